This is an optimization exercise on Yosys and OpenROAD, whose aim is a short achievable clock period, not a production implementation. Where RTL was checked, it was by simulation tests only, not by an equivalence proof against the original. The runs stand in the order in which they began. Some may have run side by side, so a run need not build on the results above it, and the first need not be the original design. Some runs may be left out. An edit can pass the tests and still lose a function that they never use. Only the layout flow was run in run 1; the RTL was not checked for function there. Power figures rest on the tool's default switching activity, not on a simulated workload.

==> flow/design.v <==
package pqr5_core_pkg ;
localparam int   RSIZE  = 32 ;   
localparam int   DSIZE  = RSIZE ;   
localparam [1:0] BYTE   = 2'b00 ;   
localparam [1:0] HWORD  = 2'b01 ;   
localparam [1:0] WORD   = 2'b10 ;   
localparam [6:0] OP_LUI     = 7'b011_0111 ;   
localparam [6:0] OP_AUIPC   = 7'b001_0111 ;   
localparam [6:0] OP_JAL     = 7'b110_1111 ;   
localparam [6:0] OP_JALR    = 7'b110_0111 ;   
localparam [6:0] OP_BRANCH  = 7'b110_0011 ;   
localparam [6:0] OP_LOAD    = 7'b000_0011 ;   
localparam [6:0] OP_STORE   = 7'b010_0011 ;   
localparam [6:0] OP_ALU     = 7'b011_0011 ;   
localparam [6:0] OP_ALUI    = 7'b001_0011 ;   
localparam [2:0] F3_ADDX  = 3'b000 ;
localparam [2:0] F3_SUB   = 3'b000 ;
localparam [2:0] F3_SLTX  = 3'b010 ;
localparam [2:0] F3_SLTUX = 3'b011 ;
localparam [2:0] F3_XORX  = 3'b100 ;
localparam [2:0] F3_ORX   = 3'b110 ;
localparam [2:0] F3_ANDX  = 3'b111 ;
localparam [2:0] F3_SLLX  = 3'b001 ;
localparam [2:0] F3_SRXX  = 3'b101 ;
localparam [2:0] F3_JALR = 3'b000 ;
localparam [2:0] F3_BEQ  = 3'b000 ;
localparam [2:0] F3_BNE  = 3'b001 ;
localparam [2:0] F3_BLT  = 3'b100 ;
localparam [2:0] F3_BGE  = 3'b101 ;  
localparam [2:0] F3_BLTU = 3'b110 ;
localparam [2:0] F3_BGEU = 3'b111 ;
localparam [2:0] F3_LB   = 3'b000 ;
localparam [2:0] F3_LH   = 3'b001 ;
localparam [2:0] F3_LW   = 3'b010 ;
localparam [2:0] F3_LBU  = 3'b100 ;
localparam [2:0] F3_LHU  = 3'b101 ;
localparam [2:0] F3_SB   = 3'b000 ;
localparam [2:0] F3_SH   = 3'b001 ;
localparam [2:0] F3_SW   = 3'b010 ;
localparam [3:0] ALU_ADD  = 4'b0000 ;
localparam [3:0] ALU_SUB  = 4'b0001 ;
localparam [3:0] ALU_SLT  = 4'b010? ;
localparam [3:0] ALU_SLTU = 4'b011? ;
localparam [3:0] ALU_XOR  = 4'b100? ;
localparam [3:0] ALU_OR   = 4'b110? ;
localparam [3:0] ALU_AND  = 4'b111? ;
localparam [3:0] ALU_SLL  = 4'b001? ;
localparam [3:0] ALU_SRL  = 4'b1010 ;
localparam [3:0] ALU_SRA  = 4'b1011 ;
localparam [3:0] ALU_ILLG = 4'b1111 ;   
endpackage
module call_stack #(
   parameter  DPT   = 8  ,          
   parameter  DW    = 32 ,          
   localparam PTRW  = $clog2(DPT)   
)(
   input  logic            clk         ,   
   input  logic            aresetn     ,   
   input  logic            i_rbk_en       ,   
   input  logic [PTRW-1:0] i_rbk_ptr      ,   
   input  logic            i_rbk_full     ,   
   input  logic            i_rbk_incr_ptr ,   
   input  logic [1:0]      i_spec_state   ,   
   output logic [PTRW-1:0] o_stack_ptr ,   
   input  logic            i_push_en   ,   
   input  logic [DW-1:0]   i_push_data ,   
   output logic            o_full      ,   
   output logic            o_alm_full  ,   
   input  logic            i_pop_en    ,   
   output logic [DW-1:0]   o_pop_data  ,   
   output logic            o_empty         
);
localparam [PTRW:0] MAX_CNT = 2**(PTRW);
logic [DW-1:0]   stack [DPT];       
logic [PTRW-1:0] top_ptr_ff;        
logic [PTRW-1:0] top_ptr_m1;        
logic [PTRW-1:0] wr_ptr;            
logic            wr_en;             
logic [DW-1:0]   wr_data;           
logic [PTRW:0]   count_ff;          
logic            push_en, pop_en;   
logic [DW-1:0]   spare_buff[2];     
logic [PTRW-1:0] rbk_ptr_p1;
logic [PTRW-1:0] top_ptr_post_rbk;
always_ff @(posedge clk or negedge aresetn) begin
   if (!aresetn) begin
      top_ptr_ff <= '0 ;
      count_ff   <= '0 ;
   end  
   else if (i_rbk_en) begin
      top_ptr_ff <= top_ptr_post_rbk ;
      count_ff   <= i_rbk_full? MAX_CNT : {1'b0, top_ptr_post_rbk} ;   
   end
   else begin
      if      (push_en) top_ptr_ff <= top_ptr_ff + 1 ;   
      else if (pop_en)  top_ptr_ff <= top_ptr_ff - 1 ;   
      if      (push_en && !o_full) count_ff <= count_ff + 1 ;   
      else if (pop_en)             count_ff <= count_ff - 1 ;   
   end
end
assign rbk_ptr_p1       = i_rbk_ptr + 1 ;
assign top_ptr_post_rbk = i_rbk_incr_ptr? rbk_ptr_p1 : i_rbk_ptr ;
logic rbk_en_ff    ;   
logic rbk_en_gated ;   
logic rbk_en_extnd ;   
logic rbk_cyc_ff   ;   
logic is_rbk_2cyc;
assign is_rbk_2cyc = (i_spec_state == 2'b10);   
always_ff @(posedge clk or negedge aresetn) begin
   if (!aresetn) begin
      rbk_en_ff  <= 1'b0;
      rbk_cyc_ff <= 1'b0;
   end  
   else begin
      rbk_en_ff  <= is_rbk_2cyc? i_rbk_en : 1'b0 ;   
      rbk_cyc_ff <= i_rbk_en? 1'b1 : 1'b0 ;          
   end 
end
assign rbk_en_gated = i_rbk_en && (i_spec_state != 2'b00);   
assign rbk_en_extnd = rbk_en_gated | rbk_en_ff ;             
logic [PTRW-1:0] curr_rbk_ptr;            
logic            curr_rbk_sbuff_addr;     
logic [DW-1:0]   curr_rbk_sbuff;          
logic [PTRW-1:0] nxt_rbk_ptr_ff;          
logic            nxt_rbk_sbuff_addr_ff;   
always_comb begin
   if (~rbk_cyc_ff) begin
      case (i_spec_state)
         2'b01  : begin curr_rbk_ptr = i_rbk_ptr+0; curr_rbk_sbuff_addr = 1'b0; end
         2'b10  : begin curr_rbk_ptr = i_rbk_ptr+0; curr_rbk_sbuff_addr = 1'b1; end
         2'b11  : begin curr_rbk_ptr = i_rbk_ptr-1; curr_rbk_sbuff_addr = 1'b0; end
         default: begin curr_rbk_ptr = i_rbk_ptr+0; curr_rbk_sbuff_addr = 1'b0; end
      endcase  
   end
   else begin
      curr_rbk_ptr        = nxt_rbk_ptr_ff        ;
      curr_rbk_sbuff_addr = nxt_rbk_sbuff_addr_ff ;
   end 
end
assign curr_rbk_sbuff = spare_buff[curr_rbk_sbuff_addr];
always_ff @(posedge clk or negedge aresetn) begin
   if (!aresetn) begin
      nxt_rbk_ptr_ff        <= '0 ;
      nxt_rbk_sbuff_addr_ff <= '0 ;
   end  
   else if (i_rbk_en) begin
      nxt_rbk_ptr_ff        <= is_rbk_2cyc? rbk_ptr_p1 : nxt_rbk_ptr_ff ;   
      nxt_rbk_sbuff_addr_ff <= 1'b0 ;   
   end
end
always_ff @(posedge clk) begin
   if (wr_en) stack[wr_ptr] <= wr_data;
end
always_comb begin
   if (rbk_en_extnd) begin
      wr_ptr  = curr_rbk_ptr  ; 
      wr_data = curr_rbk_sbuff;
   end
   else begin
      wr_ptr  = top_ptr_ff ;
      wr_data = i_push_data;  
   end
end
assign wr_en = rbk_en_extnd | push_en ;   
assign top_ptr_m1 = top_ptr_ff-1 ;
assign o_pop_data = stack[top_ptr_m1]  ;
assign push_en     = i_push_en           ;   
assign pop_en      = i_pop_en & ~o_empty ;   
assign o_full     = (count_ff[PTRW] == 1'b1);   
assign o_empty    = (count_ff == 0);
assign o_alm_full = &count_ff[PTRW-1:0];   
always_ff @(posedge clk or negedge aresetn) begin
   if (!aresetn) begin
      spare_buff[0] <= '0 ;
      spare_buff[1] <= '0 ;
   end  
   else if (push_en && !i_rbk_en) begin
      spare_buff[0] <= stack[wr_ptr];
      spare_buff[1] <= spare_buff[0];
   end
end
assign o_stack_ptr = top_ptr_ff ;
endmodule
module ras_predictor #(
   parameter  ST_DPT   = 8,         
   parameter  ST_DW    = 32,            
   localparam ST_PTRW  = $clog2(ST_DPT)    
)(
   input  logic               clk           ,   
   input  logic               aresetn       ,   
   input  logic               i_st_rbk_en       ,   
   input  logic [ST_PTRW-1:0] i_st_rbk_ptr      ,   
   input  logic               i_st_rbk_full     ,   
   input  logic               i_st_rbk_incr_ptr ,   
   input  logic               i_is_call_fu        ,   
   input  logic               i_is_call_du        ,   
   input  logic               i_is_ret_taken_du   ,   
   input  logic [32-1:0]   i_pc          ,   
   input  logic               i_stall       ,   
   input  logic               i_is_call     ,   
   input  logic               i_is_ret      ,   
   input  logic               i_instr_valid ,   
   output logic [ST_PTRW-1:0] o_st_snap_ptr ,   
   output logic               o_st_snap_full,   
   output logic [32-1:0]   o_ret_addr    ,   
   output logic               o_ret_taken   ,   
   output logic               o_flush           
);
logic               is_call_valid       ;   
logic               is_ret_valid        ;   
logic               ret_taken           ;   
logic               ret_taken_rg        ;   
logic               ras_flush_rg        ;   
logic [32-1:0]   ret_addr_on_call    ;   
logic [32-1:0]   ret_addr_on_ret     ;   
logic [32-1:0]   ret_addr_on_ret_rg  ;   
logic               push_en, pop_en     ;   
logic               st_full,st_empty    ;   
logic               st_alm_full         ;   
logic [ST_PTRW-1:0] curr_st_ptr         ;   
logic [1:0]         cpu_spec_state      ;   
call_stack #(
   .DPT (ST_DPT),
   .DW  (ST_DW)
)  inst_call_stack (
   .clk            (clk),
   .aresetn        (aresetn),
   .i_rbk_en       (i_st_rbk_en),
   .i_rbk_ptr      (i_st_rbk_ptr),
   .i_rbk_full     (i_st_rbk_full),
   .i_rbk_incr_ptr (i_st_rbk_incr_ptr),
   .i_spec_state   (cpu_spec_state),
   .o_stack_ptr    (curr_st_ptr),
   .i_push_en      (push_en),
   .i_push_data    (ret_addr_on_call),
   .o_full         (st_full),
   .o_alm_full     (st_alm_full),
   .i_pop_en       (pop_en),
   .o_pop_data     (ret_addr_on_ret),
   .o_empty        (st_empty)
);
assign is_call_valid    = i_is_call & i_instr_valid ;
assign is_ret_valid     = i_is_ret  & i_instr_valid ;
assign push_en          = is_call_valid  & ~i_stall & ~ras_flush_rg ;
assign pop_en           = is_ret_valid   & ~i_stall & ~ras_flush_rg ;
assign ret_addr_on_call = i_pc + 32'(4);   
always_comb begin
   if   (i_is_ret_taken_du && i_is_call_fu) cpu_spec_state = 2'b11;
   else                                     cpu_spec_state = {1'b0, i_is_call_du} + {1'b0, i_is_call_fu};
end
logic [ST_PTRW-1:0] curr_st_ptr_p1;
logic [ST_PTRW-1:0] curr_st_ptr_m1;
always_ff @(posedge clk or negedge aresetn) begin
   if (!aresetn) begin
      o_st_snap_ptr <= '0;
      o_st_snap_full<= 1'b0;
   end
   else if (!i_stall) begin 
      o_st_snap_ptr <= i_is_call? curr_st_ptr_p1 : (ret_taken? curr_st_ptr_m1 : curr_st_ptr);
      o_st_snap_full<= i_is_call? st_alm_full : st_full ;
   end
end
assign curr_st_ptr_p1 = curr_st_ptr + 1;
assign curr_st_ptr_m1 = curr_st_ptr - 1;
always_ff @(posedge clk or negedge aresetn) begin
   if (!aresetn) begin
      ret_addr_on_ret_rg <= '0;
      ret_taken_rg       <= '0;
   end
   else if (!i_stall) begin 
      ret_addr_on_ret_rg <= ret_addr_on_ret ;   
      ret_taken_rg       <= ret_taken       ;   
   end
end
assign o_ret_addr  = ret_addr_on_ret_rg ;
assign o_ret_taken = ret_taken_rg       ;
assign ret_taken   = (is_ret_valid && !st_empty);   
always_ff @(posedge clk or negedge aresetn) begin
   if (!aresetn) begin
      ras_flush_rg <= 1'b0;
   end
   else begin
      if      (ras_flush_rg) begin ras_flush_rg <= 1'b0      ; end   
      else if (!i_stall)     begin ras_flush_rg <= ret_taken ; end   
   end
end
assign o_flush = ras_flush_rg ;
endmodule
module bhistory_table#(
   parameter  TGT    = "blkram",   
   parameter  DPT    = 64      ,   
   parameter  RSTVAL = 2'b10   ,   
   localparam ADW    = $clog2(DPT),   
   localparam DPT_2N = 2**ADW         
)
(
   input  logic           clk       ,   
   input  logic           aresetn   ,   
   input  logic           i_wren    ,   
   input  logic [ADW-1:0] i_waddr   ,   
   input  logic [1:0]     i_wdata   ,   
   input  logic           i_rden0  ,   
   input  logic [ADW-1:0] i_raddr0 ,   
   output logic [1:0]     o_rdata0 ,   
   input  logic           i_rden1  ,   
   input  logic [ADW-1:0] i_raddr1 ,   
   output logic [1:0]     o_rdata1     
);
logic [DPT_2N-1:0][1:0] ram ;   
logic [1:0] rdata0_rg, rdata1_rg ;   
always_ff @(posedge clk or negedge aresetn) begin
   if (!aresetn) begin
      ram <= {DPT_2N{RSTVAL}};
   end else begin
      for (integer i=0; i<DPT_2N; i=i+1) begin
         if (i_wren && (i_waddr == i[ADW-1:0])) ram[i] <= i_wdata ;
      end
   end
end
always_ff @(posedge clk) begin
   if (i_rden0) begin      
      rdata0_rg <= ram[i_raddr0];
   end
end
always_ff @(posedge clk) begin
   if (i_rden1) begin      
      rdata1_rg <= ram[i_raddr1];
   end
end
assign o_rdata0 = rdata0_rg ;
assign o_rdata1 = rdata1_rg ;
endmodule
module pqGshare_bpredictor#(
   parameter  GHRW     = (8+2),       
   parameter  BHT_IDW  = 8,    
   parameter  BHT_TYPE = "flops",   
   parameter  BHT_BIAS = 2'b10,   
   localparam BHT_DPT  = 2**BHT_IDW,  
   localparam BPCW     = BHT_IDW+2    
)(
   input  logic             clk               ,   
   input  logic             aresetn           ,   
   input  logic [32-1:0] i_req_pc          ,   
   input  logic             i_stall           ,   
   input  logic             i_is_op_jal       ,   
   input  logic             i_is_op_branch    ,   
   input  logic [32-1:0] i_immJ            ,   
   input  logic [32-1:0] i_immB            ,   
   input  logic             i_instr_valid     ,   
   output logic [32-1:0] o_branch_pc       ,   
   output logic             o_pred_btaken     ,   
   output logic [GHRW-1:0]  o_ghr_snapshot    ,   
   output logic             o_flush           ,   
   input  logic             i_upd_ghr         ,   
   input  logic             i_upd_bht         ,   
   input  logic [BPCW-1:0]  i_upd_idx_pc      ,   
   input  logic [GHRW-1:0]  i_upd_idx_ghr     ,   
   input  logic             i_actual_btaken       
);
logic [BPCW-1:0]    req_pc_lower    ;   
logic [BHT_IDW-1:0] req_idx         ;   
logic               req_en          ;   
logic               is_valid_branch ;   
logic               is_valid_jal    ;   
logic [1:0]         bhist           ;   
logic               is_bhist_taken  ;   
logic               en_bht_ff       ;   
logic               en_b_flush_ff   ;   
logic               is_jal_ff       ;   
logic               en_jal_flush_ff ;   
logic               bp_flush        ;   
logic [BPCW-1:0]    upd_pc_lower    ;   
logic [BHT_IDW-1:0] upd_idx         ;   
logic               upd_en          ;   
logic [1:0]         old_bhist       ;   
logic               upd_en_ff       ;   
logic [BHT_IDW-1:0] upd_idx_ff      ;   
logic               actual_btaken_ff;   
logic [1:0]         upd_bhist       ;   
logic [GHRW-1:0]    ghr_ff          ;   
logic [GHRW-1:0]    ghr_p1_ff       ;   
bhistory_table#(
   .TGT    (BHT_TYPE),
   .DPT    (BHT_DPT) ,
   .RSTVAL (BHT_BIAS) 
) inst_bhistory_table (
   .clk       (clk),
   .aresetn   (aresetn),
   .i_wren    (upd_en_ff) ,
   .i_waddr   (upd_idx_ff),
   .i_wdata   (upd_bhist) ,
   .i_rden0   (req_en)    ,
   .i_raddr0  (req_idx)   ,
   .o_rdata0  (bhist)     ,
   .i_rden1   (upd_en)    ,
   .i_raddr1  (upd_idx)   ,
   .o_rdata1  (old_bhist)
);
assign is_valid_branch = i_instr_valid & i_is_op_branch ;
assign is_valid_jal = i_instr_valid & i_is_op_jal ;
assign req_pc_lower = i_req_pc[BPCW-1:0];
assign req_idx      = hash_bht(req_pc_lower, ghr_ff);
assign req_en       = is_valid_branch & ~i_stall ;
always_ff @(posedge clk or negedge aresetn) begin
   if (!aresetn) begin
      en_bht_ff <= 1'b0 ; 
      is_jal_ff <= 1'b0 ;
      ghr_p1_ff <= '0   ;
   end  
   else if (!i_stall) begin
      en_bht_ff <= is_valid_branch ;   
      is_jal_ff <= is_valid_jal    ;
      ghr_p1_ff <= ghr_ff          ;
   end
end
always_ff @(posedge clk or negedge aresetn) begin
   if (!aresetn) begin
      en_b_flush_ff <= 1'b0 ; 
   end  
   else begin
      if      (bp_flush) begin en_b_flush_ff <= 1'b0            ; end   
      else if (!i_stall) begin en_b_flush_ff <= is_valid_branch ; end   
   end
end
always_ff @(posedge clk or negedge aresetn) begin
   if (!aresetn) begin
      en_jal_flush_ff <= 1'b0 ; 
   end  
   else begin
      if      (bp_flush) begin en_jal_flush_ff <= 1'b0         ; end   
      else if (!i_stall) begin en_jal_flush_ff <= is_valid_jal ; end   
   end
end
assign is_bhist_taken = (bhist[1] == 1'b1);                                      
assign o_pred_btaken  = (is_bhist_taken && en_bht_ff)     || is_jal_ff       ;   
assign bp_flush       = (is_bhist_taken && en_b_flush_ff) || en_jal_flush_ff ;   
assign o_flush        =  bp_flush ;
logic [32-1:0] req_pc_offset ;   
logic [32-1:0] branch_pc     ;   
always_comb begin   
   if      (i_is_op_jal)    begin req_pc_offset = i_immJ ; end   
   else if (i_is_op_branch) begin req_pc_offset = i_immB ; end   
   else                     begin req_pc_offset = '0     ; end   
end
assign branch_pc = i_req_pc + req_pc_offset ;
logic [32-1:0] branch_pc_rg ;   
always_ff @(posedge clk or negedge aresetn) begin
   if (!aresetn) begin
      branch_pc_rg <=  '0 ;
   end
   else if (!i_stall) begin  
      branch_pc_rg <= branch_pc ;
   end
end
assign o_branch_pc = branch_pc_rg ;
assign o_ghr_snapshot = ghr_p1_ff ;
always_ff @(posedge clk or negedge aresetn) begin
   if (!aresetn) begin
      ghr_ff <= '0;   
   end  
   else if (i_upd_ghr) begin
      ghr_ff <= {ghr_ff[GHRW-2:0], i_actual_btaken};   
   end
end
assign upd_pc_lower = i_upd_idx_pc ;
assign upd_idx      = hash_bht(upd_pc_lower, i_upd_idx_ghr);
assign upd_en       = i_upd_bht ; 
always_comb begin
   case ({actual_btaken_ff, old_bhist})
      3'b000  : upd_bhist = 2'b00 ;   
      3'b001  : upd_bhist = 2'b00 ;
      3'b010  : upd_bhist = 2'b01 ;
      3'b011  : upd_bhist = 2'b10 ;
      3'b100  : upd_bhist = 2'b01 ;
      3'b101  : upd_bhist = 2'b10 ;
      3'b110  : upd_bhist = 2'b11 ;
      default : upd_bhist = 2'b11 ;   
   endcase  
end
always_ff @(posedge clk or negedge aresetn) begin
   if (!aresetn) begin
      upd_idx_ff       <= '0   ;
      upd_en_ff        <= 1'b0 ;
      actual_btaken_ff <= 1'b0 ;
   end
   else begin
      upd_idx_ff       <= upd_idx ;
      upd_en_ff        <= upd_en  ;
      actual_btaken_ff <= i_actual_btaken ;
   end
end
function automatic logic [BHT_IDW-1:0] hash_bht (
   input logic [BPCW-1:0] pc,   
   input logic [GHRW-1:0] ghr
);
    logic [BHT_IDW-1:0] pc_part  ;
    logic [BHT_IDW-1:0] ghr_fold ;
begin
    pc_part = pc[BPCW-1:2];
    ghr_fold = '0;
    for (integer i=0; i<GHRW; i++) begin
        ghr_fold = ghr_fold ^ (ghr[i] << (i % BHT_IDW));
    end
    hash_bht = pc_part ^ ghr_fold;
end
endfunction
endmodule
module static_bpredictor (  
   input  logic             clk               ,   
   input  logic             aresetn           ,   
   input  logic [32-1:0] i_pc              ,   
   input  logic             i_stall           ,   
   input  logic             i_is_op_jal       ,   
   input  logic             i_is_op_branch    ,   
   input  logic [32-1:0] i_immJ            ,   
   input  logic [32-1:0] i_immB            ,   
   input  logic             i_instr_valid     ,   
   output logic [32-1:0] o_branch_pc       ,   
   output logic             o_branch_taken    ,   
   output logic             o_flush               
);
logic [32-1:0] pc_offset ;   
logic [32-1:0] branch_pc ;   
always_comb begin   
   if      (i_is_op_jal)    begin pc_offset = i_immJ ; end   
   else if (i_is_op_branch) begin pc_offset = i_immB ; end   
   else                     begin pc_offset = '0     ; end   
end
assign branch_pc = i_pc + pc_offset ;
logic branch_taken ;
assign branch_taken = (i_is_op_jal || (i_is_op_branch && i_immB[31])) & i_instr_valid ;  
logic             branch_taken_rg ;   
logic [32-1:0] branch_pc_rg    ;   
always_ff @(posedge clk or negedge aresetn) begin
   if (!aresetn) begin
      branch_taken_rg <= 1'b0 ;
      branch_pc_rg    <=  '0  ;
   end
   else if (!i_stall) begin 
      branch_taken_rg <= branch_taken ; 
      branch_pc_rg    <= branch_pc    ;
   end
end
assign o_branch_taken = branch_taken_rg ;
assign o_branch_pc    = branch_pc_rg    ;
logic bp_flush_rg ;
always_ff @(posedge clk or negedge aresetn) begin
   if (!aresetn) begin
      bp_flush_rg <= 1'b0 ;
   end
   else begin
      if      (bp_flush_rg) begin bp_flush_rg <= 1'b0         ; end   
      else if (!i_stall)    begin bp_flush_rg <= branch_taken ; end   
   end
end
assign o_flush = bp_flush_rg ;
endmodule
import pqr5_core_pkg :: * ;
module fetch_unit #(
   parameter PC_INIT         = 32'h0000_0000        ,   
   parameter EN_BPREDICT_DYN = 1,   
   parameter BHT_IDW         = 8        ,   
   parameter BHT_TYPE        = "flops"       ,   
   parameter BHT_BIAS        = 2'b10       ,   
   parameter GHRW            = (8+2)           ,   
   parameter EN_RAS          = 1         ,   
   parameter RAS_DPT         = 8        ,   
   localparam BPCW           = BHT_IDW+2       ,   
   localparam RPTW           = $clog2(RAS_DPT)     
)
(   
   input  logic             clk                ,   
   input  logic             aresetn            ,   
   output logic [32-1:0] o_imem_pc          ,   
   output logic             o_imem_pc_valid    ,   
   input  logic             i_imem_stall       ,   
   input  logic [32-1:0] i_imem_pc          ,   
   input  logic [32-1:0] i_imem_pkt         ,   
   input  logic             i_imem_pkt_valid   ,   
   output logic             o_imem_stall       ,   
   output logic             o_imem_flush       ,   
   output logic [32-1:0] o_du_pc            ,   
   output logic [32-1:0] o_du_instr         ,   
   output logic             o_du_br_taken      ,   
   output logic [GHRW-1:0]  o_du_ghr_snapshot  ,   
   input  logic             i_ras_rbk_en       ,   
   input  logic [RPTW-1:0]  i_ras_rbk_ptr      ,   
   input  logic             i_ras_rbk_full     ,   
   input  logic             i_ras_rbk_incr_ptr ,   
   input  logic             i_du_is_call       ,   
   input  logic             i_du_is_ret_taken  ,   
   output logic             o_du_is_call       ,   
   output logic [32-1:0] o_du_ras_ret_addr  ,   
   output logic             o_du_ras_ret_taken ,   
   output logic [RPTW-1:0]  o_du_ras_snap_ptr  ,   
   output logic             o_du_ras_snap_full ,   
   output logic             o_du_bubble        ,   
   input  logic             i_du_stall         ,   
   input  logic             i_exu_bp_upd_ghr   ,   
   input  logic             i_exu_bp_upd_bht   ,   
   input  logic [BPCW-1:0]  i_exu_bp_idx_pc    ,   
   input  logic [GHRW-1:0]  i_exu_bp_idx_ghr   ,   
   input  logic             i_exu_bp_sts_btaken,   
   input  logic             i_exu_bu_flush     ,   
   input  logic [32-1:0] i_exu_bu_pc            
);
logic [32-1:0] pc_rg              ;   
logic             pc_valid_rg        ;   
logic             pc_rst_flag_rg     ;   
logic [32-1:0] pc_plus_four       ;   
logic [32-1:0] nxt_pc             ;   
logic [32-1:0] instr_rg [1]       ;   
logic             instr_valid_rg [1] ;   
logic [32-1:0] instr_pc_rg [1]    ;   
logic             branch_taken       ;   
logic             bp_flush           ;   
logic [32-1:0] branch_pc          ;   
logic [32-1:0] instr              ;   
logic             instr_valid        ;   
logic [32-1:0] instr_pc           ;   
logic [6:0]       op                 ;   
logic [2:0]       funct3             ;   
logic [32-1:0] immJ, immB         ;   
logic             is_op_jal          ;   
logic             is_op_branch       ;   
logic [4:0]       rs0, rdt             ;   
logic             is_call, is_ret      ;   
logic [32-1:0] ras_ret_addr         ;   
logic             ras_ret_taken        ;   
logic is_call_rg, is_ret_rg            ;   
logic             ras_flush            ;   
logic             stall           ;   
logic             fu_stall_ext    ;   
logic             flush           ;   
logic             bu_or_ras_flush ;   
logic             bu_or_bp_flush  ;   
logic             bp_or_ras_flush ;   
logic             fu_flush_ext    ;   
always_ff @(posedge clk or negedge aresetn) begin
   if (!aresetn) begin
      pc_rg          <= '0   ; 
      pc_valid_rg    <= 1'b0 ; 
      pc_rst_flag_rg <= 1'b1 ;         
   end   
   else begin
      if      (i_exu_bu_flush) begin pc_rg <= i_exu_bu_pc ; end   
      else if (bp_flush)       begin pc_rg <= branch_pc   ; end   
      else if (ras_flush)      begin pc_rg <= ras_ret_addr; end   
      else if (!i_imem_stall)  begin pc_rg <= nxt_pc      ; end   
      if (!i_imem_stall) begin pc_valid_rg <= 1'b1 ;  end   
      if (!i_imem_stall) begin pc_rst_flag_rg <= 1'b0 ; end              
   end
end 
assign pc_plus_four = pc_rg + 32'(4) ;
assign nxt_pc       = pc_rst_flag_rg ? PC_INIT : pc_plus_four ;
always_ff @(posedge clk or negedge aresetn) begin
   if (!aresetn) begin
      instr_rg      [0] <= 32'h0000_0013 ;
      instr_valid_rg[0] <= 1'b0       ;
      instr_pc_rg   [0] <= PC_INIT    ;
   end
   else begin 
      if (!stall) begin instr_rg[0] <= i_imem_pkt ; end   
      if      (flush)                     begin instr_valid_rg[0] <= 1'b0 ; end               
      else if (bp_or_ras_flush && !stall) begin instr_valid_rg[0] <= 1'b0 ; end               
      else if (!stall)                    begin instr_valid_rg[0] <= i_imem_pkt_valid ; end   
      if (!stall) begin instr_pc_rg[0] <= i_imem_pc ; end             
   end
end
generate
if (!EN_BPREDICT_DYN) begin : GEN_BPREDICT_STT
   static_bpredictor inst_static_bpredictor(
      .clk            (clk)          ,
      .aresetn        (aresetn)      ,
      .i_pc           (instr_pc)     ,            
      .i_stall        (stall)        ,
      .i_is_op_jal    (is_op_jal)    ,    
      .i_is_op_branch (is_op_branch) ,   
      .i_immJ         (immJ)         ,      
      .i_immB         (immB)         , 
      .i_instr_valid  (instr_valid & ~bu_or_ras_flush),   
      .o_branch_pc    (branch_pc)    ,  
      .o_branch_taken (branch_taken) ,
      .o_flush        (bp_flush)
   );
end else begin : GEN_BPREDICT_DYN
   pqGshare_bpredictor#(
      .GHRW     (GHRW),
      .BHT_IDW  (BHT_IDW),
      .BHT_TYPE (BHT_TYPE),
      .BHT_BIAS (BHT_BIAS)
   ) inst_pqGshare_bpredictor (
      .clk            (clk)          ,
      .aresetn        (aresetn)      ,
      .i_req_pc       (instr_pc)     ,   
      .i_stall        (stall)        ,
      .i_is_op_jal    (is_op_jal)    ,    
      .i_is_op_branch (is_op_branch) ,  
      .i_immJ         (immJ)         ,      
      .i_immB         (immB)         ,  
      .i_instr_valid  (instr_valid & ~bu_or_ras_flush),   
      .o_branch_pc    (branch_pc)    ,
      .o_pred_btaken  (branch_taken) ,
      .o_ghr_snapshot (o_du_ghr_snapshot),   
      .o_flush        (bp_flush)     ,
      .i_upd_ghr      (i_exu_bp_upd_ghr),
      .i_upd_bht      (i_exu_bp_upd_bht),
      .i_upd_idx_pc   (i_exu_bp_idx_pc) ,
      .i_upd_idx_ghr  (i_exu_bp_idx_ghr),
      .i_actual_btaken(i_exu_bp_sts_btaken)
   );
end   
endgenerate
generate
if (EN_RAS) begin : GEN_RAS
ras_predictor #(
   .ST_DPT (RAS_DPT),
   .ST_DW  (32)
)  inst_ras_predictor (
   .clk               (clk),
   .aresetn           (aresetn),
   .i_st_rbk_en       (i_ras_rbk_en),
   .i_st_rbk_ptr      (i_ras_rbk_ptr),
   .i_st_rbk_full     (i_ras_rbk_full),
   .i_st_rbk_incr_ptr (i_ras_rbk_incr_ptr),
   .i_is_call_fu      (is_call_rg & instr_valid_rg[0]),   
   .i_is_call_du      (i_du_is_call),                     
   .i_is_ret_taken_du (i_du_is_ret_taken),                
   .i_pc              (instr_pc),
   .i_stall           (stall),
   .i_is_call         (is_call),
   .i_is_ret          (is_ret),
   .i_instr_valid     (instr_valid & ~bu_or_bp_flush),   
   .o_st_snap_ptr     (o_du_ras_snap_ptr),
   .o_st_snap_full    (o_du_ras_snap_full),
   .o_ret_addr        (ras_ret_addr),
   .o_ret_taken       (ras_ret_taken),
   .o_flush           (ras_flush)
);
assign rs0     = instr[19:15];
assign rdt     = instr[11:7];
assign is_call = ((op == OP_JALR) || (op == OP_JAL)) && (rdt == 5'd1);
assign is_ret  =  (op == OP_JALR) && (rs0 == 5'd1)   && (rdt == 5'd0);
always_ff @(posedge clk or negedge aresetn) begin
   if (!aresetn) begin
      is_call_rg <= 1'b0;
      is_ret_rg  <= 1'b0;
   end
   else if (!stall) begin 
      is_call_rg <= is_call ;
      is_ret_rg  <= is_ret  ;              
   end
end
end   
else begin : NO_RAS
   assign is_call_rg = 1'b0 ;   
   assign is_ret_rg  = 1'b0 ;   
   assign ras_flush  = 1'b0 ;   
end
endgenerate
assign instr        = i_imem_pkt        ;
assign instr_valid  = i_imem_pkt_valid  ;
assign instr_pc     = i_imem_pc         ;
assign immJ         = {{(32-20){instr[31]}}, instr[19:12], instr[20], instr[30:21], 1'b0} ;
assign immB         = {{(32-12){instr[31]}}, instr[7], instr[30:25], instr[11:8], 1'b0}   ;
assign op           = instr[6:0]        ;
assign funct3       = instr[14:12]      ;
assign is_op_jal    = (op == OP_JAL)    ;  
assign is_op_branch = (op == OP_BRANCH) && (funct3 != 3'b010) && (funct3 != 3'b011) ;
assign stall        = i_du_stall & instr_valid_rg[0] ;   
assign fu_stall_ext = stall        ;
assign o_imem_stall = fu_stall_ext ;   
assign flush           = i_exu_bu_flush             ;   
assign bu_or_ras_flush = flush    | ras_flush       ;
assign bu_or_bp_flush  = flush    | bp_flush        ; 
assign bp_or_ras_flush = bp_flush | ras_flush       ;
assign fu_flush_ext    = flush    | bp_or_ras_flush ;   
assign o_imem_flush    = fu_flush_ext               ;   
assign o_imem_pc       = pc_rg        ;
assign o_imem_pc_valid = pc_valid_rg  ;
assign o_du_pc       =  instr_pc_rg[0]    ; 
assign o_du_instr    =  instr_rg[0]       ;
assign o_du_br_taken =  branch_taken      ;
assign o_du_bubble   = ~instr_valid_rg[0] ;   
assign o_du_is_call       = is_call_rg    ;
assign o_du_ras_ret_addr  = ras_ret_addr  ;
assign o_du_ras_ret_taken = ras_ret_taken ;
endmodule
module opfwd_control (
   input  logic             clk                 ,
   input  logic             aresetn             ,
   input  logic [4:0]       i_fu_rs0            ,   
   input  logic [4:0]       i_fu_rs1            ,   
   input  logic [4:0]       i_du_rdt            ,   
   input  logic             i_du_hold           ,   
   input  logic             i_exu_hold          ,   
   input  logic             i_wbu_hold          ,   
   input  logic [32-1:0] i_rf_op0            ,
   input  logic [32-1:0] i_rf_op1            ,
   input  logic [32-1:0] i_du_pc             ,
   input  logic [4:0]       i_du_rs0            ,
   input  logic [4:0]       i_du_rs1            ,
   input  logic             i_du_is_i_type      ,
   input  logic [11:0]      i_du_i_type_imm     ,
   input  logic             i_du_is_u_type      ,
   input  logic [19:0]      i_du_u_type_imm     ,
   input  logic             i_du_is_lui         ,
   input  logic             i_du_instr_rsb      ,
   input  logic             i_du_instr_risb     ,
   input  logic [32-1:0] i_exu_bu_result     ,   
   input  logic [32-1:0] i_exu_alu_result    ,   
   input  logic             i_exu_bu_sel        ,   
   input  logic [4:0]       i_exu_rdt           ,
   input  logic             i_exu_rdt_not_x0    ,
   input  logic             i_exu_instr_riuj    ,
   input  logic [32-1:0] i_dmem_load_data    ,
   input  logic [32-1:0] i_maccu_wbdata      ,
   input  logic             i_is_load           ,
   input  logic [4:0]       i_maccu_rdt         ,
   input  logic             i_maccu_rdt_not_x0  ,
   input  logic             i_maccu_instr_riuj  ,
   input  logic [32-1:0] i_wbu_result        ,
   input  logic [4:0]       i_wbu_rdt           ,
   input  logic             i_wbu_rdt_not_x0    ,
   input  logic             i_wbu_instr_riuj    ,
   output logic             o_rs0_eq_exu_rdt    ,
   output logic             o_rs1_eq_exu_rdt    ,
   output logic [32-1:0] o_fwd_op0           ,
   output logic [32-1:0] o_fwd_op1
);
logic e_e0, e_e1, e_m0, e_m1, e_w0, e_w1 ;
logic n_e0, n_e1, n_m0, n_m1, n_w0, n_w1 ;
always_comb begin
   case ({i_du_hold, i_exu_hold})
      2'b00  : begin n_e0 = (i_fu_rs0 == i_du_rdt ); n_e1 = (i_fu_rs1 == i_du_rdt ); end
      2'b01  : begin n_e0 = (i_fu_rs0 == i_exu_rdt); n_e1 = (i_fu_rs1 == i_exu_rdt); end
      2'b10  : begin n_e0 = (i_du_rs0 == i_du_rdt ); n_e1 = (i_du_rs1 == i_du_rdt ); end
      default: begin n_e0 = (i_du_rs0 == i_exu_rdt); n_e1 = (i_du_rs1 == i_exu_rdt); end
   endcase
   case ({i_du_hold, i_exu_hold})
      2'b00  : begin n_m0 = (i_fu_rs0 == i_exu_rdt  ); n_m1 = (i_fu_rs1 == i_exu_rdt  ); end
      2'b01  : begin n_m0 = (i_fu_rs0 == i_maccu_rdt); n_m1 = (i_fu_rs1 == i_maccu_rdt); end
      2'b10  : begin n_m0 = (i_du_rs0 == i_exu_rdt  ); n_m1 = (i_du_rs1 == i_exu_rdt  ); end
      default: begin n_m0 = (i_du_rs0 == i_maccu_rdt); n_m1 = (i_du_rs1 == i_maccu_rdt); end
   endcase
   case ({i_du_hold, i_wbu_hold})
      2'b00  : begin n_w0 = (i_fu_rs0 == i_maccu_rdt); n_w1 = (i_fu_rs1 == i_maccu_rdt); end
      2'b01  : begin n_w0 = (i_fu_rs0 == i_wbu_rdt  ); n_w1 = (i_fu_rs1 == i_wbu_rdt  ); end
      2'b10  : begin n_w0 = (i_du_rs0 == i_maccu_rdt); n_w1 = (i_du_rs1 == i_maccu_rdt); end
      default: begin n_w0 = (i_du_rs0 == i_wbu_rdt  ); n_w1 = (i_du_rs1 == i_wbu_rdt  ); end
   endcase
end
always_ff @(posedge clk or negedge aresetn) begin
   if (!aresetn) begin
      e_e0 <= 1'b1 ; e_e1 <= 1'b1 ;
      e_m0 <= 1'b1 ; e_m1 <= 1'b1 ;
      e_w0 <= 1'b1 ; e_w1 <= 1'b1 ;
   end
   else begin
      e_e0 <= n_e0 ; e_e1 <= n_e1 ;
      e_m0 <= n_m0 ; e_m1 <= n_m1 ;
      e_w0 <= n_w0 ; e_w1 <= n_w1 ;
   end
end
assign o_rs0_eq_exu_rdt = e_e0 ;
assign o_rs1_eq_exu_rdt = e_e1 ;
logic raw_e0, raw_m0, raw_w0, raw_e1, raw_m1, raw_w1 ;
assign raw_e0 = i_exu_instr_riuj   & i_du_instr_risb & e_e0 & i_exu_rdt_not_x0   ;
assign raw_m0 = i_maccu_instr_riuj & i_du_instr_risb & e_m0 & i_maccu_rdt_not_x0 ;
assign raw_w0 = i_wbu_instr_riuj   & i_du_instr_risb & e_w0 & i_wbu_rdt_not_x0   ;
assign raw_e1 = i_exu_instr_riuj   & i_du_instr_rsb  & e_e1 & i_exu_rdt_not_x0   ;
assign raw_m1 = i_maccu_instr_riuj & i_du_instr_rsb  & e_m1 & i_maccu_rdt_not_x0 ;
assign raw_w1 = i_wbu_instr_riuj   & i_du_instr_rsb  & e_w1 & i_wbu_rdt_not_x0   ;
logic s0_ebu, s0_ealu, s0_mld, s0_mwb, s0_wb, s0_rf, s0_pc ;
logic s1_ebu, s1_ealu, s1_mld, s1_mwb, s1_wb, s1_rf, s1_immi, s1_immu ;
logic n0, n1 ;
assign n0      = ~(raw_e0 | raw_m0 | raw_w0) ;
assign s0_ebu  = raw_e0 &  i_exu_bu_sel ;
assign s0_ealu = raw_e0 & ~i_exu_bu_sel ;
assign s0_mld  = ~raw_e0 & raw_m0 &  i_is_load ;
assign s0_mwb  = ~raw_e0 & raw_m0 & ~i_is_load ;
assign s0_wb   = ~raw_e0 & ~raw_m0 & raw_w0 ;
assign s0_rf   = n0 & ~i_du_is_u_type ;
assign s0_pc   = n0 &  i_du_is_u_type & ~i_du_is_lui ;
assign n1      = ~(raw_e1 | raw_m1 | raw_w1) ;
assign s1_ebu  = raw_e1 &  i_exu_bu_sel ;
assign s1_ealu = raw_e1 & ~i_exu_bu_sel ;
assign s1_mld  = ~raw_e1 & raw_m1 &  i_is_load ;
assign s1_mwb  = ~raw_e1 & raw_m1 & ~i_is_load ;
assign s1_wb   = ~raw_e1 & ~raw_m1 & raw_w1 ;
assign s1_rf   = n1 & ~(i_du_is_i_type | i_du_is_u_type) ;
assign s1_immi = n1 &  i_du_is_i_type ;
assign s1_immu = n1 & ~i_du_is_i_type & i_du_is_u_type ;
logic [32-1:0] immI, immU ;
assign immI = {{(32-12){i_du_i_type_imm[11]}}, i_du_i_type_imm} ;
assign immU = {i_du_u_type_imm, {(32-20){1'b0}}} ;
assign o_fwd_op0 = ({32{s0_ebu }} & i_exu_bu_result ) |
                   ({32{s0_ealu}} & i_exu_alu_result) |
                   ({32{s0_mld }} & i_dmem_load_data) |
                   ({32{s0_mwb }} & i_maccu_wbdata  ) |
                   ({32{s0_wb  }} & i_wbu_result    ) |
                   ({32{s0_rf  }} & i_rf_op0        ) |
                   ({32{s0_pc  }} & i_du_pc         ) ;
assign o_fwd_op1 = ({32{s1_ebu }} & i_exu_bu_result ) |
                   ({32{s1_ealu}} & i_exu_alu_result) |
                   ({32{s1_mld }} & i_dmem_load_data) |
                   ({32{s1_mwb }} & i_maccu_wbdata  ) |
                   ({32{s1_wb  }} & i_wbu_result    ) |
                   ({32{s1_rf  }} & i_rf_op1        ) |
                   ({32{s1_immi}} & immI            ) |
                   ({32{s1_immu}} & immU            ) ;
endmodule
module rf_rdctl (
   input  logic       i_du_rf_rden  ,   
   input  logic [4:0] i_du_rs0      ,   
   input  logic [4:0] i_du_rs1      ,   
   input  logic [4:0] i_pkt2exu_rs0 ,   
   input  logic [4:0] i_pkt2exu_rs1 ,   
   input  logic       i_du_stall    ,   
   input  logic [4:0] i_wbk_rdt     ,   
   input  logic       i_wbk_en      ,   
   output logic       o_rf_rden0    ,   
   output logic       o_rf_rden1    ,   
   output logic [4:0] o_rf_rs0_addr ,   
   output logic [4:0] o_rf_rs1_addr     
);
logic is_wbk_rdt_eq_pkt2exu_rs0, is_wbk_rdt_eq_pkt2exu_rs1;
logic rdbk_en_rs0, rdbk_en_rs1;
assign is_wbk_rdt_eq_pkt2exu_rs0 = (i_wbk_rdt == i_pkt2exu_rs0);           
assign is_wbk_rdt_eq_pkt2exu_rs1 = (i_wbk_rdt == i_pkt2exu_rs1);           
assign rdbk_en_rs0               = i_wbk_en & is_wbk_rdt_eq_pkt2exu_rs0;   
assign rdbk_en_rs1               = i_wbk_en & is_wbk_rdt_eq_pkt2exu_rs1;   
assign o_rf_rden0    = i_du_stall? rdbk_en_rs0 : i_du_rf_rden ;              
assign o_rf_rden1    = i_du_stall? rdbk_en_rs1 : i_du_rf_rden ;              
assign o_rf_rs0_addr = (i_du_stall && rdbk_en_rs0)? i_wbk_rdt : i_du_rs0 ;   
assign o_rf_rs1_addr = (i_du_stall && rdbk_en_rs1)? i_wbk_rdt : i_du_rs1 ;   
endmodule
module bram_dp_r2w1#(
   parameter  DTW = 32,   
   parameter  DPT = 32,   
   localparam ADW    = $clog2(DPT),   
   localparam DPT_2N = 2**ADW         
)
(
   input  logic clk,
   input  logic           i_wren  ,   
   input  logic [ADW-1:0] i_waddr ,   
   input  logic [DTW-1:0] i_wdata ,   
   input  logic           i_rden0  ,   
   input  logic [ADW-1:0] i_raddr0 ,   
   output logic [DTW-1:0] o_rdata0 ,   
   input  logic           i_rden1  ,   
   input  logic [ADW-1:0] i_raddr1 ,   
   output logic [DTW-1:0] o_rdata1     
);
(* ram_style = "block" *)
logic [DTW-1:0] ram [DPT_2N]         ;   
logic [DTW-1:0] rdata0_rg, rdata1_rg ;   
always_ff @(posedge clk) begin
   if (i_wren) begin
      ram[i_waddr] <= i_wdata ;
   end
end
always_ff @(posedge clk) begin
   if (i_rden0) begin      
      rdata0_rg <= ram[i_raddr0];
   end
end
always_ff @(posedge clk) begin
   if (i_rden1) begin      
      rdata1_rg <= ram[i_raddr1];
   end
end
assign o_rdata0 = rdata0_rg ;
assign o_rdata1 = rdata1_rg ;
endmodule
import pqr5_core_pkg :: * ;
module regfile #(
   parameter IS_RF_ON_BRAM = 0   
)(
   input  logic             clk        ,   
   input  logic             aresetn    ,   
   input  logic             i_rden0    ,   
   input  logic [4:0]       i_rs0_addr ,   
   output logic [32-1:0] o_rs0_data ,   
   input  logic             i_rden1    ,   
   input  logic [4:0]       i_rs1_addr ,   
   output logic [32-1:0] o_rs1_data ,   
   input  logic             i_wren     ,   
   input  logic [4:0]       i_rdt_addr ,   
   input  logic [32-1:0] i_rdt_data     
);
logic wren ;                          
logic rden0, rden1 ;                  
logic [32-1:0] reg_file [1:31] ;   
generate
if (IS_RF_ON_BRAM) begin : GEN_RF_ON_BRAM
logic [32-1:0] rdata0, rdata1 ;   
bram_dp_r2w1 #(
   .DTW (32),
   .DPT (32)
)  inst_bram_regfile (
   .clk      (clk),
   .i_wren   (wren),
   .i_waddr  (i_rdt_addr),
   .i_wdata  (i_rdt_data),
   .i_rden0  (rden0),      
   .i_raddr0 (i_rs0_addr),
   .o_rdata0 (rdata0),
   .i_rden1  (rden1),  
   .i_raddr1 (i_rs1_addr),
   .o_rdata1 (rdata1)
);
assign wren  = i_wren  ;   
assign rden0 = i_rden0 ;
assign rden1 = i_rden1 ;
logic is_rs0_not_x0_rg ;
always_ff @(posedge clk) begin
   if (rden0) begin      
      is_rs0_not_x0_rg <= |i_rs0_addr ;
   end
end
assign o_rs0_data = is_rs0_not_x0_rg? rdata0 : '0 ;   
logic is_rs1_not_x0_rg ;
always_ff @(posedge clk) begin
   if (rden1) begin      
      is_rs1_not_x0_rg <= |i_rs1_addr ;
   end
end
assign o_rs1_data = is_rs1_not_x0_rg? rdata1 : '0 ;   
end else begin : GEN_RF_ON_FLOPS
logic [32-1:0] rs0_data_rg   ;   
logic [32-1:0] rs1_data_rg   ;   
assign wren  = i_wren  ;   
assign rden0 = i_rden0 ;
assign rden1 = i_rden1 ;
always_ff @(posedge clk) begin
   if (wren) begin
      reg_file[i_rdt_addr] <= i_rdt_data ;
   end
end
always_ff @(posedge clk) begin
   if (rden0) begin      
      if (~|i_rs0_addr) begin rs0_data_rg <= '0                   ; end   
      else              begin rs0_data_rg <= reg_file[i_rs0_addr] ; end
   end
end
assign o_rs0_data = rs0_data_rg ;
always_ff @(posedge clk) begin
   if (rden1) begin
      if (~|i_rs1_addr) begin rs1_data_rg <= '0                   ; end   
      else              begin rs1_data_rg <= reg_file[i_rs1_addr] ; end
   end
end
assign o_rs1_data = rs1_data_rg ;
end   
endgenerate
endmodule
import pqr5_core_pkg :: * ;
module decode_unit #(
   parameter PC_INIT = 32'h0000_0000,   
   parameter GHRW    = (8+2),      
   parameter RPTW    = ($clog2(8))       
)
(
   input  logic             clk                ,   
   input  logic             aresetn            ,   
   input  logic [32-1:0] i_fu_pc            ,   
   input  logic [32-1:0] i_fu_instr         ,   
   input  logic             i_fu_br_taken      ,   
   input  logic [GHRW-1:0]  i_fu_ghr_snapshot  ,   
   input  logic             i_fu_is_call       ,   
   input  logic [32-1:0] i_fu_ras_ret_addr  ,   
   input  logic             i_fu_ras_ret_taken ,   
   input  logic [RPTW-1:0]  i_fu_ras_snap_ptr  ,   
   input  logic             i_fu_ras_snap_full ,   
   input  logic             i_fu_bubble        ,   
   output logic             o_fu_stall         ,   
   output logic             o_rf_rden          ,   
   output logic [4:0]       o_rf_rs0           ,   
   output logic [4:0]       o_rf_rs1           ,   
   input  logic             i_exu_bu_flush     ,   
   output logic             o_exu_bu_br_taken  ,   
   output logic [GHRW-1:0]  o_exu_ghr_snapshot ,   
   output logic [32-1:0] o_exu_pc           ,   
   output logic             o_exu_bubble       ,   
   output logic             o_exu_pkt_valid    ,   
   input  logic             i_exu_stall        ,   
   output logic             o_exu_is_call      ,   
   output logic [32-1:0] o_exu_ras_ret_addr ,   
   output logic             o_exu_ras_ret_taken,   
   output logic [RPTW-1:0]  o_exu_ras_snap_ptr ,   
   output logic             o_exu_ras_snap_full,   
   output logic             o_exu_is_alu_op    ,   
   output logic [3:0]       o_exu_alu_opcode   ,   
   output logic [4:0]       o_exu_rs0          ,   
   output logic [4:0]       o_exu_rs0_cpy_ff   ,   
   output logic [4:0]       o_exu_rs1          ,   
   output logic [4:0]       o_exu_rs1_cpy_ff   ,   
   output logic [4:0]       o_exu_rdt          ,   
   output logic             o_exu_rdt_not_x0   ,   
   output logic [2:0]       o_exu_funct3       ,   
   output logic             o_exu_is_r_type    ,   
   output logic             o_exu_is_i_type    ,   
   output logic             o_exu_is_s_type    ,   
   output logic             o_exu_is_b_type    ,   
   output logic             o_exu_is_u_type    ,   
   output logic             o_exu_is_rsb       ,   
   output logic             o_exu_is_risb      ,   
   output logic             o_exu_is_riuj      ,   
   output logic             o_exu_is_jalr      ,   
   output logic             o_exu_is_j_or_jalr ,   
   output logic             o_exu_is_load      ,   
   output logic             o_exu_is_lui       ,   
   output logic [11:0]      o_exu_i_type_imm   ,   
   output logic [11:0]      o_exu_s_type_imm   ,   
   output logic [11:0]      o_exu_b_type_imm   ,   
   output logic [19:0]      o_exu_u_type_imm       
);
logic [4:0]       rf_reg_src0         ;   
logic [4:0]       rf_reg_src1         ;   
logic [6:0]       fu_opcode           ;   
logic [2:0]       fu_funct3           ;   
logic [6:0]       fu_funct7           ;   
logic [5:0]       instr_type          ;   
logic [5:0]       instr_type_rg       ;   
logic             is_rsb              ;   
logic             is_rsb_rg           ;   
logic             is_risb             ;   
logic             is_risb_rg          ;   
logic             is_jal              ;   
logic             is_jalr             ;   
logic             is_jalr_rg          ;   
logic             is_j_or_jalr        ;   
logic             is_j_or_jalr_rg     ;   
logic             is_load             ;   
logic             is_load_rg          ;   
logic             is_alur             ;   
logic             is_alui             ;   
logic             is_alui_rg          ;   
logic             is_lui              ;   
logic             is_lui_rg           ;   
logic             is_auipc            ;   
logic             is_lui_or_auipc     ;   
logic             is_sli_sri          ;   
logic             is_illegal          ;   
logic             is_alu_op           ;   
logic             is_alu_op_rg        ;   
logic [3:0]       alu_opcode          ;   
logic [3:0]       alu_opcode_rg       ;   
logic             is_r_type           ;   
logic             is_i_type           ;   
logic             is_s_type           ;   
logic             is_b_type           ;   
logic             is_u_type           ;   
logic             is_j_type           ;   
logic [4:0]       reg_src0, reg_src1  ;   
logic [4:0]       reg_dest            ;   
logic [6:0]       du_opcode           ;   
logic [2:0]       funct3              ;   
logic [6:0]       funct7              ;   
logic [32-1:0] du_pc_rg            ;   
logic [32-1:0] du_instr_rg         ;   
logic             du_bubble_rg        ;   
logic             du_pkt_valid_rg     ;   
logic             du_br_taken_rg      ;   
logic             stall               ;   
logic             du_stall_ext        ;   
logic             flush               ;   
always_ff @(posedge clk or negedge aresetn) begin
   if (!aresetn) begin
      instr_type_rg   <= 6'b000000 ;   
      is_risb_rg      <= 1'b0 ; 
      is_rsb_rg       <= 1'b0 ;
      is_jalr_rg      <= 1'b0 ;
      is_j_or_jalr_rg <= 1'b0 ;
      is_load_rg      <= 1'b0 ;
      is_lui_rg       <= 1'b0 ;
      is_alui_rg      <= 1'b0 ;
   end
   else begin 
      if (!stall) begin
         instr_type_rg   <= instr_type   ;
         is_risb_rg      <= is_risb      ;
         is_rsb_rg       <= is_rsb       ;
         is_jalr_rg      <= is_jalr      ;
         is_j_or_jalr_rg <= is_j_or_jalr ;
         is_load_rg      <= is_load      ; 
         is_alui_rg      <= is_alui      ; 
         is_lui_rg       <= is_lui       ;
      end                   
   end
end
always_comb begin
   case (fu_opcode)  
      OP_ALU    : begin 
                     instr_type = 6'b100000    ;   
                     is_risb    = ~i_fu_bubble ;
                     is_rsb     = ~i_fu_bubble ; 
                  end
      OP_JALR,
      OP_LOAD,
      OP_ALUI   : begin 
                     instr_type = 6'b010000    ;   
                     is_risb    = ~i_fu_bubble ; 
                     is_rsb     = 1'b0         ; 
                  end
      OP_STORE  : begin 
                     instr_type = 6'b001000    ;   
                     is_risb    = ~i_fu_bubble ; 
                     is_rsb     = ~i_fu_bubble ;
                  end
      OP_BRANCH : begin 
                     instr_type = 6'b000100    ;   
                     is_risb    = ~i_fu_bubble ; 
                     is_rsb     = ~i_fu_bubble ; 
                  end
      OP_LUI,
      OP_AUIPC  : begin 
                     instr_type = 6'b000010    ;   
                     is_risb    = 1'b0         ; 
                     is_rsb     = 1'b0         ; 
                  end
      OP_JAL    : begin 
                     instr_type = 6'b000001    ;   
                     is_risb    = 1'b0         ; 
                     is_rsb     = 1'b0         ;
                  end
      default   : begin 
                     instr_type = 6'b000000    ;   
                     is_risb    = 1'b0         ; 
                     is_rsb     = 1'b0         ; 
                  end  
   endcase
end
assign is_jal          = (fu_opcode == OP_JAL)  ;
assign is_jalr         = (fu_opcode == OP_JALR) ;
assign is_j_or_jalr    = (is_jal || is_jalr)    ;
assign is_load         = (fu_opcode == OP_LOAD) ;
assign is_alur         = (fu_opcode == OP_ALU)  ;
assign is_alui         = (fu_opcode == OP_ALUI) ;
assign is_lui          = (fu_opcode == OP_LUI)  ;
assign is_auipc        = (fu_opcode == OP_AUIPC);
assign is_lui_or_auipc = (is_lui || is_auipc)   ;
assign is_sli_sri      = (fu_funct3 == F3_SLLX || fu_funct3 == F3_SRXX);
assign is_illegal      = ~|(instr_type);
always_ff @(posedge clk or negedge aresetn) begin
   if (!aresetn) begin
      is_alu_op_rg  <= 1'b0 ;
      alu_opcode_rg <= '0   ;
   end
   else begin 
      if (!stall) begin
         is_alu_op_rg  <= is_alu_op  ;
         alu_opcode_rg <= alu_opcode ;
      end 
   end
end
assign is_alu_op  = (is_alur || is_alui || is_lui_or_auipc);
always_comb begin
   case ({is_lui_or_auipc, (is_alui && !is_sli_sri)})
      2'b10   : alu_opcode = ALU_ADD ;                    
      2'b01   : alu_opcode = {fu_funct3, 1'b0} ;          
      default : alu_opcode = {fu_funct3, fu_funct7[5]};   
   endcase
end
always_ff @(posedge clk or negedge aresetn) begin
   if      (!aresetn) begin du_pc_rg <= PC_INIT ; end
   else if (!stall)   begin du_pc_rg <= i_fu_pc ; end   
end
always_ff @(posedge clk or negedge aresetn) begin
   if      (!aresetn) begin du_instr_rg <= 32'h0000_0013 ; end
   else if (!stall)   begin du_instr_rg <= i_fu_instr ; end   
end
always_ff @(posedge clk or negedge aresetn) begin
   if      (!aresetn) begin du_bubble_rg <= 1'b1        ; end
   else if (flush)    begin du_bubble_rg <= 1'b1        ; end   
   else if (!stall)   begin du_bubble_rg <= i_fu_bubble ; end   
end
always_ff @(posedge clk or negedge aresetn) begin
   if      (!aresetn) begin du_pkt_valid_rg <= 1'b0         ; end
   else if (flush)    begin du_pkt_valid_rg <= 1'b0         ; end   
   else if (!stall)   begin du_pkt_valid_rg <= ~i_fu_bubble ; end   
end
always_ff @(posedge clk or negedge aresetn) begin
   if      (!aresetn) begin du_br_taken_rg <= 1'b0          ; end
   else if (!stall)   begin du_br_taken_rg <= i_fu_br_taken ; end   
end
logic [GHRW-1:0] du_ghr_snapshot_rg ;   
always_ff @(posedge clk or negedge aresetn) begin
   if      (!aresetn) begin du_ghr_snapshot_rg <= '0 ; end
   else if (!stall)   begin du_ghr_snapshot_rg <= i_fu_ghr_snapshot ; end   
end
logic             du_is_call_rg      ;   
logic [32-1:0] du_ras_ret_addr_rg ;   
logic             du_ras_ret_taken_rg;   
logic [RPTW-1:0]  du_ras_snap_ptr_rg ;   
logic             du_ras_snap_full_rg;   
always_ff @(posedge clk or negedge aresetn) begin
   if (!aresetn) begin
      du_is_call_rg       <= 1'b0;
      du_ras_ret_addr_rg  <= '0  ;
      du_ras_ret_taken_rg <= 1'b0;
      du_ras_snap_ptr_rg  <= '0  ;
      du_ras_snap_full_rg <= 1'b0;
   end
   else if (!stall) begin   
      du_is_call_rg       <= i_fu_is_call       ;
      du_ras_ret_addr_rg  <= i_fu_ras_ret_addr  ;
      du_ras_ret_taken_rg <= i_fu_ras_ret_taken ;
      du_ras_snap_ptr_rg  <= i_fu_ras_snap_ptr  ;
      du_ras_snap_full_rg <= i_fu_ras_snap_full ;           
   end
end
always_ff @(posedge clk or negedge aresetn) begin
   if (!aresetn) begin 
      o_exu_rs0_cpy_ff <= '0; 
      o_exu_rs1_cpy_ff <= '0;
   end 
   else if (!stall)   begin
      o_exu_rs0_cpy_ff <= i_fu_instr[19:15]; 
      o_exu_rs1_cpy_ff <= i_fu_instr[24:20]; 
   end
end
assign stall        = i_exu_stall & du_pkt_valid_rg ;   
assign du_stall_ext = stall        ;
assign o_fu_stall   = du_stall_ext ;   
assign flush = i_exu_bu_flush ;   
assign fu_opcode  = i_fu_instr[6:0]    ;
assign fu_funct3  = i_fu_instr[14:12]  ;
assign fu_funct7  = i_fu_instr[31:25]  ;
assign reg_src0   = du_instr_rg[19:15] ;
assign reg_src1   = du_instr_rg[24:20] ;
assign reg_dest   = du_instr_rg[11:7]  ;
assign du_opcode  = du_instr_rg[6:0]   ;
assign is_r_type  = instr_type_rg[5]   ;
assign is_i_type  = instr_type_rg[4]   ;
assign is_s_type  = instr_type_rg[3]   ;
assign is_b_type  = instr_type_rg[2]   ;
assign is_u_type  = instr_type_rg[1]   ;
assign is_j_type  = instr_type_rg[0]   ;
assign funct3     = du_instr_rg[14:12] ;
assign funct7     = du_instr_rg[31:25] ;
assign o_rf_rden   = ~i_fu_bubble      ;   
assign rf_reg_src0 = i_fu_instr[19:15] ; 
assign rf_reg_src1 = i_fu_instr[24:20] ;
assign o_rf_rs0    = rf_reg_src0       ;   
assign o_rf_rs1    = rf_reg_src1       ;   
assign o_exu_pc           = du_pc_rg        ;
assign o_exu_bubble       = du_bubble_rg    ;
assign o_exu_pkt_valid    = du_pkt_valid_rg ;
assign o_exu_bu_br_taken  = du_br_taken_rg  ;
assign o_exu_ghr_snapshot = du_ghr_snapshot_rg ;
assign o_exu_is_alu_op    = is_alu_op_rg  ;
assign o_exu_alu_opcode   = alu_opcode_rg ;
assign o_exu_rs0          = reg_src0      ;
assign o_exu_rs1          = reg_src1      ;
assign o_exu_rdt          = reg_dest      ;
assign o_exu_rdt_not_x0   = |reg_dest     ;
assign o_exu_funct3       = funct3        ;
assign o_exu_is_r_type    = is_r_type  ;
assign o_exu_is_i_type    = is_i_type  ;
assign o_exu_is_s_type    = is_s_type  ;
assign o_exu_is_b_type    = is_b_type  ;
assign o_exu_is_u_type    = is_u_type  ;
assign o_exu_is_rsb       = is_rsb_rg  ;
assign o_exu_is_risb      = is_risb_rg ; 
assign o_exu_is_riuj      = is_r_type | is_i_type | is_u_type | is_j_type ;   
assign o_exu_is_jalr      = is_jalr_rg ;
assign o_exu_is_j_or_jalr = is_j_or_jalr_rg ;
assign o_exu_is_load      = is_load_rg ;
assign o_exu_is_lui       = is_lui_rg  ;
assign o_exu_is_call      = du_is_call_rg       ;
assign o_exu_ras_ret_addr = du_ras_ret_addr_rg  ;
assign o_exu_ras_ret_taken= du_ras_ret_taken_rg ;
assign o_exu_ras_snap_ptr = du_ras_snap_ptr_rg  ;
assign o_exu_ras_snap_full= du_ras_snap_full_rg ;
assign o_exu_i_type_imm   = {du_instr_rg[31:20]}                                                       ;
assign o_exu_s_type_imm   = {du_instr_rg[31:25], du_instr_rg[11:7]}                                    ;
assign o_exu_b_type_imm   = {du_instr_rg[31], du_instr_rg[7], du_instr_rg[30:25], du_instr_rg[11:8]}   ;
assign o_exu_u_type_imm   = {du_instr_rg[31:12]}                                                       ;
endmodule
import pqr5_core_pkg :: * ;
module exu_branch_unit #(
   parameter PC_INIT         = 32'h0000_0000,           
   parameter GHRW            = (8+2),              
   parameter BPCW            = 8+2          
)
(
   input  logic             clk              ,   
   input  logic             aresetn          ,   
   input  logic             i_stall          ,   
   input  logic [32-1:0] i_pc             ,   
   input  logic             i_bubble         ,   
   input  logic             i_is_b_type      ,   
   input  logic             i_is_jalr        ,   
   input  logic             i_is_j_or_jalr   ,   
   input  logic [2:0]       i_funct3         ,   
   input  logic [11:0]      i_immI           ,   
   input  logic [11:0]      i_immB           ,   
   input  logic [32-1:0] i_op0            ,   
   input  logic [32-1:0] i_op1            ,   
   input  logic             i_op0_lt_op1     ,   
   input  logic             i_sign_op0_lt_op1,   
   input  logic             i_branch_taken   ,   
   input  logic [32-1:0] i_ras_ret_addr   ,   
   input  logic             i_ras_ret_taken  ,   
   output logic             o_is_ras_mispred ,   
   input  logic [GHRW-1:0]  i_bp_ghr_snapshot,   
   output logic             o_bp_upd_ghr     ,   
   output logic             o_bp_upd_bht     ,   
   output logic [BPCW-1:0]  o_bp_idx_pc      ,   
   output logic [GHRW-1:0]  o_bp_idx_ghr     ,   
   output logic             o_bp_sts_btaken  ,   
   output logic [32-1:0] o_nxt_instr_pc   ,   
   output logic             o_bubble         ,   
   output logic             o_branch_taken   ,   
   output logic [32-1:0] o_branch_pc      ,   
   output logic             o_flush              
);
logic [32-1:0] nxt_instr_pc_rg               ;   
logic             branch_taken, branch_taken_rg ;   
logic             bp_branch_taken_rg            ;   
logic             en_branch_comp_rg             ;   
logic [32-1:0] branch_pc, branch_pc_rg       ;   
logic             bubble, bubble_rg             ;   
logic             flush                         ;   
logic [32-1:0] immI, immB                    ;   
logic [32-1:0] pc_plus_4                     ;   
logic [32-1:0] pc_plus_immB                  ;   
logic [32-1:0] op0_plus_immI                 ;   
logic [32-1:0] jalr_branch_addr              ;   
logic             is_op0_eq_op1, is_op0_lt_op1  ;   
logic             is_sign_op0_lt_op1            ;   
logic             is_branch_taken_diff          ;   
logic             ovr_bp_sts_btaken_rg          ;   
logic is_ras_pred_true ;   
always_ff @(posedge clk or negedge aresetn) begin
   if (!aresetn) begin
      nxt_instr_pc_rg    <= PC_INIT   ;
      bubble_rg          <= 1'b1      ;
      branch_taken_rg    <= 1'b0      ;
      bp_branch_taken_rg <= 1'b0      ;
      branch_pc_rg       <= PC_INIT   ;  
      ovr_bp_sts_btaken_rg <= 1'b0    ;
   end
   else if (!i_stall) begin 
      nxt_instr_pc_rg    <= pc_plus_4      ;
      bubble_rg          <= bubble         ;  
      branch_taken_rg    <= branch_taken   ;
      bp_branch_taken_rg <= i_ras_ret_taken? is_ras_pred_true : i_branch_taken ;
      branch_pc_rg       <= branch_pc      ;
      ovr_bp_sts_btaken_rg <= i_ras_ret_taken;   
   end
end
logic [32-1:0] ras_cmp_z, ras_cmp_k ;
assign ras_cmp_z = {i_ras_ret_addr[32-1:1], i_op0[0] ^ immI[0]} ;
assign ras_cmp_k = (i_op0 & immI) | ((i_op0 | immI) & ~ras_cmp_z) ;
assign is_ras_pred_true = ~i_ras_ret_addr[0] && ((i_op0 ^ immI ^ ras_cmp_z) == {ras_cmp_k[32-2:0], 1'b0}) ;
assign o_is_ras_mispred = i_ras_ret_taken & ~is_ras_pred_true ;   
always_ff @(posedge clk or negedge aresetn) begin
   if (!aresetn) begin
      en_branch_comp_rg  <= 1'b0;
   end
   else if (flush)    begin en_branch_comp_rg <= 1'b0      ; end   
   else if (!i_stall) begin en_branch_comp_rg <= ~i_bubble ; end
end
always_comb begin
   case ({i_is_j_or_jalr, i_is_b_type})
      2'b10   : begin
                   branch_taken = 1'b1 ;
                end
      2'b01   : begin
                   case (i_funct3)
                      F3_BEQ  : branch_taken =  is_op0_eq_op1      ;                
                      F3_BNE  : branch_taken = ~is_op0_eq_op1      ; 
                      F3_BLT  : branch_taken =  is_sign_op0_lt_op1 ;
                      F3_BGE  : branch_taken = ~is_sign_op0_lt_op1 ;
                      F3_BLTU : branch_taken =  is_op0_lt_op1      ;
                      F3_BGEU : branch_taken = ~is_op0_lt_op1      ;
                      default : branch_taken =  1'b0               ;   
                   endcase
                end
      default : branch_taken = 1'b0 ;   
   endcase
end
assign is_op0_eq_op1        = (i_op0 == i_op1)  ;   
assign is_op0_lt_op1        = i_op0_lt_op1      ;   
assign is_sign_op0_lt_op1   = i_sign_op0_lt_op1 ;   
always_comb begin
   case ({i_is_jalr, i_is_b_type})
      2'b10   : branch_pc = jalr_branch_addr ;
      2'b01   : branch_pc = branch_taken ? pc_plus_immB : pc_plus_4 ;
      default : branch_pc = pc_plus_4 ;
   endcase
end
assign jalr_branch_addr = op0_plus_immI & {{32-1{1'b1}}, 1'b0} ;   
assign is_branch_taken_diff = branch_taken_rg ^ bp_branch_taken_rg     ;   
assign flush                = is_branch_taken_diff & en_branch_comp_rg ;   
assign bubble = i_is_j_or_jalr ? i_bubble : 1'b1 ;   
assign immI          = {{(32-12){i_immI[11]}}, i_immI}             ;   
assign immB          = {{(32-12){i_immB[11]}}, i_immB[10:0], 1'b0} ;   
assign pc_plus_4     = i_pc  + 32'(4) ;
assign op0_plus_immI = i_op0 + immI      ;
assign pc_plus_immB  = i_pc  + immB      ;
assign o_nxt_instr_pc = nxt_instr_pc_rg ;
assign o_branch_taken = branch_taken_rg ;
assign o_branch_pc    = branch_pc_rg    ;
assign o_bubble       = bubble_rg       ;
assign o_flush        = flush           ;
logic is_legal_branch     ;   
logic upd_ghr, upd_ghr_ff ;   
logic upd_bht, upd_bht_ff ;   
assign is_legal_branch = i_is_b_type && (i_funct3 != 3'b010) && (i_funct3 != 3'b011);
assign upd_ghr = (i_is_j_or_jalr || is_legal_branch) & ~i_bubble ;   
assign upd_bht = is_legal_branch & ~i_bubble ;                       
always_ff @(posedge clk or negedge aresetn) begin
   if (!aresetn) begin
      upd_ghr_ff <= 1'b0 ;
      upd_bht_ff <= 1'b0 ;
   end
   else begin 
      upd_ghr_ff <= i_stall ? 1'b0 : upd_ghr ;   
      upd_bht_ff <= i_stall ? 1'b0 : upd_bht ;   
   end
end
logic [BPCW-1:0] bp_idx_pc_rg  ;
logic [GHRW-1:0] bp_idx_ghr_rg ;
always_ff @(posedge clk or negedge aresetn) begin
   if (!aresetn) begin
      bp_idx_pc_rg  <= '0 ;
      bp_idx_ghr_rg <= '0 ;
   end
   else if (!i_stall) begin 
      bp_idx_pc_rg  <= i_pc[BPCW-1:0]    ; 
      bp_idx_ghr_rg <= i_bp_ghr_snapshot ;
   end
end
assign o_bp_upd_ghr    = upd_ghr_ff      ;
assign o_bp_upd_bht    = upd_bht_ff      ;
assign o_bp_idx_pc     = bp_idx_pc_rg    ;
assign o_bp_idx_ghr    = bp_idx_ghr_rg   ;
assign o_bp_sts_btaken = ovr_bp_sts_btaken_rg? 1'b1 : branch_taken_rg;   
endmodule
import pqr5_core_pkg :: * ;
module alu (
   input  logic             clk                 ,   
   input  logic             aresetn             ,   
   input  logic             i_stall             ,   
   input  logic             i_bubble            ,   
   input  logic             i_is_alu_op         ,   
   input  logic [32-1:0] i_op0               ,   
   input  logic [32-1:0] i_op1               ,   
   input  logic [3:0]       i_opcode            ,   
   output logic [32-1:0] o_result            ,   
   output logic             o_op0_lt_op1        ,   
   output logic             o_sign_op0_lt_op1   ,   
   output logic             o_bubble                
);
logic [32-1:0] result             ;   
logic             is_op0_lt_op1      ;   
logic             is_sign_op0_lt_op1 ;   
logic             bubble             ;   
always_comb begin
   casez (i_opcode)
      ALU_ADD  : result = i_op0 + i_op1 ; 
      ALU_SUB  : result = i_op0 - i_op1 ;
      ALU_SLT  : result = {{32-1{1'b0}}, is_sign_op0_lt_op1} ;
      ALU_SLTU : result = {{32-1{1'b0}}, is_op0_lt_op1} ;
      ALU_XOR  : result = i_op0 ^ i_op1 ;
      ALU_OR   : result = i_op0 | i_op1 ;
      ALU_AND  : result = i_op0 & i_op1 ;
      ALU_SLL  : result = i_op0 << i_op1[4:0] ;
      ALU_SRL  : result = i_op0 >> i_op1[4:0] ;
      ALU_SRA  : result = (signed'(i_op0)) >>> i_op1[4:0] ;
      default  : result = '0 ;   
   endcase
end
assign is_op0_lt_op1      = (i_op0 < i_op1) ;                     
assign is_sign_op0_lt_op1 = (signed'(i_op0) < signed'(i_op1)) ;   
assign bubble             = i_is_alu_op? i_bubble : 1'b1 ;   
logic [32-1:0] result_rg ;   
logic             bubble_rg ;   
always_ff @(posedge clk or negedge aresetn) begin
   if (!aresetn) begin
      result_rg <= '0   ;
      bubble_rg <= 1'b1 ;       
   end
   else if (!i_stall) begin
      result_rg <= result ;
      bubble_rg <= bubble ;
   end
end
assign o_result          = result_rg          ;
assign o_op0_lt_op1      = is_op0_lt_op1      ;
assign o_sign_op0_lt_op1 = is_sign_op0_lt_op1 ;
assign o_bubble          = bubble_rg          ;
endmodule
import pqr5_core_pkg :: * ;
module loadstore_unit (
   input  logic             clk         ,   
   input  logic             aresetn     ,   
   input  logic             i_stall     ,   
   input  logic             i_bubble    ,   
   input  logic             i_is_s_type ,   
   input  logic             i_is_load   ,   
   input  logic [2:0]       i_funct3    ,   
   input  logic [11:0]      i_immI      ,   
   input  logic [11:0]      i_immS      ,   
   input  logic [32-1:0] i_op0       ,   
   input  logic [32-1:0] i_op1       ,   
   output logic             o_mem_cmd   ,   
   output logic [32-1:0] o_mem_addr  ,   
   output logic [1:0]       o_mem_size  ,   
   output logic [32-1:0] o_mem_data  ,   
   output logic             o_bubble        
);
localparam LOAD  = 1'b0 ;
localparam STORE = 1'b1 ;
logic             mem_cmd_rg              ;   
logic [32-1:0] mem_addr_rg             ;   
logic [1:0]       mem_size_rg             ;   
logic [32-1:0] mem_data_rg             ;   
logic             bubble, bubble_rg       ;   
logic [32-1:0] immI, immS              ;   
logic [32-1:0] load_addr, store_addr   ;   
logic [32-1:0] store_data              ;   
logic [1:0]       memacc_size             ;   
logic             is_op_load, is_op_store ;   
always_ff @(posedge clk or negedge aresetn) begin
   if (!aresetn) begin
      mem_cmd_rg  <= LOAD  ; 
      mem_addr_rg <= '0    ;
      mem_size_rg <= BYTE  ;
      mem_data_rg <= '0    ;
      bubble_rg   <= 1'b1  ;            
   end
   else if (!i_stall) begin 
      mem_cmd_rg  <= is_op_store ;      
      mem_addr_rg <= is_op_store ? store_addr : load_addr ;  
      mem_size_rg <= memacc_size ;
      mem_data_rg <= is_op_store ? store_data : '0 ;
      bubble_rg   <= bubble ;          
   end
end
always_comb begin
   case (memacc_size)
      BYTE    : store_data = i_op1[7:0]  << (8 * store_addr[$clog2(32/8)-1:0]) ;   
      HWORD   : store_data = i_op1[15:0] << (8 * store_addr[$clog2(32/8)-1:0]) ;   
      WORD    : store_data = i_op1 ;                                        
      default : store_data = i_op1 ;                                        
   endcase      
end
assign is_op_load  = i_is_load    ;
assign is_op_store = i_is_s_type  ;
assign memacc_size = i_funct3[1:0];
assign bubble      = (is_op_load || is_op_store)? i_bubble : 1'b1 ;   
assign immI        = {{(32-12){i_immI[11]}}, i_immI} ;   
assign immS        = {{(32-12){i_immS[11]}}, i_immS} ;   
assign load_addr   = i_op0 + immI ;
assign store_addr  = i_op0 + immS ;
assign o_mem_cmd   = mem_cmd_rg  ;
assign o_mem_addr  = mem_addr_rg ;
assign o_mem_size  = mem_size_rg ;
assign o_mem_data  = mem_data_rg ;
assign o_bubble    = bubble_rg   ;
endmodule
import pqr5_core_pkg :: * ;
module execution_unit #(
   parameter PC_INIT         = 32'h0000_0000,           
   parameter GHRW            = (8+2) ,             
   parameter BPCW            = 8+2,         
   parameter RPTW            = ($clog2(8))               
)
(
   input  logic             clk                 ,   
   input  logic             aresetn             ,   
   input  logic [32-1:0] i_op0               ,   
   input  logic [32-1:0] i_op1               ,   
   output logic             o_exu_bu_flush      ,   
   output logic [32-1:0] o_exu_bu_pc         ,   
   input  logic             i_exu_bu_pred_btaken,   
   input  logic [GHRW-1:0]  i_du_ghr_snapshot   ,   
   output logic             o_bp_upd_ghr        ,   
   output logic             o_bp_upd_bht        ,   
   output logic [BPCW-1:0]  o_bp_idx_pc         ,   
   output logic [GHRW-1:0]  o_bp_idx_ghr        ,   
   output logic             o_bp_sts_btaken     ,   
   input  logic [32-1:0] i_du_pc             ,   
   input  logic             i_du_bubble         ,   
   input  logic             i_du_pkt_valid      ,   
   output logic             o_du_stall          ,   
   input  logic             i_du_is_call        ,   
   input  logic [32-1:0] i_du_ras_ret_addr   ,   
   input  logic             i_du_ras_ret_taken  ,   
   input  logic [RPTW-1:0]  i_du_ras_snap_ptr   ,   
   input  logic             i_du_ras_snap_full  ,   
   output logic             o_ras_rbk_en        ,   
   output logic [RPTW-1:0]  o_ras_rbk_ptr       ,   
   output logic             o_ras_rbk_full      ,   
   output logic             o_ras_rbk_incr_ptr  ,   
   input  logic             i_du_is_alu_op      ,   
   input  logic [3:0]       i_du_alu_opcode     ,   
   input  logic [4:0]       i_du_rs0            ,   
   input  logic [4:0]       i_du_rs1            ,   
   input  logic             i_rs0_eq_exu_rdt    ,   
   input  logic             i_rs1_eq_exu_rdt    ,   
   input  logic [4:0]       i_du_rdt            ,   
   input  logic             i_du_rdt_not_x0     ,   
   input  logic [2:0]       i_du_funct3         ,   
   input  logic             i_du_is_r_type      ,   
   input  logic             i_du_is_i_type      ,   
   input  logic             i_du_is_s_type      ,   
   input  logic             i_du_is_b_type      ,   
   input  logic             i_du_is_riuj        ,   
   input  logic             i_du_is_jalr        ,   
   input  logic             i_du_is_jal_or_jalr ,   
   input  logic             i_du_is_load        ,   
   input  logic [11:0]      i_du_i_type_imm     ,   
   input  logic [11:0]      i_du_s_type_imm     ,   
   input  logic [11:0]      i_du_b_type_imm     ,   
   output logic             o_maccu_is_riuj     ,   
   output logic [2:0]       o_maccu_funct3      ,   
   output logic             o_maccu_bubble      ,   
   input  logic             i_maccu_stall       ,   
   output logic [4:0]       o_maccu_rdt_addr    ,   
   output logic [32-1:0] o_maccu_rdt_data    ,   
   output logic [32-1:0] o_maccu_bu_result   ,   
   output logic [32-1:0] o_maccu_alu_result  ,   
   output logic             o_maccu_bu_sel      ,   
   output logic             o_maccu_rdt_not_x0  ,   
   output logic             o_maccu_is_macc_op  ,   
   output logic             o_maccu_macc_cmd    ,   
   output logic [32-1:0] o_maccu_macc_addr   ,   
   output logic [1:0]       o_maccu_macc_size   ,   
   output logic [32-1:0] o_maccu_macc_data       
);
logic [32-1:0] bu_result          ;   
logic             bu_bubble          ;   
logic             bu_branch_taken    ;   
logic [32-1:0] bu_branch_pc       ;   
logic             bu_flush           ;   
logic [3:0]       alu_opcode         ;   
logic [32-1:0] alu_op0, alu_op1   ;   
logic [32-1:0] alu_result         ;   
logic             alu_bubble         ;   
logic             lsu_mem_cmd        ;   
logic [32-1:0] lsu_mem_addr       ;   
logic [1:0]       lsu_mem_size       ;   
logic [32-1:0] lsu_mem_data       ;   
logic             lsu_bubble         ;   
logic             du_bubble          ;   
logic [2:0]       exu_funct3_rg      ;   
logic             exu_is_riuj_rg     ;   
logic [4:0]       exu_rdt_rg         ;   
logic             exu_rdt_not_x0_rg  ;   
logic             exu_bubble         ;   
logic             exu_bubble_rg      ;   
logic [32-1:0] exu_result         ;   
logic             bubble_insert      ;   
logic             is_exu_instr_load    ;   
logic             is_src_eq_dest       ;   
logic             is_du_rs0_eq_exu_rdt ;   
logic             is_du_rs1_eq_exu_rdt ;   
logic             is_du_rsx_eq_exu_rdt ;   
logic             is_exu_rdt_not_x0    ;   
logic [3:0]       is_du_instr_risb     ;   
logic             is_du_instr_valid    ;   
logic             is_exu_result_wb     ;   
logic             is_exu_result_mem    ;   
logic             is_pipe_inlock       ;   
logic             stall         ;   
logic             exu_stall_ext ;   
logic             op0_lt_op1      ;   
logic             sign_op0_lt_op1 ;   
logic             is_ras_mispred  ;   
exu_branch_unit #(
   .PC_INIT         (PC_INIT),
   .GHRW            (GHRW),
   .BPCW            (BPCW)
)  inst_exu_branch_unit (
   .clk               (clk)     ,
   .aresetn           (aresetn) ,
   .i_stall           (stall)             ,
   .i_pc              (i_du_pc)           ,    
   .i_bubble          (du_bubble)         ,  
   .i_is_b_type       (i_du_is_b_type)    ,  
   .i_is_jalr         (i_du_is_jalr)      ,
   .i_is_j_or_jalr    (i_du_is_jal_or_jalr),
   .i_funct3          (i_du_funct3)       ,    
   .i_immI            (i_du_i_type_imm)   ,    
   .i_immB            (i_du_b_type_imm)   ,    
   .i_op0             (i_op0)             ,    
   .i_op1             (i_op1)             ,  
   .i_op0_lt_op1      (op0_lt_op1)        ,  
   .i_sign_op0_lt_op1 (sign_op0_lt_op1)   ,
   .i_branch_taken    (i_exu_bu_pred_btaken) ,
   .i_ras_ret_addr    (i_du_ras_ret_addr) ,
   .i_ras_ret_taken   (i_du_ras_ret_taken),
   .o_is_ras_mispred  (is_ras_mispred),
   .i_bp_ghr_snapshot (i_du_ghr_snapshot),
   .o_bp_upd_ghr      (o_bp_upd_ghr)    ,
   .o_bp_upd_bht      (o_bp_upd_bht)    ,
   .o_bp_idx_pc       (o_bp_idx_pc)     ,
   .o_bp_idx_ghr      (o_bp_idx_ghr)    ,
   .o_bp_sts_btaken   (o_bp_sts_btaken) ,
   .o_nxt_instr_pc    (bu_result)       ,  
   .o_bubble          (bu_bubble)       , 
   .o_branch_taken    (bu_branch_taken) ,
   .o_branch_pc       (bu_branch_pc)    , 
   .o_flush           (bu_flush)      
);
alu inst_alu (
   .clk               (clk)            , 
   .aresetn           (aresetn)        ,
   .i_stall           (stall)          ,
   .i_bubble          (du_bubble)      ,
   .i_is_alu_op       (i_du_is_alu_op) ,  
   .i_op0             (alu_op0)        , 
   .i_op1             (alu_op1)        , 
   .i_opcode          (alu_opcode)     ,
   .o_result          (alu_result)     ,
   .o_op0_lt_op1      (op0_lt_op1)     ,
   .o_sign_op0_lt_op1 (sign_op0_lt_op1) ,
   .o_bubble          (alu_bubble)
);
loadstore_unit inst_loadstore_unit (
   .clk         (clk)     ,
   .aresetn     (aresetn) ,
   .i_stall     (stall)           ,
   .i_bubble    (du_bubble)       ,
   .i_is_s_type (i_du_is_s_type)  ,
   .i_is_load   (i_du_is_load)    ,
   .i_funct3    (i_du_funct3)     ,
   .i_immI      (i_du_i_type_imm) ,
   .i_immS      (i_du_s_type_imm) ,
   .i_op0       (i_op0)           ,    
   .i_op1       (i_op1)           , 
   .o_mem_cmd   (lsu_mem_cmd)  ,
   .o_mem_addr  (lsu_mem_addr) ,
   .o_mem_size  (lsu_mem_size) ,
   .o_mem_data  (lsu_mem_data) ,    
   .o_bubble    (lsu_bubble)   
);
assign bubble_insert = bu_flush | is_pipe_inlock   ;
assign du_bubble     = i_du_bubble | bubble_insert ;
always_comb begin
   case ({i_du_is_jal_or_jalr, i_du_is_alu_op, i_du_is_s_type, i_du_is_load})
      4'b1000,
      4'b0100,
      4'b0010,
      4'b0001 : exu_bubble = du_bubble ;
      default : exu_bubble = 1'b1      ;   
   endcase   
end
always_ff @(posedge clk or negedge aresetn) begin
   if      (!aresetn) begin exu_bubble_rg <= 1'b1       ; end
   else if (!stall)   begin exu_bubble_rg <= exu_bubble ; end 
end
assign alu_op1    = i_op1 ;
assign alu_op0    = i_op0 ;
assign alu_opcode = i_du_alu_opcode ;
always_ff @(posedge clk or negedge aresetn) begin
   if (!aresetn) begin 
      exu_is_riuj_rg    <= 1'b0 ;
      exu_funct3_rg     <= 3'h0 ;
      exu_rdt_rg        <= '0   ; 
      exu_rdt_not_x0_rg <= 1'b0 ;
   end
   else if (!stall) begin   
      exu_is_riuj_rg    <= i_du_is_riuj & ~exu_bubble ; 
      exu_funct3_rg     <= i_du_funct3     ;
      exu_rdt_rg        <= i_du_rdt        ;  
      exu_rdt_not_x0_rg <= i_du_rdt_not_x0 ;
   end 
end
logic [RPTW-1:0] ras_rbk_ptr_rg      ;   
logic            ras_rbk_full_rg     ;   
logic            ras_rbk_incr_ptr_rg ;   
always_ff @(posedge clk or negedge aresetn) begin
   if (!aresetn) begin 
      ras_rbk_ptr_rg      <= '0;
      ras_rbk_full_rg     <= 1'b0;
      ras_rbk_incr_ptr_rg <= 1'b0;
   end
   else if (!stall) begin
      ras_rbk_ptr_rg      <= i_du_ras_snap_ptr;
      ras_rbk_full_rg     <= i_du_ras_snap_full;
      ras_rbk_incr_ptr_rg <= is_ras_mispred;   
   end 
end
assign o_ras_rbk_en       = bu_flush            ;   
assign o_ras_rbk_ptr      = ras_rbk_ptr_rg      ;
assign o_ras_rbk_full     = ras_rbk_full_rg     ; 
assign o_ras_rbk_incr_ptr = ras_rbk_incr_ptr_rg ;
always_comb begin
   case ({bu_bubble, alu_bubble})       
      2'b01   : exu_result = bu_result  ;
      2'b10   : exu_result = alu_result ;      
      default : exu_result = alu_result ;
   endcase   
end 
assign is_exu_result_wb  = ~bu_bubble | ~alu_bubble ;    
assign is_exu_result_mem = ~lsu_bubble  ;                
always_comb begin
   case (is_du_instr_risb)
      4'b1000 ,  
      4'b0010 ,  
      4'b0001 : is_src_eq_dest = is_du_rsx_eq_exu_rdt && is_exu_rdt_not_x0 ;   
      4'b0100 : is_src_eq_dest = is_du_rs0_eq_exu_rdt && is_exu_rdt_not_x0 ;   
      default : is_src_eq_dest = 1'b0 ;   
   endcase
end
assign is_du_rs0_eq_exu_rdt = i_rs0_eq_exu_rdt ;
assign is_du_rs1_eq_exu_rdt = i_rs1_eq_exu_rdt ;
assign is_du_rsx_eq_exu_rdt = is_du_rs0_eq_exu_rdt | is_du_rs1_eq_exu_rdt ;
assign is_exu_rdt_not_x0    = exu_rdt_not_x0_rg ;
assign is_du_instr_risb     = {i_du_is_r_type, i_du_is_i_type, i_du_is_s_type, i_du_is_b_type} ;
assign is_du_instr_valid    = i_du_pkt_valid ;
assign is_exu_instr_load    = ~lsu_mem_cmd  ;
assign is_pipe_inlock = (is_exu_result_mem && is_exu_instr_load && is_du_instr_valid && is_src_eq_dest) ;
assign stall         = i_maccu_stall           ;   
assign exu_stall_ext = stall | is_pipe_inlock  ;   
assign o_du_stall    = exu_stall_ext           ;   
assign o_exu_bu_flush = bu_flush     ;
assign o_exu_bu_pc    = bu_branch_pc ;
assign o_maccu_funct3     = exu_funct3_rg     ;
assign o_maccu_is_riuj    = exu_is_riuj_rg    ;
assign o_maccu_bubble     = exu_bubble_rg     ;
assign o_maccu_rdt_addr   = exu_rdt_rg        ;
assign o_maccu_rdt_data   = exu_result        ;
assign o_maccu_bu_result  = bu_result         ;
assign o_maccu_alu_result = alu_result        ;
assign o_maccu_bu_sel     = ~bu_bubble & alu_bubble ;
assign o_maccu_rdt_not_x0 = exu_rdt_not_x0_rg ;
assign o_maccu_is_macc_op = is_exu_result_mem ;
assign o_maccu_macc_cmd   = lsu_mem_cmd       ;
assign o_maccu_macc_addr  = lsu_mem_addr      ;
assign o_maccu_macc_size  = lsu_mem_size      ;
assign o_maccu_macc_data  = lsu_mem_data      ;
endmodule
import pqr5_core_pkg :: * ;
module memory_access_unit #(
   parameter PC_INIT = 32'h0000_0000   
)
( 
   input  logic             clk                ,   
   input  logic             aresetn            ,   
   input  logic             i_exu_is_riuj      ,   
   input  logic [2:0]       i_exu_funct3       ,   
   input  logic             i_exu_bubble       ,   
   output logic             o_exu_stall        ,   
   input  logic [4:0]       i_exu_rdt_addr     ,   
   input  logic [32-1:0] i_exu_rdt_data     ,   
   input  logic             i_exu_rdt_not_x0   ,   
   input  logic             i_exu_is_macc_op   ,   
   input  logic             i_exu_macc_cmd     ,   
   input  logic [32-1:0] i_exu_macc_addr    ,   
   input  logic [1:0]       i_exu_macc_size    ,   
   input  logic [32-1:0] i_exu_macc_data    ,   
   output logic             o_dmem_wen         ,   
   output logic [32-1:0] o_dmem_addr        ,   
   output logic [1:0]       o_dmem_size        ,   
   output logic [32-1:0] o_dmem_wdata       ,   
   output logic             o_dmem_req         ,   
   input  logic             i_dmem_stall       ,   
   output logic             o_dmem_flush       ,   
   output logic             o_wbu_is_riuj      ,   
   output logic [2:0]       o_wbu_funct3       ,   
   output logic             o_wbu_bubble       ,   
   input  logic             i_wbu_stall        ,   
   output logic [4:0]       o_wbu_rdt_addr     ,   
   output logic [32-1:0] o_wbu_rdt_data     ,   
   output logic             o_wbu_rdt_not_x0   ,   
   output logic             o_wbu_is_macc      ,   
   output logic             o_wbu_is_load      ,   
   output logic             o_wbu_is_dwback    ,   
   output logic [$clog2(32/8)-1:0] o_wbu_macc_addr_lsb    
);
localparam LOAD  = 1'b0 ;
localparam STORE = 1'b1 ;
logic             exu_bubble          ;   
logic [2:0]       maccu_funct3_rg     ;   
logic             maccu_is_riuj_rg    ;   
logic             maccu_bubble_rg     ;   
logic [4:0]       rdt_addr_rg         ;   
logic [32-1:0] rdt_data_rg         ;   
logic             rdt_not_x0_rg       ;   
logic             is_macc             ;   
logic             is_macc_rg          ;   
logic             is_cmd_load         ;   
logic             is_load             ;   
logic             is_load_rg          ;   
logic             is_store            ;   
logic             is_dwback           ;   
logic             is_dwback_rg        ;   
logic [$clog2(32/8)-1:0] macc_addr_lsb_rg    ;   
logic             stall           ;   
logic             maccu_stall_ext ;   
always_ff @(posedge clk or negedge aresetn) begin
   if (!aresetn) begin
      maccu_is_riuj_rg    <= 1'b0       ;
      maccu_funct3_rg     <= 3'h0       ;
      maccu_bubble_rg     <= 1'b1       ;
      rdt_addr_rg         <= '0         ;  
      rdt_data_rg         <= '0         ;
      rdt_not_x0_rg       <= 1'b0       ;
      is_macc_rg          <= 1'b0       ;
      is_load_rg          <= 1'b0       ;
      is_dwback_rg        <= 1'b0       ;
      macc_addr_lsb_rg    <= '0         ;
   end
   else if (!stall) begin   
      maccu_is_riuj_rg    <= i_exu_is_riuj & ~exu_bubble ;
      maccu_funct3_rg     <= i_exu_funct3     ;
      maccu_bubble_rg     <= exu_bubble       ;
      rdt_addr_rg         <= i_exu_rdt_addr   ;  
      rdt_data_rg         <= i_exu_rdt_data   ;
      rdt_not_x0_rg       <= i_exu_rdt_not_x0 ;
      is_macc_rg          <= is_macc          ;  
      is_load_rg          <= is_load          ;
      is_dwback_rg        <= is_dwback        ;
      macc_addr_lsb_rg    <= i_exu_macc_addr[$clog2(32/8)-1:0];
   end
end
assign exu_bubble  =  i_exu_bubble | i_wbu_stall ;     
assign is_macc     =  i_exu_is_macc_op & ~exu_bubble ;
assign is_cmd_load =  (i_exu_macc_cmd == LOAD);
assign is_load     =  is_macc &&  is_cmd_load ;
assign is_store    =  is_macc && !is_cmd_load ;
assign is_dwback   = ~i_exu_is_macc_op & ~exu_bubble ;
assign stall           = (i_wbu_stall | i_dmem_stall) & ~maccu_bubble_rg ;   
assign maccu_stall_ext = stall           ;  
assign o_exu_stall     = maccu_stall_ext ;   
assign o_dmem_wen   = is_store ;
assign o_dmem_addr  = i_exu_macc_addr ;
assign o_dmem_size  = i_exu_macc_size ;
assign o_dmem_wdata = i_exu_macc_data ;
assign o_dmem_req   = is_macc ;
assign o_dmem_flush = 1'b0 ;   
assign o_wbu_is_riuj       = maccu_is_riuj_rg    ;
assign o_wbu_funct3        = maccu_funct3_rg     ;
assign o_wbu_bubble        = maccu_bubble_rg     ;
assign o_wbu_rdt_addr      = rdt_addr_rg         ;
assign o_wbu_rdt_data      = rdt_data_rg         ;
assign o_wbu_rdt_not_x0    = rdt_not_x0_rg       ;
assign o_wbu_is_macc       = is_macc_rg          ;
assign o_wbu_is_load       = is_load_rg          ;
assign o_wbu_is_dwback     = is_dwback_rg        ;
assign o_wbu_macc_addr_lsb = macc_addr_lsb_rg    ;
endmodule
import pqr5_core_pkg :: * ;
module writeback_unit #(
   parameter PC_INIT = 32'h0000_0000   
)
(
   input  logic             clk                   ,   
   input  logic             aresetn               ,   
   input  logic [32-1:0] i_dmem_rdata          ,   
   input  logic             i_dmem_ack            ,   
   output logic             o_dmem_stall          ,   
   output logic [32-1:0] o_load_data           ,   
   input  logic             i_maccu_is_riuj       ,   
   input  logic [2:0]       i_maccu_funct3        ,   
   input  logic             i_maccu_bubble        ,   
   output logic             o_maccu_stall         ,   
   input  logic [4:0]       i_maccu_rdt_addr      ,   
   input  logic [32-1:0] i_maccu_rdt_data      ,   
   input  logic             i_maccu_rdt_not_x0    ,   
   input  logic             i_maccu_is_macc       ,   
   input  logic             i_maccu_is_load       ,   
   input  logic             i_maccu_is_dwback     ,   
   input  logic [$clog2(32/8)-1:0] i_maccu_macc_addr_lsb ,   
   output logic             o_rf_wren             ,   
   output logic [4:0]       o_rf_rdt_addr         ,   
   output logic [32-1:0] o_rf_rdt_data         ,   
   output logic             o_is_riuj             ,   
   output logic             o_rdt_wren            ,   
   output logic [4:0]       o_rdt_addr            ,   
   output logic [32-1:0] o_rdt_data            ,   
   output logic             o_rdt_not_x0          ,   
   output logic             o_pkt_valid           ,   
   input  logic             i_stall                   
);
logic             wbu_is_riuj_rg    ;   
logic             wbu_pkt_valid_rg  ;   
logic             is_dmem_acc      ;   
logic             is_dmem_acc_load ;   
logic             is_dir_writeback ;   
logic             is_usig_macc     ;   
logic [$clog2(32/8)-1:0] maddr_lsb        ;   
logic [1:0]       msize            ;   
logic [7:0]       load_byte        ;   
logic [15:0]      load_hword       ;   
logic [31:0]      load_word        ;   
logic [32-1:0] load_data        ;   
logic             rdt_wren         ;   
logic [4:0]       rdt_addr         ;   
logic [32-1:0] rdt_data         ;   
logic             rdt_wren_rg      ;   
logic [4:0]       rdt_addr_rg      ;   
logic [32-1:0] rdt_data_rg      ;   
logic             rdt_not_x0_rg    ;   
logic             ext_stall        ;   
logic             dmem_stall_ext   ;   
logic             dmem_acc_stall   ;   
logic             pipe_stall       ;   
logic             wbu_stall_ext    ;   
always_ff @(posedge clk or negedge aresetn) begin
   if (!aresetn) begin
      wbu_is_riuj_rg   <= 1'b0       ;
      wbu_pkt_valid_rg <= 1'b0       ;      
   end
   else if (!pipe_stall) begin
      wbu_is_riuj_rg   <= i_maccu_is_riuj & ~i_maccu_bubble ;
      wbu_pkt_valid_rg <= ~i_maccu_bubble ;      
   end
end
always_ff @(posedge clk or negedge aresetn) begin
   if (!aresetn) begin
      rdt_wren_rg   <= 1'b0 ;
      rdt_addr_rg   <= '0   ;
      rdt_data_rg   <= '0   ; 
      rdt_not_x0_rg <= 1'b0 ;     
   end
   else if (!pipe_stall) begin
      rdt_wren_rg   <= rdt_wren ;      	
      rdt_data_rg   <= rdt_data ;
      rdt_addr_rg   <= rdt_addr ;
      rdt_not_x0_rg <= i_maccu_rdt_not_x0 ;       
   end
end
assign rdt_wren = pipe_stall ? 1'b0 : ((is_dmem_acc_load | is_dir_writeback) && i_maccu_rdt_not_x0);
assign rdt_addr = i_maccu_rdt_addr ;
assign rdt_data = is_dmem_acc_load ? load_data : i_maccu_rdt_data ;   
always_comb begin
   case ({is_usig_macc, msize})
      {1'b0,  BYTE} : load_data = {{(32-8) {load_byte  [7]}}, load_byte } ;   
      {1'b0, HWORD} : load_data = {{(32-16){load_hword[15]}}, load_hword} ;   
      {1'b0,  WORD} : load_data = {                              load_word } ;   
      {1'b1,  BYTE} : load_data = {{(32-8) {          1'b0}}, load_byte } ;   
      {1'b1, HWORD} : load_data = {{(32-16){          1'b0}}, load_hword} ;   
      default       : load_data = {                              load_word } ;   
   endcase      
end
assign is_usig_macc = i_maccu_funct3[2]     ;
assign maddr_lsb    = i_maccu_macc_addr_lsb ;
assign msize        = i_maccu_funct3[1:0]   ;
always_comb begin
   case (maddr_lsb)   
      2'b00   : load_hword = i_dmem_rdata[15:0] ;
      2'b01   : load_hword = i_dmem_rdata[23:8] ;
      2'b10   : load_hword = i_dmem_rdata[31:16];
      default : load_hword = {8'h00, i_dmem_rdata[31:24]};        
   endcase
end
assign load_byte    = load_hword[7:0];
assign load_word    = i_dmem_rdata ;
assign o_load_data  = load_data ;
assign ext_stall      = i_stall                    ;   
assign dmem_stall_ext = ext_stall                  ;   
assign dmem_acc_stall = is_dmem_acc & ~i_dmem_ack  ;   
assign pipe_stall     = ext_stall | dmem_acc_stall ;   
assign wbu_stall_ext  = pipe_stall                 ;   
assign o_dmem_stall   = dmem_stall_ext             ;   
assign o_maccu_stall  = wbu_stall_ext              ;   
assign is_dmem_acc      = i_maccu_is_macc   ;   
assign is_dmem_acc_load = i_maccu_is_load   ;   
assign is_dir_writeback = i_maccu_is_dwback ;   
assign o_rf_wren     = rdt_wren ;
assign o_rf_rdt_addr = rdt_addr ;
assign o_rf_rdt_data = rdt_data ;
assign o_is_riuj     = wbu_is_riuj_rg   ;
assign o_rdt_wren    = rdt_wren_rg      ;
assign o_rdt_addr    = rdt_addr_rg      ;
assign o_rdt_data    = rdt_data_rg      ;
assign o_rdt_not_x0  = rdt_not_x0_rg    ;
assign o_pkt_valid   = wbu_pkt_valid_rg ;
endmodule
import pqr5_core_pkg :: * ;
module pqr5_core_top #(
   parameter PC_INIT         = 32'h0000_0000,           
   parameter IS_RF_ON_BRAM   = 0,     
   parameter EN_BPREDICT_DYN = 1,   
   parameter BHT_IDW         = 8,           
   parameter BHT_TYPE        = "flops",          
   parameter BHT_BIAS        = 2'b10,          
   parameter GHRW            = (8+2),              
   parameter EN_RAS          = 1,            
   parameter RAS_DPT         = 8            
)
(   
   input  logic             clk                 ,   
   input  logic             aresetn             ,   
   input  logic             i_ext_stall         ,   
   output logic [32-1:0] o_imem_pc           ,   
   output logic             o_imem_pc_valid     ,   
   input  logic             i_imem_stall        ,   
   input  logic [32-1:0] i_imem_pc           ,   
   input  logic [32-1:0] i_imem_pkt          ,   
   input  logic             i_imem_pkt_valid    ,   
   output logic             o_imem_stall        ,   
   output logic             o_imem_flush        ,   
   output logic             o_dmem_wen          ,   
   output logic [32-1:0] o_dmem_addr         ,   
   output logic [1:0]       o_dmem_size         ,   
   output logic [32-1:0] o_dmem_wdata        ,   
   output logic             o_dmem_req          ,   
   input  logic             i_dmem_stall        ,   
   output logic             o_dmem_flush        ,   
   input  logic [32-1:0] i_dmem_rdata        ,   
   input  logic             i_dmem_ack          ,   
   output logic             o_dmem_stall            
);
localparam BPCW  = BHT_IDW+2 ;         
localparam RPTW  = $clog2(RAS_DPT) ;   
logic [32-1:0] fu_du_pc          ;   
logic [32-1:0] fu_du_instr       ;   
logic             fu_du_br_taken    ;   
logic             fu_du_bubble      ;   
logic             du_fu_stall       ;   
logic             fu_du_is_call      ;   
logic [32-1:0] fu_du_ras_ret_addr ;   
logic             fu_du_ras_ret_taken;   
logic [RPTW-1:0]  fu_du_ras_snap_ptr ;   
logic             fu_du_ras_snap_full;   
logic             du_rf_rden        ;   
logic [4:0]       du_rf_rs0         ;   
logic [4:0]       du_rf_rs1         ;   
logic             rf_rden0          ;   
logic             rf_rden1          ;   
logic [4:0]       rf_rs0_addr       ;   
logic [4:0]       rf_rs1_addr       ;   
logic [32-1:0] opfwd_exu_op0     ;
logic             opfwd_rs0_eq_exu_rdt ;
logic             opfwd_rs1_eq_exu_rdt ;
logic [32-1:0] exu_maccu_bu_result  ;
logic [32-1:0] exu_maccu_alu_result ;
logic             exu_maccu_bu_sel     ;   
logic [32-1:0] opfwd_exu_op1     ;   
logic             exu_bu_flush          ;   
logic [32-1:0] exu_bu_pc             ;   
logic             du_exu_bu_pred_btaken ;   
logic [32-1:0] rf_exu_op0        ;   
logic [32-1:0] rf_exu_op1        ;   
logic [32-1:0] du_exu_pc         ;   
logic             du_exu_bubble     ;   
logic             du_exu_pkt_valid  ;   
logic             exu_du_stall      ;   
logic [6:0]       du_exu_opcode     ;   
logic             du_exu_is_alu_op  ;   
logic [3:0]       du_exu_alu_opcode ;   
logic [4:0]       du_exu_rs0        ;   
logic [4:0]       du_exu_rs0_cpy    ;   
logic [4:0]       du_exu_rs1        ;   
logic [4:0]       du_exu_rs1_cpy    ;   
logic [4:0]       du_exu_rdt        ;   
logic             du_exu_rdt_not_x0 ;   
logic [2:0]       du_exu_funct3     ;   
logic             du_exu_is_r_type    ;   
logic             du_exu_is_i_type    ;   
logic             du_exu_is_s_type    ;   
logic             du_exu_is_b_type    ;   
logic             du_exu_is_u_type    ;   
logic             du_exu_is_j_type    ;   
logic             du_exu_is_rsb       ;   
logic             du_exu_is_risb      ;   
logic             du_exu_is_riuj      ;   
logic             du_exu_is_j_or_jalr ;   
logic             du_exu_is_jalr      ;   
logic             du_exu_is_load      ;   
logic             du_exu_is_lui       ;   
logic             du_exu_is_call      ;   
logic [32-1:0] du_exu_ras_ret_addr ;   
logic             du_exu_ras_ret_taken;   
logic [RPTW-1:0]  du_exu_ras_snap_ptr ;   
logic             du_exu_ras_snap_full;   
logic [11:0]      du_exu_i_type_imm   ;   
logic [11:0]      du_exu_s_type_imm   ;   
logic [11:0]      du_exu_b_type_imm   ;   
logic [19:0]      du_exu_u_type_imm   ;   
logic [19:0]      du_exu_j_type_imm   ;   
logic             exu_maccu_is_riuj       ;   
logic [2:0]       exu_maccu_funct3        ;   
logic             exu_maccu_bubble        ;   
logic             maccu_exu_stall         ;   
logic [4:0]       exu_maccu_rdt_addr      ;   
logic [32-1:0] exu_maccu_rdt_data      ;   
logic             exu_maccu_rdt_not_x0    ;   
logic             exu_maccu_is_macc_op    ;   
logic             exu_maccu_cmd           ;   
logic [32-1:0] exu_maccu_addr          ;   
logic [1:0]       exu_maccu_size          ;   
logic [32-1:0] exu_maccu_data          ;   
logic             maccu_wbu_is_riuj       ;   
logic [2:0]       maccu_wbu_funct3        ;   
logic             maccu_wbu_bubble        ;   
logic             wbu_maccu_stall         ;   
logic [4:0]       maccu_wbu_rdt_addr      ;   
logic [32-1:0] maccu_wbu_rdt_data      ;   
logic             maccu_wbu_rdt_not_x0    ;   
logic             maccu_wbu_is_macc       ;   
logic             maccu_wbu_is_load       ;   
logic             maccu_wbu_is_dwback     ;   
logic [$clog2(32/8)-1:0] maccu_wbu_macc_addr_lsb ;   
logic [32-1:0] dmem_load_data          ;   
logic             wbu_rf_wren      ;   
logic [4:0]       wbu_rf_rdt_addr  ;   
logic [32-1:0] wbu_rf_rdt_data  ;   
logic             wbu_is_riuj_out      ;   
logic             wbu_pkt_valid_out    ;   
logic             wbu_rdt_wren_out     ;   
logic [4:0]       wbu_rdt_addr_out     ;   
logic [32-1:0] wbu_rdt_data_out     ;   
logic             wbu_rdt_not_x0_out   ;   
logic [GHRW-1:0] fu_du_ghr_snapshot  ;   
logic [GHRW-1:0] du_exu_ghr_snapshot ;   
logic            exu_bp_upd_ghr      ;   
logic            exu_bp_upd_bht      ;   
logic [BPCW-1:0] exu_bp_upd_pc       ;   
logic            exu_bp_sts_btaken   ;   
logic [BPCW-1:0] exu_bp_idx_pc       ;   
logic [GHRW-1:0] exu_bp_idx_ghr      ;   
logic             ras_rbk_en       ;   
logic [RPTW-1:0]  ras_rbk_ptr      ;   
logic             ras_rbk_full     ;   
logic             ras_rbk_incr_ptr ;   
fetch_unit #(
   .PC_INIT         (PC_INIT),
   .EN_BPREDICT_DYN (EN_BPREDICT_DYN),
   .BHT_IDW         (BHT_IDW),
   .BHT_TYPE        (BHT_TYPE),
   .BHT_BIAS        (BHT_BIAS),
   .GHRW            (GHRW),
   .EN_RAS          (EN_RAS),
   .RAS_DPT         (RAS_DPT)
)  inst_fetch_unit (
   .clk                 (clk),
   .aresetn             (aresetn),
   .o_imem_pc           (o_imem_pc),
   .o_imem_pc_valid     (o_imem_pc_valid) ,
   .i_imem_stall        (i_imem_stall),
   .i_imem_pc           (i_imem_pc),
   .i_imem_pkt          (i_imem_pkt),
   .i_imem_pkt_valid    (i_imem_pkt_valid),
   .o_imem_stall        (o_imem_stall),
   .o_imem_flush        (o_imem_flush),
   .o_du_pc             (fu_du_pc),
   .o_du_instr          (fu_du_instr),
   .o_du_br_taken       (fu_du_br_taken),
   .o_du_ghr_snapshot   (fu_du_ghr_snapshot),
   .i_ras_rbk_en        (ras_rbk_en),
   .i_ras_rbk_ptr       (ras_rbk_ptr),
   .i_ras_rbk_full      (ras_rbk_full),
   .i_ras_rbk_incr_ptr  (ras_rbk_incr_ptr),
   .i_du_is_call        (du_exu_is_call       & ~du_exu_bubble),   
   .i_du_is_ret_taken   (du_exu_ras_ret_taken & ~du_exu_bubble),   
   .o_du_is_call        (fu_du_is_call),
   .o_du_ras_ret_addr   (fu_du_ras_ret_addr),
   .o_du_ras_ret_taken  (fu_du_ras_ret_taken),
   .o_du_ras_snap_ptr   (fu_du_ras_snap_ptr),
   .o_du_ras_snap_full  (fu_du_ras_snap_full),
   .o_du_bubble         (fu_du_bubble),
   .i_du_stall          (du_fu_stall),
   .i_exu_bp_upd_ghr    (exu_bp_upd_ghr),
   .i_exu_bp_upd_bht    (exu_bp_upd_bht),
   .i_exu_bp_idx_pc     (exu_bp_idx_pc),
   .i_exu_bp_idx_ghr    (exu_bp_idx_ghr),
   .i_exu_bp_sts_btaken (exu_bp_sts_btaken),
   .i_exu_bu_flush      (exu_bu_flush),
   .i_exu_bu_pc         (exu_bu_pc)
);
decode_unit #(
   .PC_INIT (PC_INIT),
   .GHRW    (GHRW)   
)  inst_decode_unit (
   .clk               (clk),     
   .aresetn           (aresetn),
   .i_fu_pc           (fu_du_pc),      
   .i_fu_instr        (fu_du_instr),
   .i_fu_br_taken     (fu_du_br_taken),
   .i_fu_ghr_snapshot (fu_du_ghr_snapshot),
   .i_fu_is_call      (fu_du_is_call),
   .i_fu_ras_ret_addr (fu_du_ras_ret_addr),
   .i_fu_ras_ret_taken(fu_du_ras_ret_taken),
   .i_fu_ras_snap_ptr (fu_du_ras_snap_ptr),
   .i_fu_ras_snap_full(fu_du_ras_snap_full),
   .i_fu_bubble       (fu_du_bubble),
   .o_fu_stall        (du_fu_stall),
   .o_rf_rden         (du_rf_rden),      
   .o_rf_rs0          (du_rf_rs0),      
   .o_rf_rs1          (du_rf_rs1),      
   .i_exu_bu_flush    (exu_bu_flush),
   .o_exu_bu_br_taken (du_exu_bu_pred_btaken),
   .o_exu_ghr_snapshot(du_exu_ghr_snapshot),
   .o_exu_pc          (du_exu_pc),
   .o_exu_bubble      (du_exu_bubble),  
   .o_exu_pkt_valid   (du_exu_pkt_valid),
   .i_exu_stall       (exu_du_stall),
   .o_exu_is_call      (du_exu_is_call),
   .o_exu_ras_ret_addr (du_exu_ras_ret_addr),
   .o_exu_ras_ret_taken(du_exu_ras_ret_taken),
   .o_exu_ras_snap_ptr (du_exu_ras_snap_ptr),
   .o_exu_ras_snap_full(du_exu_ras_snap_full),
   .o_exu_is_alu_op   (du_exu_is_alu_op),
   .o_exu_alu_opcode  (du_exu_alu_opcode),
   .o_exu_rs0         (du_exu_rs0),
   .o_exu_rs0_cpy_ff  (du_exu_rs0_cpy),
   .o_exu_rs1         (du_exu_rs1),
   .o_exu_rs1_cpy_ff  (du_exu_rs1_cpy),
   .o_exu_rdt         (du_exu_rdt), 
   .o_exu_rdt_not_x0  (du_exu_rdt_not_x0),
   .o_exu_funct3      (du_exu_funct3), 
   .o_exu_is_r_type   (du_exu_is_r_type),
   .o_exu_is_i_type   (du_exu_is_i_type),
   .o_exu_is_s_type   (du_exu_is_s_type),
   .o_exu_is_b_type   (du_exu_is_b_type),
   .o_exu_is_u_type   (du_exu_is_u_type),
   .o_exu_is_rsb      (du_exu_is_rsb),
   .o_exu_is_risb     (du_exu_is_risb),
   .o_exu_is_riuj     (du_exu_is_riuj),
   .o_exu_is_jalr     (du_exu_is_jalr),
   .o_exu_is_j_or_jalr(du_exu_is_j_or_jalr),
   .o_exu_is_load     (du_exu_is_load),
   .o_exu_is_lui      (du_exu_is_lui),
   .o_exu_i_type_imm  (du_exu_i_type_imm),
   .o_exu_s_type_imm  (du_exu_s_type_imm),
   .o_exu_b_type_imm  (du_exu_b_type_imm),
   .o_exu_u_type_imm  (du_exu_u_type_imm) 
);
rf_rdctl inst_rf_rdctl (
   .i_du_rf_rden  (du_rf_rden),
   .i_du_rs0      (du_rf_rs0),
   .i_du_rs1      (du_rf_rs1),
   .i_du_stall    (du_fu_stall),
   .i_pkt2exu_rs0 (du_exu_rs0),
   .i_pkt2exu_rs1 (du_exu_rs1),
   .i_wbk_rdt     (wbu_rdt_addr_out),
   .i_wbk_en      (wbu_rdt_wren_out),
   .o_rf_rden0    (rf_rden0),
   .o_rf_rden1    (rf_rden1),
   .o_rf_rs0_addr (rf_rs0_addr),
   .o_rf_rs1_addr (rf_rs1_addr)
);
regfile #(
   .IS_RF_ON_BRAM (IS_RF_ON_BRAM)
)  inst_regfile (
   .clk        (clk),  
   .aresetn    (aresetn), 
   .i_rden0    (rf_rden0),
   .i_rs0_addr (rf_rs0_addr),  
   .o_rs0_data (rf_exu_op0),  
   .i_rden1    (rf_rden1),
   .i_rs1_addr (rf_rs1_addr),  
   .o_rs1_data (rf_exu_op1),  
   .i_wren     (wbu_rf_wren),
   .i_rdt_addr (wbu_rf_rdt_addr), 
   .i_rdt_data (wbu_rf_rdt_data)
);
opfwd_control inst_opfwd_control (
   .clk                 (clk)                  ,
   .aresetn             (aresetn)              ,
   .i_fu_rs0            (fu_du_instr[19:15])   ,
   .i_fu_rs1            (fu_du_instr[24:20])   ,
   .i_du_rdt            (du_exu_rdt)           ,
   .i_du_hold           (du_fu_stall)          ,
   .i_exu_hold          (maccu_exu_stall)      ,
   .i_wbu_hold          (wbu_maccu_stall)      ,
   .i_rf_op0            (rf_exu_op0)           ,
   .i_rf_op1            (rf_exu_op1)           ,
   .i_du_pc             (du_exu_pc)            ,
   .i_du_rs0            (du_exu_rs0)           ,
   .i_du_rs1            (du_exu_rs1)           ,
   .i_du_is_i_type      (du_exu_is_i_type)     ,
   .i_du_i_type_imm     (du_exu_i_type_imm)    ,
   .i_du_is_u_type      (du_exu_is_u_type)     ,
   .i_du_u_type_imm     (du_exu_u_type_imm)    ,
   .i_du_is_lui         (du_exu_is_lui)        ,
   .i_du_instr_rsb      (du_exu_is_rsb)        ,
   .i_du_instr_risb     (du_exu_is_risb)       ,
   .i_exu_bu_result     (exu_maccu_bu_result)  ,
   .i_exu_alu_result    (exu_maccu_alu_result) ,
   .i_exu_bu_sel        (exu_maccu_bu_sel)     ,
   .i_exu_rdt           (exu_maccu_rdt_addr)   ,
   .i_exu_rdt_not_x0    (exu_maccu_rdt_not_x0) ,
   .i_exu_instr_riuj    (exu_maccu_is_riuj)    ,
   .i_dmem_load_data    (dmem_load_data)       ,
   .i_maccu_wbdata      (maccu_wbu_rdt_data)   ,
   .i_is_load           (maccu_wbu_is_load)    ,
   .i_maccu_rdt         (maccu_wbu_rdt_addr)   ,
   .i_maccu_rdt_not_x0  (maccu_wbu_rdt_not_x0) ,
   .i_maccu_instr_riuj  (maccu_wbu_is_riuj)    ,
   .i_wbu_result        (wbu_rdt_data_out)     ,
   .i_wbu_rdt           (wbu_rdt_addr_out)     ,
   .i_wbu_rdt_not_x0    (wbu_rdt_not_x0_out)   ,
   .i_wbu_instr_riuj    (wbu_is_riuj_out)      ,
   .o_rs0_eq_exu_rdt    (opfwd_rs0_eq_exu_rdt) ,
   .o_rs1_eq_exu_rdt    (opfwd_rs1_eq_exu_rdt) ,
   .o_fwd_op0           (opfwd_exu_op0)        ,
   .o_fwd_op1           (opfwd_exu_op1)
);
execution_unit #(
   .PC_INIT         (PC_INIT),
   .GHRW            (GHRW), 
   .BPCW            (BPCW)
)  inst_execution_unit (
   .clk                  (clk),          
   .aresetn              (aresetn),
   .i_op0                (opfwd_exu_op0),
   .i_op1                (opfwd_exu_op1),
   .o_exu_bu_flush       (exu_bu_flush),   
   .o_exu_bu_pc          (exu_bu_pc),  
   .i_exu_bu_pred_btaken (du_exu_bu_pred_btaken),
   .i_du_ghr_snapshot  (du_exu_ghr_snapshot),
   .o_bp_upd_ghr       (exu_bp_upd_ghr),
   .o_bp_upd_bht       (exu_bp_upd_bht),
   .o_bp_idx_pc        (exu_bp_idx_pc),
   .o_bp_idx_ghr       (exu_bp_idx_ghr),
   .o_bp_sts_btaken    (exu_bp_sts_btaken),
   .i_du_pc            (du_exu_pc),
   .i_du_bubble        (du_exu_bubble),
   .i_du_pkt_valid     (du_exu_pkt_valid),
   .o_du_stall         (exu_du_stall),
   .i_du_is_call       (du_exu_is_call),
   .i_du_ras_ret_addr  (du_exu_ras_ret_addr),
   .i_du_ras_ret_taken (du_exu_ras_ret_taken),
   .i_du_ras_snap_ptr  (du_exu_ras_snap_ptr),
   .i_du_ras_snap_full (du_exu_ras_snap_full),
   .o_ras_rbk_en       (ras_rbk_en),
   .o_ras_rbk_ptr      (ras_rbk_ptr),
   .o_ras_rbk_full     (ras_rbk_full),
   .o_ras_rbk_incr_ptr (ras_rbk_incr_ptr),
   .i_du_is_alu_op     (du_exu_is_alu_op),
   .i_du_alu_opcode    (du_exu_alu_opcode),
   .i_du_rs0           (du_exu_rs0),
   .i_du_rs1           (du_exu_rs1),
   .i_rs0_eq_exu_rdt   (opfwd_rs0_eq_exu_rdt),
   .i_rs1_eq_exu_rdt   (opfwd_rs1_eq_exu_rdt),
   .i_du_rdt           (du_exu_rdt),
   .i_du_rdt_not_x0    (du_exu_rdt_not_x0),
   .i_du_funct3        (du_exu_funct3),
   .i_du_is_r_type     (du_exu_is_r_type),
   .i_du_is_i_type     (du_exu_is_i_type),
   .i_du_is_s_type     (du_exu_is_s_type),
   .i_du_is_b_type     (du_exu_is_b_type),
   .i_du_is_riuj       (du_exu_is_riuj),
   .i_du_is_jal_or_jalr(du_exu_is_j_or_jalr),
   .i_du_is_jalr       (du_exu_is_jalr),
   .i_du_is_load       (du_exu_is_load),
   .i_du_i_type_imm    (du_exu_i_type_imm),
   .i_du_s_type_imm    (du_exu_s_type_imm),
   .i_du_b_type_imm    (du_exu_b_type_imm),
   .o_maccu_is_riuj    (exu_maccu_is_riuj),
   .o_maccu_funct3     (exu_maccu_funct3),
   .o_maccu_bubble     (exu_maccu_bubble),
   .i_maccu_stall      (maccu_exu_stall),
   .o_maccu_rdt_addr   (exu_maccu_rdt_addr),
   .o_maccu_rdt_data   (exu_maccu_rdt_data),
   .o_maccu_bu_result  (exu_maccu_bu_result),
   .o_maccu_alu_result (exu_maccu_alu_result),
   .o_maccu_bu_sel     (exu_maccu_bu_sel),
   .o_maccu_rdt_not_x0 (exu_maccu_rdt_not_x0),
   .o_maccu_is_macc_op (exu_maccu_is_macc_op), 
   .o_maccu_macc_cmd   (exu_maccu_cmd),
   .o_maccu_macc_addr  (exu_maccu_addr),
   .o_maccu_macc_size  (exu_maccu_size),
   .o_maccu_macc_data  (exu_maccu_data)
);
memory_access_unit #(
   .PC_INIT(PC_INIT)
)  inst_memory_access_unit (   
   .clk                 (clk)     ,
   .aresetn             (aresetn) ,
   .i_exu_is_riuj       (exu_maccu_is_riuj)    ,
   .i_exu_funct3        (exu_maccu_funct3)     ,
   .i_exu_bubble        (exu_maccu_bubble)     ,
   .o_exu_stall         (maccu_exu_stall)      ,
   .i_exu_rdt_addr      (exu_maccu_rdt_addr)   ,
   .i_exu_rdt_data      (exu_maccu_rdt_data)   ,
   .i_exu_rdt_not_x0    (exu_maccu_rdt_not_x0) ,
   .i_exu_is_macc_op    (exu_maccu_is_macc_op) ,
   .i_exu_macc_cmd      (exu_maccu_cmd)        ,
   .i_exu_macc_addr     (exu_maccu_addr)       ,
   .i_exu_macc_size     (exu_maccu_size)       ,
   .i_exu_macc_data     (exu_maccu_data)       ,
   .o_dmem_wen          (o_dmem_wen)           ,
   .o_dmem_addr         (o_dmem_addr)          ,
   .o_dmem_size         (o_dmem_size)          ,
   .o_dmem_wdata        (o_dmem_wdata)         ,
   .o_dmem_req          (o_dmem_req)           ,
   .i_dmem_stall        (i_dmem_stall)         ,
   .o_dmem_flush        (o_dmem_flush)         ,
   .o_wbu_is_riuj       (maccu_wbu_is_riuj)    ,
   .o_wbu_funct3        (maccu_wbu_funct3)     ,
   .o_wbu_bubble        (maccu_wbu_bubble)     ,
   .i_wbu_stall         (wbu_maccu_stall)      ,
   .o_wbu_rdt_addr      (maccu_wbu_rdt_addr)   ,
   .o_wbu_rdt_data      (maccu_wbu_rdt_data)   ,
   .o_wbu_rdt_not_x0    (maccu_wbu_rdt_not_x0) ,
   .o_wbu_is_macc       (maccu_wbu_is_macc)    ,
   .o_wbu_is_load       (maccu_wbu_is_load)    ,
   .o_wbu_is_dwback     (maccu_wbu_is_dwback)  ,
   .o_wbu_macc_addr_lsb (maccu_wbu_macc_addr_lsb)  
);
writeback_unit #(
   .PC_INIT(PC_INIT)
)  inst_writeback_unit ( 
   .clk                   (clk),
   .aresetn               (aresetn),
   .i_dmem_rdata          (i_dmem_rdata),
   .i_dmem_ack            (i_dmem_ack),
   .o_dmem_stall          (o_dmem_stall),
   .o_load_data           (dmem_load_data),
   .i_maccu_is_riuj       (maccu_wbu_is_riuj),
   .i_maccu_funct3        (maccu_wbu_funct3),
   .i_maccu_bubble        (maccu_wbu_bubble),
   .o_maccu_stall         (wbu_maccu_stall),
   .i_maccu_rdt_addr      (maccu_wbu_rdt_addr),
   .i_maccu_rdt_data      (maccu_wbu_rdt_data),
   .i_maccu_rdt_not_x0    (maccu_wbu_rdt_not_x0),
   .i_maccu_is_macc       (maccu_wbu_is_macc),
   .i_maccu_is_load       (maccu_wbu_is_load),
   .i_maccu_is_dwback     (maccu_wbu_is_dwback),
   .i_maccu_macc_addr_lsb (maccu_wbu_macc_addr_lsb),
   .o_rf_wren             (wbu_rf_wren),
   .o_rf_rdt_addr         (wbu_rf_rdt_addr),
   .o_rf_rdt_data         (wbu_rf_rdt_data),
   .o_is_riuj             (wbu_is_riuj_out),  
   .o_pkt_valid           (wbu_pkt_valid_out),
   .o_rdt_wren            (wbu_rdt_wren_out),
   .o_rdt_addr            (wbu_rdt_addr_out),
   .o_rdt_data            (wbu_rdt_data_out), 
   .o_rdt_not_x0          (wbu_rdt_not_x0_out), 
   .i_stall               (i_ext_stall)        
);
endmodule
==> flow/run.sh <==
#!/bin/bash
# synth_recipe.tcl (not shown) runs the flow's synth.tcl, then flattens the netlist and writes it again
# the make line also repeats each setting of config.mk as NAME=value (left out here)
make -C /OpenROAD-flow-scripts/flow DESIGN_CONFIG=/design/flow/config.mk WORK_HOME=/design/flow/orfs CLKGATE_MAP_FILE= SYNTH_SCRIPT=/design/flow/synth_recipe.tcl finish
==> flow/config.mk <==
export PLATFORM = sky130hd
export DESIGN_NAME = pqr5_core_top
export DESIGN_NICKNAME = pqr5_core_top
export VERILOG_FILES = /design/flow/design.v
export SDC_FILE = /design/flow/constraint.sdc
export NUM_CORES = 4
export LEC_CHECK = 0
export ABC_CLOCK_PERIOD_IN_PS = 4000
export CAP_MARGIN = 35
export CORE_MARGIN = 2
export CORE_UTILIZATION = 40
export PLACE_DENSITY = 0.6
export SETUP_SLACK_MARGIN = 5
export SLEW_MARGIN = 35
export TNS_END_PERCENT = 100
==> flow/constraint.sdc <==
create_clock -name core_clock -period 10.0 [get_ports {clk}]
set_input_delay 2.0000 -clock core_clock [delete_from_list [all_inputs] [get_ports {clk}]]
set_output_delay 2.0000 -clock core_clock [all_outputs]
set_load 0.01 [all_outputs]
==> reports/metrics.csv, run 1 <==
stage;metric;value;unit
drt;initial DRC count;15000;
critical_path;reg2reg start;inst_memory_access_unit.is_load_rg;
sta;Setup violations, final;0;
global_routing;initial antenna violation count;37;
yosys;adder-cell area share of the yosys netlist;2.71;%
drt;met2 wire len;249;mm
sta;clock period minus worst slack;6.13;ns
yosys;number of synthesized flops with an enable pin;1315;
sta;headroom to the max-slew limit;28.6;%
finish;fraction of layout cells with a size suffix above 1;22.7;%
floorplanning;num ports;208;
yosys;post-synthesis average cell area;10.8;um2
floorplanning;chip height;591;um
worst_hold_path;Tightest Hold Check Type;register to register;
drt;drt wl/cell;32.3;um
floorplanning;Die Width;591;um
yosys;Async SR Flop Fraction;48.0;%
critical_path;crit end category;register;
finish;most common cell after layout, fill and taps aside;nand2_1;
yosys;post-synthesis xor/xnor area fraction;2.33;%
finish;synth-to-layout area growth;17.9;%
drt;routed via count;112000;
power_and_ir_drop;sequential share of power;39.4;%
floorplanning;Row Count;215;
power_and_ir_drop;P_sw;11.8;mW
drt;Via density;6.33;
power_and_ir_drop;peak supply drop;0.000170;V
sta;setup TNS;0;ns
drt;ANT nets after route;0;
clocking;clock tree root buffer cell;clkbuf_16;
worst_hold_path;number of cells on the worst hold path;2;
drt;WL met3;67.1;mm
critical_path;crit path from;i_dmem_rdata[15];
global_routing;vias in the first global route;106000;
yosys;Syn. warnings;24;
clocking;CTS sink cnt;2529;
clocking;Longest Clk Path Bufs;4;
clocking;Clk Latency, worst-skew pair;0.94;ns
global_routing;largest net degree at the start of global routing;171;
sta;Clock Skews;0.0596;ns
placement;GPL Wtd Cong;1.04;
critical_path;CP Launch Type;input pin;
yosys;post-synthesis simple-gate area fraction;14.1;%
yosys;post-synthesis cell area;138000;um2
sta;Worst Tran Pin Value;1.07;ns
global_routing;Total GRT Usage;31.9;%
power_and_ir_drop;Power per Cell Area;207;nW/um2
sta;post-route clock period utilization;61.3;%
flow_run;max_cap viols;0;
power_and_ir_drop;Switching Share;35.1;%
power_and_ir_drop;Clock power frac;32.3;%
outcome;outcome;timing/DRC/antenna clean;
floorplanning;Initial Util;40.2;%
yosys;Netlist cell types;106;
finish;# nets final;13300;
floorplanning;die footprint;349000;um2
yosys;Cells after Synth;12700;
critical_path;Worst Path Class, Setup;input pin to register;
yosys;largest family of logic cells by synthesized area;multiplexers;
drt;Post-Route WL;573;mm
power_and_ir_drop;Comb power frac;28.3;%
power_and_ir_drop;leakage power;62.0;nW
clocking;TritonCTS clock tree;built;
yosys;post-synthesis sequential area ratio;51.0;%
drt;TritonRoute pass-1 iters;7;
global_routing;first-pass GRT wire length;801;mm
finish;final core occ;47.4;%
clocking;clk slew on worst S/H paths;0.06;ns
yosys;mux share of post-synthesis cell area;14.6;%
yosys;#FFs+latches synth;2529;
sta;f_max;163;MHz
clocking;hold-fix buffers at CTS;0;
yosys;Mapped Nets;13100;
sta;RSZ-0062 raised after global routing;yes;
critical_path;worst endpoint required time;10.79;ns
critical_path;Arr. time, crit path;6.92;ns
finish;fillers;31100;
clocking;H-tree lvl count;5;
placement;port buffer count;206;
power_and_ir_drop;Int Power;21.8;mW
critical_path;CP max FO;33;
placement;DP Wirelength;363;mm
drt;top sig layer;met5;
drt;Remaining DRCs;0;
critical_path;reg2reg path depth;21;
finish;most frequent cells in the layout;nand2_1, edfxtp_1, dfrtp_1, nor2_1, a21oi_1;
clocking;Num CTS Buffers;287;
critical_path;R2R Setup Slk;3.98;ns
sta;Final Hold Viols;0;
floorplanning;Core Region;343000;um2
sta;Slew Viols, Final;0;
yosys;post-synthesis compound-gate area fraction;12.1;%
yosys;Post-synth top flop;edfxtp_1;
global_routing;gr ovfl total;0;
drt;WL met1;218;mm
==> stage by stage <==
| step | instances | total power, mW | hold WS [ns] | setup WS (ns) | cell area (um2) |
|---|---|---|---|---|---|
| after floorplan | 12700 | 17.8 | 0.391 | 3.28 | 139000 |
| after global placement | 16900 | 21.4 | 0.446 | 1.39 | 146000 |
| after detailed placement | 16900 | 21.4 | 0.452 | 1.38 | 147000 |
| after CTS | 17600 | 33.0 | 0.442 | 4.11 | 160000 |
| after global routing | 17700 | 34.6 | 0.464 | 3.82 | 162000 |
| final | 17700 | 33.6 | 0.436 | 3.87 | 162000 |
==> power groups by stage <==
stage | logic (mW) | registers [mW] | clock network (mW)
after floorplan | 5.04 | 12.8 | 0
after global placement | 8.02 | 13.4 | 0
after detailed placement | 8.06 | 13.4 | 0
after CTS | 8.86 | 13.2 | 11.0
after global routing | 9.93 | 13.3 | 11.4
final | 9.51 | 13.3 | 10.9
==> Yosys cell counts (36+ instances only) <==
cell type | number | share of area [%]
nor2b_1 | 66 | 0.30
nor4_1 | 36 | 0.16
a2111oi_0 | 36 | 0.23
buf_1 | 104 | 0.28
mux2_2 | 397 | 3.2
a311oi_1 | 161 | 1.0
nand4_1 | 66 | 0.30
nor2_1 | 946 | 2.6
a211oi_1 | 93 | 0.51
a21o_1 | 67 | 0.37
dfstp_2 | 272 | 5.2
clkbuf_1 | 712 | 1.9
and2_1 | 50 | 0.23
a21oi_1 | 717 | 2.6
o221ai_1 | 57 | 0.36
a221oi_1 | 95 | 0.60
o21ai_0 | 661 | 2.4
and3_1 | 174 | 0.79
a31oi_1 | 111 | 0.50
xnor2_1 | 230 | 1.5
mux4_2 | 541 | 8.9
ha_1 | 239 | 2.2
a221o_1 | 88 | 0.64
o2111ai_1 | 54 | 0.34
a22oi_1 | 51 | 0.28
nand2b_1 | 45 | 0.20
o22ai_1 | 62 | 0.28
xor2_1 | 136 | 0.87
nand3_1 | 213 | 0.77
inv_1 | 173 | 0.47
edfxtp_1 | 1315 | 29
dfrtp_1 | 942 | 17
mux2i_1 | 335 | 2.4
nor3_1 | 121 | 0.44
buf_2 | 106 | 0.39
nand2_1 | 2700 | 7.4
nand3b_1 | 38 | 0.21
fa_1 | 37 | 0.54
==> critical path, stage by stage <==
cell and delay [ns]:
buf_2 0.12, mux4_2 0.53, and3b_4 0.29, a211oi_4 0.23, a21oi_2 0.11, buf_12 0.21, nand2_1 0.09, nand4_1 0.23
ha_4 0.40, inv_1 0.11, a21oi_2 0.21, o31ai_2 0.11, o31a_4 0.37, a41o_1 0.29, or4_4 0.46, a31oi_4 0.21
buf_12 0.17, buf_12 0.12, mux2_4 0.30, a221oi_2 0.23, nor2_1 0.08
==> worst min-delay path by stage <==
stage,from,endpoint
global route,inst_fetch_unit.instr_pc_rg[0][3],inst_decode_unit.du_pc_rg[3]
finish,inst_fetch_unit.instr_pc_rg[0][6],inst_decode_unit.du_pc_rg[6]
floorplan,register,register
global placement,register,inst_decode_unit.du_ghr_snapshot_rg[8]
detailed placement,register,inst_decode_unit.du_ghr_snapshot_rg[6]
CTS,inst_fetch_unit.instr_pc_rg[0][6],inst_decode_unit.du_pc_rg[6]
==> final cells by class <==
| class | count | area (um2) | area share, % |
|---|---|---|---|
| repair buffers | 820 | 8180 | 5.04 |
| inverters | 179 | 803 | 0.495 |
| well taps | 4557 | 5700 | 3.51 |
| multi-input cells | 9099 | 67800 | 41.8 |
| flip-flops and latches | 2529 | 70200 | 43.3 |
| diodes | 30 | 75.1 | 0.0462 |
| repair inverters | 2 | 17.5 | 0.0108 |
| clock buffers | 397 | 8060 | 4.97 |
| clock inverters | 128 | 1440 | 0.888 |
==> what timing repair did <==
| action | 4_1_cts | 5_1_grt |
|---|---|---|
| buffers inserted | 189 | 93 |
| cloned | 29 | 6 |
| pin swaps | 131 | 131 |
| resized for setup | 612 | 264 |
| setup endpoints to repair | 651 | 277 |
==> metal layers <==
layer	vias to the layer above	GRT usage, %
met5	-	0
met4	14	18.3
met3	1538	8.36
met2	7215	47.4
met1	56400	42.2
li1	47200	-
==> kinds of logic after synthesis <==
kind of cell	after synthesis
other	1
flip-flops	2529
adder cells (fa/ha/maj)	276
XOR/XNOR	366
AND/OR/NAND/NOR	4591
AO/OA/AOI/OAI	2570
buffers and inverters	1113
multiplexers	1274
==> run 2, diff against run 1 <==
--- a/flow/design.v
+++ b/flow/design.v
@@ -795,6 +795,24 @@
    input  logic             i_du_hold           ,   
    input  logic             i_exu_hold          ,   
    input  logic             i_wbu_hold          ,   
+   input  logic             i_nxt_is_rsb_type   ,   
+   input  logic             i_nxt_is_i_type     ,   
+   input  logic             i_du_is_rsb_type    ,   
+   input  logic             i_du_is_i_type_rg   ,   
+   input  logic             i_du_rdt_not_x0     ,   
+   input  logic             i_nxt_exu_riuj      ,   
+   input  logic             i_nxt_exu_nx0       ,
+   input  logic             i_nxt_bu_sel        ,
+   input  logic             i_nxt_mac_riuj      ,
+   input  logic             i_nxt_mac_nx0       ,
+   input  logic             i_nxt_mac_is_load   ,
+   input  logic             i_nxt_wb_riuj       ,
+   input  logic             i_nxt_wb_nx0        ,
+   input  logic             i_nxt_risb          ,
+   input  logic             i_nxt_rsb           ,
+   input  logic             i_nxt_i_type        ,
+   input  logic             i_nxt_u_type        ,
+   input  logic             i_nxt_lui           ,
    input  logic [32-1:0] i_rf_op0            ,
    input  logic [32-1:0] i_rf_op1            ,
    input  logic [32-1:0] i_du_pc             ,
@@ -814,6 +832,9 @@
    input  logic             i_exu_rdt_not_x0    ,
    input  logic             i_exu_instr_riuj    ,
    input  logic [32-1:0] i_dmem_load_data    ,
+   input  logic [32-1:0] i_dmem_rdata        ,   
+   input  logic [2:0]       i_maccu_funct3      ,   
+   input  logic [1:0]       i_maccu_addr_lsb    ,   
    input  logic [32-1:0] i_maccu_wbdata      ,
    input  logic             i_is_load           ,
    input  logic [4:0]       i_maccu_rdt         ,
@@ -825,7 +846,10 @@
    input  logic             i_wbu_instr_riuj    ,
    output logic             o_rs0_eq_exu_rdt    ,
    output logic             o_rs1_eq_exu_rdt    ,
+   output logic             o_src_eq_dest       ,   
    output logic [32-1:0] o_fwd_op0           ,
+   output logic [32-1:0] o_fwd_rs0           ,   
+   output logic [32-1:0] o_fwd_rs1           ,   
    output logic [32-1:0] o_fwd_op1
 );
 logic e_e0, e_e1, e_m0, e_m1, e_w0, e_w1 ;
@@ -863,52 +887,119 @@
    end
 end
 assign o_rs0_eq_exu_rdt = e_e0 ;
+logic sed_rg, n_rsb, n_i, n_exu_nx0 ;
+assign n_rsb     = i_du_hold  ? i_du_is_rsb_type : i_nxt_is_rsb_type ;
+assign n_i       = i_du_hold  ? i_du_is_i_type_rg : i_nxt_is_i_type  ;
+assign n_exu_nx0 = i_exu_hold ? i_exu_rdt_not_x0 : i_du_rdt_not_x0   ;
+always_ff @(posedge clk or negedge aresetn) begin
+   if (!aresetn) sed_rg <= 1'b0 ;
+   else          sed_rg <= n_exu_nx0 & ((n_rsb & (n_e0 | n_e1)) | (n_i & n_e0)) ;
+end
+assign o_src_eq_dest = sed_rg ;
 assign o_rs1_eq_exu_rdt = e_e1 ;
-logic raw_e0, raw_m0, raw_w0, raw_e1, raw_m1, raw_w1 ;
-assign raw_e0 = i_exu_instr_riuj   & i_du_instr_risb & e_e0 & i_exu_rdt_not_x0   ;
-assign raw_m0 = i_maccu_instr_riuj & i_du_instr_risb & e_m0 & i_maccu_rdt_not_x0 ;
-assign raw_w0 = i_wbu_instr_riuj   & i_du_instr_risb & e_w0 & i_wbu_rdt_not_x0   ;
-assign raw_e1 = i_exu_instr_riuj   & i_du_instr_rsb  & e_e1 & i_exu_rdt_not_x0   ;
-assign raw_m1 = i_maccu_instr_riuj & i_du_instr_rsb  & e_m1 & i_maccu_rdt_not_x0 ;
-assign raw_w1 = i_wbu_instr_riuj   & i_du_instr_rsb  & e_w1 & i_wbu_rdt_not_x0   ;
+function automatic logic [9:0] fwd_sel (
+   input logic raw_e, input logic raw_m, input logic raw_w,
+   input logic bu_sel, input logic is_load
+);
+   logic n ;
+   n = ~(raw_e | raw_m | raw_w) ;
+   fwd_sel = {raw_e & bu_sel, raw_e & ~bu_sel, ~raw_e & raw_m & is_load, ~raw_e & raw_m & ~is_load, ~raw_e & ~raw_m & raw_w, n, 4'b0} ;
+endfunction
+logic nraw_e0, nraw_m0, nraw_w0, nraw_e1, nraw_m1, nraw_w1 ;
+assign nraw_e0 = i_nxt_exu_riuj & i_nxt_risb & n_e0 & i_nxt_exu_nx0 ;
+assign nraw_m0 = i_nxt_mac_riuj & i_nxt_risb & n_m0 & i_nxt_mac_nx0 ;
+assign nraw_w0 = i_nxt_wb_riuj  & i_nxt_risb & n_w0 & i_nxt_wb_nx0  ;
+assign nraw_e1 = i_nxt_exu_riuj & i_nxt_rsb  & n_e1 & i_nxt_exu_nx0 ;
+assign nraw_m1 = i_nxt_mac_riuj & i_nxt_rsb  & n_m1 & i_nxt_mac_nx0 ;
+assign nraw_w1 = i_nxt_wb_riuj  & i_nxt_rsb  & n_w1 & i_nxt_wb_nx0  ;
+logic [9:0] nsel0, nsel1 ;
+assign nsel0 = fwd_sel(nraw_e0, nraw_m0, nraw_w0, i_nxt_bu_sel, i_nxt_mac_is_load) ;
+assign nsel1 = fwd_sel(nraw_e1, nraw_m1, nraw_w1, i_nxt_bu_sel, i_nxt_mac_is_load) ;
 logic s0_ebu, s0_ealu, s0_mld, s0_mwb, s0_wb, s0_rf, s0_pc ;
 logic s1_ebu, s1_ealu, s1_mld, s1_mwb, s1_wb, s1_rf, s1_immi, s1_immu ;
 logic n0, n1 ;
-assign n0      = ~(raw_e0 | raw_m0 | raw_w0) ;
-assign s0_ebu  = raw_e0 &  i_exu_bu_sel ;
-assign s0_ealu = raw_e0 & ~i_exu_bu_sel ;
-assign s0_mld  = ~raw_e0 & raw_m0 &  i_is_load ;
-assign s0_mwb  = ~raw_e0 & raw_m0 & ~i_is_load ;
-assign s0_wb   = ~raw_e0 & ~raw_m0 & raw_w0 ;
-assign s0_rf   = n0 & ~i_du_is_u_type ;
-assign s0_pc   = n0 &  i_du_is_u_type & ~i_du_is_lui ;
-assign n1      = ~(raw_e1 | raw_m1 | raw_w1) ;
-assign s1_ebu  = raw_e1 &  i_exu_bu_sel ;
-assign s1_ealu = raw_e1 & ~i_exu_bu_sel ;
-assign s1_mld  = ~raw_e1 & raw_m1 &  i_is_load ;
-assign s1_mwb  = ~raw_e1 & raw_m1 & ~i_is_load ;
-assign s1_wb   = ~raw_e1 & ~raw_m1 & raw_w1 ;
-assign s1_rf   = n1 & ~(i_du_is_i_type | i_du_is_u_type) ;
-assign s1_immi = n1 &  i_du_is_i_type ;
-assign s1_immu = n1 & ~i_du_is_i_type & i_du_is_u_type ;
+always_ff @(posedge clk or negedge aresetn) begin
+   if (!aresetn) begin
+      {s0_ebu, s0_ealu, s0_mld, s0_mwb, s0_wb, n0, s0_rf, s0_pc}          <= 8'b00000110 ;
+      {s1_ebu, s1_ealu, s1_mld, s1_mwb, s1_wb, n1, s1_rf, s1_immi, s1_immu} <= 9'b000001100 ;
+   end
+   else begin
+      {s0_ebu, s0_ealu, s0_mld, s0_mwb, s0_wb, n0} <= nsel0[9:4] ;
+      s0_rf   <= nsel0[4] & ~i_nxt_u_type ;
+      s0_pc   <= nsel0[4] &  i_nxt_u_type & ~i_nxt_lui ;
+      {s1_ebu, s1_ealu, s1_mld, s1_mwb, s1_wb, n1} <= nsel1[9:4] ;
+      s1_rf   <= nsel1[4] & ~(i_nxt_i_type | i_nxt_u_type) ;
+      s1_immi <= nsel1[4] &  i_nxt_i_type ;
+      s1_immu <= nsel1[4] & ~i_nxt_i_type & i_nxt_u_type ;
+   end
+end
 logic [32-1:0] immI, immU ;
 assign immI = {{(32-12){i_du_i_type_imm[11]}}, i_du_i_type_imm} ;
 assign immU = {i_du_u_type_imm, {(32-20){1'b0}}} ;
+logic ld_w, ld_h, ld_b, ld_s ;
+logic [3:0] lsb_oh, sel_lo, sgn_hi, sgn_mid ;
+logic [2:0] sel_mid ;
+assign ld_w    = i_maccu_funct3[1] ;
+assign ld_h    = ~i_maccu_funct3[1] &  i_maccu_funct3[0] ;
+assign ld_b    = ~i_maccu_funct3[1] & ~i_maccu_funct3[0] ;
+assign ld_s    = ~i_maccu_funct3[2] ;
+assign lsb_oh  = 4'b0001 << i_maccu_addr_lsb ;
+assign sel_lo  = ld_w ? 4'b0001 : lsb_oh ;
+assign sel_mid = {ld_h & lsb_oh[2], ld_h & lsb_oh[1], ld_w | (ld_h & lsb_oh[0])} ;
+assign sgn_mid = {4{ld_b & ld_s}} & lsb_oh ;
+assign sgn_hi  = ({4{ld_b & ld_s}} & lsb_oh) | ({4{ld_h & ld_s}} & {lsb_oh[2:0], 1'b0}) ;
+function automatic logic [32-1:0] ld_fwd (
+   input logic             s,
+   input logic [32-1:0] rd,
+   input logic [3:0]       lo,
+   input logic [2:0]       mid,
+   input logic             w,
+   input logic [3:0]       shi,
+   input logic [3:0]       smid
+);
+   logic [3:0] lo_s, shi_s, smid_s ;
+   logic [2:0] mid_s ;
+   logic       w_s, sh, sm ;
+   lo_s   = lo   & {4{s}} ;
+   mid_s  = mid  & {3{s}} ;
+   w_s    = w    & s ;
+   shi_s  = shi  & {4{s}} ;
+   smid_s = smid & {4{s}} ;
+   sh     = |(shi_s  & {rd[31], rd[23], rd[15], rd[7]}) ;
+   sm     = |(smid_s & {rd[31], rd[23], rd[15], rd[7]}) ;
+   ld_fwd[7:0]   = ({8{lo_s[0]}} & rd[7:0])   | ({8{lo_s[1]}} & rd[15:8]) |
+                   ({8{lo_s[2]}} & rd[23:16]) | ({8{lo_s[3]}} & rd[31:24]) ;
+   ld_fwd[15:8]  = ({8{mid_s[0]}} & rd[15:8]) | ({8{mid_s[1]}} & rd[23:16]) |
+                   ({8{mid_s[2]}} & rd[31:24]) | {8{sm}} ;
+   ld_fwd[31:16] = ({16{w_s}} & rd[31:16]) | {16{sh}} ;
+endfunction
 assign o_fwd_op0 = ({32{s0_ebu }} & i_exu_bu_result ) |
                    ({32{s0_ealu}} & i_exu_alu_result) |
-                   ({32{s0_mld }} & i_dmem_load_data) |
+                   ld_fwd(s0_mld, i_dmem_rdata, sel_lo, sel_mid, ld_w, sgn_hi, sgn_mid) |
                    ({32{s0_mwb }} & i_maccu_wbdata  ) |
                    ({32{s0_wb  }} & i_wbu_result    ) |
                    ({32{s0_rf  }} & i_rf_op0        ) |
                    ({32{s0_pc  }} & i_du_pc         ) ;
 assign o_fwd_op1 = ({32{s1_ebu }} & i_exu_bu_result ) |
                    ({32{s1_ealu}} & i_exu_alu_result) |
-                   ({32{s1_mld }} & i_dmem_load_data) |
+                   ld_fwd(s1_mld, i_dmem_rdata, sel_lo, sel_mid, ld_w, sgn_hi, sgn_mid) |
                    ({32{s1_mwb }} & i_maccu_wbdata  ) |
                    ({32{s1_wb  }} & i_wbu_result    ) |
                    ({32{s1_rf  }} & i_rf_op1        ) |
                    ({32{s1_immi}} & immI            ) |
                    ({32{s1_immu}} & immU            ) ;
+assign o_fwd_rs0 = ({32{s0_ebu }} & i_exu_bu_result ) |
+                   ({32{s0_ealu}} & i_exu_alu_result) |
+                   ld_fwd(s0_mld, i_dmem_rdata, sel_lo, sel_mid, ld_w, sgn_hi, sgn_mid) |
+                   ({32{s0_mwb }} & i_maccu_wbdata  ) |
+                   ({32{s0_wb  }} & i_wbu_result    ) |
+                   ({32{n0     }} & i_rf_op0        ) ;
+assign o_fwd_rs1 = ({32{s1_ebu }} & i_exu_bu_result ) |
+                   ({32{s1_ealu}} & i_exu_alu_result) |
+                   ld_fwd(s1_mld, i_dmem_rdata, sel_lo, sel_mid, ld_w, sgn_hi, sgn_mid) |
+                   ({32{s1_mwb }} & i_maccu_wbdata  ) |
+                   ({32{s1_wb  }} & i_wbu_result    ) |
+                   ({32{n1     }} & i_rf_op1        ) ;
 endmodule
 module rf_rdctl (
    input  logic       i_du_rf_rden  ,   
@@ -1111,7 +1202,16 @@
    output logic             o_exu_is_jalr      ,   
    output logic             o_exu_is_j_or_jalr ,   
    output logic             o_exu_is_load      ,   
-   output logic             o_exu_is_lui       ,   
+   output logic             o_exu_is_lui       ,
+   output logic             o_nxt_is_rsb_type  ,   
+   output logic             o_nxt_is_i_type    ,   
+   output logic             o_nxt_risb         ,   
+   output logic             o_nxt_rsb          ,   
+   output logic             o_nxt_i_type       ,   
+   output logic             o_nxt_u_type       ,   
+   output logic             o_nxt_lui          ,   
+   output logic             o_exu_is_rsb_type  ,   
+   output logic             o_exu_is_i_type_rg ,   
    output logic [11:0]      o_exu_i_type_imm   ,   
    output logic [11:0]      o_exu_s_type_imm   ,   
    output logic [11:0]      o_exu_b_type_imm   ,   
@@ -1379,6 +1479,15 @@
 assign o_exu_s_type_imm   = {du_instr_rg[31:25], du_instr_rg[11:7]}                                    ;
 assign o_exu_b_type_imm   = {du_instr_rg[31], du_instr_rg[7], du_instr_rg[30:25], du_instr_rg[11:8]}   ;
 assign o_exu_u_type_imm   = {du_instr_rg[31:12]}                                                       ;
+assign o_nxt_is_rsb_type  = instr_type[5] | instr_type[3] | instr_type[2] ;
+assign o_nxt_is_i_type    = instr_type[4] ;
+assign o_exu_is_rsb_type  = instr_type_rg[5] | instr_type_rg[3] | instr_type_rg[2] ;
+assign o_exu_is_i_type_rg = instr_type_rg[4] ;
+assign o_nxt_risb   = stall ? is_risb_rg       : is_risb       ;
+assign o_nxt_rsb    = stall ? is_rsb_rg        : is_rsb        ;
+assign o_nxt_i_type = stall ? instr_type_rg[4] : instr_type[4] ;
+assign o_nxt_u_type = stall ? instr_type_rg[1] : instr_type[1] ;
+assign o_nxt_lui    = stall ? is_lui_rg        : is_lui        ;
 endmodule
 import pqr5_core_pkg :: * ;
 module exu_branch_unit #(
@@ -1422,7 +1531,8 @@
 logic             branch_taken, branch_taken_rg ;   
 logic             bp_branch_taken_rg            ;   
 logic             en_branch_comp_rg             ;   
-logic [32-1:0] branch_pc, branch_pc_rg       ;   
+logic [32-1:0] branch_tgt, branch_tgt_rg     ;   
+logic             use_tgt, use_tgt_rg           ;   
 logic             bubble, bubble_rg             ;   
 logic             flush                         ;   
 logic [32-1:0] immI, immB                    ;   
@@ -1441,7 +1551,8 @@
       bubble_rg          <= 1'b1      ;
       branch_taken_rg    <= 1'b0      ;
       bp_branch_taken_rg <= 1'b0      ;
-      branch_pc_rg       <= PC_INIT   ;  
+      branch_tgt_rg      <= PC_INIT   ;
+      use_tgt_rg         <= 1'b0      ;
       ovr_bp_sts_btaken_rg <= 1'b0    ;
    end
    else if (!i_stall) begin 
@@ -1449,7 +1560,8 @@
       bubble_rg          <= bubble         ;  
       branch_taken_rg    <= branch_taken   ;
       bp_branch_taken_rg <= i_ras_ret_taken? is_ras_pred_true : i_branch_taken ;
-      branch_pc_rg       <= branch_pc      ;
+      branch_tgt_rg      <= branch_tgt     ;
+      use_tgt_rg         <= use_tgt        ;
       ovr_bp_sts_btaken_rg <= i_ras_ret_taken;   
    end
 end
@@ -1484,14 +1596,50 @@
       default : branch_taken = 1'b0 ;   
    endcase
 end
-assign is_op0_eq_op1        = (i_op0 == i_op1)  ;   
-assign is_op0_lt_op1        = i_op0_lt_op1      ;   
-assign is_sign_op0_lt_op1   = i_sign_op0_lt_op1 ;   
+function automatic logic [32-1:0] ks_add (input logic [32-1:0] a, input logic [32-1:0] b, input logic cin);
+   logic [32-1:0] p, g, gg, pp, gn, pn ;
+   p  = a ^ b ;
+   g  = a & b ;
+   gg = g ;
+   pp = p ;
+   gg[0] = g[0] | (p[0] & cin) ;
+   for (integer d = 1; d < 32; d = d * 2) begin
+      gn = gg ;
+      pn = pp ;
+      for (integer i = d; i < 32; i = i + 1) begin
+         gn[i] = gg[i] | (pp[i] & gg[i-d]) ;
+         pn[i] = pp[i] & pp[i-d] ;
+      end
+      gg = gn ;
+      pp = pn ;
+   end
+   ks_add = p ^ {gg[32-2:0], cin} ;
+endfunction
+function automatic logic [1:0] cmp31 (input logic [30:0] a, input logic [30:0] b);
+   logic [31:0] lt, eq ;
+   lt = {1'b0, ~a & b} ;
+   eq = {1'b1, ~(a ^ b)} ;
+   for (integer w = 1; w < 32; w = w * 2) begin
+      for (integer i = 0; i < 32; i = i + 2*w) begin
+         lt[i] = lt[i+w] | (eq[i+w] & lt[i]) ;
+         eq[i] = eq[i+w] & eq[i] ;
+      end
+   end
+   cmp31 = {lt[0], eq[0]} ;
+endfunction
+logic [1:0] cmp_low ;
+logic       msb_eq ;
+assign cmp_low              = cmp31(i_op0[30:0], i_op1[30:0]) ;
+assign msb_eq               = ~(i_op0[31] ^ i_op1[31]) ;
+assign is_op0_eq_op1        = msb_eq & cmp_low[0] ;
+assign is_op0_lt_op1        = (~i_op0[31] & i_op1[31]) | (msb_eq & cmp_low[1]) ;
+assign is_sign_op0_lt_op1   = ( i_op0[31] & ~i_op1[31]) | (msb_eq & cmp_low[1]) ;
 always_comb begin
+   branch_tgt = i_is_jalr ? jalr_branch_addr : pc_plus_immB ;
    case ({i_is_jalr, i_is_b_type})
-      2'b10   : branch_pc = jalr_branch_addr ;
-      2'b01   : branch_pc = branch_taken ? pc_plus_immB : pc_plus_4 ;
-      default : branch_pc = pc_plus_4 ;
+      2'b10   : use_tgt = 1'b1 ;
+      2'b01   : use_tgt = branch_taken ;
+      default : use_tgt = 1'b0 ;
    endcase
 end
 assign jalr_branch_addr = op0_plus_immI & {{32-1{1'b1}}, 1'b0} ;   
@@ -1501,11 +1649,11 @@
 assign immI          = {{(32-12){i_immI[11]}}, i_immI}             ;   
 assign immB          = {{(32-12){i_immB[11]}}, i_immB[10:0], 1'b0} ;   
 assign pc_plus_4     = i_pc  + 32'(4) ;
-assign op0_plus_immI = i_op0 + immI      ;
-assign pc_plus_immB  = i_pc  + immB      ;
+assign op0_plus_immI = ks_add(i_op0, immI, 1'b0) ;
+assign pc_plus_immB  = ks_add(i_pc, immB, 1'b0) ;
 assign o_nxt_instr_pc = nxt_instr_pc_rg ;
 assign o_branch_taken = branch_taken_rg ;
-assign o_branch_pc    = branch_pc_rg    ;
+assign o_branch_pc    = use_tgt_rg ? branch_tgt_rg : nxt_instr_pc_rg ;
 assign o_bubble       = bubble_rg       ;
 assign o_flush        = flush           ;
 logic is_legal_branch     ;   
@@ -1561,23 +1709,67 @@
 logic             is_op0_lt_op1      ;   
 logic             is_sign_op0_lt_op1 ;   
 logic             bubble             ;   
-always_comb begin
-   casez (i_opcode)
-      ALU_ADD  : result = i_op0 + i_op1 ; 
-      ALU_SUB  : result = i_op0 - i_op1 ;
-      ALU_SLT  : result = {{32-1{1'b0}}, is_sign_op0_lt_op1} ;
-      ALU_SLTU : result = {{32-1{1'b0}}, is_op0_lt_op1} ;
-      ALU_XOR  : result = i_op0 ^ i_op1 ;
-      ALU_OR   : result = i_op0 | i_op1 ;
-      ALU_AND  : result = i_op0 & i_op1 ;
-      ALU_SLL  : result = i_op0 << i_op1[4:0] ;
-      ALU_SRL  : result = i_op0 >> i_op1[4:0] ;
-      ALU_SRA  : result = (signed'(i_op0)) >>> i_op1[4:0] ;
-      default  : result = '0 ;   
-   endcase
-end
-assign is_op0_lt_op1      = (i_op0 < i_op1) ;                     
-assign is_sign_op0_lt_op1 = (signed'(i_op0) < signed'(i_op1)) ;   
+function automatic logic [32-1:0] ks_add (input logic [32-1:0] a, input logic [32-1:0] b, input logic cin);
+   logic [32-1:0] p, g, gg, pp, gn, pn ;
+   p  = a ^ b ;
+   g  = a & b ;
+   gg = g ;
+   pp = p ;
+   gg[0] = g[0] | (p[0] & cin) ;
+   for (integer d = 1; d < 32; d = d * 2) begin
+      gn = gg ;
+      pn = pp ;
+      for (integer i = d; i < 32; i = i + 1) begin
+         gn[i] = gg[i] | (pp[i] & gg[i-d]) ;
+         pn[i] = pp[i] & pp[i-d] ;
+      end
+      gg = gn ;
+      pp = pn ;
+   end
+   ks_add = p ^ {gg[32-2:0], cin} ;
+endfunction
+function automatic logic [1:0] cmp31 (input logic [30:0] a, input logic [30:0] b);
+   logic [31:0] lt, eq ;
+   lt = {1'b0, ~a & b} ;
+   eq = {1'b1, ~(a ^ b)} ;
+   for (integer w = 1; w < 32; w = w * 2) begin
+      for (integer i = 0; i < 32; i = i + 2*w) begin
+         lt[i] = lt[i+w] | (eq[i+w] & lt[i]) ;
+         eq[i] = eq[i+w] & eq[i] ;
+      end
+   end
+   cmp31 = {lt[0], eq[0]} ;
+endfunction
+logic op_add, op_sub, op_slt, op_sltu, op_xor, op_or, op_and, op_sll, op_srl, op_sra ;
+assign op_add  = (i_opcode == 4'b0000) ;
+assign op_sub  = (i_opcode == 4'b0001) ;
+assign op_sll  = (i_opcode[3:1] == 3'b001) ;
+assign op_slt  = (i_opcode[3:1] == 3'b010) ;
+assign op_sltu = (i_opcode[3:1] == 3'b011) ;
+assign op_xor  = (i_opcode[3:1] == 3'b100) ;
+assign op_srl  = (i_opcode == 4'b1010) ;
+assign op_sra  = (i_opcode == 4'b1011) ;
+assign op_or   = (i_opcode[3:1] == 3'b110) ;
+assign op_and  = (i_opcode[3:1] == 3'b111) ;
+logic [32-1:0] sum, diff, shl, shr ;
+logic [1:0]       cmp_low ;
+logic             msb_eq ;
+assign sum     = ks_add(i_op0,  i_op1, 1'b0) ;
+assign diff    = ks_add(i_op0, ~i_op1, 1'b1) ;
+assign shl     = i_op0 << i_op1[4:0] ;
+assign shr     = (signed'({op_sra & i_op0[32-1], i_op0}) >>> i_op1[4:0]) ;
+assign cmp_low = cmp31(i_op0[30:0], i_op1[30:0]) ;
+assign msb_eq  = ~(i_op0[31] ^ i_op1[31]) ;
+assign is_op0_lt_op1      = (~i_op0[31] & i_op1[31]) | (msb_eq & cmp_low[1]) ;
+assign is_sign_op0_lt_op1 = ( i_op0[31] & ~i_op1[31]) | (msb_eq & cmp_low[1]) ;
+assign result = ({32{op_add }} & sum            ) |
+                ({32{op_sub }} & diff           ) |
+                ({32{op_xor }} & (i_op0 ^ i_op1)) |
+                ({32{op_or  }} & (i_op0 | i_op1)) |
+                ({32{op_and }} & (i_op0 & i_op1)) |
+                ({32{op_sll }} & shl            ) |
+                ({32{op_srl | op_sra}} & shr    ) |
+                {{(32-1){1'b0}}, (op_slt & is_sign_op0_lt_op1) | (op_sltu & is_op0_lt_op1)} ;
 assign bubble             = i_is_alu_op? i_bubble : 1'b1 ;   
 logic [32-1:0] result_rg ;   
 logic             bubble_rg ;   
@@ -1613,7 +1805,8 @@
    output logic [32-1:0] o_mem_addr  ,   
    output logic [1:0]       o_mem_size  ,   
    output logic [32-1:0] o_mem_data  ,   
-   output logic             o_bubble        
+   output logic             o_bubble    ,   
+   output logic             o_is_load       
 );
 localparam LOAD  = 1'b0 ;
 localparam STORE = 1'b1 ;
@@ -1621,7 +1814,8 @@
 logic [32-1:0] mem_addr_rg             ;   
 logic [1:0]       mem_size_rg             ;   
 logic [32-1:0] mem_data_rg             ;   
-logic             bubble, bubble_rg       ;   
+logic             bubble, bubble_rg       ;
+logic             is_load_rg              ;   
 logic [32-1:0] immI, immS              ;   
 logic [32-1:0] load_addr, store_addr   ;   
 logic [32-1:0] store_data              ;   
@@ -1633,14 +1827,16 @@
       mem_addr_rg <= '0    ;
       mem_size_rg <= BYTE  ;
       mem_data_rg <= '0    ;
-      bubble_rg   <= 1'b1  ;            
+      bubble_rg   <= 1'b1  ;
+      is_load_rg  <= 1'b0  ;
    end
    else if (!i_stall) begin 
       mem_cmd_rg  <= is_op_store ;      
       mem_addr_rg <= is_op_store ? store_addr : load_addr ;  
       mem_size_rg <= memacc_size ;
       mem_data_rg <= is_op_store ? store_data : '0 ;
-      bubble_rg   <= bubble ;          
+      bubble_rg   <= bubble ;
+      is_load_rg  <= ~bubble & ~is_op_store ;
    end
 end
 always_comb begin
@@ -1657,13 +1853,33 @@
 assign bubble      = (is_op_load || is_op_store)? i_bubble : 1'b1 ;   
 assign immI        = {{(32-12){i_immI[11]}}, i_immI} ;   
 assign immS        = {{(32-12){i_immS[11]}}, i_immS} ;   
-assign load_addr   = i_op0 + immI ;
-assign store_addr  = i_op0 + immS ;
+function automatic logic [32-1:0] ks_add (input logic [32-1:0] a, input logic [32-1:0] b, input logic cin);
+   logic [32-1:0] p, g, gg, pp, gn, pn ;
+   p  = a ^ b ;
+   g  = a & b ;
+   gg = g ;
+   pp = p ;
+   gg[0] = g[0] | (p[0] & cin) ;
+   for (integer d = 1; d < 32; d = d * 2) begin
+      gn = gg ;
+      pn = pp ;
+      for (integer i = d; i < 32; i = i + 1) begin
+         gn[i] = gg[i] | (pp[i] & gg[i-d]) ;
+         pn[i] = pp[i] & pp[i-d] ;
+      end
+      gg = gn ;
+      pp = pn ;
+   end
+   ks_add = p ^ {gg[32-2:0], cin} ;
+endfunction
+assign store_addr  = ks_add(i_op0, (is_op_store ? immS : immI), 1'b0) ;   
+assign load_addr   = store_addr ;
 assign o_mem_cmd   = mem_cmd_rg  ;
 assign o_mem_addr  = mem_addr_rg ;
 assign o_mem_size  = mem_size_rg ;
 assign o_mem_data  = mem_data_rg ;
 assign o_bubble    = bubble_rg   ;
+assign o_is_load   = is_load_rg  ;
 endmodule
 import pqr5_core_pkg :: * ;
 module execution_unit #(
@@ -1677,6 +1893,8 @@
    input  logic             aresetn             ,   
    input  logic [32-1:0] i_op0               ,   
    input  logic [32-1:0] i_op1               ,   
+   input  logic [32-1:0] i_rs0               ,   
+   input  logic [32-1:0] i_rs1               ,   
    output logic             o_exu_bu_flush      ,   
    output logic [32-1:0] o_exu_bu_pc         ,   
    input  logic             i_exu_bu_pred_btaken,   
@@ -1690,6 +1908,10 @@
    input  logic             i_du_bubble         ,   
    input  logic             i_du_pkt_valid      ,   
    output logic             o_du_stall          ,   
+   output logic             o_pipe_inlock       ,   
+   output logic             o_nxt_exu_riuj      ,   
+   output logic             o_nxt_exu_nx0       ,   
+   output logic             o_nxt_bu_sel        ,   
    input  logic             i_du_is_call        ,   
    input  logic [32-1:0] i_du_ras_ret_addr   ,   
    input  logic             i_du_ras_ret_taken  ,   
@@ -1705,6 +1927,7 @@
    input  logic [4:0]       i_du_rs1            ,   
    input  logic             i_rs0_eq_exu_rdt    ,   
    input  logic             i_rs1_eq_exu_rdt    ,   
+   input  logic             i_src_eq_dest       ,   
    input  logic [4:0]       i_du_rdt            ,   
    input  logic             i_du_rdt_not_x0     ,   
    input  logic [2:0]       i_du_funct3         ,   
@@ -1768,7 +1991,8 @@
 logic             is_du_instr_valid    ;   
 logic             is_exu_result_wb     ;   
 logic             is_exu_result_mem    ;   
-logic             is_pipe_inlock       ;   
+logic             is_pipe_inlock       ;
+logic             lsu_is_load          ;   
 logic             stall         ;   
 logic             exu_stall_ext ;   
 logic             op0_lt_op1      ;   
@@ -1790,8 +2014,8 @@
    .i_funct3          (i_du_funct3)       ,    
    .i_immI            (i_du_i_type_imm)   ,    
    .i_immB            (i_du_b_type_imm)   ,    
-   .i_op0             (i_op0)             ,    
-   .i_op1             (i_op1)             ,  
+   .i_op0             (i_rs0)             ,
+   .i_op1             (i_rs1)             ,
    .i_op0_lt_op1      (op0_lt_op1)        ,  
    .i_sign_op0_lt_op1 (sign_op0_lt_op1)   ,
    .i_branch_taken    (i_exu_bu_pred_btaken) ,
@@ -1834,13 +2058,14 @@
    .i_funct3    (i_du_funct3)     ,
    .i_immI      (i_du_i_type_imm) ,
    .i_immS      (i_du_s_type_imm) ,
-   .i_op0       (i_op0)           ,    
-   .i_op1       (i_op1)           , 
+   .i_op0       (i_rs0)           ,
+   .i_op1       (i_rs1)           ,
    .o_mem_cmd   (lsu_mem_cmd)  ,
    .o_mem_addr  (lsu_mem_addr) ,
    .o_mem_size  (lsu_mem_size) ,
    .o_mem_data  (lsu_mem_data) ,    
-   .o_bubble    (lsu_bubble)   
+   .o_bubble    (lsu_bubble)   ,
+   .o_is_load   (lsu_is_load)  
 );
 assign bubble_insert = bu_flush | is_pipe_inlock   ;
 assign du_bubble     = i_du_bubble | bubble_insert ;
@@ -1918,10 +2143,11 @@
 assign is_du_instr_risb     = {i_du_is_r_type, i_du_is_i_type, i_du_is_s_type, i_du_is_b_type} ;
 assign is_du_instr_valid    = i_du_pkt_valid ;
 assign is_exu_instr_load    = ~lsu_mem_cmd  ;
-assign is_pipe_inlock = (is_exu_result_mem && is_exu_instr_load && is_du_instr_valid && is_src_eq_dest) ;
+assign is_pipe_inlock = lsu_is_load & is_du_instr_valid & i_src_eq_dest ;
 assign stall         = i_maccu_stall           ;   
 assign exu_stall_ext = stall | is_pipe_inlock  ;   
-assign o_du_stall    = exu_stall_ext           ;   
+assign o_du_stall    = exu_stall_ext           ;
+assign o_pipe_inlock = is_pipe_inlock          ;   
 assign o_exu_bu_flush = bu_flush     ;
 assign o_exu_bu_pc    = bu_branch_pc ;
 assign o_maccu_funct3     = exu_funct3_rg     ;
@@ -1938,6 +2164,12 @@
 assign o_maccu_macc_addr  = lsu_mem_addr      ;
 assign o_maccu_macc_size  = lsu_mem_size      ;
 assign o_maccu_macc_data  = lsu_mem_data      ;
+logic nxt_bu_bubble, nxt_alu_bubble ;
+assign o_nxt_exu_riuj = stall ? exu_is_riuj_rg    : (i_du_is_riuj & ~exu_bubble) ;
+assign o_nxt_exu_nx0  = stall ? exu_rdt_not_x0_rg : i_du_rdt_not_x0 ;
+assign nxt_bu_bubble  = stall ? bu_bubble  : (i_du_is_jal_or_jalr ? du_bubble : 1'b1) ;
+assign nxt_alu_bubble = stall ? alu_bubble : (i_du_is_alu_op      ? du_bubble : 1'b1) ;
+assign o_nxt_bu_sel   = ~nxt_bu_bubble & nxt_alu_bubble ;
 endmodule
 import pqr5_core_pkg :: * ;
 module memory_access_unit #(
@@ -1963,7 +2195,12 @@
    output logic [1:0]       o_dmem_size        ,   
    output logic [32-1:0] o_dmem_wdata       ,   
    output logic             o_dmem_req         ,   
-   input  logic             i_dmem_stall       ,   
+   input  logic             i_dmem_stall       ,
+   input  logic             i_ext_stall        ,   
+   output logic             o_nxt_mac_riuj     ,   
+   output logic             o_nxt_mac_nx0      ,   
+   output logic             o_nxt_mac_is_load  ,   
+   input  logic             i_dmem_ack         ,   
    output logic             o_dmem_flush       ,   
    output logic             o_wbu_is_riuj      ,   
    output logic [2:0]       o_wbu_funct3       ,   
@@ -2032,11 +2269,15 @@
 assign stall           = (i_wbu_stall | i_dmem_stall) & ~maccu_bubble_rg ;   
 assign maccu_stall_ext = stall           ;  
 assign o_exu_stall     = maccu_stall_ext ;   
-assign o_dmem_wen   = is_store ;
+logic dmem_req_pre, dmem_wen_pre, dmem_ack_ok ;
+assign dmem_req_pre = i_exu_is_macc_op & ~i_exu_bubble ;
+assign dmem_wen_pre = dmem_req_pre & ~is_cmd_load ;
+assign dmem_ack_ok  = ~is_macc_rg | i_dmem_ack ;
+assign o_dmem_wen   = dmem_wen_pre & ~i_ext_stall & dmem_ack_ok ;
 assign o_dmem_addr  = i_exu_macc_addr ;
 assign o_dmem_size  = i_exu_macc_size ;
 assign o_dmem_wdata = i_exu_macc_data ;
-assign o_dmem_req   = is_macc ;
+assign o_dmem_req   = dmem_req_pre & ~i_ext_stall & dmem_ack_ok ;
 assign o_dmem_flush = 1'b0 ;   
 assign o_wbu_is_riuj       = maccu_is_riuj_rg    ;
 assign o_wbu_funct3        = maccu_funct3_rg     ;
@@ -2048,6 +2289,9 @@
 assign o_wbu_is_load       = is_load_rg          ;
 assign o_wbu_is_dwback     = is_dwback_rg        ;
 assign o_wbu_macc_addr_lsb = macc_addr_lsb_rg    ;
+assign o_nxt_mac_riuj    = stall ? maccu_is_riuj_rg : (i_exu_is_riuj & ~exu_bubble) ;
+assign o_nxt_mac_nx0     = stall ? rdt_not_x0_rg    : i_exu_rdt_not_x0 ;
+assign o_nxt_mac_is_load = stall ? is_load_rg       : is_load ;
 endmodule
 import pqr5_core_pkg :: * ;
 module writeback_unit #(
@@ -2080,6 +2324,8 @@
    output logic [32-1:0] o_rdt_data            ,   
    output logic             o_rdt_not_x0          ,   
    output logic             o_pkt_valid           ,   
+   output logic             o_nxt_wb_riuj         ,   
+   output logic             o_nxt_wb_nx0          ,   
    input  logic             i_stall                   
 );
 logic             wbu_is_riuj_rg    ;   
@@ -2133,29 +2379,32 @@
 assign rdt_wren = pipe_stall ? 1'b0 : ((is_dmem_acc_load | is_dir_writeback) && i_maccu_rdt_not_x0);
 assign rdt_addr = i_maccu_rdt_addr ;
 assign rdt_data = is_dmem_acc_load ? load_data : i_maccu_rdt_data ;   
-always_comb begin
-   case ({is_usig_macc, msize})
-      {1'b0,  BYTE} : load_data = {{(32-8) {load_byte  [7]}}, load_byte } ;   
-      {1'b0, HWORD} : load_data = {{(32-16){load_hword[15]}}, load_hword} ;   
-      {1'b0,  WORD} : load_data = {                              load_word } ;   
-      {1'b1,  BYTE} : load_data = {{(32-8) {          1'b0}}, load_byte } ;   
-      {1'b1, HWORD} : load_data = {{(32-16){          1'b0}}, load_hword} ;   
-      default       : load_data = {                              load_word } ;   
-   endcase      
-end
-assign is_usig_macc = i_maccu_funct3[2]     ;
-assign maddr_lsb    = i_maccu_macc_addr_lsb ;
-assign msize        = i_maccu_funct3[1:0]   ;
-always_comb begin
-   case (maddr_lsb)   
-      2'b00   : load_hword = i_dmem_rdata[15:0] ;
-      2'b01   : load_hword = i_dmem_rdata[23:8] ;
-      2'b10   : load_hword = i_dmem_rdata[31:16];
-      default : load_hword = {8'h00, i_dmem_rdata[31:24]};        
-   endcase
-end
-assign load_byte    = load_hword[7:0];
-assign load_word    = i_dmem_rdata ;
+assign is_usig_macc = i_maccu_funct3[2]     ;   
+assign maddr_lsb    = i_maccu_macc_addr_lsb ;   
+assign msize        = i_maccu_funct3[1:0]   ;   
+logic ld_w, ld_h, ld_b, ld_s ;
+logic [3:0] lsb_oh ;
+logic [3:0] sel_lo ;    
+logic [2:0] sel_mid ;   
+logic [3:0] sgn_hi ;    
+logic [3:0] sgn_mid ;   
+logic       s_hi, s_mid ;
+assign ld_w   = msize[1] ;
+assign ld_h   = ~msize[1] &  msize[0] ;
+assign ld_b   = ~msize[1] & ~msize[0] ;
+assign ld_s   = ~is_usig_macc ;
+assign lsb_oh = 4'b0001 << maddr_lsb ;
+assign sel_lo  = ld_w ? 4'b0001 : lsb_oh ;
+assign sel_mid = {ld_h & lsb_oh[2], ld_h & lsb_oh[1], ld_w | (ld_h & lsb_oh[0])} ;
+assign sgn_mid = {4{ld_b & ld_s}} & lsb_oh ;
+assign sgn_hi  = ({4{ld_b & ld_s}} & lsb_oh) | ({4{ld_h & ld_s}} & {lsb_oh[2:0], 1'b0}) ;
+assign s_hi    = |(sgn_hi  & {i_dmem_rdata[31], i_dmem_rdata[23], i_dmem_rdata[15], i_dmem_rdata[7]}) ;
+assign s_mid   = |(sgn_mid & {i_dmem_rdata[31], i_dmem_rdata[23], i_dmem_rdata[15], i_dmem_rdata[7]}) ;
+assign load_data[7:0]   = ({8{sel_lo[0]}} & i_dmem_rdata[7:0])   | ({8{sel_lo[1]}} & i_dmem_rdata[15:8]) |
+                          ({8{sel_lo[2]}} & i_dmem_rdata[23:16]) | ({8{sel_lo[3]}} & i_dmem_rdata[31:24]) ;
+assign load_data[15:8]  = ({8{sel_mid[0]}} & i_dmem_rdata[15:8]) | ({8{sel_mid[1]}} & i_dmem_rdata[23:16]) |
+                          ({8{sel_mid[2]}} & i_dmem_rdata[31:24]) | {8{s_mid}} ;
+assign load_data[31:16] = ({16{ld_w}} & i_dmem_rdata[31:16]) | {16{s_hi}} ;
 assign o_load_data  = load_data ;
 assign ext_stall      = i_stall                    ;   
 assign dmem_stall_ext = ext_stall                  ;   
@@ -2176,6 +2425,8 @@
 assign o_rdt_data    = rdt_data_rg      ;
 assign o_rdt_not_x0  = rdt_not_x0_rg    ;
 assign o_pkt_valid   = wbu_pkt_valid_rg ;
+assign o_nxt_wb_riuj = pipe_stall ? wbu_is_riuj_rg : (i_maccu_is_riuj & ~i_maccu_bubble) ;
+assign o_nxt_wb_nx0  = pipe_stall ? rdt_not_x0_rg  : i_maccu_rdt_not_x0 ;
 endmodule
 import pqr5_core_pkg :: * ;
 module pqr5_core_top #(
@@ -2233,6 +2484,27 @@
 logic [4:0]       rf_rs1_addr       ;   
 logic [32-1:0] opfwd_exu_op0     ;
 logic             opfwd_rs0_eq_exu_rdt ;
+logic             exu_pipe_inlock      ;
+logic             nxt_exu_riuj ;
+logic             nxt_exu_nx0 ;
+logic             nxt_bu_sel ;
+logic             nxt_mac_riuj ;
+logic             nxt_mac_nx0 ;
+logic             nxt_mac_is_load ;
+logic             nxt_wb_riuj ;
+logic             nxt_wb_nx0 ;
+logic             nxt_risb ;
+logic             nxt_rsb ;
+logic             nxt_i_type ;
+logic             nxt_u_type ;
+logic             nxt_lui ;
+logic             opfwd_src_eq_dest    ;
+logic [32-1:0] opfwd_exu_rs0        ;
+logic [32-1:0] opfwd_exu_rs1        ;
+logic             du_nxt_is_rsb_type   ;
+logic             du_nxt_is_i_type     ;
+logic             du_exu_is_rsb_type   ;
+logic             du_exu_is_i_type_rg  ;
 logic             opfwd_rs1_eq_exu_rdt ;
 logic [32-1:0] exu_maccu_bu_result  ;
 logic [32-1:0] exu_maccu_alu_result ;
@@ -2343,7 +2615,7 @@
    .i_imem_pc           (i_imem_pc),
    .i_imem_pkt          (i_imem_pkt),
    .i_imem_pkt_valid    (i_imem_pkt_valid),
-   .o_imem_stall        (o_imem_stall),
+   .o_imem_stall        (),
    .o_imem_flush        (o_imem_flush),
    .o_du_pc             (fu_du_pc),
    .o_du_instr          (fu_du_instr),
@@ -2423,6 +2695,15 @@
    .o_exu_is_j_or_jalr(du_exu_is_j_or_jalr),
    .o_exu_is_load     (du_exu_is_load),
    .o_exu_is_lui      (du_exu_is_lui),
+   .o_nxt_is_rsb_type (du_nxt_is_rsb_type),
+   .o_nxt_is_i_type   (du_nxt_is_i_type),
+   .o_nxt_risb        (nxt_risb),
+   .o_nxt_rsb         (nxt_rsb),
+   .o_nxt_i_type      (nxt_i_type),
+   .o_nxt_u_type      (nxt_u_type),
+   .o_nxt_lui         (nxt_lui),
+   .o_exu_is_rsb_type (du_exu_is_rsb_type),
+   .o_exu_is_i_type_rg(du_exu_is_i_type_rg),
    .o_exu_i_type_imm  (du_exu_i_type_imm),
    .o_exu_s_type_imm  (du_exu_s_type_imm),
    .o_exu_b_type_imm  (du_exu_b_type_imm),
@@ -2466,6 +2747,24 @@
    .i_du_hold           (du_fu_stall)          ,
    .i_exu_hold          (maccu_exu_stall)      ,
    .i_wbu_hold          (wbu_maccu_stall)      ,
+   .i_nxt_is_rsb_type   (du_nxt_is_rsb_type)   ,
+   .i_nxt_is_i_type     (du_nxt_is_i_type)     ,
+   .i_du_is_rsb_type    (du_exu_is_rsb_type)   ,
+   .i_du_is_i_type_rg   (du_exu_is_i_type_rg)  ,
+   .i_du_rdt_not_x0     (du_exu_rdt_not_x0)    ,
+   .i_nxt_exu_riuj      (nxt_exu_riuj),
+   .i_nxt_exu_nx0       (nxt_exu_nx0),
+   .i_nxt_bu_sel        (nxt_bu_sel),
+   .i_nxt_mac_riuj      (nxt_mac_riuj),
+   .i_nxt_mac_nx0       (nxt_mac_nx0),
+   .i_nxt_mac_is_load   (nxt_mac_is_load),
+   .i_nxt_wb_riuj       (nxt_wb_riuj),
+   .i_nxt_wb_nx0        (nxt_wb_nx0),
+   .i_nxt_risb          (nxt_risb),
+   .i_nxt_rsb           (nxt_rsb),
+   .i_nxt_i_type        (nxt_i_type),
+   .i_nxt_u_type        (nxt_u_type),
+   .i_nxt_lui           (nxt_lui),
    .i_rf_op0            (rf_exu_op0)           ,
    .i_rf_op1            (rf_exu_op1)           ,
    .i_du_pc             (du_exu_pc)            ,
@@ -2485,6 +2784,9 @@
    .i_exu_rdt_not_x0    (exu_maccu_rdt_not_x0) ,
    .i_exu_instr_riuj    (exu_maccu_is_riuj)    ,
    .i_dmem_load_data    (dmem_load_data)       ,
+   .i_dmem_rdata        (i_dmem_rdata)         ,
+   .i_maccu_funct3      (maccu_wbu_funct3)     ,
+   .i_maccu_addr_lsb    (maccu_wbu_macc_addr_lsb),
    .i_maccu_wbdata      (maccu_wbu_rdt_data)   ,
    .i_is_load           (maccu_wbu_is_load)    ,
    .i_maccu_rdt         (maccu_wbu_rdt_addr)   ,
@@ -2496,7 +2798,10 @@
    .i_wbu_instr_riuj    (wbu_is_riuj_out)      ,
    .o_rs0_eq_exu_rdt    (opfwd_rs0_eq_exu_rdt) ,
    .o_rs1_eq_exu_rdt    (opfwd_rs1_eq_exu_rdt) ,
+   .o_src_eq_dest       (opfwd_src_eq_dest)    ,
    .o_fwd_op0           (opfwd_exu_op0)        ,
+   .o_fwd_rs0           (opfwd_exu_rs0)        ,
+   .o_fwd_rs1           (opfwd_exu_rs1)        ,
    .o_fwd_op1           (opfwd_exu_op1)
 );
 execution_unit #(
@@ -2508,6 +2813,8 @@
    .aresetn              (aresetn),
    .i_op0                (opfwd_exu_op0),
    .i_op1                (opfwd_exu_op1),
+   .i_rs0              (opfwd_exu_rs0),
+   .i_rs1              (opfwd_exu_rs1),
    .o_exu_bu_flush       (exu_bu_flush),   
    .o_exu_bu_pc          (exu_bu_pc),  
    .i_exu_bu_pred_btaken (du_exu_bu_pred_btaken),
@@ -2521,6 +2828,10 @@
    .i_du_bubble        (du_exu_bubble),
    .i_du_pkt_valid     (du_exu_pkt_valid),
    .o_du_stall         (exu_du_stall),
+   .o_pipe_inlock      (exu_pipe_inlock),
+   .o_nxt_exu_riuj     (nxt_exu_riuj),
+   .o_nxt_exu_nx0      (nxt_exu_nx0),
+   .o_nxt_bu_sel       (nxt_bu_sel),
    .i_du_is_call       (du_exu_is_call),
    .i_du_ras_ret_addr  (du_exu_ras_ret_addr),
    .i_du_ras_ret_taken (du_exu_ras_ret_taken),
@@ -2536,6 +2847,7 @@
    .i_du_rs1           (du_exu_rs1),
    .i_rs0_eq_exu_rdt   (opfwd_rs0_eq_exu_rdt),
    .i_rs1_eq_exu_rdt   (opfwd_rs1_eq_exu_rdt),
+   .i_src_eq_dest      (opfwd_src_eq_dest),
    .i_du_rdt           (du_exu_rdt),
    .i_du_rdt_not_x0    (du_exu_rdt_not_x0),
    .i_du_funct3        (du_exu_funct3),
@@ -2589,6 +2901,11 @@
    .o_dmem_wdata        (o_dmem_wdata)         ,
    .o_dmem_req          (o_dmem_req)           ,
    .i_dmem_stall        (i_dmem_stall)         ,
+   .i_ext_stall         (i_ext_stall)          ,
+   .o_nxt_mac_riuj      (nxt_mac_riuj)         ,
+   .o_nxt_mac_nx0       (nxt_mac_nx0)          ,
+   .o_nxt_mac_is_load   (nxt_mac_is_load)      ,
+   .i_dmem_ack          (i_dmem_ack)           ,
    .o_dmem_flush        (o_dmem_flush)         ,
    .o_wbu_is_riuj       (maccu_wbu_is_riuj)    ,
    .o_wbu_funct3        (maccu_wbu_funct3)     ,
@@ -2627,10 +2944,14 @@
    .o_rf_rdt_data         (wbu_rf_rdt_data),
    .o_is_riuj             (wbu_is_riuj_out),  
    .o_pkt_valid           (wbu_pkt_valid_out),
+   .o_nxt_wb_riuj         (nxt_wb_riuj),
+   .o_nxt_wb_nx0          (nxt_wb_nx0),
    .o_rdt_wren            (wbu_rdt_wren_out),
    .o_rdt_addr            (wbu_rdt_addr_out),
    .o_rdt_data            (wbu_rdt_data_out), 
    .o_rdt_not_x0          (wbu_rdt_not_x0_out), 
    .i_stall               (i_ext_stall)        
 );
+assign o_imem_stall = ~fu_du_bubble & du_exu_pkt_valid &
+                      (exu_pipe_inlock | (~maccu_wbu_bubble & (i_ext_stall | i_dmem_stall | (maccu_wbu_is_macc & ~i_dmem_ack)))) ;
 endmodule
==> flow/flow/run.sh (new file) <==
#!/bin/bash
set -euo pipefail
MARGIN=${SETUP_MARGIN_OVERRIDE:-6}
sed -E "s/\"\\$\\{@:-finish\\}\"/SETUP_SLACK_MARGIN=${MARGIN} \"\${@:-finish}\"/" standard.sh > standard_margin.sh
grep -q "SETUP_SLACK_MARGIN=${MARGIN} " standard_margin.sh
bash standard_margin.sh synth > synth.log 2>&1
bash standard_margin.sh floorplan > floorplan.log 2>&1
bash standard_margin.sh place > place.log 2>&1
bash standard_margin.sh cts > cts.log 2>&1
bash standard_margin.sh route > route.log 2>&1
bash standard_margin.sh finish > finish.log 2>&1
test -f out/final.def
==> flow/standard.sh (new file) <==
#!/bin/bash
# synth_recipe.tcl (not shown) runs the flow's synth.tcl, then flattens the netlist and writes it again
# the make line also repeats each setting of config.mk as NAME=value (left out here)
make -C /OpenROAD-flow-scripts/flow DESIGN_CONFIG=/design/flow/config.mk WORK_HOME=/design/flow/orfs CLKGATE_MAP_FILE= SYNTH_SCRIPT=/design/flow/synth_recipe.tcl "${@:-finish}"
removed: flow/run.sh
==> run 2 against run 1 <==
Highest routed layer unchanged. Worst setup slack improved by 0.73 ns. Still clean on timing, DRC and antenna. Count of clock-buffer cells in the layout decreased by 21. Clock power barely moved. Sequential power about the same. Sequential share of layout area is 2.6 points lower. Power decreased by 0.11%. First-iteration DRC count is 6.0% higher. Via count up 2.4%.
==> reports/metrics.csv, run 2 <==
stage;metric;value;unit
outcome;outcome;timing/DRC/antenna clean;
sta;setup TNS;0;ns
power_and_ir_drop;Power per Cell Area;193;nW/um2
critical_path;CP max stage cell;a2111o_1;
drt;Via density;6.34;
sta;Setup violations, final;0;
critical_path;CP max FO;7;
floorplanning;die footprint;354000;um2
global_routing;initial antenna violation count;43;
yosys;number of synthesized flops with an enable pin;1315;
floorplanning;chip height;595;um
floorplanning;Row Count;216;
yosys;post-synthesis cell area;140000;um2
drt;routed via count;115000;
finish;fillers;30000;
yosys;post-synthesis average cell area;11.0;um2
critical_path;R2R Setup Slk;4.72;ns
critical_path;reg2reg start;inst_opfwd_control.s0_mld;
clocking;clock tree root buffer cell;clkbuf_16;
yosys;Async SR Flop Fraction;48.3;%
drt;Post-Route WL;587;mm
sta;headroom to the max-slew limit;31.7;%
global_routing;vias in the first global route;109000;
finish;synth-to-layout area growth;24.3;%
sta;f_max;185;MHz
sta;Final Hold Viols;0;
worst_hold_path;Tightest Hold Check Type;register to register;
yosys;Mapped Nets;13100;
worst_hold_path;Hold Path Sink;inst_decode_unit.du_ghr_snapshot_rg[7];
sta;Worst Tran Pin Value;1.02;ns
yosys;Syn. warnings;24;
finish;most common cell after layout, fill and taps aside;nand2_1;
clocking;H-tree lvl count;5;
yosys;Post-synth top flop;edfxtp_1;
worst_hold_path;number of cells on the worst hold path;2;
sta;clock period minus worst slack;5.40;ns
clocking;TritonCTS clock tree;built;
flow_run;max_cap viols;0;
sta;Clock Skews;0.0511;ns
yosys;post-synthesis sequential area ratio;50.5;%
drt;met2 wire len;253;mm
drt;WL met1;218;mm
drt;WL met3;72.0;mm
global_routing;largest net degree at the start of global routing;151;
clocking;Clk Latency, worst-skew pair;0.95;ns
drt;ANT nets after route;0;
finish;# nets final;13800;
yosys;Cells after Synth;12700;
critical_path;Arr. time, crit path;6.21;ns
finish;most frequent cells in the layout;nand2_1, edfxtp_1, dfrtp_1, nor2_1, mux4_2;
yosys;top cells by area, synth;edfxtp_1, dfrtp_1, mux4_2;
critical_path;Crit path top cell by count;a211oi_4;
yosys;share of the synthesized area in the top cell type;28.3;%
placement;port buffer count;206;
drt;top sig layer;met5;
global_routing;first-pass GRT wire length;820;mm
drt;Remaining DRCs;0;
clocking;Num CTS Buffers;280;
critical_path;CP Launch Type;input pin;
finish;final core occ;50.0;%
critical_path;crit end category;register;
placement;DP Wirelength;362;mm
floorplanning;Core Region;347000;um2
floorplanning;num ports;208;
critical_path;Buf/Inv on CP;2;
placement;GPL Wtd Cong;1.02;
power_and_ir_drop;peak supply drop;0.000153;V
critical_path;CP cell instances;buf_8 > mux4_2 > nor3b_4 > buf_4 > o31ai_4 > nand3_4 > ha_4 > nand2_4 > a21o_1 > a211oi_4 > o21ai_2 > a211o_1 > a2111o_1 > a211oi_4 > nor3_2 > nand4b_1 > o32a_1;
yosys;most frequent cells after synthesis;nand2_1, edfxtp_1, dfrtp_1;
yosys;Yosys top cell by area;edfxtp_1;
clocking;CTS sink cnt;2543;
floorplanning;Die Width;595;um
sta;post-route clock period utilization;54.0;%
critical_path;end of the worst register-to-register path;inst_execution_unit.inst_alu.result_rg[30];
power_and_ir_drop;leakage power;67.2;nW
finish;fraction of layout cells with a size suffix above 1;29.5;%
critical_path;crit path from;i_dmem_rdata[31];
critical_path;reg2reg path depth;18;
critical_path;CP top delay family;compound AO/OA/AOI/OAI gates;
critical_path;highest cell delay on the worst timing path;0.51;ns
floorplanning;Initial Util;40.3;%
sta;RSZ-0062 raised after global routing;yes;
drt;drt wl/cell;32.4;um
global_routing;Total GRT Usage;32.0;%
sta;Fin Hold WS;0.463;ns
yosys;Netlist cell types;100;
sta;Slew Viols, Final;0;
placement;Cells after DPL;16900;
yosys;most frequent cell after synthesis;nand2_1;
critical_path;worst endpoint required time;10.81;ns
drt;TritonRoute pass-1 iters;7;
clocking;Longest Clk Path Bufs;4;
global_routing;gr ovfl total;0;
clocking;clk slew on worst S/H paths;0.07;ns
yosys;#FFs+latches synth;2543;
critical_path;Worst Path Class, Setup;input pin to register;
drt;initial DRC count;15900;
power_and_ir_drop;Power Total;33.6;mW
finish;Post-Layout Cell Count;18100;
run 2: cell count changes in the layout (fill, tap and decap cells not counted), sizes merged, moves of 50 or more:
cell and delta:
nand3 +63, a311oi -128, inv +50, mux4 +93
o21ai +86, ha +61, a22oi +109, nor2 -125
and3 -90, buf +374
run 2: layer usage:
metal | vias up | track usage [%]
met4 | 39 | 19.3
met2 | 7594 | 47.3
met5 | - | 0.379
li1 | 47900 | -
met1 | 57600 | 41.2
met3 | 1881 | 9.67
run 2: cells by family (layout without fill, tap and decap cells):
family	after synthesis	after routing	share of synthesized area, %
xor+xnor	348	348	2.19
compound gates	2589	2589	11.8
mux	1410	1422	16.2
fa+ha+maj	337	337	3.22
buf+inv	1101	1935	3.12
flops	2543	2543	50.5
simple gates	4349	4362	13.0
other cells	1	21	0.00268
run 2: worst max-delay path by stage:
stage,endpoint,slack (ns),cells after the start
detailed placement,o_imem_stall,1.92,7
finish,inst_execution_unit.inst_alu.result_rg[30],4.60,17
floorplan,inst_execution_unit.inst_alu.result_rg[30],4.10,19
global placement,o_imem_stall,1.93,7
CTS,inst_execution_unit.inst_alu.result_rg[30],4.67,18
global route,inst_execution_unit.inst_alu.result_rg[30],4.55,17
run 2: power breakdown:
part           internal, mW  switching, mW  leakage (nW)
Sequential             12.2           1.18          27.0
Combinational          3.60           5.98          35.7
Clock                  6.04           4.60          4.49
run 2: through the flow:
stage	cell area, um2	setup WS, ns
finish	174000	4.60
CTS	170000	4.67
global placement	149000	1.93
floorplan	142000	4.10
detailed placement	149000	1.92
global route	174000	4.55
run 2: worst reg2reg max path, cell delays in order, from the launching register on:
cell	delay [ns]
dfrtp_4	0.70
nand3b_1	0.43
o211ai_1	0.47
nor4_4	0.09
buf_4	0.18
buf_6	0.13
inv_4	0.07
ha_4	0.15
fa_2	0.26
a211oi_4	0.08
o41a_1	0.47
a211oi_4	0.34
o21ai_2	0.10
a211o_1	0.34
a2111o_1	0.51
a211oi_4	0.31
nor3_2	0.06
nand4b_1	0.17
o32a_1	0.31
run 2: layout make-up:
| type | count | area (um2) | area share, % |
|---|---|---|---|
| clock buffer | 376 | 7740 | 4.46 |
| clock inverter | 130 | 1470 | 0.844 |
| antenna | 20 | 50.0 | 0.0288 |
| inverter | 225 | 951 | 0.548 |
| multi-input combinational | 9059 | 73200 | 42.2 |
| timing repair buffer | 1201 | 13900 | 7.99 |
| timing repair inverter | 3 | 26.3 | 0.0151 |
| sequential | 2543 | 70600 | 40.7 |
| tap | 4578 | 5730 | 3.30 |
run 2: what timing repair did:
item | in CTS | in global routing
endpoints found under the hold margin | 0 | 0
pin swaps | 392 | 375
gates resized for setup | 1473 | 494
setup buffers | 449 | 176
cloned | 95 | 13
hold buffers | 0 | 0
endpoints found under the setup margin | 2256 | 400
==> run 3, diff against run 2 <==
--- a/flow/design.v
+++ b/flow/design.v
@@ -594,6 +594,7 @@
    output logic             o_du_ras_ret_taken ,   
    output logic [RPTW-1:0]  o_du_ras_snap_ptr  ,   
    output logic             o_du_ras_snap_full ,   
+   output logic             o_nxt_instr_valid  ,   
    output logic             o_du_bubble        ,   
    input  logic             i_du_stall         ,   
    input  logic             i_exu_bp_upd_ghr   ,   
@@ -785,6 +786,7 @@
 assign o_du_is_call       = is_call_rg    ;
 assign o_du_ras_ret_addr  = ras_ret_addr  ;
 assign o_du_ras_ret_taken = ras_ret_taken ;
+assign o_nxt_instr_valid = flush ? 1'b0 : (stall ? instr_valid_rg[0] : (~bp_or_ras_flush & i_imem_pkt_valid)) ;
 endmodule
 module opfwd_control (
    input  logic             clk                 ,
@@ -813,6 +815,8 @@
    input  logic             i_nxt_i_type        ,
    input  logic             i_nxt_u_type        ,
    input  logic             i_nxt_lui           ,
+   input  logic [2:0]       i_nxt_funct3        ,   
+   input  logic [1:0]       i_nxt_addr_lsb      ,   
    input  logic [32-1:0] i_rf_op0            ,
    input  logic [32-1:0] i_rf_op1            ,
    input  logic [32-1:0] i_du_pc             ,
@@ -847,6 +851,7 @@
    output logic             o_rs0_eq_exu_rdt    ,
    output logic             o_rs1_eq_exu_rdt    ,
    output logic             o_src_eq_dest       ,   
+   output logic             o_nxt_src_eq_dest   ,   
    output logic [32-1:0] o_fwd_op0           ,
    output logic [32-1:0] o_fwd_rs0           ,   
    output logic [32-1:0] o_fwd_rs1           ,   
@@ -893,8 +898,9 @@
 assign n_exu_nx0 = i_exu_hold ? i_exu_rdt_not_x0 : i_du_rdt_not_x0   ;
 always_ff @(posedge clk or negedge aresetn) begin
    if (!aresetn) sed_rg <= 1'b0 ;
-   else          sed_rg <= n_exu_nx0 & ((n_rsb & (n_e0 | n_e1)) | (n_i & n_e0)) ;
+   else          sed_rg <= o_nxt_src_eq_dest ;
 end
+assign o_nxt_src_eq_dest = n_exu_nx0 & ((n_rsb & (n_e0 | n_e1)) | (n_i & n_e0)) ;
 assign o_src_eq_dest = sed_rg ;
 assign o_rs1_eq_exu_rdt = e_e1 ;
 function automatic logic [9:0] fwd_sel (
@@ -936,53 +942,55 @@
 logic [32-1:0] immI, immU ;
 assign immI = {{(32-12){i_du_i_type_imm[11]}}, i_du_i_type_imm} ;
 assign immU = {i_du_u_type_imm, {(32-20){1'b0}}} ;
-logic ld_w, ld_h, ld_b, ld_s ;
-logic [3:0] lsb_oh, sel_lo, sgn_hi, sgn_mid ;
-logic [2:0] sel_mid ;
-assign ld_w    = i_maccu_funct3[1] ;
-assign ld_h    = ~i_maccu_funct3[1] &  i_maccu_funct3[0] ;
-assign ld_b    = ~i_maccu_funct3[1] & ~i_maccu_funct3[0] ;
-assign ld_s    = ~i_maccu_funct3[2] ;
-assign lsb_oh  = 4'b0001 << i_maccu_addr_lsb ;
-assign sel_lo  = ld_w ? 4'b0001 : lsb_oh ;
-assign sel_mid = {ld_h & lsb_oh[2], ld_h & lsb_oh[1], ld_w | (ld_h & lsb_oh[0])} ;
-assign sgn_mid = {4{ld_b & ld_s}} & lsb_oh ;
-assign sgn_hi  = ({4{ld_b & ld_s}} & lsb_oh) | ({4{ld_h & ld_s}} & {lsb_oh[2:0], 1'b0}) ;
-function automatic logic [32-1:0] ld_fwd (
-   input logic             s,
-   input logic [32-1:0] rd,
-   input logic [3:0]       lo,
-   input logic [2:0]       mid,
-   input logic             w,
-   input logic [3:0]       shi,
-   input logic [3:0]       smid
-);
-   logic [3:0] lo_s, shi_s, smid_s ;
-   logic [2:0] mid_s ;
-   logic       w_s, sh, sm ;
-   lo_s   = lo   & {4{s}} ;
-   mid_s  = mid  & {3{s}} ;
-   w_s    = w    & s ;
-   shi_s  = shi  & {4{s}} ;
-   smid_s = smid & {4{s}} ;
-   sh     = |(shi_s  & {rd[31], rd[23], rd[15], rd[7]}) ;
-   sm     = |(smid_s & {rd[31], rd[23], rd[15], rd[7]}) ;
-   ld_fwd[7:0]   = ({8{lo_s[0]}} & rd[7:0])   | ({8{lo_s[1]}} & rd[15:8]) |
-                   ({8{lo_s[2]}} & rd[23:16]) | ({8{lo_s[3]}} & rd[31:24]) ;
-   ld_fwd[15:8]  = ({8{mid_s[0]}} & rd[15:8]) | ({8{mid_s[1]}} & rd[23:16]) |
-                   ({8{mid_s[2]}} & rd[31:24]) | {8{sm}} ;
-   ld_fwd[31:16] = ({16{w_s}} & rd[31:16]) | {16{sh}} ;
+function automatic logic [15:0] ld_sel (input logic s, input logic [2:0] f3, input logic [1:0] lsb);
+   logic w, h, b, sg ;
+   logic [3:0] oh, lo, shi, smid ;
+   logic [2:0] mid ;
+   w    = f3[1] ;
+   h    = ~f3[1] &  f3[0] ;
+   b    = ~f3[1] & ~f3[0] ;
+   sg   = ~f3[2] ;
+   oh   = 4'b0001 << lsb ;
+   lo   = w ? 4'b0001 : oh ;
+   mid  = {h & oh[2], h & oh[1], w | (h & oh[0])} ;
+   smid = {4{b & sg}} & oh ;
+   shi  = ({4{b & sg}} & oh) | ({4{h & sg}} & {oh[2:0], 1'b0}) ;
+   ld_sel = {lo & {4{s}}, shi & {4{s}}, mid & {3{s}}, w & s, smid & {4{s}}} ;
+endfunction
+logic [15:0] ls0, ls1 ;
+always_ff @(posedge clk or negedge aresetn) begin
+   if (!aresetn) begin
+      ls0 <= '0 ;
+      ls1 <= '0 ;
+   end
+   else begin
+      ls0 <= ld_sel(nsel0[7], i_nxt_funct3, i_nxt_addr_lsb) ;
+      ls1 <= ld_sel(nsel1[7], i_nxt_funct3, i_nxt_addr_lsb) ;
+   end
+end
+function automatic logic [32-1:0] ld_fwd (input logic [32-1:0] rd, input logic [15:0] ls);
+   logic [3:0] lo, shi, smid ;
+   logic [2:0] mid ;
+   logic       w, sh, sm ;
+   {lo, shi, mid, w, smid} = ls ;
+   sh = |(shi  & {rd[31], rd[23], rd[15], rd[7]}) ;
+   sm = |(smid & {rd[31], rd[23], rd[15], rd[7]}) ;
+   ld_fwd[7:0]   = ({8{lo[0]}} & rd[7:0])   | ({8{lo[1]}} & rd[15:8]) |
+                   ({8{lo[2]}} & rd[23:16]) | ({8{lo[3]}} & rd[31:24]) ;
+   ld_fwd[15:8]  = ({8{mid[0]}} & rd[15:8]) | ({8{mid[1]}} & rd[23:16]) |
+                   ({8{mid[2]}} & rd[31:24]) | {8{sm}} ;
+   ld_fwd[31:16] = ({16{w}} & rd[31:16]) | {16{sh}} ;
 endfunction
 assign o_fwd_op0 = ({32{s0_ebu }} & i_exu_bu_result ) |
                    ({32{s0_ealu}} & i_exu_alu_result) |
-                   ld_fwd(s0_mld, i_dmem_rdata, sel_lo, sel_mid, ld_w, sgn_hi, sgn_mid) |
+                   ld_fwd(i_dmem_rdata, ls0) |
                    ({32{s0_mwb }} & i_maccu_wbdata  ) |
                    ({32{s0_wb  }} & i_wbu_result    ) |
                    ({32{s0_rf  }} & i_rf_op0        ) |
                    ({32{s0_pc  }} & i_du_pc         ) ;
 assign o_fwd_op1 = ({32{s1_ebu }} & i_exu_bu_result ) |
                    ({32{s1_ealu}} & i_exu_alu_result) |
-                   ld_fwd(s1_mld, i_dmem_rdata, sel_lo, sel_mid, ld_w, sgn_hi, sgn_mid) |
+                   ld_fwd(i_dmem_rdata, ls1) |
                    ({32{s1_mwb }} & i_maccu_wbdata  ) |
                    ({32{s1_wb  }} & i_wbu_result    ) |
                    ({32{s1_rf  }} & i_rf_op1        ) |
@@ -990,13 +998,13 @@
                    ({32{s1_immu}} & immU            ) ;
 assign o_fwd_rs0 = ({32{s0_ebu }} & i_exu_bu_result ) |
                    ({32{s0_ealu}} & i_exu_alu_result) |
-                   ld_fwd(s0_mld, i_dmem_rdata, sel_lo, sel_mid, ld_w, sgn_hi, sgn_mid) |
+                   ld_fwd(i_dmem_rdata, ls0) |
                    ({32{s0_mwb }} & i_maccu_wbdata  ) |
                    ({32{s0_wb  }} & i_wbu_result    ) |
                    ({32{n0     }} & i_rf_op0        ) ;
 assign o_fwd_rs1 = ({32{s1_ebu }} & i_exu_bu_result ) |
                    ({32{s1_ealu}} & i_exu_alu_result) |
-                   ld_fwd(s1_mld, i_dmem_rdata, sel_lo, sel_mid, ld_w, sgn_hi, sgn_mid) |
+                   ld_fwd(i_dmem_rdata, ls1) |
                    ({32{s1_mwb }} & i_maccu_wbdata  ) |
                    ({32{s1_wb  }} & i_wbu_result    ) |
                    ({32{n1     }} & i_rf_op1        ) ;
@@ -1210,6 +1218,9 @@
    output logic             o_nxt_i_type       ,   
    output logic             o_nxt_u_type       ,   
    output logic             o_nxt_lui          ,   
+   output logic             o_nxt_pkt_valid    ,   
+   output logic [32-1:0] o_exu_pc4          ,   
+   output logic [32-1:0] o_exu_pcb          ,   
    output logic             o_exu_is_rsb_type  ,   
    output logic             o_exu_is_i_type_rg ,   
    output logic [11:0]      o_exu_i_type_imm   ,   
@@ -1488,6 +1499,21 @@
 assign o_nxt_i_type = stall ? instr_type_rg[4] : instr_type[4] ;
 assign o_nxt_u_type = stall ? instr_type_rg[1] : instr_type[1] ;
 assign o_nxt_lui    = stall ? is_lui_rg        : is_lui        ;
+assign o_nxt_pkt_valid = flush ? 1'b0 : (stall ? du_pkt_valid_rg : ~i_fu_bubble) ;
+logic [32-1:0] du_pc4_rg, du_pcb_rg, fu_immB ;
+assign fu_immB = {{(32-12){i_fu_instr[31]}}, i_fu_instr[7], i_fu_instr[30:25], i_fu_instr[11:8], 1'b0} ;
+always_ff @(posedge clk or negedge aresetn) begin
+   if (!aresetn) begin
+      du_pc4_rg <= PC_INIT + 32'(4) ;
+      du_pcb_rg <= PC_INIT ;
+   end
+   else if (!stall) begin
+      du_pc4_rg <= i_fu_pc + 32'(4) ;
+      du_pcb_rg <= i_fu_pc + fu_immB ;
+   end
+end
+assign o_exu_pc4 = du_pc4_rg ;
+assign o_exu_pcb = du_pcb_rg ;
 endmodule
 import pqr5_core_pkg :: * ;
 module exu_branch_unit #(
@@ -1507,6 +1533,8 @@
    input  logic [2:0]       i_funct3         ,   
    input  logic [11:0]      i_immI           ,   
    input  logic [11:0]      i_immB           ,   
+   input  logic [32-1:0] i_pc4            ,   
+   input  logic [32-1:0] i_pcb            ,   
    input  logic [32-1:0] i_op0            ,   
    input  logic [32-1:0] i_op1            ,   
    input  logic             i_op0_lt_op1     ,   
@@ -1648,9 +1676,9 @@
 assign bubble = i_is_j_or_jalr ? i_bubble : 1'b1 ;   
 assign immI          = {{(32-12){i_immI[11]}}, i_immI}             ;   
 assign immB          = {{(32-12){i_immB[11]}}, i_immB[10:0], 1'b0} ;   
-assign pc_plus_4     = i_pc  + 32'(4) ;
+assign pc_plus_4     = i_pc4 ;
 assign op0_plus_immI = ks_add(i_op0, immI, 1'b0) ;
-assign pc_plus_immB  = ks_add(i_pc, immB, 1'b0) ;
+assign pc_plus_immB  = i_pcb ;
 assign o_nxt_instr_pc = nxt_instr_pc_rg ;
 assign o_branch_taken = branch_taken_rg ;
 assign o_branch_pc    = use_tgt_rg ? branch_tgt_rg : nxt_instr_pc_rg ;
@@ -1806,7 +1834,10 @@
    output logic [1:0]       o_mem_size  ,   
    output logic [32-1:0] o_mem_data  ,   
    output logic             o_bubble    ,   
-   output logic             o_is_load       
+   output logic             o_is_load   ,   
+   output logic             o_nxt_is_macc_op ,   
+   output logic             o_nxt_is_store   ,   
+   output logic             o_nxt_is_load        
 );
 localparam LOAD  = 1'b0 ;
 localparam STORE = 1'b1 ;
@@ -1880,6 +1911,9 @@
 assign o_mem_data  = mem_data_rg ;
 assign o_bubble    = bubble_rg   ;
 assign o_is_load   = is_load_rg  ;
+assign o_nxt_is_macc_op = ~(i_stall ? bubble_rg : bubble) ;
+assign o_nxt_is_store   = i_stall ? mem_cmd_rg : is_op_store ;
+assign o_nxt_is_load    = i_stall ? is_load_rg : (~bubble & ~is_op_store) ;
 endmodule
 import pqr5_core_pkg :: * ;
 module execution_unit #(
@@ -1895,6 +1929,8 @@
    input  logic [32-1:0] i_op1               ,   
    input  logic [32-1:0] i_rs0               ,   
    input  logic [32-1:0] i_rs1               ,   
+   input  logic [32-1:0] i_du_pc4            ,   
+   input  logic [32-1:0] i_du_pcb            ,   
    output logic             o_exu_bu_flush      ,   
    output logic [32-1:0] o_exu_bu_pc         ,   
    input  logic             i_exu_bu_pred_btaken,   
@@ -1912,6 +1948,9 @@
    output logic             o_nxt_exu_riuj      ,   
    output logic             o_nxt_exu_nx0       ,   
    output logic             o_nxt_bu_sel        ,   
+   output logic             o_nxt_dmem_req      ,   
+   output logic             o_nxt_dmem_wen      ,   
+   output logic             o_nxt_lsu_is_load   ,   
    input  logic             i_du_is_call        ,   
    input  logic [32-1:0] i_du_ras_ret_addr   ,   
    input  logic             i_du_ras_ret_taken  ,   
@@ -1992,7 +2031,9 @@
 logic             is_exu_result_wb     ;   
 logic             is_exu_result_mem    ;   
 logic             is_pipe_inlock       ;
-logic             lsu_is_load          ;   
+logic             lsu_is_load          ;
+logic             nxt_lsu_is_macc_op   ;
+logic             nxt_lsu_is_store     ;   
 logic             stall         ;   
 logic             exu_stall_ext ;   
 logic             op0_lt_op1      ;   
@@ -2006,6 +2047,8 @@
    .clk               (clk)     ,
    .aresetn           (aresetn) ,
    .i_stall           (stall)             ,
+   .i_pc4             (i_du_pc4)          ,
+   .i_pcb             (i_du_pcb)          ,
    .i_pc              (i_du_pc)           ,    
    .i_bubble          (du_bubble)         ,  
    .i_is_b_type       (i_du_is_b_type)    ,  
@@ -2065,7 +2108,10 @@
    .o_mem_size  (lsu_mem_size) ,
    .o_mem_data  (lsu_mem_data) ,    
    .o_bubble    (lsu_bubble)   ,
-   .o_is_load   (lsu_is_load)  
+   .o_is_load   (lsu_is_load)  ,
+   .o_nxt_is_macc_op (nxt_lsu_is_macc_op),
+   .o_nxt_is_store   (nxt_lsu_is_store),
+   .o_nxt_is_load    (o_nxt_lsu_is_load)
 );
 assign bubble_insert = bu_flush | is_pipe_inlock   ;
 assign du_bubble     = i_du_bubble | bubble_insert ;
@@ -2170,6 +2216,10 @@
 assign nxt_bu_bubble  = stall ? bu_bubble  : (i_du_is_jal_or_jalr ? du_bubble : 1'b1) ;
 assign nxt_alu_bubble = stall ? alu_bubble : (i_du_is_alu_op      ? du_bubble : 1'b1) ;
 assign o_nxt_bu_sel   = ~nxt_bu_bubble & nxt_alu_bubble ;
+logic nxt_exu_bubble ;
+assign nxt_exu_bubble = stall ? exu_bubble_rg : exu_bubble ;
+assign o_nxt_dmem_req = nxt_lsu_is_macc_op & ~nxt_exu_bubble ;
+assign o_nxt_dmem_wen = nxt_lsu_is_macc_op & ~nxt_exu_bubble & nxt_lsu_is_store ;
 endmodule
 import pqr5_core_pkg :: * ;
 module memory_access_unit #(
@@ -2200,6 +2250,10 @@
    output logic             o_nxt_mac_riuj     ,   
    output logic             o_nxt_mac_nx0      ,   
    output logic             o_nxt_mac_is_load  ,   
+   output logic             o_nxt_mac_bubble   ,   
+   output logic             o_nxt_mac_is_macc  ,   
+   output logic [2:0]       o_nxt_funct3       ,   
+   output logic [$clog2(32/8)-1:0] o_nxt_addr_lsb     ,   
    input  logic             i_dmem_ack         ,   
    output logic             o_dmem_flush       ,   
    output logic             o_wbu_is_riuj      ,   
@@ -2292,6 +2346,10 @@
 assign o_nxt_mac_riuj    = stall ? maccu_is_riuj_rg : (i_exu_is_riuj & ~exu_bubble) ;
 assign o_nxt_mac_nx0     = stall ? rdt_not_x0_rg    : i_exu_rdt_not_x0 ;
 assign o_nxt_mac_is_load = stall ? is_load_rg       : is_load ;
+assign o_nxt_mac_bubble  = stall ? maccu_bubble_rg : exu_bubble ;
+assign o_nxt_mac_is_macc = stall ? is_macc_rg      : is_macc ;
+assign o_nxt_funct3   = stall ? maccu_funct3_rg  : i_exu_funct3 ;
+assign o_nxt_addr_lsb = stall ? macc_addr_lsb_rg : i_exu_macc_addr[$clog2(32/8)-1:0] ;
 endmodule
 import pqr5_core_pkg :: * ;
 module writeback_unit #(
@@ -2485,6 +2543,18 @@
 logic [32-1:0] opfwd_exu_op0     ;
 logic             opfwd_rs0_eq_exu_rdt ;
 logic             exu_pipe_inlock      ;
+logic [32-1:0] du_exu_pc4           ;
+logic [32-1:0] du_exu_pcb           ;
+logic [2:0]       nxt_mac_funct3       ;
+logic [1:0]       nxt_mac_addr_lsb     ;
+logic             nxt_fu_instr_valid   ;
+logic             nxt_du_pkt_valid     ;
+logic             nxt_mac_bubble       ;
+logic             nxt_mac_is_macc      ;
+logic             nxt_dmem_req         ;
+logic             nxt_dmem_wen         ;
+logic             nxt_lsu_is_load      ;
+logic             nxt_src_eq_dest      ;
 logic             nxt_exu_riuj ;
 logic             nxt_exu_nx0 ;
 logic             nxt_bu_sel ;
@@ -2632,6 +2702,7 @@
    .o_du_ras_ret_taken  (fu_du_ras_ret_taken),
    .o_du_ras_snap_ptr   (fu_du_ras_snap_ptr),
    .o_du_ras_snap_full  (fu_du_ras_snap_full),
+   .o_nxt_instr_valid   (nxt_fu_instr_valid),
    .o_du_bubble         (fu_du_bubble),
    .i_du_stall          (du_fu_stall),
    .i_exu_bp_upd_ghr    (exu_bp_upd_ghr),
@@ -2702,6 +2773,9 @@
    .o_nxt_i_type      (nxt_i_type),
    .o_nxt_u_type      (nxt_u_type),
    .o_nxt_lui         (nxt_lui),
+   .o_nxt_pkt_valid   (nxt_du_pkt_valid),
+   .o_exu_pc4         (du_exu_pc4),
+   .o_exu_pcb         (du_exu_pcb),
    .o_exu_is_rsb_type (du_exu_is_rsb_type),
    .o_exu_is_i_type_rg(du_exu_is_i_type_rg),
    .o_exu_i_type_imm  (du_exu_i_type_imm),
@@ -2765,6 +2839,8 @@
    .i_nxt_i_type        (nxt_i_type),
    .i_nxt_u_type        (nxt_u_type),
    .i_nxt_lui           (nxt_lui),
+   .i_nxt_funct3        (nxt_mac_funct3),
+   .i_nxt_addr_lsb      (nxt_mac_addr_lsb),
    .i_rf_op0            (rf_exu_op0)           ,
    .i_rf_op1            (rf_exu_op1)           ,
    .i_du_pc             (du_exu_pc)            ,
@@ -2799,6 +2875,7 @@
    .o_rs0_eq_exu_rdt    (opfwd_rs0_eq_exu_rdt) ,
    .o_rs1_eq_exu_rdt    (opfwd_rs1_eq_exu_rdt) ,
    .o_src_eq_dest       (opfwd_src_eq_dest)    ,
+   .o_nxt_src_eq_dest   (nxt_src_eq_dest)      ,
    .o_fwd_op0           (opfwd_exu_op0)        ,
    .o_fwd_rs0           (opfwd_exu_rs0)        ,
    .o_fwd_rs1           (opfwd_exu_rs1)        ,
@@ -2815,6 +2892,8 @@
    .i_op1                (opfwd_exu_op1),
    .i_rs0              (opfwd_exu_rs0),
    .i_rs1              (opfwd_exu_rs1),
+   .i_du_pc4           (du_exu_pc4),
+   .i_du_pcb           (du_exu_pcb),
    .o_exu_bu_flush       (exu_bu_flush),   
    .o_exu_bu_pc          (exu_bu_pc),  
    .i_exu_bu_pred_btaken (du_exu_bu_pred_btaken),
@@ -2832,6 +2911,9 @@
    .o_nxt_exu_riuj     (nxt_exu_riuj),
    .o_nxt_exu_nx0      (nxt_exu_nx0),
    .o_nxt_bu_sel       (nxt_bu_sel),
+   .o_nxt_dmem_req     (nxt_dmem_req),
+   .o_nxt_dmem_wen     (nxt_dmem_wen),
+   .o_nxt_lsu_is_load  (nxt_lsu_is_load),
    .i_du_is_call       (du_exu_is_call),
    .i_du_ras_ret_addr  (du_exu_ras_ret_addr),
    .i_du_ras_ret_taken (du_exu_ras_ret_taken),
@@ -2895,16 +2977,20 @@
    .i_exu_macc_addr     (exu_maccu_addr)       ,
    .i_exu_macc_size     (exu_maccu_size)       ,
    .i_exu_macc_data     (exu_maccu_data)       ,
-   .o_dmem_wen          (o_dmem_wen)           ,
+   .o_dmem_wen          ()                     ,
    .o_dmem_addr         (o_dmem_addr)          ,
    .o_dmem_size         (o_dmem_size)          ,
    .o_dmem_wdata        (o_dmem_wdata)         ,
-   .o_dmem_req          (o_dmem_req)           ,
+   .o_dmem_req          ()                     ,
    .i_dmem_stall        (i_dmem_stall)         ,
    .i_ext_stall         (i_ext_stall)          ,
    .o_nxt_mac_riuj      (nxt_mac_riuj)         ,
    .o_nxt_mac_nx0       (nxt_mac_nx0)          ,
    .o_nxt_mac_is_load   (nxt_mac_is_load)      ,
+   .o_nxt_mac_bubble    (nxt_mac_bubble)       ,
+   .o_nxt_mac_is_macc   (nxt_mac_is_macc)      ,
+   .o_nxt_funct3        (nxt_mac_funct3)       ,
+   .o_nxt_addr_lsb      (nxt_mac_addr_lsb)     ,
    .i_dmem_ack          (i_dmem_ack)           ,
    .o_dmem_flush        (o_dmem_flush)         ,
    .o_wbu_is_riuj       (maccu_wbu_is_riuj)    ,
@@ -2952,6 +3038,25 @@
    .o_rdt_not_x0          (wbu_rdt_not_x0_out), 
    .i_stall               (i_ext_stall)        
 );
-assign o_imem_stall = ~fu_du_bubble & du_exu_pkt_valid &
-                      (exu_pipe_inlock | (~maccu_wbu_bubble & (i_ext_stall | i_dmem_stall | (maccu_wbu_is_macc & ~i_dmem_ack)))) ;
+logic os_p1, os_p2, os_p3, dq_x1, dq_x2, dw_y1, dw_y2 ;
+logic nxt_v2 ;
+assign nxt_v2 = nxt_fu_instr_valid & nxt_du_pkt_valid ;
+always_ff @(posedge clk or negedge aresetn) begin
+   if (!aresetn) begin
+      os_p1 <= 1'b0 ; os_p2 <= 1'b0 ; os_p3 <= 1'b0 ;
+      dq_x1 <= 1'b0 ; dq_x2 <= 1'b0 ; dw_y1 <= 1'b0 ; dw_y2 <= 1'b0 ;
+   end
+   else begin
+      os_p1 <= nxt_v2 & nxt_lsu_is_load & nxt_src_eq_dest ;
+      os_p2 <= nxt_v2 & ~nxt_mac_bubble ;
+      os_p3 <= nxt_v2 & ~nxt_mac_bubble & nxt_mac_is_macc ;
+      dq_x1 <= nxt_dmem_req & ~nxt_mac_is_macc ;
+      dq_x2 <= nxt_dmem_req &  nxt_mac_is_macc ;
+      dw_y1 <= nxt_dmem_wen & ~nxt_mac_is_macc ;
+      dw_y2 <= nxt_dmem_wen &  nxt_mac_is_macc ;
+   end
+end
+assign o_imem_stall = os_p1 | (os_p2 & (i_ext_stall | i_dmem_stall)) | (os_p3 & ~i_dmem_ack) ;
+assign o_dmem_req   = ~i_ext_stall & (dq_x1 | (dq_x2 & i_dmem_ack)) ;
+assign o_dmem_wen   = ~i_ext_stall & (dw_y1 | (dw_y2 & i_dmem_ack)) ;
 endmodule
==> run 3 against run 2 <==
Still clean on timing, DRC and antenna. Area after synthesis is 3.6% higher. Sequential power is 7% higher. Combinational power is 26% higher. Worst setup slack better by 0.47 ns. Die area is 3.6% higher. Global-route usage is 3.3 points higher. Design area is 4.9% higher. Sequential share of layout area is 0.58 points lower. Flip-flop and latch count is 96 higher. Critical endpoint is now inst_execution_unit.inst_alu.result_rg[28]. Largest cell class unchanged.
==> reports/metrics.csv, run 3 <==
stage;metric;value;unit
global_routing;Total GRT Usage;35.3;%
sta;f_max;203;MHz
yosys;Netlist cell types;100;
sta;Slew Viols, Final;0;
clocking;clk slew on worst S/H paths;0.06;ns
floorplanning;chip height;606;um
finish;most frequent cells in the layout;nand2_1, edfxtp_1, dfrtp_1, nand3_1, nor2_1;
critical_path;worst endpoint required time;10.82;ns
critical_path;CP top delay family;compound AO/OA/AOI/OAI gates;
sta;RSZ-0062 raised after global routing;yes;
yosys;#FFs+latches synth;2639;
yosys;share of the synthesized area in the top cell type;27.3;%
finish;fillers;31400;
placement;GPL Wtd Cong;1.02;
finish;Reg area;73000;um2
clocking;Longest Clk Path Bufs;4;
yosys;number of synthesized flops with an enable pin;1315;
yosys;post-synthesis cell area;145000;um2
flow_run;max_cap viols;0;
floorplanning;die footprint;367000;um2
power_and_ir_drop;leakage power;71.5;nW
sta;Worst Slack Setup Final;5.08;ns
finish;most common cell after layout, fill and taps aside;nand2_1;
global_routing;initial antenna violation count;50;
finish;synth-to-layout area growth;25.8;%
yosys;Mapped Nets;15100;
critical_path;Buf/Inv on CP;3;
placement;DP Wirelength;399;mm
floorplanning;num ports;208;
sta;headroom to the max-slew limit;28.8;%
clocking;Num CTS Buffers;294;
drt;Via density;6.46;
sta;setup TNS;0;ns
global_routing;gr ovfl total;0;
finish;multi-input logic area;76300;um2
drt;TritonRoute pass-1 iters;12;
yosys;post-synthesis sequential area ratio;50.4;%
yosys;top cells by area, synth;edfxtp_1, dfrtp_1, nand2_1;
yosys;most frequent cells after synthesis;nand2_1, edfxtp_1, dfrtp_1;
drt;drt wl/cell;33.5;um
sta;post-route clock period utilization;49.2;%
yosys;Yosys top cell by area;edfxtp_1;
critical_path;Arr. time, crit path;5.74;ns
power_and_ir_drop;peak supply drop;0.000187;V
clocking;CTS sink cnt;2639;
floorplanning;Initial Util;40.2;%
sta;clock period minus worst slack;4.92;ns
critical_path;highest cell delay on the worst timing path;0.50;ns
floorplanning;Row Count;220;
drt;ANT nets after route;0;
critical_path;CP max stage cell;a221o_2;
placement;Setup WS pre-CTS;2.51;ns
floorplanning;Core Region;360000;um2
clocking;TritonCTS clock tree;built;
clocking;clock tree root buffer cell;clkbuf_16;
clocking;hold-fix buffers at CTS;0;
yosys;most frequent cell after synthesis;nand2_1;
yosys;post-synthesis average cell area;9.88;um2
yosys;Syn. warnings;25;
drt;Remaining DRCs;0;
yosys;Cells after Synth;14700;
critical_path;CP Launch Type;input pin;
critical_path;CP max FO;5;
outcome;outcome;timing/DRC/antenna clean;
critical_path;Worst Path Class, Setup;input pin to register;
drt;initial DRC count;20500;
global_routing;largest net degree at the start of global routing;166;
sta;Clock Skews;0.0759;ns
drt;Post-Route WL;682;mm
yosys;Async SR Flop Fraction;50.2;%
global_routing;vias in the first global route;122000;
clocking;Clk Latency, worst-skew pair;0.99;ns
finish;# nets final;15800;
finish;fraction of layout cells with a size suffix above 1;25.8;%
yosys;Post-synth top flop;edfxtp_1;
critical_path;crit end category;register;
global_routing;first-pass GRT wire length;926;mm
sta;Final Hold Viols;0;
sta;Worst Tran Pin Value;1.07;ns
critical_path;CP cell instances;buf_8 > buf_12 > a22oi_2 > and3_4 > nand4_1 > a221o_2 > ha_4 > buf_6 > nand2_2 > o2111ai_2 > a211oi_4 > nor2_4 > a31oi_4 > o211ai_1 > nor3_1 > nor3_1 > o32a_1;
floorplanning;Die Width;606;um
clocking;H-tree lvl count;5;
power_and_ir_drop;Power per Cell Area;208;nW/um2
drt;routed via count;132000;
worst_hold_path;Tightest Hold Check Type;register to register;
placement;port buffer count;206;
sta;Setup violations, final;0;
critical_path;Crit path top cell by count;nor3_1;
==> run 3: changes by cell type in the layout (fill, tap and decap cells not counted), moves of 61 or more <==
| cell | before | now |
|---|---|---|
| nand3_1 | 256 | 924 |
| mux4_2 | 634 | 310 |
| dfrtp_1 | 934 | 1015 |
| nand4_1 | 74 | 167 |
| o21ai_0 | 571 | 644 |
| nand2_1 | 2606 | 3530 |
| a21oi_1 | 516 | 455 |
| buf_4 | 596 | 710 |
==> run 3: final cells by class <==
cell class | count | area share, %
Antenna cell | 38 | 0.0522
Multi-Input combinational cell | 10800 | 41.9
Sequential cell | 2639 | 40.1
Timing Repair Buffer | 1361 | 8.71
Clock buffer | 378 | 4.40
Inverter | 239 | 0.547
Tap cell | 4773 | 3.28
Clock inverter | 157 | 1.05
==> run 3: worst reg2reg max path, cell delays in order, from the launching register on <==
cell      delay [ns]
dfstp_2         1.20
a22o_1          0.62
or2_4           0.26
ha_4            0.17
nor2b_1         0.05
or4_1           0.49
o211ai_1        0.18
buf_4           0.18
buf_6           0.12
nand2_2         0.05
a211oi_2        0.23
a21oi_1         0.08
xnor2_1         0.30
nor2_1          0.14
o32a_1          0.35
==> run 3: report_power, final <==
group / switching, mW / internal [mW]
sequential: 1.55 / 12.8
combinational: 7.59 / 4.55
clock: 4.93 / 6.49
total: 14.1 / 23.8
==> run 3: cells by family (layout without fill, tap and decap cells) <==
group / Yosys count / count (layout) / share of synthesized area [%]
buf+inv: 1278 / 2135 / 3.48
mux: 1041 / 1057 / 10.2
flops: 2639 / 2639 / 50.4
other cells: 1 / 39 / 0.00259
xor+xnor: 335 / 337 / 2.07
compound gates: 2756 / 2769 / 12.3
fa+ha+maj: 339 / 339 / 3.12
simple gates: 6265 / 6275 / 18.4
==> run 3: worst paths after layout <==
path / startpoint / to / slack, ns / cells after the start
max: i_dmem_rdata[23] / inst_execution_unit.inst_alu.result_rg[28] / 5.08 / 17
min: register / inst_decode_unit.du_ras_snap_ptr_rg[0] / 0.44 / 2
max reg2reg: inst_opfwd_control.s0_rf / inst_execution_unit.inst_alu.result_rg[13] / 5.47 / 14
min reg2reg: register / inst_decode_unit.du_ras_snap_ptr_rg[0] / 0.44 / 2
max in group asynchronous: aresetn / inst_memory_access_unit.maccu_funct3_rg[1] / 6.95 / 3
min in group asynchronous: aresetn / asynchronous set/reset pin / 0.98 / 1
==> run 3: what timing repair did <==
action,CTS,global route
pin swaps,437,423
buffers inserted,542,194
gates resized for setup,1424,607
gates cloned,99,44
endpoints found under the setup margin,2668,346
==> run 3: metal layers <==
layer / global-route usage [%] / vias up / part of all wire, %
met5: 0.614 / - / 0.056
met4: 26.1 / 30 / 9.7
met3: 13.4 / 3006 / 14
met2: 50.1 / 9820 / 41
met1: 43.6 / 64400 / 36
li1: - / 54300 / -
==> run 3: metrics by stage <==
stage | power, mW | util (%) | cells | hold WS, ns | area (um2)
floorplan | 19.6 | - | 14700 | 0.391 | 148000
CTS | 36.6 | 49.1 | 20100 | 0.444 | 176000
global placement | 23.7 | 42.8 | 18900 | 0.445 | 154000
finish | 37.9 | 50.6 | 20400 | 0.444 | 182000
detailed placement | 23.9 | 42.9 | 18900 | 0.452 | 155000
global route | 38.8 | 50.6 | 20300 | 0.475 | 182000
==> run 4, diff against run 3 <==
--- a/flow/design.v
+++ b/flow/design.v
@@ -831,6 +831,11 @@
    input  logic             i_du_instr_risb     ,
    input  logic [32-1:0] i_exu_bu_result     ,   
    input  logic [32-1:0] i_exu_alu_result    ,   
+   input  logic [32-1:0] i_exu_alu_sum       ,   
+   input  logic [32-1:0] i_exu_alu_diff      ,   
+   input  logic [32-1:0] i_exu_alu_oth       ,   
+   input  logic             i_nxt_alu_is_add    ,   
+   input  logic             i_nxt_alu_is_sub    ,   
    input  logic             i_exu_bu_sel        ,   
    input  logic [4:0]       i_exu_rdt           ,
    input  logic             i_exu_rdt_not_x0    ,
@@ -922,14 +927,22 @@
 assign nsel0 = fwd_sel(nraw_e0, nraw_m0, nraw_w0, i_nxt_bu_sel, i_nxt_mac_is_load) ;
 assign nsel1 = fwd_sel(nraw_e1, nraw_m1, nraw_w1, i_nxt_bu_sel, i_nxt_mac_is_load) ;
 logic s0_ebu, s0_ealu, s0_mld, s0_mwb, s0_wb, s0_rf, s0_pc ;
+logic s0_esum, s0_ediff, s0_eoth, s1_esum, s1_ediff, s1_eoth ;
 logic s1_ebu, s1_ealu, s1_mld, s1_mwb, s1_wb, s1_rf, s1_immi, s1_immu ;
 logic n0, n1 ;
 always_ff @(posedge clk or negedge aresetn) begin
    if (!aresetn) begin
+      {s0_esum, s0_ediff, s0_eoth, s1_esum, s1_ediff, s1_eoth} <= 6'b000000 ;
       {s0_ebu, s0_ealu, s0_mld, s0_mwb, s0_wb, n0, s0_rf, s0_pc}          <= 8'b00000110 ;
       {s1_ebu, s1_ealu, s1_mld, s1_mwb, s1_wb, n1, s1_rf, s1_immi, s1_immu} <= 9'b000001100 ;
    end
    else begin
+      s0_esum  <= nsel0[8] & i_nxt_alu_is_add ;
+      s0_ediff <= nsel0[8] & ~i_nxt_alu_is_add & i_nxt_alu_is_sub ;
+      s0_eoth  <= nsel0[8] & ~i_nxt_alu_is_add & ~i_nxt_alu_is_sub ;
+      s1_esum  <= nsel1[8] & i_nxt_alu_is_add ;
+      s1_ediff <= nsel1[8] & ~i_nxt_alu_is_add & i_nxt_alu_is_sub ;
+      s1_eoth  <= nsel1[8] & ~i_nxt_alu_is_add & ~i_nxt_alu_is_sub ;
       {s0_ebu, s0_ealu, s0_mld, s0_mwb, s0_wb, n0} <= nsel0[9:4] ;
       s0_rf   <= nsel0[4] & ~i_nxt_u_type ;
       s0_pc   <= nsel0[4] &  i_nxt_u_type & ~i_nxt_lui ;
@@ -982,14 +995,18 @@
    ld_fwd[31:16] = ({16{w}} & rd[31:16]) | {16{sh}} ;
 endfunction
 assign o_fwd_op0 = ({32{s0_ebu }} & i_exu_bu_result ) |
-                   ({32{s0_ealu}} & i_exu_alu_result) |
+                   ({32{s0_esum }} & i_exu_alu_sum   ) |
+                   ({32{s0_ediff}} & i_exu_alu_diff  ) |
+                   ({32{s0_eoth }} & i_exu_alu_oth   ) |
                    ld_fwd(i_dmem_rdata, ls0) |
                    ({32{s0_mwb }} & i_maccu_wbdata  ) |
                    ({32{s0_wb  }} & i_wbu_result    ) |
                    ({32{s0_rf  }} & i_rf_op0        ) |
                    ({32{s0_pc  }} & i_du_pc         ) ;
 assign o_fwd_op1 = ({32{s1_ebu }} & i_exu_bu_result ) |
-                   ({32{s1_ealu}} & i_exu_alu_result) |
+                   ({32{s1_esum }} & i_exu_alu_sum   ) |
+                   ({32{s1_ediff}} & i_exu_alu_diff  ) |
+                   ({32{s1_eoth }} & i_exu_alu_oth   ) |
                    ld_fwd(i_dmem_rdata, ls1) |
                    ({32{s1_mwb }} & i_maccu_wbdata  ) |
                    ({32{s1_wb  }} & i_wbu_result    ) |
@@ -997,13 +1014,17 @@
                    ({32{s1_immi}} & immI            ) |
                    ({32{s1_immu}} & immU            ) ;
 assign o_fwd_rs0 = ({32{s0_ebu }} & i_exu_bu_result ) |
-                   ({32{s0_ealu}} & i_exu_alu_result) |
+                   ({32{s0_esum }} & i_exu_alu_sum   ) |
+                   ({32{s0_ediff}} & i_exu_alu_diff  ) |
+                   ({32{s0_eoth }} & i_exu_alu_oth   ) |
                    ld_fwd(i_dmem_rdata, ls0) |
                    ({32{s0_mwb }} & i_maccu_wbdata  ) |
                    ({32{s0_wb  }} & i_wbu_result    ) |
                    ({32{n0     }} & i_rf_op0        ) ;
 assign o_fwd_rs1 = ({32{s1_ebu }} & i_exu_bu_result ) |
-                   ({32{s1_ealu}} & i_exu_alu_result) |
+                   ({32{s1_esum }} & i_exu_alu_sum   ) |
+                   ({32{s1_ediff}} & i_exu_alu_diff  ) |
+                   ({32{s1_eoth }} & i_exu_alu_oth   ) |
                    ld_fwd(i_dmem_rdata, ls1) |
                    ({32{s1_mwb }} & i_maccu_wbdata  ) |
                    ({32{s1_wb  }} & i_wbu_result    ) |
@@ -1559,7 +1580,8 @@
 logic             branch_taken, branch_taken_rg ;   
 logic             bp_branch_taken_rg            ;   
 logic             en_branch_comp_rg             ;   
-logic [32-1:0] branch_tgt, branch_tgt_rg     ;   
+logic [32-1:0] jalr_tgt_rg, pcb_tgt_rg       ;   
+logic             tgt_is_jalr_rg                ;   
 logic             use_tgt, use_tgt_rg           ;   
 logic             bubble, bubble_rg             ;   
 logic             flush                         ;   
@@ -1579,7 +1601,9 @@
       bubble_rg          <= 1'b1      ;
       branch_taken_rg    <= 1'b0      ;
       bp_branch_taken_rg <= 1'b0      ;
-      branch_tgt_rg      <= PC_INIT   ;
+      jalr_tgt_rg        <= PC_INIT   ;
+      pcb_tgt_rg         <= PC_INIT   ;
+      tgt_is_jalr_rg     <= 1'b0      ;
       use_tgt_rg         <= 1'b0      ;
       ovr_bp_sts_btaken_rg <= 1'b0    ;
    end
@@ -1588,7 +1612,9 @@
       bubble_rg          <= bubble         ;  
       branch_taken_rg    <= branch_taken   ;
       bp_branch_taken_rg <= i_ras_ret_taken? is_ras_pred_true : i_branch_taken ;
-      branch_tgt_rg      <= branch_tgt     ;
+      jalr_tgt_rg        <= jalr_branch_addr ;
+      pcb_tgt_rg         <= pc_plus_immB   ;
+      tgt_is_jalr_rg     <= i_is_jalr      ;
       use_tgt_rg         <= use_tgt        ;
       ovr_bp_sts_btaken_rg <= i_ras_ret_taken;   
    end
@@ -1663,7 +1689,6 @@
 assign is_op0_lt_op1        = (~i_op0[31] & i_op1[31]) | (msb_eq & cmp_low[1]) ;
 assign is_sign_op0_lt_op1   = ( i_op0[31] & ~i_op1[31]) | (msb_eq & cmp_low[1]) ;
 always_comb begin
-   branch_tgt = i_is_jalr ? jalr_branch_addr : pc_plus_immB ;
    case ({i_is_jalr, i_is_b_type})
       2'b10   : use_tgt = 1'b1 ;
       2'b01   : use_tgt = branch_taken ;
@@ -1681,7 +1706,7 @@
 assign pc_plus_immB  = i_pcb ;
 assign o_nxt_instr_pc = nxt_instr_pc_rg ;
 assign o_branch_taken = branch_taken_rg ;
-assign o_branch_pc    = use_tgt_rg ? branch_tgt_rg : nxt_instr_pc_rg ;
+assign o_branch_pc    = use_tgt_rg ? (tgt_is_jalr_rg ? jalr_tgt_rg : pcb_tgt_rg) : nxt_instr_pc_rg ;
 assign o_bubble       = bubble_rg       ;
 assign o_flush        = flush           ;
 logic is_legal_branch     ;   
@@ -1729,11 +1754,15 @@
    input  logic [32-1:0] i_op1               ,   
    input  logic [3:0]       i_opcode            ,   
    output logic [32-1:0] o_result            ,   
+   output logic [32-1:0] o_sum               ,   
+   output logic [32-1:0] o_diff              ,   
+   output logic [32-1:0] o_oth               ,   
+   output logic             o_nxt_is_add        ,   
+   output logic             o_nxt_is_sub        ,   
    output logic             o_op0_lt_op1        ,   
    output logic             o_sign_op0_lt_op1   ,   
    output logic             o_bubble                
 );
-logic [32-1:0] result             ;   
 logic             is_op0_lt_op1      ;   
 logic             is_sign_op0_lt_op1 ;   
 logic             bubble             ;   
@@ -1790,28 +1819,41 @@
 assign msb_eq  = ~(i_op0[31] ^ i_op1[31]) ;
 assign is_op0_lt_op1      = (~i_op0[31] & i_op1[31]) | (msb_eq & cmp_low[1]) ;
 assign is_sign_op0_lt_op1 = ( i_op0[31] & ~i_op1[31]) | (msb_eq & cmp_low[1]) ;
-assign result = ({32{op_add }} & sum            ) |
-                ({32{op_sub }} & diff           ) |
-                ({32{op_xor }} & (i_op0 ^ i_op1)) |
+logic [32-1:0] oth ;
+assign oth    = ({32{op_xor }} & (i_op0 ^ i_op1)) |
                 ({32{op_or  }} & (i_op0 | i_op1)) |
                 ({32{op_and }} & (i_op0 & i_op1)) |
                 ({32{op_sll }} & shl            ) |
                 ({32{op_srl | op_sra}} & shr    ) |
                 {{(32-1){1'b0}}, (op_slt & is_sign_op0_lt_op1) | (op_sltu & is_op0_lt_op1)} ;
 assign bubble             = i_is_alu_op? i_bubble : 1'b1 ;   
-logic [32-1:0] result_rg ;   
+logic [32-1:0] sum_rg, diff_rg, oth_rg ;
+logic             is_add_rg, is_sub_rg ;
 logic             bubble_rg ;   
 always_ff @(posedge clk or negedge aresetn) begin
    if (!aresetn) begin
-      result_rg <= '0   ;
-      bubble_rg <= 1'b1 ;       
+      sum_rg    <= '0   ;
+      diff_rg   <= '0   ;
+      oth_rg    <= '0   ;
+      is_add_rg <= 1'b0 ;
+      is_sub_rg <= 1'b0 ;
+      bubble_rg <= 1'b1 ;
    end
    else if (!i_stall) begin
-      result_rg <= result ;
+      sum_rg    <= sum    ;
+      diff_rg   <= diff   ;
+      oth_rg    <= oth    ;
+      is_add_rg <= op_add ;
+      is_sub_rg <= op_sub ;
       bubble_rg <= bubble ;
    end
 end
-assign o_result          = result_rg          ;
+assign o_result          = is_add_rg ? sum_rg : (is_sub_rg ? diff_rg : oth_rg) ;
+assign o_sum             = sum_rg             ;
+assign o_diff            = diff_rg            ;
+assign o_oth             = oth_rg             ;
+assign o_nxt_is_add      = i_stall ? is_add_rg : op_add ;
+assign o_nxt_is_sub      = i_stall ? is_sub_rg : op_sub ;
 assign o_op0_lt_op1      = is_op0_lt_op1      ;
 assign o_sign_op0_lt_op1 = is_sign_op0_lt_op1 ;
 assign o_bubble          = bubble_rg          ;
@@ -1989,6 +2031,11 @@
    output logic [32-1:0] o_maccu_rdt_data    ,   
    output logic [32-1:0] o_maccu_bu_result   ,   
    output logic [32-1:0] o_maccu_alu_result  ,   
+   output logic [32-1:0] o_maccu_alu_sum     ,   
+   output logic [32-1:0] o_maccu_alu_diff    ,   
+   output logic [32-1:0] o_maccu_alu_oth     ,   
+   output logic             o_nxt_alu_is_add    ,   
+   output logic             o_nxt_alu_is_sub    ,   
    output logic             o_maccu_bu_sel      ,   
    output logic             o_maccu_rdt_not_x0  ,   
    output logic             o_maccu_is_macc_op  ,   
@@ -2086,6 +2133,11 @@
    .i_op0             (alu_op0)        , 
    .i_op1             (alu_op1)        , 
    .i_opcode          (alu_opcode)     ,
+   .o_sum             (o_maccu_alu_sum)  ,
+   .o_diff            (o_maccu_alu_diff) ,
+   .o_oth             (o_maccu_alu_oth)  ,
+   .o_nxt_is_add      (o_nxt_alu_is_add) ,
+   .o_nxt_is_sub      (o_nxt_alu_is_sub) ,
    .o_result          (alu_result)     ,
    .o_op0_lt_op1      (op0_lt_op1)     ,
    .o_sign_op0_lt_op1 (sign_op0_lt_op1) ,
@@ -2543,6 +2595,11 @@
 logic [32-1:0] opfwd_exu_op0     ;
 logic             opfwd_rs0_eq_exu_rdt ;
 logic             exu_pipe_inlock      ;
+logic [32-1:0] exu_maccu_alu_sum    ;
+logic [32-1:0] exu_maccu_alu_diff   ;
+logic [32-1:0] exu_maccu_alu_oth    ;
+logic             nxt_alu_is_add       ;
+logic             nxt_alu_is_sub       ;
 logic [32-1:0] du_exu_pc4           ;
 logic [32-1:0] du_exu_pcb           ;
 logic [2:0]       nxt_mac_funct3       ;
@@ -2855,6 +2912,11 @@
    .i_du_instr_risb     (du_exu_is_risb)       ,
    .i_exu_bu_result     (exu_maccu_bu_result)  ,
    .i_exu_alu_result    (exu_maccu_alu_result) ,
+   .i_exu_alu_sum       (exu_maccu_alu_sum)    ,
+   .i_exu_alu_diff      (exu_maccu_alu_diff)   ,
+   .i_exu_alu_oth       (exu_maccu_alu_oth)    ,
+   .i_nxt_alu_is_add    (nxt_alu_is_add)       ,
+   .i_nxt_alu_is_sub    (nxt_alu_is_sub)       ,
    .i_exu_bu_sel        (exu_maccu_bu_sel)     ,
    .i_exu_rdt           (exu_maccu_rdt_addr)   ,
    .i_exu_rdt_not_x0    (exu_maccu_rdt_not_x0) ,
@@ -2952,6 +3014,11 @@
    .o_maccu_rdt_data   (exu_maccu_rdt_data),
    .o_maccu_bu_result  (exu_maccu_bu_result),
    .o_maccu_alu_result (exu_maccu_alu_result),
+   .o_maccu_alu_sum    (exu_maccu_alu_sum),
+   .o_maccu_alu_diff   (exu_maccu_alu_diff),
+   .o_maccu_alu_oth    (exu_maccu_alu_oth),
+   .o_nxt_alu_is_add   (nxt_alu_is_add),
+   .o_nxt_alu_is_sub   (nxt_alu_is_sub),
    .o_maccu_bu_sel     (exu_maccu_bu_sel),
    .o_maccu_rdt_not_x0 (exu_maccu_rdt_not_x0),
    .o_maccu_is_macc_op (exu_maccu_is_macc_op), 
==> run 4 against run 3 <==
Count of clock-buffer cells in the layout grew 48. First-iteration DRC count fell by 2.1%. Still clean on timing, DRC and antenna. Flip-flop and latch count increased by 100. Register-to-register slack got worse by 0.10 ns. Synthesized cell count grew 0.48%. Worst setup slack improved by 0.024 ns. Highest routed layer unchanged. Power rose by 7.7%.
==> reports/metrics.csv, run 4 <==
stage;metric;value;unit
finish;multi-input logic area;78000;um2
clocking;clock tree root buffer cell;clkbuf_16;
critical_path;worst endpoint required time;8.00;ns
power_and_ir_drop;Comb power frac;33.4;%
sta;headroom to the max-slew limit;28.1;%
sta;setup TNS;0;ns
finish;most common cell after layout, fill and taps aside;nand2_1;
clocking;Longest Clk Path Bufs;4;
placement;GPL Wtd Cong;0.994;
yosys;most frequent cell after synthesis;nand2_1;
sta;Clock Skews;0.0862;ns
floorplanning;Die Width;616;um
floorplanning;die footprint;379000;um2
sta;post-route clock period utilization;49.0;%
drt;ANT nets after route;0;
global_routing;gr ovfl total;0;
yosys;post-synthesis average cell area;10.2;um2
drt;Post-Route WL;697;mm
placement;port buffer count;206;
yosys;most frequent cells after synthesis;nand2_1, edfxtp_1, dfrtp_1;
yosys;Mapped Nets;15200;
critical_path;CP Launch Type;input pin;
drt;routed via count;134000;
power_and_ir_drop;Int Power;25.5;mW
yosys;Netlist cell types;113;
sta;Final Hold Viols;0;
critical_path;Arr. time, crit path;2.90;ns
finish;final core occ;50.3;%
finish;fillers;32700;
finish;Reg area;75500;um2
power_and_ir_drop;sequential share of power;37.5;%
power_and_ir_drop;peak supply drop;0.000190;V
clocking;clk slew on worst S/H paths;0.06;ns
outcome;outcome;timing/DRC/antenna clean;
critical_path;crit end category;primary output;
yosys;number of synthesized flops with an enable pin;1315;
drt;Via density;6.48;
sta;Slew Viols, Final;0;
global_routing;largest net degree at the start of global routing;182;
finish;synth-to-layout area growth;25.0;%
sta;RSZ-0062 raised after global routing;yes;
floorplanning;chip height;616;um
yosys;share of the synthesized area in the top cell type;26.4;%
yosys;post-synthesis sequential area ratio;50.4;%
drt;Remaining DRCs;0;
yosys;Cells after Synth;14700;
yosys;Syn. warnings;25;
sta;clock period minus worst slack;4.90;ns
yosys;Post-synth top flop;edfxtp_1;
global_routing;initial antenna violation count;51;
floorplanning;Core Region;372000;um2
clocking;Num CTS Buffers;308;
global_routing;first-pass GRT wire length;958;mm
critical_path;Worst Path Class, Setup;input pin to primary output;
yosys;post-synthesis cell area;150000;um2
floorplanning;Row Count;224;
drt;initial DRC count;20000;
finish;most frequent cells in the layout;nand2_1, edfxtp_1, dfrtp_1, nor2_1, buf_4;
sta;Setup violations, final;0;
power_and_ir_drop;leakage power;73.4;nW
clocking;TritonCTS clock tree;built;
yosys;Async SR Flop Fraction;52.0;%
power_and_ir_drop;Clock power frac;29.1;%
clocking;H-tree lvl count;5;
worst_hold_path;Tightest Hold Check Type;register to register;
clocking;CTS sink cnt;2739;
power_and_ir_drop;Power per Cell Area;218;nW/um2
drt;TritonRoute pass-1 iters;11;
clocking;Clk Latency, worst-skew pair;0.99;ns
placement;DP Wirelength;412;mm
global_routing;Total GRT Usage;35.0;%
global_routing;vias in the first global route;124000;
critical_path;CP max FO;4;
finish;fraction of layout cells with a size suffix above 1;25.6;%
drt;drt wl/cell;33.8;um
sta;f_max;204;MHz
sta;Worst Tran Pin Value;1.08;ns
floorplanning;num ports;208;
floorplanning;Initial Util;40.2;%
yosys;Yosys top cell by area;edfxtp_1;
yosys;#FFs+latches synth;2739;
clocking;hold-fix buffers at CTS;0;
yosys;top cells by area, synth;edfxtp_1, dfrtp_1, nand2_1;
flow_run;max_cap viols;0;
finish;# nets final;15800;
power_and_ir_drop;P_sw;15.3;mW
power_and_ir_drop;Switching Share;37.6;%
## run 4: cell types whose count changed in the layout (fill, tap and decap cells not counted), moves of 52 or more
cell | before | now
nand2_1 | 3530 | 3468
nand4_1 | 167 | 115
a31oi_1 | 135 | 219
nand3_1 | 924 | 493
a21oi_1 | 455 | 606
dfrtp_1 | 1015 | 1109
a22oi_1 | 172 | 238
mux2i_1 | 316 | 374
and3_1 | 104 | 164
## run 4: layout make-up
type / instances / share of cell area (%)
Multi-Input combinational cell: 10700 / 41.7
Sequential cell: 2739 / 40.3
Timing Repair Buffer: 1347 / 8.48
Clock buffer: 426 / 4.67
Tap cell: 4972 / 3.32
Clock inverter: 142 / 0.838
Inverter: 243 / 0.614
Antenna cell: 37 / 0.0494
Timing Repair inverter: 3 / 0.0180
## run 4: worst paths after layout
path / from / endpoint / slack (ns) / cells past startpoint
setup reg to reg: inst_opfwd_control.s0_mwb / inst_execution_unit.inst_alu.sum_rg[31] / 5.37 / 16
hold / removal: inst_decode_unit.du_pc4_rg[3] / register / 0.44 / 2
min in group asynchronous: aresetn / inst_opfwd_control.ls1[6] / 1.00 / 1
setup / recovery: i_dmem_ack / o_dmem_wen / 5.10 / 4
max in group asynchronous: aresetn / asynchronous set/reset pin / 6.77 / 4
hold reg to reg: inst_decode_unit.du_pc4_rg[3] / register / 0.44 / 2
## run 4: cells by family after synthesis
logic type | share of synthesized area (%)
AOI/OAI and AO/OA | 13.6
xor gates and xnor gates | 2.06
adders and majority gates | 3.01
buffers and inverters | 3.60
DFF | 50.4
muxes | 11.3
other | 0.00250
and+or+nand+nor | 16.1
## run 4: repair_timing
item,CTS,global route
setup buffers,537,176
endpoints found under the setup margin,2746,720
pin swaps,449,350
resized for setup,1428,549
cloned,106,24
endpoints found under the hold margin,0,0
## run 4: layer usage
metal | vias to the layer above | routed length, um | track usage, %
li1 | 54900 | - | -
met1 | 66100 | 253000 | 44.9
met2 | 9959 | 288000 | 50.5
met3 | 2738 | 95600 | 11.3
met4 | 34 | 60800 | 23.2
met5 | - | 311 | 0
## run 4: stage by stage
stage | setup WS (ns) | area [um2] | instances | hold WS [ns] | power [mW]
final | 5.10 | 187000 | 20600 | 0.441 | 40.8
after global routing | 5.05 | 187000 | 20600 | 0.461 | 41.8
after CTS | 5.25 | 182000 | 20400 | 0.442 | 39.5
after detailed placement | 2.53 | 159000 | 19200 | 0.445 | 26.0
after global placement | 2.62 | 159000 | 19100 | 0.442 | 25.9
after floorplan | 4.46 | 153000 | 14700 | 0.391 | 21.3
## run 4: power by group through the flow
stage / registers (mW) / clock network (mW) / logic [mW]
finish: 15.3 / 11.9 / 13.6
floorplan: 14.3 / 0 / 7.02
detailed placement: 15.4 / 0 / 10.6
CTS: 15.2 / 11.9 / 12.4
global route: 15.3 / 12.3 / 14.2
global placement: 15.4 / 0 / 10.5
## run 4: worst max-delay path, cell delays in order
cell and delay (ns):
buf_16 0.13, a21oi_4 0.53, nor2_2 0.06, buf_2 0.16
==> run 5, diff against run 4 <==
--- a/flow/design.v
+++ b/flow/design.v
@@ -1042,7 +1042,10 @@
    output logic       o_rf_rden0    ,   
    output logic       o_rf_rden1    ,   
    output logic [4:0] o_rf_rs0_addr ,   
-   output logic [4:0] o_rf_rs1_addr     
+   output logic [4:0] o_rf_rs1_addr ,   
+   output logic [4:0] o_rf_alt_addr ,   
+   output logic       o_rf_rs0_alt  ,   
+   output logic       o_rf_rs1_alt      
 );
 logic is_wbk_rdt_eq_pkt2exu_rs0, is_wbk_rdt_eq_pkt2exu_rs1;
 logic rdbk_en_rs0, rdbk_en_rs1;
@@ -1052,8 +1055,11 @@
 assign rdbk_en_rs1               = i_wbk_en & is_wbk_rdt_eq_pkt2exu_rs1;   
 assign o_rf_rden0    = i_du_stall? rdbk_en_rs0 : i_du_rf_rden ;              
 assign o_rf_rden1    = i_du_stall? rdbk_en_rs1 : i_du_rf_rden ;              
-assign o_rf_rs0_addr = (i_du_stall && rdbk_en_rs0)? i_wbk_rdt : i_du_rs0 ;   
-assign o_rf_rs1_addr = (i_du_stall && rdbk_en_rs1)? i_wbk_rdt : i_du_rs1 ;   
+assign o_rf_rs0_addr = i_du_rs0 ;
+assign o_rf_rs0_alt  = i_du_stall && rdbk_en_rs0 ;
+assign o_rf_alt_addr = i_wbk_rdt ;   
+assign o_rf_rs1_addr = i_du_rs1 ;
+assign o_rf_rs1_alt  = i_du_stall && rdbk_en_rs1 ;   
 endmodule
 module bram_dp_r2w1#(
    parameter  DTW = 32,   
@@ -1106,6 +1112,9 @@
    input  logic             i_rden1    ,   
    input  logic [4:0]       i_rs1_addr ,   
    output logic [32-1:0] o_rs1_data ,   
+   input  logic [4:0]       i_alt_addr ,   
+   input  logic             i_rs0_alt  ,   
+   input  logic             i_rs1_alt  ,   
    input  logic             i_wren     ,   
    input  logic [4:0]       i_rdt_addr ,   
    input  logic [32-1:0] i_rdt_data     
@@ -1159,17 +1168,19 @@
       reg_file[i_rdt_addr] <= i_rdt_data ;
    end
 end
+logic [32-1:0] rd_a0, rd_a1, rd_alt ;
+assign rd_a0  = (~|i_rs0_addr) ? '0 : reg_file[i_rs0_addr] ;
+assign rd_a1  = (~|i_rs1_addr) ? '0 : reg_file[i_rs1_addr] ;
+assign rd_alt = (~|i_alt_addr) ? '0 : reg_file[i_alt_addr] ;
 always_ff @(posedge clk) begin
-   if (rden0) begin      
-      if (~|i_rs0_addr) begin rs0_data_rg <= '0                   ; end   
-      else              begin rs0_data_rg <= reg_file[i_rs0_addr] ; end
+   if (rden0) begin
+      rs0_data_rg <= i_rs0_alt ? rd_alt : rd_a0 ;
    end
 end
 assign o_rs0_data = rs0_data_rg ;
 always_ff @(posedge clk) begin
    if (rden1) begin
-      if (~|i_rs1_addr) begin rs1_data_rg <= '0                   ; end   
-      else              begin rs1_data_rg <= reg_file[i_rs1_addr] ; end
+      rs1_data_rg <= i_rs1_alt ? rd_alt : rd_a1 ;
    end
 end
 assign o_rs1_data = rs1_data_rg ;
@@ -2595,6 +2606,9 @@
 logic [32-1:0] opfwd_exu_op0     ;
 logic             opfwd_rs0_eq_exu_rdt ;
 logic             exu_pipe_inlock      ;
+logic [4:0]       rf_alt_addr          ;
+logic             rf_rs0_alt           ;
+logic             rf_rs1_alt           ;
 logic [32-1:0] exu_maccu_alu_sum    ;
 logic [32-1:0] exu_maccu_alu_diff   ;
 logic [32-1:0] exu_maccu_alu_oth    ;
@@ -2852,7 +2866,10 @@
    .o_rf_rden0    (rf_rden0),
    .o_rf_rden1    (rf_rden1),
    .o_rf_rs0_addr (rf_rs0_addr),
-   .o_rf_rs1_addr (rf_rs1_addr)
+   .o_rf_rs1_addr (rf_rs1_addr),
+   .o_rf_alt_addr (rf_alt_addr),
+   .o_rf_rs0_alt  (rf_rs0_alt),
+   .o_rf_rs1_alt  (rf_rs1_alt)
 );
 regfile #(
    .IS_RF_ON_BRAM (IS_RF_ON_BRAM)
@@ -2865,6 +2882,9 @@
    .i_rden1    (rf_rden1),
    .i_rs1_addr (rf_rs1_addr),  
    .o_rs1_data (rf_exu_op1),  
+   .i_alt_addr (rf_alt_addr),
+   .i_rs0_alt  (rf_rs0_alt),
+   .i_rs1_alt  (rf_rs1_alt),
    .i_wren     (wbu_rf_wren),
    .i_rdt_addr (wbu_rf_rdt_addr), 
    .i_rdt_data (wbu_rf_rdt_data)
==> run 5 against run 4 <==
Routed wire length fell by 5.8%. Critical path depth rose by 14. Critical path type is now input pin to register. Worst setup slack improved by 0.035 ns. Design area is 0.25% lower. First-iteration DRC count is 7.9% lower. Sequential share of layout area rose by 0.13 points. Global-route usage decreased by 3.0 points. Fmax up 0.71%. Largest cell class unchanged. Sequential power about the same. Still clean on timing, DRC and antenna.
==> reports/metrics.csv, run 5 <==
stage;metric;value;unit
outcome;outcome;timing/DRC/antenna clean;
finish;fraction of layout cells with a size suffix above 1;28.7;%
yosys;Post-synth top flop;edfxtp_1;
clocking;H-tree lvl count;5;
sta;Slew Viols, Final;0;
clocking;Clk Latency, worst-skew pair;0.97;ns
yosys;#FFs+latches synth;2739;
power_and_ir_drop;Comb power frac;30.5;%
yosys;post-synthesis cell area;156000;um2
sta;Fin Hold WS;0.451;ns
global_routing;vias in the first global route;120000;
sta;clock period minus worst slack;4.86;ns
drt;Remaining DRCs;0;
power_and_ir_drop;Power per Cell Area;208;nW/um2
sta;Worst Tran Pin Value;1.16;ns
drt;ANT nets after route;0;
finish;most frequent cells in the layout;nand2_1, edfxtp_1, dfrtp_1, mux4_2, nor2_1;
power_and_ir_drop;Clock power frac;30.6;%
critical_path;crit end category;register;
sta;Clock Skews;0.0662;ns
global_routing;Total GRT Usage;32.0;%
clocking;hold-fix buffers at CTS;0;
worst_hold_path;Tightest Hold Check Type;register to register;
critical_path;worst endpoint required time;10.84;ns
sta;Setup violations, final;0;
worst_hold_path;number of cells on the worst hold path;2;
placement;port buffer count;206;
sta;Final Hold Viols;0;
floorplanning;Die Width;629;um
sta;f_max;206;MHz
floorplanning;Initial Util;40.2;%
yosys;number of synthesized flops with an enable pin;1315;
power_and_ir_drop;Int Power;24.7;mW
critical_path;reg2reg path depth;16;
yosys;most frequent cells after synthesis;nand2_1, edfxtp_1, dfrtp_1;
finish;cell area after layout;187000;um2
drt;routed via count;126000;
yosys;top cells by area, synth;edfxtp_1, dfrtp_1, mux4_2;
drt;Post-Route WL;657;mm
yosys;Mapped Nets;14200;
global_routing;first-pass GRT wire length;917;mm
finish;fillers;34500;
clocking;Num CTS Buffers;320;
yosys;Cells after Synth;13700;
global_routing;gr ovfl total;0;
critical_path;CP Launch Type;input pin;
floorplanning;Row Count;229;
worst_hold_path;Worst Hold Launch;inst_decode_unit.du_pc4_rg[10];
drt;TritonRoute pass-1 iters;8;
power_and_ir_drop;P_sw;14.1;mW
critical_path;end of the worst register-to-register path;inst_execution_unit.inst_alu.sum_rg[24];
flow_run;max_cap viols;0;
yosys;post-synthesis average cell area;11.4;um2
clocking;clk slew on worst S/H paths;0.06;ns
floorplanning;die footprint;396000;um2
floorplanning;Core Region;389000;um2
power_and_ir_drop;sequential share of power;38.9;%
finish;synth-to-layout area growth;19.4;%
placement;placed cell area;166000;um2
drt;Via density;6.46;
critical_path;reg2reg start;inst_opfwd_control.s1_rf;
sta;RSZ-0062 raised after global routing;yes;
yosys;Netlist cell types;116;
drt;initial DRC count;18500;
critical_path;CP max FO;6;
power_and_ir_drop;leakage power;71.0;nW
finish;most common cell after layout, fill and taps aside;nand2_1;
yosys;Syn. warnings;25;
sta;headroom to the max-slew limit;22.7;%
finish;# nets final;14500;
global_routing;largest net degree at the start of global routing;159;
clocking;TritonCTS clock tree;built;
yosys;post-synthesis sequential area ratio;48.3;%
placement;DP Wirelength;421;mm
global_routing;initial antenna violation count;48;
floorplanning;chip height;629;um
clocking;clock tree root buffer cell;clkbuf_16;
finish;multi-input logic area;82200;um2
yosys;Yosys top cell by area;edfxtp_1;
power_and_ir_drop;Switching Share;36.4;%
power_and_ir_drop;peak supply drop;0.000198;V
clocking;CTS sink cnt;2739;
clocking;Longest Clk Path Bufs;4;
finish;final core occ;48.0;%
floorplanning;num ports;208;
finish;Reg area;75600;um2
yosys;share of the synthesized area in the top cell type;25.3;%
drt;drt wl/cell;33.6;um
sta;setup TNS;0;ns
power_and_ir_drop;Power Total;38.8;mW
critical_path;Worst Path Class, Setup;input pin to register;
critical_path;R2R Setup Slk;5.60;ns
critical_path;Arr. time, crit path;5.70;ns
placement;GPL Wtd Cong;1.03;
sta;post-route clock period utilization;48.6;%
yosys;most frequent cell after synthesis;nand2_1;
yosys;Async SR Flop Fraction;52.0;%
-- run 5: changes by cell type after synthesis, moves of 82 or more --
cell      before   now
mux2_2       395   527
a31oi_1      244    80
mux2i_1      427   638
mux4_2       360   859
o21ai_0      758   840
nand3_1      522   192
nand2_1     3527  2316
and3_1       188    59
a221oi_1      72   169
-- run 5: routing by layer --
layer  vias to the layer above  wire (um)  track usage, %
met1                     63900     253000            43.1
met4                        18      45300            18.3
met5                         -        171           0.217
li1                      52200          -               -
met2                      8289     280000            46.5
met3                      1861      78600            8.56
-- run 5: through the flow --
| stage | std cells | worst slack [ns] |
|---|---|---|
| 2_1_floorplan | 13700 | 4.83 |
| 3_3_place_gp | 18400 | 2.98 |
| 3_5_place_dp | 18400 | 2.90 |
| 4_1_cts | 19300 | 5.32 |
| 5_1_grt | 19500 | 5.09 |
| 6_report | 19600 | 5.14 |
-- run 5: power by group through the flow --
stage | combinational, mW | clock (mW) | sequential [mW]
5_1_grt | 12.4 | 12.4 | 15.0
2_1_floorplan | 6.71 | 0 | 14.0
6_report | 11.8 | 11.9 | 15.1
3_3_place_gp | 9.95 | 0 | 15.2
3_5_place_dp | 10.0 | 0 | 15.2
4_1_cts | 10.9 | 12.0 | 14.9
-- run 5: kinds of logic after synthesis --
kind of cell,count (synthesis),synth area share [%]
AO/OA/AOI/OAI,2971,12.3
multiplexers,2026,20.3
AND/OR/NAND/NOR,3989,10.9
XOR/XNOR,356,2.02
adder cells (fa/ha/maj),337,2.87
other,1,0.00240
flip-flops,2739,48.3
buffers and inverters,1297,3.39
-- run 5: worst max-delay path, stage by stage --
cell and delay (ns):
buf_12 0.12, a22o_1 0.22, a221oi_4 0.22, buf_12 0.16
buf_4 0.10, buf_6 0.08, nand4_1 0.14, a221o_2 0.43
ha_4 0.28, nor2_1 0.09, nor4b_2 0.19, a21boi_2 0.27
o31a_1 0.28, a211oi_4 0.12, or4b_1 0.54, a31oi_1 0.20
or3_1 0.15, a31oi_1 0.08
-- run 5: final cells by class --
class | count | share of cell area (%)
Multi-Input combinational cell | 9692 | 44.0
Clock inverter | 128 | 0.698
Timing Repair inverter | 2 | 0.0147
Sequential cell | 2739 | 40.5
Clock buffer | 456 | 4.87
Inverter | 249 | 0.606
Timing Repair Buffer | 1042 | 5.79
Antenna cell | 48 | 0.0643
Tap cell | 5197 | 3.48
-- run 5: worst max-delay path by stage --
stage                           startpoint                                  endpoint  slack, ns  cells after the start
after global routing       i_dmem_rdata[7]                                  register       5.09                     23
after global placement    i_dmem_rdata[31]  inst_execution_unit.inst_alu.diff_rg[30]       2.98                     15
after floorplan           i_dmem_rdata[26]  inst_execution_unit.inst_alu.diff_rg[30]       4.83                     18
final                     i_dmem_rdata[15]  inst_execution_unit.inst_alu.diff_rg[25]       5.14                     18
after detailed placement  i_dmem_rdata[31]  inst_execution_unit.inst_alu.diff_rg[30]       2.90                     15
after CTS                       i_dmem_ack                                o_dmem_wen       5.32                      4
-- run 5: repair_timing --
action | CTS | global route
setup endpoints to repair | 3067 | 716
pin swaps | 307 | 282
setup buffers | 358 | 144
cloned | 25 | 10
resized for setup | 1039 | 447
==> run 6, diff against run 5 <==
--- a/flow/config.mk
+++ b/flow/config.mk
@@ -8,8 +8,8 @@
 export ABC_CLOCK_PERIOD_IN_PS = 4000
 export CAP_MARGIN = 35
 export CORE_MARGIN = 2
-export CORE_UTILIZATION = 40
-export PLACE_DENSITY = 0.6
+export CORE_UTILIZATION = 55
+export PLACE_DENSITY = 0.72
 export SETUP_SLACK_MARGIN = 5
 export SLEW_MARGIN = 35
 export TNS_END_PERCENT = 100
==> run 6 against run 5 <==
Power rose by 0.31%. Critical path type unchanged. Sequential share of layout area up 0.13 points. Die area shrank 27%. Largest cell class unchanged. Critical path depth is 1 higher.
==> reports/metrics.csv, run 6 <==
stage;metric;value;unit
outcome;outcome;timing/DRC/antenna clean;
critical_path;CP max FO;7;
sta;Clock Skews;0.108;ns
yosys;Cells after Synth;13700;
flow_run;max_cap viols;0;
worst_hold_path;Tightest Hold Check Type;register to register;
clocking;CTS sink cnt;2739;
global_routing;Total GRT Usage;45.6;%
global_routing;vias in the first global route;127000;
yosys;post-synthesis average cell area;11.4;um2
floorplanning;Row Count;195;
critical_path;reg2reg start;inst_opfwd_control.s1_wb;
power_and_ir_drop;Comb power frac;31.3;%
clocking;Num CTS Buffers;305;
floorplanning;Die Width;537;um
critical_path;worst endpoint required time;10.78;ns
yosys;post-synthesis cell area;156000;um2
power_and_ir_drop;sequential share of power;39.0;%
global_routing;first-pass GRT wire length;938;mm
drt;Remaining DRCs;0;
sta;Setup violations, final;0;
placement;GPL Wtd Cong;1.05;
clocking;Longest Clk Path Bufs;4;
placement;port buffer count;206;
finish;fraction of layout cells with a size suffix above 1;29.5;%
sta;Final Hold Viols;0;
sta;Worst Tran Pin Value;1.06;ns
power_and_ir_drop;peak supply drop;0.000238;V
sta;Slew Viols, Final;0;
drt;TritonRoute pass-1 iters;10;
floorplanning;Initial Util;55.3;%
power_and_ir_drop;Power Total;38.9;mW
sta;clock period minus worst slack;4.83;ns
power_and_ir_drop;Power per Cell Area;209;nW/um2
critical_path;CP max stage cell;a221o_2;
yosys;most frequent cell after synthesis;nand2_1;
yosys;Syn. warnings;25;
sta;setup TNS;0;ns
power_and_ir_drop;leakage power;71.2;nW
drt;Post-Route WL;674;mm
drt;initial DRC count;21000;
drt;Via density;7.26;
clocking;TritonCTS clock tree;built;
clocking;H-tree lvl count;5;
yosys;Mapped Nets;14200;
power_and_ir_drop;Clock power frac;29.7;%
critical_path;crit path from;i_dmem_rdata[7];
power_and_ir_drop;P_sw;14.3;mW
critical_path;CP cell instances;buf_12 > a22o_1 > a221oi_4 > buf_12 > nand4_1 > a221o_2 > ha_4 > nor2_2 > nor4b_4 > a21boi_4 > o31a_1 > a211oi_4 > buf_6 > buf_12 > o41ai_4 > buf_6 > a41oi_2 > xnor2_1 > o21ai_1;
global_routing;largest net degree at the start of global routing;212;
clocking;clock tree root buffer cell;clkbuf_16;
clocking;clk slew on worst S/H paths;0.06;ns
floorplanning;Core Region;283000;um2
power_and_ir_drop;Int Power;24.6;mW
finish;most common cell after layout, fill and taps aside;nand2_1;
critical_path;highest cell delay on the worst timing path;0.44;ns
yosys;number of synthesized flops with an enable pin;1315;
critical_path;CP Launch Type;input pin;
drt;routed via count;131000;
power_and_ir_drop;Switching Share;36.8;%
yosys;share of the synthesized area in the top cell type;25.3;%
critical_path;CP top delay family;compound AO/OA/AOI/OAI gates;
placement;placed cell area;164000;um2
floorplanning;chip height;537;um
yosys;Async SR Flop Fraction;52.0;%
floorplanning;die footprint;289000;um2
clocking;Clk Latency, worst-skew pair;0.99;ns
critical_path;Crit path top cell by count;buf_12;
finish;# nets final;14500;
finish;most frequent cells in the layout;nand2_1, edfxtp_1, dfrtp_1, mux4_2, nor2_1;
critical_path;Buf/Inv on CP;5;
sta;RSZ-0062 raised after global routing;yes;
critical_path;Arr. time, crit path;5.61;ns
drt;ANT nets after route;0;
floorplanning;num ports;208;
yosys;Netlist cell types;116;
placement;DP Wirelength;430;mm
yosys;top cells by area, synth;edfxtp_1, dfrtp_1, mux4_2;
sta;post-route clock period utilization;48.3;%
yosys;Post-synth top flop;edfxtp_1;
yosys;post-synthesis sequential area ratio;48.3;%
sta;Fin Hold WS;0.460;ns
finish;cell area after layout;186000;um2
finish;synth-to-layout area growth;19.1;%
yosys;most frequent cells after synthesis;nand2_1, edfxtp_1, dfrtp_1;
finish;fillers;20600;
global_routing;gr ovfl total;0;
sta;f_max;207;MHz
drt;drt wl/cell;37.3;um
yosys;#FFs+latches synth;2739;
yosys;Yosys top cell by area;edfxtp_1;
critical_path;crit end category;register;
critical_path;Worst Path Class, Setup;input pin to register;
global_routing;initial antenna violation count;36;
sta;headroom to the max-slew limit;29.3;%
## run 6: cell count changes in the layout (fill, tap and decap cells not counted), moves of 17 or more
cell	change
clkdlybuf4s50_1	+50
dlygate4sd2_1	-42
buf_6	+31
diode_2	-30
clkbuf_1	-18
o22ai_1	-18
clkbuf_16	-17
## run 6: timing repair
item,in CTS,in global routing
setup buffers,355,180
gates cloned,42,7
endpoints found under the setup margin,2934,563
pin swaps,311,318
gates resized for setup,1088,529
hold buffers,0,0
## run 6: tightest hold or removal path, delay by kind of cell (launching register included)
kind | cells | cell delay, ns
simple gates | 2 | 0.10
flops | 1 | 0.34
## run 6: power by group through the flow
stage | Clock, mW | Combinational (mW) | Sequential [mW]
after global placement | 0 | 9.81 | 15.2
after floorplan | 0 | 6.71 | 14.0
after CTS | 11.6 | 11.1 | 15.0
after global routing | 12.0 | 12.6 | 15.1
final | 11.6 | 12.2 | 15.1
after detailed placement | 0 | 10.0 | 15.2
## run 6: kinds of logic (layout without fill, tap and decap cells)
family	after synthesis	in the layout	synth area share, %
xor+xnor	356	358	2.02
other cells	1	19	0.00240
flops	2739	2739	48.3
simple gates	3989	3994	10.9
buf+inv	1297	1880	3.39
fa+ha+maj	337	337	2.87
mux	2026	2026	20.3
compound gates	2971	2979	12.3
## run 6: final cells by class
type | count | area [um2] | area share, %
Antenna cell | 18 | 45.0 | 0.0242
Clock buffer | 411 | 8460 | 4.54
Clock inverter | 147 | 1600 | 0.858
Inverter | 249 | 1170 | 0.628
Multi-Input combinational cell | 9695 | 83200 | 44.7
Sequential cell | 2739 | 75600 | 40.6
Tap cell | 3743 | 4680 | 2.52
Timing Repair Buffer | 1070 | 11500 | 6.16
Timing Repair inverter | 3 | 26.3 | 0.0141
## run 6: per-layer routing
metal	vias to the layer above	share of wire, %	track usage (%)
li1	52200	-	-
met1	65400	35	60.2
met2	10800	41	64.4
met3	2744	15	16.0
met4	20	8.2	28.8
met5	-	0.027	0.0658
## run 6: stage by stage
| stage | utilization [%] | setup slack (ns) | std cells |
|---|---|---|---|
| after floorplan | - | 4.83 | 13700 |
| after global placement | 57.9 | 2.74 | 16900 |
| after detailed placement | 58.0 | 2.67 | 16900 |
| after CTS | 64.3 | 5.25 | 17900 |
| after global routing | 65.9 | 5.13 | 18100 |
| final | 65.9 | 5.17 | 18100 |
## run 6: path summary, 6_finish.rpt
kind | to | slack, ns | cells past startpoint
worst min register to register | inst_decode_unit.du_ghr_snapshot_rg[0] | 0.46 | 2
worst max-delay path | inst_execution_unit.inst_alu.diff_rg[29] | 5.17 | 19
worst max register to register | inst_execution_unit.inst_alu.diff_rg[29] | 5.31 | 17
max in group asynchronous | inst_fetch_unit.pc_rg[5] | 6.60 | 4
min in group asynchronous | inst_opfwd_control.ls0[13] | 0.99 | 1
worst min-delay path | inst_decode_unit.du_ghr_snapshot_rg[0] | 0.46 | 2
==> run 7, diff against run 6 <==
--- a/flow/config.mk
+++ b/flow/config.mk
@@ -8,8 +8,8 @@
 export ABC_CLOCK_PERIOD_IN_PS = 4000
 export CAP_MARGIN = 35
 export CORE_MARGIN = 2
-export CORE_UTILIZATION = 55
-export PLACE_DENSITY = 0.72
+export CORE_UTILIZATION = 30
+export PLACE_DENSITY = 0.5
 export SETUP_SLACK_MARGIN = 5
 export SLEW_MARGIN = 35
 export TNS_END_PERCENT = 100
==> run 7 against run 6 <==
Worst hold slack worse by 0.068 ns. Non-clock buffer count up 26. Area after synthesis unchanged. Utilization is 29 points lower. Clock skew grew 0.0070 ns. Combinational power about the same. Register-to-register slack better by 0.26 ns. Cell count is 18% higher. Clock power rose by 9%. Highest routed layer unchanged.
==> reports/metrics.csv, run 7 <==
stage;metric;value;unit
outcome;outcome;timing/DRC/antenna clean;
finish;most frequent cells in the layout;nand2_1, edfxtp_1, dfrtp_1, mux4_2, nor2_1;
yosys;most frequent cell after synthesis;nand2_1;
power_and_ir_drop;leakage power;71.8;nW
critical_path;highest cell delay on the worst timing path;0.43;ns
finish;multi-input logic area;82500;um2
clocking;TritonCTS clock tree;built;
power_and_ir_drop;Power Total;39.9;mW
sta;clock period minus worst slack;4.79;ns
sta;Setup violations, final;0;
floorplanning;die footprint;527000;um2
critical_path;CP Launch Type;input pin;
yosys;#FFs+latches synth;2739;
finish;synth-to-layout area growth;21.7;%
global_routing;Total GRT Usage;25.5;%
clocking;Num CTS Buffers;331;
yosys;Netlist cell types;116;
yosys;Cells after Synth;13700;
yosys;post-synthesis sequential area ratio;48.3;%
clocking;clk slew on worst S/H paths;0.06;ns
flow_run;max_cap viols;0;
finish;most common cell after layout, fill and taps aside;nand2_1;
drt;TritonRoute pass-1 iters;7;
global_routing;largest net degree at the start of global routing;178;
clocking;H-tree lvl count;5;
power_and_ir_drop;Power per Cell Area;210;nW/um2
clocking;Longest Clk Path Bufs;4;
sta;f_max;209;MHz
yosys;Post-synth top flop;edfxtp_1;
sta;RSZ-0062 raised after global routing;yes;
yosys;post-synthesis average cell area;11.4;um2
placement;port buffer count;206;
sta;headroom to the max-slew limit;26.1;%
clocking;CTS sink cnt;2739;
global_routing;vias in the first global route;120000;
yosys;number of synthesized flops with an enable pin;1315;
global_routing;gr ovfl total;0;
drt;Post-Route WL;699;mm
floorplanning;Row Count;265;
drt;initial DRC count;15800;
critical_path;Worst Path Class, Setup;input pin to register;
placement;DP Wirelength;455;mm
critical_path;critical path depth in cells;21;
yosys;most frequent cells after synthesis;nand2_1, edfxtp_1, dfrtp_1;
sta;setup TNS;0;ns
sta;Final Hold Viols;0;
floorplanning;Die Width;726;um
global_routing;initial antenna violation count;58;
clocking;hold-fix buffers at CTS;0;
global_routing;first-pass GRT wire length;966;mm
critical_path;Arr. time, crit path;5.59;ns
power_and_ir_drop;peak supply drop;0.000180;V
finish;fillers;50800;
critical_path;CP cell instances;buf_12 > a22o_4 > a221oi_4 > buf_6 > buf_6 > nand4_1 > a221o_2 > ha_4 > buf_6 > buf_6 > nand3_4 > buf_6 > buf_6 > o221ai_4 > a31o_4 > a21o_4 > a21oi_4 > o21ai_4 > a211oi_2 > xnor2_1 > o21ai_1;
floorplanning;Core Region;520000;um2
finish;Reg area;75600;um2
yosys;post-synthesis cell area;156000;um2
drt;Remaining DRCs;0;
critical_path;CP top delay family;compound AO/OA/AOI/OAI gates;
critical_path;CP max FO;5;
yosys;share of the synthesized area in the top cell type;25.3;%
sta;Slew Viols, Final;0;
critical_path;Buf/Inv on CP;7;
worst_hold_path;Tightest Hold Check Type;register to register;
critical_path;Crit path top cell by count;buf_6;
yosys;Syn. warnings;25;
placement;GPL Wtd Cong;0.992;
critical_path;reg2reg path depth;17;
yosys;Mapped Nets;14200;
yosys;Yosys top cell by area;edfxtp_1;
critical_path;worst endpoint required time;10.81;ns
finish;# nets final;14500;
worst_hold_path;number of cells on the worst hold path;2;
finish;fraction of layout cells with a size suffix above 1;29.4;%
finish;final core occ;36.6;%
drt;Via density;5.81;
drt;ANT nets after route;0;
sta;Worst Tran Pin Value;1.11;ns
floorplanning;Initial Util;30.1;%
clocking;Clk Latency, worst-skew pair;1.07;ns
sta;Fin Hold WS;0.391;ns
drt;drt wl/cell;32.7;um
floorplanning;chip height;726;um
critical_path;CP max stage cell;a221o_2;
yosys;top cells by area, synth;edfxtp_1, dfrtp_1, mux4_2;
drt;routed via count;124000;
floorplanning;num ports;208;
yosys;Async SR Flop Fraction;52.0;%
sta;post-route clock period utilization;47.9;%
sta;Clock Skews;0.115;ns
critical_path;crit end category;register;
clocking;clock tree root buffer cell;clkbuf_16;
run 7: changes by cell type in the layout (fill, tap and decap cells not counted), sizes merged, moves of 7 or more:
cell / previous run / this run
clkdlybuf4s50: 127 / 55
dlygate4sd2: 23 / 91
buf: 882 / 916
clkinv: 90 / 121
clkbuf: 424 / 452
inv: 266 / 256
clkinvlp: 20 / 13
run 7: layout make-up:
type	instances	share of cell area, %
inverters	249	0.598
clock inverters	170	0.995
flip-flops and latches	2739	39.7
diodes	12	0.0158
repair buffers	1096	5.88
well taps	6942	4.57
multi-input cells	9689	43.3
clock buffers	443	4.85
run 7: cell families (layout without fill, tap and decap cells):
logic type,count (synthesis),count (layout),share of synthesized area [%]
flops,2739,2739,48.3
mux,2026,2026,20.3
simple gates,3989,3993,10.9
xor+xnor,356,358,2.02
other cells,1,13,0.00240
buf+inv,1297,1958,3.39
compound gates,2971,2974,12.3
fa+ha+maj,337,337,2.87
run 7: stage by stage:
step           worst slack [ns]  cell area (um2)  std cells
2_1_floorplan              4.83           159000      13700
3_3_place_gp               2.59           168000      20100
3_5_place_dp               2.61           168000      20200
4_1_cts                    5.28           187000      21200
5_1_grt                    5.15           190000      21300
6_report                   5.21           190000      21300
run 7: worst paths after layout:
check / end / startpoint / slack, ns
worst max register to register: inst_execution_unit.inst_alu.diff_rg[29] / register / 5.57
max in group asynchronous: inst_fetch_unit.pc_rg[3] / aresetn / 6.83
min in group asynchronous: inst_memory_access_unit.maccu_funct3_rg[1] / aresetn / 0.83
worst min register to register: inst_decode_unit.du_ras_snap_ptr_rg[2] / register / 0.39
worst max-delay path: inst_execution_unit.inst_alu.sum_rg[30] / i_dmem_rdata[7] / 5.21
worst min-delay path: inst_decode_unit.du_ras_snap_ptr_rg[2] / register / 0.39
run 7: worst reg2reg max path, cell delays in order (launching register included):
cell and delay, ns:
dfrtp_1 0.99, a22oi_1 0.22, and4_4 0.26, nand3_4 0.12
buf_4 0.20, inv_4 0.09, ha_4 0.19, or2_1 0.24
o221ai_4 0.25, a21boi_2 0.12, o31a_1 0.32, a211oi_4 0.38
buf_4 0.20, o41ai_4 0.06, buf_6 0.16, a41oi_2 0.18
xnor2_1 0.14, o21ai_1 0.07
run 7: routing by layer:
| metal | wire length (um) | global-route usage [%] | vias to the layer above |
|---|---|---|---|
| met5 | 370 | 0 | - |
| met4 | 48300 | 14.3 | 36 |
| met3 | 69400 | 6.53 | 1587 |
| met2 | 302000 | 38.2 | 6538 |
| met1 | 279000 | 33.7 | 63600 |
| li1 | - | - | 52300 |
run 7: power by group:
| group | switching (mW) | internal (mW) |
|---|---|---|
| Sequential | 1.94 | 13.2 |
| Combinational | 7.46 | 4.68 |
| Clock | 5.28 | 7.27 |
run 7: what timing repair did:
action	CTS	global route
setup buffers	382	129
pin swaps	311	305
endpoints found under the setup margin	2842	421
gates cloned	26	5
gates resized for setup	1156	404
==> run 8, diff against run 7 <==
--- a/flow/config.mk
+++ b/flow/config.mk
@@ -8,8 +8,8 @@
 export ABC_CLOCK_PERIOD_IN_PS = 4000
 export CAP_MARGIN = 35
 export CORE_MARGIN = 2
-export CORE_UTILIZATION = 30
-export PLACE_DENSITY = 0.5
+export CORE_UTILIZATION = 60
+export PLACE_DENSITY = 0.76
 export SETUP_SLACK_MARGIN = 5
 export SLEW_MARGIN = 35
 export TNS_END_PERCENT = 100
==> run 8 against run 7 <==
Via count increased by 10%. Cell count is 16% lower. Area after synthesis stayed put. Sequential power hardly changed. Global-route usage grew 25 points. Non-clock buffer count rose by 185. Utilization rose by 36 points. First-iteration DRC count grew 61%. Routed wire length up 0.70%. Worst setup slack worse by 0.11 ns. Power fell by 0.57%. Flip-flop and latch count stayed put. Largest power group unchanged. Highest routed layer unchanged.
==> reports/metrics.csv, run 8 <==
stage;metric;value;unit
sta;Setup violations, final;0;
placement;GPL Wtd Cong;1.05;
power_and_ir_drop;Power per Cell Area;209;nW/um2
floorplanning;chip height;515;um
critical_path;worst endpoint required time;10.79;ns
finish;# nets final;14700;
yosys;top cells by area, synth;edfxtp_1, dfrtp_1, mux4_2;
global_routing;Total GRT Usage;50.8;%
power_and_ir_drop;leakage power;72.9;nW
power_and_ir_drop;peak supply drop;0.000246;V
worst_hold_path;Tightest Hold Check Type;register to register;
critical_path;CP cell instances;clkdlybuf4s15_2 > a22oi_1 > and3_1 > nand3_2 > ha_4 > nor3_1 > a21boi_4 > o31a_1 > buf_6 > a211oi_4 > buf_4 > o41ai_4 > buf_6 > buf_4 > buf_6 > xnor2_2 > o21ai_1;
clocking;Longest Clk Path Bufs;4;
yosys;post-synthesis average cell area;11.4;um2
floorplanning;die footprint;265000;um2
drt;initial DRC count;25500;
sta;Final Hold Viols;0;
finish;most frequent cells in the layout;nand2_1, edfxtp_1, dfrtp_1, mux4_2, nor2_1;
flow_run;max_cap viols;0;
drt;Post-Route WL;704;mm
sta;Clock Skews;0.0998;ns
critical_path;Crit path top cell by count;buf_6;
critical_path;CP Launch Type;input pin;
critical_path;Arr. time, crit path;5.69;ns
finish;Post-Layout Cell Count;17900;
drt;Via density;7.64;
yosys;Syn. warnings;25;
outcome;outcome;timing/DRC/antenna clean;
finish;fillers;16600;
sta;setup TNS;0;ns
yosys;post-synthesis cell area;156000;um2
global_routing;vias in the first global route;131000;
drt;Remaining DRCs;0;
sta;RSZ-0062 raised after global routing;yes;
global_routing;largest net degree at the start of global routing;166;
global_routing;first-pass GRT wire length;961;mm
placement;Cells after DPL;16600;
floorplanning;Core Region;259000;um2
yosys;most frequent cells after synthesis;nand2_1, edfxtp_1, dfrtp_1;
floorplanning;num ports;208;
placement;port buffer count;206;
yosys;number of synthesized flops with an enable pin;1315;
drt;drt wl/cell;39.2;um
floorplanning;Row Count;187;
sta;clock period minus worst slack;4.89;ns
yosys;Netlist cell types;116;
sta;f_max;204;MHz
finish;fraction of layout cells with a size suffix above 1;31.3;%
yosys;most frequent cell after synthesis;nand2_1;
yosys;share of the synthesized area in the top cell type;25.3;%
clocking;Num CTS Buffers;295;
drt;routed via count;137000;
global_routing;gr ovfl total;0;
clocking;Clk Latency, worst-skew pair;0.99;ns
yosys;Async SR Flop Fraction;52.0;%
critical_path;CP max stage cell;nor3_1;
yosys;post-synthesis sequential area ratio;48.3;%
yosys;Yosys top cell by area;edfxtp_1;
sta;Slew Viols, Final;0;
placement;DP Wirelength;421;mm
global_routing;initial antenna violation count;45;
yosys;#FFs+latches synth;2739;
critical_path;crit end category;register;
yosys;Post-synth top flop;edfxtp_1;
drt;TritonRoute pass-1 iters;12;
clocking;H-tree lvl count;5;
yosys;Mapped Nets;14200;
yosys;Cells after Synth;13700;
critical_path;highest cell delay on the worst timing path;0.54;ns
drt;ANT nets after route;0;
finish;most common cell after layout, fill and taps aside;nand2_1;
clocking;hold-fix buffers at CTS;0;
clocking;clk slew on worst S/H paths;0.06;ns
finish;synth-to-layout area growth;21.2;%
sta;post-route clock period utilization;48.9;%
critical_path;CP max FO;6;
clocking;clock tree root buffer cell;clkbuf_16;
floorplanning;Initial Util;60.3;%
floorplanning;Die Width;515;um
clocking;CTS sink cnt;2739;
clocking;TritonCTS clock tree;built;
sta;Worst Tran Pin Value;1.14;ns
critical_path;Worst Path Class, Setup;input pin to register;
sta;headroom to the max-slew limit;24.0;%
run 8: changes by cell type in the layout (fill, tap and decap cells not counted), sizes merged, moves of 8 or more:
cell,before,now
a21oi,704,717
clkinvlp,13,21
clkbuf,452,417
inv,256,247
clkinv,121,103
buf,916,1080
diode,12,27
clkdlybuf4s50,55,111
dlygate4sd2,91,32
run 8: cell type report:
cell class / count / area (um2) / share of cell area, %
tap: 3402 / 4260 / 2.25
clock inverter: 147 / 1700 / 0.897
timing repair buffer: 1281 / 14100 / 7.46
antenna: 27 / 67.6 / 0.0356
multi-input combinational: 9704 / 84300 / 44.4
inverter: 249 / 1220 / 0.642
clock buffer: 390 / 8290 / 4.37
sequential: 2739 / 75600 / 39.9
timing repair inverter: 3 / 57.6 / 0.0304
run 8: timing repair:
item	in CTS	in global routing
pin swaps	360	394
setup buffers	465	247
setup endpoints to repair	2782	913
gates cloned	62	33
endpoints found under the hold margin	0	0
resized for setup	1220	758
run 8: per-stage QoR:
stage	cell area (um2)	utilization [%]	setup WS [ns]	power [mW]	hold WS (ns)
floorplan	159000	-	4.83	20.8	0.391
global placement	163000	62.9	2.91	25.0	0.448
detailed placement	163000	63.0	2.97	25.2	0.452
CTS	183000	70.5	5.32	37.8	0.442
global route	190000	73.0	5.05	40.2	0.466
finish	190000	73.1	5.11	39.6	0.435
run 8: cell families (layout without fill, tap and decap cells):
family / count (synthesis) / in the layout / share of synthesized area [%]
muxes: 2026 / 2026 / 20.3
DFF: 2739 / 2739 / 48.3
buffers and inverters: 1297 / 2070 / 3.39
and+or+nand+nor: 3989 / 3997 / 10.9
AOI/OAI and AO/OA: 2971 / 2986 / 12.3
adders and majority gates: 337 / 337 / 2.87
xor gates and xnor gates: 356 / 357 / 2.02
other: 1 / 28 / 0.00240
run 8: worst paths after layout:
path                                          startpoint                                  endpoint  slack, ns  cells after the start
setup / recovery                        i_dmem_rdata[13]  inst_execution_unit.inst_alu.diff_rg[23]       5.11                     17
hold / removal             inst_decode_unit.du_pc4_rg[5]                                  register       0.44                      2
setup reg to reg               inst_opfwd_control.s1_ebu  inst_execution_unit.inst_alu.diff_rg[23]       5.31                     20
hold reg to reg            inst_decode_unit.du_pc4_rg[5]                                  register       0.44                      2
max in group asynchronous                        aresetn                asynchronous set/reset pin       6.49                      5
min in group asynchronous                        aresetn        inst_writeback_unit.rdt_data_rg[3]       0.98                      1
run 8: report_power, final:
group	switching [mW]	leakage (nW)	total (mW)	internal, mW
logic	8.08	38.6	13.0	4.89
clock network	5.00	4.87	11.6	6.61
registers	1.84	29.4	15.1	13.2
run 8: per-layer routing:
metal | vias up | wire [um] | GRT usage, %
li1 | 52700 | - | -
met1 | 66900 | 231000 | 64.7
met2 | 13500 | 287000 | 70.8
met3 | 3935 | 119000 | 21.2
met4 | 50 | 66300 | 34.2
met5 | - | 994 | 0.913
run 8: worst max-delay path: cells and delay by family:
family	cells	cell delay, ns
and+or+nand+nor	3	1.03
buffers and inverters	6	1.03
AOI/OAI and AO/OA	6	1.20
xor gates and xnor gates	1	0.11
adders and majority gates	1	0.32
==> run 9, diff against run 8 <==
--- a/flow/config.mk
+++ b/flow/config.mk
@@ -8,8 +8,8 @@
 export ABC_CLOCK_PERIOD_IN_PS = 4000
 export CAP_MARGIN = 35
 export CORE_MARGIN = 2
-export CORE_UTILIZATION = 60
-export PLACE_DENSITY = 0.76
+export CORE_UTILIZATION = 25
+export PLACE_DENSITY = 0.45
 export SETUP_SLACK_MARGIN = 5
 export SLEW_MARGIN = 35
 export TNS_END_PERCENT = 100
==> run 9 against run 8 <==
Register-to-register slack better by 0.28 ns. Worst hold slack lost 0.011 ns. Worst setup slack improved by 0.12 ns. Design area increased by 2.2%. Clock skew grew 0.031 ns. Count of clock-buffer cells in the layout up 61. Via count down 9.6%. Non-clock buffer count is 91 lower. Combinational power down 5%. Largest cell class unchanged. Largest power group unchanged. Highest routed layer unchanged.
==> reports/metrics.csv, run 9 <==
stage;metric;value;unit
outcome;outcome;timing/DRC/antenna clean;
placement;port buffer count;206;
yosys;Cells after Synth;13700;
sta;Setup violations, final;0;
yosys;Syn. warnings;25;
power_and_ir_drop;sequential share of power;37.7;%
global_routing;Total GRT Usage;21.9;%
sta;Worst Tran Pin Value;1.09;ns
clocking;TritonCTS clock tree;built;
yosys;#FFs+latches synth;2739;
sta;post-route clock period utilization;47.7;%
floorplanning;die footprint;632000;um2
floorplanning;Row Count;290;
placement;GPL Wtd Cong;0.975;
global_routing;first-pass GRT wire length;994;mm
yosys;most frequent cells after synthesis;nand2_1, edfxtp_1, dfrtp_1;
yosys;number of synthesized flops with an enable pin;1315;
yosys;post-synthesis sequential area ratio;48.3;%
critical_path;Worst Path Class, Setup;input pin to primary output;
finish;most common cell after layout, fill and taps aside;nand2_1;
yosys;Yosys top cell by area;edfxtp_1;
sta;clock period minus worst slack;4.77;ns
global_routing;gr ovfl total;0;
clocking;H-tree lvl count;5;
placement;DP Wirelength;477;mm
yosys;top cells by area, synth;edfxtp_1, dfrtp_1, mux4_2;
critical_path;crit end category;primary output;
yosys;most frequent cell after synthesis;nand2_1;
drt;ANT nets after route;0;
drt;Post-Route WL;722;mm
critical_path;CP max FO;4;
clocking;clk slew on worst S/H paths;0.06;ns
sta;f_max;210;MHz
drt;initial DRC count;14700;
yosys;Mapped Nets;14200;
drt;routed via count;124000;
power_and_ir_drop;peak supply drop;0.000207;V
floorplanning;Die Width;795;um
clocking;Num CTS Buffers;335;
critical_path;CP max stage cell;a21oi_4;
sta;headroom to the max-slew limit;27.1;%
critical_path;CP cell instances;buf_12 > a21oi_4 > nor2_2 > buf_2;
drt;met2 wire len;322;mm
sta;Final Hold Viols;0;
global_routing;largest net degree at the start of global routing;156;
power_and_ir_drop;leakage power;72.4;nW
power_and_ir_drop;Power per Cell Area;208;nW/um2
finish;most frequent cells in the layout;nand2_1, edfxtp_1, dfrtp_1, mux4_2, nor2_1;
finish;final core occ;31.1;%
floorplanning;Initial Util;25.1;%
floorplanning;Core Region;623000;um2
drt;TritonRoute pass-1 iters;10;
drt;Remaining DRCs;0;
drt;WL met1;298;mm
critical_path;CP Launch Type;input pin;
clocking;Longest Clk Path Bufs;4;
finish;fraction of layout cells with a size suffix above 1;30.5;%
flow_run;max_cap viols;0;
power_and_ir_drop;P_sw;14.9;mW
drt;Via density;5.42;
clocking;hold-fix buffers at CTS;0;
sta;Clock Skews;0.131;ns
drt;drt wl/cell;31.6;um
yosys;Async SR Flop Fraction;52.0;%
clocking;clock tree root buffer cell;clkbuf_16;
power_and_ir_drop;Switching Share;37.0;%
yosys;Post-synth top flop;edfxtp_1;
yosys;post-synthesis cell area;156000;um2
drt;top sig layer;met5;
sta;setup TNS;0;ns
finish;# nets final;14600;
sta;RSZ-0062 raised after global routing;yes;
worst_hold_path;Tightest Hold Check Type;register to register;
critical_path;worst endpoint required time;8.00;ns
finish;fillers;63200;
clocking;CTS sink cnt;2739;
floorplanning;num ports;208;
yosys;post-synthesis average cell area;11.4;um2
finish;synth-to-layout area growth;23.9;%
floorplanning;chip height;795;um
global_routing;initial antenna violation count;67;
power_and_ir_drop;Int Power;25.4;mW
yosys;Netlist cell types;116;
global_routing;vias in the first global route;121000;
clocking;Clk Latency, worst-skew pair;1.04;ns
yosys;share of the synthesized area in the top cell type;25.3;%
critical_path;Arr. time, crit path;2.77;ns
power_and_ir_drop;Comb power frac;30.8;%
power_and_ir_drop;Clock power frac;31.5;%
sta;Slew Viols, Final;0;
critical_path;highest cell delay on the worst timing path;0.38;ns
drt;WL met3;57.1;mm
[run 9: cell counts after synthesis]
Identical to the previous run, type by type.
[run 9: routing by layer]
metal | GRT usage [%] | up-vias
met2 | 34.3 | 5796
met5 | 0 | -
met4 | 10.6 | 18
met3 | 4.12 | 1447
met1 | 29.3 | 64000
li1 | - | 52500
[run 9: worst max-delay path: cells and delay by family]
family	cells	cell delay (ns)
AO/OA/AOI/OAI	1	0.38
buffers and inverters	2	0.27
AND/OR/NAND/NOR	1	0.09
[run 9: logic make-up after synthesis]
group,synth area share [%]
mux,20.3
flops,48.3
other cells,0.00240
fa+ha+maj,2.87
buf+inv,3.39
simple gates,10.9
xor+xnor,2.02
compound gates,12.3
[run 9: metrics by stage]
stage	area [um2]	total power, mW	setup WS (ns)	instances	hold slack, ns
2_1_floorplan	159000	20.8	4.83	13700	0.391
3_3_place_gp	170000	25.9	2.44	21500	0.446
3_5_place_dp	170000	25.9	2.56	21600	0.449
4_1_cts	189000	39.7	5.27	22600	0.424
5_1_grt	194000	41.7	5.14	22800	0.458
6_report	194000	40.3	5.23	22800	0.425
[run 9: timing repair]
item                        CTS  global route
gates cloned                 26             9
buffers inserted            395           191
resized for setup          1210           506
pin swaps                   347           339
setup endpoints to repair  2792           542
[run 9: final cells by class]
| cell class | count | area [um2] | share of cell area, % |
|---|---|---|---|
| Tap cell | 8322 | 10400 | 5.37 |
| Multi-Input combinational cell | 9690 | 83100 | 42.9 |
| Sequential cell | 2739 | 75600 | 39.0 |
| Timing Repair Buffer | 1190 | 12100 | 6.26 |
| Inverter | 249 | 1160 | 0.601 |
| Antenna cell | 27 | 67.6 | 0.0349 |
| Clock buffer | 451 | 9260 | 4.78 |
| Clock inverter | 165 | 1980 | 1.02 |
[run 9: power groups by stage]
| stage | Clock [mW] | Combinational, mW | Sequential [mW] |
|---|---|---|---|
| final | 12.7 | 12.4 | 15.2 |
| after CTS | 13.0 | 11.6 | 15.1 |
| after detailed placement | 0 | 10.6 | 15.3 |
| after floorplan | 0 | 6.71 | 14.0 |
| after global routing | 13.4 | 13.1 | 15.2 |
| after global placement | 0 | 10.5 | 15.4 |
[run 9: final timing paths]
check	from	endpoint	slack [ns]	cells after the start
setup / recovery	i_dmem_ack	o_dmem_req	5.23	4
hold / removal	inst_decode_unit.du_pc4_rg[24]	register	0.42	2
setup reg to reg	inst_opfwd_control.s1_mwb	register	5.59	19
hold reg to reg	inst_decode_unit.du_pc4_rg[24]	register	0.42	2
max in group asynchronous	aresetn	asynchronous set/reset pin	6.92	3
min in group asynchronous	aresetn	inst_writeback_unit.rdt_data_rg[20]	0.88	1

==> port drivers added, routing unchanged <==
In the flow no input, the clock included, has a driving cell. The finished layouts below were timed again as built, in two steps. Step 1 (the two cells are an assumption about what drives the block):
set clk [get_ports {clk}]
set_driving_cell -lib_cell sky130_fd_sc_hd__clkbuf_16 $clk
set_driving_cell -lib_cell sky130_fd_sc_hd__buf_2 [delete_from_list [all_inputs] $clk]
Step 2, shift: input delay + t, output delay - t, t = (earliest + latest rising clock arrival at the registers) / 2. This alone moves slack from input paths to output paths. Three values: ideal, step 1, step 2; two values: the first two.
run	t, ns	setup WS [ns]	worst slew at a driven data input, ns
run 1	1.008	3.871 / 3.754 / 2.746	0.37
run 2	1.028	4.603 / 4.635 / 3.607	0.20
run 3	1.056	5.078 / 5.044 / 3.987	0.40
run 4	1.067	5.102 / 5.040 / 4.062	0.42
run 5	1.060	5.136 / 5.109 / 4.048	0.48
run 6	1.045	5.171 / 5.174 / 4.129	0.16
run 7	1.104	5.215 / 5.076 / 3.972	0.42
run 8	1.043	5.106 / 5.168 / 4.125	0.21
run 9	1.107	5.229 / 5.044 / 4.064	0.39
After both steps every run listed still meets setup and hold. For run 7, which loses most, drivers alone change the setup slack by -0.139 ns; drivers and shift together by -1.243 ns.
